What follows belongs to an exercise in optimizing a design on an open flow for small area, a short achievable clock period and few clock cycles per item; a production flow would make more cautious choices.
RTL that was checked went through simulation tests only; none was proved equivalent to the original.
Runs are listed by start time; runs that overlapped did not see each other's results, and the first one shown may already differ from the original design.
Some runs may be left out. An edit can pass the tests and still lose a function that they never use.
The RTL of runs 4, 7 to 9, 11, 15, 17 to 22, 29, 36, 37, 60 and 63 was laid out without a check of its function.
In runs 26, 28 to 39, 41 to 47 and 49 to 63 the design's own scripts or RTL, not TritonCTS, make the clock network.
No driver is modelled on the clock port, so clock power and skew are understated where the tree is cut down; a real chip needs a root buffer or a tree.
Power is estimated from default activity; no workload was simulated.

===== design/flow/design.v =====
`timescale 1ns / 1ps
module SquareRoot(outdata,checkflag,clk,rst,start,indata);
 input wire clk;
 input wire rst;
 input wire start;
 input wire [31:0] indata;
 output reg [15:0] outdata;    
 output reg checkflag;
 reg [27:0] x;       
 reg [15:0] r;       
 reg        neg;     
 reg [3:0]  cnt;     
 wire go = start & (cnt == 4'd0);
 wire [17:0] sum = {r, x[27:26]} + {outdata ^ {16{~neg}}, 2'b11};
 reg [2:0] r0;       
 reg       n0;       
 reg [1:0] q0;
 always @(*) begin
    case (indata[31:28])
    4'd0:  begin r0 = 3'b111; n0 = 1'b1; q0 = 2'd0; end
    4'd1:  begin r0 = 3'd0;   n0 = 1'b0; q0 = 2'd1; end
    4'd2:  begin r0 = 3'd1;   n0 = 1'b0; q0 = 2'd1; end
    4'd3:  begin r0 = 3'd2;   n0 = 1'b0; q0 = 2'd1; end
    4'd4:  begin r0 = 3'b011; n0 = 1'b1; q0 = 2'd2; end
    4'd5:  begin r0 = 3'b100; n0 = 1'b1; q0 = 2'd2; end
    4'd6:  begin r0 = 3'b101; n0 = 1'b1; q0 = 2'd2; end
    4'd7:  begin r0 = 3'b110; n0 = 1'b1; q0 = 2'd2; end
    4'd8:  begin r0 = 3'b111; n0 = 1'b1; q0 = 2'd2; end
    4'd9:  begin r0 = 3'd0;   n0 = 1'b0; q0 = 2'd3; end
    4'd10: begin r0 = 3'd1;   n0 = 1'b0; q0 = 2'd3; end
    4'd11: begin r0 = 3'd2;   n0 = 1'b0; q0 = 2'd3; end
    4'd12: begin r0 = 3'd3;   n0 = 1'b0; q0 = 2'd3; end
    4'd13: begin r0 = 3'd4;   n0 = 1'b0; q0 = 2'd3; end
    4'd14: begin r0 = 3'd5;   n0 = 1'b0; q0 = 2'd3; end
    default: begin r0 = 3'd6; n0 = 1'b0; q0 = 2'd3; end
    endcase
 end
 always @(posedge clk) begin
    if (go) begin
        x       <= indata[27:0];
        r       <= {{13{n0}}, r0};
        neg     <= n0;
        outdata <= {14'd0, q0};
    end else begin
        x       <= {x[25:0], 2'b00};
        r       <= sum[15:0];
        neg     <= sum[17];
        if (cnt != 4'd0)
            outdata <= {outdata[14:0], ~sum[17]};
    end
 end
 always @(posedge clk) begin
    if (rst) begin
        cnt       <= 4'd0;
        checkflag <= 1'b0;
    end else if (go) begin
        cnt       <= 4'd14;
        checkflag <= 1'b0;
    end else if (cnt != 4'd0) begin
        cnt       <= cnt - 4'd1;
        checkflag <= (cnt == 4'd1);
    end
 end
endmodule

===== design/flow/run.sh =====
#!/bin/bash
# synth_recipe.tcl (not shown) runs the flow's synth.tcl, then flattens the netlist and writes it again
# the make line also repeats each setting of config.mk as NAME=value (left out here)
make -C /OpenROAD-flow-scripts/flow DESIGN_CONFIG=/design/flow/config.mk WORK_HOME=/design/flow/orfs CLKGATE_MAP_FILE= SYNTH_SCRIPT=/design/flow/synth_recipe.tcl finish

===== design/flow/config.mk =====
export PLATFORM = sky130hd
export DESIGN_NAME = SquareRoot
export DESIGN_NICKNAME = SquareRoot
export VERILOG_FILES = /design/flow/design.v
export SDC_FILE = /design/flow/constraint.sdc
export NUM_CORES = 4
export LEC_CHECK = 0
export CAP_MARGIN = 20
export CORE_MARGIN = 2
export CORE_UTILIZATION = 40
export SLEW_MARGIN = 20

===== design/flow/constraint.sdc =====
create_clock -name core_clock -period 8.5 [get_ports {clk}]
set_input_delay 1.7000 -clock core_clock [delete_from_list [all_inputs] [get_ports {clk}]]
set_output_delay 1.7000 -clock core_clock [all_outputs]
set_load 0.01 [all_outputs]

==> results of run 1 <==
[layer usage]
metal / share of wire [%] / GRT usage (%)
met1: 49 / 22.8
met2: 46 / 26.0
met3: 3.6 / 2.85
met4: 0.92 / 7.09
met5: 0 / 0
[cells in the final DEF, fill, tap and decap left out, types with 2 or more instances in the layout]
master / instances
clkdlybuf4s50_1: 51
o21ai_0: 31
nor2b_1: 2
and2_1: 3
a21boi_0: 2
inv_1: 14
nand4_1: 7
mux2i_1: 2
a21o_1: 3
buf_4: 2
a21oi_1: 18
o211ai_1: 7
a31oi_1: 3
a31o_2: 2
clkbuf_8: 11
dfxtp_1: 64
a211oi_1: 4
o31ai_1: 3
nand2b_1: 4
xnor2_1: 22
edfxtp_1: 2
xor2_1: 8
nor2_1: 7
nand2_1: 115
ha_1: 19
nor3_1: 4
nand3_1: 3
[area by class of cell]
class / instances / area share [%]
well taps: 102 / 3.23
clock buffers: 12 / 4.46
inverters: 15 / 1.42
repair buffers: 53 / 13.3
multi-input cells: 284 / 42.2
flip-flops and latches: 66 / 33.9
clock inverters: 4 / 1.39
[logic make-up after synthesis]
family | share of synthesized area (%)
multiplexers | 0.640
flip-flops | 42.9
AO/OA/AOI/OAI | 16.2
buffers and inverters | 3.88
adder cells (fa/ha/maj) | 7.60
AND/OR/NAND/NOR | 20.4
XOR/XNOR | 8.40
[sequential cells by signal, summed over array words and instances (netlist names)]
signal and flops:
checkflag 1, outdata 16, cnt 4, neg 1
x 28, r 16
[worst min-delay path: stages, from the launching register on]
cell and delay (ns):
dfxtp_1 0.31, nand2_1 0.04, nand2_1 0.05
[stage by stage]
step / setup slack (ns) / area [sq um]
floorplan: 5.71 / 3130
global placement: 4.69 / 3720
detailed placement: 4.65 / 3720
CTS: 5.01 / 3950
global route: 4.84 / 3950
finish: 5.00 / 3950
[final timing paths]
path              cells past startpoint          start                    to  slack [ns]
setup / recovery                      5          start  outdata[0]$_DFFE_PP_        5.00
hold / removal                        2  x[25]$_DFF_P_         x[27]$_DFF_P_        0.42
setup reg to reg                      8    neg$_DFF_P_         r[15]$_DFF_P_        5.51
hold reg to reg                       2  x[25]$_DFF_P_         x[27]$_DFF_P_        0.42
==> flow_metrics.env, run 1 <==
export IMPL_grt_antenna_before_repair=0
export IMPL_synth_most_common_cell="nand2_1"
export IMPL_grt_pass1_vias=2431
export IMPL_fillers=725
export IMPL_clockBufferDepth=2
export IMPL_drive_gt1_share_pct=5.99
export IMPL_crit_family="buffers and inverters"
export IMPL_die_h_um=92.5
export IMPL_hold_viol=0
export IMPL_cts_root_buffer="clkbuf_8"
export IMPL_dr_total_vias=2625
export IMPL_cp_slowest_cell="clkdlybuf4s50_1"
export IMPL_num_antenna_cells=0
export IMPL_drt_initial_drc_count=121
export IMPL_max_cap_violations=0
export IMPL_relSlewSlack_pct=32.7
export IMPL_ctsHoldBuffers=0
export IMPL_netlist_instances=382
export IMPL_place_inst=520
export IMPL_rows=32
export IMPL_fin_tns_setup_ns=0
export IMPL_cts_resized_gates=0
export IMPL_pin_count=52
export IMPL_clk_pin_slew_ns=0.08
export IMPL_insertion_delay_ns=0.34
export IMPL_synth_top_area_share_pct=40.9
export IMPL_crit_type="input pin to flop"
export IMPL_cts_tree="yes"
export IMPL_rsz0062_at_grt="false"
export IMPL_initial_core_util_pct=40.9
export IMPL_hold_class="flop to flop"
export IMPL_dieArea_sq_um=8550
export IMPL_synthTopCellsByArea="dfxtp_1 41%, nand2_1 14%, ha_1 7.6%, xnor2_1 6.2%, o21ai_0 5.0%"
export IMPL_ys_async_sr_fraction_pct=0
export IMPL_crit_chain="clkdlybuf4s50_1 > clkinv_1 > nor2_2 > o211ai_1 > o21a_1"
export IMPL_port_buffers=51
export IMPL_multiInputGateArea_sq_um=1670
export IMPL_post_synth_num_cell_types=42
export IMPL_synth_area_per_cell_sq_um=8.19
export IMPL_fin_nets=483
export IMPL_grt_total_usage_pct=16.7
export IMPL_worstSetupEndpointType="flop"
export IMPL_cts_setup_buffers=0
export IMPL_drv_slew=0
export IMPL_gp_congestion=0.827
export IMPL_cp_arrival_ns=3.59
export IMPL_dp_hpwl_um=4930
export IMPL_wl_um=6760
export IMPL_synth_largest_area_cell="dfxtp_1"
export IMPL_fmax_ghz=0.286
export IMPL_area_growth_pct=26.3
export IMPL_min_period_ns=3.50
export IMPL_synth_edf_count=2
export IMPL_viasPerCell=4.90
export IMPL_grt_pass1_wl_um=11300
export IMPL_cts_max_level=3
export IMPL_critPathLaunchType="input pin"
export IMPL_outcome="complete, no violations"
export IMPL_cts_sinks=66
export IMPL_ys_ff_latch=66
export IMPL_synth_common_cells="115 x nand2_1, 64 x dfxtp_1, 31 x o21ai_0, 22 x xnor2_1, 19 x ha_1"
export IMPL_fin_util_pct=51.7
export IMPL_skew_ns=0.00709
export IMPL_synth_area_sq_um=3130
export IMPL_wire_per_inst_um=12.6
export IMPL_core_area_sq_um=7650
export IMPL_crit_fanout=17
export IMPL_setup_viol=0
export IMPL_cp_num_buf_inv=2
export IMPL_cts_buffers=9
export IMPL_grt_max_degree=45
export IMPL_final_cells=536
export IMPL_layout_worst_path_cycle_share_pct=41.1
export IMPL_antenna_left=0
export IMPL_tightestPinTransition_ns=1.01
export IMPL_drc=0
export IMPL_seq_area_sq_um=1340
export IMPL_crit_required_ns=8.59
export IMPL_synth_yosys_seq_area_share_pct=42.9
export IMPL_synthFlopType="dfxtp_1"
export IMPL_max_stage_delay_ns=0.54
export IMPL_die_w_um=92.5
export IMPL_overflow=0
export IMPL_drtPass1Iterations=4
export IMPL_ys_warnings_count=1
export IMPL_hold_ws_ns=0.420
Testbench counts, summed over its fixed seeds: cycles 30,720, ops 2,048.
Power of run 1 is not shown: the default activity estimate is doubtful for this run.
==> run 2: changes to the inputs <==
--- a/design/flow/config.mk
+++ b/design/flow/config.mk
@@ -5,6 +5,7 @@
 export SDC_FILE = /design/flow/constraint.sdc
 export NUM_CORES = 4
 export LEC_CHECK = 0
+export ABC_CLOCK_PERIOD_IN_PS = 2500
 export CAP_MARGIN = 20
 export CORE_MARGIN = 2
 export CORE_UTILIZATION = 40
==> flow_metrics.env, run 2 <==
export IMPL_outcome="complete, no violations"
export IMPL_cp_slowest_cell="clkdlybuf4s50_1"
export IMPL_multiInputGateArea_sq_um=1670
export IMPL_dieArea_sq_um=8550
export IMPL_die_w_um=92.5
export IMPL_mostFrequentLayoutCells="115 x nand2_1, 64 x dfxtp_1, 51 x clkdlybuf4s50_1"
export IMPL_drv_slew=0
export IMPL_dp_hpwl_um=4930
export IMPL_ys_ff_latch=66
export IMPL_hold_path_depth=2
export IMPL_layout_worst_path_cycle_share_pct=41.1
export IMPL_post_synth_num_cell_types=42
export IMPL_seq_area_sq_um=1340
export IMPL_fillers=725
export IMPL_cts_buffers=9
export IMPL_netlist_instances=382
export IMPL_hold_viol=0
export IMPL_drc=0
export IMPL_max_stage_delay_ns=0.54
export IMPL_largest_register_ffs=28
export IMPL_grt_max_degree=45
export IMPL_r2r_start="neg$_DFF_P_"
export IMPL_cts_setup_buffers=0
export IMPL_critPathLaunchType="input pin"
export IMPL_fin_tns_setup_ns=0
export IMPL_dp_slack_ns=4.65
export IMPL_crit_chain="clkdlybuf4s50_1 > clkinv_1 > nor2_2 > o211ai_1 > o21a_1"
export IMPL_fmax_ghz=0.286
export IMPL_setup_viol=0
export IMPL_reg2reg_depth=8
export IMPL_hold_class="flop to flop"
export IMPL_cp_arrival_ns=3.59
export IMPL_insertion_delay_ns=0.34
export IMPL_die_h_um=92.5
export IMPL_tightestPinTransition_ns=1.01
export IMPL_rows=32
export IMPL_synth_most_common_cell="nand2_1"
export IMPL_drive_gt1_share_pct=5.99
export IMPL_skew_ns=0.00709
export IMPL_synth_top_area_share_pct=40.9
export IMPL_cts_sinks=66
export IMPL_grt_util_met3_pct=2.85
export IMPL_worstSetupEndpointType="flop"
export IMPL_synth_common_cells="115 x nand2_1, 64 x dfxtp_1, 31 x o21ai_0, 22 x xnor2_1, 19 x ha_1"
export IMPL_grt_antenna_before_repair=0
export IMPL_overflow=0
export IMPL_area_growth_pct=26.3
export IMPL_port_buffers=51
export IMPL_grt_pass1_vias=2431
export IMPL_wire_per_inst_um=12.6
export IMPL_dr_total_vias=2625
export IMPL_crit_required_ns=8.59
export IMPL_core_area_sq_um=7650
export IMPL_hold_ws_ns=0.420
export IMPL_setup_ws_ns=5.00
export IMPL_grt_total_usage_pct=16.7
export IMPL_crit_fanout=17
export IMPL_relSlewSlack_pct=32.7
export IMPL_drtPass1Iterations=4
export IMPL_wl_um=6760
export IMPL_synth_area_per_cell_sq_um=8.19
export IMPL_cts_resized_gates=0
export IMPL_initial_core_util_pct=40.9
export IMPL_min_period_ns=3.50
export IMPL_layout_commonest_cell="nand2_1"
export IMPL_met1_usage_pct=22.8
export IMPL_r2r_slack_ns=5.51
export IMPL_hold_start="x[25]$_DFF_P_"
export IMPL_synth_area_sq_um=3130
export IMPL_synth_yosys_seq_area_share_pct=42.9
export IMPL_drt_initial_drc_count=121
export IMPL_clockBufferDepth=2
export IMPL_synth_edf_count=2
export IMPL_ctsHoldBuffers=0
export IMPL_reg_top3="x: 28 flops, outdata: 16 flops, r: 16 flops"
export IMPL_synthTopCellsByArea="dfxtp_1 41%, nand2_1 14%, ha_1 7.6%, xnor2_1 6.2%, o21ai_0 5.0%"
export IMPL_r2r_end="r[15]$_DFF_P_"
export IMPL_top_register="x"
export IMPL_max_cap_violations=0
export IMPL_pin_count=52
export IMPL_busiest_layer="met2"
export IMPL_synth_largest_area_cell="dfxtp_1"
export IMPL_globalRouteMet2Util_pct=26.0
export IMPL_antenna_left=0
export IMPL_grt_pass1_wl_um=11300
export IMPL_num_antenna_cells=0
export IMPL_ys_warnings_count=1
export IMPL_gp_congestion=0.827
export IMPL_cts_max_level=3
export IMPL_hold_path_end="x[27]$_DFF_P_"
export IMPL_fin_nets=483
export IMPL_synthFlopType="dfxtp_1"
export IMPL_viasPerCell=4.90
export IMPL_crit_type="input pin to flop"
export IMPL_rsz0062_at_grt="false"
export IMPL_clk_pin_slew_ns=0.08
export IMPL_ys_async_sr_fraction_pct=0
export IMPL_cts_tree="yes"
export IMPL_cts_root_buffer="clkbuf_8"
==> run 2: how the worst max path moves through the flow <==
stage | startpoint | to | slack [ns] | cells after the start
after CTS | start | outdata[0]$_DFFE_PP_ | 5.01 | 5
after detailed placement | start | outdata[0]$_DFFE_PP_ | 4.65 | 5
after global placement | start | outdata[0]$_DFFE_PP_ | 4.69 | 5
after global routing | start | outdata[0]$_DFFE_PP_ | 4.84 | 5
after floorplan | start | outdata[0]$_DFFE_PP_ | 5.71 | 4
final | start | outdata[0]$_DFFE_PP_ | 5.00 | 5
==> run 2: per-layer routing <==
layer	routed length [um]	vias up
met1	3340	1192
met2	3110	43
li1	-	1383
met5	0	-
met4	62	0
met3	245	7
==> run 2: cell families after synthesis <==
family,Yosys count,share of synthesized area [%]
and+or+nand+nor,152,20.4
AOI/OAI and AO/OA,81,16.2
DFF,66,42.9
buffers and inverters,32,3.88
xor gates and xnor gates,30,8.40
adders and majority gates,19,7.60
muxes,2,0.640
==> run 2: critical path: cells and delay by family <==
kind	cells	cell delay (ns)
AO/OA/AOI/OAI	2	0.69
buffers and inverters	2	0.94
AND/OR/NAND/NOR	1	0.25
==> run 2: stage by stage <==
step / util, % / instance area (sq um) / cells
2_1_floorplan: - / 3130 / 382
3_3_place_gp: 48.6 / 3720 / 520
3_5_place_dp: 48.6 / 3720 / 520
4_1_cts: 51.7 / 3950 / 536
5_1_grt: 51.7 / 3950 / 536
6_report: 51.7 / 3950 / 536
==> run 2: layout make-up <==
class | count | share of cell area, %
inverter | 15 | 1.42
timing repair buffer | 53 | 13.3
clock inverter | 4 | 1.39
clock buffer | 12 | 4.46
sequential | 66 | 33.9
tap | 102 | 3.23
multi-input combinational | 284 | 42.2
Power of run 2 is not shown: the default activity estimate is doubtful for this run.
==> run 3: changes to the inputs <==
--- a/design/flow/config.mk
+++ b/design/flow/config.mk
@@ -5,7 +5,7 @@
 export SDC_FILE = /design/flow/constraint.sdc
 export NUM_CORES = 4
 export LEC_CHECK = 0
-export ABC_CLOCK_PERIOD_IN_PS = 2500
+export ABC_AREA = 1
 export CAP_MARGIN = 20
 export CORE_MARGIN = 2
 export CORE_UTILIZATION = 40
==> flow_metrics.env, run 3 <==
export IMPL_hold_class="flop to flop"
export IMPL_layout_commonest_cell="nand2_1"
export IMPL_setup_viol=0
export IMPL_largest_register_ffs=28
export IMPL_dieArea_sq_um=8710
export IMPL_synth_top_area_share_pct=40.1
export IMPL_synthFlopType="dfxtp_1"
export IMPL_relSlewSlack_pct=41.8
export IMPL_cts_buffers=9
export IMPL_wl_um=6900
export IMPL_reg_top3="x: 28 flops, outdata: 16 flops, r: 16 flops"
export IMPL_overflow=0
export IMPL_tightestPinTransition_ns=0.870
export IMPL_synth_xor_area_share_pct=4.94
export IMPL_worstSetupEndpointType="flop"
export IMPL_outcome="complete, no violations"
export IMPL_seq_area_sq_um=1340
export IMPL_mostFrequentLayoutCells="160 x nand2_1, 64 x dfxtp_1, 51 x clkdlybuf4s50_1"
export IMPL_wire_per_inst_um=11.7
export IMPL_die_w_um=93.3
export IMPL_cp_slowest_cell="nor2_4"
export IMPL_num_antenna_cells=0
export IMPL_synth_yosys_seq_area_share_pct=42.0
export IMPL_cts_sinks=66
export IMPL_ys_async_sr_fraction_pct=0
export IMPL_grt_pass1_wl_um=11800
export IMPL_layout_worst_path_cycle_share_pct=43.3
export IMPL_netlist_instances=435
export IMPL_synth_compound_area_share_pct=9.76
export IMPL_skew_ns=0.00832
export IMPL_synth_simple_area_share_pct=27.7
export IMPL_insertion_delay_ns=0.34
export IMPL_synth_largest_area_cell="dfxtp_1"
export IMPL_dp_hpwl_um=5150
export IMPL_clockBufferDepth=2
export IMPL_cts_root_buffer="clkbuf_8"
export IMPL_synth_area_sq_um=3190
export IMPL_die_h_um=93.3
export IMPL_drtPass1Iterations=4
export IMPL_fin_nets=538
export IMPL_grt_max_degree=42
export IMPL_gp_congestion=0.806
export IMPL_synth_area_mux_share_pct=0.313
export IMPL_crit_required_ns=8.71
export IMPL_synth_top_family_by_area="simple AND/OR/NAND/NOR gates"
export IMPL_viasPerCell=4.64
export IMPL_drive_gt1_share_pct=4.50
export IMPL_synth_most_common_cell="nand2_1"
export IMPL_antenna_left=0
export IMPL_rows=32
export IMPL_synth_area_per_cell_sq_um=7.34
export IMPL_top_register="x"
export IMPL_cp_num_buf_inv=3
export IMPL_pin_count=52
export IMPL_cp_arrival_ns=3.89
export IMPL_synth_adder_area_share_pct=7.45
export IMPL_area_growth_pct=24.1
export IMPL_port_buffers=51
export IMPL_synth_common_cells="160 x nand2_1, 64 x dfxtp_1, 46 x inv_1"
export IMPL_ys_ff_latch=66
export IMPL_max_cap_violations=0
export IMPL_max_stage_delay_ns=0.68
export IMPL_ys_warnings_count=1
export IMPL_synth_edf_count=2
export IMPL_critPathLaunchType="input pin"
export IMPL_cts_tree="yes"
export IMPL_post_synth_num_cell_types=33
export IMPL_grt_pass1_vias=2612
export IMPL_fmax_ghz=0.272
export IMPL_drv_slew=0
export IMPL_crit_fanout=41
export IMPL_multiInputGateArea_sq_um=1600
export IMPL_fin_tns_setup_ns=0
export IMPL_min_period_ns=3.68
export IMPL_grt_antenna_before_repair=0
export IMPL_crit_chain="clkdlybuf4s50_1 > inv_1 > nor2_4 > inv_2 > or2_0 > nand2_1"
export IMPL_dr_total_vias=2742
export IMPL_cts_setup_buffers=0
export IMPL_fillers=770
export IMPL_clk_pin_slew_ns=0.08
export IMPL_drt_initial_drc_count=77
export IMPL_crit_type="input pin to flop"
export IMPL_cts_resized_gates=0
export IMPL_hold_viol=0
export IMPL_initial_core_util_pct=41.3
export IMPL_rsz0062_at_grt="false"
export IMPL_crit_family="buffers and inverters"
export IMPL_grt_total_usage_pct=17.2
export IMPL_synthTopCellsByArea="dfxtp_1 40%, nand2_1 19%, ha_1 7.4%, inv_1 5.4%, xnor2_1 4.1%"
export IMPL_cts_max_level=3
export IMPL_core_area_sq_um=7730
export IMPL_ctsHoldBuffers=0
export IMPL_drc=0
run 3: cell types whose count changed after synthesis, moves of 12 or more:
cell and change:
clkbuf_1 -12, inv_1 +32, nand2_1 +45, nand3_1 +17, nor2_1 +12, o21ai_0 -15
o22ai_1 +12
run 3: routing by layer:
layer / routed length [um] / vias to the layer above / GRT usage, %
li1: - / 1481 / -
met1: 3380 / 1202 / 22.8
met2: 3110 / 49 / 26.6
met3: 307 / 10 / 4.51
met4: 115 / 0 / 6.99
met5: 0 / - / 0
run 3: layout make-up:
type                            instances  area share [%]
Multi-Input combinational cell        309            40.4
Sequential cell                        66            33.8
Timing Repair Buffer                   51            12.9
Inverter                               47            4.45
Tap cell                              102            3.22
Clock buffer                            9            3.13
Clock inverter                          7            2.08
run 3: stage by stage:
step                      setup WS [ns]  util [%]  hold slack (ns)  cell area (sq um)  instances
final                              4.82      51.3            0.418               3960        591
after detailed placement           4.43      48.6            0.402               3760        575
after global placement             4.44      48.6            0.401               3760        575
after global routing               4.59      51.3            0.425               3960        591
after CTS                          4.78      51.3            0.420               3960        591
after floorplan                    5.92         -            0.396               3190        435
run 3: final timing paths:
path,end,slack (ns),start,cells past startpoint
max,outdata[0]$_DFFE_PP_,4.82,start,6
min,x[14]$_DFF_P_,0.42,x[12]$_DFF_P_,2
max reg2reg,outdata[0]$_DFFE_PP_,5.78,neg$_DFF_P_,11
min reg2reg,x[14]$_DFF_P_,0.42,x[12]$_DFF_P_,2
run 3: kinds of logic (layout without fill, tap and decap cells):
| logic type | after synthesis | in the layout |
|---|---|---|
| AOI/OAI and AO/OA | 55 | 55 |
| xor gates and xnor gates | 18 | 18 |
| adders and majority gates | 19 | 19 |
| buffers and inverters | 60 | 114 |
| DFF | 66 | 66 |
| muxes | 1 | 1 |
| and+or+nand+nor | 216 | 216 |
run 3: worst min-delay path: stages, from the launching register on:
cell and delay [ns]:
dfxtp_1 0.31, nand2_1 0.05, nand2_1 0.04
Power of run 3 is not shown: the default activity estimate is doubtful for this run.
==> run 4: changes to the inputs <==
--- a/design/flow/design.v
+++ b/design/flow/design.v
@@ -9,9 +9,11 @@
  reg [27:0] x;       
  reg [15:0] r;       
  reg        neg;     
- reg [3:0]  cnt;     
- wire go = start & (cnt == 4'd0);
- wire [17:0] sum = {r, x[27:26]} + {outdata ^ {16{~neg}}, 2'b11};
+ reg [2:0]  cnt;     
+ wire go = start & (cnt == 3'd0);
+ wire [17:0] sa = {r, x[27:26]} + {outdata ^ {16{~neg}}, 2'b11};
+ wire [15:0] qa = {outdata[14:0], ~sa[17]};
+ wire [17:0] sum = {sa[15:0], x[25:24]} + {qa ^ {16{~sa[17]}}, 2'b11};
  reg [2:0] r0;       
  reg       n0;       
  reg [1:0] q0;
@@ -42,23 +44,23 @@
         neg     <= n0;
         outdata <= {14'd0, q0};
     end else begin
-        x       <= {x[25:0], 2'b00};
+        x       <= {x[23:0], 4'b0000};
         r       <= sum[15:0];
         neg     <= sum[17];
-        if (cnt != 4'd0)
-            outdata <= {outdata[14:0], ~sum[17]};
+        if (cnt != 3'd0)
+            outdata <= {qa[14:0], ~sum[17]};
     end
  end
  always @(posedge clk) begin
     if (rst) begin
-        cnt       <= 4'd0;
+        cnt       <= 3'd0;
         checkflag <= 1'b0;
     end else if (go) begin
-        cnt       <= 4'd14;
+        cnt       <= 3'd7;
         checkflag <= 1'b0;
-    end else if (cnt != 4'd0) begin
-        cnt       <= cnt - 4'd1;
-        checkflag <= (cnt == 4'd1);
+    end else if (cnt != 3'd0) begin
+        cnt       <= cnt - 3'd1;
+        checkflag <= (cnt == 3'd1);
     end
  end
 endmodule
--- a/design/flow/config.mk
+++ b/design/flow/config.mk
@@ -5,7 +5,6 @@
 export SDC_FILE = /design/flow/constraint.sdc
 export NUM_CORES = 4
 export LEC_CHECK = 0
-export ABC_AREA = 1
 export CAP_MARGIN = 20
 export CORE_MARGIN = 2
 export CORE_UTILIZATION = 40
==> flow_metrics.env, run 4 <==
export IMPL_outcome="complete, no violations"
export IMPL_drtPass1Iterations=4
export IMPL_dr_total_vias=3275
export IMPL_place_inst=635
export IMPL_initial_core_util_pct=41.6
export IMPL_min_period_ns=5.63
export IMPL_insertion_delay_ns=0.36
export IMPL_largest_register_ffs=28
export IMPL_drt_initial_drc_count=113
export IMPL_grt_total_usage_pct=18.8
export IMPL_max_stage_delay_ns=0.97
export IMPL_worstSetupEndpointType="flop"
export IMPL_critPathLaunchType="flop"
export IMPL_cts_root_buffer="clkbuf_8"
export IMPL_placed_area_sq_um=4500
export IMPL_rsz0062_at_grt="false"
export IMPL_ys_ff_latch=65
export IMPL_layout_worst_path_cycle_share_pct=66.2
export IMPL_crit_chain="xnor2_1 > ha_1 > o211ai_1 > o21ai_1 > o2111ai_1 > a21oi_1 > nor4_1 > nor3_4 > xnor2_1 > ha_1 > nand2b_1 > o21ai_0 > a21oi_1 > o22ai_1 > o221ai_1 > o21ai_0 > xor3_1 > o21a_1"
export IMPL_cts_tree="yes"
export IMPL_synth_most_common_cell="nand2_1"
export IMPL_dp_slack_ns=2.79
export IMPL_setup_viol=0
export IMPL_cp_num_buf_inv=0
export IMPL_hold_path_depth=2
export IMPL_relSlewSlack_pct=35.0
export IMPL_ys_async_sr_fraction_pct=0
export IMPL_r2r_slack_ns=2.87
export IMPL_port_buffers=51
export IMPL_hold_class="flop to flop"
export IMPL_die_w_um=102
export IMPL_fin_tns_setup_ns=0
export IMPL_synth_yosys_seq_area_share_pct=34.2
export IMPL_setup_ws_ns=2.87
export IMPL_wire_per_inst_um=13.7
export IMPL_fmax_ghz=0.178
export IMPL_synthTopCellsByArea="dfxtp_1 33%, ha_1 12%, nand2_1 11%, xnor2_1 10%, o21ai_0 4.8%"
export IMPL_netlist_instances=469
export IMPL_hold_viol=0
export IMPL_gp_congestion=0.838
export IMPL_crit_fanout=16
export IMPL_clk_pin_slew_ns=0.08
export IMPL_top_register="x"
export IMPL_rows=35
export IMPL_crit_type="flop to flop"
export IMPL_synth_common_cells="115 x nand2_1, 63 x dfxtp_1, 46 x xnor2_1, 37 x o21ai_0, 36 x ha_1"
export IMPL_grt_pass1_vias=3179
export IMPL_synth_largest_area_cell="dfxtp_1"
export IMPL_grt_max_degree=51
export IMPL_cp_arrival_ns=5.75
export IMPL_synth_area_per_cell_sq_um=8.24
export IMPL_dieArea_sq_um=10500
export IMPL_synth_edf_count=2
export IMPL_clockBufferDepth=2
export IMPL_die_h_um=102
export IMPL_core_area_sq_um=9280
export IMPL_worst_path_stages=18
export IMPL_synthFlopType="dfxtp_1"
export IMPL_synth_top_area_share_pct=32.7
export IMPL_drv_slew=0
export IMPL_grt_antenna_before_repair=0
export IMPL_cts_setup_buffers=0
export IMPL_overflow=0
export IMPL_final_cells=651
export IMPL_crit_family="compound AO/OA/AOI/OAI gates"
export IMPL_ys_warnings_count=1
export IMPL_layout_commonest_cell="nand2_1"
export IMPL_cts_resized_gates=0
export IMPL_viasPerCell=5.03
export IMPL_fin_nets=588
export IMPL_area_growth_pct=21.6
==> run 4: area by class of cell <==
cell class / count / area (sq um)
clock buffers: 9 / 124
clock inverters: 7 / 76.3
fillers: 939 / 4590
inverters: 12 / 45.0
multi-input cells: 375 / 2440
flip-flops and latches: 65 / 1320
well taps: 129 / 161
repair buffers: 54 / 533
==> run 4: worst paths after layout <==
kind	start	to
worst max-delay path	neg$_DFF_P_	outdata[0]$_DFFE_PP_
worst min-delay path	x[15]$_DFF_P_	x[19]$_DFF_P_
worst max register to register	neg$_DFF_P_	outdata[0]$_DFFE_PP_
worst min register to register	x[15]$_DFF_P_	x[19]$_DFF_P_
==> run 4: layer usage <==
layer | GRT usage (%) | vias to the layer above | routed length, um
met2 | 30.3 | 58 | 4210
met4 | 5.54 | 0 | 135
li1 | - | 1701 | -
met1 | 23.4 | 1508 | 4200
met5 | 0 | - | 0
met3 | 6.98 | 8 | 352
==> run 4: cells by family after synthesis <==
kind of cell               Yosys count  share of synthesized area (%)
and+or+nand+nor                    179                           21.0
DFF                                 65                           34.2
adders and majority gates           36                           11.7
buffers and inverters               29                           2.92
AOI/OAI and AO/OA                  101                           16.3
muxes                                5                           1.30
xor gates and xnor gates            54                           12.6
==> run 4: stage by stage <==
| stage | hold slack (ns) | util, % |
|---|---|---|
| after detailed placement | 0.409 | 48.4 |
| after floorplan | 0.399 | - |
| after global placement | 0.402 | 48.4 |
| after CTS | 0.426 | 50.6 |
| after global routing | 0.456 | 50.6 |
| final | 0.424 | 50.6 |
==> run 4: worst register-to-register path: stages, from the launching register on <==
cell       delay [ns]
dfxtp_1          0.97
xnor2_1          0.17
ha_1             0.38
o211ai_1         0.11
o21ai_1          0.35
o2111ai_1        0.18
a21oi_1          0.31
nor4_1           0.13
nor3_4           0.76
xnor2_1          0.16
ha_1             0.36
nand2b_1         0.08
o21ai_0          0.24
a21oi_1          0.14
o22ai_1          0.20
o221ai_1         0.19
o21ai_0          0.23
xor3_1           0.27
o21a_1           0.17
Power of run 4 is left out: the tool's default activity adds up to more than one toggle a clock period on the data nets, which glitch-free logic cannot reach.
==> run 5: changes to the inputs <==
--- a/design/flow/design.v
+++ b/design/flow/design.v
@@ -9,11 +9,9 @@
  reg [27:0] x;       
  reg [15:0] r;       
  reg        neg;     
- reg [2:0]  cnt;     
- wire go = start & (cnt == 3'd0);
- wire [17:0] sa = {r, x[27:26]} + {outdata ^ {16{~neg}}, 2'b11};
- wire [15:0] qa = {outdata[14:0], ~sa[17]};
- wire [17:0] sum = {sa[15:0], x[25:24]} + {qa ^ {16{~sa[17]}}, 2'b11};
+ reg [3:0]  cnt;     
+ wire go = start & (cnt == 4'd0);
+ wire [17:0] sum = {r, x[27:26]} + {outdata ^ {16{~neg}}, 2'b11};
  reg [2:0] r0;       
  reg       n0;       
  reg [1:0] q0;
@@ -44,23 +42,23 @@
         neg     <= n0;
         outdata <= {14'd0, q0};
     end else begin
-        x       <= {x[23:0], 4'b0000};
+        x       <= {x[25:0], 2'b00};
         r       <= sum[15:0];
         neg     <= sum[17];
-        if (cnt != 3'd0)
-            outdata <= {qa[14:0], ~sum[17]};
+        if (cnt != 4'd0)
+            outdata <= {outdata[14:0], ~sum[17]};
     end
  end
  always @(posedge clk) begin
     if (rst) begin
-        cnt       <= 3'd0;
+        cnt       <= 4'd0;
         checkflag <= 1'b0;
     end else if (go) begin
-        cnt       <= 3'd7;
+        cnt       <= 4'd14;
         checkflag <= 1'b0;
-    end else if (cnt != 3'd0) begin
-        cnt       <= cnt - 3'd1;
-        checkflag <= (cnt == 3'd1);
+    end else if (cnt != 4'd0) begin
+        cnt       <= cnt - 4'd1;
+        checkflag <= (cnt == 4'd1);
     end
  end
 endmodule
--- a/design/flow/config.mk
+++ b/design/flow/config.mk
@@ -7,5 +7,6 @@
 export LEC_CHECK = 0
 export CAP_MARGIN = 20
 export CORE_MARGIN = 2
-export CORE_UTILIZATION = 40
+export CORE_UTILIZATION = 60
+export SETUP_SLACK_MARGIN = 5
 export SLEW_MARGIN = 20
==> flow_metrics.env, run 5 <==
export IMPL_synth_top_area_share_pct=40.9
export IMPL_synth_yosys_seq_area_share_pct=42.9
export IMPL_seq_area_sq_um=1340
export IMPL_ys_ff_latch=66
export IMPL_ctsHoldBuffers=0
export IMPL_post_synth_num_cell_types=42
export IMPL_signal_buffers=54
export IMPL_placed_area_sq_um=3680
export IMPL_port_buffers=51
export IMPL_max_cap_violations=0
export IMPL_multi_input_gates=284
export IMPL_crit_type="input pin to flop"
export IMPL_nClkBuffers=12
export IMPL_die_w_um=76.2
export IMPL_inverters_excl_clock=15
export IMPL_synth_common_cells="115 x nand2_1, 64 x dfxtp_1, 31 x o21ai_0, 22 x xnor2_1, 19 x ha_1"
export IMPL_die_h_um=76.2
export IMPL_initial_core_util_pct=61.7
export IMPL_area_dominant_class="multi-input gates"
export IMPL_core_area_sq_um=5070
export IMPL_fin_tns_setup_ns=0
export IMPL_cts_max_level=3
export IMPL_synthTopCellsByArea="dfxtp_1 41%, nand2_1 14%, ha_1 7.6%, xnor2_1 6.2%, o21ai_0 5.0%"
export IMPL_dieArea_sq_um=5810
export IMPL_cts_tree="yes"
export IMPL_antenna_left=0
export IMPL_crit_required_ns=8.71
export IMPL_clk_pin_slew_ns=0.08
export IMPL_grt_pass1_wl_um=11700
export IMPL_hold_viol=0
export IMPL_busiest_layer="met2"
export IMPL_drv_slew=0
export IMPL_outcome="complete, no violations"
export IMPL_clk_share_pct=6.44
export IMPL_top_register="x"
export IMPL_taps=70
export IMPL_setup_viol=0
export IMPL_drtPass1Iterations=4
export IMPL_fmax_ghz=0.302
export IMPL_globalRouteMet2Util_pct=41.3
export IMPL_drc=0
export IMPL_seq_cells=66
export IMPL_synth_largest_area_cell="dfxtp_1"
export IMPL_synth_area_sq_um=3130
export IMPL_synth_xor_area_share_pct=8.40
export IMPL_wire_per_inst_um=13.3
export IMPL_overflow=0
export IMPL_synth_adder_area_share_pct=7.60
export IMPL_synth_simple_area_share_pct=20.4
export IMPL_clockBufferDepth=2
export IMPL_reg_top3="x: 28 flops, outdata: 16 flops, r: 16 flops"
export IMPL_grt_max_degree=45
export IMPL_netlist_instances=382
export IMPL_multi_input_area_share_pct=42.3
export IMPL_synth_top_family_by_area="simple AND/OR/NAND/NOR gates"
export IMPL_grt_antenna_before_repair=0
export IMPL_cts_buffers=9
export IMPL_synth_compound_area_share_pct=16.2
export IMPL_gp_congestion=0.848
export IMPL_cp_arrival_ns=3.52
export IMPL_pin_count=52
export IMPL_synth_area_mux_share_pct=0.640
export IMPL_dp_slack_ns=4.66
export IMPL_layout_commonest_cell="nand2_1"
export IMPL_tightestPinTransition_ns=0.835
export IMPL_fin_nets=484
export IMPL_drive_gt1_share_pct=6.21
export IMPL_buf_share_pct=13.5
export IMPL_synth_edf_count=2
export IMPL_dp_hpwl_um=4700
export IMPL_crit_fanout=44
-- run 5: cell count changes in the layout (fill, tap and decap cells not counted), moves of 5 or more --
| cell | change |
|---|---|
| nand4_1 | +5 |
| a21oi_1 | +5 |
| ha_1 | -17 |
| nor2b_1 | -5 |
| o21a_1 | -11 |
| a21o_1 | -5 |
| xnor2_1 | -24 |
| nor2_1 | -13 |
| o21ai_0 | -6 |
-- run 5: cells by family (layout without fill, tap and decap cells) --
group,after synthesis,in the layout
AO/OA/AOI/OAI,81,81
XOR/XNOR,30,30
buffers and inverters,32,85
adder cells (fa/ha/maj),19,19
AND/OR/NAND/NOR,152,152
flip-flops,66,66
multiplexers,2,2
-- run 5: layer usage --
layer | up-vias | routed length, um
li1 | 1380 | -
met5 | - | 0
met1 | 1210 | 3100
met3 | 5 | 321
met2 | 68 | 3230
met4 | 0 | 59
-- run 5: metrics by stage --
| step | hold slack, ns | util (%) | instances |
|---|---|---|---|
| global route | 0.437 | 77.7 | 505 |
| global placement | 0.401 | 72.5 | 488 |
| CTS | 0.423 | 77.5 | 504 |
| detailed placement | 0.406 | 72.5 | 488 |
| finish | 0.421 | 77.7 | 505 |
| floorplan | 0.399 | - | 382 |
-- run 5: timing repair --
item | 4_1_cts | 5_1_grt
buffers inserted | 0 | 1
setup endpoints to repair | 0 | 15
gates resized for setup | 0 | 1
-- run 5: final timing paths --
path | start | endpoint | slack [ns] | cells after the start
max | start | r[15]$_DFF_P_ | 5.19 | 6
min | x[8]$_DFF_P_ | x[10]$_DFF_P_ | 0.42 | 2
max reg2reg | neg$_DFF_P_ | outdata[0]$_DFFE_PP_ | 5.44 | 8
min reg2reg | x[8]$_DFF_P_ | x[10]$_DFF_P_ | 0.42 | 2
-- run 5: critical path: stages --
cell             delay (ns)
clkdlybuf4s50_1        0.59
clkinvlp_4             0.32
nor2_2                 0.22
buf_4                  0.41
or4_1                  0.19
nand4_1                0.09
Testbench counts for the RTL of run 5, summed over its fixed seeds: cycles 30,720, ops 2,048.
Power of run 5 is not shown: the default activity estimate is doubtful for this run.
==> run 6: changes to the inputs <==
--- a/design/flow/design.v
+++ b/design/flow/design.v
@@ -36,18 +36,21 @@
     endcase
  end
  always @(posedge clk) begin
-    if (go) begin
-        x       <= indata[27:0];
-        r       <= {{13{n0}}, r0};
-        neg     <= n0;
+    if (cnt == 4'd0) begin
+        x   <= indata[27:0];
+        r   <= {{13{n0}}, r0};
+        neg <= n0;
+    end else begin
+        x   <= {x[25:0], 2'b00};
+        r   <= sum[15:0];
+        neg <= sum[17];
+    end
+ end
+ always @(posedge clk) begin
+    if (cnt != 4'd0)
+        outdata <= {outdata[14:0], ~sum[17]};
+    else if (start)
         outdata <= {14'd0, q0};
-    end else begin
-        x       <= {x[25:0], 2'b00};
-        r       <= sum[15:0];
-        neg     <= sum[17];
-        if (cnt != 4'd0)
-            outdata <= {outdata[14:0], ~sum[17]};
-    end
  end
  always @(posedge clk) begin
     if (rst) begin
==> flow_metrics.env, run 6 <==
export IMPL_outcome="complete, no violations"
export IMPL_synth_edf_count=16
export IMPL_hold_start="x[0]$_SDFF_PN0_"
export IMPL_tightestPinTransition_ns=0.917
export IMPL_synthFlopType="dfxtp_1"
export IMPL_fin_area_sq_um=3940
export IMPL_ys_warnings_count=1
export IMPL_hold_path_depth=2
export IMPL_multiInputGateArea_sq_um=1610
export IMPL_busiest_layer="met2"
export IMPL_relSlewSlack_pct=38.8
export IMPL_die_w_um=77.2
export IMPL_core_area_sq_um=5140
export IMPL_synth_most_common_cell="nand2_1"
export IMPL_largest_register_ffs=28
export IMPL_drc=0
export IMPL_globalRouteMet2Util_pct=40.0
export IMPL_critPathLaunchType="input pin"
export IMPL_synth_largest_area_cell="dfxtp_1"
export IMPL_placed_area_sq_um=3740
export IMPL_top_register="x"
export IMPL_r2r_end="outdata[0]$_DFFE_PP_"
export IMPL_worstSetupEndpointType="flop"
export IMPL_grt_pass1_vias=2594
export IMPL_dieArea_sq_um=5950
export IMPL_ys_async_sr_fraction_pct=0
export IMPL_antenna_left=0
export IMPL_fin_util_pct=76.6
export IMPL_wire_per_inst_um=12.9
export IMPL_post_synth_num_cell_types=41
export IMPL_grt_total_usage_pct=23.3
export IMPL_cts_tree="yes"
export IMPL_port_buffers=51
export IMPL_r2r_slack_ns=5.56
export IMPL_clockBufferDepth=2
export IMPL_synth_common_cells="92 x nand2_1, 50 x dfxtp_1, 22 x xnor2_1, 20 x ha_1"
export IMPL_cp_arrival_ns=3.52
export IMPL_crit_fanout=3
export IMPL_synth_yosys_seq_area_share_pct=46.1
export IMPL_reg2reg_depth=7
export IMPL_layout_commonest_cell="nand2_1"
export IMPL_fillers=426
export IMPL_grt_util_met3_pct=5.29
export IMPL_r2r_start="neg$_DFF_P_"
export IMPL_dr_total_vias=2564
export IMPL_ys_ff_latch=66
export IMPL_mostFrequentLayoutCells="92 x nand2_1, 51 x clkdlybuf4s50_1, 50 x dfxtp_1"
export IMPL_fin_nets=460
export IMPL_insertion_delay_ns=0.35
export IMPL_rsz0062_at_grt="false"
export IMPL_synth_area_per_cell_sq_um=9.05
export IMPL_met1_usage_pct=26.8
export IMPL_fmax_ghz=0.300
export IMPL_wl_um=6210
export IMPL_synth_area_sq_um=3210
export IMPL_grt_pass1_wl_um=11000
export IMPL_grt_max_degree=51
export IMPL_setup_viol=0
export IMPL_initial_core_util_pct=62.5
export IMPL_crit_required_ns=8.69
export IMPL_gp_congestion=0.867
export IMPL_hold_viol=0
export IMPL_pin_count=52
export IMPL_max_cap_violations=0
export IMPL_drv_slew=0
export IMPL_synthTopCellsByArea="dfxtp_1 31%, edfxtp_1 15%, nand2_1 11%, ha_1 7.8%, xnor2_1 6.0%"
export IMPL_drive_gt1_share_pct=5.85
export IMPL_hold_class="flop to flop"
export IMPL_grt_antenna_before_repair=0
export IMPL_synth_top_area_share_pct=31.2
export IMPL_viasPerCell=5.34
export IMPL_dp_hpwl_um=4290
export IMPL_skew_ns=0.00833
export IMPL_cts_root_buffer="clkbuf_8"
export IMPL_clk_pin_slew_ns=0.08
export IMPL_drtPass1Iterations=4
export IMPL_drt_initial_drc_count=159
export IMPL_cts_max_level=3
export IMPL_netlist_instances=355
export IMPL_layout_worst_path_cycle_share_pct=39.2
export IMPL_overflow=0
export IMPL_hold_ws_ns=0.423
export IMPL_crit_type="input pin to flop"
export IMPL_seq_area_sq_um=1480
export IMPL_area_growth_pct=22.6
export IMPL_min_period_ns=3.33
export IMPL_cts_sinks=66
export IMPL_hold_path_end="x[2]$_DFF_P_"
export IMPL_die_h_um=77.2
export IMPL_reg_top3="x: 28 flops, outdata: 16 flops, r: 16 flops"
export IMPL_cts_buffers=9
export IMPL_num_antenna_cells=0
export IMPL_fin_tns_setup_ns=0
export IMPL_ctsHoldBuffers=0
export IMPL_rows=26
## run 6: cell types whose count changed after synthesis, moves of 8 or more
cell	change
and2_1	+13
edfxtp_1	+14
o21ai_0	-15
nand2_1	-23
dfxtp_1	-14
clkbuf_1	-8
## run 6: final cells by class
class                           count  area share [%]
Sequential cell                    66            37.6
Timing Repair Buffer               54            13.5
Inverter                           11            1.05
Clock inverter                      6            1.24
Tap cell                           70            2.22
Multi-Input combinational cell    263            40.9
Clock buffer                       10            3.49
## run 6: cells by family after synthesis
family / synth area share, %
buffers and inverters: 4.17
multiplexers: 0.935
AO/OA/AOI/OAI: 12.2
flip-flops: 46.1
AND/OR/NAND/NOR: 21.5
adder cells (fa/ha/maj): 7.79
XOR/XNOR: 7.36
## run 6: repair_timing
action,CTS,global route
setup buffers,1,0
setup endpoints to repair,2,0
resized for setup,1,0
endpoints found under the hold margin,0,0
## run 6: how the worst max path moves through the flow
stage / startpoint / to / slack (ns)
after global placement: indata[28] / outdata[0]$_DFFE_PP_ / 4.52
after detailed placement: indata[28] / outdata[0]$_DFFE_PP_ / 4.40
after floorplan: indata[28] / outdata[0]$_DFFE_PP_ / 5.39
after global routing: indata[28] / outdata[0]$_DFFE_PP_ / 5.08
after CTS: indata[28] / outdata[0]$_DFFE_PP_ / 5.16
final: indata[28] / outdata[0]$_DFFE_PP_ / 5.17
## run 6: stage by stage
step,std cells,setup WS [ns]
2_1_floorplan,355,5.39
3_3_place_gp,463,4.52
3_5_place_dp,463,4.40
4_1_cts,480,5.16
5_1_grt,480,5.08
6_report,480,5.17
## run 6: worst max-delay path, stage by stage
cell and delay (ns):
clkdlybuf4s50_1 0.48, inv_1 0.05, ha_1 0.20, nor2b_1 0.16, o21ai_4 0.17, inv_1 0.09
or4_1 0.56, o211ai_1 0.12
## run 6: metal layers
layer  share of wire (%)  up-vias
li1                    -     1309
met1                  44     1184
met2                  49       56
met3                 4.1       15
met4                 2.5        0
met5                   0        -
Testbench counts for the RTL of run 6, summed over its fixed seeds: cycles 30,720, ops 2,048.
Power of run 6 is not shown: the default activity estimate is doubtful for this run.
==> run 7: changes to the inputs <==
--- a/design/flow/design.v
+++ b/design/flow/design.v
@@ -6,12 +6,18 @@
  input wire [31:0] indata;
  output reg [15:0] outdata;    
  output reg checkflag;
- reg [27:0] x;       
+ reg [13:0] h;       
  reg [15:0] r;       
  reg        neg;     
  reg [3:0]  cnt;     
- wire go = start & (cnt == 4'd0);
- wire [17:0] sum = {r, x[27:26]} + {outdata ^ {16{~neg}}, 2'b11};
+ wire idle = (cnt == 4'd0);
+ reg [15:0] q;
+ integer k;
+ always @(*) begin
+    for (k = 0; k < 16; k = k + 1)
+        q[k] = outdata[k] & (cnt <= 15 - k);
+ end
+ wire [17:0] sum = {r, h[13], outdata[15]} + {q ^ {16{~neg}}, 2'b11};
  reg [2:0] r0;       
  reg       n0;       
  reg [1:0] q0;
@@ -35,31 +41,38 @@
     default: begin r0 = 3'd6; n0 = 1'b0; q0 = 2'd3; end
     endcase
  end
+ reg [13:0] hi_in, lo_in;
+ always @(*) begin
+    for (k = 0; k < 14; k = k + 1) begin
+        hi_in[k] = indata[2*k+1];
+        lo_in[k] = indata[2*k];
+    end
+ end
  always @(posedge clk) begin
-    if (cnt == 4'd0) begin
-        x   <= indata[27:0];
+    if (idle) begin
+        h   <= hi_in;
         r   <= {{13{n0}}, r0};
         neg <= n0;
     end else begin
-        x   <= {x[25:0], 2'b00};
+        h   <= {h[12:0], 1'b0};
         r   <= sum[15:0];
         neg <= sum[17];
     end
  end
  always @(posedge clk) begin
-    if (cnt != 4'd0)
+    if (!idle)
         outdata <= {outdata[14:0], ~sum[17]};
     else if (start)
-        outdata <= {14'd0, q0};
+        outdata <= {lo_in, q0};
  end
  always @(posedge clk) begin
     if (rst) begin
         cnt       <= 4'd0;
         checkflag <= 1'b0;
-    end else if (go) begin
+    end else if (start & idle) begin
         cnt       <= 4'd14;
         checkflag <= 1'b0;
-    end else if (cnt != 4'd0) begin
+    end else if (!idle) begin
         cnt       <= cnt - 4'd1;
         checkflag <= (cnt == 4'd1);
     end
==> design/flow/flow/run.sh (new file) <==
#!/bin/bash
set -euo pipefail
MARGIN=$(cat flow/margin.txt)
bash standard.sh "BUFFER_PORTS_ARGS=-buffer_cell sky130_fd_sc_hd__buf_2" \
  "SETUP_SLACK_MARGIN=$MARGIN" finish > standard.log 2>&1
==> design/flow/flow/margin.txt (new file) <==
5.8
==> design/flow/standard.sh (new file) <==
#!/bin/bash
# synth_recipe.tcl (not shown) runs the flow's synth.tcl, then flattens the netlist and writes it again
# the make line also repeats each setting of config.mk as NAME=value (left out here)
make -C /OpenROAD-flow-scripts/flow DESIGN_CONFIG=/design/flow/config.mk WORK_HOME=/design/flow/orfs CLKGATE_MAP_FILE= SYNTH_SCRIPT=/design/flow/synth_recipe.tcl "${@:-finish}"
removed: design/flow/run.sh
==> flow_metrics.env, run 7 <==
export IMPL_outcome="complete, no violations"
export IMPL_synthTopCellsByArea="dfxtp_1 24%, edfxtp_1 16%, nand2_1 13%, ha_1 9.9%, xor2_1 3.8%"
export IMPL_tightestPinTransition_ns=0.836
export IMPL_pin_count=52
export IMPL_antenna_left=0
export IMPL_post_synth_num_cell_types=48
export IMPL_hold_class="flop to flop"
export IMPL_drt_initial_drc_count=158
export IMPL_clk_pin_slew_ns=0.10
export IMPL_grt_total_usage_pct=26.4
export IMPL_worstSetupEndpointType="primary output"
export IMPL_wl_um=7410
export IMPL_dp_slack_ns=4.97
export IMPL_crit_fanout=5
export IMPL_crit_type="flop to primary output"
export IMPL_die_h_um=75.1
export IMPL_fin_nets=483
export IMPL_cts_root_buffer="clkbuf_8"
export IMPL_drive_gt1_share_pct=29.9
export IMPL_rsz0062_at_grt="true"
export IMPL_ctsHoldBuffers=0
export IMPL_r2r_slack_ns=5.85
export IMPL_grt_pass1_vias=2654
export IMPL_area_growth_pct=28.0
export IMPL_synth_yosys_seq_area_share_pct=39.7
export IMPL_rows=25
export IMPL_insertion_delay_ns=0.30
export IMPL_initial_core_util_pct=63.3
export IMPL_core_area_sq_um=4790
export IMPL_reg_top3="outdata: 16 flops, r: 16 flops, h: 14 flops"
export IMPL_setup_viol=0
export IMPL_cp_arrival_ns=0.97
export IMPL_synth_largest_area_cell="dfxtp_1"
export IMPL_drtPass1Iterations=4
export IMPL_max_cap_violations=0
export IMPL_ys_ff_latch=52
export IMPL_relSlewSlack_pct=44.3
export IMPL_mostFrequentLayoutCells="100 x nand2_1, 51 x buf_2, 31 x dfxtp_1"
export IMPL_wire_per_inst_um=15.1
export IMPL_grt_antenna_before_repair=0
export IMPL_die_w_um=75.1
export IMPL_fin_tns_setup_ns=0
export IMPL_overflow=0
export IMPL_num_antenna_cells=0
export IMPL_synthFlopType="dfxtp_1"
export IMPL_viasPerCell=5.57
export IMPL_synth_most_common_cell="nand2_1"
export IMPL_fillers=324
export IMPL_cts_max_level=2
export IMPL_cts_sinks=52
export IMPL_netlist_instances=354
export IMPL_max_stage_delay_ns=0.48
export IMPL_multiInputGateArea_sq_um=1920
export IMPL_grt_pass1_wl_um=11400
export IMPL_skew_ns=0.00522
export IMPL_synth_area_sq_um=3030
export IMPL_dr_total_vias=2740
export IMPL_crit_required_ns=6.80
export IMPL_seq_area_sq_um=1220
export IMPL_crit_family="flip-flops"
export IMPL_synth_area_per_cell_sq_um=8.56
export IMPL_clockBufferDepth=2
export IMPL_critPathLaunchType="flop"
export IMPL_min_period_ns=2.67
export IMPL_synth_edf_count=16
export IMPL_drc=0
export IMPL_cts_buffers=5
export IMPL_setup_ws_ns=5.83
export IMPL_synth_common_cells="103 x nand2_1, 36 x dfxtp_1, 24 x ha_1, 19 x a21oi_1, 18 x o21ai_0"
export IMPL_cp_slowest_cell="edfxtp_1"
export IMPL_dp_hpwl_um=4870
export IMPL_synth_top_area_share_pct=23.8
export IMPL_layout_worst_path_cycle_share_pct=31.5
export IMPL_dieArea_sq_um=5630
export IMPL_gp_congestion=0.857
export IMPL_layout_commonest_cell="nand2_1"
export IMPL_crit_chain="buf_2"
export IMPL_ys_async_sr_fraction_pct=0
export IMPL_cp_num_buf_inv=1
export IMPL_hold_viol=0
export IMPL_cts_tree="yes"
export IMPL_ys_warnings_count=1
export IMPL_fmax_ghz=0.374
export IMPL_grt_max_degree=41
export IMPL_drv_slew=0
export IMPL_port_buffers=51
-- run 7: changes by cell type in the layout (fill, tap and decap cells not counted), sizes merged, moves of 4 or more --
cell,delta
o21ai,+4
xor2,+8
o21a,+4
clkbuf,-5
and2,-15
xnor2,-12
a21oi,+4
dfxtp,-14
ha,+4
buf,+74
nand2,+11
clkdlybuf4s50,-51
-- run 7: path summary, 6_finish.rpt --
| check | startpoint | endpoint | cells after the start |
|---|---|---|---|
| min | h[6]$_DFF_P_ | h[7]$_DFF_P_ | 2 |
| min reg2reg | h[6]$_DFF_P_ | h[7]$_DFF_P_ | 2 |
| max reg2reg | cnt[1]$_SDFFE_PP0P_ | neg$_DFF_P_ | 12 |
| max | outdata[15]$_DFFE_PP_ | outdata[15] | 1 |
-- run 7: area by class of cell --
cell class	instances	area share (%)
multi-input combinational	278	49.6
sequential	52	31.4
timing repair buffer	77	12.0
tap	67	2.16
clock buffer	5	1.77
clock inverter	3	1.77
inverter	10	1.29
-- run 7: cells by family (layout without fill, tap and decap cells) --
group                      count (synthesis)  after routing  synth area share (%)
adders and majority gates                 24             24                  9.91
DFF                                       52             52                  39.7
and+or+nand+nor                          149            149                  21.2
muxes                                      3              3                  1.16
xor gates and xnor gates                  23             23                  6.65
buffers and inverters                     24             95                  3.18
AOI/OAI and AO/OA                         79             79                  18.3
-- run 7: repair_timing --
action                     CTS  global route
hold endpoints to repair     0             0
pin swaps                    9            21
setup endpoints to repair   16            11
resized for setup           20            33
buffers inserted             5            19
-- run 7: routing by layer --
metal,wire [um],global-route usage [%]
met5,0,0
met1,3350,33.8
met2,3580,44.0
met3,305,4.82
met4,172,10.9
-- run 7: metrics by stage --
stage          std cells  util [%]  hold WS (ns)  instance area, sq um
3_3_place_gp         460      69.8         0.401                  3340
2_1_floorplan        354         -         0.399                  3040
4_1_cts              473      74.8         0.431                  3580
6_report             492      81.0         0.429                  3880
3_5_place_dp         460      69.8         0.410                  3340
5_1_grt              492      81.0         0.448                  3880
Power of run 7 is left out: the tool's default activity adds up to more than one toggle a clock period on the data nets, which glitch-free logic cannot reach.
==> run 8: changes to the inputs <==
==> design/flow/design.v (replaced) <==
`timescale 1ns / 1ps
module SquareRoot(outdata,checkflag,clk,rst,start,indata);
 input wire clk;
 input wire rst;
 input wire start;
 input wire [31:0] indata;
 output reg [15:0] outdata;    
 output reg checkflag;
 reg [13:0] h;       
 reg [15:0] r;       
 reg        neg;     
 reg [2:0]  cnt;     
 wire idle = (cnt == 3'd0);
 wire [15:0] qa, qb;
 wire [15:0] za = {outdata[14:0], ~sa[17]};
 genvar k;
 generate
    for (k = 0; k < 16; k = k + 1) begin : mask
        assign qa[k] = outdata[k] & (2 * cnt <= 15 - k);
        assign qb[k] = za[k] & (2 * cnt <= 16 - k);
    end
 endgenerate
 wire [17:0] sa = {r, h[13], outdata[15]} + {qa ^ {16{~neg}}, 2'b11};
 wire [17:0] sum = {sa[15:0], h[12], outdata[14]} + {qb ^ {16{~sa[17]}}, 2'b11};
 function [5:0] first2;
    input [3:0] n;
    reg [2:0] r0;
    reg       n0;
    reg [1:0] q0;
    begin
    case (n)
    4'd0:  begin r0 = 3'b111; n0 = 1'b1; q0 = 2'd0; end
    4'd1:  begin r0 = 3'd0;   n0 = 1'b0; q0 = 2'd1; end
    4'd2:  begin r0 = 3'd1;   n0 = 1'b0; q0 = 2'd1; end
    4'd3:  begin r0 = 3'd2;   n0 = 1'b0; q0 = 2'd1; end
    4'd4:  begin r0 = 3'b011; n0 = 1'b1; q0 = 2'd2; end
    4'd5:  begin r0 = 3'b100; n0 = 1'b1; q0 = 2'd2; end
    4'd6:  begin r0 = 3'b101; n0 = 1'b1; q0 = 2'd2; end
    4'd7:  begin r0 = 3'b110; n0 = 1'b1; q0 = 2'd2; end
    4'd8:  begin r0 = 3'b111; n0 = 1'b1; q0 = 2'd2; end
    4'd9:  begin r0 = 3'd0;   n0 = 1'b0; q0 = 2'd3; end
    4'd10: begin r0 = 3'd1;   n0 = 1'b0; q0 = 2'd3; end
    4'd11: begin r0 = 3'd2;   n0 = 1'b0; q0 = 2'd3; end
    4'd12: begin r0 = 3'd3;   n0 = 1'b0; q0 = 2'd3; end
    4'd13: begin r0 = 3'd4;   n0 = 1'b0; q0 = 2'd3; end
    4'd14: begin r0 = 3'd5;   n0 = 1'b0; q0 = 2'd3; end
    default: begin r0 = 3'd6; n0 = 1'b0; q0 = 2'd3; end
    endcase
    first2 = {n0, r0, q0};
    end
 endfunction
 wire [2:0] r0;
 wire       n0;
 wire [1:0] q0;
 assign {n0, r0, q0} = first2(indata[31:28]);
 wire [13:0] hi_in, lo_in;
 generate
    for (k = 0; k < 14; k = k + 1) begin : split
        assign hi_in[k] = indata[2*k+1];
        assign lo_in[k] = indata[2*k];
    end
 endgenerate
 always @(posedge clk) begin
    if (idle) begin
        h   <= hi_in;
        r   <= {{13{n0}}, r0};
        neg <= n0;
    end else begin
        h   <= {h[11:0], 2'b00};
        r   <= sum[15:0];
        neg <= sum[17];
    end
 end
 always @(posedge clk) begin
    if (!idle)
        outdata <= {za[14:0], ~sum[17]};
    else if (start)
        outdata <= {lo_in, q0};
 end
 always @(posedge clk) begin
    if (rst) begin
        cnt       <= 3'd0;
        checkflag <= 1'b0;
    end else if (start & idle) begin
        cnt       <= 3'd7;
        checkflag <= 1'b0;
    end else if (!idle) begin
        cnt       <= cnt - 3'd1;
        checkflag <= (cnt == 3'd1);
    end
 end
endmodule
==> design/flow/run.sh (new file) <==
#!/bin/bash
# synth_recipe.tcl (not shown) runs the flow's synth.tcl, then flattens the netlist and writes it again
# the make line also repeats each setting of config.mk as NAME=value (left out here)
make -C /OpenROAD-flow-scripts/flow DESIGN_CONFIG=/design/flow/config.mk WORK_HOME=/design/flow/orfs CLKGATE_MAP_FILE= SYNTH_SCRIPT=/design/flow/synth_recipe.tcl finish
removed: design/flow/flow/run.sh
removed: design/flow/flow/margin.txt
removed: design/flow/standard.sh
==> flow_metrics.env, run 8 <==
export IMPL_clockBufferDepth=2
export IMPL_cts_setup_buffers=36
export IMPL_die_h_um=81.8
export IMPL_drv_slew=0
export IMPL_cts_root_buffer="clkbuf_8"
export IMPL_ys_async_sr_fraction_pct=0
export IMPL_synth_common_cells="40 x ha_1, 35 x dfxtp_1, 31 x xnor2_1, 26 x mux2_2, 26 x o21ai_0"
export IMPL_relSlewSlack_pct=50.3
export IMPL_drt_initial_drc_count=336
export IMPL_layout_worst_path_cycle_share_pct=51.8
export IMPL_synthFlopType="dfxtp_1"
export IMPL_seq_area_sq_um=1200
export IMPL_wl_um=10400
export IMPL_fin_tns_setup_ns=0
export IMPL_cts_sinks=51
export IMPL_crit_chain="ha_4 > o311ai_4 > xor2_1 > ha_1 > nand2_1 > o31ai_4 > o221ai_4 > xnor2_4 > buf_12 > xor2_1 > ha_1 > a21oi_2 > o21ai_2 > o21ai_2 > a31oi_2 > a31oi_1 > xnor3_1 > o21a_1"
export IMPL_hold_start="h[8]$_DFF_P_"
export IMPL_reg_top3="outdata: 16 flops, r: 16 flops, h: 14 flops"
export IMPL_fillers=273
export IMPL_clk_pin_slew_ns=0.10
export IMPL_initial_core_util_pct=61.8
export IMPL_layout_commonest_cell="clkdlybuf4s50_1"
export IMPL_gp_congestion=0.907
export IMPL_hold_path_end="h[10]$_DFF_P_"
export IMPL_crit_required_ns=8.57
export IMPL_worstSetupEndpointType="flop"
export IMPL_cts_resized_gates=31
export IMPL_port_buffers=51
export IMPL_cts_buffers=5
export IMPL_setup_viol=0
export IMPL_fmax_ghz=0.227
export IMPL_synth_edf_count=16
export IMPL_max_cap_violations=0
export IMPL_hold_path_depth=1
export IMPL_grt_max_degree=53
export IMPL_r2r_end="outdata[0]$_DFFE_PP_"
export IMPL_antenna_left=0
export IMPL_reg2reg_depth=18
export IMPL_hold_class="flop to flop"
export IMPL_drive_gt1_share_pct=31.8
export IMPL_post_synth_num_cell_types=43
export IMPL_multiInputGateArea_sq_um=2750
export IMPL_crit_fanout=9
export IMPL_cp_slowest_cell="dfxtp_4"
export IMPL_r2r_slack_ns=4.10
export IMPL_cts_tree="yes"
export IMPL_drtPass1Iterations=5
export IMPL_cts_max_level=2
export IMPL_fin_nets=546
export IMPL_critPathLaunchType="flop"
export IMPL_mostFrequentLayoutCells="51 x clkdlybuf4s50_1, 44 x buf_4, 31 x dfxtp_1"
export IMPL_dp_hpwl_um=6590
export IMPL_area_growth_pct=40.6
export IMPL_ctsHoldBuffers=0
export IMPL_core_area_sq_um=5890
export IMPL_die_w_um=81.8
export IMPL_outcome="complete, no violations"
export IMPL_synth_most_common_cell="ha_1"
export IMPL_crit_type="flop to flop"
export IMPL_dp_slack_ns=3.54
export IMPL_max_stage_delay_ns=0.41
export IMPL_crit_family="compound AO/OA/AOI/OAI gates"
export IMPL_grt_pass1_vias=3152
export IMPL_synthTopCellsByArea="dfxtp_1 19%, ha_1 14%, edfxtp_1 13%, mux2_2 8.1%, xnor2_1 7.5%"
export IMPL_ys_warnings_count=1
export IMPL_rows=28
export IMPL_drc=0
export IMPL_grt_antenna_before_repair=0
export IMPL_wire_per_inst_um=18.9
export IMPL_r2r_start="cnt[1]$_SDFFE_PP0P_"
export IMPL_tightestPinTransition_ns=0.745
[run 8: how the worst max path moves through the flow]
stage / startpoint / end / slack (ns) / cells past startpoint
2_1_floorplan: cnt[2]$_SDFFE_PP0P_ / outdata[0]$_DFFE_PP_ / 4.36 / 21
3_5_place_dp: neg$_DFF_P_ / outdata[0]$_DFFE_PP_ / 3.54 / 17
3_3_place_gp: neg$_DFF_P_ / outdata[0]$_DFFE_PP_ / 3.66 / 17
4_1_cts: cnt[1]$_SDFFE_PP0P_ / outdata[0]$_DFFE_PP_ / 4.26 / 23
6_report: cnt[1]$_SDFFE_PP0P_ / outdata[0]$_DFFE_PP_ / 4.10 / 18
5_1_grt: cnt[1]$_SDFFE_PP0P_ / outdata[0]$_DFFE_PP_ / 3.95 / 23
[run 8: cells by family after synthesis]
logic type | count (synthesis) | share of synthesized area, %
adders and majority gates | 40 | 13.8
and+or+nand+nor | 75 | 9.47
buffers and inverters | 31 | 3.24
DFF | 51 | 32.5
muxes | 29 | 8.88
xor gates and xnor gates | 57 | 14.6
AOI/OAI and AO/OA | 96 | 17.5
[run 8: metrics by stage]
step | instances | instance area (sq um) | utilization (%) | hold WS, ns
final | 547 | 5110 | 86.8 | 0.463
after global routing | 547 | 5110 | 86.8 | 0.480
after CTS | 537 | 4940 | 84.0 | 0.467
after detailed placement | 493 | 4410 | 74.9 | 0.440
after global placement | 493 | 4410 | 74.9 | 0.436
after floorplan | 379 | 3880 | - | 0.434
[run 8: layer usage]
layer / vias to the layer above / GRT usage, % / wire [um]
met3: 33 / 6.26 / 747
met5: - / 0 / 0
met4: 0 / 6.83 / 315
li1: 1531 / - / -
met2: 143 / 52.4 / 4980
met1: 1596 / 38.1 / 4310
[run 8: cell type report]
type | count | area share (%)
repair buffers | 98 | 17.3
clock inverters | 3 | 0.857
multi-input cells | 297 | 53.8
flip-flops and latches | 51 | 23.4
inverters | 18 | 1.47
well taps | 75 | 1.84
clock buffers | 5 | 1.35
Power of run 8 is left out for the same reason.
==> run 9: changes to the inputs <==
==> design/flow/flow/run.sh (new file) <==
#!/bin/bash
set -euo pipefail
MARGIN=$(cat flow/margin.txt)
bash standard.sh "BUFFER_PORTS_ARGS=-buffer_cell sky130_fd_sc_hd__buf_2" \
  "SETUP_SLACK_MARGIN=$MARGIN" finish > standard.log 2>&1
==> design/flow/flow/margin.txt (new file) <==
5.0
==> design/flow/standard.sh (new file) <==
#!/bin/bash
# synth_recipe.tcl (not shown) runs the flow's synth.tcl, then flattens the netlist and writes it again
# the make line also repeats each setting of config.mk as NAME=value (left out here)
make -C /OpenROAD-flow-scripts/flow DESIGN_CONFIG=/design/flow/config.mk WORK_HOME=/design/flow/orfs CLKGATE_MAP_FILE= SYNTH_SCRIPT=/design/flow/synth_recipe.tcl "${@:-finish}"
removed: design/flow/run.sh
==> flow_metrics.env, run 9 <==
export IMPL_antenna_left=0
export IMPL_synth_common_cells="40 x ha_1, 35 x dfxtp_1, 31 x xnor2_1, 26 x mux2_2, 26 x o21ai_0"
export IMPL_layout_worst_path_cycle_share_pct=51.5
export IMPL_min_period_ns=4.38
export IMPL_globalRouteMet2Util_pct=46.9
export IMPL_overflow=0
export IMPL_cts_max_level=2
export IMPL_multiInputGateArea_sq_um=2830
export IMPL_hold_class="flop to flop"
export IMPL_grt_util_met3_pct=5.05
export IMPL_busiest_layer="met2"
export IMPL_ys_ff_latch=51
export IMPL_cts_root_buffer="clkbuf_8"
export IMPL_cp_arrival_ns=4.47
export IMPL_gp_congestion=1.03
export IMPL_clk_pin_slew_ns=0.11
export IMPL_critPathLaunchType="flop"
export IMPL_cts_tree="yes"
export IMPL_fmax_ghz=0.228
export IMPL_dp_hpwl_um=6420
export IMPL_setup_viol=0
export IMPL_synthTopCellsByArea="dfxtp_1 19%, ha_1 14%, edfxtp_1 13%, mux2_2 8.1%, xnor2_1 7.5%"
export IMPL_die_h_um=81.8
export IMPL_fin_nets=556
export IMPL_core_area_sq_um=5890
export IMPL_crit_required_ns=8.59
export IMPL_wl_met3_um=705
export IMPL_taps=75
export IMPL_buf_share_pct=14.6
export IMPL_reg_top3="outdata: 16 flops, r: 16 flops, h: 14 flops"
export IMPL_grt_antenna_before_repair=0
export IMPL_drtPass1Iterations=4
export IMPL_cts_buffers=5
export IMPL_fillers=309
export IMPL_multi_input_gates=297
export IMPL_mostFrequentLayoutCells="51 x buf_2, 50 x buf_4, 31 x dfxtp_1"
export IMPL_dr_total_vias=3249
export IMPL_grt_total_usage_pct=28.3
export IMPL_synth_top_area_share_pct=19.3
export IMPL_crit_type="flop to flop"
export IMPL_drive_gt1_share_pct=46.5
export IMPL_port_buffers=51
export IMPL_drt_initial_drc_count=246
export IMPL_crit_fanout=6
export IMPL_drv_slew=0
export IMPL_rows=28
export IMPL_synth_edf_count=16
export IMPL_area_growth_pct=38.3
export IMPL_inverters_excl_clock=18
export IMPL_wl_um=10300
export IMPL_nClkBuffers=5
export IMPL_layout_commonest_cell="buf_2"
export IMPL_die_w_um=81.8
export IMPL_rsz0062_at_grt="true"
export IMPL_synth_area_sq_um=3630
export IMPL_synth_largest_area_cell="dfxtp_1"
export IMPL_synth_area_per_cell_sq_um=9.59
export IMPL_signal_buffers=108
export IMPL_wl_met1_um=4280
export IMPL_synthFlopType="dfxtp_1"
export IMPL_dieArea_sq_um=6700
export IMPL_pin_count=52
export IMPL_relSlewSlack_pct=48.9
export IMPL_tightestPinTransition_ns=0.767
export IMPL_top_layer="met4"
export IMPL_netlist_instances=379
export IMPL_met2_length_um=4940
export IMPL_met1_usage_pct=37.4
export IMPL_worstSetupEndpointType="flop"
export IMPL_drc=0
export IMPL_synth_yosys_seq_area_share_pct=32.5
export IMPL_grt_pass1_vias=2943
export IMPL_post_synth_num_cell_types=43
export IMPL_initial_core_util_pct=61.8
export IMPL_fin_tns_setup_ns=0
export IMPL_ys_async_sr_fraction_pct=0
export IMPL_grt_pass1_wl_um=14100
export IMPL_num_antenna_cells=0
export IMPL_outcome="complete, no violations"
export IMPL_grt_max_degree=53
export IMPL_wire_per_inst_um=18.4
export IMPL_clk_share_pct=1.89
export IMPL_insertion_delay_ns=0.32
export IMPL_viasPerCell=5.83
export IMPL_cts_sinks=51
export IMPL_seq_cell_share_pct=23.8
export IMPL_multi_input_area_share_pct=56.3
export IMPL_synth_most_common_cell="ha_1"
export IMPL_hold_viol=0
export IMPL_seq_area_sq_um=1200
export IMPL_ys_warnings_count=1
export IMPL_max_cap_violations=0
export IMPL_clockBufferDepth=2
export IMPL_skew_ns=0.0172
export IMPL_area_dominant_class="multi-input gates"
export IMPL_seq_cells=51
==> run 9: cell counts after synthesis <==
Identical to the previous run, type by type.
==> run 9: worst paths after layout <==
path	start	cells past startpoint	to	slack [ns]
max	cnt[1]$_SDFFE_PP0P_	24	outdata[0]$_DFFE_PP_	4.12
min	h[4]$_DFF_P_	1	h[6]$_DFF_P_	0.46
max reg2reg	cnt[1]$_SDFFE_PP0P_	24	outdata[0]$_DFFE_PP_	4.12
min reg2reg	h[4]$_DFF_P_	1	h[6]$_DFF_P_	0.46
==> run 9: timing repair <==
item,CTS,global route
setup endpoints to repair,15,14
resized for setup,35,45
pin swaps,31,37
hold buffers,0,0
setup buffers,35,19
gates cloned,1,0
==> run 9: cells by family after synthesis <==
kind of cell	synth area share, %
flops	32.5
compound gates	17.5
mux	8.88
xor+xnor	14.6
simple gates	9.47
buf+inv	3.24
fa+ha+maj	13.8
==> run 9: through the flow <==
stage	hold WS, ns	std cells	utilization (%)	worst slack, ns	area (sq um)
finish	0.461	557	85.4	4.12	5030
global placement	0.436	494	70.7	3.64	4160
global route	0.480	557	85.4	4.00	5030
floorplan	0.434	379	-	4.36	3880
CTS	0.468	538	79.7	4.19	4690
detailed placement	0.442	494	70.7	3.49	4160
==> run 9: critical path, cell delays in order (launching register included) <==
cell and delay [ns]:
dfxtp_4 0.41, inv_4 0.09, ha_4 0.13, inv_2 0.04
ha_4 0.15, nor2b_4 0.14, xnor2_1 0.08, ha_1 0.32
nand2_2 0.07, o21ai_2 0.18, nand3_2 0.12, o31ai_4 0.08
o221ai_4 0.16, xnor2_4 0.16, buf_6 0.15, buf_16 0.14
xor2_1 0.16, ha_2 0.37, o21ai_4 0.08, nor3_4 0.21
o21ai_2 0.11, a31oi_1 0.24, a31oi_1 0.15, xnor3_1 0.21
o21a_1 0.17
Power of run 9 is left out for the same reason.
==> run 10: changes to the inputs <==
==> design/flow/design.v (replaced) <==
`timescale 1ns / 1ps
module SquareRoot(outdata,checkflag,clk,rst,start,indata);
 input wire clk;
 input wire rst;
 input wire start;
 input wire [31:0] indata;
 output reg [15:0] outdata;    
 output reg checkflag;
 reg [27:0] x;       
 reg [15:0] r;       
 reg        neg;     
 reg [3:0]  cnt;     
 wire go = start & (cnt == 4'd0);
 wire [17:0] sum = {r, x[27:26]} + {outdata ^ {16{~neg}}, 2'b11};
 reg [2:0] r0;       
 reg       n0;       
 reg [1:0] q0;
 always @(*) begin
    case (indata[31:28])
    4'd0:  begin r0 = 3'b111; n0 = 1'b1; q0 = 2'd0; end
    4'd1:  begin r0 = 3'd0;   n0 = 1'b0; q0 = 2'd1; end
    4'd2:  begin r0 = 3'd1;   n0 = 1'b0; q0 = 2'd1; end
    4'd3:  begin r0 = 3'd2;   n0 = 1'b0; q0 = 2'd1; end
    4'd4:  begin r0 = 3'b011; n0 = 1'b1; q0 = 2'd2; end
    4'd5:  begin r0 = 3'b100; n0 = 1'b1; q0 = 2'd2; end
    4'd6:  begin r0 = 3'b101; n0 = 1'b1; q0 = 2'd2; end
    4'd7:  begin r0 = 3'b110; n0 = 1'b1; q0 = 2'd2; end
    4'd8:  begin r0 = 3'b111; n0 = 1'b1; q0 = 2'd2; end
    4'd9:  begin r0 = 3'd0;   n0 = 1'b0; q0 = 2'd3; end
    4'd10: begin r0 = 3'd1;   n0 = 1'b0; q0 = 2'd3; end
    4'd11: begin r0 = 3'd2;   n0 = 1'b0; q0 = 2'd3; end
    4'd12: begin r0 = 3'd3;   n0 = 1'b0; q0 = 2'd3; end
    4'd13: begin r0 = 3'd4;   n0 = 1'b0; q0 = 2'd3; end
    4'd14: begin r0 = 3'd5;   n0 = 1'b0; q0 = 2'd3; end
    default: begin r0 = 3'd6; n0 = 1'b0; q0 = 2'd3; end
    endcase
 end
 always @(posedge clk) begin
    if (cnt == 4'd0) begin
        x   <= indata[27:0];
        r   <= {{13{n0}}, r0};
        neg <= n0;
    end else begin
        x   <= {x[25:0], 2'b00};
        r   <= sum[15:0];
        neg <= sum[17];
    end
 end
 always @(posedge clk) begin
    if (cnt != 4'd0)
        outdata <= {outdata[14:0], ~sum[17]};
    else if (start)
        outdata <= {14'd0, q0};
 end
 always @(posedge clk) begin
    if (rst) begin
        cnt       <= 4'd0;
        checkflag <= 1'b0;
    end else if (go) begin
        cnt       <= 4'd14;
        checkflag <= 1'b0;
    end else if (cnt != 4'd0) begin
        cnt       <= cnt - 4'd1;
        checkflag <= (cnt == 4'd1);
    end
 end
endmodule
==> design/flow/flow/margin.txt (replaced) <==
5.8
==> flow_metrics.env, run 10 <==
export IMPL_outcome="complete, no violations"
export IMPL_met2_length_um=3120
export IMPL_tightestPinTransition_ns=0.487
export IMPL_setup_ws_ns=5.81
export IMPL_fin_tns_setup_ns=0
export IMPL_gp_congestion=0.850
export IMPL_seq_cell_share_pct=39.6
export IMPL_clk_pin_slew_ns=0.07
export IMPL_layout_worst_path_cycle_share_pct=31.7
export IMPL_dieArea_sq_um=5950
export IMPL_nClkBuffers=11
export IMPL_cts_buffers=9
export IMPL_top_register="x"
export IMPL_clk_share_pct=4.51
export IMPL_dp_slack_ns=5.18
export IMPL_crit_fanout=3
export IMPL_initial_core_util_pct=62.5
export IMPL_cp_arrival_ns=2.87
export IMPL_multi_input_gates=263
export IMPL_die_w_um=77.2
export IMPL_dr_total_vias=2553
export IMPL_crit_type="input pin to flop"
export IMPL_cts_max_level=3
export IMPL_insertion_delay_ns=0.34
export IMPL_drtPass1Iterations=4
export IMPL_inverters_excl_clock=11
export IMPL_signal_buffers=56
export IMPL_mostFrequentLayoutCells="92 x nand2_1, 49 x dfxtp_1, 49 x buf_2"
export IMPL_area_growth_pct=16.7
export IMPL_relSlewSlack_pct=67.6
export IMPL_synth_edf_count=16
export IMPL_taps=70
export IMPL_top_layer="met4"
export IMPL_core_area_sq_um=5140
export IMPL_wl_met3_um=364
export IMPL_cts_sinks=66
export IMPL_multi_input_area_share_pct=43.6
export IMPL_hold_class="flop to flop"
export IMPL_wl_um=6440
export IMPL_synthFlopType="dfxtp_1"
export IMPL_synth_area_sq_um=3210
export IMPL_reg_top3="x: 28 flops, outdata: 16 flops, r: 16 flops"
export IMPL_grt_pass1_wl_um=11000
export IMPL_num_antenna_cells=0
export IMPL_buf_share_pct=8.28
export IMPL_synth_largest_area_cell="dfxtp_1"
export IMPL_max_cap_violations=0
export IMPL_synth_common_cells="92 x nand2_1, 50 x dfxtp_1, 22 x xnor2_1, 20 x ha_1"
export IMPL_antenna_left=0
export IMPL_fillers=417
export IMPL_fin_nets=462
export IMPL_min_period_ns=2.69
export IMPL_setup_viol=0
export IMPL_pin_count=52
export IMPL_drc=0
export IMPL_cts_root_buffer="clkbuf_8"
export IMPL_grt_total_usage_pct=23.2
export IMPL_worstSetupEndpointType="flop"
export IMPL_synth_most_common_cell="nand2_1"
export IMPL_drive_gt1_share_pct=20.4
export IMPL_synth_area_per_cell_sq_um=9.05
export IMPL_multiInputGateArea_sq_um=1630
export IMPL_synth_yosys_seq_area_share_pct=46.1
export IMPL_grt_antenna_before_repair=0
export IMPL_largest_register_ffs=28
export IMPL_seq_area_sq_um=1490
export IMPL_wl_met1_um=2820
export IMPL_ys_async_sr_fraction_pct=0
export IMPL_clockBufferDepth=2
export IMPL_grt_max_degree=51
export IMPL_dp_hpwl_um=4240
export IMPL_netlist_instances=355
export IMPL_overflow=0
export IMPL_ys_warnings_count=1
export IMPL_grt_pass1_vias=2555
export IMPL_crit_required_ns=8.68
export IMPL_layout_commonest_cell="nand2_1"
export IMPL_viasPerCell=5.30
export IMPL_synth_top_area_share_pct=31.2
export IMPL_cts_tree="yes"
export IMPL_wire_per_inst_um=13.4
export IMPL_drv_slew=0
export IMPL_ys_ff_latch=66
export IMPL_synthTopCellsByArea="dfxtp_1 31%, edfxtp_1 15%, nand2_1 11%, ha_1 7.8%, xnor2_1 6.0%"
export IMPL_fmax_ghz=0.372
export IMPL_area_dominant_class="multi-input gates"
export IMPL_die_h_um=77.2
export IMPL_port_buffers=51
export IMPL_rsz0062_at_grt="true"
export IMPL_drt_initial_drc_count=116
export IMPL_post_synth_num_cell_types=41
export IMPL_rows=26
export IMPL_critPathLaunchType="input pin"
export IMPL_hold_viol=0
export IMPL_skew_ns=0.00761
export IMPL_seq_cells=66
==> run 10: through the flow <==
step / util [%] / instance area, sq um / instances / hold WS [ns]
final: 72.9 / 3750 / 482 / 0.423
after floorplan: - / 3260 / 355 / 0.399
after CTS: 72.1 / 3710 / 480 / 0.425
after global routing: 72.9 / 3750 / 482 / 0.443
after global placement: 68.6 / 3530 / 463 / 0.401
after detailed placement: 68.6 / 3530 / 463 / 0.409
==> run 10: worst paths after layout <==
check	endpoint	depth (start not counted)	slack, ns	from
worst max-delay path	outdata[0]$_DFFE_PP_	8	5.81	indata[29]
worst min-delay path	x[2]$_DFF_P_	2	0.42	x[0]$_SDFF_PN0_
worst max register to register	r[15]$_DFF_P_	8	6.05	neg$_DFF_P_
worst min register to register	x[2]$_DFF_P_	2	0.42	x[0]$_SDFF_PN0_
==> run 10: worst max-delay path, cell delays in order <==
cell and delay (ns):
buf_4 0.13, inv_12 0.03, ha_4 0.14, nor2b_4 0.13, o21ai_4 0.13, inv_2 0.06, or4_4 0.43, o211ai_1 0.11
==> run 10: cells by family after synthesis <==
logic type / count (synthesis) / share of synthesized area [%]
xor gates and xnor gates: 27 / 7.36
adders and majority gates: 20 / 7.79
and+or+nand+nor: 153 / 21.5
muxes: 3 / 0.935
buffers and inverters: 26 / 4.17
DFF: 66 / 46.1
AOI/OAI and AO/OA: 60 / 12.2
==> run 10: per-layer routing <==
| layer | vias to the layer above | global-route usage [%] |
|---|---|---|
| li1 | 1306 | - |
| met1 | 1160 | 26.8 |
| met2 | 75 | 41.7 |
| met3 | 12 | 4.47 |
| met4 | 0 | 9.64 |
| met5 | - | 0 |
==> run 10: timing repair <==
action | 4_1_cts | 5_1_grt
pin swaps | 1 | 0
endpoints found under the setup margin | 8 | 21
buffers inserted | 1 | 2
resized for setup | 2 | 4
hold buffers | 0 | 0
Testbench counts for the RTL of run 10, summed over its fixed seeds: cycles 30,720, ops 2,048.
Power of run 10 is left out for the same reason.
==> run 11: changes to the inputs <==
--- a/design/flow/design.v
+++ b/design/flow/design.v
@@ -6,17 +6,44 @@
  input wire [31:0] indata;
  output reg [15:0] outdata;    
  output reg checkflag;
- reg [27:0] x;       
+ reg [13:0] h;       
  reg [15:0] r;       
  reg        neg;     
  reg [3:0]  cnt;     
- wire go = start & (cnt == 4'd0);
- wire [17:0] sum = {r, x[27:26]} + {outdata ^ {16{~neg}}, 2'b11};
- reg [2:0] r0;       
- reg       n0;       
- reg [1:0] q0;
- always @(*) begin
-    case (indata[31:28])
+ wire idle = (cnt == 4'd0);
+ function [15:0] qmask;
+    input [3:0] c;
+    begin
+    case (c)
+    4'd0: qmask = 16'b1111111111111111;
+    4'd1: qmask = 16'b0111111111111111;
+    4'd2: qmask = 16'b0011111111111111;
+    4'd3: qmask = 16'b0001111111111111;
+    4'd4: qmask = 16'b0000111111111111;
+    4'd5: qmask = 16'b0000011111111111;
+    4'd6: qmask = 16'b0000001111111111;
+    4'd7: qmask = 16'b0000000111111111;
+    4'd8: qmask = 16'b0000000011111111;
+    4'd9: qmask = 16'b0000000001111111;
+    4'd10: qmask = 16'b0000000000111111;
+    4'd11: qmask = 16'b0000000000011111;
+    4'd12: qmask = 16'b0000000000001111;
+    4'd13: qmask = 16'b0000000000000111;
+    4'd14: qmask = 16'b0000000000000011;
+    default: qmask = 16'b0;
+    endcase
+    end
+ endfunction
+ wire [15:0] q = outdata & qmask(cnt);
+ genvar k;
+ wire [17:0] sum = {r, h[13], outdata[15]} + {q ^ {16{~neg}}, 2'b11};
+ function [5:0] first2;
+    input [3:0] n;
+    reg [2:0] r0;
+    reg       n0;
+    reg [1:0] q0;
+    begin
+    case (n)
     4'd0:  begin r0 = 3'b111; n0 = 1'b1; q0 = 2'd0; end
     4'd1:  begin r0 = 3'd0;   n0 = 1'b0; q0 = 2'd1; end
     4'd2:  begin r0 = 3'd1;   n0 = 1'b0; q0 = 2'd1; end
@@ -34,32 +61,45 @@
     4'd14: begin r0 = 3'd5;   n0 = 1'b0; q0 = 2'd3; end
     default: begin r0 = 3'd6; n0 = 1'b0; q0 = 2'd3; end
     endcase
- end
+    first2 = {n0, r0, q0};
+    end
+ endfunction
+ wire [2:0] r0;
+ wire       n0;
+ wire [1:0] q0;
+ assign {n0, r0, q0} = first2(indata[31:28]);
+ wire [13:0] hi_in, lo_in;
+ generate
+    for (k = 0; k < 14; k = k + 1) begin : split
+        assign hi_in[k] = indata[2*k+1];
+        assign lo_in[k] = indata[2*k];
+    end
+ endgenerate
  always @(posedge clk) begin
-    if (cnt == 4'd0) begin
-        x   <= indata[27:0];
+    if (idle) begin
+        h   <= hi_in;
         r   <= {{13{n0}}, r0};
         neg <= n0;
     end else begin
-        x   <= {x[25:0], 2'b00};
+        h   <= {h[12:0], 1'b0};
         r   <= sum[15:0];
         neg <= sum[17];
     end
  end
  always @(posedge clk) begin
-    if (cnt != 4'd0)
+    if (!idle)
         outdata <= {outdata[14:0], ~sum[17]};
     else if (start)
-        outdata <= {14'd0, q0};
+        outdata <= {lo_in, q0};
  end
  always @(posedge clk) begin
     if (rst) begin
         cnt       <= 4'd0;
         checkflag <= 1'b0;
-    end else if (go) begin
+    end else if (start & idle) begin
         cnt       <= 4'd14;
         checkflag <= 1'b0;
-    end else if (cnt != 4'd0) begin
+    end else if (!idle) begin
         cnt       <= cnt - 4'd1;
         checkflag <= (cnt == 4'd1);
     end
==> flow_metrics.env, run 11 <==
export IMPL_relSlewSlack_pct=57.0
export IMPL_grt_antenna_before_repair=0
export IMPL_fin_nets=482
export IMPL_layout_commonest_cell="nand2_1"
export IMPL_hold_ws_ns=0.431
export IMPL_place_inst=462
export IMPL_crit_family="compound AO/OA/AOI/OAI gates"
export IMPL_setup_viol=0
export IMPL_final_cells=493
export IMPL_fin_tns_setup_ns=0
export IMPL_worst_path_stages=10
export IMPL_netlist_instances=357
export IMPL_tightestPinTransition_ns=0.644
export IMPL_grt_util_met3_pct=4.42
export IMPL_outcome="complete, no violations"
export IMPL_cts_sinks=52
export IMPL_drtPass1Iterations=4
export IMPL_synthTopCellsByArea="dfxtp_1 24%, edfxtp_1 16%, nand2_1 13%, ha_1 9.1%, xor2_1 5.2%"
export IMPL_synth_yosys_seq_area_share_pct=39.7
export IMPL_met2_length_um=3480
export IMPL_skew_ns=0.0124
export IMPL_cp_slowest_cell="a2111o_1"
export IMPL_dp_hpwl_um=4820
export IMPL_crit_chain="ha_1 > nand2_1 > and3_1 > xnor2_1 > ha_2 > nand2_1 > o21ai_1 > a221o_1 > a2111o_1 > and3_1"
export IMPL_synth_largest_area_cell="dfxtp_1"
export IMPL_viasPerCell=5.59
export IMPL_drv_slew=0
export IMPL_cts_root_buffer="clkbuf_8"
export IMPL_pin_count=52
export IMPL_synth_area_sq_um=3020
export IMPL_r2r_start="cnt[1]$_SDFFE_PP0P_"
export IMPL_r2r_slack_ns=5.66
export IMPL_overflow=0
export IMPL_synth_common_cells="105 x nand2_1, 36 x dfxtp_1, 22 x ha_1, 18 x xor2_1, 16 x edfxtp_1"
export IMPL_crit_type="flop to flop"
export IMPL_drive_gt1_share_pct=29.6
export IMPL_synth_edf_count=16
export IMPL_cts_buffers=5
export IMPL_rows=25
export IMPL_globalRouteMet2Util_pct=42.0
export IMPL_crit_fanout=8
export IMPL_clk_pin_slew_ns=0.10
export IMPL_wire_per_inst_um=15.0
export IMPL_dr_total_vias=2755
export IMPL_fin_area_sq_um=3760
export IMPL_fmax_ghz=0.352
export IMPL_antenna_left=0
export IMPL_ys_ff_latch=52
export IMPL_crit_start="cnt[1]$_SDFFE_PP0P_"
export IMPL_synth_most_common_cell="nand2_1"
export IMPL_worstSetupEndpointType="flop"
export IMPL_busiest_layer="met2"
export IMPL_critPathLaunchType="flop"
export IMPL_rsz0062_at_grt="true"
export IMPL_max_stage_delay_ns=0.42
export IMPL_core_area_sq_um=4790
export IMPL_cts_max_level=2
export IMPL_port_buffers=51
export IMPL_placed_area_sq_um=3330
export IMPL_area_growth_pct=24.5
export IMPL_initial_core_util_pct=63.2
export IMPL_wl_um=7400
export IMPL_setup_worst_path_end="outdata[0]$_DFFE_PP_"
export IMPL_gp_congestion=0.866
export IMPL_wl_met3_um=498
export IMPL_setup_ws_ns=5.66
export IMPL_ys_warnings_count=1
export IMPL_r2r_end="outdata[0]$_DFFE_PP_"
export IMPL_grt_max_degree=43
export IMPL_ys_async_sr_fraction_pct=0
export IMPL_clockBufferDepth=2
[run 11: changes by cell type after synthesis, moves of 4 or more]
| cell | delta |
|---|---|
| and3_1 | +5 |
| o21a_1 | +5 |
| nand2_1 | +13 |
| dfxtp_1 | -14 |
| a21o_1 | +4 |
| xnor2_1 | -17 |
| nor3_1 | +4 |
| and2_1 | -16 |
| nand3_1 | +5 |
| nand4_1 | -5 |
| xor2_1 | +13 |
| a21oi_1 | -4 |
[run 11: logic make-up (layout without fill, tap and decap cells)]
logic type	Yosys count	after routing	share of synthesized area, %
AOI/OAI and AO/OA	72	72	16.8
xor gates and xnor gates	23	23	6.66
adders and majority gates	22	22	9.11
buffers and inverters	29	98	4.39
DFF	52	52	39.7
muxes	2	2	0.662
and+or+nand+nor	157	157	22.6
[run 11: worst min-delay path by stage]
stage	from	end	slack [ns]	cells past startpoint
finish	h[7]$_DFF_P_	h[8]$_DFF_P_	0.43	2
global route	h[6]$_DFF_P_	h[7]$_DFF_P_	0.44	2
CTS	h[7]$_DFF_P_	h[8]$_DFF_P_	0.43	2
detailed placement	h[6]$_DFF_P_	h[7]$_DFF_P_	0.41	2
global placement	h[6]$_DFF_P_	h[7]$_DFF_P_	0.40	2
floorplan	h[9]$_DFF_P_	h[10]$_DFF_P_	0.40	2
[run 11: final cells by class]
class / instances / area (sq um) / share of cell area (%)
multi-input cells: 276 / 1860 / 49.5
flip-flops and latches: 52 / 1220 / 32.4
repair buffers: 77 / 450 / 12.0
well taps: 67 / 83.8 / 2.23
clock buffers: 5 / 68.8 / 1.83
inverters: 13 / 56.3 / 1.50
clock inverters: 3 / 22.5 / 0.599
[run 11: timing repair]
action | 4_1_cts | 5_1_grt
resized for setup | 19 | 24
setup buffers | 12 | 11
endpoints found under the setup margin | 9 | 9
pin swaps | 8 | 13
Power of run 11 is left out for the same reason.
==> run 12: changes to the inputs <==
==> design/flow/design.v (replaced) <==
`timescale 1ns / 1ps
module SquareRoot(outdata,checkflag,clk,rst,start,indata);
 input wire clk;
 input wire rst;
 input wire start;
 input wire [31:0] indata;
 output reg [15:0] outdata;    
 output reg checkflag;
 reg [27:0] x;       
 reg [15:0] r;       
 reg        neg;     
 reg [3:0]  cnt;     
 wire go = start & (cnt == 4'd0);
 wire [17:0] sum = {r, x[27:26]} + {outdata ^ {16{~neg}}, 2'b11};
 reg [2:0] r0;       
 reg       n0;       
 reg [1:0] q0;
 always @(*) begin
    case (indata[31:28])
    4'd0:  begin r0 = 3'b111; n0 = 1'b1; q0 = 2'd0; end
    4'd1:  begin r0 = 3'd0;   n0 = 1'b0; q0 = 2'd1; end
    4'd2:  begin r0 = 3'd1;   n0 = 1'b0; q0 = 2'd1; end
    4'd3:  begin r0 = 3'd2;   n0 = 1'b0; q0 = 2'd1; end
    4'd4:  begin r0 = 3'b011; n0 = 1'b1; q0 = 2'd2; end
    4'd5:  begin r0 = 3'b100; n0 = 1'b1; q0 = 2'd2; end
    4'd6:  begin r0 = 3'b101; n0 = 1'b1; q0 = 2'd2; end
    4'd7:  begin r0 = 3'b110; n0 = 1'b1; q0 = 2'd2; end
    4'd8:  begin r0 = 3'b111; n0 = 1'b1; q0 = 2'd2; end
    4'd9:  begin r0 = 3'd0;   n0 = 1'b0; q0 = 2'd3; end
    4'd10: begin r0 = 3'd1;   n0 = 1'b0; q0 = 2'd3; end
    4'd11: begin r0 = 3'd2;   n0 = 1'b0; q0 = 2'd3; end
    4'd12: begin r0 = 3'd3;   n0 = 1'b0; q0 = 2'd3; end
    4'd13: begin r0 = 3'd4;   n0 = 1'b0; q0 = 2'd3; end
    4'd14: begin r0 = 3'd5;   n0 = 1'b0; q0 = 2'd3; end
    default: begin r0 = 3'd6; n0 = 1'b0; q0 = 2'd3; end
    endcase
 end
 always @(posedge clk) begin
    if (cnt == 4'd0) begin
        x   <= indata[27:0];
        r   <= {{13{n0}}, r0};
        neg <= n0;
    end else begin
        x   <= {x[25:0], 2'b00};
        r   <= sum[15:0];
        neg <= sum[17];
    end
 end
 always @(posedge clk) begin
    if (cnt != 4'd0)
        outdata <= {outdata[14:0], ~sum[17]};
    else if (start)
        outdata <= {14'd0, q0};
 end
 always @(posedge clk) begin
    if (rst) begin
        cnt       <= 4'd0;
        checkflag <= 1'b0;
    end else if (go) begin
        cnt       <= 4'd14;
        checkflag <= 1'b0;
    end else if (cnt != 4'd0) begin
        cnt       <= cnt - 4'd1;
        checkflag <= (cnt == 4'd1);
    end
 end
endmodule
==> design/flow/flow/run.sh (replaced) <==
#!/bin/bash
set -euo pipefail
MARGIN=$(cat flow/margin.txt)
bash standard.sh "BUFFER_PORTS_ARGS=-buffer_cell sky130_fd_sc_hd__buf_1" \
  "SETUP_SLACK_MARGIN=$MARGIN" finish > standard.log 2>&1
--- a/design/flow/config.mk
+++ b/design/flow/config.mk
@@ -7,6 +7,6 @@
 export LEC_CHECK = 0
 export CAP_MARGIN = 20
 export CORE_MARGIN = 2
-export CORE_UTILIZATION = 60
+export CORE_UTILIZATION = 75
 export SETUP_SLACK_MARGIN = 5
 export SLEW_MARGIN = 20
==> flow_metrics.env, run 12 <==
export IMPL_outcome="complete, no violations"
export IMPL_synth_edf_count=16
export IMPL_synth_simple_area_share_pct=21.5
export IMPL_top_layer="met4"
export IMPL_dieArea_sq_um=4820
export IMPL_netlist_instances=355
export IMPL_skew_ns=0.00563
export IMPL_synth_largest_area_cell="dfxtp_1"
export IMPL_synth_adder_area_share_pct=7.79
export IMPL_synth_top_family_by_area="simple AND/OR/NAND/NOR gates"
export IMPL_rows=23
export IMPL_wire_per_inst_um=15.7
export IMPL_overflow=0
export IMPL_grt_total_usage_pct=31.5
export IMPL_crit_fanout=2
export IMPL_cts_root_buffer="clkbuf_8"
export IMPL_ctsHoldBuffers=0
export IMPL_worstSetupEndpointType="flop"
export IMPL_insertion_delay_ns=0.35
export IMPL_hold_class="flop to flop"
export IMPL_synth_most_common_cell="nand2_1"
export IMPL_grt_pass1_wl_um=11900
export IMPL_drtPass1Iterations=5
export IMPL_ys_async_sr_fraction_pct=0
export IMPL_drt_initial_drc_count=176
export IMPL_synth_xor_area_share_pct=7.36
export IMPL_max_cap_violations=0
export IMPL_cts_tree="yes"
export IMPL_fin_tns_setup_ns=0
export IMPL_area_growth_pct=14.8
export IMPL_dp_hpwl_um=4490
export IMPL_min_period_ns=2.66
export IMPL_relSlewSlack_pct=53.8
export IMPL_clockBufferDepth=2
export IMPL_mostFrequentLayoutCells="92 x nand2_1, 49 x dfxtp_1, 49 x buf_1"
export IMPL_synth_common_cells="92 x nand2_1, 50 x dfxtp_1, 22 x xnor2_1, 20 x ha_1"
export IMPL_grt_max_degree=51
export IMPL_top_register="x"
export IMPL_critPathLaunchType="input pin"
export IMPL_num_antenna_cells=0
export IMPL_antenna_left=0
export IMPL_die_w_um=69.4
export IMPL_synthFlopType="dfxtp_1"
export IMPL_synth_compound_area_share_pct=12.2
export IMPL_met1_usage_pct=36.3
export IMPL_dr_total_vias=2674
export IMPL_wl_met1_um=2940
export IMPL_ys_warnings_count=1
export IMPL_wl_met3_um=345
export IMPL_busiest_layer="met2"
export IMPL_core_area_sq_um=4060
export IMPL_post_synth_num_cell_types=41
export IMPL_fmax_ghz=0.375
export IMPL_crit_type="input pin to flop"
export IMPL_cts_buffers=9
export IMPL_met2_length_um=3720
export IMPL_crit_required_ns=8.69
export IMPL_grt_pass1_vias=2603
export IMPL_synth_yosys_seq_area_share_pct=46.1
export IMPL_synth_area_mux_share_pct=0.935
export IMPL_synth_area_per_cell_sq_um=9.05
export IMPL_port_buffers=51
export IMPL_reg_top3="x: 28 flops, outdata: 16 flops, r: 16 flops"
export IMPL_setup_viol=0
export IMPL_synthTopCellsByArea="dfxtp_1 31%, edfxtp_1 15%, nand2_1 11%, ha_1 7.8%, xnor2_1 6.0%"
export IMPL_tightestPinTransition_ns=0.692
export IMPL_cts_sinks=66
export IMPL_synth_top_area_share_pct=31.2
export IMPL_globalRouteMet2Util_pct=55.2
export IMPL_grt_antenna_before_repair=0
export IMPL_ys_ff_latch=66
export IMPL_gp_congestion=0.878
export IMPL_cp_arrival_ns=2.86
export IMPL_drive_gt1_share_pct=8.03
export IMPL_drc=0
export IMPL_cts_max_level=3
export IMPL_largest_register_ffs=28
export IMPL_layout_worst_path_cycle_share_pct=31.3
export IMPL_rsz0062_at_grt="false"
export IMPL_drv_slew=0
export IMPL_clk_pin_slew_ns=0.08
export IMPL_viasPerCell=5.80
export IMPL_initial_core_util_pct=79.2
export IMPL_pin_count=52
export IMPL_synth_area_sq_um=3210
export IMPL_wl_um=7250
export IMPL_fin_nets=461
export IMPL_hold_viol=0
export IMPL_fillers=175
export IMPL_die_h_um=69.4
export IMPL_grt_util_met3_pct=5.96
export IMPL_layout_commonest_cell="nand2_1"
==> run 12: cell count changes in the layout (fill, tap and decap cells not counted), moves of 11 or more <==
cell	before	now
xnor2_1	5	22
dfxtp_1	31	49
buf_2	51	0
nand2_1	103	92
buf_4	26	5
and2_1	0	16
xor2_1	17	5
buf_1	0	49
==> run 12: timing repair <==
item | CTS | global route
gates resized for setup | 4 | 4
endpoints found under the setup margin | 8 | 4
pin swaps | 1 | 1
setup buffers | 1 | 1
==> run 12: critical path, stage by stage <==
cell	delay [ns]
buf_4	0.11
inv_6	0.03
ha_4	0.14
nor2b_4	0.13
o21ai_4	0.17
inv_2	0.06
or4_4	0.42
o211ai_1	0.10
==> run 12: worst paths after layout <==
check	start	slack [ns]	endpoint	depth (start not counted)
max	indata[28]	5.84	outdata[0]$_DFFE_PP_	8
min	x[18]$_DFF_P_	0.43	x[20]$_DFF_P_	2
max reg2reg	neg$_DFF_P_	6.01	outdata[0]$_DFFE_PP_	7
min reg2reg	x[18]$_DFF_P_	0.43	x[20]$_DFF_P_	2
==> run 12: cells by family after synthesis <==
logic type,count (synthesis)
AND/OR/NAND/NOR,153
flip-flops,66
AO/OA/AOI/OAI,60
XOR/XNOR,27
buffers and inverters,26
adder cells (fa/ha/maj),20
multiplexers,3
==> run 12: cell type report <==
class                   count  area (sq um)  area share (%)
clock buffers              10           128            3.46
clock inverters             6          88.8            2.41
inverters                  11          58.8            1.59
multi-input cells         263          1630            44.3
flip-flops and latches     66          1490            40.3
well taps                  50          62.6            1.70
repair buffers             55           233            6.31
==> run 12: per-stage QoR <==
step                instance area [sq um]  std cells  util (%)  setup slack [ns]  hold slack [ns]
floorplan                            3260        355         -              5.62            0.399
global route                         3690        461      90.9              5.80            0.450
finish                               3690        461      90.9              5.84            0.429
global placement                     3440        443      84.7              5.11            0.401
detailed placement                   3440        443      84.7              5.05            0.410
CTS                                  3670        460      90.4              5.82            0.430
Testbench counts for the RTL of run 12, summed over its fixed seeds: cycles 30,720, ops 2,048.
Power of run 12 is left out for the same reason.
==> run 13: changes to the inputs <==
==> design/flow/flow/run.sh (replaced) <==
#!/bin/bash
set -euo pipefail
MARGIN=$(cat flow/margin.txt)
bash standard.sh "BUFFER_PORTS_ARGS=-buffer_cell sky130_fd_sc_hd__buf_2" \
  "SETUP_SLACK_MARGIN=$MARGIN" finish > standard.log 2>&1
==> design/flow/flow/margin.txt (replaced) <==
6.0
--- a/design/flow/config.mk
+++ b/design/flow/config.mk
@@ -7,6 +7,6 @@
 export LEC_CHECK = 0
 export CAP_MARGIN = 20
 export CORE_MARGIN = 2
-export CORE_UTILIZATION = 75
+export CORE_UTILIZATION = 60
 export SETUP_SLACK_MARGIN = 5
 export SLEW_MARGIN = 20
==> flow_metrics.env, run 13 <==
export IMPL_synth_compound_area_share_pct=12.2
export IMPL_num_antenna_cells=0
export IMPL_worstSetupEndpointType="primary output"
export IMPL_crit_chain="buf_2"
export IMPL_fmax_ghz=0.378
export IMPL_hold_viol=0
export IMPL_clockBufferDepth=2
export IMPL_post_synth_num_cell_types=41
export IMPL_dr_total_vias=2617
export IMPL_r2r_slack_ns=6.05
export IMPL_synthTopCellsByArea="dfxtp_1 31%, edfxtp_1 15%, nand2_1 11%, ha_1 7.8%, xnor2_1 6.0%"
export IMPL_ys_async_sr_fraction_pct=0
export IMPL_ys_warnings_count=1
export IMPL_antenna_left=0
export IMPL_cts_max_level=3
export IMPL_ctsHoldBuffers=0
export IMPL_insertion_delay_ns=0.35
export IMPL_overflow=0
export IMPL_hold_start="x[7]$_DFF_P_"
export IMPL_wire_per_inst_um=12.8
export IMPL_gp_congestion=0.851
export IMPL_synth_largest_area_cell="dfxtp_1"
export IMPL_top_register="x"
export IMPL_cts_tree="yes"
export IMPL_r2r_start="neg$_DFF_P_"
export IMPL_cp_num_buf_inv=1
export IMPL_hold_class="flop to flop"
export IMPL_skew_ns=0.00608
export IMPL_tightestPinTransition_ns=0.504
export IMPL_drv_slew=0
export IMPL_cts_buffers=9
export IMPL_layout_commonest_cell="nand2_1"
export IMPL_cts_root_buffer="clkbuf_8"
export IMPL_drtPass1Iterations=4
export IMPL_synth_common_cells="92 x nand2_1, 50 x dfxtp_1, 22 x xnor2_1, 20 x ha_1"
export IMPL_synth_simple_area_share_pct=21.5
export IMPL_crit_start="outdata[6]$_SDFFCE_PP0P_"
export IMPL_die_h_um=77.2
export IMPL_fin_area_sq_um=3950
export IMPL_grt_total_usage_pct=23.1
export IMPL_mostFrequentLayoutCells="92 x nand2_1, 48 x dfxtp_1, 48 x buf_2"
export IMPL_drt_initial_drc_count=139
export IMPL_viasPerCell=5.19
export IMPL_relSlewSlack_pct=66.4
export IMPL_core_area_sq_um=5140
export IMPL_max_cap_violations=0
export IMPL_synth_yosys_seq_area_share_pct=46.1
export IMPL_netlist_instances=355
export IMPL_rsz0062_at_grt="true"
export IMPL_synth_top_family_by_area="simple AND/OR/NAND/NOR gates"
export IMPL_synth_area_mux_share_pct=0.935
export IMPL_outcome="complete, no violations"
export IMPL_crit_type="flop to primary output"
export IMPL_synth_most_common_cell="nand2_1"
export IMPL_cts_sinks=66
export IMPL_largest_register_ffs=28
export IMPL_synth_adder_area_share_pct=7.79
export IMPL_setup_viol=0
export IMPL_drc=0
export IMPL_fillers=412
export IMPL_die_w_um=77.2
export IMPL_hold_path_depth=2
export IMPL_fin_tns_setup_ns=0
export IMPL_max_stage_delay_ns=0.43
export IMPL_grt_antenna_before_repair=0
export IMPL_grt_pass1_wl_um=10900
export IMPL_cp_slowest_cell="edfxtp_1"
export IMPL_wl_um=6470
export IMPL_synth_edf_count=16
export IMPL_drive_gt1_share_pct=25.6
export IMPL_grt_pass1_vias=2559
## run 13: cell counts after synthesis
No cell type changed its count.
## run 13: kinds of logic after synthesis
group | after synthesis
muxes | 3
DFF | 66
adders and majority gates | 20
xor gates and xnor gates | 27
buffers and inverters | 26
AOI/OAI and AO/OA | 60
and+or+nand+nor | 153
## run 13: per-layer routing
layer / up-vias / track usage (%) / wire, um
met3: 7 / 4.59 / 238
met4: 0 / 11.1 / 85
met2: 54 / 39.3 / 3160
met1: 1200 / 27.9 / 2990
met5: - / 0 / 0
li1: 1356 / - / -
## run 13: worst register-to-register path, stage by stage (launching register included)
cell and delay, ns:
dfxtp_4 0.53, xnor2_1 0.14, ha_1 0.46, nand4_1 0.19, o221ai_1 0.19, a31oi_1 0.12, or4_4 0.55, o211ai_1 0.10
## run 13: per-stage QoR
| stage | worst slack [ns] | hold WS, ns | util [%] | instances |
|---|---|---|---|---|
| 6_report | 5.86 | 0.418 | 76.9 | 504 |
| 5_1_grt | 5.82 | 0.438 | 76.9 | 504 |
| 2_1_floorplan | 5.62 | 0.399 | - | 355 |
| 3_5_place_dp | 5.19 | 0.403 | 68.6 | 463 |
| 3_3_place_gp | 5.22 | 0.402 | 68.6 | 463 |
| 4_1_cts | 5.84 | 0.418 | 75.2 | 494 |
## run 13: how the worst max path moves through the flow
stage | endpoint
finish | outdata[6]
global route | outdata[6]
CTS | outdata[6]
detailed placement | outdata[0]$_DFFE_PP_
global placement | outdata[0]$_DFFE_PP_
floorplan | outdata[0]$_DFFE_PP_
## run 13: timing repair
item	in CTS	in global routing
resized for setup	10	6
setup buffers	15	10
pin swaps	1	3
setup endpoints to repair	28	38
## run 13: cell type report
type                       instances  area, sq um  area share (%)
multi-input combinational        263         1640            41.6
sequential                        66         1490            37.6
timing repair buffer              78          480            12.2
clock buffer                       9          124            3.13
tap                               70         87.6            2.22
clock inverter                     7         68.8            1.74
inverter                          11         62.6            1.58
Power of run 13 is left out for the same reason.
==> run 14: changes to the inputs <==
==> design/flow/design.v (replaced) <==
`timescale 1ns / 1ps
module SquareRoot(outdata,checkflag,clk,rst,start,indata);
 input wire clk;
 input wire rst;
 input wire start;
 input wire [31:0] indata;
 output reg [15:0] outdata;    
 output reg checkflag;
 reg [27:0] x;       
 reg [15:0] r;       
 reg        neg;     
 reg [3:0]  cnt;     
 wire idle = (cnt == 4'd0);
 wire [17:0] sum = {r, x[27:26]} + {outdata ^ {16{~neg}}, 2'b11};
 function [4:0] first2;
    input [3:0] n;
    begin
    case (n)
    4'd0:  first2 = {2'd0, 3'd0};
    4'd1:  first2 = {2'd1, 3'd0};
    4'd2:  first2 = {2'd1, 3'd1};
    4'd3:  first2 = {2'd1, 3'd2};
    4'd4:  first2 = {2'd2, 3'd0};
    4'd5:  first2 = {2'd2, 3'd1};
    4'd6:  first2 = {2'd2, 3'd2};
    4'd7:  first2 = {2'd2, 3'd3};
    4'd8:  first2 = {2'd2, 3'd4};
    4'd9:  first2 = {2'd3, 3'd0};
    4'd10: first2 = {2'd3, 3'd1};
    4'd11: first2 = {2'd3, 3'd2};
    4'd12: first2 = {2'd3, 3'd3};
    4'd13: first2 = {2'd3, 3'd4};
    4'd14: first2 = {2'd3, 3'd5};
    default: first2 = {2'd3, 3'd6};
    endcase
    end
 endfunction
 wire [1:0] q0;
 wire [2:0] r0;
 assign {q0, r0} = first2(indata[31:28]);
 always @(posedge clk) begin
    if (idle) begin
        x   <= indata[27:0];
        r   <= {13'd0, r0};
        neg <= 1'b0;
    end else begin
        x   <= {x[25:0], 2'b00};
        r   <= sum[15:0];
        neg <= sum[17];
    end
 end
 always @(posedge clk) begin
    if (!idle)
        outdata <= {outdata[14:0], ~sum[17]};
    else if (start)
        outdata <= {14'd0, q0};
 end
 always @(posedge clk) begin
    if (rst) begin
        cnt       <= 4'd0;
        checkflag <= 1'b0;
    end else if (start & idle) begin
        cnt       <= 4'd14;
        checkflag <= 1'b0;
    end else if (!idle) begin
        cnt       <= cnt - 4'd1;
        checkflag <= (cnt == 4'd1);
    end
 end
endmodule
==> design/flow/flow/run.sh (replaced) <==
#!/bin/bash
set -euo pipefail
MARGIN=$(cat flow/margin.txt)
bash standard.sh "BUFFER_PORTS_ARGS=-buffer_cell sky130_fd_sc_hd__buf_1" \
  "SETUP_SLACK_MARGIN=$MARGIN" finish > standard.log 2>&1
==> design/flow/flow/margin.txt (replaced) <==
5.7
--- a/design/flow/config.mk
+++ b/design/flow/config.mk
@@ -7,6 +7,6 @@
 export LEC_CHECK = 0
 export CAP_MARGIN = 20
 export CORE_MARGIN = 2
-export CORE_UTILIZATION = 60
+export CORE_UTILIZATION = 75
 export SETUP_SLACK_MARGIN = 5
 export SLEW_MARGIN = 20
==> flow_metrics.env, run 14 <==
export IMPL_crit_required_ns=8.47
export IMPL_area_growth_pct=14.2
export IMPL_synthFlopType="dfxtp_1"
export IMPL_ys_async_sr_fraction_pct=0
export IMPL_placed_area_sq_um=3390
export IMPL_grt_max_degree=52
export IMPL_drt_initial_drc_count=238
export IMPL_min_period_ns=2.67
export IMPL_synth_yosys_seq_area_share_pct=46.7
export IMPL_cp_num_buf_inv=1
export IMPL_setup_ws_ns=5.83
export IMPL_drc=0
export IMPL_wire_per_inst_um=16.4
export IMPL_layout_commonest_cell="nand2_1"
export IMPL_drtPass1Iterations=4
export IMPL_synth_area_per_cell_sq_um=9.16
export IMPL_wl_um=7410
export IMPL_dieArea_sq_um=4760
export IMPL_skew_ns=0.00526
export IMPL_mostFrequentLayoutCells="92 x nand2_1, 51 x buf_1, 49 x dfxtp_1"
export IMPL_fmax_ghz=0.374
export IMPL_antenna_left=0
export IMPL_ys_ff_latch=66
export IMPL_rows=23
export IMPL_synth_largest_area_cell="dfxtp_1"
export IMPL_port_buffers=51
export IMPL_tightestPinTransition_ns=0.898
export IMPL_cts_tree="yes"
export IMPL_synthTopCellsByArea="dfxtp_1 32%, edfxtp_1 15%, nand2_1 11%, ha_1 8.7%, xnor2_1 6.4%"
export IMPL_insertion_delay_ns=0.34
export IMPL_dp_hpwl_um=4570
export IMPL_reg_top3="x: 28 flops, outdata: 16 flops, r: 16 flops"
export IMPL_dp_slack_ns=5.46
export IMPL_core_area_sq_um=4030
export IMPL_relSlewSlack_pct=40.1
export IMPL_crit_fanout=17
export IMPL_cp_slowest_cell="nand2b_1"
export IMPL_initial_core_util_pct=78.7
export IMPL_viasPerCell=5.81
export IMPL_die_h_um=69.0
export IMPL_top_register="x"
export IMPL_grt_pass1_vias=2706
export IMPL_drv_slew=0
export IMPL_cts_max_level=3
export IMPL_grt_pass1_wl_um=12100
export IMPL_cts_setup_buffers=0
export IMPL_synth_common_cells="92 x nand2_1, 50 x dfxtp_1, 23 x xnor2_1, 22 x ha_1, 17 x nor2_1"
export IMPL_crit_family="simple AND/OR/NAND/NOR gates"
export IMPL_gp_congestion=0.893
export IMPL_setup_viol=0
export IMPL_largest_register_ffs=28
export IMPL_critPathLaunchType="input pin"
export IMPL_drive_gt1_share_pct=6.97
export IMPL_multiInputGateArea_sq_um=1610
export IMPL_dr_total_vias=2624
export IMPL_synth_top_area_share_pct=31.6
export IMPL_overflow=0
export IMPL_cts_buffers=9
export IMPL_fin_area_sq_um=3620
export IMPL_fillers=195
export IMPL_grt_total_usage_pct=32.1
export IMPL_fin_tns_setup_ns=0
export IMPL_synth_most_common_cell="nand2_1"
export IMPL_die_w_um=69.0
export IMPL_clockBufferDepth=2
export IMPL_max_stage_delay_ns=0.74
export IMPL_cp_arrival_ns=2.64
export IMPL_fin_util_pct=89.8
export IMPL_fin_nets=454
export IMPL_ys_warnings_count=1
export IMPL_crit_type="input pin to flop"
export IMPL_num_antenna_cells=0
export IMPL_clk_pin_slew_ns=0.07
export IMPL_max_cap_violations=0
export IMPL_crit_chain="buf_1 > nand2b_1"
export IMPL_layout_worst_path_cycle_share_pct=31.4
export IMPL_post_synth_num_cell_types=39
export IMPL_synth_area_sq_um=3170
export IMPL_outcome="complete, no violations"
export IMPL_pin_count=52
export IMPL_hold_class="flop to flop"
export IMPL_cts_sinks=66
export IMPL_cts_root_buffer="clkbuf_8"
export IMPL_synth_edf_count=16
export IMPL_hold_viol=0
export IMPL_grt_antenna_before_repair=0
export IMPL_netlist_instances=346
export IMPL_seq_area_sq_um=1490
export IMPL_rsz0062_at_grt="false"
export IMPL_worstSetupEndpointType="flop"
## run 14: cell count changes in the layout (fill, tap and decap cells not counted), moves of 4 or more
cell / delta
buf_1: +51
buf_2: -48
buf_4: -25
nand4_1: -5
nor2_1: +4
o21a_1: +5
o21ai_1: -5
## run 14: timing repair
action | in CTS | in global routing
resized for setup | 1 | 1
hold endpoints to repair | 0 | 0
endpoints found under the setup margin | 4 | 1
hold buffers | 0 | 0
## run 14: final timing paths
check	to	depth (start not counted)	slack, ns	from
worst max-delay path	outdata[2]$_SDFFCE_PP0P_	2	5.83	start
worst min-delay path	x[3]$_DFF_P_	2	0.42	x[1]$_SDFF_PN0_
worst max register to register	outdata[0]$_DFFE_PP_	8	5.91	neg$_SDFF_PP0_
worst min register to register	x[3]$_DFF_P_	2	0.42	x[1]$_SDFF_PN0_
## run 14: stage by stage
step / hold WS [ns] / std cells
5_1_grt: 0.449 / 452
2_1_floorplan: 0.399 / 346
3_3_place_gp: 0.403 / 436
3_5_place_dp: 0.408 / 436
4_1_cts: 0.429 / 452
6_report: 0.425 / 452
## run 14: kinds of logic (layout without fill, tap and decap cells)
logic type / after synthesis / count (layout) / share of synthesized area [%]
buf+inv: 21 / 77 / 2.49
xor+xnor: 30 / 30 / 8.29
simple gates: 148 / 148 / 20.5
fa+ha+maj: 22 / 22 / 8.69
flops: 66 / 66 / 46.7
compound gates: 59 / 59 / 13.3
## run 14: cell type report
type	instances	area share, %
flip-flops and latches	66	41.0
clock inverters	5	1.62
repair buffers	53	5.70
inverters	8	0.830
clock buffers	11	4.49
multi-input cells	259	44.6
well taps	50	1.73
## run 14: routing by layer
metal  global-route usage [%]  wire, um  up-vias
met5                        0         0        -
met4                     15.9       213        0
met3                     6.14       400       27
met2                     56.6      3820       94
met1                     36.9      2980     1222
li1                         -         -     1281
Testbench counts for the RTL of run 14, summed over its fixed seeds: cycles 30,720, ops 2,048.
Power of run 14 is left out for the same reason.
==> run 15: changes to the inputs <==
--- a/design/flow/design.v
+++ b/design/flow/design.v
@@ -11,7 +11,9 @@
  reg        neg;     
  reg [3:0]  cnt;     
  wire idle = (cnt == 4'd0);
- wire [17:0] sum = {r, x[27:26]} + {outdata ^ {16{~neg}}, 2'b11};
+ wire [15:0] s;
+ add16 adder (.a(r), .b(outdata ^ {16{~neg}}), .cin(x[27] | x[26]), .s(s));
+ wire [17:0] sum = {s, ~(x[27] ^ x[26]), ~x[26]};
  function [4:0] first2;
     input [3:0] n;
     begin
@@ -68,3 +70,91 @@
     end
  end
 endmodule
+module pg_black(input g1, input p1, input g0, input p0, output g, output p);
+ assign g = g1 | (p1 & g0);
+ assign p = p1 & p0;
+endmodule
+module pg_grey(input g1, input p1, input g0, output g);
+ assign g = g1 | (p1 & g0);
+endmodule
+module pg_gen(input a, input b, output g, output p);
+ assign g = a & b;
+ assign p = a ^ b;
+endmodule
+module add16(input [15:0] a, input [15:0] b, input cin, output [15:0] s);
+ wire [15:0] g0, p0;
+ genvar i;
+ generate for (i = 0; i < 16; i = i + 1) begin : gen
+  pg_gen u (.a(a[i]), .b(b[i]), .g(g0[i]), .p(p0[i]));
+ end endgenerate
+ wire c0g;
+ pg_grey uc (.g1(g0[0]), .p1(p0[0]), .g0(cin), .g(c0g));
+ wire n1;
+ pg_grey un1 (.g1(g0[1]), .p1(p0[1]), .g0(c0g), .g(n1));
+ wire n2, n3;
+ pg_black un2 (.g1(g0[3]), .p1(p0[3]), .g0(g0[2]), .p0(p0[2]), .g(n2), .p(n3));
+ wire n4, n5;
+ pg_black un4 (.g1(g0[5]), .p1(p0[5]), .g0(g0[4]), .p0(p0[4]), .g(n4), .p(n5));
+ wire n6, n7;
+ pg_black un6 (.g1(g0[7]), .p1(p0[7]), .g0(g0[6]), .p0(p0[6]), .g(n6), .p(n7));
+ wire n8, n9;
+ pg_black un8 (.g1(g0[9]), .p1(p0[9]), .g0(g0[8]), .p0(p0[8]), .g(n8), .p(n9));
+ wire n10, n11;
+ pg_black un10 (.g1(g0[11]), .p1(p0[11]), .g0(g0[10]), .p0(p0[10]), .g(n10), .p(n11));
+ wire n12, n13;
+ pg_black un12 (.g1(g0[13]), .p1(p0[13]), .g0(g0[12]), .p0(p0[12]), .g(n12), .p(n13));
+ wire n14, n15;
+ pg_black un14 (.g1(g0[15]), .p1(p0[15]), .g0(g0[14]), .p0(p0[14]), .g(n14), .p(n15));
+ wire n16;
+ pg_grey un16 (.g1(n2), .p1(n3), .g0(n1), .g(n16));
+ wire n17, n18;
+ pg_black un17 (.g1(n6), .p1(n7), .g0(n4), .p0(n5), .g(n17), .p(n18));
+ wire n19, n20;
+ pg_black un19 (.g1(n10), .p1(n11), .g0(n8), .p0(n9), .g(n19), .p(n20));
+ wire n21, n22;
+ pg_black un21 (.g1(n14), .p1(n15), .g0(n12), .p0(n13), .g(n21), .p(n22));
+ wire n23;
+ pg_grey un23 (.g1(n17), .p1(n18), .g0(n16), .g(n23));
+ wire n24, n25;
+ pg_black un24 (.g1(n21), .p1(n22), .g0(n19), .p0(n20), .g(n24), .p(n25));
+ wire n26;
+ pg_grey un26 (.g1(n24), .p1(n25), .g0(n23), .g(n26));
+ wire n27;
+ pg_grey un27 (.g1(n19), .p1(n20), .g0(n23), .g(n27));
+ wire n28;
+ pg_grey un28 (.g1(n4), .p1(n5), .g0(n16), .g(n28));
+ wire n29;
+ pg_grey un29 (.g1(n8), .p1(n9), .g0(n23), .g(n29));
+ wire n30;
+ pg_grey un30 (.g1(n12), .p1(n13), .g0(n27), .g(n30));
+ wire n31;
+ pg_grey un31 (.g1(g0[2]), .p1(p0[2]), .g0(n1), .g(n31));
+ wire n32;
+ pg_grey un32 (.g1(g0[4]), .p1(p0[4]), .g0(n16), .g(n32));
+ wire n33;
+ pg_grey un33 (.g1(g0[6]), .p1(p0[6]), .g0(n28), .g(n33));
+ wire n34;
+ pg_grey un34 (.g1(g0[8]), .p1(p0[8]), .g0(n23), .g(n34));
+ wire n35;
+ pg_grey un35 (.g1(g0[10]), .p1(p0[10]), .g0(n29), .g(n35));
+ wire n36;
+ pg_grey un36 (.g1(g0[12]), .p1(p0[12]), .g0(n27), .g(n36));
+ wire n37;
+ pg_grey un37 (.g1(g0[14]), .p1(p0[14]), .g0(n30), .g(n37));
+ assign s[0] = p0[0] ^ cin;
+ assign s[1] = p0[1] ^ c0g;
+ assign s[2] = p0[2] ^ n1;
+ assign s[3] = p0[3] ^ n31;
+ assign s[4] = p0[4] ^ n16;
+ assign s[5] = p0[5] ^ n32;
+ assign s[6] = p0[6] ^ n28;
+ assign s[7] = p0[7] ^ n33;
+ assign s[8] = p0[8] ^ n23;
+ assign s[9] = p0[9] ^ n34;
+ assign s[10] = p0[10] ^ n29;
+ assign s[11] = p0[11] ^ n35;
+ assign s[12] = p0[12] ^ n27;
+ assign s[13] = p0[13] ^ n36;
+ assign s[14] = p0[14] ^ n30;
+ assign s[15] = p0[15] ^ n37;
+endmodule
==> design/flow/flow/margin.txt (replaced) <==
5.8
--- a/design/flow/config.mk
+++ b/design/flow/config.mk
@@ -10,3 +10,4 @@
 export CORE_UTILIZATION = 75
 export SETUP_SLACK_MARGIN = 5
 export SLEW_MARGIN = 20
+export SYNTH_HIERARCHICAL = 1
==> flow_metrics.env, run 15 <==
export IMPL_synth_area_per_cell_sq_um=11.7
export IMPL_pin_count=52
export IMPL_crit_fanout=3
export IMPL_viasPerCell=5.86
export IMPL_crit_type="flop to flop"
export IMPL_hold_start="x[5]$_DFF_P_"
export IMPL_die_h_um=68.0
export IMPL_drtPass1Iterations=4
export IMPL_rsz0062_at_grt="true"
export IMPL_dr_total_vias=2245
export IMPL_setup_viol=0
export IMPL_fmax_ghz=0.328
export IMPL_grt_antenna_before_repair=0
export IMPL_wire_per_inst_um=18.6
export IMPL_r2r_slack_ns=5.45
export IMPL_clockBufferDepth=2
export IMPL_top_register="x"
export IMPL_crit_required_ns=8.58
export IMPL_initial_core_util_pct=77.4
export IMPL_drv_slew=0
export IMPL_outcome="complete, no violations"
export IMPL_fillers=160
export IMPL_reg_top3="x: 28 flops, outdata: 16 flops, r: 16 flops"
export IMPL_grt_total_usage_pct=32.0
export IMPL_top_layer="met4"
export IMPL_grt_pass1_vias=2191
export IMPL_relSlewSlack_pct=51.5
export IMPL_drc=0
export IMPL_cts_buffers=9
export IMPL_max_cap_violations=0
export IMPL_antenna_left=0
export IMPL_ctsHoldBuffers=0
export IMPL_cts_root_buffer="clkbuf_8"
export IMPL_cp_arrival_ns=3.12
export IMPL_drt_initial_drc_count=251
export IMPL_overflow=0
export IMPL_fin_nets=386
export IMPL_hold_class="flop to flop"
export IMPL_grt_pass1_wl_um=10400
export IMPL_largest_register_ffs=28
export IMPL_r2r_start="outdata[0]$_DFFE_PP_"
export IMPL_gp_congestion=0.819
export IMPL_cts_tree="yes"
export IMPL_skew_ns=0.00845
export IMPL_wl_met1_um=2780
export IMPL_layout_commonest_cell="buf_1"
export IMPL_hold_viol=0
export IMPL_dieArea_sq_um=4630
export IMPL_synth_area_sq_um=3080
export IMPL_grt_max_degree=69
export IMPL_num_antenna_cells=0
export IMPL_cts_max_level=3
export IMPL_wl_um=7110
export IMPL_port_buffers=51
export IMPL_min_period_ns=3.05
export IMPL_worstSetupEndpointType="flop"
export IMPL_layout_worst_path_cycle_share_pct=35.9
export IMPL_fin_tns_setup_ns=0
export IMPL_dp_slack_ns=5.00
export IMPL_area_growth_pct=17.6
export IMPL_tightestPinTransition_ns=0.727
export IMPL_dp_hpwl_um=3840
export IMPL_met2_length_um=3530
export IMPL_rows=23
export IMPL_core_area_sq_um=3970
export IMPL_setup_ws_ns=5.45
export IMPL_insertion_delay_ns=0.35
export IMPL_die_w_um=68.0
export IMPL_critPathLaunchType="flop"
export IMPL_crit_start="outdata[0]$_DFFE_PP_"
export IMPL_drive_gt1_share_pct=18.6
export IMPL_wl_met3_um=500
export IMPL_netlist_instances=262
export IMPL_mostFrequentLayoutCells="51 x buf_1, 49 x dfxtp_1, 27 x nor2b_1"
export IMPL_clk_pin_slew_ns=0.07
export IMPL_cts_sinks=66
export IMPL_ys_warnings_count=7
run 15: cell count changes in the layout (fill, tap and decap cells not counted), sizes merged, moves of 7 or more:
cell / previous run / this run
buf: 53 / 65
o21ai: 11 / 4
nor2: 17 / 2
nand2: 92 / 3
nor2b: 1 / 28
o21a: 8 / 0
a21o: 2 / 23
xor2: 7 / 15
a21oi: 14 / 4
mux2: 0 / 26
run 15: stage by stage:
step                      utilization (%)  cell area, sq um  hold WS, ns  std cells
after floorplan                         -              3080        0.410        262
after global placement               82.3              3270        0.419        354
after detailed placement             82.3              3270        0.433        354
after CTS                            89.9              3570        0.440        379
after global routing                 91.1              3620        0.455        383
final                                91.1              3620        0.439        383
run 15: routing by layer:
metal	global-route usage, %	up-vias
li1	-	1025
met1	36.6	1070
met2	52.3	119
met3	9.38	31
met4	20.0	0
met5	0	-
run 15: timing repair:
item                                    in CTS  in global routing
hold endpoints to repair                     0                  0
pin swaps                                    7                  9
setup buffers                                9                  4
resized for setup                            4                  4
endpoints found under the setup margin      11                 21
run 15: final timing paths:
check                                            end  depth (start not counted)
worst min register to register          x[7]$_DFF_P_                          1
worst min-delay path                    x[7]$_DFF_P_                          1
worst max register to register  outdata[0]$_DFFE_PP_                         12
worst max-delay path            outdata[0]$_DFFE_PP_                         12
run 15: cell type report:
cell class | count | area [sq um] | area share, %
clock buffers | 11 | 163 | 4.50
multi-input cells | 175 | 1510 | 41.6
repair buffers | 65 | 300 | 8.30
inverters | 11 | 41.3 | 1.14
well taps | 50 | 62.6 | 1.73
clock inverters | 5 | 58.8 | 1.63
flip-flops and latches | 66 | 1490 | 41.1
run 15: critical path, cell delays in order (launching register included):
cell,delay [ns]
edfxtp_1,0.47
xnor2_2,0.18
ha_1,0.32
a21o_1,0.22
a21o_1,0.18
a21o_1,0.18
a21o_1,0.17
a21o_1,0.19
a21o_1,0.20
a21o_1,0.17
xor2_1,0.23
nor2b_4,0.22
a21oi_2,0.04
Power of run 15 is not shown: the default activity estimate is doubtful for this run.
==> run 16: changes to the inputs <==
==> design/flow/design.v (replaced) <==
`timescale 1ns / 1ps
module SquareRoot(outdata,checkflag,clk,rst,start,indata);
 input wire clk;
 input wire rst;
 input wire start;
 input wire [31:0] indata;
 output reg [15:0] outdata;    
 output reg checkflag;
 reg [27:0] x;       
 reg [15:0] r;       
 reg        neg;     
 reg [3:0]  cnt;     
 wire idle = (cnt == 4'd0);
 wire [17:0] sum = {r, x[27:26]} + {outdata ^ {16{~neg}}, 2'b11};
 function [4:0] first2;
    input [3:0] n;
    begin
    case (n)
    4'd0:  first2 = {2'd0, 3'd0};
    4'd1:  first2 = {2'd1, 3'd0};
    4'd2:  first2 = {2'd1, 3'd1};
    4'd3:  first2 = {2'd1, 3'd2};
    4'd4:  first2 = {2'd2, 3'd0};
    4'd5:  first2 = {2'd2, 3'd1};
    4'd6:  first2 = {2'd2, 3'd2};
    4'd7:  first2 = {2'd2, 3'd3};
    4'd8:  first2 = {2'd2, 3'd4};
    4'd9:  first2 = {2'd3, 3'd0};
    4'd10: first2 = {2'd3, 3'd1};
    4'd11: first2 = {2'd3, 3'd2};
    4'd12: first2 = {2'd3, 3'd3};
    4'd13: first2 = {2'd3, 3'd4};
    4'd14: first2 = {2'd3, 3'd5};
    default: first2 = {2'd3, 3'd6};
    endcase
    end
 endfunction
 wire [1:0] q0;
 wire [2:0] r0;
 assign {q0, r0} = first2(indata[31:28]);
 always @(posedge clk) begin
    if (idle) begin
        x   <= indata[27:0];
        r   <= {13'd0, r0};
        neg <= 1'b0;
    end else begin
        x   <= {x[25:0], 2'b00};
        r   <= sum[15:0];
        neg <= sum[17];
    end
 end
 always @(posedge clk) begin
    if (!idle)
        outdata <= {outdata[14:0], ~sum[17]};
    else if (start)
        outdata <= {14'd0, q0};
 end
 always @(posedge clk) begin
    if (rst) begin
        cnt       <= 4'd0;
        checkflag <= 1'b0;
    end else if (start & idle) begin
        cnt       <= 4'd14;
        checkflag <= 1'b0;
    end else if (!idle) begin
        cnt       <= cnt - 4'd1;
        checkflag <= (cnt == 4'd1);
    end
 end
endmodule
--- a/design/flow/config.mk
+++ b/design/flow/config.mk
@@ -10,4 +10,3 @@
 export CORE_UTILIZATION = 75
 export SETUP_SLACK_MARGIN = 5
 export SLEW_MARGIN = 20
-export SYNTH_HIERARCHICAL = 1
==> flow_metrics.env, run 16 <==
export IMPL_synth_most_common_cell="nand2_1"
export IMPL_wl_met1_um=2850
export IMPL_outcome="complete, no violations"
export IMPL_synth_largest_area_cell="dfxtp_1"
export IMPL_crit_fanout=3
export IMPL_die_w_um=69.0
export IMPL_drc=0
export IMPL_crit_type="flop to primary output"
export IMPL_clockBufferDepth=2
export IMPL_dieArea_sq_um=4760
export IMPL_synthFlopType="dfxtp_1"
export IMPL_synth_edf_count=16
export IMPL_drive_gt1_share_pct=7.62
export IMPL_grt_pass1_wl_um=11400
export IMPL_cts_sinks=66
export IMPL_synth_area_sq_um=3170
export IMPL_synth_area_per_cell_sq_um=9.16
export IMPL_max_cap_violations=0
export IMPL_netlist_instances=346
export IMPL_layout_worst_path_cycle_share_pct=31.4
export IMPL_fmax_ghz=0.375
export IMPL_skew_ns=0.00752
export IMPL_synthTopCellsByArea="dfxtp_1 32%, edfxtp_1 15%, nand2_1 11%, ha_1 8.7%, xnor2_1 6.4%"
export IMPL_grt_max_degree=52
export IMPL_die_h_um=69.0
export IMPL_port_buffers=51
export IMPL_met2_length_um=3610
export IMPL_multiInputGateArea_sq_um=1610
export IMPL_overflow=0
export IMPL_reg_top3="x: 28 flops, outdata: 16 flops, r: 16 flops"
export IMPL_ys_async_sr_fraction_pct=0
export IMPL_synth_common_cells="92 x nand2_1, 50 x dfxtp_1, 23 x xnor2_1, 22 x ha_1, 17 x nor2_1"
export IMPL_viasPerCell=5.88
export IMPL_ys_ff_latch=66
export IMPL_cts_buffers=9
export IMPL_ctsHoldBuffers=0
export IMPL_rsz0062_at_grt="false"
export IMPL_fillers=177
export IMPL_dr_total_vias=2685
export IMPL_wl_um=7190
export IMPL_fin_nets=459
export IMPL_grt_antenna_before_repair=0
export IMPL_clk_pin_slew_ns=0.07
export IMPL_ys_warnings_count=1
export IMPL_gp_congestion=0.914
export IMPL_initial_core_util_pct=78.7
export IMPL_crit_family="flip-flops"
export IMPL_tightestPinTransition_ns=0.867
export IMPL_insertion_delay_ns=0.35
export IMPL_antenna_left=0
export IMPL_largest_register_ffs=28
export IMPL_core_area_sq_um=4030
export IMPL_top_layer="met4"
export IMPL_final_cells=457
export IMPL_top_register="x"
export IMPL_cp_slowest_cell="edfxtp_1"
export IMPL_crit_chain="buf_1"
export IMPL_hold_viol=0
export IMPL_cts_max_level=3
export IMPL_num_antenna_cells=0
export IMPL_synth_top_area_share_pct=31.6
export IMPL_cts_root_buffer="clkbuf_8"
export IMPL_drtPass1Iterations=5
export IMPL_grt_total_usage_pct=30.4
export IMPL_fin_util_pct=90.7
export IMPL_drt_initial_drc_count=179
export IMPL_max_stage_delay_ns=0.45
export IMPL_rows=23
export IMPL_hold_class="flop to flop"
export IMPL_layout_commonest_cell="nand2_1"
export IMPL_drv_slew=0
export IMPL_critPathLaunchType="flop"
export IMPL_wire_per_inst_um=15.7
export IMPL_area_growth_pct=15.3
export IMPL_place_inst=436
export IMPL_fin_tns_setup_ns=0
export IMPL_dp_hpwl_um=4370
export IMPL_cp_num_buf_inv=1
export IMPL_wl_met3_um=485
export IMPL_mostFrequentLayoutCells="92 x nand2_1, 51 x buf_1, 49 x dfxtp_1"
export IMPL_crit_required_ns=6.80
export IMPL_cp_arrival_ns=0.97
export IMPL_dp_slack_ns=5.41
export IMPL_relSlewSlack_pct=42.2
export IMPL_min_period_ns=2.67
export IMPL_worstSetupEndpointType="primary output"
export IMPL_cts_tree="yes"
export IMPL_setup_viol=0
export IMPL_setup_ws_ns=5.83
export IMPL_synth_yosys_seq_area_share_pct=46.7
export IMPL_seq_area_sq_um=1490
export IMPL_pin_count=52
export IMPL_post_synth_num_cell_types=39
export IMPL_grt_pass1_vias=2521
[run 16: per-layer routing]
metal  GRT usage, %  vias to the layer above
met3           8.04                       27
li1               -                     1286
met4           15.3                        0
met5              0                        -
met1           36.1                     1246
met2           50.9                      126
[run 16: final timing paths]
check / start / end / slack, ns / cells past startpoint
worst max-delay path: outdata[14]$_SDFFCE_PP0P_ / outdata[14] / 5.83 / 1
worst min-delay path: x[13]$_DFF_P_ / x[15]$_DFF_P_ / 0.43 / 2
worst max register to register: outdata[0]$_DFFE_PP_ / outdata[0]$_DFFE_PP_ / 5.88 / 8
worst min register to register: x[13]$_DFF_P_ / x[15]$_DFF_P_ / 0.43 / 2
[run 16: cell type report]
class | count | share of cell area, %
clock buffer | 14 | 5.65
clock inverter | 2 | 0.308
inverter | 8 | 0.822
multi-input combinational | 259 | 44.2
sequential | 66 | 40.7
tap | 50 | 1.71
timing repair buffer | 58 | 6.68
[run 16: cell families (layout without fill, tap and decap cells)]
group | after synthesis | count (layout) | share of synthesized area (%)
adders and majority gates | 22 | 22 | 8.69
xor gates and xnor gates | 30 | 30 | 8.29
buffers and inverters | 21 | 82 | 2.49
DFF | 66 | 66 | 46.7
and+or+nand+nor | 148 | 148 | 20.5
AOI/OAI and AO/OA | 59 | 59 | 13.3
[run 16: per-stage QoR]
step,area [sq um],hold WS (ns)
6_report,3650,0.426
5_1_grt,3650,0.436
4_1_cts,3620,0.425
3_5_place_dp,3390,0.409
3_3_place_gp,3390,0.403
2_1_floorplan,3170,0.399
[run 16: what timing repair did]
item	CTS	global route
setup endpoints to repair	7	1
resized for setup	2	0
buffers inserted	0	5
[run 16: worst reg2reg max path: cells and delay by family, from the launching register on]
kind	cells	cell delay [ns]
adder cells (fa/ha/maj)	1	0.24
flip-flops	1	0.44
AO/OA/AOI/OAI	4	0.97
AND/OR/NAND/NOR	1	0.43
XOR/XNOR	2	0.30
Testbench counts for the RTL of run 16, summed over its fixed seeds: cycles 30,720, ops 2,048.
Power of run 16 is not shown: default switching activity piles up to over one toggle a cycle in this logic, so the estimate is an artifact.
==> run 17: changes to the inputs <==
==> design/flow/design.v (replaced) <==
`timescale 1ns / 1ps
module SquareRoot(outdata,checkflag,clk,rst,start,indata);
 input wire clk;
 input wire rst;
 input wire start;
 input wire [31:0] indata;
 output reg [15:0] outdata;    
 output reg checkflag;
 reg [25:0] x;       
 reg [15:0] r;       
 reg        neg;     
 reg [3:0]  cnt;     
 wire idle = (cnt == 4'd0);
 wire [17:0] sum = {r, x[25:24]} + {outdata ^ {16{~neg}}, 2'b11};
 function [6:0] first3;
    input [5:0] n;
    begin
    case (n)
    6'd0: first3 = {3'd0, 4'd0};
    6'd1: first3 = {3'd1, 4'd0};
    6'd2: first3 = {3'd1, 4'd1};
    6'd3: first3 = {3'd1, 4'd2};
    6'd4: first3 = {3'd2, 4'd0};
    6'd5: first3 = {3'd2, 4'd1};
    6'd6: first3 = {3'd2, 4'd2};
    6'd7: first3 = {3'd2, 4'd3};
    6'd8: first3 = {3'd2, 4'd4};
    6'd9: first3 = {3'd3, 4'd0};
    6'd10: first3 = {3'd3, 4'd1};
    6'd11: first3 = {3'd3, 4'd2};
    6'd12: first3 = {3'd3, 4'd3};
    6'd13: first3 = {3'd3, 4'd4};
    6'd14: first3 = {3'd3, 4'd5};
    6'd15: first3 = {3'd3, 4'd6};
    6'd16: first3 = {3'd4, 4'd0};
    6'd17: first3 = {3'd4, 4'd1};
    6'd18: first3 = {3'd4, 4'd2};
    6'd19: first3 = {3'd4, 4'd3};
    6'd20: first3 = {3'd4, 4'd4};
    6'd21: first3 = {3'd4, 4'd5};
    6'd22: first3 = {3'd4, 4'd6};
    6'd23: first3 = {3'd4, 4'd7};
    6'd24: first3 = {3'd4, 4'd8};
    6'd25: first3 = {3'd5, 4'd0};
    6'd26: first3 = {3'd5, 4'd1};
    6'd27: first3 = {3'd5, 4'd2};
    6'd28: first3 = {3'd5, 4'd3};
    6'd29: first3 = {3'd5, 4'd4};
    6'd30: first3 = {3'd5, 4'd5};
    6'd31: first3 = {3'd5, 4'd6};
    6'd32: first3 = {3'd5, 4'd7};
    6'd33: first3 = {3'd5, 4'd8};
    6'd34: first3 = {3'd5, 4'd9};
    6'd35: first3 = {3'd5, 4'd10};
    6'd36: first3 = {3'd6, 4'd0};
    6'd37: first3 = {3'd6, 4'd1};
    6'd38: first3 = {3'd6, 4'd2};
    6'd39: first3 = {3'd6, 4'd3};
    6'd40: first3 = {3'd6, 4'd4};
    6'd41: first3 = {3'd6, 4'd5};
    6'd42: first3 = {3'd6, 4'd6};
    6'd43: first3 = {3'd6, 4'd7};
    6'd44: first3 = {3'd6, 4'd8};
    6'd45: first3 = {3'd6, 4'd9};
    6'd46: first3 = {3'd6, 4'd10};
    6'd47: first3 = {3'd6, 4'd11};
    6'd48: first3 = {3'd6, 4'd12};
    6'd49: first3 = {3'd7, 4'd0};
    6'd50: first3 = {3'd7, 4'd1};
    6'd51: first3 = {3'd7, 4'd2};
    6'd52: first3 = {3'd7, 4'd3};
    6'd53: first3 = {3'd7, 4'd4};
    6'd54: first3 = {3'd7, 4'd5};
    6'd55: first3 = {3'd7, 4'd6};
    6'd56: first3 = {3'd7, 4'd7};
    6'd57: first3 = {3'd7, 4'd8};
    6'd58: first3 = {3'd7, 4'd9};
    6'd59: first3 = {3'd7, 4'd10};
    6'd60: first3 = {3'd7, 4'd11};
    6'd61: first3 = {3'd7, 4'd12};
    6'd62: first3 = {3'd7, 4'd13};
    6'd63: first3 = {3'd7, 4'd14};
    endcase
    end
 endfunction
 wire [2:0] q0;
 wire [3:0] r0;
 assign {q0, r0} = first3(indata[31:26]);
 always @(posedge clk) begin
    if (idle) begin
        x   <= indata[25:0];
        r   <= {12'd0, r0};
        neg <= 1'b0;
    end else begin
        x   <= {x[23:0], 2'b00};
        r   <= sum[15:0];
        neg <= sum[17];
    end
 end
 always @(posedge clk) begin
    if (!idle)
        outdata <= {outdata[14:0], ~sum[17]};
    else if (start)
        outdata <= {13'd0, q0};
 end
 always @(posedge clk) begin
    if (rst) begin
        cnt       <= 4'd0;
        checkflag <= 1'b0;
    end else if (start & idle) begin
        cnt       <= 4'd13;
        checkflag <= 1'b0;
    end else if (!idle) begin
        cnt       <= cnt - 4'd1;
        checkflag <= (cnt == 4'd1);
    end
 end
endmodule
==> flow_metrics.env, run 17 <==
export IMPL_outcome="complete, no violations"
export IMPL_wire_per_inst_um=15.0
export IMPL_skew_ns=0.00930
export IMPL_crit_required_ns=8.76
export IMPL_hold_ws_ns=0.421
export IMPL_critPathLaunchType="input pin"
export IMPL_area_growth_pct=12.8
export IMPL_setup_ws_ns=5.75
export IMPL_crit_type="input pin to flop"
export IMPL_drtPass1Iterations=5
export IMPL_port_buffers=51
export IMPL_wl_um=7370
export IMPL_worstSetupEndpointType="flop"
export IMPL_synth_most_common_cell="nand2_1"
export IMPL_drive_gt1_share_pct=9.09
export IMPL_crit_fanout=4
export IMPL_rows=24
export IMPL_grt_max_degree=51
export IMPL_cts_tree="yes"
export IMPL_cts_sinks=64
export IMPL_gp_congestion=0.890
export IMPL_ys_async_sr_fraction_pct=0
export IMPL_placed_area_sq_um=3540
export IMPL_layout_commonest_cell="nand2_1"
export IMPL_synthFlopType="dfxtp_1"
export IMPL_dieArea_sq_um=5020
export IMPL_relSlewSlack_pct=48.4
export IMPL_ys_ff_latch=64
export IMPL_hold_class="flop to flop"
export IMPL_final_cells=492
export IMPL_core_area_sq_um=4320
export IMPL_min_period_ns=2.75
export IMPL_synth_area_sq_um=3350
export IMPL_fin_area_sq_um=3780
export IMPL_grt_pass1_wl_um=12200
export IMPL_grt_pass1_vias=2729
export IMPL_place_inst=470
export IMPL_overflow=0
export IMPL_grt_antenna_before_repair=0
export IMPL_cts_root_buffer="clkbuf_8"
export IMPL_rsz0062_at_grt="true"
export IMPL_max_cap_violations=0
export IMPL_drc=0
export IMPL_synth_top_area_share_pct=28.7
export IMPL_fin_tns_setup_ns=0
export IMPL_tightestPinTransition_ns=0.773
export IMPL_fin_nets=492
export IMPL_drv_slew=0
export IMPL_dp_slack_ns=5.26
export IMPL_max_stage_delay_ns=0.25
export IMPL_grt_total_usage_pct=30.6
export IMPL_reg_top3="x: 26 flops, outdata: 16 flops, r: 16 flops"
export IMPL_num_antenna_cells=0
export IMPL_cp_slowest_cell="ha_1"
export IMPL_die_w_um=70.9
export IMPL_clockBufferDepth=2
export IMPL_cp_arrival_ns=3.00
export IMPL_clk_pin_slew_ns=0.07
export IMPL_largest_register_ffs=26
export IMPL_crit_chain="buf_1 > inv_2 > ha_1 > nor3_1 > a31oi_1 > o22ai_1 > nor2_1 > a21oi_1"
export IMPL_synth_common_cells="86 x nand2_1, 48 x dfxtp_1, 26 x a21oi_1, 26 x nor2_1, 22 x ha_1"
export IMPL_antenna_left=0
export IMPL_crit_family="compound AO/OA/AOI/OAI gates"
export IMPL_synthTopCellsByArea="dfxtp_1 29%, edfxtp_1 14%, nand2_1 9.6%, ha_1 8.2%, xnor2_1 5.0%"
export IMPL_cts_buffers=9
export IMPL_ys_warnings_count=1
export IMPL_hold_viol=0
export IMPL_synth_yosys_seq_area_share_pct=43.0
export IMPL_layout_worst_path_cycle_share_pct=32.3
export IMPL_initial_core_util_pct=77.5
export IMPL_pin_count=52
export IMPL_netlist_instances=386
export IMPL_cp_num_buf_inv=2
export IMPL_synth_edf_count=16
export IMPL_die_h_um=70.9
export IMPL_top_register="x"
export IMPL_drt_initial_drc_count=257
export IMPL_dr_total_vias=2950
export IMPL_synth_largest_area_cell="dfxtp_1"
export IMPL_fin_util_pct=87.5
export IMPL_dp_hpwl_um=4710
export IMPL_synth_area_per_cell_sq_um=8.69
export IMPL_setup_viol=0
export IMPL_viasPerCell=6.00
export IMPL_post_synth_num_cell_types=50
export IMPL_insertion_delay_ns=0.34
export IMPL_cts_max_level=3
export IMPL_fmax_ghz=0.364
export IMPL_mostFrequentLayoutCells="86 x nand2_1, 47 x dfxtp_1, 45 x buf_1"
[run 17: changes by cell type in the layout (fill, tap and decap cells not counted), moves of 6 or more]
cell,before,now
a21oi_1,14,25
buf_1,51,45
nand2_1,92,86
nor2_1,17,25
[run 17: timing repair]
item / CTS / global route
buffers inserted: 0 / 6
hold buffers: 0 / 0
endpoints found under the setup margin: 11 / 9
gates resized for setup: 5 / 7
[run 17: per-layer routing]
metal	GRT usage, %	up-vias	share of wire [%]
met5	0	-	0
met4	11.5	0	2.8
met3	6.70	31	7.6
met2	49.6	149	47
met1	40.5	1353	42
li1	-	1417	-
[run 17: cells by family after synthesis]
group                      after synthesis  share of synthesized area, %
AOI/OAI and AO/OA                       73                          13.8
xor gates and xnor gates                30                          7.84
adders and majority gates               22                          8.21
buffers and inverters                   32                          4.25
DFF                                     64                          43.0
muxes                                    3                          1.08
and+or+nand+nor                        162                          21.8
[run 17: final cells by class]
| class | instances | area, sq um |
|---|---|---|
| sequential | 64 | 1450 |
| inverter | 11 | 41.3 |
| tap | 52 | 65.1 |
| fill | 243 | 541 |
| clock buffer | 13 | 149 |
| multi-input combinational | 290 | 1800 |
| timing repair buffer | 59 | 262 |
| clock inverter | 3 | 17.5 |
[run 17: path summary, 6_finish.rpt]
check / from / end / slack (ns) / cells past startpoint
max: indata[26] / r[3]$_DFF_P_ / 5.75 / 8
min reg2reg: x[21]$_DFF_P_ / x[23]$_DFF_P_ / 0.42 / 2
min: x[21]$_DFF_P_ / x[23]$_DFF_P_ / 0.42 / 2
max reg2reg: neg$_SDFF_PP0_ / outdata[0]$_DFFE_PP_ / 5.91 / 8
[run 17: worst reg2reg max path, cell delays in order (launching register included)]
cell	delay [ns]
dfxtp_4	0.49
xnor2_1	0.12
ha_1	0.41
nand4_2	0.17
or2_0	0.27
or4_1	0.40
nand3_1	0.11
xnor2_1	0.11
mux2_4	0.27
Power of run 17 is not shown: the default activity estimate is doubtful for this run.
==> run 18: changes to the inputs <==
==> design/flow/design.v (replaced) <==
`timescale 1ns / 1ps
module SquareRoot(outdata,checkflag,clk,rst,start,indata);
 input wire clk;
 input wire rst;
 input wire start;
 input wire [31:0] indata;
 output reg [15:0] outdata;    
 output reg checkflag;
 reg [13:0] h;       
 reg [15:0] r;       
 reg        neg;     
 reg        busy;
 reg [6:0]  j;       
 wire late = j[6] & ~j[0];
 wire last = j[6] & ~j[5];       
 wire [15:0] m;
 assign m[1:0] = 2'b11;
 genvar k;
 generate
    for (k = 2; k <= 8; k = k + 1) begin : mlo
        assign m[k] = j[k-2] | late;
    end
    for (k = 9; k <= 14; k = k + 1) begin : mhi
        assign m[k] = late & ~j[k-9];
    end
 endgenerate
 assign m[15] = 1'b0;
 wire [17:0] sum = {r, h[13], outdata[15]} + {(outdata & m) ^ {16{~neg}}, 2'b11};
 function [4:0] first2;
    input [3:0] n;
    begin
    case (n)
    4'd0:  first2 = {2'd0, 3'd0};
    4'd1:  first2 = {2'd1, 3'd0};
    4'd2:  first2 = {2'd1, 3'd1};
    4'd3:  first2 = {2'd1, 3'd2};
    4'd4:  first2 = {2'd2, 3'd0};
    4'd5:  first2 = {2'd2, 3'd1};
    4'd6:  first2 = {2'd2, 3'd2};
    4'd7:  first2 = {2'd2, 3'd3};
    4'd8:  first2 = {2'd2, 3'd4};
    4'd9:  first2 = {2'd3, 3'd0};
    4'd10: first2 = {2'd3, 3'd1};
    4'd11: first2 = {2'd3, 3'd2};
    4'd12: first2 = {2'd3, 3'd3};
    4'd13: first2 = {2'd3, 3'd4};
    4'd14: first2 = {2'd3, 3'd5};
    default: first2 = {2'd3, 3'd6};
    endcase
    end
 endfunction
 wire [1:0] q0;
 wire [2:0] r0;
 assign {q0, r0} = first2(indata[31:28]);
 wire [13:0] hi_in, lo_in;
 generate
    for (k = 0; k < 14; k = k + 1) begin : split
        assign hi_in[k] = indata[2*k+1];
        assign lo_in[k] = indata[2*k];
    end
 endgenerate
 always @(posedge clk) begin
    if (!busy) begin
        h   <= hi_in;
        r   <= {13'd0, r0};
        neg <= 1'b0;
        j   <= 7'd0;
    end else begin
        h   <= {h[12:0], 1'b0};
        r   <= sum[15:0];
        neg <= sum[17];
        j   <= {j[5:0], ~j[6]};
    end
 end
 always @(posedge clk) begin
    if (busy)
        outdata <= {outdata[14:0], ~sum[17]};
    else if (start)
        outdata <= {lo_in, q0};
 end
 always @(posedge clk) begin
    if (rst) begin
        busy      <= 1'b0;
        checkflag <= 1'b0;
    end else if (start & !busy) begin
        busy      <= 1'b1;
        checkflag <= 1'b0;
    end else if (busy & last) begin
        busy      <= 1'b0;
        checkflag <= 1'b1;
    end
 end
endmodule
==> flow_metrics.env, run 18 <==
export IMPL_layout_worst_path_cycle_share_pct=31.9
export IMPL_clk_share_pct=2.60
export IMPL_synthTopCellsByArea="dfxtp_1 26%, edfxtp_1 16%, mux2_2 10%, ha_1 8.9%, xor2_1 4.3%"
export IMPL_cts_buffers=5
export IMPL_ys_async_sr_fraction_pct=0
export IMPL_max_cap_violations=0
export IMPL_fmax_ghz=0.369
export IMPL_seq_cell_share_pct=36.3
export IMPL_ys_ff_latch=56
export IMPL_met2_length_um=3780
export IMPL_die_h_um=68.1
export IMPL_initial_core_util_pct=77.7
export IMPL_drv_slew=0
export IMPL_worstSetupEndpointType="flop"
export IMPL_setup_viol=0
export IMPL_ys_warnings_count=1
export IMPL_antenna_left=0
export IMPL_core_area_sq_um=3970
export IMPL_multi_input_area_share_pct=50.9
export IMPL_synth_area_sq_um=3080
export IMPL_rsz0062_at_grt="true"
export IMPL_fin_tns_setup_ns=0
export IMPL_synth_top_area_share_pct=26.0
export IMPL_drive_gt1_share_pct=20.8
export IMPL_top_layer="met4"
export IMPL_clockBufferDepth=2
export IMPL_insertion_delay_ns=0.32
export IMPL_synthFlopType="dfxtp_1"
export IMPL_rows=23
export IMPL_multi_input_gates=221
export IMPL_grt_pass1_vias=2214
export IMPL_reg_top3="outdata: 16 flops, r: 16 flops, h: 14 flops"
export IMPL_seq_cells=56
export IMPL_cp_arrival_ns=2.94
export IMPL_inverters_excl_clock=10
export IMPL_crit_required_ns=8.73
export IMPL_final_cells=405
export IMPL_nClkBuffers=5
export IMPL_tightestPinTransition_ns=0.652
export IMPL_hold_viol=0
export IMPL_min_period_ns=2.71
export IMPL_pin_count=52
export IMPL_buf_share_pct=7.31
export IMPL_drc=0
export IMPL_die_w_um=68.1
export IMPL_grt_pass1_wl_um=10500
export IMPL_synth_common_cells="40 x dfxtp_1, 28 x mux2_2, 22 x ha_1, 21 x nand2_1, 19 x o21ai_0"
export IMPL_cts_root_buffer="clkbuf_8"
export IMPL_overflow=0
export IMPL_cts_max_level=2
export IMPL_synth_edf_count=16
export IMPL_grt_total_usage_pct=31.1
export IMPL_wire_per_inst_um=18.3
export IMPL_wl_met3_um=439
export IMPL_fin_nets=411
export IMPL_dr_total_vias=2534
export IMPL_port_buffers=51
export IMPL_fillers=179
export IMPL_crit_fanout=17
export IMPL_relSlewSlack_pct=56.5
export IMPL_num_antenna_cells=0
export IMPL_met1_usage_pct=37.3
export IMPL_clk_pin_slew_ns=0.11
export IMPL_cts_tree="yes"
export IMPL_grt_max_degree=44
export IMPL_signal_buffers=60
export IMPL_dieArea_sq_um=4640
export IMPL_synth_area_per_cell_sq_um=10.2
export IMPL_area_dominant_class="multi-input gates"
export IMPL_sequentialPowerShare_pct=30.5
export IMPL_hold_class="flop to flop"
export IMPL_cts_sinks=56
export IMPL_drt_initial_drc_count=194
export IMPL_place_inst=388
export IMPL_multiInputGateArea_sq_um=1810
export IMPL_gp_congestion=0.896
export IMPL_seq_area_sq_um=1290
export IMPL_mostFrequentLayoutCells="50 x buf_1, 36 x dfxtp_1, 28 x mux2_2"
export IMPL_hold_ws_ns=0.462
export IMPL_synth_largest_area_cell="dfxtp_1"
export IMPL_layout_commonest_cell="buf_1"
export IMPL_setup_ws_ns=5.79
export IMPL_outcome="complete, no violations"
export IMPL_synth_most_common_cell="dfxtp_1"
export IMPL_dp_hpwl_um=4840
export IMPL_synth_yosys_seq_area_share_pct=41.5
export IMPL_wl_um=7430
export IMPL_globalRouteMet2Util_pct=53.9
export IMPL_area_growth_pct=15.4
export IMPL_busiest_layer="met2"
export IMPL_taps=50
export IMPL_critPathLaunchType="flop"
export IMPL_post_synth_num_cell_types=45
export IMPL_drtPass1Iterations=5
export IMPL_crit_type="flop to flop"
export IMPL_dp_slack_ns=5.27
export IMPL_grt_util_met3_pct=7.57
export IMPL_skew_ns=0.00957
export IMPL_grt_antenna_before_repair=0
export IMPL_viasPerCell=6.26
export IMPL_wl_met1_um=2980
export IMPL_netlist_instances=301
[run 18: worst max-delay path: stages, from the launching register on]
cell	delay (ns)
dfxtp_4	0.56
xor2_1	0.24
ha_1	0.37
a21oi_1	0.34
o211a_1	0.27
o41ai_4	0.10
buf_4	0.17
or3_2	0.40
and3_1	0.17
[run 18: what timing repair did]
action                                  4_1_cts  5_1_grt
cloned                                        1        0
endpoints found under the setup margin       10        1
pin swaps                                     2        9
gates resized for setup                      11       16
hold buffers                                  0        0
buffers inserted                              2        6
[run 18: final timing paths]
| path | depth (start not counted) | endpoint | slack, ns | startpoint |
|---|---|---|---|---|
| setup / recovery | 8 | r[13]$_SDFF_PN0_ | 5.79 | neg$_SDFF_PN0_ |
| hold / removal | 1 | h[10]$_DFF_P_ | 0.46 | h[9]$_DFF_P_ |
| setup reg to reg | 8 | r[13]$_SDFF_PN0_ | 5.79 | neg$_SDFF_PN0_ |
| hold reg to reg | 1 | h[10]$_DFF_P_ | 0.46 | h[9]$_DFF_P_ |
[run 18: power by group through the flow]
stage | Clock [mW] | Combinational (mW) | Sequential (mW)
after floorplan | 0 | 0.488 | 0.350
after global placement | 0 | 0.563 | 0.368
after detailed placement | 0 | 0.583 | 0.370
after CTS | 0.155 | 0.603 | 0.366
after global routing | 0.164 | 0.741 | 0.373
final | 0.156 | 0.686 | 0.369
[run 18: kinds of logic after synthesis]
group	after synthesis	share of synthesized area, %
AND/OR/NAND/NOR	80	14.5
adder cells (fa/ha/maj)	22	8.92
flip-flops	56	41.5
multiplexers	36	12.8
AO/OA/AOI/OAI	57	12.0
buffers and inverters	25	3.16
XOR/XNOR	25	7.10
[run 18: through the flow]
stage	cell area, sq um	utilization (%)
2_1_floorplan	3110	-
3_3_place_gp	3310	83.4
3_5_place_dp	3310	83.4
4_1_cts	3460	87.1
5_1_grt	3560	89.6
6_report	3560	89.6
==> run 19: changes to the inputs <==
==> design/flow/design.v (replaced) <==
`timescale 1ns / 1ps
module SquareRoot(outdata,checkflag,clk,rst,start,indata);
 input wire clk;
 input wire rst;
 input wire start;
 input wire [31:0] indata;
 output reg [15:0] outdata;    
 output reg checkflag;
 reg [27:0] x;       
 reg [15:0] r;       
 reg        neg;     
 reg [2:0]  cnt;     
 wire idle = (cnt == 3'd0);
 wire [17:0] sa = {r, x[27:26]} + {outdata ^ {16{~neg}}, 2'b11};
 wire [15:0] qa = {outdata[14:0], ~sa[17]};
 wire [17:0] sum = {sa[15:0], x[25:24]} + {qa ^ {16{~sa[17]}}, 2'b11};
 function [4:0] first2;
    input [3:0] n;
    begin
    case (n)
    4'd0:  first2 = {2'd0, 3'd0};
    4'd1:  first2 = {2'd1, 3'd0};
    4'd2:  first2 = {2'd1, 3'd1};
    4'd3:  first2 = {2'd1, 3'd2};
    4'd4:  first2 = {2'd2, 3'd0};
    4'd5:  first2 = {2'd2, 3'd1};
    4'd6:  first2 = {2'd2, 3'd2};
    4'd7:  first2 = {2'd2, 3'd3};
    4'd8:  first2 = {2'd2, 3'd4};
    4'd9:  first2 = {2'd3, 3'd0};
    4'd10: first2 = {2'd3, 3'd1};
    4'd11: first2 = {2'd3, 3'd2};
    4'd12: first2 = {2'd3, 3'd3};
    4'd13: first2 = {2'd3, 3'd4};
    4'd14: first2 = {2'd3, 3'd5};
    default: first2 = {2'd3, 3'd6};
    endcase
    end
 endfunction
 wire [1:0] q0;
 wire [2:0] r0;
 assign {q0, r0} = first2(indata[31:28]);
 always @(posedge clk) begin
    if (idle) begin
        x   <= indata[27:0];
        r   <= {13'd0, r0};
        neg <= 1'b0;
    end else begin
        x   <= {x[23:0], 4'b0000};
        r   <= sum[15:0];
        neg <= sum[17];
    end
 end
 always @(posedge clk) begin
    if (!idle)
        outdata <= {qa[14:0], ~sum[17]};
    else if (start)
        outdata <= {14'd0, q0};
 end
 always @(posedge clk) begin
    if (rst) begin
        cnt       <= 3'd0;
        checkflag <= 1'b0;
    end else if (start & idle) begin
        cnt       <= 3'd7;
        checkflag <= 1'b0;
    end else if (!idle) begin
        cnt       <= cnt - 3'd1;
        checkflag <= (cnt == 3'd1);
    end
 end
endmodule
==> design/flow/flow/margin.txt (replaced) <==
4.6
==> flow_metrics.env, run 19 <==
export IMPL_die_h_um=77.3
export IMPL_synth_area_sq_um=4030
export IMPL_rows=26
export IMPL_synth_edf_count=16
export IMPL_netlist_instances=449
export IMPL_synth_largest_area_cell="dfxtp_1"
export IMPL_cts_max_level=3
export IMPL_ys_warnings_count=1
export IMPL_synth_common_cells="89 x nand2_1, 49 x dfxtp_1, 39 x ha_1, 33 x xnor2_1, 24 x nor2_1"
export IMPL_outcome="stopped before the end"
export IMPL_worstEpCategory="register input"
export IMPL_synth_top_area_share_pct=24.4
export IMPL_grt_max_degree=32
export IMPL_worst_endpoint="outdata[0]$_DFFE_PP_/D"
export IMPL_synthTopCellsByArea="dfxtp_1 24%, ha_1 12%, edfxtp_1 12%, nand2_1 8.3%, xnor2_1 7.2%"
export IMPL_synth_most_common_cell="nand2_1"
export IMPL_synth_yosys_seq_area_share_pct=36.3
export IMPL_clockBufferDepth=2
export IMPL_synth_area_per_cell_sq_um=8.97
export IMPL_lastStage="global routing"
export IMPL_gp_congestion=0.939
export IMPL_initial_core_util_pct=78.3
export IMPL_ys_ff_latch=65
export IMPL_cts_buffers=9
export IMPL_cts_sinks=65
export IMPL_dp_hpwl_um=6180
export IMPL_ys_async_sr_fraction_pct=0
export IMPL_port_buffers=51
export IMPL_ctsHoldBuffers=0
export IMPL_die_w_um=77.3
export IMPL_stop_error="[ERROR DPL-0038] Utilization greater than 100%, impossible to legalize"
export IMPL_pin_count=52
export IMPL_cts_root_buffer="clkbuf_8"
export IMPL_synthFlopType="dfxtp_1"
export IMPL_post_synth_num_cell_types=54
## run 19: cells by family after synthesis
logic type | after synthesis | synth area share (%)
buffers and inverters | 29 | 3.85
AOI/OAI and AO/OA | 89 | 16.3
adders and majority gates | 39 | 12.1
and+or+nand+nor | 172 | 19.4
muxes | 1 | 0.342
DFF | 65 | 36.3
xor gates and xnor gates | 54 | 11.7
## run 19: per-stage QoR
step / cells / utilization [%] / cell area (sq um) / setup slack (ns)
CTS: 610 / 94.3 / 4850 / 4.36
global placement: 557 / 82.2 / 4230 / 3.33
floorplan: 449 / - / 4050 / 4.26
detailed placement: 557 / 82.2 / 4230 / 3.13
## run 19: timing repair
action | in CTS
gates resized for setup | 24
pin swaps | 35
endpoints found under the setup margin | 15
setup buffers | 37
## run 19: how the worst max path moves through the flow
stage | from | slack [ns] | to
3_5_place_dp | neg$_SDFF_PP0_ | 3.13 | outdata[0]$_DFFE_PP_
3_3_place_gp | neg$_SDFF_PP0_ | 3.33 | outdata[0]$_DFFE_PP_
4_1_cts | neg$_SDFF_PP0_ | 4.36 | outdata[0]$_DFFE_PP_
2_1_floorplan | neg$_SDFF_PP0_ | 4.26 | outdata[0]$_DFFE_PP_
==> run 20: changes to the inputs <==
--- a/design/flow/design.v
+++ b/design/flow/design.v
@@ -11,9 +11,14 @@
  reg        neg;     
  reg [2:0]  cnt;     
  wire idle = (cnt == 3'd0);
- wire [17:0] sa = {r, x[27:26]} + {outdata ^ {16{~neg}}, 2'b11};
- wire [15:0] qa = {outdata[14:0], ~sa[17]};
- wire [17:0] sum = {sa[15:0], x[25:24]} + {qa ^ {16{~sa[17]}}, 2'b11};
+ wire [15:0] qx = outdata ^ {16{~neg}};
+ wire [17:0] r1 = {r, x[27:26]} + {qx, 2'b11};
+ wire        q1 = ~r1[17];
+ wire [17:0] four_a = {r[13:0], x[27:24]};           
+ wire [17:0] four_b = {qx[13:0], 4'b1100};           
+ wire [17:0] rp = four_a + four_b + {~outdata[14:0], 3'b011};    
+ wire [17:0] rn = four_a + four_b + { outdata[14:0], 3'b011};    
+ wire [17:0] sum = q1 ? rp : rn;
  function [4:0] first2;
     input [3:0] n;
     begin
@@ -53,7 +58,7 @@
  end
  always @(posedge clk) begin
     if (!idle)
-        outdata <= {qa[14:0], ~sum[17]};
+        outdata <= {outdata[13:0], q1, ~sum[17]};
     else if (start)
         outdata <= {14'd0, q0};
  end
==> design/flow/flow/margin.txt (replaced) <==
5.8
==> flow_metrics.env, run 20 <==
export IMPL_outcome="stopped before the end"
export IMPL_lastStage="global routing"
export IMPL_stop_error="[ERROR DPL-0038] Utilization greater than 100%, impossible to legalize"
export IMPL_synth_area_sq_um=3960
export IMPL_gp_congestion=0.918
export IMPL_synth_most_common_cell="nand2_1"
export IMPL_cts_sinks=65
export IMPL_dp_slack_ns=3.75
export IMPL_synth_compound_area_share_pct=13.8
export IMPL_clockBufferDepth=2
export IMPL_grt_max_degree=47
export IMPL_ys_async_sr_fraction_pct=0
export IMPL_synth_largest_area_cell="dfxtp_1"
export IMPL_synth_area_per_cell_sq_um=8.82
export IMPL_post_synth_num_cell_types=50
export IMPL_cts_root_buffer="clkbuf_8"
export IMPL_die_w_um=76.7
export IMPL_worst_endpoint="r[14]$_SDFF_PP0_/D"
export IMPL_placed_area_sq_um=4220
export IMPL_synth_adder_area_share_pct=12.3
export IMPL_synth_yosys_seq_area_share_pct=36.9
export IMPL_ctsHoldBuffers=0
export IMPL_synth_top_area_share_pct=24.8
export IMPL_pin_count=52
export IMPL_port_buffers=51
export IMPL_rows=26
export IMPL_synthTopCellsByArea="dfxtp_1 25%, ha_1 12%, edfxtp_1 12%, nand2_1 8.2%, xnor2_1 6.4%"
export IMPL_synth_area_mux_share_pct=0.537
export IMPL_synth_edf_count=16
export IMPL_synth_simple_area_share_pct=20.4
export IMPL_netlist_instances=449
export IMPL_synth_common_cells="87 x nand2_1, 49 x dfxtp_1, 39 x ha_1, 32 x nor2_1, 29 x xnor2_1"
export IMPL_synth_top_family_by_area="simple AND/OR/NAND/NOR gates"
export IMPL_dp_hpwl_um=6310
export IMPL_cts_buffers=9
export IMPL_cts_max_level=3
export IMPL_synthFlopType="dfxtp_1"
export IMPL_synth_xor_area_share_pct=12.7
export IMPL_die_h_um=76.7
export IMPL_initial_core_util_pct=77.6
export IMPL_ys_ff_latch=65
export IMPL_worstEpCategory="register input"
export IMPL_ys_warnings_count=1
[run 20: changes by cell type after synthesis, sizes merged, moves of 4 or more]
cell,change
o211ai,+4
nor3,-6
xor2,+5
nor2,+8
a21o,-8
xnor2,-4
a21oi,+6
o21a,-7
[run 20: how the worst min path moves through the flow]
stage,cells after the start,endpoint,slack [ns],startpoint
detailed placement,2,x[8]$_DFF_P_,0.41,x[4]$_DFF_P_
CTS,2,x[10]$_DFF_P_,0.43,x[6]$_DFF_P_
floorplan,2,x[10]$_DFF_P_,0.40,x[6]$_DFF_P_
global placement,2,x[9]$_DFF_P_,0.40,x[5]$_DFF_P_
[run 20: cell families after synthesis]
| logic type | after synthesis |
|---|---|
| AOI/OAI and AO/OA | 81 |
| xor gates and xnor gates | 56 |
| adders and majority gates | 39 |
| buffers and inverters | 30 |
| DFF | 65 |
| muxes | 2 |
| and+or+nand+nor | 176 |
[run 20: stage by stage]
stage / hold WS [ns] / std cells
floorplan: 0.399 / 449
global placement: 0.401 / 558
detailed placement: 0.406 / 558
CTS: 0.427 / 610
[run 20: timing repair]
item	4_1_cts
pin swaps	27
endpoints found under the setup margin	22
buffers inserted	35
gates resized for setup	28
cloned	1
==> run 21: changes to the inputs <==
==> design/flow/flow/margin.txt (replaced) <==
4.8
--- a/design/flow/config.mk
+++ b/design/flow/config.mk
@@ -7,6 +7,6 @@
 export LEC_CHECK = 0
 export CAP_MARGIN = 20
 export CORE_MARGIN = 2
-export CORE_UTILIZATION = 75
+export CORE_UTILIZATION = 50
 export SETUP_SLACK_MARGIN = 5
 export SLEW_MARGIN = 20
==> flow_metrics.env, run 21 <==
export IMPL_hold_path_depth=2
export IMPL_crit_required_ns=8.61
export IMPL_outcome="complete, no violations"
export IMPL_grt_util_met3_pct=5.40
export IMPL_max_stage_delay_ns=0.37
export IMPL_grt_pass1_vias=2953
export IMPL_met2_length_um=4460
export IMPL_core_area_sq_um=7690
export IMPL_synth_common_cells="87 x nand2_1, 49 x dfxtp_1, 39 x ha_1, 32 x nor2_1, 29 x xnor2_1"
export IMPL_post_synth_num_cell_types=50
export IMPL_skew_ns=0.0162
export IMPL_layout_commonest_cell="nand2_1"
export IMPL_mostFrequentLayoutCells="85 x nand2_1, 51 x buf_1, 48 x dfxtp_1"
export IMPL_initial_core_util_pct=51.5
export IMPL_drive_gt1_share_pct=19.1
export IMPL_top_layer="met4"
export IMPL_cts_max_level=3
export IMPL_ys_async_sr_fraction_pct=0
export IMPL_fmax_ghz=0.246
export IMPL_top_register="x"
export IMPL_hold_viol=0
export IMPL_cts_tree="yes"
export IMPL_drv_slew=0
export IMPL_wire_per_inst_um=14.3
export IMPL_cts_buffers=9
export IMPL_worstSetupEndpointType="flop"
export IMPL_dieArea_sq_um=8650
export IMPL_max_cap_violations=0
export IMPL_crit_family="compound AO/OA/AOI/OAI gates"
export IMPL_dp_hpwl_um=5910
export IMPL_synth_most_common_cell="nand2_1"
export IMPL_busiest_layer="met2"
export IMPL_drc=0
export IMPL_synth_area_per_cell_sq_um=8.82
export IMPL_globalRouteMet2Util_pct=34.2
export IMPL_grt_max_degree=47
export IMPL_ys_ff_latch=65
export IMPL_tightestPinTransition_ns=0.507
export IMPL_synth_largest_area_cell="dfxtp_1"
export IMPL_layout_worst_path_cycle_share_pct=47.8
export IMPL_r2r_end="outdata[0]$_DFFE_PP_"
export IMPL_final_cells=647
export IMPL_fin_nets=614
export IMPL_rows=32
export IMPL_synth_area_sq_um=3960
export IMPL_wl_met1_um=4280
export IMPL_pin_count=52
export IMPL_cp_arrival_ns=4.18
export IMPL_synth_edf_count=16
export IMPL_insertion_delay_ns=0.36
export IMPL_fillers=683
export IMPL_grt_pass1_wl_um=14000
export IMPL_hold_start="x[1]$_SDFF_PN0_"
export IMPL_crit_type="flop to flop"
export IMPL_clockBufferDepth=2
export IMPL_min_period_ns=4.06
export IMPL_ys_warnings_count=1
export IMPL_drtPass1Iterations=4
export IMPL_hold_path_end="x[5]$_DFF_P_"
export IMPL_setup_viol=0
export IMPL_area_growth_pct=25.3
export IMPL_netlist_instances=449
export IMPL_fin_tns_setup_ns=0
export IMPL_cts_sinks=65
export IMPL_synth_yosys_seq_area_share_pct=36.9
export IMPL_port_buffers=51
export IMPL_wl_met3_um=409
export IMPL_wl_um=9260
export IMPL_antenna_left=0
export IMPL_reg2reg_depth=20
export IMPL_synthFlopType="dfxtp_1"
run 21: kinds of logic (layout without fill, tap and decap cells):
| logic type | Yosys count | in the layout | share of synthesized area, % |
|---|---|---|---|
| fa+ha+maj | 39 | 39 | 12.3 |
| flops | 65 | 65 | 36.9 |
| buf+inv | 30 | 126 | 3.28 |
| compound gates | 81 | 81 | 13.8 |
| mux | 2 | 2 | 0.537 |
| simple gates | 176 | 176 | 20.4 |
| xor+xnor | 56 | 56 | 12.7 |
run 21: worst max-delay path by stage:
| stage | startpoint | to | slack, ns | cells past startpoint |
|---|---|---|---|---|
| final | neg$_SDFF_PP0_ | outdata[0]$_DFFE_PP_ | 4.44 | 20 |
| after global routing | neg$_SDFF_PP0_ | outdata[0]$_DFFE_PP_ | 4.13 | 20 |
| after CTS | neg$_SDFF_PP0_ | outdata[0]$_DFFE_PP_ | 4.52 | 19 |
| after detailed placement | neg$_SDFF_PP0_ | outdata[0]$_DFFE_PP_ | 3.78 | 18 |
| after global placement | neg$_SDFF_PP0_ | outdata[0]$_DFFE_PP_ | 3.93 | 18 |
| after floorplan | neg$_SDFF_PP0_ | outdata[0]$_DFFE_PP_ | 4.60 | 21 |
run 21: repair_timing:
action,4_1_cts,5_1_grt
pin swaps,17,22
resized for setup,21,21
hold buffers,0,0
endpoints found under the setup margin,15,12
buffers inserted,23,18
gates cloned,0,0
run 21: area by class of cell:
type | instances | area, sq um | share of cell area (%)
Clock buffer | 9 | 124 | 2.50
Clock inverter | 7 | 82.6 | 1.66
Inverter | 15 | 56.3 | 1.13
Multi-Input combinational cell | 354 | 2540 | 51.1
Sequential cell | 65 | 1470 | 29.5
Tap cell | 102 | 128 | 2.57
Timing Repair Buffer | 95 | 569 | 11.5
run 21: per-stage QoR:
step	instance area, sq um	hold slack, ns	util (%)
after floorplan	4020	0.399	-
after global placement	4260	0.403	55.4
after detailed placement	4260	0.405	55.4
after CTS	4730	0.427	61.5
after global routing	4960	0.440	64.6
final	4960	0.426	64.6
Power of run 21 is left out: the tool's default activity adds up to more than one toggle a clock period on the data nets, which glitch-free logic cannot reach.
==> run 22: changes to the inputs <==
--- a/design/flow/design.v
+++ b/design/flow/design.v
@@ -16,8 +16,9 @@
  wire        q1 = ~r1[17];
  wire [17:0] four_a = {r[13:0], x[27:24]};           
  wire [17:0] four_b = {qx[13:0], 4'b1100};           
- wire [17:0] rp = four_a + four_b + {~outdata[14:0], 3'b011};    
- wire [17:0] rn = four_a + four_b + { outdata[14:0], 3'b011};    
+ wire [17:0] rp, rn;
+ add3 addp (.a(four_a), .b(four_b), .c({~outdata[14:0], 3'b011}), .s(rp));   
+ add3 addn (.a(four_a), .b(four_b), .c({ outdata[14:0], 3'b011}), .s(rn));   
  wire [17:0] sum = q1 ? rp : rn;
  function [4:0] first2;
     input [3:0] n;
@@ -75,3 +76,8 @@
     end
  end
 endmodule
+module add3(a, b, c, s);
+ input wire [17:0] a, b, c;
+ output wire [17:0] s;
+ assign s = a + b + c;
+endmodule
==> design/flow/flow/margin.txt (replaced) <==
5.5
--- a/design/flow/config.mk
+++ b/design/flow/config.mk
@@ -10,3 +10,4 @@
 export CORE_UTILIZATION = 50
 export SETUP_SLACK_MARGIN = 5
 export SLEW_MARGIN = 20
+export SYNTH_HIERARCHICAL = 1
==> flow_metrics.env, run 22 <==
export IMPL_hold_ws_ns=0.422
export IMPL_max_cap_violations=0
export IMPL_netlist_instances=571
export IMPL_overflow=0
export IMPL_initial_core_util_pct=51.2
export IMPL_reg_top3="x: 28 flops, outdata: 16 flops, r: 16 flops"
export IMPL_antenna_left=0
export IMPL_wire_per_inst_um=17.0
export IMPL_crit_type="flop to flop"
export IMPL_fin_nets=785
export IMPL_crit_fanout=5
export IMPL_top_register="x"
export IMPL_grt_pass1_vias=4303
export IMPL_worstSetupEndpointType="flop"
export IMPL_die_h_um=106
export IMPL_hold_class="flop to flop"
export IMPL_outcome="complete, no violations"
export IMPL_grt_total_usage_pct=24.3
export IMPL_setup_ws_ns=5.43
export IMPL_tightestPinTransition_ns=0.644
export IMPL_cp_slowest_cell="fa_2"
export IMPL_drt_initial_drc_count=242
export IMPL_insertion_delay_ns=0.37
export IMPL_pin_count=52
export IMPL_mostFrequentLayoutCells="90 x nand2_1, 51 x buf_1, 47 x dfxtp_1"
export IMPL_dr_total_vias=4374
export IMPL_ctsHoldBuffers=0
export IMPL_port_buffers=51
export IMPL_cts_max_level=3
export IMPL_final_cells=801
export IMPL_drtPass1Iterations=5
export IMPL_clockBufferDepth=2
export IMPL_cts_buffers=9
export IMPL_grt_pass1_wl_um=21100
export IMPL_place_inst=756
export IMPL_dieArea_sq_um=11300
export IMPL_rsz0062_at_grt="true"
export IMPL_skew_ns=0.0155
export IMPL_cts_root_buffer="clkbuf_8"
export IMPL_wl_um=13600
export IMPL_cts_sinks=65
export IMPL_setup_viol=0
export IMPL_num_antenna_cells=0
export IMPL_max_stage_delay_ns=0.58
export IMPL_gp_congestion=0.880
export IMPL_die_w_um=106
export IMPL_min_period_ns=3.07
export IMPL_dp_slack_ns=5.17
export IMPL_drive_gt1_share_pct=19.7
export IMPL_rows=37
export IMPL_ys_warnings_count=7
export IMPL_area_growth_pct=27.0
export IMPL_crit_required_ns=8.61
export IMPL_critPathLaunchType="flop"
export IMPL_grt_antenna_before_repair=0
export IMPL_synth_area_per_cell_sq_um=9.17
export IMPL_synth_area_sq_um=5240
export IMPL_core_area_sq_um=10200
export IMPL_fin_tns_setup_ns=0
export IMPL_largest_register_ffs=28
export IMPL_crit_chain="xnor2_4 > buf_4 > fa_2 > ha_4 > a21oi_2 > o211ai_1 > a211oi_1 > nor2_1 > xnor2_1 > nand2_1 > nor3_2 > nor3_1"
export IMPL_cp_arrival_ns=3.18
export IMPL_dp_hpwl_um=9540
export IMPL_viasPerCell=5.46
export IMPL_grt_max_degree=58
export IMPL_layout_commonest_cell="nand2_1"
export IMPL_fmax_ghz=0.326
export IMPL_relSlewSlack_pct=57.1
export IMPL_cts_tree="yes"
export IMPL_drv_slew=0
export IMPL_clk_pin_slew_ns=0.08
export IMPL_hold_viol=0
export IMPL_layout_worst_path_cycle_share_pct=36.1
export IMPL_drc=0
-- run 22: metal layers --
layer  wire, um  share of wire [%]  track usage (%)
met5          0                  0                0
met4        285                2.1             7.99
met3        801                5.9             4.23
met2       6760                 50             41.3
met1       5780                 42             31.5
-- run 22: cell type report --
class | instances | area (sq um)
clock inverters | 7 | 76.3
well taps | 136 | 170
repair buffers | 83 | 494
flip-flops and latches | 65 | 1470
multi-input cells | 461 | 4170
inverters | 40 | 150
fillers | 877 | 3580
clock buffers | 9 | 124
-- run 22: path summary, 6_finish.rpt --
check	depth (start not counted)	from	slack, ns	end
hold reg to reg	2	x[21]$_DFF_P_	0.42	x[25]$_DFF_P_
setup / recovery	12	outdata[4]$_SDFFCE_PP0P_	5.43	outdata[0]$_DFFE_PP_
hold / removal	2	x[21]$_DFF_P_	0.42	x[25]$_DFF_P_
setup reg to reg	12	outdata[4]$_SDFFCE_PP0P_	5.43	outdata[0]$_DFFE_PP_
-- run 22: timing repair --
| item | CTS | global route |
|---|---|---|
| buffers inserted | 11 | 17 |
| hold endpoints to repair | 0 | 0 |
| pin swaps | 7 | 31 |
| cloned | 1 | 0 |
| endpoints found under the setup margin | 19 | 18 |
| gates resized for setup | 25 | 58 |
-- run 22: worst max-delay path, delay by kind of cell (launching register included) --
| kind | cells | cell delay (ns) |
|---|---|---|
| simple gates | 4 | 0.36 |
| xor+xnor | 2 | 0.37 |
| fa+ha+maj | 2 | 0.81 |
| flops | 1 | 0.52 |
| compound gates | 3 | 0.61 |
| buf+inv | 1 | 0.15 |
-- run 22: stage by stage --
step	instance area, sq um	utilization, %
after floorplan	5360	-
after global placement	5650	55.2
after detailed placement	5650	55.2
after CTS	6160	60.2
after global routing	6650	65.0
final	6650	65.0
Power of run 22 is left out for the same reason.
==> run 23: changes to the inputs <==
==> design/flow/design.v (replaced) <==
`timescale 1ns / 1ps
module SquareRoot(outdata,checkflag,clk,rst,start,indata);
 input wire clk;
 input wire rst;
 input wire start;
 input wire [31:0] indata;
 output reg [15:0] outdata;    
 output reg checkflag;
 reg [13:0] h;       
 reg [15:0] r;       
 reg        neg;     
 reg        busy;
 reg [6:0]  j;       
 reg        late;    
 wire last = j[6] & ~j[5];       
 wire [15:0] m;
 assign m[1:0] = 2'b11;
 genvar k;
 generate
    for (k = 2; k <= 8; k = k + 1) begin : mlo
        assign m[k] = j[k-2] | late;
    end
    for (k = 9; k <= 14; k = k + 1) begin : mhi
        assign m[k] = late & ~j[k-9];
    end
 endgenerate
 assign m[15] = 1'b0;
 wire [17:0] sum = {r, h[13], outdata[15]} + {(outdata & m) ^ {16{~neg}}, 2'b11};
 function [4:0] first2;
    input [3:0] n;
    begin
    case (n)
    4'd0:  first2 = {2'd0, 3'd0};
    4'd1:  first2 = {2'd1, 3'd0};
    4'd2:  first2 = {2'd1, 3'd1};
    4'd3:  first2 = {2'd1, 3'd2};
    4'd4:  first2 = {2'd2, 3'd0};
    4'd5:  first2 = {2'd2, 3'd1};
    4'd6:  first2 = {2'd2, 3'd2};
    4'd7:  first2 = {2'd2, 3'd3};
    4'd8:  first2 = {2'd2, 3'd4};
    4'd9:  first2 = {2'd3, 3'd0};
    4'd10: first2 = {2'd3, 3'd1};
    4'd11: first2 = {2'd3, 3'd2};
    4'd12: first2 = {2'd3, 3'd3};
    4'd13: first2 = {2'd3, 3'd4};
    4'd14: first2 = {2'd3, 3'd5};
    default: first2 = {2'd3, 3'd6};
    endcase
    end
 endfunction
 wire [1:0] q0;
 wire [2:0] r0;
 assign {q0, r0} = first2(indata[31:28]);
 wire [13:0] hi_in, lo_in;
 generate
    for (k = 0; k < 14; k = k + 1) begin : split
        assign hi_in[k] = indata[2*k+1];
        assign lo_in[k] = indata[2*k];
    end
 endgenerate
 always @(posedge clk) begin
    if (!busy) begin
        h   <= hi_in;
        r   <= {13'd0, r0};
        neg <= 1'b0;
        j   <= 7'd0;
        late <= 1'b0;
    end else begin
        h   <= {h[12:0], 1'b0};
        r   <= sum[15:0];
        neg <= sum[17];
        j   <= {j[5:0], ~j[6]};
        late <= j[6] & (j[0] | j[5]);    
    end
 end
 always @(posedge clk) begin
    if (busy)
        outdata <= {outdata[14:0], ~sum[17]};
    else if (start)
        outdata <= {lo_in, q0};
 end
 always @(posedge clk) begin
    if (rst) begin
        busy      <= 1'b0;
        checkflag <= 1'b0;
    end else if (start & !busy) begin
        busy      <= 1'b1;
        checkflag <= 1'b0;
    end else if (busy & last) begin
        busy      <= 1'b0;
        checkflag <= 1'b1;
    end
 end
endmodule
==> design/flow/flow/run.sh (replaced) <==
#!/bin/bash
set -euo pipefail
MARGIN=$(cat flow/margin.txt)
CTS=$(cat flow/cts_args.txt)
bash standard.sh "BUFFER_PORTS_ARGS=-buffer_cell sky130_fd_sc_hd__buf_1" \
  "SETUP_SLACK_MARGIN=$MARGIN" "CTS_ARGS=$CTS" finish > standard.log 2>&1
==> design/flow/flow/cts_args.txt (new file) <==
-sink_clustering_enable -repair_clock_nets -dont_use_dummy_load
==> design/flow/flow/margin.txt (replaced) <==
5.8
--- a/design/flow/config.mk
+++ b/design/flow/config.mk
@@ -7,7 +7,6 @@
 export LEC_CHECK = 0
 export CAP_MARGIN = 20
 export CORE_MARGIN = 2
-export CORE_UTILIZATION = 50
+export CORE_UTILIZATION = 75
 export SETUP_SLACK_MARGIN = 5
 export SLEW_MARGIN = 20
-export SYNTH_HIERARCHICAL = 1
==> flow_metrics.env, run 23 <==
export IMPL_port_buffers=51
export IMPL_crit_chain="buf_1"
export IMPL_dieArea_sq_um=4530
export IMPL_met1_usage_pct=39.0
export IMPL_busiest_layer="met2"
export IMPL_rows=22
export IMPL_total_power_mw=1.11
export IMPL_cts_setup_buffers=0
export IMPL_hold_class="flop to flop"
export IMPL_cts_tree="yes"
export IMPL_drt_initial_drc_count=214
export IMPL_skew_ns=0.0179
export IMPL_die_w_um=67.3
export IMPL_hold_viol=0
export IMPL_grt_max_degree=51
export IMPL_viasPerCell=6.15
export IMPL_drv_slew=0
export IMPL_cts_root_buffer="clkbuf_8"
export IMPL_worstSetupEndpointType="primary output"
export IMPL_tightestPinTransition_ns=0.644
export IMPL_hold_path_depth=1
export IMPL_relSlewSlack_pct=57.0
export IMPL_drive_gt1_share_pct=14.8
export IMPL_cts_max_level=3
export IMPL_cp_num_buf_inv=1
export IMPL_synth_common_cells="41 x dfxtp_1, 27 x mux2_2, 22 x ha_1"
export IMPL_mostFrequentLayoutCells="51 x buf_1, 37 x dfxtp_1, 27 x mux2_2"
export IMPL_dr_total_vias=2331
export IMPL_max_stage_delay_ns=0.47
export IMPL_rsz0062_at_grt="false"
export IMPL_cp_slowest_cell="edfxtp_1"
export IMPL_fin_tns_setup_ns=0
export IMPL_synth_area_sq_um=3000
export IMPL_synth_most_common_cell="dfxtp_1"
export IMPL_grt_total_usage_pct=35.6
export IMPL_fin_nets=390
export IMPL_synthTopCellsByArea="dfxtp_1 27%, edfxtp_1 16%, mux2_2 10%, ha_1 9.2%, xor2_1 5.2%"
export IMPL_gp_congestion=0.878
export IMPL_dp_hpwl_um=4920
export IMPL_core_area_sq_um=3740
export IMPL_globalRouteMet2Util_pct=60.8
export IMPL_synthFlopType="dfxtp_1"
export IMPL_p_leak_nw=1.33
export IMPL_layout_worst_path_cycle_share_pct=31.5
export IMPL_crit_required_ns=6.80
export IMPL_post_synth_num_cell_types=41
export IMPL_wire_per_inst_um=18.7
export IMPL_ir_worst_vdd_mv=0.191
export IMPL_ys_ff_latch=57
export IMPL_cts_buffers=9
export IMPL_grt_util_met3_pct=9.50
export IMPL_crit_fanout=3
export IMPL_overflow=0
export IMPL_die_h_um=67.3
export IMPL_antenna_left=0
export IMPL_crit_family="flip-flops"
export IMPL_fmax_ghz=0.374
export IMPL_reg2reg_depth=9
export IMPL_synth_area_per_cell_sq_um=10.6
export IMPL_synth_edf_count=16
export IMPL_pin_count=52
export IMPL_ys_async_sr_fraction_pct=0
export IMPL_cts_resized_gates=2
export IMPL_synth_largest_area_cell="dfxtp_1"
export IMPL_cts_sinks=57
export IMPL_p_per_area_nw_per_um2=330
export IMPL_reg_top3="outdata: 16 flops, r: 16 flops, h: 14 flops"
export IMPL_synth_top_area_share_pct=27.3
export IMPL_setup_ws_ns=5.82
export IMPL_crit_type="flop to primary output"
export IMPL_insertion_delay_ns=0.34
export IMPL_wl_um=7080
export IMPL_outcome="complete, no violations"
export IMPL_cp_arrival_ns=0.98
export IMPL_grt_antenna_before_repair=0
export IMPL_area_growth_pct=11.7
export IMPL_initial_core_util_pct=80.2
export IMPL_dp_slack_ns=5.63
export IMPL_min_period_ns=2.68
export IMPL_worst_path_stages=1
export IMPL_ys_warnings_count=1
export IMPL_grt_pass1_vias=2433
export IMPL_fillers=171
export IMPL_layout_commonest_cell="buf_1"
export IMPL_synth_yosys_seq_area_share_pct=43.3
export IMPL_drc=0
export IMPL_setup_viol=0
export IMPL_grt_pass1_wl_um=11400
export IMPL_critPathLaunchType="flop"
export IMPL_num_antenna_cells=0
export IMPL_fin_util_pct=89.6
export IMPL_drtPass1Iterations=4
export IMPL_netlist_instances=282
export IMPL_clk_pin_slew_ns=0.05
export IMPL_clockBufferDepth=2
export IMPL_ctsHoldBuffers=0
export IMPL_max_cap_violations=0
-- run 23: kinds of logic (layout without fill, tap and decap cells) --
logic type | count (synthesis) | count (layout) | share of synthesized area (%)
and+or+nand+nor | 71 | 71 | 13.5
muxes | 34 | 34 | 12.5
xor gates and xnor gates | 27 | 27 | 7.88
AOI/OAI and AO/OA | 51 | 51 | 11.0
buffers and inverters | 20 | 69 | 2.71
adders and majority gates | 22 | 22 | 9.17
DFF | 57 | 57 | 43.3
-- run 23: cell type report --
class	instances	area, sq um	share of cell area (%)
Sequential cell	57	1310	39.1
Clock buffer	9	124	3.69
Timing Repair Buffer	52	199	5.93
Tap cell	48	60.1	1.79
Multi-Input combinational cell	205	1630	48.6
Inverter	8	30.0	0.895
-- run 23: path summary, 6_finish.rpt --
path,end,slack (ns),from
hold / removal,h[13]$_DFF_P_,0.45,h[12]$_DFF_P_
setup / recovery,outdata[0],5.82,outdata[0]$_DFFE_PP_
setup reg to reg,outdata[0]$_DFFE_PP_,5.88,late$_SDFF_PN0_
hold reg to reg,h[13]$_DFF_P_,0.45,h[12]$_DFF_P_
-- run 23: routing by layer --
| layer | wire [um] | share of wire, % | up-vias |
|---|---|---|---|
| met5 | 0 | 0 | - |
| met4 | 271 | 3.8 | 0 |
| met3 | 504 | 7.1 | 29 |
| met2 | 3580 | 50 | 110 |
| met1 | 2730 | 39 | 1101 |
| li1 | - | - | 1091 |
-- run 23: report_power, final --
group          total, mW  leakage, nW  internal (mW)  switching, mW
Clock              0.188       0.0647         0.0938         0.0947
Sequential         0.366        0.503          0.330         0.0361
Combinational      0.552        0.767          0.244          0.309
-- run 23: through the flow --
stage / instances / cell area, sq um / hold WS [ns]
after floorplan: 282 / 3000 / 0.423
after global routing: 379 / 3350 / 0.467
final: 379 / 3350 / 0.454
after detailed placement: 370 / 3210 / 0.444
after global placement: 370 / 3210 / 0.436
after CTS: 379 / 3340 / 0.456
Testbench counts for the RTL of run 23, summed over its fixed seeds: cycles 30,720, ops 2,048.
==> run 24: changes to the inputs <==
==> design/flow/flow/run.sh (replaced) <==
#!/bin/bash
set -euo pipefail
MARGIN=$(cat flow/margin.txt)
bash standard.sh "BUFFER_PORTS_ARGS=-buffer_cell sky130_fd_sc_hd__buf_1" \
  "SETUP_SLACK_MARGIN=$MARGIN" finish > standard.log 2>&1
removed: design/flow/flow/cts_args.txt
==> flow_metrics.env, run 24 <==
export IMPL_port_buffers=51
export IMPL_outcome="complete, no violations"
export IMPL_cp_slowest_cell="edfxtp_1"
export IMPL_grt_antenna_before_repair=0
export IMPL_p_leak_nw=1.39
export IMPL_cp_arrival_ns=0.98
export IMPL_cts_tree="yes"
export IMPL_grt_max_degree=51
export IMPL_setup_viol=0
export IMPL_layout_commonest_cell="buf_1"
export IMPL_drv_slew=0
export IMPL_synth_area_sq_um=3000
export IMPL_clk_pin_slew_ns=0.07
export IMPL_antenna_left=0
export IMPL_synth_area_per_cell_sq_um=10.6
export IMPL_fin_util_pct=92.7
export IMPL_wl_met1_um=3140
export IMPL_pin_count=52
export IMPL_post_synth_num_cell_types=41
export IMPL_netlist_instances=282
export IMPL_drc=0
export IMPL_synthFlopType="dfxtp_1"
export IMPL_cp_num_buf_inv=1
export IMPL_core_area_sq_um=3740
export IMPL_area_growth_pct=15.6
export IMPL_overflow=0
export IMPL_mostFrequentLayoutCells="51 x buf_1, 38 x dfxtp_1, 27 x mux2_2"
export IMPL_num_antenna_cells=0
export IMPL_hold_ws_ns=0.457
export IMPL_die_h_um=67.3
export IMPL_total_power_mw=1.23
export IMPL_wl_um=7920
export IMPL_crit_required_ns=6.80
export IMPL_synth_most_common_cell="dfxtp_1"
export IMPL_synth_common_cells="41 x dfxtp_1, 27 x mux2_2, 22 x ha_1"
export IMPL_synthTopCellsByArea="dfxtp_1 27%, edfxtp_1 16%, mux2_2 10%, ha_1 9.2%, xor2_1 5.2%"
export IMPL_max_cap_violations=0
export IMPL_layout_worst_path_cycle_share_pct=31.5
export IMPL_dr_total_vias=2450
export IMPL_cts_sinks=57
export IMPL_grt_total_usage_pct=35.6
export IMPL_gp_congestion=0.878
export IMPL_critPathLaunchType="flop"
export IMPL_synth_edf_count=16
export IMPL_die_w_um=67.3
export IMPL_dp_slack_ns=5.63
export IMPL_skew_ns=0.00682
export IMPL_min_period_ns=2.68
export IMPL_grt_pass1_wl_um=11400
export IMPL_grt_pass1_vias=2410
export IMPL_tightestPinTransition_ns=0.656
export IMPL_ys_async_sr_fraction_pct=0
export IMPL_insertion_delay_ns=0.35
export IMPL_crit_chain="buf_1"
export IMPL_wl_met3_um=534
export IMPL_dieArea_sq_um=4530
export IMPL_setup_ws_ns=5.82
export IMPL_hold_class="flop to flop"
export IMPL_synth_top_area_share_pct=27.3
export IMPL_drtPass1Iterations=5
export IMPL_worstSetupEndpointType="primary output"
export IMPL_p_per_area_nw_per_um2=355
export IMPL_viasPerCell=6.31
export IMPL_ys_warnings_count=1
export IMPL_fin_nets=392
export IMPL_cts_max_level=3
export IMPL_max_stage_delay_ns=0.46
export IMPL_reg_top3="outdata: 16 flops, r: 16 flops, h: 14 flops"
export IMPL_met2_length_um=4040
export IMPL_cts_buffers=9
export IMPL_fmax_ghz=0.374
export IMPL_relSlewSlack_pct=56.2
export IMPL_hold_viol=0
export IMPL_placed_area_sq_um=3210
export IMPL_dp_hpwl_um=4920
export IMPL_cts_root_buffer="clkbuf_8"
export IMPL_place_inst=370
export IMPL_crit_family="flip-flops"
export IMPL_rsz0062_at_grt="false"
export IMPL_synth_yosys_seq_area_share_pct=43.3
export IMPL_initial_core_util_pct=80.2
export IMPL_rows=22
export IMPL_fin_tns_setup_ns=0
export IMPL_wire_per_inst_um=20.4
export IMPL_crit_type="flop to primary output"
export IMPL_drt_initial_drc_count=308
export IMPL_clockBufferDepth=2
export IMPL_crit_fanout=4
export IMPL_top_layer="met4"
export IMPL_drive_gt1_share_pct=16.2
export IMPL_final_cells=388
export IMPL_ys_ff_latch=57
export IMPL_fin_area_sq_um=3470
export IMPL_synth_largest_area_cell="dfxtp_1"
export IMPL_ir_worst_vdd_mv=0.216
## run 24: final timing paths
| kind | from | to | slack, ns | depth (start not counted) |
|---|---|---|---|---|
| min | h[12]$_DFF_P_ | h[13]$_DFF_P_ | 0.46 | 1 |
| max | outdata[15]$_DFFE_PP_ | outdata[15] | 5.82 | 1 |
| max reg2reg | late$_SDFF_PN0_ | outdata[0]$_DFFE_PP_ | 5.85 | 9 |
| min reg2reg | h[12]$_DFF_P_ | h[13]$_DFF_P_ | 0.46 | 1 |
## run 24: timing repair
action | CTS | global route
setup buffers | 0 | 2
gates resized for setup | 3 | 11
gates cloned | 0 | 0
endpoints found under the hold margin | 0 | 0
endpoints found under the setup margin | 6 | 7
hold buffers | 0 | 0
## run 24: kinds of logic after synthesis
| family | share of synthesized area [%] |
|---|---|
| buffers and inverters | 2.71 |
| AO/OA/AOI/OAI | 11.0 |
| adder cells (fa/ha/maj) | 9.17 |
| AND/OR/NAND/NOR | 13.5 |
| XOR/XNOR | 7.88 |
| multiplexers | 12.5 |
| flip-flops | 43.3 |
## run 24: per-layer routing
layer  GRT usage [%]  vias to the layer above
met1            39.7                     1169
met5               0                        -
li1                -                     1092
met4            23.2                        0
met3            9.00                       23
met2            60.3                      166
## run 24: report_power, final
| part | internal [mW] | switching, mW |
|---|---|---|
| Combinational | 0.248 | 0.332 |
| Sequential | 0.330 | 0.0378 |
| Clock | 0.168 | 0.115 |
## run 24: layout make-up
cell class | instances | area [sq um]
clock buffers | 12 | 176
clock inverters | 4 | 47.5
fillers | 130 | 273
inverters | 8 | 30.0
multi-input cells | 205 | 1630
flip-flops and latches | 57 | 1310
well taps | 48 | 60.1
repair buffers | 54 | 214
==> run 25: changes to the inputs <==
==> design/flow/flow/run.sh (replaced) <==
#!/bin/bash
set -euo pipefail
MARGIN=$(cat flow/margin.txt)
CTS=$(cat flow/cts_args.txt)
bash standard.sh "BUFFER_PORTS_ARGS=-buffer_cell sky130_fd_sc_hd__buf_1" \
  "SETUP_SLACK_MARGIN=$MARGIN" "CTS_ARGS=$CTS" finish > standard.log 2>&1
==> design/flow/flow/cts_args.txt (new file) <==
-sink_clustering_enable -repair_clock_nets -dont_use_dummy_load -root_buf sky130_fd_sc_hd__clkbuf_16 -buf_list sky130_fd_sc_hd__clkbuf_16 -sink_clustering_size 80 -sink_clustering_max_diameter 400
==> flow_metrics.env, run 25 <==
export IMPL_critPathLaunchType="flop"
export IMPL_globalRouteMet2Util_pct=71.7
export IMPL_drive_gt1_share_pct=15.4
export IMPL_p_per_area_nw_per_um2=373
export IMPL_worstSetupEndpointType="flop"
export IMPL_synth_top_area_share_pct=27.3
export IMPL_relSlewSlack_pct=54.9
export IMPL_busiest_layer="met2"
export IMPL_dp_slack_ns=5.63
export IMPL_die_w_um=67.3
export IMPL_drc=0
export IMPL_max_cap_violations=0
export IMPL_dp_hpwl_um=4920
export IMPL_core_area_sq_um=3740
export IMPL_p_leak_nw=1.39
export IMPL_synthFlopType="dfxtp_1"
export IMPL_skew_ns=0.0133
export IMPL_crit_type="flop to flop"
export IMPL_setup_worst_path_end="outdata[0]$_DFFE_PP_"
export IMPL_netlist_instances=282
export IMPL_synthTopCellsByArea="dfxtp_1 27%, edfxtp_1 16%, mux2_2 10%, ha_1 9.2%, xor2_1 5.2%"
export IMPL_gp_congestion=0.878
export IMPL_hold_class="flop to flop"
export IMPL_drv_slew=0
export IMPL_cts_sinks=57
export IMPL_ys_async_sr_fraction_pct=0
export IMPL_r2r_end="outdata[0]$_DFFE_PP_"
export IMPL_synth_edf_count=16
export IMPL_pin_count=52
export IMPL_hold_viol=0
export IMPL_synth_area_per_cell_sq_um=10.6
export IMPL_clk_pin_slew_ns=0.05
export IMPL_layout_worst_path_cycle_share_pct=33.4
export IMPL_post_synth_num_cell_types=41
export IMPL_synth_largest_area_cell="dfxtp_1"
export IMPL_setup_viol=0
export IMPL_num_antenna_cells=0
export IMPL_wl_met1_um=3330
export IMPL_crit_start="late$_SDFF_PN0_"
export IMPL_wl_um=9870
export IMPL_synth_common_cells="41 x dfxtp_1, 27 x mux2_2, 22 x ha_1"
export IMPL_insertion_delay_ns=0.33
export IMPL_grt_pass1_wl_um=13200
export IMPL_min_period_ns=2.84
export IMPL_cts_max_level=3
export IMPL_rsz0062_at_grt="false"
export IMPL_area_growth_pct=15.8
export IMPL_drtPass1Iterations=5
export IMPL_die_h_um=67.3
export IMPL_ir_worst_vdd_mv=0.259
export IMPL_outcome="complete, no violations"
export IMPL_cts_buffers=9
export IMPL_cts_tree="yes"
export IMPL_grt_antenna_before_repair=0
export IMPL_ys_ff_latch=57
export IMPL_tightestPinTransition_ns=0.675
export IMPL_synth_area_sq_um=3000
export IMPL_ctsHoldBuffers=0
export IMPL_synth_simple_area_share_pct=13.5
export IMPL_setup_ws_ns=5.66
export IMPL_r2r_slack_ns=5.66
export IMPL_dieArea_sq_um=4530
export IMPL_antenna_left=0
export IMPL_met2_length_um=4750
export IMPL_ys_warnings_count=1
export IMPL_synth_compound_area_share_pct=11.0
export IMPL_top_layer="met4"
export IMPL_synth_xor_area_share_pct=7.87
export IMPL_synth_area_mux_share_pct=12.5
export IMPL_viasPerCell=7.08
export IMPL_met1_usage_pct=44.7
==> run 25: cell counts after synthesis <==
No cell type changed its count.
==> run 25: critical path, cell delays in order (launching register included) <==
cell	delay, ns
dfxtp_4	0.40
o21ai_0	0.30
xor2_1	0.36
ha_1	0.34
a21oi_1	0.31
o22ai_1	0.14
nor2_2	0.22
o311ai_2	0.17
xnor2_2	0.21
a21oi_1	0.09
==> run 25: layout make-up <==
| class | instances | area (sq um) | area share (%) |
|---|---|---|---|
| clock buffers | 9 | 225 | 6.48 |
| well taps | 48 | 60.1 | 1.73 |
| repair buffers | 53 | 206 | 5.94 |
| inverters | 8 | 30.0 | 0.864 |
| flip-flops and latches | 57 | 1310 | 37.7 |
| multi-input cells | 205 | 1650 | 47.3 |
==> run 25: worst min-delay path by stage <==
stage                    start              end  slack [ns]  cells after the start
2_1_floorplan  j[6]$_SDFF_PN0_  j[0]$_SDFF_PN0_        0.42                      1
3_3_place_gp      h[2]$_DFF_P_     h[3]$_DFF_P_        0.44                      1
3_5_place_dp     h[12]$_DFF_P_    h[13]$_DFF_P_        0.44                      1
4_1_cts          h[12]$_DFF_P_    h[13]$_DFF_P_        0.46                      1
5_1_grt           h[1]$_DFF_P_     h[2]$_DFF_P_        0.47                      1
6_report       h[0]$_SDFF_PP0_     h[1]$_DFF_P_        0.46                      1
==> run 25: per-stage QoR <==
step | hold slack, ns | area [sq um] | power (mW) | std cells
after floorplan | 0.423 | 3000 | 0.782 | 282
after global placement | 0.436 | 3210 | 0.867 | 370
after detailed placement | 0.444 | 3210 | 0.889 | 370
after CTS | 0.456 | 3440 | 1.20 | 379
after global routing | 0.473 | 3480 | 1.33 | 380
final | 0.459 | 3480 | 1.30 | 380
==> run 25: where the power goes <==
group / internal [mW] / switching (mW) / total (mW)
Sequential: 0.331 / 0.0401 / 0.371
Combinational: 0.254 / 0.368 / 0.622
Clock: 0.185 / 0.120 / 0.305
Total: 0.769 / 0.528 / 1.30
==> run 26: changes to the inputs <==
==> design/flow/flow/run.sh (replaced) <==
#!/bin/bash
set -euo pipefail
MARGIN=$(cat flow/margin.txt)
export PRE_CTS_TCL="$PWD/flow/pre_cts.tcl"
bash standard.sh "BUFFER_PORTS_ARGS=-buffer_cell sky130_fd_sc_hd__buf_1" \
  "SETUP_SLACK_MARGIN=$MARGIN" "PRE_CTS_TCL=$PRE_CTS_TCL" finish > standard.log 2>&1
==> design/flow/flow/pre_cts.tcl (new file) <==
# Sourced by ORFS's cts.tcl (PRE_CTS_TCL) just before clock_tree_synthesis.
# The design is small, so instead of TritonCTS's tree (a root buffer, eight
# leaf buffers and dummy loads) the clock port drives NBUF buffers directly,
# each driving the registers of one vertical stripe of the core: sinks are
# sorted by x and split evenly, and each buffer sits at its sinks' centroid.
# Every register sees one buffer between the port and its clock pin.
set ::manual_cts_nbuf 2
set ::manual_cts_cell sky130_fd_sc_hd__clkbuf_16

proc manual_cts {nbuf cb} {
  set block [ord::get_db_block]
  set clknet [$block findNet clk]
  set master [[ord::get_db] findMaster $cb]
  set sinks {}
  foreach iterm [$clknet getITerms] {
    set bb [[$iterm getInst] getBBox]
    lappend sinks [list [expr {([$bb xMin] + [$bb xMax]) / 2}] \
      [expr {([$bb yMin] + [$bb yMax]) / 2}] $iterm]
  }
  set sinks [lsort -integer -index 0 $sinks]
  set n [llength $sinks]
  puts "manual_cts: $n sinks, $nbuf x $cb"
  for {set k 0} {$k < $nbuf} {incr k} {
    set lo [expr {$k * $n / $nbuf}]
    set hi [expr {($k + 1) * $n / $nbuf - 1}]
    set buf [odb::dbInst_create $block $master clkbuf_${k}_clk]
    set net [odb::dbNet_create $block clknet_${k}_clk]
    $net setSigType CLOCK
    set sx 0
    set sy 0
    set m 0
    foreach s [lrange $sinks $lo $hi] {
      lassign $s x y iterm
      incr sx $x
      incr sy $y
      incr m
      $iterm disconnect
      $iterm connect $net
    }
    [$buf findITerm A] connect $clknet
    [$buf findITerm X] connect $net
    $buf setLocation [expr {$sx / $m}] [expr {$sy / $m}]
    $buf setPlacementStatus PLACED
  }
  set_propagated_clock [all_clocks]
}

rename clock_tree_synthesis tritoncts_clock_tree_synthesis
proc clock_tree_synthesis {args} {
  manual_cts $::manual_cts_nbuf $::manual_cts_cell
}
removed: design/flow/flow/cts_args.txt
==> flow_metrics.env, run 26 <==
export IMPL_outcome="complete, no violations"
export IMPL_pin_count=52
export IMPL_r2r_start="late$_SDFF_PN0_"
export IMPL_grt_pass1_wl_um=10100
export IMPL_wire_per_inst_um=17.1
export IMPL_hold_path_end="h[13]$_DFF_P_"
export IMPL_dieArea_sq_um=4530
export IMPL_hold_viol=0
export IMPL_drc=0
export IMPL_die_h_um=67.3
export IMPL_max_cap_violations=0
export IMPL_cts_setup_buffers=0
export IMPL_tightestPinTransition_ns=0.642
export IMPL_grt_pass1_vias=2239
export IMPL_fmax_ghz=0.388
export IMPL_synth_area_mux_share_pct=12.5
export IMPL_overflow=0
export IMPL_setup_viol=0
export IMPL_synth_adder_area_share_pct=9.17
export IMPL_antenna_left=0
export IMPL_layout_commonest_cell="buf_1"
export IMPL_crit_type="input pin to flop"
export IMPL_fillers=186
export IMPL_worstSetupEndpointType="flop"
export IMPL_insertion_delay_ns=0.17
export IMPL_synth_area_per_cell_sq_um=10.6
export IMPL_grt_max_degree=51
export IMPL_dr_total_vias=2240
export IMPL_initial_core_util_pct=80.2
export IMPL_synth_top_family_by_area="simple AND/OR/NAND/NOR gates"
export IMPL_dp_hpwl_um=4920
export IMPL_min_period_ns=2.58
export IMPL_crit_start="start"
export IMPL_ys_async_sr_fraction_pct=0
export IMPL_critPathLaunchType="input pin"
export IMPL_hold_ws_ns=0.467
export IMPL_synthTopCellsByArea="dfxtp_1 27%, edfxtp_1 16%, mux2_2 10%, ha_1 9.2%, xor2_1 5.2%"
export IMPL_relSlewSlack_pct=57.2
export IMPL_p_leak_nw=1.29
export IMPL_clk_pin_slew_ns=0.10
export IMPL_drv_slew=0
export IMPL_drtPass1Iterations=4
export IMPL_wl_um=6380
export IMPL_ys_warnings_count=1
export IMPL_r2r_end="outdata[0]$_DFFE_PP_"
export IMPL_synth_most_common_cell="dfxtp_1"
export IMPL_num_antenna_cells=0
export IMPL_grt_total_usage_pct=29.4
export IMPL_gp_congestion=0.878
export IMPL_port_buffers=51
export IMPL_total_power_mw=1.02
export IMPL_rsz0062_at_grt="false"
export IMPL_fin_nets=383
export IMPL_core_area_sq_um=3740
export IMPL_die_w_um=67.3
export IMPL_dp_slack_ns=5.63
export IMPL_layout_worst_path_cycle_share_pct=30.3
export IMPL_drive_gt1_share_pct=13.0
export IMPL_crit_required_ns=8.30
export IMPL_cts_resized_gates=2
export IMPL_synth_common_cells="41 x dfxtp_1, 27 x mux2_2, 22 x ha_1"
export IMPL_cp_arrival_ns=2.38
export IMPL_synth_area_sq_um=3000
export IMPL_ctsHoldBuffers=0
export IMPL_synth_top_area_share_pct=27.3
export IMPL_synth_largest_area_cell="dfxtp_1"
export IMPL_drt_initial_drc_count=217
export IMPL_hold_path_depth=1
export IMPL_fin_util_pct=87.6
export IMPL_skew_ns=0.0155
export IMPL_synth_simple_area_share_pct=13.5
export IMPL_synth_compound_area_share_pct=11.0
export IMPL_synth_edf_count=16
export IMPL_mostFrequentLayoutCells="51 x buf_1, 37 x dfxtp_1, 27 x mux2_2"
export IMPL_final_cells=372
export IMPL_synth_xor_area_share_pct=7.87
export IMPL_crit_fanout=16
export IMPL_netlist_instances=282
export IMPL_grt_antenna_before_repair=0
export IMPL_hold_class="flop to flop"
export IMPL_fin_tns_setup_ns=0
export IMPL_reg2reg_depth=9
export IMPL_synthFlopType="dfxtp_1"
export IMPL_place_inst=370
export IMPL_ys_ff_latch=57
export IMPL_r2r_slack_ns=5.94
export IMPL_placed_area_sq_um=3210
export IMPL_p_per_area_nw_per_um2=311
export IMPL_ir_worst_vdd_mv=0.260
export IMPL_rows=22
export IMPL_post_synth_num_cell_types=41
export IMPL_hold_start="h[12]$_DFF_P_"
export IMPL_viasPerCell=6.02
export IMPL_reg_top3="outdata: 16 flops, r: 16 flops, h: 14 flops"
export IMPL_setup_ws_ns=5.92
export IMPL_area_growth_pct=9.25
export IMPL_synth_yosys_seq_area_share_pct=43.3
export IMPL_fin_area_sq_um=3280
-- run 26: cell counts after synthesis --
No cell type changed its count.
-- run 26: worst max-delay path by stage --
| stage | endpoint | cells past startpoint |
|---|---|---|
| floorplan | outdata[0]$_DFFE_PP_ | 10 |
| global placement | outdata[0]$_DFFE_PP_ | 8 |
| detailed placement | outdata[0]$_DFFE_PP_ | 8 |
| CTS | outdata[0]$_DFFE_PP_ | 8 |
| global route | outdata[0]$_DFFE_PP_ | 9 |
| finish | outdata[8]$_DFFE_PP_ | 3 |
-- run 26: where the power goes --
| group | total [mW] | switching [mW] | internal [mW] | leakage (nW) |
|---|---|---|---|---|
| registers | 0.365 | 0.0353 | 0.329 | 0.503 |
| logic | 0.545 | 0.303 | 0.242 | 0.767 |
| clock network | 0.111 | 0.0670 | 0.0437 | 0.0246 |
| total | 1.02 | 0.405 | 0.615 | 1.29 |
-- run 26: area by class of cell --
cell class	instances	area (sq um)	share of cell area, %
Multi-Input combinational cell	205	1630	49.7
Sequential cell	57	1310	40.0
Timing Repair Buffer	52	199	6.06
Tap cell	48	60.1	1.83
Buffer	2	50.0	1.53
Inverter	8	30.0	0.915
-- run 26: per-layer routing --
metal | vias up | global-route usage, % | part of all wire, %
met4 | 0 | 8.67 | 2.2
li1 | 1077 | - | -
met5 | - | 0 | 0
met2 | 71 | 54.7 | 52
met3 | 18 | 4.33 | 4.5
met1 | 1074 | 35.0 | 42
-- run 26: critical path: stages --
cell and delay [ns]:
buf_1 0.10, nor2_1 0.07, inv_1 0.51
-- run 26: cell families (layout without fill, tap and decap cells) --
logic type               Yosys count  count (layout)
buffers and inverters             20              62
AND/OR/NAND/NOR                   71              71
AO/OA/AOI/OAI                     51              51
multiplexers                      34              34
adder cells (fa/ha/maj)           22              22
flip-flops                        57              57
XOR/XNOR                          27              27
==> run 27: changes to the inputs <==
--- a/design/flow/config.mk
+++ b/design/flow/config.mk
@@ -7,6 +7,6 @@
 export LEC_CHECK = 0
 export CAP_MARGIN = 20
 export CORE_MARGIN = 2
-export CORE_UTILIZATION = 75
+export CORE_UTILIZATION = 85
 export SETUP_SLACK_MARGIN = 5
 export SLEW_MARGIN = 20
==> flow_metrics.env, run 27 <==
export IMPL_netlist_instances=282
export IMPL_synth_largest_area_cell="dfxtp_1"
export IMPL_synthFlopType="dfxtp_1"
export IMPL_port_buffers=51
export IMPL_synth_common_cells="41 x dfxtp_1, 27 x mux2_2, 22 x ha_1"
export IMPL_ys_async_sr_fraction_pct=0
export IMPL_die_h_um=63.4
export IMPL_synth_yosys_seq_area_share_pct=43.3
export IMPL_synth_most_common_cell="dfxtp_1"
export IMPL_outcome="stopped before the end"
export IMPL_lastStage="global placement"
export IMPL_synth_edf_count=16
export IMPL_synthTopCellsByArea="dfxtp_1 27%, edfxtp_1 16%, mux2_2 10%, ha_1 9.2%, xor2_1 5.2%"
export IMPL_ys_ff_latch=57
export IMPL_rows=21
export IMPL_ys_warnings_count=1
export IMPL_stop_error="[ERROR GPL-0301] Utilization 100.646 % exceeds 100%."
export IMPL_synth_area_sq_um=3000
export IMPL_die_w_um=63.4
export IMPL_synth_area_per_cell_sq_um=10.6
export IMPL_post_synth_num_cell_types=41
export IMPL_initial_core_util_pct=89.3
export IMPL_pin_count=52
export IMPL_synth_top_area_share_pct=27.3
[run 27: kinds of logic after synthesis]
| family | after synthesis | share of synthesized area, % |
|---|---|---|
| adders and majority gates | 22 | 9.17 |
| and+or+nand+nor | 71 | 13.5 |
| AOI/OAI and AO/OA | 51 | 11.0 |
| buffers and inverters | 20 | 2.71 |
| xor gates and xnor gates | 27 | 7.88 |
| DFF | 57 | 43.3 |
| muxes | 34 | 12.5 |
==> run 28: changes to the inputs <==
==> design/flow/flow/margin.txt (replaced) <==
5.95
--- a/design/flow/config.mk
+++ b/design/flow/config.mk
@@ -7,6 +7,6 @@
 export LEC_CHECK = 0
 export CAP_MARGIN = 20
 export CORE_MARGIN = 2
-export CORE_UTILIZATION = 85
+export CORE_UTILIZATION = 75
 export SETUP_SLACK_MARGIN = 5
 export SLEW_MARGIN = 20
==> flow_metrics.env, run 28 <==
export IMPL_hold_path_end="h[9]$_DFF_P_"
export IMPL_port_buffers=51
export IMPL_synth_yosys_seq_area_share_pct=43.3
export IMPL_multiInputGateArea_sq_um=1650
export IMPL_crit_start="indata[29]"
export IMPL_p_clk_share_pct=10.7
export IMPL_r2r_start="late$_SDFF_PN0_"
export IMPL_crit_fanout=3
export IMPL_crit_type="input pin to flop"
export IMPL_drtPass1Iterations=4
export IMPL_r2r_slack_ns=6.00
export IMPL_ctsHoldBuffers=0
export IMPL_reg_top3="outdata: 16 flops, r: 16 flops, h: 14 flops"
export IMPL_die_w_um=67.3
export IMPL_power_frac_comb_pct=53.5
export IMPL_area_growth_pct=11.4
export IMPL_fin_nets=388
export IMPL_seq_cells=57
export IMPL_die_h_um=67.3
export IMPL_relSlewSlack_pct=56.6
export IMPL_pin_count=52
export IMPL_p_int_mw=0.627
export IMPL_gp_congestion=0.847
export IMPL_insertion_delay_ns=0.17
export IMPL_drive_gt1_share_pct=16.1
export IMPL_fillers=161
export IMPL_multi_input_gates=205
export IMPL_num_antenna_cells=0
export IMPL_synth_top_area_share_pct=27.3
export IMPL_ys_async_sr_fraction_pct=0
export IMPL_p_leak_nw=1.32
export IMPL_clk_pin_slew_ns=0.10
export IMPL_dr_total_vias=2290
export IMPL_hold_viol=0
export IMPL_inverters_excl_clock=8
export IMPL_ys_warnings_count=1
export IMPL_core_area_sq_um=3740
export IMPL_final_cells=377
export IMPL_critPathLaunchType="input pin"
export IMPL_layout_worst_path_cycle_share_pct=29.8
export IMPL_dieArea_sq_um=4530
export IMPL_synthFlopType="dfxtp_1"
export IMPL_ir_worst_vdd_mv=0.221
export IMPL_hold_class="flop to flop"
export IMPL_r2r_end="outdata[0]$_DFFE_PP_"
export IMPL_hold_path_depth=1
export IMPL_rsz0062_at_grt="true"
export IMPL_dp_hpwl_um=4690
export IMPL_netlist_instances=282
export IMPL_initial_core_util_pct=80.2
export IMPL_rows=22
export IMPL_synth_edf_count=16
export IMPL_setup_viol=0
export IMPL_synth_most_common_cell="dfxtp_1"
export IMPL_fin_tns_setup_ns=0
export IMPL_grt_antenna_before_repair=0
export IMPL_worstSetupEndpointType="flop"
export IMPL_viasPerCell=6.07
export IMPL_outcome="complete, no violations"
export IMPL_drv_slew=0
export IMPL_area_dominant_class="multi-input gates"
export IMPL_drc=0
export IMPL_reg2reg_depth=9
export IMPL_seq_area_sq_um=1310
export IMPL_layout_commonest_cell="buf_1"
export IMPL_max_cap_violations=0
export IMPL_p_switching_mw=0.408
export IMPL_synth_area_per_cell_sq_um=10.6
export IMPL_fin_util_pct=89.3
export IMPL_hold_start="h[8]$_DFF_P_"
export IMPL_taps=48
export IMPL_overflow=0
export IMPL_antenna_left=0
export IMPL_fmax_ghz=0.395
export IMPL_multi_input_area_share_pct=49.3
export IMPL_skew_ns=0.0135
export IMPL_synth_common_cells="41 x dfxtp_1, 27 x mux2_2, 22 x ha_1"
export IMPL_p_sw_share_pct=39.4
export IMPL_ys_ff_latch=57
export IMPL_cp_arrival_ns=2.56
export IMPL_sequentialPowerShare_pct=35.8
export IMPL_tightestPinTransition_ns=0.651
export IMPL_synthTopCellsByArea="dfxtp_1 27%, edfxtp_1 16%, mux2_2 10%, ha_1 9.2%, xor2_1 5.2%"
export IMPL_grt_total_usage_pct=27.8
export IMPL_min_period_ns=2.53
export IMPL_total_power_mw=1.04
export IMPL_post_synth_num_cell_types=41
export IMPL_place_inst=369
export IMPL_grt_max_degree=65
export IMPL_crit_required_ns=8.53
export IMPL_seq_cell_share_pct=39.3
export IMPL_mostFrequentLayoutCells="49 x buf_1, 37 x dfxtp_1, 27 x mux2_2"
export IMPL_p_per_area_nw_per_um2=310
export IMPL_setup_worst_path_end="r[1]$_DFF_P_"
export IMPL_synth_area_sq_um=3000
export IMPL_wire_per_inst_um=17.8
export IMPL_drt_initial_drc_count=153
export IMPL_synth_largest_area_cell="dfxtp_1"
export IMPL_grt_pass1_wl_um=9770
export IMPL_wl_um=6720
export IMPL_grt_pass1_vias=2167
-- run 28: power by group through the flow --
| stage | combinational [mW] | clock, mW | sequential [mW] |
|---|---|---|---|
| floorplan | 0.429 | 0 | 0.354 |
| global placement | 0.494 | 0 | 0.372 |
| detailed placement | 0.515 | 0 | 0.373 |
| CTS | 0.525 | 0.110 | 0.368 |
| global route | 0.605 | 0.120 | 0.376 |
| finish | 0.554 | 0.111 | 0.370 |
-- run 28: worst max-delay path, cell delays in order --
cell,delay [ns]
buf_2,0.12
inv_2,0.06
ha_1,0.29
mux2i_1,0.08
mux2i_1,0.21
mux2i_1,0.11
-- run 28: metal layers --
metal | wire length (um) | vias up | global-route usage [%]
met5 | 0 | - | 0
li1 | - | 1087 | -
met4 | 132 | 0 | 6.38
met1 | 2630 | 1094 | 34.2
met2 | 3630 | 94 | 52.2
met3 | 332 | 15 | 2.50
-- run 28: stage by stage --
| step | instance area (sq um) | hold slack (ns) | setup WS, ns |
|---|---|---|---|
| final | 3340 | 0.469 | 5.97 |
| after global routing | 3340 | 0.485 | 5.93 |
| after CTS | 3280 | 0.466 | 5.93 |
| after detailed placement | 3200 | 0.441 | 5.64 |
| after global placement | 3200 | 0.436 | 5.76 |
| after floorplan | 3010 | 0.423 | 5.99 |
-- run 28: timing repair --
| action | CTS | global route |
|---|---|---|
| buffers inserted | 2 | 4 |
| pin swaps | 0 | 3 |
| endpoints found under the setup margin | 26 | 7 |
| gates resized for setup | 6 | 17 |
-- run 28: logic make-up after synthesis --
kind of cell / count (synthesis) / share of synthesized area, %
buffers and inverters: 20 / 2.71
xor gates and xnor gates: 27 / 7.88
DFF: 57 / 43.3
and+or+nand+nor: 71 / 13.5
muxes: 34 / 12.5
adders and majority gates: 22 / 9.17
AOI/OAI and AO/OA: 51 / 11.0
==> run 29: changes to the inputs <==
==> design/flow/design.v (replaced) <==
`timescale 1ns / 1ps
module SquareRoot(outdata,checkflag,clk,rst,start,indata);
 input wire clk;
 input wire rst;
 input wire start;
 input wire [31:0] indata;
 output reg [15:0] outdata;    
 output reg checkflag;
 reg [12:0] h;       
 reg [15:0] r;       
 reg        neg;     
 reg        busy;
 reg [6:0]  j;       
 reg        late;    
 wire last = j[5] & ~j[4];       
 wire [15:0] m;
 assign m[2:0] = 3'b111;
 genvar k;
 generate
    for (k = 3; k <= 9; k = k + 1) begin : mlo
        assign m[k] = j[k-3] | late;
    end
    for (k = 10; k <= 14; k = k + 1) begin : mhi
        assign m[k] = late & ~j[k-10];
    end
 endgenerate
 assign m[15] = 1'b0;
 wire [17:0] sum = {r, h[12], outdata[15]} + {(outdata & m) ^ {16{~neg}}, 2'b11};
 function [6:0] first3;
    input [5:0] n;
    begin
    case (n)
    6'd0: first3 = {3'd0, 4'd0};
    6'd1: first3 = {3'd1, 4'd0};
    6'd2: first3 = {3'd1, 4'd1};
    6'd3: first3 = {3'd1, 4'd2};
    6'd4: first3 = {3'd2, 4'd0};
    6'd5: first3 = {3'd2, 4'd1};
    6'd6: first3 = {3'd2, 4'd2};
    6'd7: first3 = {3'd2, 4'd3};
    6'd8: first3 = {3'd2, 4'd4};
    6'd9: first3 = {3'd3, 4'd0};
    6'd10: first3 = {3'd3, 4'd1};
    6'd11: first3 = {3'd3, 4'd2};
    6'd12: first3 = {3'd3, 4'd3};
    6'd13: first3 = {3'd3, 4'd4};
    6'd14: first3 = {3'd3, 4'd5};
    6'd15: first3 = {3'd3, 4'd6};
    6'd16: first3 = {3'd4, 4'd0};
    6'd17: first3 = {3'd4, 4'd1};
    6'd18: first3 = {3'd4, 4'd2};
    6'd19: first3 = {3'd4, 4'd3};
    6'd20: first3 = {3'd4, 4'd4};
    6'd21: first3 = {3'd4, 4'd5};
    6'd22: first3 = {3'd4, 4'd6};
    6'd23: first3 = {3'd4, 4'd7};
    6'd24: first3 = {3'd4, 4'd8};
    6'd25: first3 = {3'd5, 4'd0};
    6'd26: first3 = {3'd5, 4'd1};
    6'd27: first3 = {3'd5, 4'd2};
    6'd28: first3 = {3'd5, 4'd3};
    6'd29: first3 = {3'd5, 4'd4};
    6'd30: first3 = {3'd5, 4'd5};
    6'd31: first3 = {3'd5, 4'd6};
    6'd32: first3 = {3'd5, 4'd7};
    6'd33: first3 = {3'd5, 4'd8};
    6'd34: first3 = {3'd5, 4'd9};
    6'd35: first3 = {3'd5, 4'd10};
    6'd36: first3 = {3'd6, 4'd0};
    6'd37: first3 = {3'd6, 4'd1};
    6'd38: first3 = {3'd6, 4'd2};
    6'd39: first3 = {3'd6, 4'd3};
    6'd40: first3 = {3'd6, 4'd4};
    6'd41: first3 = {3'd6, 4'd5};
    6'd42: first3 = {3'd6, 4'd6};
    6'd43: first3 = {3'd6, 4'd7};
    6'd44: first3 = {3'd6, 4'd8};
    6'd45: first3 = {3'd6, 4'd9};
    6'd46: first3 = {3'd6, 4'd10};
    6'd47: first3 = {3'd6, 4'd11};
    6'd48: first3 = {3'd6, 4'd12};
    6'd49: first3 = {3'd7, 4'd0};
    6'd50: first3 = {3'd7, 4'd1};
    6'd51: first3 = {3'd7, 4'd2};
    6'd52: first3 = {3'd7, 4'd3};
    6'd53: first3 = {3'd7, 4'd4};
    6'd54: first3 = {3'd7, 4'd5};
    6'd55: first3 = {3'd7, 4'd6};
    6'd56: first3 = {3'd7, 4'd7};
    6'd57: first3 = {3'd7, 4'd8};
    6'd58: first3 = {3'd7, 4'd9};
    6'd59: first3 = {3'd7, 4'd10};
    6'd60: first3 = {3'd7, 4'd11};
    6'd61: first3 = {3'd7, 4'd12};
    6'd62: first3 = {3'd7, 4'd13};
    6'd63: first3 = {3'd7, 4'd14};
    endcase
    end
 endfunction
 wire [2:0] q0;
 wire [3:0] r0;
 assign {q0, r0} = first3(indata[31:26]);
 wire [12:0] hi_in, lo_in;
 generate
    for (k = 0; k < 13; k = k + 1) begin : split
        assign hi_in[k] = indata[2*k+1];
        assign lo_in[k] = indata[2*k];
    end
 endgenerate
 always @(posedge clk) begin
    if (!busy) begin
        h   <= hi_in;
        r   <= {12'd0, r0};
        neg <= 1'b0;
        j   <= 7'd0;
        late <= 1'b0;
    end else begin
        h   <= {h[11:0], 1'b0};
        r   <= sum[15:0];
        neg <= sum[17];
        j   <= {j[5:0], ~j[6]};
        late <= j[6] & j[4];             
    end
 end
 always @(posedge clk) begin
    if (busy)
        outdata <= {outdata[14:0], ~sum[17]};
    else if (start)
        outdata <= {lo_in, q0};
 end
 always @(posedge clk) begin
    if (rst) begin
        busy      <= 1'b0;
        checkflag <= 1'b0;
    end else if (start & !busy) begin
        busy      <= 1'b1;
        checkflag <= 1'b0;
    end else if (busy & last) begin
        busy      <= 1'b0;
        checkflag <= 1'b1;
    end
 end
endmodule
==> design/flow/flow/margin.txt (replaced) <==
5.8
==> flow_metrics.env, run 29 <==
export IMPL_tightestPinTransition_ns=1.07
export IMPL_crit_type="input pin to flop"
export IMPL_layout_worst_path_cycle_share_pct=32.2
export IMPL_skew_ns=0.0158
export IMPL_grt_antenna_before_repair=0
export IMPL_synth_area_mux_share_pct=10.4
export IMPL_p_leak_nw=1.36
export IMPL_synth_xor_area_share_pct=6.87
export IMPL_ys_async_sr_fraction_pct=0
export IMPL_core_area_sq_um=4060
export IMPL_overflow=0
export IMPL_drc=0
export IMPL_total_power_mw=1.05
export IMPL_drtPass1Iterations=5
export IMPL_final_cells=412
export IMPL_area_dominant_class="multi-input gates"
export IMPL_grt_pass1_vias=2328
export IMPL_dieArea_sq_um=4790
export IMPL_ys_ff_latch=56
export IMPL_inverters_excl_clock=16
export IMPL_multi_input_area_share_pct=52.6
export IMPL_synth_adder_area_share_pct=8.64
export IMPL_die_w_um=69.2
export IMPL_multi_input_gates=237
export IMPL_drt_initial_drc_count=187
export IMPL_ir_worst_vdd_mv=0.195
export IMPL_antenna_left=0
export IMPL_drive_gt1_share_pct=14.9
export IMPL_wl_um=6840
export IMPL_num_antenna_cells=0
export IMPL_sequentialPowerShare_pct=34.6
export IMPL_synth_top_area_share_pct=25.1
export IMPL_synthFlopType="dfxtp_1"
export IMPL_fin_area_sq_um=3500
export IMPL_seq_area_sq_um=1280
export IMPL_clk_pin_slew_ns=0.11
export IMPL_synth_simple_area_share_pct=12.5
export IMPL_area_growth_pct=9.93
export IMPL_grt_pass1_wl_um=10700
export IMPL_p_clk_share_pct=10.6
export IMPL_netlist_instances=324
export IMPL_dp_hpwl_um=5070
export IMPL_wire_per_inst_um=16.6
export IMPL_placed_area_sq_um=3380
export IMPL_mostFrequentLayoutCells="45 x buf_1, 37 x dfxtp_1, 26 x mux2_2"
export IMPL_p_int_mw=0.628
export IMPL_cp_arrival_ns=2.84
export IMPL_place_inst=410
export IMPL_die_h_um=69.2
export IMPL_drv_slew=0
export IMPL_crit_required_ns=8.61
export IMPL_worstSetupEndpointType="flop"
export IMPL_reg_top3="outdata: 16 flops, r: 16 flops, h: 13 flops"
export IMPL_insertion_delay_ns=0.17
export IMPL_port_buffers=51
export IMPL_synth_top_family_by_area="compound AO/OA/AOI/OAI gates"
export IMPL_taps=50
export IMPL_fin_util_pct=86.3
export IMPL_ys_warnings_count=1
export IMPL_max_cap_violations=0
export IMPL_outcome="complete, no violations"
export IMPL_synth_edf_count=16
export IMPL_rsz0062_at_grt="true"
export IMPL_viasPerCell=6.24
export IMPL_rows=23
export IMPL_gp_congestion=0.933
export IMPL_hold_class="flop to flop"
export IMPL_power_frac_comb_pct=54.8
export IMPL_fin_tns_setup_ns=0
export IMPL_synthTopCellsByArea="dfxtp_1 25%, edfxtp_1 15%, mux2_2 9.2%, ha_1 8.6%, xor2_1 4.7%"
export IMPL_setup_viol=0
## run 29: cell types whose count changed after synthesis, moves of 3 or more
cell      delta
a21oi_1      +5
o21ai_0      +4
a21o_1       -3
nor3_1       +4
nor2_1      +14
clkbuf_1     +5
and2_1      -11
a31oi_1      +4
and3_1       +4
inv_1        +8
mux2i_1      -3
## run 29: power groups by stage
| stage | clock network, mW | logic (mW) | registers [mW] |
|---|---|---|---|
| after floorplan | 0 | 0.468 | 0.350 |
| after global placement | 0 | 0.546 | 0.367 |
| after detailed placement | 0 | 0.559 | 0.368 |
| after CTS | 0.111 | 0.565 | 0.363 |
| after global routing | 0.120 | 0.640 | 0.368 |
| final | 0.111 | 0.574 | 0.363 |
## run 29: final timing paths
path                                        endpoint  slack (ns)             from
worst max-delay path                    r[1]$_DFF_P_        5.77       indata[26]
worst min-delay path                 j[0]$_SDFF_PN0_        0.44  j[6]$_SDFF_PN0_
worst max register to register  outdata[0]$_DFFE_PP_        5.98   neg$_SDFF_PN0_
worst min register to register       j[0]$_SDFF_PN0_        0.44  j[6]$_SDFF_PN0_
## run 29: per-layer routing
metal  up-vias  global-route usage [%]  wire length [um]  share of wire (%)
met1      1223                    37.7              3050                 45
li1       1241                       -                 -                  -
met2        94                    46.2              3310                 48
met4         0                    3.70                87                1.3
met5         -                       0                 0                  0
met3        13                    2.18               380                5.6
## run 29: timing repair
action                     CTS  global route
hold buffers                 0             0
pin swaps                    2             2
setup buffers                0             0
hold endpoints to repair     0             0
setup endpoints to repair    9             6
resized for setup           12            12
## run 29: cells by family (layout without fill, tap and decap cells)
logic type / after synthesis / after routing
compound gates: 82 / 82
simple gates: 78 / 78
flops: 56 / 56
buf+inv: 31 / 69
mux: 30 / 30
xor+xnor: 25 / 25
fa+ha+maj: 22 / 22
## run 29: critical path: stages
cell and delay, ns:
buf_2 0.13, inv_2 0.11, ha_4 0.22, a32oi_1 0.24, o311a_1 0.23, a311oi_2 0.05
a21oi_1 0.16
==> run 30: changes to the inputs <==
==> design/flow/design.v (replaced) <==
`timescale 1ns / 1ps
module SquareRoot(outdata,checkflag,clk,rst,start,indata);
 input wire clk;
 input wire rst;
 input wire start;
 input wire [31:0] indata;
 output reg [15:0] outdata;    
 output reg checkflag;
 reg [13:0] h;       
 reg [15:0] r;       
 reg        neg;     
 reg        busy;
 reg [6:0]  j;       
 reg        late;    
 wire last = j[6] & ~j[5];       
 wire [15:0] m;
 assign m[1:0] = 2'b11;
 genvar k;
 generate
    for (k = 2; k <= 8; k = k + 1) begin : mlo
        assign m[k] = j[k-2] | late;
    end
    for (k = 9; k <= 14; k = k + 1) begin : mhi
        assign m[k] = late & ~j[k-9];
    end
 endgenerate
 assign m[15] = 1'b0;
 wire [17:0] sum = {r, h[13], outdata[15]} + {(outdata & m) ^ {16{~neg}}, 2'b11};
 function [4:0] first2;
    input [3:0] n;
    begin
    case (n)
    4'd0:  first2 = {2'd0, 3'd0};
    4'd1:  first2 = {2'd1, 3'd0};
    4'd2:  first2 = {2'd1, 3'd1};
    4'd3:  first2 = {2'd1, 3'd2};
    4'd4:  first2 = {2'd2, 3'd0};
    4'd5:  first2 = {2'd2, 3'd1};
    4'd6:  first2 = {2'd2, 3'd2};
    4'd7:  first2 = {2'd2, 3'd3};
    4'd8:  first2 = {2'd2, 3'd4};
    4'd9:  first2 = {2'd3, 3'd0};
    4'd10: first2 = {2'd3, 3'd1};
    4'd11: first2 = {2'd3, 3'd2};
    4'd12: first2 = {2'd3, 3'd3};
    4'd13: first2 = {2'd3, 3'd4};
    4'd14: first2 = {2'd3, 3'd5};
    default: first2 = {2'd3, 3'd6};
    endcase
    end
 endfunction
 wire [1:0] q0;
 wire [2:0] r0;
 assign {q0, r0} = first2(indata[31:28]);
 wire [13:0] hi_in, lo_in;
 generate
    for (k = 0; k < 14; k = k + 1) begin : split
        assign hi_in[k] = indata[2*k+1];
        assign lo_in[k] = indata[2*k];
    end
 endgenerate
 always @(posedge clk) begin
    if (!busy) begin
        h   <= hi_in;
        r   <= {13'd0, r0};
        neg <= 1'b0;
        j   <= 7'd0;
        late <= 1'b0;
    end else begin
        h   <= {h[12:0], 1'b0};
        r   <= sum[15:0];
        neg <= sum[17];
        j   <= {j[5:0], ~j[6]};
        late <= j[6] & (j[0] | j[5]);    
    end
 end
 always @(posedge clk) begin
    if (busy)
        outdata <= {outdata[14:0], ~sum[17]};
    else if (start)
        outdata <= {lo_in, q0};
 end
 always @(posedge clk) begin
    if (rst) begin
        busy      <= 1'b0;
        checkflag <= 1'b0;
    end else if (start & !busy) begin
        busy      <= 1'b1;
        checkflag <= 1'b0;
    end else if (busy & last) begin
        busy      <= 1'b0;
        checkflag <= 1'b1;
    end
 end
endmodule
--- a/design/flow/flow/pre_cts.tcl
+++ b/design/flow/flow/pre_cts.tcl
@@ -4,8 +4,8 @@
 # each driving the registers of one vertical stripe of the core: sinks are
 # sorted by x and split evenly, and each buffer sits at its sinks' centroid.
 # Every register sees one buffer between the port and its clock pin.
-set ::manual_cts_nbuf 2
-set ::manual_cts_cell sky130_fd_sc_hd__clkbuf_16
+set ::manual_cts_nbuf 3
+set ::manual_cts_cell sky130_fd_sc_hd__clkbuf_8
 
 proc manual_cts {nbuf cb} {
   set block [ord::get_db_block]
==> flow_metrics.env, run 30 <==
export IMPL_hold_path_end="h[13]$_DFF_P_"
export IMPL_max_cap_violations=0
export IMPL_area_growth_pct=8.96
export IMPL_ctsHoldBuffers=0
export IMPL_synth_most_common_cell="dfxtp_1"
export IMPL_p_sw_share_pct=40.1
export IMPL_pg_seq_mw=0.364
export IMPL_grt_total_usage_pct=29.5
export IMPL_fillers=188
export IMPL_r2r_start="late$_SDFF_PN0_"
export IMPL_r2r_slack_ns=5.95
export IMPL_die_h_um=67.3
export IMPL_grt_pass1_wl_um=10100
export IMPL_drive_gt1_share_pct=13.2
export IMPL_cp_num_buf_inv=2
export IMPL_outcome="complete, no violations"
export IMPL_hold_ws_ns=0.467
export IMPL_synth_edf_count=16
export IMPL_synth_top_area_share_pct=27.3
export IMPL_rows=22
export IMPL_setup_worst_path_end="outdata[9]$_DFFE_PP_"
export IMPL_synth_area_mux_share_pct=12.5
export IMPL_tightestPinTransition_ns=0.642
export IMPL_critPathLaunchType="input pin"
export IMPL_die_w_um=67.3
export IMPL_synth_area_per_cell_sq_um=10.6
export IMPL_sequentialPowerShare_pct=36.1
export IMPL_synth_xor_area_share_pct=7.87
export IMPL_fin_tns_setup_ns=0
export IMPL_synth_simple_area_share_pct=13.5
export IMPL_reg2reg_depth=9
export IMPL_crit_chain="buf_1 > nor2_1 > inv_1"
export IMPL_grt_max_degree=51
export IMPL_antenna_left=0
export IMPL_drc=0
export IMPL_p_per_area_nw_per_um2=308
export IMPL_wl_met3_um=319
export IMPL_skew_ns=0.0158
export IMPL_ys_ff_latch=57
export IMPL_worstSetupEndpointType="flop"
export IMPL_p_comb_mw=0.542
export IMPL_mostFrequentLayoutCells="51 x buf_1, 37 x dfxtp_1, 27 x mux2_2"
export IMPL_synth_top_family_by_area="simple AND/OR/NAND/NOR gates"
export IMPL_crit_type="input pin to flop"
export IMPL_p_int_mw=0.604
export IMPL_drt_initial_drc_count=204
export IMPL_p_clk_share_pct=10.0
export IMPL_synthTopCellsByArea="dfxtp_1 27%, edfxtp_1 16%, mux2_2 10%, ha_1 9.2%, xor2_1 5.2%"
export IMPL_r2r_end="outdata[0]$_DFFE_PP_"
export IMPL_fin_nets=384
export IMPL_crit_start="start"
export IMPL_post_synth_num_cell_types=41
export IMPL_synthFlopType="dfxtp_1"
export IMPL_fmax_ghz=0.389
export IMPL_port_buffers=51
export IMPL_met2_length_um=3280
export IMPL_powerClk_mw=0.101
export IMPL_dieArea_sq_um=4530
export IMPL_relSlewSlack_pct=57.2
export IMPL_multiInputGateArea_sq_um=1630
export IMPL_netlist_instances=282
export IMPL_worst_path_stages=3
export IMPL_layout_worst_path_cycle_share_pct=30.2
export IMPL_reg_top3="outdata: 16 flops, r: 16 flops, h: 14 flops"
export IMPL_crit_required_ns=8.31
export IMPL_max_stage_delay_ns=0.51
export IMPL_setup_viol=0
export IMPL_clk_pin_slew_ns=0.11
export IMPL_cp_arrival_ns=2.38
export IMPL_min_period_ns=2.57
export IMPL_ys_warnings_count=1
run 30: changes by cell type after synthesis, moves of 3 or more:
cell	delta
nor2_1	-14
and2_1	+11
inv_1	-8
a21oi_1	-5
clkbuf_1	-5
a31oi_1	-4
and3_1	-4
nor3_1	-4
o21ai_0	-4
a21o_1	+3
mux2i_1	+3
run 30: timing repair:
| action | in CTS | in global routing |
|---|---|---|
| pin swaps | 0 | 0 |
| endpoints found under the setup margin | 6 | 4 |
| gates resized for setup | 2 | 13 |
| buffers inserted | 0 | 0 |
run 30: cell type report:
type / count / area share [%]
tap: 48 / 1.84
multi-input combinational: 205 / 49.8
timing repair buffer: 52 / 6.08
buffer: 3 / 1.26
sequential: 57 / 40.1
inverter: 8 / 0.918
run 30: logic make-up after synthesis:
group	Yosys count
simple gates	71
flops	57
compound gates	51
mux	34
xor+xnor	27
fa+ha+maj	22
buf+inv	20
run 30: layer usage:
layer / track usage [%] / vias up
met2: 54.6 / 86
met1: 33.8 / 1067
met5: 0 / -
li1: - / 1078
met3: 4.67 / 25
met4: 11.5 / 0
run 30: through the flow:
| step | utilization (%) | worst slack, ns | std cells | instance area (sq um) | power [mW] |
|---|---|---|---|---|---|
| 4_1_cts | 87.0 | 5.90 | 373 | 3260 | 0.991 |
| 2_1_floorplan | - | 5.92 | 282 | 3000 | 0.782 |
| 3_5_place_dp | 85.8 | 5.63 | 370 | 3210 | 0.889 |
| 5_1_grt | 87.4 | 5.81 | 373 | 3270 | 1.08 |
| 3_3_place_gp | 85.8 | 5.77 | 370 | 3210 | 0.867 |
| 6_report | 87.4 | 5.93 | 373 | 3270 | 1.01 |
run 30: worst register-to-register path, cell delays in order (launching register included):
cell,delay [ns]
dfxtp_4,0.41
o21ai_0,0.28
xor2_1,0.16
ha_1,0.36
nand2_1,0.12
a2111oi_4,0.23
nor2_2,0.09
o311ai_2,0.32
xnor2_1,0.21
a21oi_1,0.11
Testbench counts for the RTL of run 30, summed over its fixed seeds: cycles 30,720, ops 2,048.
==> run 31: changes to the inputs <==
--- a/design/flow/flow/pre_cts.tcl
+++ b/design/flow/flow/pre_cts.tcl
@@ -4,8 +4,8 @@
 # each driving the registers of one vertical stripe of the core: sinks are
 # sorted by x and split evenly, and each buffer sits at its sinks' centroid.
 # Every register sees one buffer between the port and its clock pin.
-set ::manual_cts_nbuf 3
-set ::manual_cts_cell sky130_fd_sc_hd__clkbuf_8
+set ::manual_cts_nbuf 2
+set ::manual_cts_cell sky130_fd_sc_hd__clkbuf_16
 
 proc manual_cts {nbuf cb} {
   set block [ord::get_db_block]
--- a/design/flow/config.mk
+++ b/design/flow/config.mk
@@ -8,5 +8,6 @@
 export CAP_MARGIN = 20
 export CORE_MARGIN = 2
 export CORE_UTILIZATION = 75
+export PLACE_DENSITY = 0.8
 export SETUP_SLACK_MARGIN = 5
 export SLEW_MARGIN = 20
==> flow_metrics.env, run 31 <==
export IMPL_outcome="complete, no violations"
export IMPL_rows=22
export IMPL_rsz0062_at_grt="false"
export IMPL_layout_worst_path_cycle_share_pct=30.3
export IMPL_setup_ws_ns=5.92
export IMPL_crit_required_ns=8.30
export IMPL_dr_total_vias=2240
export IMPL_grt_antenna_before_repair=0
export IMPL_mostFrequentLayoutCells="51 x buf_1, 37 x dfxtp_1, 27 x mux2_2"
export IMPL_port_buffers=51
export IMPL_drive_gt1_share_pct=13.0
export IMPL_die_h_um=67.3
export IMPL_grt_pass1_wl_um=10100
export IMPL_hold_viol=0
export IMPL_r2r_slack_ns=5.94
export IMPL_worstSetupEndpointType="flop"
export IMPL_synth_top_area_share_pct=27.3
export IMPL_ys_warnings_count=1
export IMPL_gp_congestion=0.878
export IMPL_globalRouteMet2Util_pct=54.7
export IMPL_cp_arrival_ns=2.38
export IMPL_dp_hpwl_um=4920
export IMPL_synth_edf_count=16
export IMPL_ir_worst_vdd_mv=0.260
export IMPL_reg2reg_depth=9
export IMPL_synth_yosys_seq_area_share_pct=43.3
export IMPL_dp_slack_ns=5.63
export IMPL_crit_family="buffers and inverters"
export IMPL_cp_num_buf_inv=2
export IMPL_drv_slew=0
export IMPL_post_synth_num_cell_types=41
export IMPL_critPathLaunchType="input pin"
export IMPL_antenna_left=0
export IMPL_ys_ff_latch=57
export IMPL_hold_path_end="h[13]$_DFF_P_"
export IMPL_setup_viol=0
export IMPL_dieArea_sq_um=4530
export IMPL_grt_max_degree=51
export IMPL_r2r_end="outdata[0]$_DFFE_PP_"
export IMPL_max_cap_violations=0
export IMPL_grt_util_met3_pct=4.33
export IMPL_total_power_mw=1.02
export IMPL_die_w_um=67.3
export IMPL_cts_setup_buffers=0
export IMPL_busiest_layer="met2"
export IMPL_layout_commonest_cell="buf_1"
export IMPL_crit_type="input pin to flop"
export IMPL_p_int_mw=0.615
export IMPL_synthFlopType="dfxtp_1"
export IMPL_p_switching_mw=0.405
export IMPL_grt_total_usage_pct=29.4
export IMPL_viasPerCell=6.02
export IMPL_core_area_sq_um=3740
export IMPL_drt_initial_drc_count=217
export IMPL_drtPass1Iterations=4
export IMPL_synth_common_cells="41 x dfxtp_1, 27 x mux2_2, 22 x ha_1"
export IMPL_grt_pass1_vias=2239
export IMPL_final_cells=372
export IMPL_skew_ns=0.0155
export IMPL_overflow=0
export IMPL_met1_usage_pct=35.0
export IMPL_num_antenna_cells=0
export IMPL_hold_ws_ns=0.467
export IMPL_r2r_start="late$_SDFF_PN0_"
export IMPL_hold_start="h[12]$_DFF_P_"
export IMPL_hold_class="flop to flop"
export IMPL_sequentialPowerShare_pct=35.8
export IMPL_p_per_area_nw_per_um2=311
export IMPL_ys_async_sr_fraction_pct=0
export IMPL_drc=0
export IMPL_crit_chain="buf_1 > nor2_1 > inv_1"
==> run 31: cell counts after synthesis <==
Identical to the previous run, type by type.
==> run 31: cell type report <==
type	count	area [sq um]	area share, %
repair buffers	52	199	6.06
inverters	8	30.0	0.915
plain buffers	2	50.0	1.53
well taps	48	60.1	1.83
flip-flops and latches	57	1310	40.0
multi-input cells	205	1630	49.7
==> run 31: power by group through the flow <==
stage	registers, mW	clock network, mW	logic [mW]
after floorplan	0.354	0	0.428
after CTS	0.364	0.109	0.528
after global placement	0.367	0	0.500
after detailed placement	0.370	0	0.519
after global routing	0.370	0.116	0.597
final	0.365	0.111	0.545
==> run 31: cells by family after synthesis <==
family                   count (synthesis)  share of synthesized area [%]
flip-flops                              57                           43.3
AND/OR/NAND/NOR                         71                           13.5
XOR/XNOR                                27                           7.88
multiplexers                            34                           12.5
buffers and inverters                   20                           2.71
adder cells (fa/ha/maj)                 22                           9.17
AO/OA/AOI/OAI                           51                           11.0
==> run 31: per-layer routing <==
layer	part of all wire [%]	wire length, um
met4	2.2	138
met5	0	0
met2	52	3300
met1	42	2660
met3	4.5	286
==> run 31: timing repair <==
action,in CTS,in global routing
setup endpoints to repair,5,5
gates resized for setup,2,12
hold buffers,0,0
==> run 31: worst max-delay path by stage <==
stage                    start                    to  slack, ns  depth (start not counted)
3_3_place_gp    neg$_SDFF_PN0_  outdata[0]$_DFFE_PP_       5.77                          8
3_5_place_dp    neg$_SDFF_PN0_  outdata[0]$_DFFE_PP_       5.63                          8
5_1_grt        late$_SDFF_PN0_  outdata[0]$_DFFE_PP_       5.81                          9
2_1_floorplan   neg$_SDFF_PN0_  outdata[0]$_DFFE_PP_       5.92                         10
4_1_cts         neg$_SDFF_PN0_  outdata[0]$_DFFE_PP_       5.91                          8
6_report                 start  outdata[8]$_DFFE_PP_       5.92                          3
==> run 32: changes to the inputs <==
--- a/design/flow/config.mk
+++ b/design/flow/config.mk
@@ -8,6 +8,6 @@
 export CAP_MARGIN = 20
 export CORE_MARGIN = 2
 export CORE_UTILIZATION = 75
-export PLACE_DENSITY = 0.8
+export GPL_TIMING_DRIVEN = 1
 export SETUP_SLACK_MARGIN = 5
 export SLEW_MARGIN = 20
==> flow_metrics.env, run 32 <==
export IMPL_hold_viol=0
export IMPL_synth_adder_area_share_pct=9.17
export IMPL_crit_type="input pin to flop"
export IMPL_layout_commonest_cell="buf_1"
export IMPL_reg_top3="outdata: 16 flops, r: 16 flops, h: 14 flops"
export IMPL_fin_tns_setup_ns=0
export IMPL_synth_xor_area_share_pct=7.87
export IMPL_netlist_instances=282
export IMPL_setup_viol=0
export IMPL_core_area_sq_um=3740
export IMPL_drive_gt1_share_pct=13.0
export IMPL_drtPass1Iterations=4
export IMPL_clk_pin_slew_ns=0.10
export IMPL_final_cells=372
export IMPL_dieArea_sq_um=4530
export IMPL_synth_edf_count=16
export IMPL_mostFrequentLayoutCells="51 x buf_1, 37 x dfxtp_1, 27 x mux2_2"
export IMPL_fin_nets=383
export IMPL_area_growth_pct=9.25
export IMPL_antenna_left=0
export IMPL_place_inst=370
export IMPL_crit_required_ns=8.30
export IMPL_insertion_delay_ns=0.17
export IMPL_die_h_um=67.3
export IMPL_ir_worst_vdd_mv=0.260
export IMPL_cts_setup_buffers=0
export IMPL_ys_warnings_count=1
export IMPL_post_synth_num_cell_types=41
export IMPL_critPathLaunchType="input pin"
export IMPL_overflow=0
export IMPL_drv_slew=0
export IMPL_layout_worst_path_cycle_share_pct=30.3
export IMPL_cp_arrival_ns=2.38
export IMPL_setup_ws_ns=5.92
export IMPL_gp_congestion=0.878
export IMPL_grt_pass1_wl_um=10100
export IMPL_initial_core_util_pct=80.2
export IMPL_synth_common_cells="41 x dfxtp_1, 27 x mux2_2, 22 x ha_1"
export IMPL_hold_class="flop to flop"
export IMPL_multiInputGateArea_sq_um=1630
export IMPL_synth_compound_area_share_pct=11.0
export IMPL_p_leak_nw=1.29
export IMPL_port_buffers=51
export IMPL_outcome="complete, no violations"
export IMPL_synth_area_sq_um=3000
export IMPL_relSlewSlack_pct=57.2
export IMPL_grt_pass1_vias=2239
export IMPL_seq_area_sq_um=1310
export IMPL_synth_top_family_by_area="simple AND/OR/NAND/NOR gates"
export IMPL_globalRouteMet2Util_pct=54.7
export IMPL_tightestPinTransition_ns=0.642
export IMPL_pin_count=52
export IMPL_worstSetupEndpointType="flop"
export IMPL_synthFlopType="dfxtp_1"
export IMPL_rsz0062_at_grt="false"
export IMPL_p_per_area_nw_per_um2=311
export IMPL_die_w_um=67.3
export IMPL_synth_top_area_share_pct=27.3
export IMPL_fmax_ghz=0.388
export IMPL_grt_antenna_before_repair=0
export IMPL_grt_util_met3_pct=4.33
export IMPL_ys_async_sr_fraction_pct=0
export IMPL_grt_total_usage_pct=29.4
export IMPL_dr_total_vias=2240
export IMPL_ys_ff_latch=57
export IMPL_wl_um=6380
export IMPL_viasPerCell=6.02
export IMPL_drc=0
export IMPL_synth_largest_area_cell="dfxtp_1"
export IMPL_drt_initial_drc_count=217
export IMPL_wire_per_inst_um=17.1
export IMPL_max_cap_violations=0
export IMPL_synth_most_common_cell="dfxtp_1"
export IMPL_crit_fanout=16
export IMPL_synth_simple_area_share_pct=13.5
export IMPL_synth_yosys_seq_area_share_pct=43.3
export IMPL_min_period_ns=2.58
export IMPL_dp_hpwl_um=4920
export IMPL_rows=22
export IMPL_num_antenna_cells=0
export IMPL_grt_max_degree=51
export IMPL_met1_usage_pct=35.0
export IMPL_synthTopCellsByArea="dfxtp_1 27%, edfxtp_1 16%, mux2_2 10%, ha_1 9.2%, xor2_1 5.2%"
export IMPL_synth_area_per_cell_sq_um=10.6
export IMPL_fillers=186
export IMPL_skew_ns=0.0155
export IMPL_dp_slack_ns=5.63
export IMPL_busiest_layer="met2"
export IMPL_synth_area_mux_share_pct=12.5
-- run 32: worst paths after layout --
kind,endpoint,startpoint,depth (start not counted),slack (ns)
max,outdata[8]$_DFFE_PP_,start,3,5.92
min,h[13]$_DFF_P_,h[12]$_DFF_P_,1,0.47
max reg2reg,outdata[0]$_DFFE_PP_,late$_SDFF_PN0_,9,5.94
min reg2reg,h[13]$_DFF_P_,h[12]$_DFF_P_,1,0.47
-- run 32: layout make-up --
type                       instances  area share, %
buffer                             2           1.53
inverter                           8          0.915
multi-input combinational        205           49.7
sequential                        57           40.0
tap                               48           1.83
timing repair buffer              52           6.06
-- run 32: per-stage QoR --
step           total power [mW]  utilization (%)  hold slack (ns)  area [sq um]
3_5_place_dp              0.889             85.8            0.444          3210
3_3_place_gp              0.867             85.8            0.436          3210
4_1_cts                    1.00             87.2            0.467          3260
2_1_floorplan             0.782                -            0.423          3000
6_report                   1.02             87.6            0.467          3280
5_1_grt                    1.08             87.6            0.479          3280
-- run 32: worst max-delay path, cell delays in order --
cell    delay (ns)
buf_1         0.10
nor2_1        0.07
inv_1         0.51
-- run 32: what timing repair did --
item | in CTS | in global routing
hold buffers | 0 | 0
endpoints found under the setup margin | 5 | 5
resized for setup | 2 | 12
pin swaps | 0 | 0
-- run 32: kinds of logic after synthesis --
| family | Yosys count |
|---|---|
| AO/OA/AOI/OAI | 51 |
| XOR/XNOR | 27 |
| adder cells (fa/ha/maj) | 22 |
| buffers and inverters | 20 |
| flip-flops | 57 |
| multiplexers | 34 |
| AND/OR/NAND/NOR | 71 |
-- run 32: per-layer routing --
layer	vias up	routed length, um
li1	1077	-
met1	1074	2660
met2	71	3300
met3	18	286
met4	0	138
met5	-	0
-- run 32: power by group --
| part | total, mW | switching [mW] | leakage, nW | internal (mW) |
|---|---|---|---|---|
| registers | 0.365 | 0.0353 | 0.503 | 0.329 |
| logic | 0.545 | 0.303 | 0.767 | 0.242 |
| clock network | 0.111 | 0.0670 | 0.0246 | 0.0437 |
==> run 33: changes to the inputs <==
--- a/design/flow/config.mk
+++ b/design/flow/config.mk
@@ -7,7 +7,6 @@
 export LEC_CHECK = 0
 export CAP_MARGIN = 20
 export CORE_MARGIN = 2
-export CORE_UTILIZATION = 75
-export GPL_TIMING_DRIVEN = 1
+export CORE_UTILIZATION = 80
 export SETUP_SLACK_MARGIN = 5
 export SLEW_MARGIN = 20
==> flow_metrics.env, run 33 <==
export IMPL_fillers=145
export IMPL_multiInputGateArea_sq_um=1630
export IMPL_drt_initial_drc_count=214
export IMPL_power_frac_comb_pct=54.1
export IMPL_synth_most_common_cell="dfxtp_1"
export IMPL_synth_edf_count=16
export IMPL_fin_nets=384
export IMPL_wl_met1_um=2780
export IMPL_grt_antenna_before_repair=0
export IMPL_p_switching_mw=0.420
export IMPL_gp_congestion=0.897
export IMPL_synth_common_cells="41 x dfxtp_1, 27 x mux2_2, 22 x ha_1"
export IMPL_pin_count=52
export IMPL_hold_viol=0
export IMPL_relSlewSlack_pct=58.4
export IMPL_rsz0062_at_grt="false"
export IMPL_dp_hpwl_um=5150
export IMPL_wl_um=7120
export IMPL_num_antenna_cells=0
export IMPL_worstSetupEndpointType="flop"
export IMPL_wl_met3_um=403
export IMPL_placed_area_sq_um=3210
export IMPL_synth_area_per_cell_sq_um=10.6
export IMPL_min_period_ns=2.57
export IMPL_drv_slew=0
export IMPL_crit_type="flop to flop"
export IMPL_met2_length_um=3810
export IMPL_wire_per_inst_um=19.1
export IMPL_fmax_ghz=0.390
export IMPL_ys_warnings_count=1
export IMPL_ys_ff_latch=57
export IMPL_crit_required_ns=8.41
export IMPL_outcome="complete, no violations"
export IMPL_mostFrequentLayoutCells="51 x buf_1, 38 x dfxtp_1, 27 x mux2_2"
export IMPL_fin_tns_setup_ns=0
export IMPL_grt_pass1_wl_um=11200
export IMPL_die_h_um=65.3
export IMPL_drive_gt1_share_pct=12.9
export IMPL_crit_start="late$_SDFF_PN0_"
export IMPL_synth_area_sq_um=3000
export IMPL_total_power_mw=1.04
export IMPL_clk_pin_slew_ns=0.11
export IMPL_core_area_sq_um=3630
export IMPL_post_synth_num_cell_types=41
export IMPL_final_cells=373
export IMPL_initial_core_util_pct=82.6
export IMPL_setup_ws_ns=5.94
export IMPL_hold_start="h[8]$_DFF_P_"
export IMPL_seq_area_sq_um=1310
export IMPL_synth_top_area_share_pct=27.3
export IMPL_top_layer="met4"
export IMPL_netlist_instances=282
export IMPL_antenna_left=0
export IMPL_p_clk_share_pct=10.8
export IMPL_skew_ns=0.0144
export IMPL_critPathLaunchType="flop"
export IMPL_dp_slack_ns=5.64
export IMPL_drc=0
export IMPL_place_inst=370
export IMPL_drtPass1Iterations=4
export IMPL_fin_util_pct=90.5
export IMPL_grt_total_usage_pct=33.8
export IMPL_dieArea_sq_um=4260
export IMPL_max_cap_violations=0
export IMPL_setup_viol=0
export IMPL_grt_max_degree=50
export IMPL_p_sw_share_pct=40.4
export IMPL_area_growth_pct=9.50
export IMPL_synth_yosys_seq_area_share_pct=43.3
export IMPL_r2r_start="late$_SDFF_PN0_"
export IMPL_tightestPinTransition_ns=0.624
export IMPL_hold_ws_ns=0.472
export IMPL_port_buffers=51
export IMPL_cp_arrival_ns=2.48
export IMPL_hold_class="flop to flop"
export IMPL_viasPerCell=6.15
export IMPL_die_w_um=65.3
export IMPL_dr_total_vias=2294
export IMPL_fin_area_sq_um=3290
export IMPL_p_int_mw=0.620
export IMPL_p_leak_nw=1.30
export IMPL_sequentialPowerShare_pct=35.1
export IMPL_reg_top3="outdata: 16 flops, r: 16 flops, h: 14 flops"
export IMPL_synth_largest_area_cell="dfxtp_1"
export IMPL_rows=22
export IMPL_synthFlopType="dfxtp_1"
export IMPL_overflow=0
export IMPL_ys_async_sr_fraction_pct=0
export IMPL_ir_worst_vdd_mv=0.217
export IMPL_synthTopCellsByArea="dfxtp_1 27%, edfxtp_1 16%, mux2_2 10%, ha_1 9.2%, xor2_1 5.2%"
export IMPL_insertion_delay_ns=0.17
export IMPL_layout_worst_path_cycle_share_pct=30.2
export IMPL_crit_fanout=13
export IMPL_layout_commonest_cell="buf_1"
export IMPL_p_per_area_nw_per_um2=316
export IMPL_grt_pass1_vias=2257
[run 33: cell counts after synthesis]
Identical to the previous run, type by type.
[run 33: power by group through the flow]
stage	clock (mW)	combinational, mW	sequential [mW]
4_1_cts	0.110	0.530	0.364
3_5_place_dp	0	0.521	0.370
6_report	0.112	0.563	0.365
5_1_grt	0.119	0.613	0.369
3_3_place_gp	0	0.499	0.367
2_1_floorplan	0	0.428	0.354
[run 33: path summary, 6_finish.rpt]
kind	end	slack, ns	cells after the start
setup / recovery	outdata[0]$_DFFE_PP_	5.94	9
hold / removal	h[9]$_DFF_P_	0.47	1
setup reg to reg	outdata[0]$_DFFE_PP_	5.94	9
hold reg to reg	h[9]$_DFF_P_	0.47	1
[run 33: final cells by class]
| cell class | count | share of cell area, % |
|---|---|---|
| flip-flops and latches | 57 | 39.8 |
| well taps | 48 | 1.83 |
| multi-input cells | 205 | 49.6 |
| inverters | 8 | 0.913 |
| repair buffers | 53 | 6.28 |
| plain buffers | 2 | 1.52 |
[run 33: kinds of logic after synthesis]
group	Yosys count	share of synthesized area [%]
AO/OA/AOI/OAI	51	11.0
multiplexers	34	12.5
buffers and inverters	20	2.71
adder cells (fa/ha/maj)	22	9.17
flip-flops	57	43.3
AND/OR/NAND/NOR	71	13.5
XOR/XNOR	27	7.88
[run 33: metal layers]
metal | track usage [%] | vias to the layer above
met2 | 64.9 | 102
met3 | 2.91 | 16
li1 | - | 1078
met1 | 41.9 | 1098
met5 | 0 | -
met4 | 4.69 | 0
[run 33: what timing repair did]
item,CTS,global route
gates resized for setup,2,11
setup buffers,0,1
hold buffers,0,0
endpoints found under the setup margin,5,6
hold endpoints to repair,0,0
cloned,0,0
pin swaps,0,1
[run 33: critical path, stage by stage (launching register included)]
cell,delay (ns)
dfxtp_4,0.41
o21ai_0,0.25
xor2_1,0.29
ha_1,0.23
nand2_1,0.11
a2111oi_4,0.32
nor2_2,0.09
o311ai_2,0.29
xnor2_1,0.20
a21oi_1,0.11
==> run 34: changes to the inputs <==
==> design/flow/flow/margin.txt (replaced) <==
5.7
--- a/design/flow/config.mk
+++ b/design/flow/config.mk
@@ -7,6 +7,6 @@
 export LEC_CHECK = 0
 export CAP_MARGIN = 20
 export CORE_MARGIN = 2
-export CORE_UTILIZATION = 80
+export CORE_UTILIZATION = 75
 export SETUP_SLACK_MARGIN = 5
 export SLEW_MARGIN = 20
==> flow_metrics.env, run 34 <==
export IMPL_sequentialPowerShare_pct=35.8
export IMPL_synth_top_area_share_pct=27.3
export IMPL_p_comb_mw=0.543
export IMPL_hold_class="flop to flop"
export IMPL_layout_commonest_cell="buf_1"
export IMPL_worstSetupEndpointType="flop"
export IMPL_powerClk_mw=0.110
export IMPL_core_area_sq_um=3740
export IMPL_post_synth_num_cell_types=41
export IMPL_cts_setup_buffers=0
export IMPL_p_switching_mw=0.404
export IMPL_top_power_group="combinational cells"
export IMPL_reg_top3="outdata: 16 flops, r: 16 flops, h: 14 flops"
export IMPL_synth_area_mux_share_pct=12.5
export IMPL_r2r_slack_ns=5.84
export IMPL_max_cap_violations=0
export IMPL_p_int_mw=0.613
export IMPL_viasPerCell=6.05
export IMPL_reg2reg_depth=9
export IMPL_wire_per_inst_um=17.1
export IMPL_drc=0
export IMPL_synth_common_cells="41 x dfxtp_1, 27 x mux2_2, 22 x ha_1"
export IMPL_dp_hpwl_um=4920
export IMPL_ys_ff_latch=57
export IMPL_cp_arrival_ns=2.58
export IMPL_rsz0062_at_grt="false"
export IMPL_cp_num_buf_inv=0
export IMPL_synth_xor_area_share_pct=7.87
export IMPL_clk_pin_slew_ns=0.11
export IMPL_outcome="complete, no violations"
export IMPL_pg_seq_mw=0.365
export IMPL_p_sw_share_pct=39.7
export IMPL_p_leak_nw=1.29
export IMPL_min_period_ns=2.66
export IMPL_ir_worst_vdd_mv=0.259
export IMPL_fin_nets=383
export IMPL_overflow=0
export IMPL_num_antenna_cells=0
export IMPL_setup_viol=0
export IMPL_dieArea_sq_um=4530
export IMPL_ctsHoldBuffers=0
export IMPL_ys_async_sr_fraction_pct=0
export IMPL_crit_chain="o21ai_0 > xor2_1 > ha_1 > nand2_1 > a2111oi_4 > nor2_2 > o311ai_2 > xnor2_1 > a21oi_1"
export IMPL_synth_edf_count=16
export IMPL_antenna_left=0
export IMPL_grt_max_degree=51
export IMPL_synth_yosys_seq_area_share_pct=43.3
export IMPL_port_buffers=51
export IMPL_ys_warnings_count=1
export IMPL_p_per_area_nw_per_um2=311
export IMPL_drv_slew=0
export IMPL_drive_gt1_share_pct=12.0
export IMPL_mostFrequentLayoutCells="51 x buf_1, 38 x dfxtp_1, 27 x mux2_2"
export IMPL_netlist_instances=282
export IMPL_grt_pass1_vias=2250
export IMPL_p_clk_share_pct=10.8
export IMPL_crit_type="flop to flop"
export IMPL_hold_path_end="h[13]$_DFF_P_"
export IMPL_crit_family="compound AO/OA/AOI/OAI gates"
export IMPL_pin_count=52
export IMPL_synth_top_family_by_area="simple AND/OR/NAND/NOR gates"
export IMPL_tightestPinTransition_ns=0.650
export IMPL_grt_pass1_wl_um=10100
export IMPL_area_growth_pct=8.96
export IMPL_fin_tns_setup_ns=0
export IMPL_total_power_mw=1.02
export IMPL_synthTopCellsByArea="dfxtp_1 27%, edfxtp_1 16%, mux2_2 10%, ha_1 9.2%, xor2_1 5.2%"
export IMPL_wl_um=6380
export IMPL_fillers=188
export IMPL_hold_start="h[12]$_DFF_P_"
export IMPL_synth_adder_area_share_pct=9.17
run 34: cell type report:
| cell class | count | share of cell area, % |
|---|---|---|
| Tap cell | 48 | 1.84 |
| Buffer | 2 | 1.53 |
| Inverter | 8 | 0.918 |
| Multi-Input combinational cell | 205 | 49.6 |
| Timing Repair Buffer | 52 | 6.08 |
| Sequential cell | 57 | 40.0 |
run 34: per-layer routing:
layer / GRT usage, % / share of wire [%] / vias to the layer above / wire length (um)
met2: 54.5 / 52 / 75 / 3300
li1: - / - / 1078 / -
met5: 0 / 0 / - / 0
met3: 4.67 / 5.0 / 22 / 320
met4: 9.18 / 2.5 / 0 / 161
met1: 34.4 / 41 / 1076 / 2600
run 34: worst max path at each step:
stage / from / endpoint / slack, ns / cells past startpoint
2_1_floorplan: neg$_SDFF_PN0_ / outdata[0]$_DFFE_PP_ / 5.92 / 10
3_3_place_gp: neg$_SDFF_PN0_ / outdata[0]$_DFFE_PP_ / 5.77 / 8
3_5_place_dp: neg$_SDFF_PN0_ / outdata[0]$_DFFE_PP_ / 5.63 / 8
4_1_cts: late$_SDFF_PN0_ / outdata[0]$_DFFE_PP_ / 5.77 / 9
5_1_grt: late$_SDFF_PN0_ / outdata[0]$_DFFE_PP_ / 5.73 / 9
6_report: late$_SDFF_PN0_ / outdata[0]$_DFFE_PP_ / 5.84 / 9
run 34: timing repair:
item                       CTS  global route
cloned                       0             0
pin swaps                    0             0
setup endpoints to repair    1             7
gates resized for setup      1             6
run 34: through the flow:
stage                     hold WS, ns  cell area, sq um  instances  util [%]  worst slack, ns
final                           0.467              3270        372      87.4             5.84
after global routing            0.479              3270        372      87.4             5.73
after CTS                       0.467              3260        372      87.2             5.77
after detailed placement        0.444              3210        370      85.8             5.63
after global placement          0.436              3210        370      85.8             5.77
after floorplan                 0.423              3000        282         -             5.92
==> run 35: changes to the inputs <==
==> design/flow/flow/margin.txt (replaced) <==
5.85
==> flow_metrics.env, run 35 <==
export IMPL_outcome="complete, no violations"
export IMPL_wire_per_inst_um=19.0
export IMPL_synth_most_common_cell="dfxtp_1"
export IMPL_worst_path_stages=10
export IMPL_die_h_um=67.3
export IMPL_crit_start="late$_SDFF_PN0_"
export IMPL_synth_largest_area_cell="dfxtp_1"
export IMPL_grt_total_usage_pct=29.4
export IMPL_die_w_um=67.3
export IMPL_layout_commonest_cell="buf_1"
export IMPL_worstSetupEndpointType="flop"
export IMPL_dp_hpwl_um=4920
export IMPL_critPathLaunchType="flop"
export IMPL_cp_num_buf_inv=1
export IMPL_rsz0062_at_grt="false"
export IMPL_core_area_sq_um=3740
export IMPL_drt_initial_drc_count=250
export IMPL_fin_area_sq_um=3390
export IMPL_wl_um=7240
export IMPL_grt_antenna_before_repair=0
export IMPL_crit_type="flop to flop"
export IMPL_mostFrequentLayoutCells="51 x buf_1, 37 x dfxtp_1, 27 x mux2_2"
export IMPL_total_power_mw=1.10
export IMPL_dp_slack_ns=5.63
export IMPL_fin_tns_setup_ns=0
export IMPL_max_stage_delay_ns=0.40
export IMPL_p_leak_nw=1.35
export IMPL_setup_worst_path_end="outdata[0]$_DFFE_PP_"
export IMPL_min_period_ns=2.64
export IMPL_fin_nets=393
export IMPL_setup_ws_ns=5.86
export IMPL_area_growth_pct=13.0
export IMPL_gp_congestion=0.878
export IMPL_grt_max_degree=51
export IMPL_hold_viol=0
export IMPL_r2r_end="outdata[0]$_DFFE_PP_"
export IMPL_reg2reg_depth=10
export IMPL_drtPass1Iterations=5
export IMPL_crit_chain="buf_4 > o21ai_4 > xor2_1 > ha_1 > and4_2 > nor2b_1 > o21ai_1 > o311ai_2 > xnor2_1 > a21oi_1"
export IMPL_overflow=0
export IMPL_dr_total_vias=2395
export IMPL_crit_required_ns=8.41
export IMPL_synth_common_cells="41 x dfxtp_1, 27 x mux2_2, 22 x ha_1"
export IMPL_pin_count=52
export IMPL_skew_ns=0.0162
export IMPL_r2r_start="late$_SDFF_PN0_"
export IMPL_crit_fanout=8
export IMPL_initial_core_util_pct=80.2
export IMPL_hold_path_end="h[13]$_DFF_P_"
export IMPL_layout_worst_path_cycle_share_pct=31.0
export IMPL_cp_arrival_ns=2.55
export IMPL_rows=22
export IMPL_fmax_ghz=0.379
export IMPL_antenna_left=0
export IMPL_drive_gt1_share_pct=17.4
export IMPL_clk_pin_slew_ns=0.11
export IMPL_ir_worst_vdd_mv=0.262
export IMPL_relSlewSlack_pct=57.2
export IMPL_hold_path_depth=1
export IMPL_synth_edf_count=16
export IMPL_placed_area_sq_um=3210
export IMPL_ys_async_sr_fraction_pct=0
export IMPL_insertion_delay_ns=0.17
export IMPL_synth_top_area_share_pct=27.3
export IMPL_p_per_area_nw_per_um2=324
export IMPL_synthFlopType="dfxtp_1"
export IMPL_max_cap_violations=0
export IMPL_setup_viol=0
export IMPL_num_antenna_cells=0
export IMPL_synthTopCellsByArea="dfxtp_1 27%, edfxtp_1 16%, mux2_2 10%, ha_1 9.2%, xor2_1 5.2%"
export IMPL_fillers=155
export IMPL_hold_start="h[12]$_DFF_P_"
export IMPL_synth_yosys_seq_area_share_pct=43.3
export IMPL_dieArea_sq_um=4530
export IMPL_grt_pass1_wl_um=10100
export IMPL_multiInputGateArea_sq_um=1670
export IMPL_hold_class="flop to flop"
export IMPL_ctsHoldBuffers=0
export IMPL_port_buffers=51
export IMPL_r2r_slack_ns=5.86
export IMPL_ys_ff_latch=57
export IMPL_grt_pass1_vias=2239
export IMPL_seq_area_sq_um=1310
export IMPL_reg_top3="outdata: 16 flops, r: 16 flops, h: 14 flops"
export IMPL_drv_slew=0
export IMPL_synth_area_sq_um=3000
export IMPL_synth_area_per_cell_sq_um=10.6
export IMPL_cp_slowest_cell="dfxtp_4"
export IMPL_fin_util_pct=90.6
export IMPL_ys_warnings_count=1
export IMPL_tightestPinTransition_ns=0.641
export IMPL_viasPerCell=6.27
export IMPL_post_synth_num_cell_types=41
export IMPL_crit_family="compound AO/OA/AOI/OAI gates"
export IMPL_netlist_instances=282
export IMPL_drc=0
-- run 35: power breakdown --
| part | switching [mW] | total (mW) | internal, mW |
|---|---|---|---|
| logic | 0.350 | 0.622 | 0.272 |
| clock network | 0.0669 | 0.111 | 0.0437 |
| registers | 0.0368 | 0.366 | 0.329 |
| total | 0.454 | 1.10 | 0.645 |
-- run 35: cell type report --
cell class,instances,share of cell area (%)
plain buffers,2,1.47
well taps,48,1.77
flip-flops and latches,57,38.6
multi-input cells,205,49.2
repair buffers,62,8.08
inverters,8,0.885
-- run 35: metrics by stage --
step | std cells | hold slack [ns]
after floorplan | 282 | 0.423
after global placement | 370 | 0.436
after detailed placement | 370 | 0.444
after CTS | 372 | 0.467
after global routing | 382 | 0.479
final | 382 | 0.466
-- run 35: logic make-up after synthesis --
family | count (synthesis) | synth area share (%)
DFF | 57 | 43.3
buffers and inverters | 20 | 2.71
muxes | 34 | 12.5
adders and majority gates | 22 | 9.17
and+or+nand+nor | 71 | 13.5
xor gates and xnor gates | 27 | 7.88
AOI/OAI and AO/OA | 51 | 11.0
-- run 35: timing repair --
action / CTS / global route
pin swaps: 0 / 9
setup buffers: 0 / 10
setup endpoints to repair: 7 / 7
gates resized for setup: 2 / 25
-- run 35: layer usage --
metal  vias to the layer above  wire [um]  GRT usage, %  part of all wire, %
met4                         0        221          8.67                  3.1
met3                        36        417          4.33                  5.8
met2                       114       3760          54.7                   52
met5                         -          0             0                    0
li1                       1102          -             -                    -
met1                      1143       2840          35.0                   39
==> run 36: changes to the inputs <==
--- a/design/flow/design.v
+++ b/design/flow/design.v
@@ -10,22 +10,33 @@
  reg [15:0] r;       
  reg        neg;     
  reg        busy;
- reg [6:0]  j;       
+ reg [3:0]  c;       
  reg        late;    
- wire last = j[6] & ~j[5];       
- wire [15:0] m;
- assign m[1:0] = 2'b11;
+ wire last = c[2] & ~c[1];       
+ wire [6:1] ge;
+ assign ge[1] = c[0] | late;
+ assign ge[2] = c[1] | late;
+ assign ge[3] = c[2] | late;
+ assign ge[4] = c[3] | late;
+ assign ge[5] = late;
+ assign ge[6] = late & ~c[1];
+ wire [15:0] m1, m2;
+ assign m1[1:0] = 2'b11;
+ assign m2[2:0] = 3'b111;
  genvar k;
  generate
-    for (k = 2; k <= 8; k = k + 1) begin : mlo
-        assign m[k] = j[k-2] | late;
+    for (k = 2; k <= 13; k = k + 1) begin : mask1
+        assign m1[k] = ge[k/2];
     end
-    for (k = 9; k <= 14; k = k + 1) begin : mhi
-        assign m[k] = late & ~j[k-9];
+    for (k = 3; k <= 14; k = k + 1) begin : mask2
+        assign m2[k] = ge[(k-1)/2];
     end
  endgenerate
- assign m[15] = 1'b0;
- wire [17:0] sum = {r, h[13], outdata[15]} + {(outdata & m) ^ {16{~neg}}, 2'b11};
+ assign m1[15:14] = 2'b00;
+ assign m2[15] = 1'b0;
+ wire [17:0] sa = {r, h[13], outdata[15]} + {(outdata & m1) ^ {16{~neg}}, 2'b11};
+ wire [15:0] za = {outdata[14:0], ~sa[17]};
+ wire [17:0] sum = {sa[15:0], h[12], outdata[14]} + {(za & m2) ^ {16{~sa[17]}}, 2'b11};
  function [4:0] first2;
     input [3:0] n;
     begin
@@ -61,22 +72,22 @@
  endgenerate
  always @(posedge clk) begin
     if (!busy) begin
-        h   <= hi_in;
-        r   <= {13'd0, r0};
-        neg <= 1'b0;
-        j   <= 7'd0;
+        h    <= hi_in;
+        r    <= {13'd0, r0};
+        neg  <= 1'b0;
+        c    <= 4'd0;
         late <= 1'b0;
     end else begin
-        h   <= {h[12:0], 1'b0};
-        r   <= sum[15:0];
-        neg <= sum[17];
-        j   <= {j[5:0], ~j[6]};
-        late <= j[6] & (j[0] | j[5]);    
+        h    <= {h[11:0], 2'b00};
+        r    <= sum[15:0];
+        neg  <= sum[17];
+        c    <= {c[2:0], ~c[3]};
+        late <= c[3] & (c[0] | c[2]);    
     end
  end
  always @(posedge clk) begin
     if (busy)
-        outdata <= {outdata[14:0], ~sum[17]};
+        outdata <= {za[14:0], ~sum[17]};
     else if (start)
         outdata <= {lo_in, q0};
  end
==> design/flow/flow/margin.txt (replaced) <==
4.6
--- a/design/flow/config.mk
+++ b/design/flow/config.mk
@@ -7,6 +7,6 @@
 export LEC_CHECK = 0
 export CAP_MARGIN = 20
 export CORE_MARGIN = 2
-export CORE_UTILIZATION = 75
+export CORE_UTILIZATION = 65
 export SETUP_SLACK_MARGIN = 5
 export SLEW_MARGIN = 20
==> flow_metrics.env, run 36 <==
export IMPL_ys_ff_latch=54
export IMPL_viasPerCell=5.78
export IMPL_critPathLaunchType="flop"
export IMPL_top_layer="met4"
export IMPL_die_h_um=78.6
export IMPL_grt_total_usage_pct=27.5
export IMPL_outcome="complete, no violations"
export IMPL_rsz0062_at_grt="true"
export IMPL_hold_start="c[3]$_SDFF_PN0_"
export IMPL_core_area_sq_um=5440
export IMPL_layout_commonest_cell="buf_1"
export IMPL_relSlewSlack_pct=47.7
export IMPL_netlist_instances=377
export IMPL_synth_largest_area_cell="dfxtp_1"
export IMPL_dp_hpwl_um=5940
export IMPL_cp_arrival_ns=5.04
export IMPL_drv_slew=0
export IMPL_layout_worst_path_cycle_share_pct=59.9
export IMPL_rows=27
export IMPL_hold_class="flop to flop"
export IMPL_r2r_start="c[0]$_SDFF_PN0_"
export IMPL_setup_viol=0
export IMPL_ys_warnings_count=1
export IMPL_cp_slowest_cell="dfxtp_1"
export IMPL_drive_gt1_share_pct=22.8
export IMPL_drtPass1Iterations=6
export IMPL_num_antenna_cells=0
export IMPL_fmax_ghz=0.197
export IMPL_area_growth_pct=20.7
export IMPL_crit_chain="o21ai_4 > xnor2_2 > ha_1 > a21oi_1 > o211ai_1 > a221oi_2 > a211oi_2 > o31a_1 > buf_4 > a311oi_4 > buf_6 > xor2_2 > ha_4 > a211o_1 > a21oi_2 > o21ai_2 > a41oi_2 > a211oi_2 > or3_4 > and3_4 > o31a_1"
export IMPL_fin_nets=527
export IMPL_synth_top_family_by_area="compound AO/OA/AOI/OAI gates"
export IMPL_synth_area_mux_share_pct=8.93
export IMPL_synth_area_per_cell_sq_um=9.59
export IMPL_synth_area_sq_um=3620
export IMPL_max_cap_violations=0
export IMPL_worstSetupEndpointType="flop"
export IMPL_synthTopCellsByArea="dfxtp_1 21%, edfxtp_1 13%, ha_1 13%, xnor2_1 8.7%, mux2_2 8.1%"
export IMPL_crit_fanout=6
export IMPL_fin_tns_setup_ns=0
export IMPL_overflow=0
export IMPL_dieArea_sq_um=6180
export IMPL_grt_antenna_before_repair=0
export IMPL_antenna_left=0
export IMPL_crit_required_ns=8.45
export IMPL_hold_viol=0
export IMPL_pin_count=52
export IMPL_tightestPinTransition_ns=0.783
export IMPL_mostFrequentLayoutCells="51 x buf_1, 35 x ha_1, 35 x dfxtp_1"
export IMPL_post_synth_num_cell_types=48
export IMPL_synth_xor_area_share_pct=11.4
export IMPL_synth_yosys_seq_area_share_pct=34.3
export IMPL_wl_met3_um=412
export IMPL_synth_adder_area_share_pct=13.1
export IMPL_crit_type="flop to flop"
export IMPL_skew_ns=0.0268
export IMPL_clk_pin_slew_ns=0.12
export IMPL_max_stage_delay_ns=0.45
export IMPL_met2_length_um=4300
export IMPL_ctsHoldBuffers=0
export IMPL_hold_ws_ns=0.446
export IMPL_synth_top_area_share_pct=21.0
export IMPL_ys_async_sr_fraction_pct=0
export IMPL_min_period_ns=5.09
export IMPL_drc=0
export IMPL_grt_pass1_wl_um=13600
export IMPL_crit_start="c[0]$_SDFF_PN0_"
export IMPL_synthFlopType="dfxtp_1"
export IMPL_synth_common_cells="38 x dfxtp_1, 38 x ha_1, 36 x xnor2_1, 31 x nor2_1, 26 x mux2_2"
export IMPL_dr_total_vias=3028
export IMPL_port_buffers=51
export IMPL_synth_simple_area_share_pct=13.5
export IMPL_grt_pass1_vias=2911
export IMPL_drt_initial_drc_count=126
export IMPL_wire_per_inst_um=17.0
export IMPL_gp_congestion=0.844
export IMPL_insertion_delay_ns=0.18
export IMPL_wl_um=8890
export IMPL_synth_compound_area_share_pct=15.7
export IMPL_initial_core_util_pct=66.5
export IMPL_die_w_um=78.6
export IMPL_fillers=340
export IMPL_synth_edf_count=16
export IMPL_grt_max_degree=41
export IMPL_wl_met1_um=3970
export IMPL_reg_top3="outdata: 16 flops, r: 16 flops, h: 14 flops"
==> run 36: cell types whose count changed in the layout (fill, tap and decap cells not counted), sizes merged, moves of 5 or more <==
cell	change
nor3	+9
o211ai	+5
o21a	+7
xnor2	+27
nand2	+11
ha	+16
xor2	-7
and2	-16
nor2	+21
inv	+8
buf	+21
==> run 36: path summary, 6_finish.rpt <==
check | to | slack (ns) | cells after the start
min reg2reg | c[0]$_SDFF_PN0_ | 0.45 | 1
max | outdata[0]$_DFFE_PP_ | 3.41 | 21
max reg2reg | outdata[0]$_DFFE_PP_ | 3.41 | 21
min | c[0]$_SDFF_PN0_ | 0.45 | 1
==> run 36: worst max-delay path: cells and delay by family (launching register included) <==
family | cells | cell delay [ns]
buf+inv | 2 | 0.34
xor+xnor | 2 | 0.32
compound gates | 13 | 2.63
fa+ha+maj | 2 | 0.53
simple gates | 2 | 0.55
flops | 1 | 0.45
==> run 36: through the flow <==
stage                     cell area [sq um]  setup WS, ns  instances  utilization [%]
after global routing                   4360          3.28        524             80.2
after global placement                 3950          2.74        491             72.6
after floorplan                        3710          3.57        377                -
after CTS                              4220          3.38        517             77.6
after detailed placement               3950          2.61        491             72.6
final                                  4360          3.41        524             80.2
==> run 36: repair_timing <==
| action | CTS | global route |
|---|---|---|
| endpoints found under the setup margin | 15 | 15 |
| pin swaps | 20 | 21 |
| resized for setup | 12 | 15 |
| setup buffers | 24 | 7 |
| gates cloned | 0 | 0 |
==> run 36: layer usage <==
| metal | GRT usage (%) | vias to the layer above |
|---|---|---|
| met5 | 0 | - |
| met4 | 5.09 | 0 |
| met3 | 2.18 | 17 |
| met2 | 49.3 | 86 |
| met1 | 36.4 | 1431 |
| li1 | - | 1494 |
==> run 36: area by class of cell <==
cell class                      count  area, sq um  share of cell area, %
Sequential cell                    54         1250                   28.6
Tap cell                           72         90.1                   2.06
Inverter                           17         68.8                   1.58
Multi-Input combinational cell    296         2470                   56.5
Buffer                              2         50.0                   1.15
Timing Repair Buffer               83          439                   10.1
Power of run 36 is not shown: default switching activity piles up to over one toggle a cycle in this logic, so the estimate is an artifact.
==> run 37: changes to the inputs <==
--- a/design/flow/design.v
+++ b/design/flow/design.v
@@ -10,33 +10,23 @@
  reg [15:0] r;       
  reg        neg;     
  reg        busy;
- reg [3:0]  c;       
+ reg [6:0]  j;       
  reg        late;    
- wire last = c[2] & ~c[1];       
- wire [6:1] ge;
- assign ge[1] = c[0] | late;
- assign ge[2] = c[1] | late;
- assign ge[3] = c[2] | late;
- assign ge[4] = c[3] | late;
- assign ge[5] = late;
- assign ge[6] = late & ~c[1];
- wire [15:0] m1, m2;
- assign m1[1:0] = 2'b11;
- assign m2[2:0] = 3'b111;
+ wire last = j[6] & ~j[5];       
+ wire [15:0] m;
+ assign m[1:0] = 2'b11;
  genvar k;
  generate
-    for (k = 2; k <= 13; k = k + 1) begin : mask1
-        assign m1[k] = ge[k/2];
+    for (k = 2; k <= 8; k = k + 1) begin : mlo
+        assign m[k] = j[k-2] | late;
     end
-    for (k = 3; k <= 14; k = k + 1) begin : mask2
-        assign m2[k] = ge[(k-1)/2];
+    for (k = 9; k <= 14; k = k + 1) begin : mhi
+        assign m[k] = late & ~j[k-9];
     end
  endgenerate
- assign m1[15:14] = 2'b00;
- assign m2[15] = 1'b0;
- wire [17:0] sa = {r, h[13], outdata[15]} + {(outdata & m1) ^ {16{~neg}}, 2'b11};
- wire [15:0] za = {outdata[14:0], ~sa[17]};
- wire [17:0] sum = {sa[15:0], h[12], outdata[14]} + {(za & m2) ^ {16{~sa[17]}}, 2'b11};
+ assign m[15] = 1'b0;
+ wire [17:0] sum;
+ add18 adder (.a({r, h[13], outdata[15]}), .b({(outdata & m) ^ {16{~neg}}, 2'b11}), .s(sum));
  function [4:0] first2;
     input [3:0] n;
     begin
@@ -72,22 +62,22 @@
  endgenerate
  always @(posedge clk) begin
     if (!busy) begin
-        h    <= hi_in;
-        r    <= {13'd0, r0};
-        neg  <= 1'b0;
-        c    <= 4'd0;
+        h   <= hi_in;
+        r   <= {13'd0, r0};
+        neg <= 1'b0;
+        j   <= 7'd0;
         late <= 1'b0;
     end else begin
-        h    <= {h[11:0], 2'b00};
-        r    <= sum[15:0];
-        neg  <= sum[17];
-        c    <= {c[2:0], ~c[3]};
-        late <= c[3] & (c[0] | c[2]);    
+        h   <= {h[12:0], 1'b0};
+        r   <= sum[15:0];
+        neg <= sum[17];
+        j   <= {j[5:0], ~j[6]};
+        late <= j[6] & (j[0] | j[5]);    
     end
  end
  always @(posedge clk) begin
     if (busy)
-        outdata <= {za[14:0], ~sum[17]};
+        outdata <= {outdata[14:0], ~sum[17]};
     else if (start)
         outdata <= {lo_in, q0};
  end
@@ -104,3 +94,8 @@
     end
  end
 endmodule
+module add18(a, b, s);
+ input wire [17:0] a, b;
+ output wire [17:0] s;
+ assign s = a + b;
+endmodule
==> design/flow/flow/margin.txt (replaced) <==
5.8
--- a/design/flow/config.mk
+++ b/design/flow/config.mk
@@ -7,6 +7,7 @@
 export LEC_CHECK = 0
 export CAP_MARGIN = 20
 export CORE_MARGIN = 2
-export CORE_UTILIZATION = 65
+export CORE_UTILIZATION = 75
 export SETUP_SLACK_MARGIN = 5
 export SLEW_MARGIN = 20
+export SYNTH_HIERARCHICAL = 1
==> flow_metrics.env, run 37 <==
export IMPL_outcome="complete, no violations"
export IMPL_dr_total_vias=2309
export IMPL_initial_core_util_pct=77.6
export IMPL_skew_ns=0.0116
export IMPL_crit_type="flop to flop"
export IMPL_cp_slowest_cell="edfxtp_1"
export IMPL_reg2reg_depth=8
export IMPL_layout_worst_path_cycle_share_pct=30.7
export IMPL_drt_initial_drc_count=88
export IMPL_die_h_um=68.3
export IMPL_setup_ws_ns=5.89
export IMPL_synth_area_sq_um=3100
export IMPL_critPathLaunchType="flop"
export IMPL_drc=0
export IMPL_total_power_mw=1.08
export IMPL_dp_slack_ns=5.58
export IMPL_cp_num_buf_inv=0
export IMPL_min_period_ns=2.61
export IMPL_hold_path_depth=1
export IMPL_wl_um=6120
export IMPL_core_area_sq_um=4000
export IMPL_crit_family="compound AO/OA/AOI/OAI gates"
export IMPL_crit_start="outdata[0]$_DFFE_PP_"
export IMPL_setup_viol=0
export IMPL_fin_util_pct=85.5
export IMPL_grt_max_degree=62
export IMPL_ys_warnings_count=7
export IMPL_p_per_area_nw_per_um2=315
export IMPL_grt_total_usage_pct=26.0
export IMPL_cp_arrival_ns=2.73
export IMPL_dp_hpwl_um=4430
export IMPL_antenna_left=0
export IMPL_drv_slew=0
export IMPL_max_cap_violations=0
export IMPL_reg_top3="outdata: 16 flops, r: 16 flops, h: 14 flops"
export IMPL_crit_fanout=5
export IMPL_hold_class="flop to flop"
export IMPL_port_buffers=51
export IMPL_fmax_ghz=0.383
export IMPL_drtPass1Iterations=4
export IMPL_ir_worst_vdd_mv=0.178
export IMPL_hold_start="h[5]$_DFF_P_"
export IMPL_viasPerCell=5.74
export IMPL_insertion_delay_ns=0.17
export IMPL_crit_chain="xnor2_1 > ha_1 > a211oi_1 > nor2_1 > o21ai_1 > o21ai_0 > o311ai_0 > and2_1"
export IMPL_worst_path_stages=8
export IMPL_place_inst=395
export IMPL_layout_commonest_cell="buf_1"
export IMPL_grt_pass1_vias=2152
export IMPL_r2r_start="outdata[0]$_DFFE_PP_"
export IMPL_ctsHoldBuffers=0
export IMPL_dieArea_sq_um=4670
export IMPL_overflow=0
export IMPL_num_antenna_cells=0
export IMPL_worstSetupEndpointType="flop"
export IMPL_die_w_um=68.3
export IMPL_max_stage_delay_ns=0.46
export IMPL_fin_tns_setup_ns=0
export IMPL_relSlewSlack_pct=52.8
export IMPL_netlist_instances=304
export IMPL_rows=23
export IMPL_rsz0062_at_grt="false"
export IMPL_area_growth_pct=10.2
export IMPL_fin_nets=411
export IMPL_drive_gt1_share_pct=12.5
export IMPL_tightestPinTransition_ns=0.707
export IMPL_grt_antenna_before_repair=0
export IMPL_grt_pass1_wl_um=9400
export IMPL_gp_congestion=0.872
export IMPL_wire_per_inst_um=15.2
export IMPL_final_cells=402
export IMPL_hold_viol=0
export IMPL_p_leak_nw=1.34
export IMPL_mostFrequentLayoutCells="51 x buf_1, 38 x dfxtp_1, 26 x nor2_1"
export IMPL_pin_count=52
export IMPL_clk_pin_slew_ns=0.11
export IMPL_synth_area_per_cell_sq_um=10.2
export IMPL_crit_required_ns=8.62
==> run 37: routing by layer <==
| metal | GRT usage (%) | wire (um) | up-vias |
|---|---|---|---|
| met5 | 0 | 0 | - |
| li1 | - | - | 1154 |
| met4 | 1.50 | 17 | 0 |
| met1 | 32.6 | 2590 | 1094 |
| met2 | 50.0 | 3260 | 59 |
| met3 | 2.63 | 252 | 2 |
==> run 37: final cells by class <==
cell class                      count  area, sq um
Timing Repair Buffer               56          229
Sequential cell                    57         1310
Inverter                           12         45.0
Buffer                              2         50.0
Tap cell                           50         62.6
Multi-Input combinational cell    225         1720
Fill cell                         222          581
==> run 37: worst paths after layout <==
kind,end,slack (ns)
max,r[11]$_SDFF_PN0_,5.89
min,h[6]$_DFF_P_,0.46
max reg2reg,r[11]$_SDFF_PN0_,5.89
min reg2reg,h[6]$_DFF_P_,0.46
==> run 37: what timing repair did <==
action,CTS,global route
endpoints found under the setup margin,5,4
gates resized for setup,3,13
pin swaps,0,2
setup buffers,0,5
==> run 37: per-stage QoR <==
step                cell area (sq um)  hold WS [ns]
floorplan                        3110         0.409
global placement                 3280         0.421
detailed placement               3280         0.441
CTS                              3330         0.458
global route                     3420         0.480
finish                           3420         0.460
==> run 37: power by group <==
group,internal (mW),switching (mW),total [mW],leakage (nW)
clock,0.0436,0.0659,0.110,0.0246
combinational,0.286,0.321,0.606,0.818
sequential,0.329,0.0311,0.360,0.503
==> run 38: changes to the inputs <==
--- a/design/flow/design.v
+++ b/design/flow/design.v
@@ -25,8 +25,7 @@
     end
  endgenerate
  assign m[15] = 1'b0;
- wire [17:0] sum;
- add18 adder (.a({r, h[13], outdata[15]}), .b({(outdata & m) ^ {16{~neg}}, 2'b11}), .s(sum));
+ wire [17:0] sum = {r, h[13], outdata[15]} + {(outdata & m) ^ {16{~neg}}, 2'b11};
  function [4:0] first2;
     input [3:0] n;
     begin
@@ -94,8 +93,3 @@
     end
  end
 endmodule
-module add18(a, b, s);
- input wire [17:0] a, b;
- output wire [17:0] s;
- assign s = a + b;
-endmodule
==> design/flow/config.mk (replaced) <==
export PLATFORM = sky130hd
export DESIGN_NAME = SquareRoot
export DESIGN_NICKNAME = SquareRoot
export VERILOG_FILES = /design/flow/design.v
export SDC_FILE = /design/flow/constraint.sdc
export NUM_CORES = 4
export LEC_CHECK = 0
export CAP_MARGIN = 0
export CORE_MARGIN = 2
export CORE_UTILIZATION = 75
export SETUP_SLACK_MARGIN = 5
export SLEW_MARGIN = 0
==> flow_metrics.env, run 38 <==
export IMPL_outcome="complete, no violations"
export IMPL_synthTopCellsByArea="dfxtp_1 27%, edfxtp_1 16%, mux2_2 10%, ha_1 9.2%, xor2_1 5.2%"
export IMPL_layout_worst_path_cycle_share_pct=30.3
export IMPL_rows=22
export IMPL_ys_async_sr_fraction_pct=0
export IMPL_crit_family="buffers and inverters"
export IMPL_mostFrequentLayoutCells="51 x buf_1, 37 x dfxtp_1, 27 x mux2_2"
export IMPL_synth_area_sq_um=3000
export IMPL_gp_congestion=0.878
export IMPL_rsz0062_at_grt="false"
export IMPL_min_period_ns=2.58
export IMPL_drtPass1Iterations=4
export IMPL_core_area_sq_um=3740
export IMPL_reg2reg_depth=9
export IMPL_initial_core_util_pct=80.2
export IMPL_seq_area_sq_um=1310
export IMPL_cp_slowest_cell="inv_1"
export IMPL_crit_chain="buf_1 > nor2_1 > inv_1"
export IMPL_hold_path_end="h[13]$_DFF_P_"
export IMPL_hold_class="flop to flop"
export IMPL_overflow=0
export IMPL_hold_ws_ns=0.467
export IMPL_clk_pin_slew_ns=0.10
export IMPL_place_inst=370
export IMPL_r2r_end="outdata[0]$_DFFE_PP_"
export IMPL_fin_tns_setup_ns=0
export IMPL_area_growth_pct=9.25
export IMPL_dp_slack_ns=5.63
export IMPL_ys_warnings_count=1
export IMPL_antenna_left=0
export IMPL_fillers=186
export IMPL_drv_slew=0
export IMPL_max_cap_violations=0
export IMPL_dieArea_sq_um=4530
export IMPL_synth_common_cells="41 x dfxtp_1, 27 x mux2_2, 22 x ha_1"
export IMPL_tightestPinTransition_ns=0.642
export IMPL_drive_gt1_share_pct=13.0
export IMPL_relSlewSlack_pct=57.2
export IMPL_wl_um=6380
export IMPL_crit_fanout=16
export IMPL_synth_largest_area_cell="dfxtp_1"
export IMPL_dr_total_vias=2240
export IMPL_p_per_area_nw_per_um2=311
export IMPL_placed_area_sq_um=3210
export IMPL_netlist_instances=282
export IMPL_skew_ns=0.0155
export IMPL_cts_setup_buffers=0
export IMPL_num_antenna_cells=0
export IMPL_multiInputGateArea_sq_um=1630
export IMPL_synth_top_area_share_pct=27.3
export IMPL_synth_edf_count=16
export IMPL_ir_worst_vdd_mv=0.260
export IMPL_crit_required_ns=8.30
export IMPL_p_leak_nw=1.29
export IMPL_hold_path_depth=1
export IMPL_final_cells=372
export IMPL_hold_start="h[12]$_DFF_P_"
export IMPL_total_power_mw=1.02
export IMPL_critPathLaunchType="input pin"
export IMPL_drc=0
export IMPL_worstSetupEndpointType="flop"
export IMPL_grt_antenna_before_repair=0
export IMPL_pin_count=52
export IMPL_layout_commonest_cell="buf_1"
export IMPL_cts_resized_gates=2
export IMPL_crit_type="input pin to flop"
export IMPL_post_synth_num_cell_types=41
export IMPL_fin_util_pct=87.6
export IMPL_crit_start="start"
export IMPL_worst_path_stages=3
export IMPL_cp_arrival_ns=2.38
export IMPL_ctsHoldBuffers=0
export IMPL_wire_per_inst_um=17.1
export IMPL_synthFlopType="dfxtp_1"
export IMPL_synth_yosys_seq_area_share_pct=43.3
export IMPL_synth_most_common_cell="dfxtp_1"
export IMPL_die_h_um=67.3
export IMPL_r2r_slack_ns=5.94
export IMPL_grt_max_degree=51
export IMPL_cp_num_buf_inv=2
export IMPL_port_buffers=51
export IMPL_die_w_um=67.3
export IMPL_drt_initial_drc_count=217
export IMPL_insertion_delay_ns=0.17
export IMPL_reg_top3="outdata: 16 flops, r: 16 flops, h: 14 flops"
export IMPL_viasPerCell=6.02
export IMPL_hold_viol=0
export IMPL_r2r_start="late$_SDFF_PN0_"
export IMPL_grt_pass1_wl_um=10100
export IMPL_fmax_ghz=0.388
export IMPL_dp_hpwl_um=4920
export IMPL_fin_area_sq_um=3280
export IMPL_grt_pass1_vias=2239
export IMPL_setup_viol=0
export IMPL_max_stage_delay_ns=0.51
export IMPL_grt_total_usage_pct=29.4
export IMPL_synth_area_per_cell_sq_um=10.6
export IMPL_ys_ff_latch=57
export IMPL_fin_nets=383
export IMPL_setup_ws_ns=5.92
-- run 38: how the worst max path moves through the flow --
stage / end / slack (ns)
floorplan: outdata[0]$_DFFE_PP_ / 5.92
global placement: outdata[0]$_DFFE_PP_ / 5.77
detailed placement: outdata[0]$_DFFE_PP_ / 5.63
CTS: outdata[0]$_DFFE_PP_ / 5.91
global route: outdata[0]$_DFFE_PP_ / 5.81
finish: outdata[8]$_DFFE_PP_ / 5.92
-- run 38: cells by family after synthesis --
kind of cell | share of synthesized area (%)
AO/OA/AOI/OAI | 11.0
XOR/XNOR | 7.88
adder cells (fa/ha/maj) | 9.17
buffers and inverters | 2.71
flip-flops | 43.3
multiplexers | 12.5
AND/OR/NAND/NOR | 13.5
-- run 38: final cells by class --
class	instances	share of cell area, %
repair buffers	52	6.06
inverters	8	0.915
well taps	48	1.83
plain buffers	2	1.53
flip-flops and latches	57	40.0
multi-input cells	205	49.7
-- run 38: power breakdown --
part | switching, mW | internal [mW]
Sequential | 0.0353 | 0.329
Combinational | 0.303 | 0.242
Clock | 0.0670 | 0.0437
-- run 38: metal layers --
metal,routed length (um),part of all wire [%],track usage (%)
met1,2660,42,35.0
met2,3300,52,54.7
met3,286,4.5,4.33
met4,138,2.2,8.67
met5,0,0,0
Testbench counts for the RTL of run 38, summed over its fixed seeds: cycles 30,720, ops 2,048.
==> run 39: changes to the inputs <==
--- a/design/flow/design.v
+++ b/design/flow/design.v
@@ -74,12 +74,13 @@
         late <= j[6] & (j[0] | j[5]);    
     end
  end
- always @(posedge clk) begin
-    if (busy)
-        outdata <= {outdata[14:0], ~sum[17]};
-    else if (start)
-        outdata <= {lo_in, q0};
- end
+ wire sel_shift = busy;
+ wire sel_load  = ~busy & start;
+ wire sel_hold  = ~busy & ~start;
+ always @(posedge clk)
+    outdata <= ({16{sel_shift}} & {outdata[14:0], ~sum[17]})
+             | ({16{sel_load}}  & {lo_in, q0})
+             | ({16{sel_hold}}  & outdata);
  always @(posedge clk) begin
     if (rst) begin
         busy      <= 1'b0;
--- a/design/flow/config.mk
+++ b/design/flow/config.mk
@@ -5,8 +5,8 @@
 export SDC_FILE = /design/flow/constraint.sdc
 export NUM_CORES = 4
 export LEC_CHECK = 0
-export CAP_MARGIN = 0
+export CAP_MARGIN = 20
 export CORE_MARGIN = 2
 export CORE_UTILIZATION = 75
 export SETUP_SLACK_MARGIN = 5
-export SLEW_MARGIN = 0
+export SLEW_MARGIN = 20
==> flow_metrics.env, run 39 <==
export IMPL_relSlewSlack_pct=59.2
export IMPL_wl_met1_um=2790
export IMPL_wl_met3_um=221
export IMPL_synthTopCellsByArea="dfxtp_1 38%, ha_1 8.3%, mux2i_1 5.7%, mux2_1 4.9%, xnor2_1 4.1%"
export IMPL_port_buffers=51
export IMPL_synth_edf_count=0
export IMPL_fillers=217
export IMPL_placed_area_sq_um=3190
export IMPL_overflow=0
export IMPL_crit_required_ns=8.54
export IMPL_outcome="complete, no violations"
export IMPL_wire_per_inst_um=15.6
export IMPL_dp_slack_ns=5.40
export IMPL_fin_util_pct=87.0
export IMPL_synth_yosys_seq_area_share_pct=38.0
export IMPL_sequentialPowerShare_pct=32.7
export IMPL_initial_core_util_pct=80.2
export IMPL_crit_type="input pin to flop"
export IMPL_powerClk_mw=0.111
export IMPL_tightestPinTransition_ns=0.613
export IMPL_hold_class="flop to flop"
export IMPL_grt_antenna_before_repair=0
export IMPL_rsz0062_at_grt="false"
export IMPL_die_h_um=67.3
export IMPL_worstSetupEndpointType="flop"
export IMPL_p_sw_share_pct=41.9
export IMPL_hold_ws_ns=0.452
export IMPL_p_leak_nw=1.33
export IMPL_drt_initial_drc_count=157
export IMPL_top_power_group="combinational cells"
export IMPL_p_clk_share_pct=9.9
export IMPL_dieArea_sq_um=4530
export IMPL_synth_area_sq_um=3000
export IMPL_crit_chain="buf_1 > inv_1 > ha_1 > a21oi_1 > a211oi_2 > a21oi_1"
export IMPL_dr_total_vias=2438
export IMPL_drive_gt1_share_pct=3.86
export IMPL_met1_usage_pct=35.7
export IMPL_top_layer="met4"
export IMPL_grt_max_degree=70
export IMPL_min_period_ns=2.57
export IMPL_met2_length_um=3330
export IMPL_synth_common_cells="57 x dfxtp_1, 30 x nand2_1, 22 x o21ai_0, 20 x ha_1, 17 x mux2i_1"
export IMPL_place_inst=409
export IMPL_pg_seq_mw=0.366
export IMPL_critPathLaunchType="input pin"
export IMPL_hold_viol=0
export IMPL_synth_most_common_cell="dfxtp_1"
export IMPL_drv_slew=0
export IMPL_total_power_mw=1.12
export IMPL_globalRouteMet2Util_pct=57.2
export IMPL_ys_warnings_count=1
export IMPL_fin_tns_setup_ns=0
export IMPL_clk_pin_slew_ns=0.11
export IMPL_post_synth_num_cell_types=46
export IMPL_core_area_sq_um=3740
export IMPL_grt_pass1_wl_um=10300
export IMPL_ctsHoldBuffers=0
export IMPL_area_growth_pct=8.50
export IMPL_max_stage_delay_ns=0.29
export IMPL_synth_top_area_share_pct=38.0
export IMPL_skew_ns=0.0151
export IMPL_ys_async_sr_fraction_pct=0
export IMPL_fmax_ghz=0.388
export IMPL_setup_ws_ns=5.93
export IMPL_power_frac_comb_pct=57.4
export IMPL_p_per_area_nw_per_um2=344
export IMPL_antenna_left=0
export IMPL_grt_total_usage_pct=29.2
export IMPL_synth_largest_area_cell="dfxtp_1"
export IMPL_num_antenna_cells=0
export IMPL_drc=0
## run 39: changes by cell type in the layout (fill, tap and decap cells not counted), sizes merged, moves of 6 or more
cell    before  now
dfxtp       41   57
edfxtp      16    0
nand2       14   30
o21ai       19   35
mux2        27   13
mux2i        7   17
xor2        18   12
## run 39: final timing paths
| kind | end | slack [ns] | start | cells past startpoint |
|---|---|---|---|---|
| min | h[6]$_DFF_P_ | 0.45 | h[5]$_DFF_P_ | 1 |
| max reg2reg | outdata[0]$_DFF_P_ | 5.98 | late$_SDFF_PN0_ | 9 |
| max | r[1]$_DFF_P_ | 5.93 | indata[28] | 6 |
| min reg2reg | h[6]$_DFF_P_ | 0.45 | h[5]$_DFF_P_ | 1 |
## run 39: layout make-up
class | count | area (sq um) | share of cell area, %
multi-input combinational | 246 | 1770 | 54.4
sequential | 57 | 1150 | 35.2
timing repair buffer | 52 | 206 | 6.34
tap | 48 | 60.1 | 1.84
buffer | 2 | 50.0 | 1.54
inverter | 6 | 22.5 | 0.691
## run 39: worst reg2reg max path: cells and delay by family (launching register included)
family | cells | cell delay, ns
xor+xnor | 1 | 0.22
simple gates | 4 | 0.76
compound gates | 3 | 0.65
fa+ha+maj | 1 | 0.32
flops | 1 | 0.47
## run 39: what timing repair did
item                       4_1_cts  5_1_grt
setup endpoints to repair       19        3
hold endpoints to repair         0        0
gates resized for setup          3        3
cloned                           0        0
setup buffers                    0        0
## run 39: cells by family (layout without fill, tap and decap cells)
group / Yosys count / count (layout) / synth area share [%]
AO/OA/AOI/OAI: 81 / 81 / 17.0
AND/OR/NAND/NOR: 89 / 89 / 15.4
adder cells (fa/ha/maj): 20 / 20 / 8.33
flip-flops: 57 / 57 / 38.0
buffers and inverters: 20 / 60 / 3.17
multiplexers: 30 / 30 / 10.5
XOR/XNOR: 26 / 26 / 7.58
Testbench counts for the RTL of run 39, summed over its fixed seeds: cycles 30,720, ops 2,048.
==> run 40: changes to the inputs <==
==> design/flow/flow/margin.txt (replaced) <==
6.1
==> flow_metrics.env, run 40 <==
export IMPL_place_inst=409
export IMPL_synth_common_cells="57 x dfxtp_1, 30 x nand2_1, 22 x o21ai_0, 20 x ha_1, 17 x mux2i_1"
export IMPL_synth_area_mux_share_pct=10.5
export IMPL_ys_async_sr_fraction_pct=0
export IMPL_synth_yosys_seq_area_share_pct=38.0
export IMPL_synth_xor_area_share_pct=7.58
export IMPL_lastStage="global routing"
export IMPL_synth_area_per_cell_sq_um=9.30
export IMPL_synth_compound_area_share_pct=17.0
export IMPL_dp_hpwl_um=4830
export IMPL_synth_simple_area_share_pct=15.4
export IMPL_outcome="stopped before the end"
export IMPL_initial_core_util_pct=80.2
export IMPL_synthTopCellsByArea="dfxtp_1 38%, ha_1 8.3%, mux2i_1 5.7%, mux2_1 4.9%, xnor2_1 4.1%"
export IMPL_pin_count=52
export IMPL_grt_max_degree=73
export IMPL_synthFlopType="dfxtp_1"
export IMPL_post_synth_num_cell_types=46
export IMPL_synth_most_common_cell="dfxtp_1"
export IMPL_die_h_um=67.3
export IMPL_synth_adder_area_share_pct=8.33
export IMPL_rows=22
export IMPL_placed_area_sq_um=3190
export IMPL_die_w_um=67.3
export IMPL_synth_area_sq_um=3000
export IMPL_stop_error="[ERROR DPL-0038] Utilization greater than 100%, impossible to legalize"
export IMPL_ctsHoldBuffers=0
export IMPL_synth_largest_area_cell="dfxtp_1"
export IMPL_gp_congestion=0.895
export IMPL_synth_edf_count=0
export IMPL_netlist_instances=323
export IMPL_worst_endpoint="outdata[0]$_DFF_P_/D"
export IMPL_port_buffers=51
export IMPL_ys_ff_latch=57
export IMPL_worstEpCategory="register input"
export IMPL_ys_warnings_count=1
export IMPL_synth_top_area_share_pct=38.0
export IMPL_synth_top_family_by_area="compound AO/OA/AOI/OAI gates"
## run 40: cells by family after synthesis
group                    Yosys count
AND/OR/NAND/NOR                   89
AO/OA/AOI/OAI                     81
flip-flops                        57
multiplexers                      30
XOR/XNOR                          26
buffers and inverters             20
adder cells (fa/ha/maj)           20
## run 40: stage by stage
step	setup WS, ns	hold slack, ns
after detailed placement	5.37	0.430
after floorplan	6.10	0.417
after CTS	6.10	0.457
after global placement	5.47	0.418
## run 40: timing repair
item                                    CTS
buffers inserted                          5
gates resized for setup                  47
gates cloned                              0
endpoints found under the setup margin   46
pin swaps                                 4
## run 40: how the worst max path moves through the flow
stage	from	end	cells past startpoint	slack, ns
2_1_floorplan	indata[28]	r[1]$_DFF_P_	5	6.10
3_3_place_gp	start	outdata[11]$_DFF_P_	3	5.47
3_5_place_dp	start	outdata[14]$_DFF_P_	3	5.37
4_1_cts	outdata[9]$_DFF_P_	outdata[9]	1	6.10
==> run 41: changes to the inputs <==
==> design/flow/flow/margin.txt (replaced) <==
6.0
==> flow_metrics.env, run 41 <==
export IMPL_critPathLaunchType="flop"
export IMPL_grt_pass1_wl_um=9800
export IMPL_worst_path_stages=1
export IMPL_drt_initial_drc_count=164
export IMPL_p_leak_nw=1.35
export IMPL_relSlewSlack_pct=59.5
export IMPL_ys_ff_latch=57
export IMPL_rows=22
export IMPL_cp_arrival_ns=0.80
export IMPL_outcome="complete, no violations"
export IMPL_synth_simple_area_share_pct=15.4
export IMPL_insertion_delay_ns=0.17
export IMPL_synth_area_sq_um=3000
export IMPL_synth_common_cells="57 x dfxtp_1, 30 x nand2_1, 22 x o21ai_0, 20 x ha_1, 17 x mux2i_1"
export IMPL_fillers=204
export IMPL_dp_slack_ns=5.40
export IMPL_synth_top_area_share_pct=38.0
export IMPL_grt_pass1_vias=2203
export IMPL_overflow=0
export IMPL_synth_area_mux_share_pct=10.5
export IMPL_antenna_left=0
export IMPL_hold_path_depth=1
export IMPL_grt_total_usage_pct=27.2
export IMPL_synth_compound_area_share_pct=17.0
export IMPL_fin_area_sq_um=3310
export IMPL_dr_total_vias=2482
export IMPL_mostFrequentLayoutCells="51 x dfxtp_1, 47 x buf_1, 30 x nand2_1"
export IMPL_max_cap_violations=0
export IMPL_layout_commonest_cell="dfxtp_1"
export IMPL_max_stage_delay_ns=0.45
export IMPL_pin_count=52
export IMPL_core_area_sq_um=3740
export IMPL_synth_most_common_cell="dfxtp_1"
export IMPL_wire_per_inst_um=14.8
export IMPL_num_antenna_cells=0
export IMPL_synth_edf_count=0
export IMPL_ctsHoldBuffers=0
export IMPL_port_buffers=51
export IMPL_drive_gt1_share_pct=7.38
export IMPL_r2r_slack_ns=6.03
export IMPL_min_period_ns=2.50
export IMPL_die_w_um=67.3
export IMPL_dieArea_sq_um=4530
export IMPL_hold_viol=0
export IMPL_skew_ns=0.0153
export IMPL_dp_hpwl_um=4550
export IMPL_setup_viol=0
export IMPL_setup_ws_ns=6.00
export IMPL_cp_num_buf_inv=1
export IMPL_drtPass1Iterations=4
export IMPL_wl_um=6150
export IMPL_ir_worst_vdd_mv=0.207
export IMPL_grt_max_degree=48
export IMPL_reg_top3="outdata: 16 flops, r: 16 flops, h: 14 flops"
export IMPL_rsz0062_at_grt="true"
export IMPL_reg2reg_depth=9
export IMPL_cp_slowest_cell="dfxtp_1"
export IMPL_hold_class="flop to flop"
export IMPL_netlist_instances=323
export IMPL_placed_area_sq_um=3190
export IMPL_ys_warnings_count=1
export IMPL_crit_family="flip-flops"
export IMPL_synth_yosys_seq_area_share_pct=38.0
export IMPL_p_per_area_nw_per_um2=341
export IMPL_crit_chain="buf_1"
export IMPL_fin_util_pct=88.3
export IMPL_fin_tns_setup_ns=0
export IMPL_viasPerCell=6.00
export IMPL_synth_largest_area_cell="dfxtp_1"
export IMPL_fin_nets=423
export IMPL_clk_pin_slew_ns=0.12
export IMPL_die_h_um=67.3
export IMPL_post_synth_num_cell_types=46
export IMPL_ys_async_sr_fraction_pct=0
export IMPL_area_growth_pct=10.1
export IMPL_synth_xor_area_share_pct=7.58
export IMPL_grt_antenna_before_repair=0
export IMPL_gp_congestion=0.851
export IMPL_synth_adder_area_share_pct=8.33
export IMPL_synthFlopType="dfxtp_1"
export IMPL_synth_area_per_cell_sq_um=9.30
export IMPL_fmax_ghz=0.400
export IMPL_worstSetupEndpointType="primary output"
export IMPL_crit_fanout=4
export IMPL_initial_core_util_pct=80.2
export IMPL_layout_worst_path_cycle_share_pct=29.4
export IMPL_synthTopCellsByArea="dfxtp_1 38%, ha_1 8.3%, mux2i_1 5.7%, mux2_1 4.9%, xnor2_1 4.1%"
export IMPL_crit_required_ns=6.80
export IMPL_drc=0
export IMPL_drv_slew=0
export IMPL_tightestPinTransition_ns=0.607
export IMPL_crit_type="flop to primary output"
export IMPL_synth_top_family_by_area="compound AO/OA/AOI/OAI gates"
## run 41: cell counts after synthesis
No cell type changed its count.
## run 41: path summary, 6_finish.rpt
check                     start                 end
max reg2reg     late$_SDFF_PN0_  outdata[0]$_DFF_P_
min reg2reg        h[4]$_DFF_P_        h[5]$_DFF_P_
max          outdata[0]$_DFF_P_          outdata[0]
min                h[4]$_DFF_P_        h[5]$_DFF_P_
## run 41: timing repair
item / 4_1_cts / 5_1_grt
setup endpoints to repair: 28 / 9
pin swaps: 3 / 4
resized for setup: 9 / 14
buffers inserted: 0 / 3
## run 41: cell families (layout without fill, tap and decap cells)
logic type                 Yosys count  after routing
AOI/OAI and AO/OA                   81             81
muxes                               30             30
xor gates and xnor gates            26             26
DFF                                 57             57
buffers and inverters               20             63
and+or+nand+nor                     89             89
adders and majority gates           20             20
## run 41: power by group
part / switching [mW] / internal, mW
clock: 0.0685 / 0.0437
combinational: 0.348 / 0.298
sequential: 0.0468 / 0.321
## run 41: metal layers
| metal | share of wire, % | vias up | GRT usage [%] |
|---|---|---|---|
| li1 | - | 1231 | - |
| met2 | 50 | 82 | 48.5 |
| met1 | 43 | 1157 | 35.5 |
| met5 | 0 | - | 0 |
| met3 | 5.5 | 12 | 3.67 |
| met4 | 1.4 | 0 | 4.59 |
## run 41: through the flow
step | power [mW] | hold slack, ns | instances
floorplan | 0.857 | 0.417 | 323
global placement | 0.953 | 0.418 | 409
detailed placement | 0.982 | 0.426 | 409
CTS | 1.10 | 0.452 | 411
global route | 1.20 | 0.472 | 414
finish | 1.13 | 0.448 | 414
## run 41: final cells by class
cell class / count / area (sq um) / share of cell area, %
buffer: 2 / 50.0 / 1.51
sequential: 57 / 1150 / 34.9
inverter: 6 / 25.0 / 0.757
timing repair buffer: 55 / 231 / 7.00
multi-input combinational: 246 / 1790 / 54.0
tap: 48 / 60.1 / 1.82
==> run 42: changes to the inputs <==
==> design/flow/flow/margin.txt (replaced) <==
6.1
--- a/design/flow/config.mk
+++ b/design/flow/config.mk
@@ -5,6 +5,7 @@
 export SDC_FILE = /design/flow/constraint.sdc
 export NUM_CORES = 4
 export LEC_CHECK = 0
+export ABC_AREA = 1
 export CAP_MARGIN = 20
 export CORE_MARGIN = 2
 export CORE_UTILIZATION = 75
==> flow_metrics.env, run 42 <==
export IMPL_outcome="complete, no violations"
export IMPL_drc=0
export IMPL_drtPass1Iterations=7
export IMPL_synth_top_area_share_pct=38.4
export IMPL_multiInputGateArea_sq_um=1640
export IMPL_ys_warnings_count=1
export IMPL_post_synth_num_cell_types=23
export IMPL_ys_ff_latch=57
export IMPL_layout_worst_path_cycle_share_pct=29.5
export IMPL_drive_gt1_share_pct=12.3
export IMPL_p_per_area_nw_per_um2=325
export IMPL_total_power_mw=1.10
export IMPL_clk_pin_slew_ns=0.12
export IMPL_antenna_left=0
export IMPL_synthFlopType="dfxtp_1"
export IMPL_r2r_slack_ns=6.22
export IMPL_pin_count=52
export IMPL_crit_type="input pin to flop"
export IMPL_hold_class="flop to flop"
export IMPL_relSlewSlack_pct=49.7
export IMPL_hold_viol=0
export IMPL_grt_antenna_before_repair=0
export IMPL_synthTopCellsByArea="dfxtp_1 38%, nand2_1 19%, ha_1 8.4%, a21oi_1 5.2%, nand3_1 5.2%"
export IMPL_reg_top3="outdata: 16 flops, r: 16 flops, h: 14 flops"
export IMPL_grt_pass1_wl_um=11500
export IMPL_area_growth_pct=13.6
export IMPL_synth_common_cells="150 x nand2_1, 57 x dfxtp_1, 38 x inv_1"
export IMPL_synth_yosys_seq_area_share_pct=38.4
export IMPL_hold_ws_ns=0.423
export IMPL_seq_area_sq_um=1180
export IMPL_dieArea_sq_um=4480
export IMPL_core_area_sq_um=3740
export IMPL_fin_area_sq_um=3370
export IMPL_crit_fanout=4
export IMPL_die_h_um=66.9
export IMPL_fin_nets=535
export IMPL_setup_ws_ns=5.99
export IMPL_viasPerCell=6.00
export IMPL_fin_util_pct=90.0
export IMPL_fillers=174
export IMPL_overflow=0
export IMPL_setup_viol=0
export IMPL_cp_arrival_ns=2.62
export IMPL_fin_tns_setup_ns=0
export IMPL_num_antenna_cells=0
export IMPL_netlist_instances=429
export IMPL_mostFrequentLayoutCells="149 x nand2_1, 39 x dfxtp_1, 35 x inv_1"
export IMPL_tightestPinTransition_ns=0.753
export IMPL_layout_commonest_cell="nand2_1"
export IMPL_fmax_ghz=0.399
export IMPL_grt_max_degree=53
export IMPL_rows=22
export IMPL_grt_total_usage_pct=32.9
export IMPL_ir_worst_vdd_mv=0.199
export IMPL_synth_area_per_cell_sq_um=6.92
export IMPL_drt_initial_drc_count=510
export IMPL_synth_edf_count=0
export IMPL_dr_total_vias=3155
export IMPL_dp_slack_ns=5.84
export IMPL_drv_slew=0
export IMPL_min_period_ns=2.51
export IMPL_placed_area_sq_um=3160
export IMPL_insertion_delay_ns=0.18
export IMPL_skew_ns=0.0220
export IMPL_max_cap_violations=0
export IMPL_crit_required_ns=8.61
export IMPL_wire_per_inst_um=15.5
export IMPL_final_cells=526
export IMPL_synth_largest_area_cell="dfxtp_1"
export IMPL_grt_pass1_vias=2615
export IMPL_p_leak_nw=1.68
export IMPL_port_buffers=51
export IMPL_ys_async_sr_fraction_pct=0
export IMPL_wl_um=8150
export IMPL_critPathLaunchType="input pin"
export IMPL_place_inst=516
export IMPL_synth_area_sq_um=2970
export IMPL_die_w_um=66.9
export IMPL_gp_congestion=0.831
export IMPL_worstSetupEndpointType="flop"
export IMPL_initial_core_util_pct=79.3
export IMPL_dp_hpwl_um=5050
export IMPL_rsz0062_at_grt="false"
export IMPL_synth_most_common_cell="nand2_1"
## run 42: changes by cell type after synthesis, moves of 15 or more
cell / previous run / this run
a21oi_1: 16 / 31
inv_1: 6 / 38
mux2i_1: 17 / 0
nand2_1: 30 / 150
nand3_1: 3 / 31
nor2_1: 13 / 31
## run 42: final cells by class
class / instances / share of cell area (%)
multi-input combinational: 321 / 48.7
timing repair buffer: 60 / 8.50
sequential: 57 / 35.1
buffer: 2 / 1.48
tap: 48 / 1.78
inverter: 38 / 4.42
## run 42: kinds of logic after synthesis
family          synth area share (%)
compound gates                  11.3
buf+inv                         6.91
fa+ha+maj                       8.43
simple gates                    30.2
xor+xnor                        4.72
flops                           38.4
## run 42: where the power goes
group | total [mW] | internal [mW] | switching (mW)
Clock | 0.114 | 0.0438 | 0.0701
Sequential | 0.360 | 0.321 | 0.0391
Combinational | 0.622 | 0.211 | 0.411
Total | 1.10 | 0.576 | 0.520
## run 42: routing by layer
layer	global-route usage [%]	vias to the layer above	part of all wire, %
li1	-	1460	-
met1	41.6	1383	37
met2	61.4	253	48
met3	2.20	59	10
met4	6.38	0	5.1
met5	0	-	0
## run 42: worst max-delay path, stage by stage
cell and delay, ns:
buf_4 0.13, inv_2 0.08, ha_4 0.19, a21oi_1 0.19, o21ai_1 0.15, a22oi_1 0.17
## run 42: worst paths after layout
| kind | start | end | cells past startpoint |
|---|---|---|---|
| worst max register to register | late$_SDFF_PN0_ | outdata[0]$_DFF_P_ | 11 |
| worst max-delay path | indata[29] | r[1]$_DFF_P_ | 6 |
| worst min register to register | j[6]$_SDFF_PN0_ | j[0]$_SDFF_PN0_ | 1 |
| worst min-delay path | j[6]$_SDFF_PN0_ | j[0]$_SDFF_PN0_ | 1 |
## run 42: what timing repair did
item                                    in CTS  in global routing
resized for setup                           30                 25
pin swaps                                    2                  0
hold buffers                                 0                  0
setup buffers                                0                  8
hold endpoints to repair                     0                  0
endpoints found under the setup margin      35                 38
==> run 43: changes to the inputs <==
==> design/flow/flow/margin.txt (replaced) <==
5.9
==> flow_metrics.env, run 43 <==
export IMPL_outcome="complete, no violations"
export IMPL_drt_initial_drc_count=275
export IMPL_fin_nets=528
export IMPL_fin_area_sq_um=3250
export IMPL_crit_required_ns=6.80
export IMPL_reg2reg_depth=10
export IMPL_netlist_instances=429
export IMPL_p_leak_nw=1.59
export IMPL_grt_max_degree=53
export IMPL_r2r_slack_ns=6.20
export IMPL_synth_common_cells="150 x nand2_1, 57 x dfxtp_1, 38 x inv_1"
export IMPL_dieArea_sq_um=4480
export IMPL_relSlewSlack_pct=53.6
export IMPL_die_w_um=66.9
export IMPL_rows=22
export IMPL_die_h_um=66.9
export IMPL_mostFrequentLayoutCells="150 x nand2_1, 55 x dfxtp_1, 51 x buf_1"
export IMPL_ys_async_sr_fraction_pct=0
export IMPL_tightestPinTransition_ns=0.695
export IMPL_ys_ff_latch=57
export IMPL_num_antenna_cells=0
export IMPL_synth_most_common_cell="nand2_1"
export IMPL_synth_yosys_seq_area_share_pct=38.4
export IMPL_crit_type="flop to primary output"
export IMPL_grt_total_usage_pct=31.9
export IMPL_synth_largest_area_cell="dfxtp_1"
export IMPL_synthTopCellsByArea="dfxtp_1 38%, nand2_1 19%, ha_1 8.4%, a21oi_1 5.2%, nand3_1 5.2%"
export IMPL_grt_antenna_before_repair=0
export IMPL_total_power_mw=1.03
export IMPL_clk_pin_slew_ns=0.12
export IMPL_drv_slew=0
export IMPL_max_cap_violations=0
export IMPL_synth_area_sq_um=2970
export IMPL_dp_slack_ns=5.81
export IMPL_layout_commonest_cell="nand2_1"
export IMPL_synth_area_per_cell_sq_um=6.92
export IMPL_crit_fanout=6
export IMPL_r2r_start="neg$_SDFF_PN0_"
export IMPL_setup_viol=0
export IMPL_synthFlopType="dfxtp_1"
export IMPL_r2r_end="r[11]$_SDFF_PN0_"
export IMPL_grt_pass1_vias=2685
export IMPL_synth_top_area_share_pct=38.4
export IMPL_rsz0062_at_grt="false"
export IMPL_drc=0
export IMPL_crit_chain="buf_1"
export IMPL_layout_worst_path_cycle_share_pct=30.0
export IMPL_placed_area_sq_um=3160
export IMPL_cp_num_buf_inv=1
export IMPL_ir_worst_vdd_mv=0.214
export IMPL_crit_family="flip-flops"
export IMPL_wire_per_inst_um=13.4
export IMPL_reg_top3="outdata: 16 flops, r: 16 flops, h: 14 flops"
export IMPL_skew_ns=0.0207
export IMPL_post_synth_num_cell_types=23
export IMPL_p_per_area_nw_per_um2=317
export IMPL_final_cells=519
export IMPL_viasPerCell=5.61
export IMPL_dp_hpwl_um=5040
export IMPL_place_inst=516
export IMPL_max_stage_delay_ns=0.47
export IMPL_core_area_sq_um=3740
export IMPL_ctsHoldBuffers=0
export IMPL_fmax_ghz=0.392
export IMPL_worst_path_stages=1
export IMPL_grt_pass1_wl_um=11400
export IMPL_insertion_delay_ns=0.18
export IMPL_worstSetupEndpointType="primary output"
export IMPL_antenna_left=0
export IMPL_area_growth_pct=9.36
export IMPL_gp_congestion=0.837
export IMPL_hold_path_depth=2
export IMPL_drive_gt1_share_pct=2.97
export IMPL_synth_edf_count=0
export IMPL_cp_arrival_ns=0.85
export IMPL_fin_tns_setup_ns=0
export IMPL_critPathLaunchType="flop"
export IMPL_drtPass1Iterations=5
export IMPL_min_period_ns=2.55
export IMPL_wl_um=6970
export IMPL_port_buffers=51
export IMPL_hold_class="flop to flop"
export IMPL_ys_warnings_count=1
export IMPL_pin_count=52
export IMPL_dr_total_vias=2912
export IMPL_overflow=0
export IMPL_crit_start="outdata[15]$_DFF_P_"
export IMPL_setup_worst_path_end="outdata[15]"
export IMPL_cp_slowest_cell="dfxtp_1"
export IMPL_hold_viol=0
export IMPL_initial_core_util_pct=79.3
export IMPL_setup_ws_ns=5.95
## run 43: report_power, final
part	internal (mW)	switching (mW)	leakage [nW]
clock	0.0437	0.0676	0.0246
combinational	0.196	0.367	1.09
sequential	0.316	0.0384	0.476
total	0.556	0.473	1.59
## run 43: cell type report
cell class                 count  area [sq um]
timing repair buffer          53           219
fill                         217           498
multi-input combinational    321          1630
buffer                         2          50.0
sequential                    57          1140
inverter                      38           146
tap                           48          60.1
## run 43: per-stage QoR
step	util (%)	hold slack [ns]
final	86.7	0.425
after global routing	86.7	0.447
after CTS	85.9	0.421
after detailed placement	84.5	0.411
after global placement	84.5	0.404
after floorplan	-	0.403
## run 43: kinds of logic (layout without fill, tap and decap cells)
group / Yosys count / count (layout) / share of synthesized area, %
AO/OA/AOI/OAI: 63 / 63 / 11.3
adder cells (fa/ha/maj): 20 / 20 / 8.43
buffers and inverters: 51 / 93 / 6.91
flip-flops: 57 / 57 / 38.4
AND/OR/NAND/NOR: 222 / 222 / 30.2
XOR/XNOR: 16 / 16 / 4.72
## run 43: routing by layer
layer / GRT usage, % / part of all wire, %
met5: 0 / 0
met4: 7.65 / 2.7
met3: 2.36 / 6.8
met2: 59.3 / 48
met1: 39.7 / 43
## run 43: worst min-delay path by stage
stage | slack (ns) | endpoint | from
floorplan | 0.40 | h[10]$_DFF_P_ | h[9]$_DFF_P_
global placement | 0.40 | h[2]$_DFF_P_ | h[1]$_DFF_P_
detailed placement | 0.41 | h[6]$_DFF_P_ | h[5]$_DFF_P_
CTS | 0.42 | h[11]$_DFF_P_ | h[10]$_DFF_P_
global route | 0.45 | h[11]$_DFF_P_ | h[10]$_DFF_P_
finish | 0.42 | h[11]$_DFF_P_ | h[10]$_DFF_P_
## run 43: repair_timing
item / in CTS / in global routing
resized for setup: 0 / 4
setup buffers: 0 / 1
setup endpoints to repair: 0 / 11
hold endpoints to repair: 0 / 0
==> run 44: changes to the inputs <==
==> design/flow/flow/margin.txt (replaced) <==
6.0
==> flow_metrics.env, run 44 <==
export IMPL_outcome="complete, no violations"
export IMPL_p_per_area_nw_per_um2=317
export IMPL_reg_top3="outdata: 16 flops, r: 16 flops, h: 14 flops"
export IMPL_drt_initial_drc_count=285
export IMPL_synth_most_common_cell="nand2_1"
export IMPL_drive_gt1_share_pct=4.25
export IMPL_dp_hpwl_um=5040
export IMPL_setup_viol=0
export IMPL_synth_common_cells="150 x nand2_1, 57 x dfxtp_1, 38 x inv_1"
export IMPL_core_area_sq_um=3740
export IMPL_worst_path_stages=1
export IMPL_skew_ns=0.0182
export IMPL_critPathLaunchType="flop"
export IMPL_crit_family="flip-flops"
export IMPL_synth_top_area_share_pct=38.4
export IMPL_drtPass1Iterations=5
export IMPL_grt_total_usage_pct=32.0
export IMPL_cp_num_buf_inv=1
export IMPL_drv_slew=0
export IMPL_grt_pass1_vias=2691
export IMPL_cp_slowest_cell="dfxtp_1"
export IMPL_r2r_end="outdata[0]$_DFF_P_"
export IMPL_ys_async_sr_fraction_pct=0
export IMPL_wl_um=7120
export IMPL_fin_util_pct=86.9
export IMPL_final_cells=519
export IMPL_p_sw_share_pct=46.0
export IMPL_placed_area_sq_um=3160
export IMPL_dieArea_sq_um=4480
export IMPL_setup_worst_path_end="outdata[0]"
export IMPL_dp_slack_ns=5.81
export IMPL_synth_area_sq_um=2970
export IMPL_place_inst=516
export IMPL_crit_start="outdata[0]$_DFF_P_"
export IMPL_die_w_um=66.9
export IMPL_p_comb_mw=0.562
export IMPL_hold_ws_ns=0.436
export IMPL_power_frac_comb_pct=54.6
export IMPL_fin_tns_setup_ns=0
export IMPL_min_period_ns=2.48
export IMPL_total_power_mw=1.03
export IMPL_initial_core_util_pct=79.3
export IMPL_r2r_slack_ns=6.19
export IMPL_wire_per_inst_um=13.7
export IMPL_antenna_left=0
export IMPL_overflow=0
export IMPL_rsz0062_at_grt="false"
export IMPL_viasPerCell=5.57
export IMPL_ys_ff_latch=57
export IMPL_powerClk_mw=0.112
export IMPL_crit_fanout=4
export IMPL_synthTopCellsByArea="dfxtp_1 38%, nand2_1 19%, ha_1 8.4%, a21oi_1 5.2%, nand3_1 5.2%"
export IMPL_cp_arrival_ns=0.78
export IMPL_insertion_delay_ns=0.17
export IMPL_reg2reg_depth=10
export IMPL_post_synth_num_cell_types=23
export IMPL_crit_required_ns=6.80
export IMPL_hold_viol=0
export IMPL_fin_area_sq_um=3250
export IMPL_fmax_ghz=0.404
export IMPL_layout_worst_path_cycle_share_pct=29.1
export IMPL_p_switching_mw=0.473
export IMPL_worstSetupEndpointType="primary output"
export IMPL_relSlewSlack_pct=50.9
export IMPL_synth_yosys_seq_area_share_pct=38.4
export IMPL_hold_class="flop to flop"
export IMPL_rows=22
export IMPL_p_int_mw=0.556
export IMPL_grt_max_degree=53
export IMPL_crit_type="flop to primary output"
export IMPL_clk_pin_slew_ns=0.12
export IMPL_gp_congestion=0.837
export IMPL_tightestPinTransition_ns=0.735
export IMPL_crit_chain="buf_1"
export IMPL_mostFrequentLayoutCells="150 x nand2_1, 52 x dfxtp_1, 49 x buf_1"
export IMPL_dr_total_vias=2892
export IMPL_area_growth_pct=9.57
export IMPL_max_cap_violations=0
export IMPL_grt_antenna_before_repair=0
export IMPL_max_stage_delay_ns=0.42
export IMPL_r2r_start="neg$_SDFF_PN0_"
export IMPL_port_buffers=51
export IMPL_num_antenna_cells=0
export IMPL_pg_seq_mw=0.356
export IMPL_die_h_um=66.9
export IMPL_top_power_group="combinational cells"
export IMPL_fin_nets=528
export IMPL_grt_pass1_wl_um=11400
export IMPL_synth_edf_count=0
export IMPL_ir_worst_vdd_mv=0.215
export IMPL_synth_largest_area_cell="dfxtp_1"
export IMPL_p_clk_share_pct=10.9
export IMPL_layout_commonest_cell="nand2_1"
export IMPL_drc=0
export IMPL_pin_count=52
export IMPL_netlist_instances=429
export IMPL_sequentialPowerShare_pct=34.6
export IMPL_synthFlopType="dfxtp_1"
export IMPL_p_leak_nw=1.59
export IMPL_synth_area_per_cell_sq_um=6.92
export IMPL_ys_warnings_count=1
export IMPL_setup_ws_ns=6.02
==> run 44: cell types whose count changed in the layout (fill, tap and decap cells not counted) <==
cell and change:
dfxtp_1 -3, inv_2 +1, o21ai_1 +1, buf_1 -2, dfxtp_2 +3, inv_1 -1
o21ai_0 -1, clkbuf_2 +2
==> run 44: what timing repair did <==
action,CTS,global route
endpoints found under the setup margin,5,19
gates resized for setup,5,6
hold buffers,0,0
setup buffers,0,1
==> run 44: cells by family after synthesis <==
logic type / Yosys count / share of synthesized area [%]
AO/OA/AOI/OAI: 63 / 11.3
flip-flops: 57 / 38.4
adder cells (fa/ha/maj): 20 / 8.43
XOR/XNOR: 16 / 4.72
buffers and inverters: 51 / 6.91
AND/OR/NAND/NOR: 222 / 30.2
==> run 44: cell type report <==
cell class                 count  area [sq um]
sequential                    57          1150
timing repair buffer          53           221
tap                           48          60.1
inverter                      38           146
multi-input combinational    321          1630
buffer                         2          50.0
fill                         216           492
==> run 44: routing by layer <==
| layer | vias up | wire length [um] | GRT usage (%) |
|---|---|---|---|
| met5 | - | 0 | 0 |
| met4 | 0 | 164 | 8.67 |
| met3 | 14 | 390 | 2.36 |
| met2 | 128 | 3480 | 58.9 |
| met1 | 1296 | 3080 | 40.0 |
| li1 | 1454 | - | - |
==> run 44: how the worst min path moves through the flow <==
stage	from	endpoint	slack, ns	cells past startpoint
floorplan	h[9]$_DFF_P_	h[10]$_DFF_P_	0.40	2
global placement	h[1]$_DFF_P_	h[2]$_DFF_P_	0.40	2
finish	h[7]$_DFF_P_	h[8]$_DFF_P_	0.44	2
detailed placement	h[5]$_DFF_P_	h[6]$_DFF_P_	0.41	2
global route	h[9]$_DFF_P_	h[10]$_DFF_P_	0.46	2
CTS	h[10]$_DFF_P_	h[11]$_DFF_P_	0.42	2
==> run 45: changes to the inputs <==
--- a/design/flow/config.mk
+++ b/design/flow/config.mk
@@ -6,6 +6,7 @@
 export NUM_CORES = 4
 export LEC_CHECK = 0
 export ABC_AREA = 1
+export ABC_CLOCK_PERIOD_IN_PS = 2500
 export CAP_MARGIN = 20
 export CORE_MARGIN = 2
 export CORE_UTILIZATION = 75
==> flow_metrics.env, run 45 <==
export IMPL_outcome="complete, no violations"
export IMPL_ys_async_sr_fraction_pct=0
export IMPL_layout_commonest_cell="nand2_1"
export IMPL_synthFlopType="dfxtp_1"
export IMPL_clk_pin_slew_ns=0.12
export IMPL_grt_pass1_wl_um=11400
export IMPL_ys_warnings_count=1
export IMPL_overflow=0
export IMPL_setup_viol=0
export IMPL_core_area_sq_um=3740
export IMPL_synth_common_cells="150 x nand2_1, 57 x dfxtp_1, 38 x inv_1"
export IMPL_synth_yosys_seq_area_share_pct=38.4
export IMPL_drt_initial_drc_count=285
export IMPL_synth_simple_area_share_pct=30.2
export IMPL_initial_core_util_pct=79.3
export IMPL_dp_hpwl_um=5040
export IMPL_grt_pass1_vias=2691
export IMPL_p_clk_share_pct=10.9
export IMPL_r2r_start="neg$_SDFF_PN0_"
export IMPL_sequentialPowerShare_pct=34.6
export IMPL_crit_chain="buf_1"
export IMPL_cp_slowest_cell="dfxtp_1"
export IMPL_setup_ws_ns=6.02
export IMPL_skew_ns=0.0182
export IMPL_p_int_mw=0.556
export IMPL_synth_area_sq_um=2970
export IMPL_num_antenna_cells=0
export IMPL_synth_top_family_by_area="simple AND/OR/NAND/NOR gates"
export IMPL_area_growth_pct=9.57
export IMPL_tightestPinTransition_ns=0.735
export IMPL_drtPass1Iterations=5
export IMPL_synth_largest_area_cell="dfxtp_1"
export IMPL_synth_edf_count=0
export IMPL_drive_gt1_share_pct=4.25
export IMPL_met1_usage_pct=40.0
export IMPL_hold_ws_ns=0.436
export IMPL_grt_antenna_before_repair=0
export IMPL_crit_type="flop to primary output"
export IMPL_hold_start="h[7]$_DFF_P_"
export IMPL_worst_path_stages=1
export IMPL_relSlewSlack_pct=50.9
export IMPL_fmax_ghz=0.404
export IMPL_die_w_um=66.9
export IMPL_viasPerCell=5.57
export IMPL_hold_viol=0
export IMPL_reg2reg_depth=10
export IMPL_p_leak_nw=1.59
export IMPL_mostFrequentLayoutCells="150 x nand2_1, 52 x dfxtp_1, 49 x buf_1"
export IMPL_hold_path_end="h[8]$_DFF_P_"
export IMPL_fin_tns_setup_ns=0
export IMPL_min_period_ns=2.48
export IMPL_crit_required_ns=6.80
export IMPL_synth_xor_area_share_pct=4.72
export IMPL_synth_area_mux_share_pct=0
export IMPL_p_per_area_nw_per_um2=317
export IMPL_hold_class="flop to flop"
export IMPL_synthTopCellsByArea="dfxtp_1 38%, nand2_1 19%, ha_1 8.4%, a21oi_1 5.2%, nand3_1 5.2%"
export IMPL_antenna_left=0
export IMPL_synth_adder_area_share_pct=8.43
export IMPL_max_cap_violations=0
export IMPL_wl_um=7120
export IMPL_drv_slew=0
export IMPL_final_cells=519
export IMPL_power_frac_comb_pct=54.6
export IMPL_die_h_um=66.9
export IMPL_pin_count=52
export IMPL_fin_nets=528
export IMPL_globalRouteMet2Util_pct=58.9
export IMPL_p_switching_mw=0.473
export IMPL_wire_per_inst_um=13.7
export IMPL_drc=0
-- run 45: area by class of cell --
class,instances,area (sq um)
Multi-Input combinational cell,321,1630
Tap cell,48,60.1
Sequential cell,57,1150
Timing Repair Buffer,53,221
Buffer,2,50.0
Inverter,38,146
Fill cell,216,492
-- run 45: power by group through the flow --
| stage | clock network [mW] | logic, mW | registers [mW] |
|---|---|---|---|
| floorplan | 0 | 0.426 | 0.349 |
| global placement | 0 | 0.511 | 0.357 |
| detailed placement | 0 | 0.537 | 0.359 |
| CTS | 0.110 | 0.546 | 0.354 |
| global route | 0.119 | 0.632 | 0.361 |
| finish | 0.112 | 0.562 | 0.356 |
-- run 45: per-layer routing --
metal  part of all wire [%]  up-vias
li1                       -     1454
met1                     43     1296
met2                     49      128
met3                    5.5       14
met4                    2.3        0
met5                      0        -
-- run 45: worst reg2reg max path: cells and delay by family, from the launching register on --
family / cells / cell delay (ns)
adders and majority gates: 1 / 0.32
xor gates and xnor gates: 1 / 0.25
and+or+nand+nor: 6 / 0.73
buffers and inverters: 1 / 0.05
AOI/OAI and AO/OA: 1 / 0.22
DFF: 1 / 0.64
-- run 45: cell families after synthesis --
family                   count (synthesis)
AND/OR/NAND/NOR                        222
AO/OA/AOI/OAI                           63
flip-flops                              57
buffers and inverters                   51
adder cells (fa/ha/maj)                 20
XOR/XNOR                                16
-- run 45: how the worst max path moves through the flow --
stage | to | slack [ns]
6_report | outdata[0] | 6.02
5_1_grt | outdata[0] | 6.01
3_3_place_gp | r[1]$_DFF_P_ | 5.88
4_1_cts | outdata[2]$_DFF_P_ | 6.00
3_5_place_dp | r[1]$_DFF_P_ | 5.81
2_1_floorplan | r[1]$_DFF_P_ | 6.08
-- run 45: timing repair --
item | in CTS | in global routing
endpoints found under the hold margin | 0 | 0
endpoints found under the setup margin | 5 | 19
resized for setup | 5 | 6
setup buffers | 0 | 1
==> run 46: changes to the inputs <==
==> design/flow/flow/run.sh (replaced) <==
#!/bin/bash
set -euo pipefail
MARGIN=$(cat flow/margin.txt)
export PRE_CTS_TCL="$PWD/flow/pre_cts.tcl"
bash standard.sh "SYNTH_SCRIPT=$PWD/flow/synth.tcl" \
  "BUFFER_PORTS_ARGS=-buffer_cell sky130_fd_sc_hd__buf_1" \
  "SETUP_SLACK_MARGIN=$MARGIN" "PRE_CTS_TCL=$PRE_CTS_TCL" finish > standard.log 2>&1
==> design/flow/flow/abc.script (new file) <==
strash
&get -n
&st
&dch -f
&nf -a
&put
topo
stime -c
buffer -c
upsize -c
dnsize -c
==> design/flow/flow/synth.tcl (new file) <==
# The standard synthesis (synth_recipe.tcl, which keeps the registers and
# their names), with ABC given flow/abc.script instead of ORFS's script.
set ::own_abc_script [file join [file dirname [file normalize [info script]]] abc.script]
proc abc {args} {
  set i [lsearch -exact $args -script]
  if {$i >= 0} { lset args [expr {$i + 1}] $::own_abc_script }
  yosys abc {*}$args
}
source [file join [file dirname [file dirname [file normalize [info script]]]] synth_recipe.tcl]
--- a/design/flow/config.mk
+++ b/design/flow/config.mk
@@ -6,7 +6,6 @@
 export NUM_CORES = 4
 export LEC_CHECK = 0
 export ABC_AREA = 1
-export ABC_CLOCK_PERIOD_IN_PS = 2500
 export CAP_MARGIN = 20
 export CORE_MARGIN = 2
 export CORE_UTILIZATION = 75
==> flow_metrics.env, run 46 <==
export IMPL_outcome="complete, no violations"
export IMPL_synth_yosys_seq_area_share_pct=41.5
export IMPL_reg_top3="outdata: 16 flops, r: 16 flops, h: 14 flops"
export IMPL_met1_usage_pct=44.1
export IMPL_mostFrequentLayoutCells="49 x dfxtp_1, 47 x buf_1, 30 x nor2_1"
export IMPL_crit_fanout=13
export IMPL_die_w_um=64.5
export IMPL_crit_start="late$_SDFF_PN0_"
export IMPL_fmax_ghz=0.387
export IMPL_globalRouteMet2Util_pct=65.1
export IMPL_p_clk_share_pct=10.2
export IMPL_met2_length_um=4160
export IMPL_insertion_delay_ns=0.17
export IMPL_p_int_mw=0.616
export IMPL_post_synth_num_cell_types=34
export IMPL_drtPass1Iterations=8
export IMPL_fin_nets=411
export IMPL_p_per_area_nw_per_um2=349
export IMPL_fin_util_pct=93.3
export IMPL_total_power_mw=1.11
export IMPL_synthTopCellsByArea="dfxtp_1 42%, ha_1 9.1%, mux2_2 5.3%, a222oi_1 5.1%, xnor2_1 4.8%"
export IMPL_synth_area_sq_um=2750
export IMPL_netlist_instances=305
export IMPL_layout_worst_path_cycle_share_pct=30.4
export IMPL_setup_worst_path_end="outdata[0]$_DFF_P_"
export IMPL_synth_top_area_share_pct=41.5
export IMPL_dp_hpwl_um=4700
export IMPL_r2r_slack_ns=5.91
export IMPL_crit_type="flop to flop"
export IMPL_fin_area_sq_um=3190
export IMPL_wl_met3_um=924
export IMPL_ir_worst_vdd_mv=0.241
export IMPL_clk_pin_slew_ns=0.11
export IMPL_power_frac_comb_pct=57.1
export IMPL_max_cap_violations=0
export IMPL_grt_max_degree=48
export IMPL_tightestPinTransition_ns=0.492
export IMPL_antenna_left=0
export IMPL_sequentialPowerShare_pct=32.7
export IMPL_num_antenna_cells=0
export IMPL_hold_ws_ns=0.474
export IMPL_p_sw_share_pct=44.7
export IMPL_synth_most_common_cell="dfxtp_1"
export IMPL_hold_path_end="h[7]$_DFF_P_"
export IMPL_synth_area_per_cell_sq_um=9.00
export IMPL_min_period_ns=2.59
export IMPL_ys_warnings_count=1
export IMPL_crit_required_ns=8.54
export IMPL_setup_viol=0
export IMPL_grt_util_met3_pct=3.13
export IMPL_hold_class="flop to flop"
export IMPL_reg2reg_depth=9
export IMPL_grt_pass1_vias=2408
export IMPL_r2r_start="late$_SDFF_PN0_"
export IMPL_placed_area_sq_um=2960
export IMPL_drt_initial_drc_count=512
export IMPL_core_area_sq_um=3420
export IMPL_grt_pass1_wl_um=11500
export IMPL_gp_congestion=0.893
export IMPL_p_switching_mw=0.497
export IMPL_synthFlopType="dfxtp_1"
export IMPL_rows=21
export IMPL_critPathLaunchType="flop"
export IMPL_busiest_layer="met2"
export IMPL_dieArea_sq_um=4160
export IMPL_top_layer="met4"
export IMPL_pin_count=52
export IMPL_drc=0
export IMPL_drive_gt1_share_pct=14.1
export IMPL_drv_slew=0
export IMPL_initial_core_util_pct=80.4
-- run 46: cell types whose count changed after synthesis, moves of 7 or more --
cell      previous run  this run
xnor2_1              8        15
mux2_2               0        13
buf_2                8         1
nand3_1             31         2
a21oi_1             31        24
inv_1               38        20
a222oi_1             0        14
nand2_1            150        24
-- run 46: metrics by stage --
stage                     setup slack, ns  std cells
after global placement               5.52        391
after global routing                 5.83        400
after detailed placement             5.31        391
after CTS                            6.00        393
after floorplan                      5.96        305
final                                5.91        400
-- run 46: repair_timing --
action / CTS / global route
setup endpoints to repair: 28 / 26
hold buffers: 0 / 0
pin swaps: 3 / 5
resized for setup: 16 / 25
gates cloned: 0 / 1
buffers inserted: 0 / 6
-- run 46: logic make-up (layout without fill, tap and decap cells) --
family / Yosys count / count (layout) / synth area share, %
AO/OA/AOI/OAI: 81 / 81 / 19.0
XOR/XNOR: 28 / 28 / 8.93
adder cells (fa/ha/maj): 20 / 20 / 9.11
buffers and inverters: 32 / 81 / 4.42
flip-flops: 57 / 57 / 41.5
multiplexers: 13 / 13 / 5.33
AND/OR/NAND/NOR: 74 / 74 / 11.7
-- run 46: worst max-delay path, cell delays in order, from the launching register on --
cell     delay [ns]
dfxtp_4        0.41
o21ai_1        0.19
xor2_1         0.27
ha_1           0.26
nand2_1        0.14
nor4_1         0.35
a221o_1        0.35
a31oi_4        0.15
xnor2_2        0.24
o21ai_1        0.09
-- run 46: power by group through the flow --
stage / sequential, mW / combinational, mW / clock, mW
floorplan: 0.349 / 0.415 / 0
global placement: 0.359 / 0.497 / 0
detailed placement: 0.361 / 0.519 / 0
CTS: 0.357 / 0.563 / 0.111
global route: 0.366 / 0.676 / 0.120
finish: 0.364 / 0.635 / 0.113
-- run 46: layout make-up --
cell class / instances / area (sq um)
sequential: 57 / 1160
buffer: 2 / 50.0
timing repair buffer: 59 / 297
fill: 102 / 228
tap: 46 / 57.6
multi-input combinational: 216 / 1550
inverter: 20 / 75.1
==> run 47: changes to the inputs <==
==> design/flow/flow/abc.script (replaced) <==
strash
dch -f
map -a
topo
stime -c
buffer -c
upsize -c
dnsize -c
==> flow_metrics.env, run 47 <==
export IMPL_max_cap_violations=0
export IMPL_gp_congestion=0.835
export IMPL_grt_total_usage_pct=29.5
export IMPL_hold_path_depth=2
export IMPL_wl_met3_um=359
export IMPL_synthFlopType="dfxtp_1"
export IMPL_synth_simple_area_share_pct=18.5
export IMPL_worst_path_stages=1
export IMPL_synth_compound_area_share_pct=19.0
export IMPL_initial_core_util_pct=77.0
export IMPL_busiest_layer="met2"
export IMPL_synth_yosys_seq_area_share_pct=41.1
export IMPL_ir_worst_vdd_mv=0.186
export IMPL_outcome="complete, no violations"
export IMPL_critPathLaunchType="flop"
export IMPL_viasPerCell=5.79
export IMPL_area_growth_pct=14.2
export IMPL_synth_top_family_by_area="compound AO/OA/AOI/OAI gates"
export IMPL_grt_antenna_before_repair=0
export IMPL_wl_met1_um=2920
export IMPL_crit_family="flip-flops"
export IMPL_pin_count=52
export IMPL_tightestPinTransition_ns=0.414
export IMPL_wire_per_inst_um=15.1
export IMPL_reg_top3="outdata: 16 flops, r: 16 flops, h: 14 flops"
export IMPL_synth_adder_area_share_pct=9.01
export IMPL_place_inst=443
export IMPL_synth_common_cells="83 x nand2_1, 57 x dfxtp_1, 30 x a21oi_1, 28 x inv_1, 27 x nor2_1"
export IMPL_die_w_um=64.9
export IMPL_synth_area_sq_um=2780
export IMPL_drc=0
export IMPL_p_leak_nw=1.42
export IMPL_max_stage_delay_ns=0.46
export IMPL_crit_required_ns=6.80
export IMPL_met2_length_um=3410
export IMPL_drtPass1Iterations=5
export IMPL_overflow=0
export IMPL_ys_async_sr_fraction_pct=0
export IMPL_mostFrequentLayoutCells="82 x nand2_1, 54 x dfxtp_1, 48 x buf_1"
export IMPL_skew_ns=0.0153
export IMPL_hold_class="flop to flop"
export IMPL_crit_chain="buf_1"
export IMPL_synth_area_per_cell_sq_um=7.85
export IMPL_die_h_um=64.9
export IMPL_reg2reg_depth=13
export IMPL_grt_pass1_wl_um=10100
export IMPL_cp_num_buf_inv=1
export IMPL_fmax_ghz=0.398
export IMPL_rsz0062_at_grt="true"
export IMPL_port_buffers=51
export IMPL_cp_slowest_cell="dfxtp_1"
export IMPL_clk_pin_slew_ns=0.11
export IMPL_multiInputGateArea_sq_um=1500
export IMPL_dieArea_sq_um=4210
export IMPL_rows=22
export IMPL_crit_type="flop to primary output"
export IMPL_min_period_ns=2.51
export IMPL_synth_top_area_share_pct=41.1
export IMPL_grt_pass1_vias=2433
export IMPL_met1_usage_pct=37.9
export IMPL_cp_arrival_ns=0.81
export IMPL_r2r_start="outdata[0]$_DFF_P_"
export IMPL_setup_viol=0
export IMPL_crit_start="outdata[0]$_DFF_P_"
export IMPL_grt_util_met3_pct=2.26
export IMPL_hold_ws_ns=0.426
export IMPL_synth_largest_area_cell="dfxtp_1"
export IMPL_grt_max_degree=41
export IMPL_fillers=204
export IMPL_fin_nets=464
export IMPL_layout_worst_path_cycle_share_pct=29.6
[run 47: cell types whose count changed after synthesis, sizes merged, moves of 7 or more]
cell    change
inv        +12
nand2      +59
xnor2      -13
a222oi     -14
nand3       +7
mux2       -13
a22oi      +12
a21oi       +7
and2        -7
[run 47: cell type report]
type                            count  area share, %
Timing Repair Buffer               62           8.75
Multi-Input combinational cell    253           47.4
Tap cell                           48           1.89
Timing Repair inverter              1          0.237
Buffer                              2           1.58
Sequential cell                    57           36.2
Inverter                           32           3.90
[run 47: per-stage QoR]
stage / instance area, sq um / setup slack (ns) / power [mW] / util [%]
floorplan: 2780 / 6.07 / 0.757 / -
CTS: 3050 / 5.99 / 0.979 / 84.7
detailed placement: 2990 / 5.58 / 0.865 / 83.0
global placement: 2990 / 5.66 / 0.838 / 83.0
finish: 3170 / 5.99 / 1.05 / 88.0
global route: 3170 / 5.93 / 1.12 / 88.0
[run 47: where the power goes]
group / leakage [nW] / internal [mW] / total (mW) / switching [mW]
registers: 0.477 / 0.319 / 0.352 / 0.0331
clock network: 0.0246 / 0.0437 / 0.112 / 0.0683
logic: 0.923 / 0.221 / 0.590 / 0.370
[run 47: timing repair]
| action | 4_1_cts | 5_1_grt |
|---|---|---|
| endpoints found under the setup margin | 27 | 25 |
| resized for setup | 8 | 15 |
| buffers inserted | 0 | 9 |
| pin swaps | 0 | 7 |
| gates cloned | 0 | 1 |
[run 47: final timing paths]
path	to	slack (ns)
min	h[11]$_DFF_P_	0.43
max reg2reg	outdata[0]$_DFF_P_	6.08
min reg2reg	h[11]$_DFF_P_	0.43
max	outdata[0]	5.99
[run 47: worst register-to-register path, stage by stage, from the launching register on]
cell       delay [ns]
dfxtp_1          0.46
xnor2_1          0.19
ha_1             0.30
a21oi_1          0.26
o21ai_2          0.11
a21oi_2          0.22
o211ai_2         0.09
nand2_1          0.10
inv_2            0.06
nand3_2          0.06
o2111ai_2        0.11
xor2_1           0.25
nand2_1          0.08
nand3_1          0.07
==> run 48: changes to the inputs <==
==> design/flow/flow/abc.script (replaced) <==
strash
dc2
dch -f
map -a
topo
stime -c
buffer -c
upsize -c
dnsize -c
==> flow_metrics.env, run 48 <==
export IMPL_outcome="stopped before the end"
export IMPL_lastStage="global routing"
export IMPL_stop_error="[ERROR GRT-0232] Routing congestion too high. Check the congestion heatmap in the GUI."
export IMPL_worst_endpoint="outdata[0]$_DFF_P_/D"
export IMPL_synthFlopType="dfxtp_1"
export IMPL_initial_core_util_pct=79.7
export IMPL_post_synth_num_cell_types=32
export IMPL_synth_common_cells="82 x nand2_1, 57 x dfxtp_1, 31 x inv_1, 26 x nor2_1, 25 x o21ai_0"
export IMPL_overflow=225
export IMPL_synth_most_common_cell="nand2_1"
export IMPL_port_buffers=51
export IMPL_synth_yosys_seq_area_share_pct=42.3
export IMPL_grt_max_degree=45
export IMPL_grt_total_usage_pct=87.4
export IMPL_synth_largest_area_cell="dfxtp_1"
export IMPL_dp_slack_ns=4.76
export IMPL_gp_congestion=0.869
export IMPL_synth_area_per_cell_sq_um=7.96
export IMPL_worstEpCategory="register input"
export IMPL_synthTopCellsByArea="dfxtp_1 42%, nand2_1 11%, ha_1 9.3%, xor2_1 4.9%, o21ai_0 4.6%"
export IMPL_rows=21
export IMPL_synth_top_area_share_pct=42.3
export IMPL_die_h_um=64
export IMPL_dp_hpwl_um=4510
export IMPL_ctsHoldBuffers=0
export IMPL_synth_area_sq_um=2700
export IMPL_ys_async_sr_fraction_pct=0
export IMPL_die_w_um=64
export IMPL_pin_count=52
export IMPL_ys_warnings_count=1
export IMPL_synth_edf_count=0
export IMPL_netlist_instances=339
export IMPL_ys_ff_latch=57
## run 48: cell count changes after synthesis, sizes merged, moves of 3 or more
cell and change:
xor2 -3, nor3 -5, o21a -4, a21oi -11
## run 48: cells by family after synthesis
group,count (synthesis),share of synthesized area [%]
fa+ha+maj,20,9.27
simple gates,124,18.6
compound gates,74,17.8
flops,57,42.3
xor+xnor,17,5.51
buf+inv,47,6.58
## run 48: how the worst min path moves through the flow
stage,startpoint,endpoint,slack (ns),cells after the start
detailed placement,h[0]$_SDFF_PP0_,h[1]$_DFF_P_,0.41,2
floorplan,h[9]$_DFF_P_,h[10]$_DFF_P_,0.40,2
CTS,h[12]$_DFF_P_,h[13]$_DFF_P_,0.43,2
global placement,h[0]$_SDFF_PP0_,h[1]$_DFF_P_,0.41,2
## run 48: stage by stage
stage          util, %  instance area (sq um)  std cells
2_1_floorplan        -                   2720        339
3_3_place_gp      85.8                   2910        424
3_5_place_dp      85.8                   2910        424
4_1_cts           94.2                   3190        452
## run 48: repair_timing
item / in CTS
buffers inserted: 26
endpoints found under the setup margin: 28
hold endpoints to repair: 0
resized for setup: 15
pin swaps: 14
## run 48: per-layer routing
metal  GRT usage (%)  GRT overflow
met1            84.9             1
met2             115           169
met3            59.3             0
met4            95.7            55
met5               0             0
==> run 49: changes to the inputs <==
==> design/flow/flow/abc.script (replaced) <==
strash
dch -f
map -a
topo
stime -c
==> flow_metrics.env, run 49 <==
export IMPL_r2r_end="r[14]$_SDFF_PN0_"
export IMPL_drt_initial_drc_count=561
export IMPL_dp_hpwl_um=4720
export IMPL_fmax_ghz=0.389
export IMPL_fin_util_pct=95.2
export IMPL_relSlewSlack_pct=65.9
export IMPL_met2_length_um=4290
export IMPL_drv_slew=0
export IMPL_layout_worst_path_cycle_share_pct=30.3
export IMPL_rsz0062_at_grt="true"
export IMPL_fin_area_sq_um=3230
export IMPL_crit_family="simple AND/OR/NAND/NOR gates"
export IMPL_synth_largest_area_cell="dfxtp_1"
export IMPL_r2r_slack_ns=5.93
export IMPL_crit_start="neg$_SDFF_PN0_"
export IMPL_worst_path_stages=14
export IMPL_ys_ff_latch=57
export IMPL_outcome="complete, no violations"
export IMPL_viasPerCell=6.62
export IMPL_fin_tns_setup_ns=0
export IMPL_crit_chain="xnor2_1 > ha_1 > clkinvlp_4 > o31ai_4 > nand3_1 > nand2_1 > inv_2 > nor3_2 > nor2_1 > a21oi_2 > nand2_1 > nand2_1 > o21ai_0 > a21oi_1"
export IMPL_ir_worst_vdd_mv=0.208
export IMPL_synth_common_cells="83 x nand2_1, 57 x dfxtp_1, 32 x a21oi_1, 32 x clkinv_1, 28 x o21ai_0"
export IMPL_hold_start="h[6]$_DFF_P_"
export IMPL_port_buffers=51
export IMPL_top_layer="met4"
export IMPL_hold_path_end="h[7]$_DFF_P_"
export IMPL_synth_most_common_cell="nand2_1"
export IMPL_antenna_left=0
export IMPL_pin_count=52
export IMPL_crit_type="flop to flop"
export IMPL_max_cap_violations=0
export IMPL_grt_max_degree=41
export IMPL_drtPass1Iterations=6
export IMPL_core_area_sq_um=3390
export IMPL_setup_worst_path_end="r[14]$_SDFF_PN0_"
export IMPL_grt_pass1_wl_um=11600
export IMPL_overflow=0
export IMPL_place_inst=440
export IMPL_cp_slowest_cell="dfxtp_4"
export IMPL_dr_total_vias=3026
export IMPL_p_leak_nw=1.38
export IMPL_initial_core_util_pct=79.2
export IMPL_wl_met3_um=929
export IMPL_drive_gt1_share_pct=13.4
export IMPL_cp_num_buf_inv=2
export IMPL_gp_congestion=0.886
export IMPL_synth_edf_count=0
export IMPL_worstSetupEndpointType="flop"
export IMPL_insertion_delay_ns=0.17
export IMPL_synth_area_sq_um=2680
export IMPL_ctsHoldBuffers=0
export IMPL_synth_area_per_cell_sq_um=7.85
export IMPL_ys_async_sr_fraction_pct=0
export IMPL_setup_viol=0
export IMPL_final_cells=457
export IMPL_mostFrequentLayoutCells="83 x nand2_1, 52 x dfxtp_1, 48 x buf_1"
export IMPL_die_w_um=63.8
export IMPL_crit_required_ns=8.61
export IMPL_netlist_instances=342
export IMPL_ys_warnings_count=1
export IMPL_p_per_area_nw_per_um2=369
export IMPL_grt_pass1_vias=2568
export IMPL_area_growth_pct=20.3
export IMPL_reg_top3="outdata: 16 flops, r: 16 flops, h: 14 flops"
export IMPL_r2r_start="neg$_SDFF_PN0_"
export IMPL_critPathLaunchType="flop"
export IMPL_skew_ns=0.0177
export IMPL_dieArea_sq_um=4070
export IMPL_tightestPinTransition_ns=0.511
export IMPL_synthTopCellsByArea="dfxtp_1 43%, nand2_1 12%, ha_1 9.3%, a21oi_1 6.0%, xor2_1 5.9%"
## run 49: changes by cell type after synthesis, moves of 4 or more
| cell | delta |
|---|---|
| clkbuf_1 | -10 |
| clkinv_1 | +32 |
| a21oi_2 | -4 |
| nor3_1 | +5 |
| a21oi_1 | +15 |
| inv_1 | -31 |
| o21a_1 | +4 |
## run 49: routing by layer
| layer | vias to the layer above | track usage (%) |
|---|---|---|
| met2 | 290 | 63.3 |
| met4 | 0 | 8.42 |
| li1 | 1287 | - |
| met3 | 73 | 2.29 |
| met5 | - | 0 |
| met1 | 1376 | 44.7 |
## run 49: where the power goes
part	leakage, nW	internal, mW	total [mW]	switching [mW]
combinational	0.883	0.272	0.717	0.445
sequential	0.477	0.320	0.360	0.0402
clock	0.0246	0.0438	0.114	0.0698
total	1.38	0.636	1.19	0.555
## run 49: final cells by class
type / instances / area [sq um] / share of cell area (%)
multi-input combinational: 253 / 1520 / 47.2
inverter: 32 / 130 / 4.03
buffer: 2 / 50.0 / 1.55
timing repair buffer: 67 / 315 / 9.77
sequential: 57 / 1150 / 35.7
tap: 46 / 57.6 / 1.78
## run 49: stage by stage
stage	setup WS [ns]	hold WS, ns	power [mW]
after detailed placement	5.61	0.413	0.843
after floorplan	6.02	0.403	0.719
after global routing	5.81	0.460	1.23
after global placement	5.75	0.406	0.806
after CTS	5.87	0.435	0.978
final	5.93	0.439	1.19
## run 49: cells by family (layout without fill, tap and decap cells)
kind of cell	after synthesis	after routing	share of synthesized area, %
buf+inv	32	101	4.48
flops	57	57	42.5
fa+ha+maj	20	20	9.32
compound gates	86	86	18.6
simple gates	127	127	18.6
xor+xnor	20	20	6.53
## run 49: repair_timing
| item | in CTS | in global routing |
|---|---|---|
| setup buffers | 4 | 11 |
| hold endpoints to repair | 0 | 0 |
| gates resized for setup | 16 | 29 |
| pin swaps | 2 | 16 |
| endpoints found under the setup margin | 28 | 24 |
==> run 50: changes to the inputs <==
==> design/flow/flow/abc.script (replaced) <==
strash
dc2
dch -f
map -a
topo
stime -c
buffer -c
upsize -c
dnsize -c
--- a/design/flow/config.mk
+++ b/design/flow/config.mk
@@ -8,6 +8,6 @@
 export ABC_AREA = 1
 export CAP_MARGIN = 20
 export CORE_MARGIN = 2
-export CORE_UTILIZATION = 75
+export CORE_UTILIZATION = 65
 export SETUP_SLACK_MARGIN = 5
 export SLEW_MARGIN = 20
==> flow_metrics.env, run 50 <==
export IMPL_viasPerCell=6.08
export IMPL_gp_congestion=0.825
export IMPL_synthTopCellsByArea="dfxtp_1 42%, nand2_1 11%, ha_1 9.3%, xor2_1 4.9%, o21ai_0 4.6%"
export IMPL_layout_worst_path_cycle_share_pct=44.9
export IMPL_overflow=0
export IMPL_synthFlopType="dfxtp_1"
export IMPL_placed_area_sq_um=2910
export IMPL_reg_top3="outdata: 16 flops, r: 16 flops, h: 14 flops"
export IMPL_inverters_excl_clock=34
export IMPL_multi_input_gates=235
export IMPL_multi_input_area_share_pct=40.9
export IMPL_hold_path_end="h[10]$_DFF_P_"
export IMPL_fin_util_pct=88.7
export IMPL_wl_um=9740
export IMPL_setup_viol=0
export IMPL_synth_area_sq_um=2700
export IMPL_grt_antenna_before_repair=0
export IMPL_critPathLaunchType="flop"
export IMPL_place_inst=428
export IMPL_tightestPinTransition_ns=1.12
export IMPL_ys_ff_latch=57
export IMPL_relSlewSlack_pct=24.8
export IMPL_synth_common_cells="82 x nand2_1, 57 x dfxtp_1, 31 x inv_1, 26 x nor2_1, 25 x o21ai_0"
export IMPL_seq_cells=57
export IMPL_die_w_um=68.5
export IMPL_rows=23
export IMPL_fin_area_sq_um=3550
export IMPL_cp_slowest_cell="dfxtp_4"
export IMPL_ys_async_sr_fraction_pct=0
export IMPL_crit_family="compound AO/OA/AOI/OAI gates"
export IMPL_grt_pass1_vias=2701
export IMPL_area_growth_pct=31.4
export IMPL_drc=0
export IMPL_grt_total_usage_pct=37.4
export IMPL_synth_yosys_seq_area_share_pct=42.3
export IMPL_drt_initial_drc_count=361
export IMPL_hold_viol=0
export IMPL_port_buffers=51
export IMPL_synth_area_per_cell_sq_um=7.96
export IMPL_crit_fanout=3
export IMPL_synth_most_common_cell="nand2_1"
export IMPL_skew_ns=0.0242
export IMPL_rsz0062_at_grt="true"
export IMPL_core_area_sq_um=4000
export IMPL_hold_class="flop to flop"
export IMPL_drive_gt1_share_pct=25.2
export IMPL_drv_slew=0
export IMPL_synth_largest_area_cell="dfxtp_1"
export IMPL_ys_warnings_count=1
export IMPL_dp_slack_ns=4.86
export IMPL_grt_pass1_wl_um=12900
export IMPL_grt_max_degree=45
export IMPL_hold_start="h[9]$_DFF_P_"
export IMPL_multiInputGateArea_sq_um=1450
export IMPL_post_synth_num_cell_types=32
export IMPL_wire_per_inst_um=19.7
export IMPL_dp_hpwl_um=3940
export IMPL_max_stage_delay_ns=0.39
export IMPL_fmax_ghz=0.262
export IMPL_fin_nets=501
export IMPL_hold_ws_ns=0.436
export IMPL_min_period_ns=3.82
export IMPL_seq_cell_share_pct=32.6
export IMPL_reg2reg_depth=26
export IMPL_insertion_delay_ns=0.18
export IMPL_initial_core_util_pct=67.5
export IMPL_fin_tns_setup_ns=0
export IMPL_seq_area_sq_um=1160
export IMPL_setup_ws_ns=4.68
export IMPL_worstSetupEndpointType="flop"
export IMPL_num_antenna_cells=0
export IMPL_crit_required_ns=8.57
export IMPL_layout_commonest_cell="nand2_1"
export IMPL_final_cells=494
export IMPL_clk_pin_slew_ns=0.12
export IMPL_outcome="complete, no violations"
export IMPL_cp_num_buf_inv=4
export IMPL_drtPass1Iterations=6
export IMPL_hold_path_depth=2
export IMPL_synth_top_area_share_pct=42.3
export IMPL_taps=50
export IMPL_max_cap_violations=0
export IMPL_area_dominant_class="multi-input gates"
export IMPL_die_h_um=68.5
export IMPL_antenna_left=0
export IMPL_fillers=184
export IMPL_netlist_instances=339
export IMPL_r2r_end="outdata[0]$_DFF_P_"
export IMPL_synth_edf_count=0
export IMPL_ctsHoldBuffers=0
export IMPL_pin_count=52
export IMPL_mostFrequentLayoutCells="80 x nand2_1, 61 x buf_4, 48 x dfxtp_1, 48 x buf_1, 28 x inv_1"
export IMPL_dieArea_sq_um=4690
export IMPL_r2r_slack_ns=4.68
export IMPL_cp_arrival_ns=3.89
export IMPL_crit_type="flop to flop"
export IMPL_dr_total_vias=3005
export IMPL_r2r_start="neg$_SDFF_PN0_"
run 50: changes by cell type in the layout (fill, tap and decap cells not counted), moves of 5 or more:
| cell | previous run | this run |
|---|---|---|
| clkinv_1 | 22 | 0 |
| o21ai_1 | 2 | 7 |
| o21ai_0 | 24 | 18 |
| inv_1 | 0 | 28 |
| buf_4 | 16 | 61 |
| a21oi_1 | 25 | 14 |
run 50: what timing repair did:
| item | 4_1_cts | 5_1_grt |
|---|---|---|
| endpoints found under the setup margin | 28 | 36 |
| buffers inserted | 57 | 7 |
| resized for setup | 16 | 25 |
| pin swaps | 8 | 14 |
run 50: routing by layer:
layer / share of wire, % / global-route usage (%)
met4: 8.7 / 23.3
met2: 46 / 62.1
met3: 11 / 9.54
met5: 0 / 0
met1: 34 / 42.5
run 50: kinds of logic (layout without fill, tap and decap cells):
group                    count (synthesis)  after routing  synth area share [%]
AO/OA/AOI/OAI                           74             74                  17.8
XOR/XNOR                                17             17                  5.51
flip-flops                              57             57                  42.3
AND/OR/NAND/NOR                        124            124                  18.6
buffers and inverters                   47            152                  6.58
adder cells (fa/ha/maj)                 20             20                  9.27
run 50: tightest hold or removal path: cells and delay by family, from the launching register on:
| family | cells | cell delay [ns] |
|---|---|---|
| flops | 1 | 0.32 |
| simple gates | 2 | 0.10 |
run 50: how the worst max path moves through the flow:
stage,startpoint,end,depth (start not counted)
floorplan,neg$_SDFF_PN0_,outdata[0]$_DFF_P_,27
finish,neg$_SDFF_PN0_,outdata[0]$_DFF_P_,26
global route,neg$_SDFF_PN0_,r[5]$_SDFF_PN0_,23
detailed placement,neg$_SDFF_PN0_,outdata[0]$_DFF_P_,25
global placement,neg$_SDFF_PN0_,outdata[0]$_DFF_P_,25
CTS,neg$_SDFF_PN0_,r[14]$_SDFF_PN0_,26
Power of run 50 is not shown: the default activity estimate is doubtful for this run.
==> run 51: changes to the inputs <==
==> design/flow/flow/abc.script (replaced) <==
strash
dch -f
map -a
topo
stime -c
buffer -c
upsize -c
dnsize -c
==> flow_metrics.env, run 51 <==
export IMPL_min_period_ns=2.46
export IMPL_power_frac_comb_pct=53.4
export IMPL_die_h_um=69.4
export IMPL_netlist_instances=354
export IMPL_setup_worst_path_end="outdata[7]$_DFF_P_"
export IMPL_ys_async_sr_fraction_pct=0
export IMPL_fmax_ghz=0.406
export IMPL_worstSetupEndpointType="flop"
export IMPL_synth_most_common_cell="nand2_1"
export IMPL_ys_warnings_count=1
export IMPL_outcome="complete, no violations"
export IMPL_initial_core_util_pct=68.5
export IMPL_synth_largest_area_cell="dfxtp_1"
export IMPL_drc=0
export IMPL_grt_total_usage_pct=24.3
export IMPL_p_sw_share_pct=42.6
export IMPL_cp_slowest_cell="buf_12"
export IMPL_worst_path_stages=6
export IMPL_skew_ns=0.00936
export IMPL_crit_fanout=12
export IMPL_synth_xor_area_share_pct=6.31
export IMPL_relSlewSlack_pct=71.2
export IMPL_crit_chain="buf_1 > nand2_2 > clkinvlp_4 > buf_12 > a22oi_1 > nand2_1"
export IMPL_r2r_slack_ns=6.16
export IMPL_grt_pass1_vias=2256
export IMPL_pin_count=52
export IMPL_sequentialPowerShare_pct=35.7
export IMPL_drtPass1Iterations=6
export IMPL_place_inst=445
export IMPL_die_w_um=69.4
export IMPL_reg2reg_depth=14
export IMPL_fillers=321
export IMPL_synth_area_per_cell_sq_um=7.85
export IMPL_p_per_area_nw_per_um2=313
export IMPL_r2r_start="late$_SDFF_PN0_"
export IMPL_drt_initial_drc_count=87
export IMPL_rsz0062_at_grt="true"
export IMPL_crit_family="buffers and inverters"
export IMPL_critPathLaunchType="input pin"
export IMPL_wl_met1_um=2810
export IMPL_top_layer="met4"
export IMPL_antenna_left=0
export IMPL_post_synth_num_cell_types=30
export IMPL_layout_commonest_cell="nand2_1"
export IMPL_top_power_group="combinational cells"
export IMPL_p_int_mw=0.570
export IMPL_viasPerCell=5.40
export IMPL_hold_ws_ns=0.436
export IMPL_r2r_end="outdata[0]$_DFF_P_"
export IMPL_wl_met3_um=329
export IMPL_overflow=0
export IMPL_total_power_mw=0.993
export IMPL_core_area_sq_um=4060
export IMPL_dieArea_sq_um=4810
export IMPL_gp_congestion=0.866
export IMPL_insertion_delay_ns=0.17
export IMPL_wl_um=6030
export IMPL_grt_pass1_wl_um=10100
export IMPL_fin_util_pct=78.3
export IMPL_tightestPinTransition_ns=0.432
export IMPL_ys_ff_latch=57
export IMPL_setup_viol=0
export IMPL_crit_start="start"
export IMPL_final_cells=453
export IMPL_synth_common_cells="83 x nand2_1, 57 x dfxtp_1, 30 x a21oi_1, 28 x inv_1, 27 x nor2_1"
export IMPL_synthFlopType="dfxtp_1"
export IMPL_p_comb_mw=0.530
export IMPL_crit_type="input pin to flop"
export IMPL_rows=23
export IMPL_reg_top3="outdata: 16 flops, r: 16 flops, h: 14 flops"
export IMPL_dp_slack_ns=5.55
-- run 51: cell count changes after synthesis, sizes merged, moves of 2 or more --
cell    delta
nand3      +2
a31oi      -2
or2        -2
clkbuf     -2
o21ai      -2
xor2       +3
o211ai     +2
nor3       +5
a21oi     +11
o21a       +4
inv        -2
-- run 51: how the worst min path moves through the flow --
stage,from,to,slack (ns),depth (start not counted)
after floorplan,h[9]$_DFF_P_,h[10]$_DFF_P_,0.40,2
after global placement,h[0]$_SDFF_PP0_,h[1]$_DFF_P_,0.41,2
final,h[10]$_DFF_P_,h[11]$_DFF_P_,0.44,2
after global routing,h[12]$_DFF_P_,h[13]$_DFF_P_,0.45,2
after detailed placement,h[2]$_DFF_P_,h[3]$_DFF_P_,0.41,2
after CTS,h[10]$_DFF_P_,h[11]$_DFF_P_,0.43,2
-- run 51: timing repair --
item | CTS | global route
pin swaps | 0 | 2
resized for setup | 5 | 15
setup buffers | 0 | 6
setup endpoints to repair | 26 | 26
hold endpoints to repair | 0 | 0
-- run 51: layout make-up --
type	instances	share of cell area, %
buffer	2	1.58
multi-input combinational	253	47.6
timing repair buffer	59	8.79
sequential	57	36.2
tap	50	1.97
inverter	32	3.90
-- run 51: tightest hold or removal path: cells and delay by family (launching register included) --
kind,cells,cell delay [ns]
AND/OR/NAND/NOR,2,0.10
flip-flops,1,0.32
-- run 51: routing by layer --
layer	vias up	global-route usage (%)
met2	74	41.8
met3	7	1.74
met4	0	1.96
li1	1276	-
met5	-	0
met1	1089	35.0
-- run 51: kinds of logic (layout without fill, tap and decap cells) --
kind of cell / count (synthesis) / in the layout
buffers and inverters: 44 / 93
AO/OA/AOI/OAI: 86 / 86
flip-flops: 57 / 57
XOR/XNOR: 20 / 20
adder cells (fa/ha/maj): 20 / 20
AND/OR/NAND/NOR: 127 / 127
==> run 52: changes to the inputs <==
--- a/design/flow/config.mk
+++ b/design/flow/config.mk
@@ -8,6 +8,6 @@
 export ABC_AREA = 1
 export CAP_MARGIN = 20
 export CORE_MARGIN = 2
-export CORE_UTILIZATION = 65
+export CORE_UTILIZATION = 60
 export SETUP_SLACK_MARGIN = 5
 export SLEW_MARGIN = 20
==> flow_metrics.env, run 52 <==
export IMPL_wire_per_inst_um=12.8
export IMPL_hold_path_end="h[11]$_DFF_P_"
export IMPL_synth_xor_area_share_pct=6.31
export IMPL_core_area_sq_um=4410
export IMPL_synth_simple_area_share_pct=18.5
export IMPL_clk_pin_slew_ns=0.11
export IMPL_viasPerCell=5.24
export IMPL_worstSetupEndpointType="primary output"
export IMPL_total_power_mw=1.00
export IMPL_cp_slowest_cell="dfxtp_1"
export IMPL_synth_yosys_seq_area_share_pct=41.1
export IMPL_synth_area_mux_share_pct=0
export IMPL_skew_ns=0.0122
export IMPL_final_cells=460
export IMPL_fin_tns_setup_ns=0
export IMPL_p_clk_share_pct=11.1
export IMPL_synth_top_family_by_area="compound AO/OA/AOI/OAI gates"
export IMPL_hold_start="h[10]$_DFF_P_"
export IMPL_p_sw_share_pct=42.5
export IMPL_post_synth_num_cell_types=30
export IMPL_crit_fanout=4
export IMPL_rsz0062_at_grt="true"
export IMPL_dp_slack_ns=5.59
export IMPL_power_frac_comb_pct=53.9
export IMPL_synthTopCellsByArea="dfxtp_1 41%, nand2_1 11%, ha_1 9.0%, xor2_1 5.7%, a21oi_1 5.4%"
export IMPL_placed_area_sq_um=3000
export IMPL_drtPass1Iterations=4
export IMPL_rows=24
export IMPL_grt_antenna_before_repair=0
export IMPL_mostFrequentLayoutCells="82 x nand2_1, 54 x dfxtp_1, 49 x buf_1"
export IMPL_die_h_um=72.0
export IMPL_outcome="complete, no violations"
export IMPL_place_inst=447
export IMPL_reg_top3="outdata: 16 flops, r: 16 flops, h: 14 flops"
export IMPL_fmax_ghz=0.407
export IMPL_drt_initial_drc_count=143
export IMPL_port_buffers=51
export IMPL_r2r_start="late$_SDFF_PN0_"
export IMPL_crit_required_ns=6.80
export IMPL_fin_area_sq_um=3190
export IMPL_max_cap_violations=0
export IMPL_r2r_end="r[15]$_SDFF_PN0_"
export IMPL_grt_pass1_wl_um=9850
export IMPL_cp_num_buf_inv=1
export IMPL_fin_util_pct=72.3
export IMPL_sequentialPowerShare_pct=35.0
export IMPL_drive_gt1_share_pct=9.80
export IMPL_dp_hpwl_um=4230
export IMPL_setup_viol=0
export IMPL_ys_async_sr_fraction_pct=0
export IMPL_p_switching_mw=0.426
export IMPL_min_period_ns=2.46
export IMPL_p_leak_nw=1.44
export IMPL_fin_nets=465
export IMPL_dieArea_sq_um=5190
export IMPL_cp_arrival_ns=0.76
export IMPL_critPathLaunchType="flop"
export IMPL_num_antenna_cells=0
export IMPL_relSlewSlack_pct=70.3
export IMPL_synth_area_sq_um=2780
export IMPL_ir_worst_vdd_mv=0.218
export IMPL_pin_count=52
export IMPL_setup_ws_ns=6.04
export IMPL_ctsHoldBuffers=0
export IMPL_dr_total_vias=2410
export IMPL_drc=0
export IMPL_gp_congestion=0.845
export IMPL_wl_um=5870
export IMPL_netlist_instances=354
export IMPL_synth_edf_count=0
export IMPL_insertion_delay_ns=0.17
## run 52: worst max-delay path by stage
| stage | start | end | slack, ns | cells past startpoint |
|---|---|---|---|---|
| after floorplan | indata[28] | r[1]$_DFF_P_ | 6.07 | 5 |
| after global placement | start | outdata[15]$_DFF_P_ | 5.64 | 4 |
| after detailed placement | start | outdata[15]$_DFF_P_ | 5.59 | 4 |
| after CTS | neg$_SDFF_PN0_ | outdata[0]$_DFF_P_ | 6.00 | 15 |
| after global routing | late$_SDFF_PN0_ | outdata[0]$_DFF_P_ | 5.93 | 16 |
| final | outdata[0]$_DFF_P_ | outdata[0] | 6.04 | 1 |
## run 52: power groups by stage
stage | combinational [mW] | sequential, mW | clock, mW
global placement | 0.484 | 0.362 | 0
floorplan | 0.405 | 0.352 | 0
finish | 0.541 | 0.351 | 0.112
detailed placement | 0.491 | 0.363 | 0
global route | 0.616 | 0.357 | 0.123
CTS | 0.498 | 0.356 | 0.113
## run 52: kinds of logic (layout without fill, tap and decap cells)
| kind of cell | count (synthesis) | in the layout |
|---|---|---|
| simple gates | 127 | 127 |
| compound gates | 86 | 86 |
| flops | 57 | 57 |
| buf+inv | 44 | 98 |
| fa+ha+maj | 20 | 20 |
| xor+xnor | 20 | 20 |
## run 52: layout make-up
type                            instances  area [sq um]
Multi-Input combinational cell        253          1490
Buffer                                  2          50.0
Inverter                               32           124
Sequential cell                        57          1150
Fill cell                             366          1220
Timing Repair Buffer                   64           317
Tap cell                               52          65.1
## run 52: repair_timing
item / CTS / global route
pin swaps: 0 / 5
endpoints found under the hold margin: 0 / 0
setup buffers: 0 / 11
endpoints found under the setup margin: 26 / 19
gates resized for setup: 3 / 13
cloned: 0 / 0
## run 52: layer usage
layer	track usage, %	share of wire [%]	vias up
li1	-	-	1289
met1	32.8	51	1076
met2	39.3	46	43
met3	1.11	3.3	2
met4	2.10	0.46	0
met5	0	0	-
==> run 53: changes to the inputs <==
--- a/design/flow/config.mk
+++ b/design/flow/config.mk
@@ -8,6 +8,6 @@
 export ABC_AREA = 1
 export CAP_MARGIN = 20
 export CORE_MARGIN = 2
-export CORE_UTILIZATION = 60
+export CORE_UTILIZATION = 55
 export SETUP_SLACK_MARGIN = 5
 export SLEW_MARGIN = 20
==> flow_metrics.env, run 53 <==
export IMPL_outcome="complete, no violations"
export IMPL_synth_yosys_seq_area_share_pct=41.1
export IMPL_drt_initial_drc_count=115
export IMPL_p_leak_nw=1.42
export IMPL_mostFrequentLayoutCells="82 x nand2_1, 53 x dfxtp_1, 49 x buf_1"
export IMPL_post_synth_num_cell_types=30
export IMPL_crit_fanout=4
export IMPL_seq_area_sq_um=1150
export IMPL_core_area_sq_um=4790
export IMPL_grt_max_degree=40
export IMPL_dr_total_vias=2378
export IMPL_crit_chain="buf_1"
export IMPL_layout_commonest_cell="nand2_1"
export IMPL_synth_simple_area_share_pct=18.5
export IMPL_wl_met1_um=3080
export IMPL_dp_slack_ns=5.60
export IMPL_cp_num_buf_inv=1
export IMPL_synth_top_family_by_area="compound AO/OA/AOI/OAI gates"
export IMPL_hold_ws_ns=0.428
export IMPL_multiInputGateArea_sq_um=1480
export IMPL_fin_util_pct=66.3
export IMPL_rsz0062_at_grt="true"
export IMPL_pin_count=52
export IMPL_clk_pin_slew_ns=0.11
export IMPL_synth_most_common_cell="nand2_1"
export IMPL_netlist_instances=354
export IMPL_skew_ns=0.0112
export IMPL_grt_total_usage_pct=20.6
export IMPL_overflow=0
export IMPL_grt_pass1_vias=2045
export IMPL_wl_met3_um=187
export IMPL_layout_worst_path_cycle_share_pct=29.1
export IMPL_rows=25
export IMPL_max_cap_violations=0
export IMPL_synthFlopType="dfxtp_1"
export IMPL_r2r_slack_ns=6.17
export IMPL_cp_arrival_ns=0.77
export IMPL_synth_area_per_cell_sq_um=7.85
export IMPL_critPathLaunchType="flop"
export IMPL_ys_ff_latch=57
export IMPL_synth_area_sq_um=2780
export IMPL_initial_core_util_pct=58.0
export IMPL_num_antenna_cells=0
export IMPL_ir_worst_vdd_mv=0.222
export IMPL_synth_xor_area_share_pct=6.31
export IMPL_fmax_ghz=0.405
export IMPL_viasPerCell=5.04
export IMPL_crit_required_ns=6.80
export IMPL_relSlewSlack_pct=72.7
export IMPL_fin_nets=462
export IMPL_setup_viol=0
export IMPL_gp_congestion=0.923
export IMPL_ys_async_sr_fraction_pct=0
export IMPL_crit_start="outdata[2]$_DFF_P_"
export IMPL_tightestPinTransition_ns=0.409
export IMPL_hold_class="flop to flop"
export IMPL_cp_slowest_cell="dfxtp_1"
export IMPL_synth_common_cells="83 x nand2_1, 57 x dfxtp_1, 30 x a21oi_1, 28 x inv_1, 27 x nor2_1"
export IMPL_synth_largest_area_cell="dfxtp_1"
export IMPL_die_h_um=75.1
export IMPL_fin_tns_setup_ns=0
export IMPL_p_per_area_nw_per_um2=311
export IMPL_met2_length_um=2480
export IMPL_grt_pass1_wl_um=9350
export IMPL_wl_um=5780
export IMPL_setup_ws_ns=6.03
export IMPL_drive_gt1_share_pct=9.14
export IMPL_drtPass1Iterations=5
export IMPL_top_layer="met4"
export IMPL_drv_slew=0
export IMPL_insertion_delay_ns=0.17
-- run 53: changes by cell type in the layout (fill, tap and decap cells not counted) --
cell	delta
buf_12	-1
a21oi_1	+1
dfxtp_1	-1
o21ai_1	+1
a21oi_2	-1
o21ai_0	-1
buf_4	-2
dfxtp_2	+1
-- run 53: metrics by stage --
step | cell area (sq um) | cells | power (mW)
after floorplan | 2780 | 354 | 0.757
after global placement | 3020 | 462 | 0.848
after detailed placement | 3020 | 462 | 0.854
after CTS | 3070 | 464 | 0.964
after global routing | 3170 | 472 | 1.07
final | 3170 | 472 | 0.986
-- run 53: repair_timing --
action / CTS / global route
buffers inserted: 0 / 8
pin swaps: 0 / 3
endpoints found under the setup margin: 25 / 23
hold buffers: 0 / 0
resized for setup: 3 / 14
-- run 53: logic make-up after synthesis --
family,count (synthesis)
simple gates,127
compound gates,86
fa+ha+maj,20
buf+inv,44
xor+xnor,20
flops,57
-- run 53: final timing paths --
kind | endpoint | depth (start not counted)
max | outdata[2] | 1
max reg2reg | r[15]$_SDFF_PN0_ | 12
min | h[11]$_DFF_P_ | 2
min reg2reg | h[11]$_DFF_P_ | 2
-- run 53: power breakdown --
group | internal, mW | switching (mW) | total [mW]
Sequential | 0.320 | 0.0308 | 0.351
Clock | 0.0437 | 0.0666 | 0.110
Combinational | 0.205 | 0.321 | 0.525
Total | 0.568 | 0.418 | 0.986
-- run 53: layout make-up --
| class | instances | area share, % |
|---|---|---|
| repair buffers | 61 | 8.87 |
| flip-flops and latches | 57 | 36.3 |
| multi-input cells | 253 | 46.7 |
| well taps | 67 | 2.64 |
| plain buffers | 2 | 1.58 |
| inverters | 32 | 3.90 |
-- run 53: metal layers --
| layer | up-vias | GRT usage [%] |
|---|---|---|
| met4 | 0 | 0.794 |
| li1 | 1276 | - |
| met1 | 1050 | 31.7 |
| met3 | 2 | 1.07 |
| met5 | - | 0 |
| met2 | 50 | 33.5 |
==> run 54: changes to the inputs <==
==> design/flow/flow/margin.txt (replaced) <==
5.9
==> flow_metrics.env, run 54 <==
export IMPL_outcome="complete, no violations"
export IMPL_fin_tns_setup_ns=0
export IMPL_hold_path_end="h[11]$_DFF_P_"
export IMPL_dp_hpwl_um=4240
export IMPL_worst_path_stages=6
export IMPL_max_stage_delay_ns=0.21
export IMPL_synth_largest_area_cell="dfxtp_1"
export IMPL_grt_max_degree=40
export IMPL_setup_ws_ns=5.95
export IMPL_core_area_sq_um=4790
export IMPL_drtPass1Iterations=4
export IMPL_antenna_left=0
export IMPL_rsz0062_at_grt="true"
export IMPL_crit_required_ns=8.54
export IMPL_hold_start="h[10]$_DFF_P_"
export IMPL_initial_core_util_pct=58.0
export IMPL_skew_ns=0.0152
export IMPL_synth_top_area_share_pct=41.1
export IMPL_p_int_mw=0.555
export IMPL_fin_util_pct=65.0
export IMPL_grt_pass1_wl_um=9350
export IMPL_ys_async_sr_fraction_pct=0
export IMPL_layout_commonest_cell="nand2_1"
export IMPL_synth_area_per_cell_sq_um=7.85
export IMPL_relSlewSlack_pct=62.2
export IMPL_post_synth_num_cell_types=30
export IMPL_synth_edf_count=0
export IMPL_ys_warnings_count=1
export IMPL_dr_total_vias=2371
export IMPL_ir_worst_vdd_mv=0.213
export IMPL_synth_common_cells="83 x nand2_1, 57 x dfxtp_1, 30 x a21oi_1, 28 x inv_1, 27 x nor2_1"
export IMPL_reg_top3="outdata: 16 flops, r: 16 flops, h: 14 flops"
export IMPL_fmax_ghz=0.392
export IMPL_placed_area_sq_um=3020
export IMPL_drv_slew=0
export IMPL_p_clk_share_pct=11.5
export IMPL_crit_type="input pin to flop"
export IMPL_hold_path_depth=2
export IMPL_hold_viol=0
export IMPL_rows=25
export IMPL_synth_yosys_seq_area_share_pct=41.1
export IMPL_ctsHoldBuffers=0
export IMPL_wl_um=5620
export IMPL_setup_viol=0
export IMPL_crit_chain="buf_1 > nand2_1 > clkinvlp_4 > buf_4 > a22oi_1 > o21ai_0"
export IMPL_r2r_start="late$_SDFF_PN0_"
export IMPL_insertion_delay_ns=0.17
export IMPL_crit_fanout=6
export IMPL_num_antenna_cells=0
export IMPL_overflow=0
export IMPL_grt_pass1_vias=2058
export IMPL_layout_worst_path_cycle_share_pct=30.0
export IMPL_r2r_end="outdata[0]$_DFF_P_"
export IMPL_wire_per_inst_um=12.0
export IMPL_grt_total_usage_pct=20.4
export IMPL_gp_congestion=0.904
export IMPL_mostFrequentLayoutCells="83 x nand2_1, 55 x dfxtp_1, 51 x buf_1"
export IMPL_ys_ff_latch=57
export IMPL_synthFlopType="dfxtp_1"
export IMPL_worstSetupEndpointType="flop"
export IMPL_tightestPinTransition_ns=0.567
export IMPL_port_buffers=51
export IMPL_min_period_ns=2.55
export IMPL_drive_gt1_share_pct=6.25
export IMPL_sequentialPowerShare_pct=37.1
export IMPL_critPathLaunchType="input pin"
export IMPL_power_frac_comb_pct=51.4
export IMPL_area_growth_pct=12.1
export IMPL_synthTopCellsByArea="dfxtp_1 41%, nand2_1 11%, ha_1 9.0%, xor2_1 5.7%, a21oi_1 5.4%"
export IMPL_p_switching_mw=0.410
export IMPL_cp_slowest_cell="clkinvlp_4"
==> run 54: cell counts after synthesis <==
No cell type changed its count.
==> run 54: layout make-up <==
cell class,count,area (sq um)
Fill cell,472,1670
Multi-Input combinational cell,253,1470
Sequential cell,57,1150
Timing Repair Buffer,56,241
Inverter,32,124
Tap cell,67,83.8
Buffer,2,50.0
==> run 54: stage by stage <==
step                      std cells  hold WS, ns
after floorplan                 354        0.403
after global placement          462        0.405
after detailed placement        462        0.413
after CTS                       464        0.432
after global routing            467        0.443
final                           467        0.427
==> run 54: cell families after synthesis <==
family | Yosys count | share of synthesized area, %
AOI/OAI and AO/OA | 86 | 19.0
buffers and inverters | 44 | 6.17
DFF | 57 | 41.1
adders and majority gates | 20 | 9.01
xor gates and xnor gates | 20 | 6.31
and+or+nand+nor | 127 | 18.5
==> run 54: routing by layer <==
metal	GRT usage, %	part of all wire, %	vias up
met4	0.794	0.52	0
met5	0	0	-
li1	-	-	1267
met3	1.20	3.0	2
met1	31.2	53	1061
met2	33.4	43	41
==> run 54: what timing repair did <==
| action | CTS | global route |
|---|---|---|
| buffers inserted | 0 | 3 |
| endpoints found under the setup margin | 13 | 10 |
| pin swaps | 0 | 0 |
| resized for setup | 2 | 5 |
==> run 54: worst reg2reg max path: cells and delay by family, from the launching register on <==
family,cells,cell delay (ns)
AO/OA/AOI/OAI,4,0.46
XOR/XNOR,2,0.39
adder cells (fa/ha/maj),1,0.37
buffers and inverters,3,0.18
flip-flops,1,0.45
AND/OR/NAND/NOR,6,0.51
==> run 54: power by group through the flow <==
stage	clock, mW	sequential [mW]	combinational (mW)
floorplan	0	0.352	0.404
detailed placement	0	0.363	0.490
finish	0.111	0.358	0.496
global route	0.121	0.365	0.564
global placement	0	0.363	0.486
CTS	0.114	0.358	0.495
==> run 55: changes to the inputs <==
==> design/flow/flow/margin.txt (replaced) <==
6.3
==> flow_metrics.env, run 55 <==
export IMPL_outcome="complete, no violations"
export IMPL_fin_area_sq_um=3800
export IMPL_viasPerCell=5.19
export IMPL_ir_worst_vdd_mv=0.179
export IMPL_layout_worst_path_cycle_share_pct=29.2
export IMPL_ys_async_sr_fraction_pct=0
export IMPL_hold_path_depth=2
export IMPL_p_per_area_nw_per_um2=307
export IMPL_dr_total_vias=2596
export IMPL_synth_top_area_share_pct=41.1
export IMPL_drv_slew=0
export IMPL_netlist_instances=354
export IMPL_synthFlopType="dfxtp_1"
export IMPL_synth_common_cells="83 x nand2_1, 57 x dfxtp_1, 30 x a21oi_1, 28 x inv_1, 27 x nor2_1"
export IMPL_reg2reg_depth=17
export IMPL_synthTopCellsByArea="dfxtp_1 41%, nand2_1 11%, ha_1 9.0%, xor2_1 5.7%, a21oi_1 5.4%"
export IMPL_synth_largest_area_cell="dfxtp_1"
export IMPL_fin_tns_setup_ns=0
export IMPL_ys_ff_latch=57
export IMPL_hold_viol=0
export IMPL_port_buffers=51
export IMPL_p_leak_nw=1.70
export IMPL_drtPass1Iterations=4
export IMPL_clk_pin_slew_ns=0.10
export IMPL_powerClk_mw=0.112
export IMPL_grt_max_degree=41
export IMPL_antenna_left=0
export IMPL_r2r_start="outdata[2]$_DFF_P_"
export IMPL_skew_ns=0.0164
export IMPL_crit_start="outdata[2]$_DFF_P_"
export IMPL_fmax_ghz=0.403
export IMPL_area_growth_pct=36.9
export IMPL_drc=0
export IMPL_pg_seq_mw=0.351
export IMPL_rows=25
export IMPL_num_antenna_cells=0
export IMPL_initial_core_util_pct=58.0
export IMPL_hold_start="h[4]$_DFF_P_"
export IMPL_power_frac_comb_pct=60.3
export IMPL_placed_area_sq_um=3120
export IMPL_dp_hpwl_um=4540
export IMPL_hold_path_end="h[5]$_DFF_P_"
export IMPL_grt_total_usage_pct=24.1
export IMPL_dieArea_sq_um=5630
export IMPL_ctsHoldBuffers=0
export IMPL_synth_area_sq_um=2780
export IMPL_p_switching_mw=0.487
export IMPL_p_comb_mw=0.702
export IMPL_worstSetupEndpointType="primary output"
export IMPL_reg_top3="outdata: 16 flops, r: 16 flops, h: 14 flops"
export IMPL_gp_congestion=0.880
export IMPL_p_int_mw=0.678
export IMPL_max_cap_violations=0
export IMPL_crit_type="flop to primary output"
export IMPL_rsz0062_at_grt="true"
export IMPL_overflow=0
export IMPL_grt_pass1_wl_um=10900
export IMPL_min_period_ns=2.48
export IMPL_cp_arrival_ns=0.78
export IMPL_die_h_um=75.1
export IMPL_synth_most_common_cell="nand2_1"
export IMPL_grt_antenna_before_repair=0
export IMPL_crit_fanout=3
export IMPL_grt_pass1_vias=2456
export IMPL_crit_required_ns=6.80
export IMPL_fin_nets=490
export IMPL_synth_edf_count=0
export IMPL_sequentialPowerShare_pct=30.1
export IMPL_critPathLaunchType="flop"
export IMPL_p_sw_share_pct=41.8
export IMPL_setup_viol=0
export IMPL_tightestPinTransition_ns=0.660
export IMPL_relSlewSlack_pct=56.0
export IMPL_p_clk_share_pct=9.6
export IMPL_wire_per_inst_um=14.0
export IMPL_wl_um=7020
export IMPL_synth_yosys_seq_area_share_pct=41.1
export IMPL_mostFrequentLayoutCells="79 x nand2_1, 38 x dfxtp_1, 32 x buf_4"
export IMPL_core_area_sq_um=4790
export IMPL_r2r_slack_ns=6.05
export IMPL_drt_initial_drc_count=127
export IMPL_top_power_group="combinational cells"
export IMPL_drive_gt1_share_pct=30.5
export IMPL_pin_count=52
export IMPL_die_w_um=75.1
export IMPL_hold_class="flop to flop"
export IMPL_synth_area_per_cell_sq_um=7.85
export IMPL_post_synth_num_cell_types=30
export IMPL_layout_commonest_cell="nand2_1"
export IMPL_insertion_delay_ns=0.17
export IMPL_r2r_end="outdata[0]$_DFF_P_"
export IMPL_ys_warnings_count=1
==> run 55: kinds of logic after synthesis <==
family | after synthesis | synth area share [%]
simple gates | 127 | 18.5
compound gates | 86 | 19.0
flops | 57 | 41.1
buf+inv | 44 | 6.17
xor+xnor | 20 | 6.31
fa+ha+maj | 20 | 9.01
==> run 55: metal layers <==
metal,GRT usage (%),vias to the layer above,routed length [um]
li1,-,1340,-
met1,29.8,1187,3010
met2,45.8,59,3640
met3,2.81,10,294
met4,3.17,0,78
met5,0,-,0
==> run 55: final cells by class <==
| class | count | area (sq um) |
|---|---|---|
| timing repair buffer | 89 | 687 |
| fill | 355 | 983 |
| sequential | 57 | 1180 |
| multi-input combinational | 253 | 1660 |
| inverter | 32 | 148 |
| buffer | 2 | 50.0 |
| tap | 67 | 83.8 |
==> run 55: worst max-delay path, stage by stage, from the launching register on <==
cell	delay (ns)
dfxtp_4	0.37
buf_4	0.14
buf_6	0.11
==> run 55: through the flow <==
| stage | instances | worst slack (ns) | power [mW] | hold slack [ns] | utilization [%] |
|---|---|---|---|---|---|
| floorplan | 354 | 6.21 | 0.767 | 0.403 | - |
| finish | 500 | 6.02 | 1.17 | 0.434 | 79.5 |
| global route | 500 | 5.89 | 1.25 | 0.469 | 79.5 |
| detailed placement | 462 | 5.76 | 0.867 | 0.415 | 65.2 |
| global placement | 462 | 5.81 | 0.858 | 0.405 | 65.2 |
| CTS | 491 | 6.15 | 1.08 | 0.440 | 75.9 |
==> run 55: worst max path at each step <==
stage          slack (ns)  cells after the start            endpoint
6_report             6.02                      2          outdata[2]
5_1_grt              5.89                     17  outdata[0]$_DFF_P_
4_1_cts              6.15                      1         outdata[10]
3_5_place_dp         5.76                     11    r[15]$_SDFF_PN0_
3_3_place_gp         5.81                      6        r[1]$_DFF_P_
2_1_floorplan        6.21                      5        r[1]$_DFF_P_
==> run 55: timing repair <==
item,4_1_cts,5_1_grt
pin swaps,7,18
setup endpoints to repair,50,37
gates resized for setup,81,33
buffers inserted,27,9
==> run 56: changes to the inputs <==
==> design/flow/flow/margin.txt (replaced) <==
6.2
==> flow_metrics.env, run 56 <==
export IMPL_relSlewSlack_pct=71.3
export IMPL_grt_max_degree=41
export IMPL_max_cap_violations=0
export IMPL_rows=25
export IMPL_ir_worst_vdd_mv=0.162
export IMPL_setup_ws_ns=6.05
export IMPL_fillers=366
export IMPL_worstSetupEndpointType="primary output"
export IMPL_place_inst=461
export IMPL_synth_largest_area_cell="dfxtp_1"
export IMPL_synthTopCellsByArea="dfxtp_1 41%, nand2_1 11%, ha_1 9.0%, xor2_1 5.7%, a21oi_1 5.4%"
export IMPL_die_h_um=75.1
export IMPL_initial_core_util_pct=58.0
export IMPL_mostFrequentLayoutCells="82 x nand2_1, 37 x dfxtp_1, 29 x buf_1"
export IMPL_grt_antenna_before_repair=0
export IMPL_hold_viol=0
export IMPL_p_per_area_nw_per_um2=309
export IMPL_crit_type="flop to primary output"
export IMPL_min_period_ns=2.45
export IMPL_port_buffers=51
export IMPL_synth_common_cells="83 x nand2_1, 57 x dfxtp_1, 30 x a21oi_1, 28 x inv_1, 27 x nor2_1"
export IMPL_grt_pass1_vias=2460
export IMPL_layout_worst_path_cycle_share_pct=28.8
export IMPL_crit_fanout=2
export IMPL_hold_class="flop to flop"
export IMPL_sequentialPowerShare_pct=31.5
export IMPL_post_synth_num_cell_types=30
export IMPL_p_leak_nw=1.65
export IMPL_p_clk_share_pct=10.0
export IMPL_drive_gt1_share_pct=24.5
export IMPL_critPathLaunchType="flop"
export IMPL_fin_util_pct=76.1
export IMPL_skew_ns=0.0176
export IMPL_drc=0
export IMPL_drt_initial_drc_count=160
export IMPL_synth_yosys_seq_area_share_pct=41.1
export IMPL_cp_arrival_ns=0.75
export IMPL_grt_pass1_wl_um=10900
export IMPL_num_antenna_cells=0
export IMPL_ys_warnings_count=1
export IMPL_fin_nets=482
export IMPL_hold_ws_ns=0.413
export IMPL_reg_top3="outdata: 16 flops, r: 16 flops, h: 14 flops"
export IMPL_power_frac_comb_pct=58.5
export IMPL_wl_um=6650
export IMPL_tightestPinTransition_ns=0.431
export IMPL_dr_total_vias=2552
export IMPL_synth_area_sq_um=2780
export IMPL_gp_congestion=0.880
export IMPL_placed_area_sq_um=3040
export IMPL_die_w_um=75.1
export IMPL_dieArea_sq_um=5630
export IMPL_netlist_instances=354
export IMPL_viasPerCell=5.19
export IMPL_total_power_mw=1.12
export IMPL_synth_edf_count=0
export IMPL_synth_area_per_cell_sq_um=7.85
export IMPL_overflow=0
export IMPL_area_growth_pct=31.0
export IMPL_synth_most_common_cell="nand2_1"
export IMPL_final_cells=492
export IMPL_drtPass1Iterations=4
export IMPL_pin_count=52
export IMPL_core_area_sq_um=4790
export IMPL_dp_hpwl_um=4470
export IMPL_drv_slew=0
export IMPL_insertion_delay_ns=0.18
export IMPL_antenna_left=0
export IMPL_outcome="complete, no violations"
export IMPL_rsz0062_at_grt="true"
export IMPL_clk_pin_slew_ns=0.12
export IMPL_synthFlopType="dfxtp_1"
export IMPL_fin_tns_setup_ns=0
export IMPL_p_switching_mw=0.470
export IMPL_p_sw_share_pct=41.8
export IMPL_dp_slack_ns=5.76
export IMPL_p_int_mw=0.653
export IMPL_synth_top_area_share_pct=41.1
export IMPL_wire_per_inst_um=13.5
export IMPL_fin_area_sq_um=3640
export IMPL_grt_total_usage_pct=24.0
export IMPL_crit_required_ns=6.80
export IMPL_ys_async_sr_fraction_pct=0
export IMPL_ys_ff_latch=57
export IMPL_fmax_ghz=0.409
export IMPL_layout_commonest_cell="nand2_1"
export IMPL_setup_viol=0
[run 56: cell counts after synthesis]
No cell type changed its count.
[run 56: power by group through the flow]
stage	registers [mW]	clock network [mW]	logic (mW)
2_1_floorplan	0.352	0	0.407
3_3_place_gp	0.363	0	0.487
3_5_place_dp	0.364	0	0.497
4_1_cts	0.351	0.113	0.580
5_1_grt	0.360	0.123	0.733
6_report	0.354	0.112	0.657
[run 56: cell type report]
type                    instances  area (sq um)  area share [%]
multi-input cells             253          1560            43.0
plain buffers                   2          50.0            1.38
well taps                      67          83.8            2.30
repair buffers                 81           631            17.3
inverters                      32           138            3.78
flip-flops and latches         57          1170            32.2
[run 56: metal layers]
metal / vias to the layer above / wire, um / global-route usage [%]
li1: 1319 / - / -
met2: 51 / 3170 / 41.3
met4: 0 / 55 / 2.58
met3: 5 / 257 / 1.74
met5: - / 0 / 0
met1: 1177 / 3170 / 34.1
[run 56: critical path, stage by stage, from the launching register on]
cell and delay, ns:
dfxtp_2 0.35, buf_6 0.11, buf_6 0.11
[run 56: path summary, 6_finish.rpt]
check,startpoint,endpoint,slack (ns),cells past startpoint
setup / recovery,outdata[0]$_DFF_P_,outdata[0],6.05,2
hold / removal,h[10]$_DFF_P_,h[11]$_DFF_P_,0.41,2
setup reg to reg,outdata[0]$_DFF_P_,r[12]$_SDFF_PN0_,6.18,15
hold reg to reg,h[10]$_DFF_P_,h[11]$_DFF_P_,0.41,2
[run 56: repair_timing]
item / CTS / global route
gates resized for setup: 67 / 28
hold endpoints to repair: 0 / 0
pin swaps: 4 / 16
buffers inserted: 22 / 6
endpoints found under the setup margin: 48 / 36
hold buffers: 0 / 0
[run 56: logic make-up after synthesis]
group                      Yosys count  share of synthesized area, %
adders and majority gates           20                          9.01
DFF                                 57                          41.1
buffers and inverters               44                          6.17
xor gates and xnor gates            20                          6.31
AOI/OAI and AO/OA                   86                          19.0
and+or+nand+nor                    127                          18.5
==> run 57: changes to the inputs <==
==> design/flow/flow/margin.txt (replaced) <==
6.1
==> flow_metrics.env, run 57 <==
export IMPL_outcome="complete, no violations"
export IMPL_max_stage_delay_ns=0.38
export IMPL_drt_initial_drc_count=112
export IMPL_overflow=0
export IMPL_crit_fanout=4
export IMPL_r2r_end="outdata[0]$_DFF_P_"
export IMPL_power_frac_comb_pct=54.3
export IMPL_globalRouteMet2Util_pct=34.4
export IMPL_grt_util_met3_pct=1.47
export IMPL_worstSetupEndpointType="primary output"
export IMPL_reg_top3="outdata: 16 flops, r: 16 flops, h: 14 flops"
export IMPL_wl_met1_um=2970
export IMPL_min_period_ns=2.37
export IMPL_clk_pin_slew_ns=0.11
export IMPL_r2r_start="neg$_SDFF_PN0_"
export IMPL_grt_max_degree=33
export IMPL_drc=0
export IMPL_top_layer="met4"
export IMPL_grt_pass1_wl_um=9730
export IMPL_hold_class="flop to flop"
export IMPL_total_power_mw=1.02
export IMPL_crit_chain="clkbuf_2"
export IMPL_netlist_instances=354
export IMPL_ir_worst_vdd_mv=0.182
export IMPL_fin_tns_setup_ns=0
export IMPL_viasPerCell=5.02
export IMPL_hold_viol=0
export IMPL_hold_ws_ns=0.421
export IMPL_synth_yosys_seq_area_share_pct=41.1
export IMPL_core_area_sq_um=4790
export IMPL_synth_largest_area_cell="dfxtp_1"
export IMPL_critPathLaunchType="flop"
export IMPL_antenna_left=0
export IMPL_setup_ws_ns=6.13
export IMPL_crit_required_ns=6.80
export IMPL_cp_slowest_cell="dfxtp_2"
export IMPL_p_leak_nw=1.51
export IMPL_ctsHoldBuffers=0
export IMPL_sequentialPowerShare_pct=34.8
export IMPL_ys_warnings_count=1
export IMPL_max_cap_violations=0
export IMPL_drive_gt1_share_pct=19.2
export IMPL_p_switching_mw=0.426
export IMPL_die_w_um=75.1
export IMPL_synth_edf_count=0
export IMPL_grt_pass1_vias=2181
export IMPL_p_sw_share_pct=41.9
export IMPL_dp_hpwl_um=4330
export IMPL_wire_per_inst_um=12.2
export IMPL_reg2reg_depth=11
export IMPL_layout_worst_path_cycle_share_pct=27.9
export IMPL_dieArea_sq_um=5630
export IMPL_hold_start="h[10]$_DFF_P_"
export IMPL_ys_async_sr_fraction_pct=0
export IMPL_area_growth_pct=18.1
export IMPL_cp_arrival_ns=0.67
export IMPL_post_synth_num_cell_types=30
export IMPL_gp_congestion=0.831
export IMPL_insertion_delay_ns=0.17
export IMPL_dr_total_vias=2401
export IMPL_initial_core_util_pct=58.0
export IMPL_p_int_mw=0.590
export IMPL_r2r_slack_ns=6.18
export IMPL_die_h_um=75.1
export IMPL_mostFrequentLayoutCells="82 x nand2_1, 39 x dfxtp_1, 31 x buf_1"
export IMPL_hold_path_end="h[11]$_DFF_P_"
export IMPL_layout_commonest_cell="nand2_1"
export IMPL_rows=25
export IMPL_synth_common_cells="83 x nand2_1, 57 x dfxtp_1, 30 x a21oi_1, 28 x inv_1, 27 x nor2_1"
export IMPL_fmax_ghz=0.421
export IMPL_met1_usage_pct=32.5
[run 57: cell counts after synthesis]
Identical to the previous run, type by type.
[run 57: power groups by stage]
stage	sequential (mW)	clock (mW)	combinational (mW)
after global routing	0.360	0.121	0.629
after global placement	0.365	0	0.484
after CTS	0.361	0.113	0.503
after floorplan	0.352	0	0.405
final	0.354	0.111	0.552
after detailed placement	0.365	0	0.492
[run 57: how the worst max path moves through the flow]
stage,to,cells after the start
after floorplan,r[1]$_DFF_P_,5
after global placement,outdata[15]$_DFF_P_,4
after detailed placement,outdata[15]$_DFF_P_,4
after CTS,r[14]$_SDFF_PN0_,14
after global routing,r[14]$_SDFF_PN0_,15
final,outdata[4],1
[run 57: final cells by class]
cell class | instances | area [sq um] | share of cell area (%)
plain buffers | 2 | 50.0 | 1.53
inverters | 32 | 124 | 3.78
multi-input cells | 253 | 1510 | 45.9
flip-flops and latches | 57 | 1180 | 35.9
well taps | 67 | 83.8 | 2.56
repair buffers | 67 | 340 | 10.4
[run 57: cells by family (layout without fill, tap and decap cells)]
kind of cell	count (synthesis)	in the layout	share of synthesized area [%]
flops	57	57	41.1
xor+xnor	20	20	6.31
fa+ha+maj	20	20	9.01
buf+inv	44	101	6.17
compound gates	86	86	19.0
simple gates	127	127	18.5
[run 57: tightest hold or removal path, cell delays in order, from the launching register on]
cell,delay [ns]
dfxtp_1,0.32
nand2_1,0.04
nand2_1,0.05
[run 57: repair_timing]
item / in CTS / in global routing
buffers inserted: 3 / 11
gates resized for setup: 32 / 27
pin swaps: 0 / 2
endpoints found under the setup margin: 43 / 37
[run 57: through the flow]
stage          cells  area [sq um]  util (%)
2_1_floorplan    354          2780         -
3_3_place_gp     462          3020      63.0
3_5_place_dp     462          3020      63.0
4_1_cts          467          3140      65.6
5_1_grt          478          3280      68.5
6_report         478          3280      68.5
==> run 58: changes to the inputs <==
--- a/design/flow/config.mk
+++ b/design/flow/config.mk
@@ -8,6 +8,6 @@
 export ABC_AREA = 1
 export CAP_MARGIN = 20
 export CORE_MARGIN = 2
-export CORE_UTILIZATION = 55
+export CORE_UTILIZATION = 45
 export SETUP_SLACK_MARGIN = 5
 export SLEW_MARGIN = 20
==> flow_metrics.env, run 58 <==
export IMPL_grt_pass1_wl_um=10000
export IMPL_rsz0062_at_grt="true"
export IMPL_crit_type="flop to primary output"
export IMPL_fillers=585
export IMPL_synth_simple_area_share_pct=18.5
export IMPL_fmax_ghz=0.417
export IMPL_place_inst=470
export IMPL_drv_slew=0
export IMPL_overflow=0
export IMPL_synth_adder_area_share_pct=9.01
export IMPL_wl_um=6180
export IMPL_die_w_um=82.6
export IMPL_synth_area_per_cell_sq_um=7.85
export IMPL_reg_top3="outdata: 16 flops, r: 16 flops, h: 14 flops"
export IMPL_critPathLaunchType="flop"
export IMPL_clk_pin_slew_ns=0.12
export IMPL_drt_initial_drc_count=76
export IMPL_synth_compound_area_share_pct=19.0
export IMPL_sequentialPowerShare_pct=34.6
export IMPL_grt_antenna_before_repair=0
export IMPL_insertion_delay_ns=0.18
export IMPL_fin_tns_setup_ns=0
export IMPL_fin_nets=472
export IMPL_p_per_area_nw_per_um2=302
export IMPL_synthTopCellsByArea="dfxtp_1 41%, nand2_1 11%, ha_1 9.0%, xor2_1 5.7%, a21oi_1 5.4%"
export IMPL_crit_required_ns=6.80
export IMPL_skew_ns=0.0184
export IMPL_hold_class="flop to flop"
export IMPL_outcome="complete, no violations"
export IMPL_synth_edf_count=0
export IMPL_grt_max_degree=42
export IMPL_layout_commonest_cell="nand2_1"
export IMPL_netlist_instances=354
export IMPL_multiInputGateArea_sq_um=1530
export IMPL_gp_congestion=0.805
export IMPL_crit_fanout=4
export IMPL_fin_area_sq_um=3390
export IMPL_cp_num_buf_inv=1
export IMPL_worst_path_stages=1
export IMPL_ys_async_sr_fraction_pct=0
export IMPL_reg2reg_depth=11
export IMPL_dp_slack_ns=5.52
export IMPL_ir_worst_vdd_mv=0.192
export IMPL_synth_yosys_seq_area_share_pct=41.1
export IMPL_worstSetupEndpointType="primary output"
export IMPL_drive_gt1_share_pct=20.7
export IMPL_ys_warnings_count=1
export IMPL_dp_hpwl_um=4400
export IMPL_grt_pass1_vias=2202
export IMPL_p_int_mw=0.592
export IMPL_synth_area_mux_share_pct=0
export IMPL_cp_slowest_cell="dfxtp_2"
export IMPL_core_area_sq_um=5960
export IMPL_synth_largest_area_cell="dfxtp_1"
export IMPL_num_antenna_cells=0
export IMPL_relSlewSlack_pct=70.9
export IMPL_hold_ws_ns=0.420
export IMPL_initial_core_util_pct=46.6
export IMPL_area_growth_pct=22.0
export IMPL_synth_area_sq_um=2780
export IMPL_grt_total_usage_pct=18.3
export IMPL_hold_path_depth=2
export IMPL_power_frac_comb_pct=54.2
export IMPL_pin_count=52
export IMPL_rows=28
export IMPL_synth_top_family_by_area="compound AO/OA/AOI/OAI gates"
export IMPL_total_power_mw=1.02
export IMPL_ys_ff_latch=57
export IMPL_min_period_ns=2.40
export IMPL_dieArea_sq_um=6820
export IMPL_tightestPinTransition_ns=0.437
export IMPL_drc=0
export IMPL_crit_family="flip-flops"
export IMPL_setup_ws_ns=6.10
export IMPL_r2r_slack_ns=6.19
export IMPL_drtPass1Iterations=4
export IMPL_port_buffers=51
export IMPL_post_synth_num_cell_types=30
export IMPL_mostFrequentLayoutCells="82 x nand2_1, 38 x dfxtp_1, 32 x buf_1"
export IMPL_viasPerCell=4.95
export IMPL_die_h_um=82.6
export IMPL_setup_viol=0
export IMPL_synth_top_area_share_pct=41.1
export IMPL_wire_per_inst_um=12.6
export IMPL_p_sw_share_pct=42.2
export IMPL_max_cap_violations=0
export IMPL_max_stage_delay_ns=0.39
export IMPL_placed_area_sq_um=3030
export IMPL_antenna_left=0
export IMPL_synthFlopType="dfxtp_1"
export IMPL_crit_chain="buf_2"
export IMPL_synth_xor_area_share_pct=6.31
export IMPL_cp_arrival_ns=0.70
export IMPL_dr_total_vias=2426
export IMPL_p_clk_share_pct=11.2
export IMPL_seq_area_sq_um=1180
export IMPL_p_leak_nw=1.53
export IMPL_final_cells=490
export IMPL_p_switching_mw=0.432
export IMPL_synth_common_cells="83 x nand2_1, 57 x dfxtp_1, 30 x a21oi_1, 28 x inv_1, 27 x nor2_1"
export IMPL_hold_viol=0
export IMPL_layout_worst_path_cycle_share_pct=28.2
==> run 58: per-layer routing <==
| metal | up-vias | GRT usage, % | wire length [um] |
|---|---|---|---|
| met5 | - | 0 | 0 |
| met4 | 0 | 0.656 | 32 |
| met2 | 39 | 32.5 | 2780 |
| li1 | 1303 | - | - |
| met1 | 1082 | 25.9 | 3170 |
| met3 | 2 | 0.978 | 197 |
==> run 58: worst paths after layout <==
kind,startpoint,to
worst max-delay path,outdata[0]$_DFF_P_,outdata[0]
worst min-delay path,h[10]$_DFF_P_,h[11]$_DFF_P_
worst max register to register,neg$_SDFF_PN0_,outdata[0]$_DFF_P_
worst min register to register,h[10]$_DFF_P_,h[11]$_DFF_P_
==> run 58: power by group through the flow <==
stage          logic [mW]  clock network, mW  registers [mW]
2_1_floorplan       0.405                  0           0.352
3_3_place_gp        0.489                  0           0.363
3_5_place_dp        0.494                  0           0.364
4_1_cts             0.514              0.116           0.361
5_1_grt             0.627              0.125           0.361
6_report            0.555              0.114           0.354
==> run 58: timing repair <==
item,in CTS,in global routing
endpoints found under the setup margin,43,33
setup buffers,1,16
cloned,1,0
pin swaps,2,10
hold buffers,0,0
gates resized for setup,44,33
==> run 58: logic make-up (layout without fill, tap and decap cells) <==
kind of cell | Yosys count | in the layout
adder cells (fa/ha/maj) | 20 | 20
flip-flops | 57 | 57
buffers and inverters | 44 | 105
AO/OA/AOI/OAI | 86 | 86
AND/OR/NAND/NOR | 127 | 127
XOR/XNOR | 20 | 20
==> run 58: layout make-up <==
class	count	area share, %
tap	75	2.77
multi-input combinational	253	45.0
sequential	57	34.9
inverter	32	3.73
buffer	2	1.48
timing repair inverter	1	0.222
timing repair buffer	70	11.9
==> run 59: changes to the inputs <==
--- a/design/flow/config.mk
+++ b/design/flow/config.mk
@@ -8,6 +8,6 @@
 export ABC_AREA = 1
 export CAP_MARGIN = 20
 export CORE_MARGIN = 2
-export CORE_UTILIZATION = 45
+export CORE_UTILIZATION = 50
 export SETUP_SLACK_MARGIN = 5
 export SLEW_MARGIN = 20
==> flow_metrics.env, run 59 <==
export IMPL_synthTopCellsByArea="dfxtp_1 41%, nand2_1 11%, ha_1 9.0%, xor2_1 5.7%, a21oi_1 5.4%"
export IMPL_layout_worst_path_cycle_share_pct=28.9
export IMPL_insertion_delay_ns=0.17
export IMPL_final_cells=483
export IMPL_setup_viol=0
export IMPL_ctsHoldBuffers=0
export IMPL_max_stage_delay_ns=0.39
export IMPL_synth_area_per_cell_sq_um=7.85
export IMPL_num_antenna_cells=0
export IMPL_ys_async_sr_fraction_pct=0
export IMPL_tightestPinTransition_ns=0.424
export IMPL_overflow=0
export IMPL_rsz0062_at_grt="true"
export IMPL_reg_top3="outdata: 16 flops, r: 16 flops, h: 14 flops"
export IMPL_layout_commonest_cell="nand2_1"
export IMPL_skew_ns=0.0119
export IMPL_drc=0
export IMPL_relSlewSlack_pct=71.7
export IMPL_multi_input_area_share_pct=46.1
export IMPL_synthFlopType="dfxtp_1"
export IMPL_grt_antenna_before_repair=0
export IMPL_reg2reg_depth=17
export IMPL_dp_hpwl_um=4460
export IMPL_drt_initial_drc_count=94
export IMPL_drv_slew=0
export IMPL_hold_start="h[10]$_DFF_P_"
export IMPL_r2r_start="outdata[2]$_DFF_P_"
export IMPL_synth_yosys_seq_area_share_pct=41.1
export IMPL_outcome="complete, no violations"
export IMPL_multiInputGateArea_sq_um=1540
export IMPL_setup_worst_path_end="outdata[0]$_DFF_P_"
export IMPL_setup_ws_ns=6.05
export IMPL_synth_edf_count=0
export IMPL_hold_ws_ns=0.433
export IMPL_p_per_area_nw_per_um2=312
export IMPL_min_period_ns=2.45
export IMPL_ys_ff_latch=57
export IMPL_dp_slack_ns=5.55
export IMPL_clk_pin_slew_ns=0.11
export IMPL_drive_gt1_share_pct=20.9
export IMPL_place_inst=467
export IMPL_fillers=526
export IMPL_wl_um=6250
export IMPL_mostFrequentLayoutCells="81 x nand2_1, 37 x dfxtp_1, 30 x buf_1"
export IMPL_fin_nets=468
export IMPL_synth_largest_area_cell="dfxtp_1"
export IMPL_viasPerCell=5.00
export IMPL_synth_area_sq_um=2780
export IMPL_antenna_left=0
export IMPL_seq_cells=57
export IMPL_critPathLaunchType="flop"
export IMPL_hold_viol=0
export IMPL_die_w_um=78.5
export IMPL_drtPass1Iterations=4
export IMPL_fin_tns_setup_ns=0
export IMPL_synth_common_cells="83 x nand2_1, 57 x dfxtp_1, 30 x a21oi_1, 28 x inv_1, 27 x nor2_1"
export IMPL_p_leak_nw=1.51
export IMPL_seq_cell_share_pct=35.5
export IMPL_taps=72
export IMPL_initial_core_util_pct=51.1
export IMPL_crit_type="flop to flop"
export IMPL_ir_worst_vdd_mv=0.186
export IMPL_grt_pass1_wl_um=10200
export IMPL_synth_top_area_share_pct=41.1
export IMPL_total_power_mw=1.04
export IMPL_seq_area_sq_um=1180
export IMPL_grt_total_usage_pct=19.7
export IMPL_wire_per_inst_um=12.9
export IMPL_netlist_instances=354
export IMPL_rows=27
export IMPL_dr_total_vias=2417
[run 59: cell types whose count changed in the layout (fill, tap and decap cells not counted), sizes merged]
cell / change
buf: -9
clkinvlp: -1
clkbuf: +6
[run 59: metal layers]
metal,GRT usage (%),vias to the layer above,part of all wire (%)
met2,33.2,41,45
met1,29.2,1078,51
met4,1.23,0,0.48
met3,1.03,2,3.6
met5,0,-,0
li1,-,1296,-
[run 59: how the worst min path moves through the flow]
stage	to	slack, ns	cells after the start
after detailed placement	h[13]$_DFF_P_	0.41	2
after floorplan	h[10]$_DFF_P_	0.40	2
after CTS	h[11]$_DFF_P_	0.44	2
after global placement	h[1]$_DFF_P_	0.41	2
final	h[11]$_DFF_P_	0.43	2
after global routing	h[9]$_DFF_P_	0.46	2
[run 59: power by group]
part	leakage, nW	switching [mW]	total (mW)	internal, mW
logic	1.01	0.349	0.578	0.229
registers	0.481	0.0292	0.352	0.323
clock network	0.0246	0.0672	0.111	0.0437
[run 59: metrics by stage]
| stage | area (sq um) | utilization (%) |
|---|---|---|
| floorplan | 2780 | - |
| global placement | 3020 | 55.6 |
| detailed placement | 3020 | 55.6 |
| CTS | 3160 | 58.0 |
| global route | 3340 | 61.3 |
| finish | 3340 | 61.3 |
[run 59: cell families (layout without fill, tap and decap cells)]
kind of cell / Yosys count / count (layout) / synth area share, %
compound gates: 86 / 86 / 19.0
xor+xnor: 20 / 20 / 6.31
fa+ha+maj: 20 / 20 / 9.01
buf+inv: 44 / 101 / 6.17
flops: 57 / 57 / 41.1
simple gates: 127 / 127 / 18.5
[run 59: critical path: cells and delay by family, from the launching register on]
kind	cells	cell delay, ns
AO/OA/AOI/OAI	4	0.36
buffers and inverters	4	0.34
XOR/XNOR	2	0.40
AND/OR/NAND/NOR	6	0.52
flip-flops	1	0.39
adder cells (fa/ha/maj)	1	0.38
[run 59: timing repair]
item | in CTS | in global routing
endpoints found under the setup margin | 43 | 36
buffers inserted | 4 | 10
pin swaps | 0 | 12
gates resized for setup | 34 | 39
==> run 60: changes to the inputs <==
==> design/flow/design.v (replaced) <==
`timescale 1ns / 1ps
module SquareRoot(outdata,checkflag,clk,rst,start,indata);
 input wire clk;
 input wire rst;
 input wire start;
 input wire [31:0] indata;
 output reg [15:0] outdata;    
 output reg checkflag;
 reg [12:0] h;       
 reg [15:0] r;       
 reg        neg;     
 reg        busy;
 reg [6:0]  j;       
 reg        late;    
 wire last = j[5] & ~j[4];       
 wire [15:0] m;
 assign m[2:0] = 3'b111;
 genvar k;
 generate
    for (k = 3; k <= 9; k = k + 1) begin : mlo
        assign m[k] = j[k-3] | late;
    end
    for (k = 10; k <= 14; k = k + 1) begin : mhi
        assign m[k] = late & ~j[k-10];
    end
 endgenerate
 assign m[15] = 1'b0;
 wire [17:0] sum = {r, h[12], outdata[15]} + {(outdata & m) ^ {16{~neg}}, 2'b11};
 function [6:0] first3;
    input [5:0] n;
    begin
    case (n)
    6'd0: first3 = {3'd0, 4'd0};
    6'd1: first3 = {3'd1, 4'd0};
    6'd2: first3 = {3'd1, 4'd1};
    6'd3: first3 = {3'd1, 4'd2};
    6'd4: first3 = {3'd2, 4'd0};
    6'd5: first3 = {3'd2, 4'd1};
    6'd6: first3 = {3'd2, 4'd2};
    6'd7: first3 = {3'd2, 4'd3};
    6'd8: first3 = {3'd2, 4'd4};
    6'd9: first3 = {3'd3, 4'd0};
    6'd10: first3 = {3'd3, 4'd1};
    6'd11: first3 = {3'd3, 4'd2};
    6'd12: first3 = {3'd3, 4'd3};
    6'd13: first3 = {3'd3, 4'd4};
    6'd14: first3 = {3'd3, 4'd5};
    6'd15: first3 = {3'd3, 4'd6};
    6'd16: first3 = {3'd4, 4'd0};
    6'd17: first3 = {3'd4, 4'd1};
    6'd18: first3 = {3'd4, 4'd2};
    6'd19: first3 = {3'd4, 4'd3};
    6'd20: first3 = {3'd4, 4'd4};
    6'd21: first3 = {3'd4, 4'd5};
    6'd22: first3 = {3'd4, 4'd6};
    6'd23: first3 = {3'd4, 4'd7};
    6'd24: first3 = {3'd4, 4'd8};
    6'd25: first3 = {3'd5, 4'd0};
    6'd26: first3 = {3'd5, 4'd1};
    6'd27: first3 = {3'd5, 4'd2};
    6'd28: first3 = {3'd5, 4'd3};
    6'd29: first3 = {3'd5, 4'd4};
    6'd30: first3 = {3'd5, 4'd5};
    6'd31: first3 = {3'd5, 4'd6};
    6'd32: first3 = {3'd5, 4'd7};
    6'd33: first3 = {3'd5, 4'd8};
    6'd34: first3 = {3'd5, 4'd9};
    6'd35: first3 = {3'd5, 4'd10};
    6'd36: first3 = {3'd6, 4'd0};
    6'd37: first3 = {3'd6, 4'd1};
    6'd38: first3 = {3'd6, 4'd2};
    6'd39: first3 = {3'd6, 4'd3};
    6'd40: first3 = {3'd6, 4'd4};
    6'd41: first3 = {3'd6, 4'd5};
    6'd42: first3 = {3'd6, 4'd6};
    6'd43: first3 = {3'd6, 4'd7};
    6'd44: first3 = {3'd6, 4'd8};
    6'd45: first3 = {3'd6, 4'd9};
    6'd46: first3 = {3'd6, 4'd10};
    6'd47: first3 = {3'd6, 4'd11};
    6'd48: first3 = {3'd6, 4'd12};
    6'd49: first3 = {3'd7, 4'd0};
    6'd50: first3 = {3'd7, 4'd1};
    6'd51: first3 = {3'd7, 4'd2};
    6'd52: first3 = {3'd7, 4'd3};
    6'd53: first3 = {3'd7, 4'd4};
    6'd54: first3 = {3'd7, 4'd5};
    6'd55: first3 = {3'd7, 4'd6};
    6'd56: first3 = {3'd7, 4'd7};
    6'd57: first3 = {3'd7, 4'd8};
    6'd58: first3 = {3'd7, 4'd9};
    6'd59: first3 = {3'd7, 4'd10};
    6'd60: first3 = {3'd7, 4'd11};
    6'd61: first3 = {3'd7, 4'd12};
    6'd62: first3 = {3'd7, 4'd13};
    6'd63: first3 = {3'd7, 4'd14};
    endcase
    end
 endfunction
 wire [2:0] q0;
 wire [3:0] r0;
 assign {q0, r0} = first3(indata[31:26]);
 wire [12:0] hi_in, lo_in;
 generate
    for (k = 0; k < 13; k = k + 1) begin : split
        assign hi_in[k] = indata[2*k+1];
        assign lo_in[k] = indata[2*k];
    end
 endgenerate
 always @(posedge clk) begin
    if (!busy) begin
        h   <= hi_in;
        r   <= {12'd0, r0};
        neg <= 1'b0;
        j   <= 7'd0;
        late <= 1'b0;
    end else begin
        h   <= {h[11:0], 1'b0};
        r   <= sum[15:0];
        neg <= sum[17];
        j   <= {j[5:0], ~j[6]};
        late <= j[6] & j[4];             
    end
 end
 wire sel_shift = busy;
 wire sel_load  = ~busy & start;
 wire sel_hold  = ~busy & ~start;
 always @(posedge clk)
    outdata <= ({16{sel_shift}} & {outdata[14:0], ~sum[17]})
             | ({16{sel_load}}  & {lo_in, q0})
             | ({16{sel_hold}}  & outdata);
 always @(posedge clk) begin
    if (rst) begin
        busy      <= 1'b0;
        checkflag <= 1'b0;
    end else if (start & !busy) begin
        busy      <= 1'b1;
        checkflag <= 1'b0;
    end else if (busy & last) begin
        busy      <= 1'b0;
        checkflag <= 1'b1;
    end
 end
endmodule
--- a/design/flow/config.mk
+++ b/design/flow/config.mk
@@ -8,6 +8,6 @@
 export ABC_AREA = 1
 export CAP_MARGIN = 20
 export CORE_MARGIN = 2
-export CORE_UTILIZATION = 50
+export CORE_UTILIZATION = 55
 export SETUP_SLACK_MARGIN = 5
 export SLEW_MARGIN = 20
==> flow_metrics.env, run 60 <==
export IMPL_setup_viol=0
export IMPL_ys_async_sr_fraction_pct=0
export IMPL_r2r_start="neg$_SDFF_PN0_"
export IMPL_r2r_slack_ns=6.17
export IMPL_p_per_area_nw_per_um2=280
export IMPL_fillers=474
export IMPL_min_period_ns=2.57
export IMPL_multiInputGateArea_sq_um=1770
export IMPL_synth_area_sq_um=2970
export IMPL_area_growth_pct=26.3
export IMPL_fin_util_pct=72.9
export IMPL_reg_top3="outdata: 16 flops, r: 16 flops, h: 13 flops"
export IMPL_wire_per_inst_um=13.8
export IMPL_critPathLaunchType="input pin"
export IMPL_rsz0062_at_grt="true"
export IMPL_dieArea_sq_um=5990
export IMPL_drt_initial_drc_count=154
export IMPL_ctsHoldBuffers=0
export IMPL_ys_warnings_count=1
export IMPL_reg2reg_depth=11
export IMPL_hold_start="h[11]$_DFF_P_"
export IMPL_synth_most_common_cell="nand2_1"
export IMPL_mostFrequentLayoutCells="85 x nand2_1, 38 x dfxtp_1, 30 x inv_1"
export IMPL_synthTopCellsByArea="dfxtp_1 38%, nand2_1 11%, ha_1 8.4%, o21ai_0 5.6%, a21oi_1 4.7%"
export IMPL_fmax_ghz=0.390
export IMPL_drive_gt1_share_pct=22.1
export IMPL_overflow=0
export IMPL_fin_nets=515
export IMPL_globalRouteMet2Util_pct=44.1
export IMPL_dp_hpwl_um=5060
export IMPL_setup_worst_path_end="r[1]$_DFF_P_"
export IMPL_grt_max_degree=38
export IMPL_synth_edf_count=0
export IMPL_die_h_um=77.4
export IMPL_ir_worst_vdd_mv=0.165
export IMPL_synthFlopType="dfxtp_1"
export IMPL_fin_tns_setup_ns=0
export IMPL_drtPass1Iterations=4
export IMPL_synth_common_cells="88 x nand2_1, 56 x dfxtp_1, 37 x inv_1, 34 x nor2_1, 33 x o21ai_0"
export IMPL_outcome="complete, no violations"
export IMPL_drc=0
export IMPL_r2r_end="outdata[0]$_DFF_P_"
export IMPL_grt_pass1_vias=2555
export IMPL_cp_slowest_cell="ha_4"
export IMPL_cp_num_buf_inv=2
export IMPL_rows=26
export IMPL_synth_top_area_share_pct=37.8
export IMPL_grt_antenna_before_repair=0
export IMPL_crit_path_frequent_cell="nand2_1"
export IMPL_hold_path_depth=2
export IMPL_max_stage_delay_ns=0.24
export IMPL_seq_area_sq_um=1150
export IMPL_die_w_um=77.4
export IMPL_post_synth_num_cell_types=39
export IMPL_pin_count=52
export IMPL_p_leak_nw=1.67
export IMPL_insertion_delay_ns=0.17
export IMPL_clk_pin_slew_ns=0.11
export IMPL_layout_commonest_cell="nand2_1"
export IMPL_ys_ff_latch=56
export IMPL_cp_arrival_ns=2.68
export IMPL_synth_yosys_seq_area_share_pct=37.8
export IMPL_netlist_instances=396
export IMPL_synth_largest_area_cell="dfxtp_1"
export IMPL_crit_chain="buf_12 > inv_12 > ha_4 > o21ai_4 > a21oi_2 > o221ai_1 > nand2_1 > nand2_1 > nand2_1 > o21ai_1"
export IMPL_crit_type="input pin to flop"
export IMPL_gp_congestion=0.876
export IMPL_port_buffers=51
export IMPL_skew_ns=0.0104
export IMPL_met1_usage_pct=28.3
export IMPL_crit_start="indata[27]"
==> run 60: changes by cell type after synthesis, sizes merged, moves of 3 or more <==
| cell | before | now |
|---|---|---|
| nor2 | 27 | 34 |
| a21oi | 32 | 29 |
| o21ai | 28 | 33 |
| inv | 32 | 38 |
| nand2 | 83 | 89 |
| xor2 | 18 | 14 |
| clkbuf | 8 | 12 |
| o221ai | 2 | 5 |
==> run 60: area by class of cell <==
| class | instances | area share (%) |
|---|---|---|
| inverters | 40 | 5.31 |
| flip-flops and latches | 56 | 30.8 |
| repair buffers | 74 | 12.8 |
| multi-input cells | 286 | 47.4 |
| well taps | 70 | 2.34 |
| plain buffers | 2 | 1.34 |
==> run 60: cell families after synthesis <==
kind of cell	share of synthesized area, %
fa+ha+maj	8.44
xor+xnor	5.32
flops	37.8
simple gates	21.1
buf+inv	6.88
compound gates	20.4
==> run 60: what timing repair did <==
| item | in CTS | in global routing |
|---|---|---|
| pin swaps | 10 | 16 |
| buffers inserted | 4 | 17 |
| resized for setup | 55 | 39 |
| gates cloned | 0 | 0 |
| setup endpoints to repair | 47 | 36 |
==> run 60: tightest hold or removal path: stages, from the launching register on <==
cell and delay [ns]:
dfxtp_1 0.32, nand2_1 0.04, nand2_1 0.05
==> run 60: report_power, final <==
part           internal, mW  leakage [nW]  switching [mW]
sequential            0.317         0.471          0.0304
combinational         0.239          1.17           0.346
clock                0.0438        0.0246          0.0707
==> run 60: through the flow <==
| stage | area, sq um | std cells | worst slack [ns] |
|---|---|---|---|
| after floorplan | 3080 | 396 | 5.90 |
| after global placement | 3290 | 505 | 5.42 |
| after detailed placement | 3290 | 505 | 5.40 |
| after CTS | 3490 | 511 | 5.92 |
| after global routing | 3740 | 528 | 5.86 |
| final | 3740 | 528 | 5.93 |
==> run 60: routing by layer <==
layer | wire [um] | part of all wire (%)
met5 | 0 | 0
met4 | 48 | 0.66
met3 | 266 | 3.7
met2 | 3930 | 54
met1 | 3030 | 42
==> run 61: changes to the inputs <==
==> design/flow/design.v: back to that of run 39 <==
==> design/flow/flow/abc.script (replaced) <==
strash
dch -f
map -a
strash
dch -f
map -a
topo
stime -c
buffer -c
upsize -c
dnsize -c
==> flow_metrics.env, run 61 <==
export IMPL_outcome="complete, no violations"
export IMPL_p_sw_share_pct=41.2
export IMPL_multiInputGateArea_sq_um=1500
export IMPL_synth_simple_area_share_pct=17.5
export IMPL_sequentialPowerShare_pct=35.0
export IMPL_p_leak_nw=1.52
export IMPL_p_per_area_nw_per_um2=311
export IMPL_worstSetupEndpointType="flop"
export IMPL_grt_max_degree=37
export IMPL_die_h_um=74.8
export IMPL_crit_fanout=4
export IMPL_post_synth_num_cell_types=32
export IMPL_skew_ns=0.0179
export IMPL_rows=25
export IMPL_fin_area_sq_um=3300
export IMPL_relSlewSlack_pct=59.7
export IMPL_num_antenna_cells=0
export IMPL_synth_compound_area_share_pct=20.0
export IMPL_grt_pass1_vias=2250
export IMPL_pin_count=52
export IMPL_synth_common_cells="76 x nand2_1, 57 x dfxtp_1, 31 x inv_1, 28 x a21oi_1, 27 x o21ai_0"
export IMPL_dieArea_sq_um=5590
export IMPL_fin_nets=455
export IMPL_synth_area_mux_share_pct=0
export IMPL_port_buffers=51
export IMPL_initial_core_util_pct=57.5
export IMPL_max_stage_delay_ns=0.37
export IMPL_drt_initial_drc_count=128
export IMPL_ys_async_sr_fraction_pct=0
export IMPL_grt_util_met3_pct=1.47
export IMPL_synth_adder_area_share_pct=9.09
export IMPL_min_period_ns=2.42
export IMPL_synth_largest_area_cell="dfxtp_1"
export IMPL_mostFrequentLayoutCells="76 x nand2_1, 39 x dfxtp_1, 31 x buf_1"
export IMPL_power_frac_comb_pct=54.1
export IMPL_dp_hpwl_um=4340
export IMPL_synth_area_per_cell_sq_um=8.08
export IMPL_synth_most_common_cell="nand2_1"
export IMPL_placed_area_sq_um=2980
export IMPL_grt_pass1_wl_um=9890
export IMPL_globalRouteMet2Util_pct=38.2
export IMPL_p_int_mw=0.606
export IMPL_synth_edf_count=0
export IMPL_seq_area_sq_um=1180
export IMPL_layout_worst_path_cycle_share_pct=28.5
export IMPL_rsz0062_at_grt="true"
export IMPL_critPathLaunchType="flop"
export IMPL_synth_top_family_by_area="compound AO/OA/AOI/OAI gates"
export IMPL_area_growth_pct=20.0
export IMPL_tightestPinTransition_ns=0.604
export IMPL_netlist_instances=341
export IMPL_place_inst=448
export IMPL_crit_family="compound AO/OA/AOI/OAI gates"
export IMPL_insertion_delay_ns=0.17
export IMPL_crit_path_frequent_cell="nand2_1"
export IMPL_hold_class="flop to flop"
export IMPL_top_layer="met4"
export IMPL_hold_ws_ns=0.427
export IMPL_ys_warnings_count=1
export IMPL_setup_ws_ns=6.08
export IMPL_busiest_layer="met2"
export IMPL_met1_usage_pct=31.1
export IMPL_crit_required_ns=8.58
export IMPL_synthTopCellsByArea="dfxtp_1 41%, nand2_1 10%, ha_1 9.1%, a21oi_1 5.1%, o21ai_0 4.9%"
export IMPL_fin_tns_setup_ns=0
export IMPL_grt_antenna_before_repair=0
export IMPL_drv_slew=0
export IMPL_total_power_mw=1.03
export IMPL_wl_met3_um=214
export IMPL_overflow=0
export IMPL_ir_worst_vdd_mv=0.194
-- run 61: changes by cell type in the layout (fill, tap and decap cells not counted), sizes merged, moves of 2 or more --
cell / before / now
a22oi: 14 / 16
buf: 67 / 59
inv: 38 / 33
nand2: 89 / 77
nor2: 34 / 26
nor3: 8 / 3
o21ai: 33 / 29
o221ai: 5 / 1
o22ai: 2 / 0
or2: 2 / 0
xnor2: 4 / 2
-- run 61: final timing paths --
kind | startpoint | endpoint | slack, ns
min reg2reg | h[0]$_SDFF_PP0_ | h[1]$_DFF_P_ | 0.43
max reg2reg | neg$_SDFF_PN0_ | outdata[0]$_DFF_P_ | 6.08
max | neg$_SDFF_PN0_ | outdata[0]$_DFF_P_ | 6.08
min | h[0]$_SDFF_PP0_ | h[1]$_DFF_P_ | 0.43
-- run 61: power groups by stage --
stage | Sequential, mW | Clock [mW] | Combinational [mW]
finish | 0.360 | 0.113 | 0.557
global route | 0.365 | 0.123 | 0.620
CTS | 0.359 | 0.114 | 0.492
detailed placement | 0.368 | 0 | 0.467
global placement | 0.367 | 0 | 0.454
floorplan | 0.354 | 0 | 0.393
-- run 61: timing repair --
item | 4_1_cts | 5_1_grt
setup endpoints to repair | 45 | 38
setup buffers | 4 | 11
cloned | 0 | 0
pin swaps | 2 | 7
resized for setup | 38 | 37
-- run 61: cell type report --
type                            count  area share (%)
Buffer                              2            1.51
Sequential cell                    57            35.8
Tap cell                           67            2.54
Multi-Input combinational cell    239            45.4
Timing Repair Buffer               67            10.9
Inverter                           33            3.75
-- run 61: kinds of logic (layout without fill, tap and decap cells) --
family                   count (synthesis)  count (layout)
flip-flops                              57              57
adder cells (fa/ha/maj)                 20              20
AND/OR/NAND/NOR                        118             118
XOR/XNOR                                17              17
AO/OA/AOI/OAI                           84              84
buffers and inverters                   45             102
-- run 61: tightest hold or removal path: stages, from the launching register on --
cell and delay [ns]:
dfxtp_1 0.32, nand2_1 0.05, nand2_1 0.05
Testbench counts for the RTL of run 61, summed over its fixed seeds: cycles 30,720, ops 2,048.
==> run 62: changes to the inputs <==
==> design/flow/flow/abc.script (replaced) <==
strash
dch -f
map -a
topo
stime -c
buffer -c
upsize -c
dnsize -c
--- a/design/flow/flow/synth.tcl
+++ b/design/flow/flow/synth.tcl
@@ -4,6 +4,9 @@
 proc abc {args} {
   set i [lsearch -exact $args -script]
   if {$i >= 0} { lset args [expr {$i + 1}] $::own_abc_script }
+  # ORFS passes the SDC period (in ns) as -D, which ABC reads as ps
+  set i [lsearch -exact $args -D]
+  if {$i >= 0} { lset args [expr {$i + 1}] 2400 }
   yosys abc {*}$args
 }
 source [file join [file dirname [file dirname [file normalize [info script]]]] synth_recipe.tcl]
==> flow_metrics.env, run 62 <==
export IMPL_outcome="complete, no violations"
export IMPL_hold_start="h[10]$_DFF_P_"
export IMPL_reg_top3="outdata: 16 flops, r: 16 flops, h: 14 flops"
export IMPL_skew_ns=0.0144
export IMPL_synth_common_cells="83 x nand2_1, 57 x dfxtp_1, 30 x a21oi_1, 28 x inv_1, 27 x nor2_1"
export IMPL_max_stage_delay_ns=0.38
export IMPL_total_power_mw=1.02
export IMPL_rows=25
export IMPL_ctsHoldBuffers=0
export IMPL_drive_gt1_share_pct=19.2
export IMPL_synthTopCellsByArea="dfxtp_1 41%, nand2_1 11%, ha_1 9.0%, xor2_1 5.7%, a21oi_1 5.4%"
export IMPL_hold_class="flop to flop"
export IMPL_final_cells=478
export IMPL_placed_area_sq_um=3020
export IMPL_crit_type="flop to primary output"
export IMPL_area_growth_pct=18.1
export IMPL_place_inst=462
export IMPL_dieArea_sq_um=5630
export IMPL_sequentialPowerShare_pct=34.8
export IMPL_pin_count=52
export IMPL_relSlewSlack_pct=42.9
export IMPL_setup_ws_ns=6.13
export IMPL_dp_hpwl_um=4330
export IMPL_p_int_mw=0.590
export IMPL_fin_nets=468
export IMPL_p_per_area_nw_per_um2=310
export IMPL_critPathLaunchType="flop"
export IMPL_overflow=0
export IMPL_dr_total_vias=2401
export IMPL_cp_arrival_ns=0.67
export IMPL_drtPass1Iterations=4
export IMPL_netlist_instances=354
export IMPL_grt_pass1_vias=2181
export IMPL_drt_initial_drc_count=112
export IMPL_crit_family="flip-flops"
export IMPL_hold_viol=0
export IMPL_fillers=450
export IMPL_layout_commonest_cell="nand2_1"
export IMPL_port_buffers=51
export IMPL_min_period_ns=2.37
export IMPL_synth_area_sq_um=2780
export IMPL_p_clk_share_pct=10.9
export IMPL_antenna_left=0
export IMPL_p_leak_nw=1.51
export IMPL_tightestPinTransition_ns=0.856
export IMPL_ys_async_sr_fraction_pct=0
export IMPL_p_switching_mw=0.426
export IMPL_crit_fanout=4
export IMPL_gp_congestion=0.831
export IMPL_setup_viol=0
export IMPL_fmax_ghz=0.421
export IMPL_grt_max_degree=33
export IMPL_synth_area_per_cell_sq_um=7.85
export IMPL_synthFlopType="dfxtp_1"
export IMPL_fin_area_sq_um=3280
export IMPL_power_frac_comb_pct=54.3
export IMPL_grt_pass1_wl_um=9730
export IMPL_ys_ff_latch=57
export IMPL_synth_yosys_seq_area_share_pct=41.1
export IMPL_max_cap_violations=0
export IMPL_r2r_start="neg$_SDFF_PN0_"
export IMPL_initial_core_util_pct=58.0
export IMPL_grt_antenna_before_repair=0
export IMPL_dp_slack_ns=5.58
export IMPL_viasPerCell=5.02
export IMPL_grt_total_usage_pct=21.3
export IMPL_wl_um=5840
export IMPL_rsz0062_at_grt="true"
export IMPL_ir_worst_vdd_mv=0.182
export IMPL_layout_worst_path_cycle_share_pct=27.9
export IMPL_hold_ws_ns=0.421
export IMPL_fin_util_pct=68.5
export IMPL_synth_top_area_share_pct=41.1
export IMPL_crit_start="outdata[4]$_DFF_P_"
export IMPL_drv_slew=0
export IMPL_cp_num_buf_inv=1
export IMPL_die_h_um=75.1
export IMPL_post_synth_num_cell_types=30
export IMPL_p_sw_share_pct=41.9
export IMPL_num_antenna_cells=0
export IMPL_drc=0
export IMPL_synth_most_common_cell="nand2_1"
export IMPL_wire_per_inst_um=12.2
export IMPL_fin_tns_setup_ns=0
export IMPL_synth_edf_count=0
export IMPL_die_w_um=75.1
export IMPL_mostFrequentLayoutCells="82 x nand2_1, 39 x dfxtp_1, 31 x buf_1"
export IMPL_crit_chain="clkbuf_2"
export IMPL_worstSetupEndpointType="primary output"
export IMPL_synth_largest_area_cell="dfxtp_1"
export IMPL_clk_pin_slew_ns=0.11
export IMPL_crit_required_ns=6.80
export IMPL_core_area_sq_um=4790
export IMPL_cp_slowest_cell="dfxtp_2"
export IMPL_insertion_delay_ns=0.17
export IMPL_ys_warnings_count=1
run 62: layout make-up:
cell class / count / area, sq um / area share [%]
Buffer: 2 / 50.0 / 1.53
Inverter: 32 / 124 / 3.78
Multi-Input combinational cell: 253 / 1510 / 45.9
Sequential cell: 57 / 1180 / 35.9
Tap cell: 67 / 83.8 / 2.56
Timing Repair Buffer: 67 / 340 / 10.4
run 62: cell families (layout without fill, tap and decap cells):
logic type / count (synthesis) / count (layout) / share of synthesized area (%)
buf+inv: 44 / 101 / 6.17
simple gates: 127 / 127 / 18.5
compound gates: 86 / 86 / 19.0
xor+xnor: 20 / 20 / 6.31
fa+ha+maj: 20 / 20 / 9.01
flops: 57 / 57 / 41.1
run 62: worst paths after layout:
kind                   endpoint  slack, ns  cells after the start
max                  outdata[4]       6.13                      1
min               h[11]$_DFF_P_       0.42                      2
max reg2reg  outdata[0]$_DFF_P_       6.18                     11
min reg2reg       h[11]$_DFF_P_       0.42                      2
run 62: power groups by stage:
stage          clock (mW)  sequential, mW  combinational (mW)
2_1_floorplan           0           0.352               0.405
3_3_place_gp            0           0.365               0.484
3_5_place_dp            0           0.365               0.492
4_1_cts             0.113           0.361               0.503
5_1_grt             0.121           0.360               0.629
6_report            0.111           0.354               0.552
run 62: routing by layer:
metal  GRT usage, %  up-vias  part of all wire (%)  wire (um)
li1               -     1296                     -          -
met1           32.5     1059                    51       2970
met2           34.4       44                    45       2650
met3           1.47        2                   3.3        192
met4           1.59        0                  0.50         29
met5              0        -                     0          0
run 62: repair_timing:
| action | in CTS | in global routing |
|---|---|---|
| gates resized for setup | 32 | 27 |
| pin swaps | 0 | 2 |
| endpoints found under the setup margin | 43 | 37 |
| buffers inserted | 3 | 11 |
| endpoints found under the hold margin | 0 | 0 |
==> run 63: changes to the inputs <==
--- a/design/flow/design.v
+++ b/design/flow/design.v
@@ -11,7 +11,7 @@
  reg        neg;     
  reg        busy;
  reg [6:0]  j;       
- reg        late;    
+ wire late = j[6] & ~j[0];
  wire last = j[6] & ~j[5];       
  wire [15:0] m;
  assign m[1:0] = 2'b11;
@@ -65,13 +65,11 @@
         r   <= {13'd0, r0};
         neg <= 1'b0;
         j   <= 7'd0;
-        late <= 1'b0;
     end else begin
         h   <= {h[12:0], 1'b0};
         r   <= sum[15:0];
         neg <= sum[17];
         j   <= {j[5:0], ~j[6]};
-        late <= j[6] & (j[0] | j[5]);    
     end
  end
  wire sel_shift = busy;
==> design/flow/flow/synth.tcl (replaced) <==
# The standard synthesis (synth_recipe.tcl, which keeps the registers and
# their names), with ABC given flow/abc.script instead of ORFS's script.
set ::own_abc_script [file join [file dirname [file normalize [info script]]] abc.script]
proc abc {args} {
  set i [lsearch -exact $args -script]
  if {$i >= 0} { lset args [expr {$i + 1}] $::own_abc_script }
  yosys abc {*}$args
}
source [file join [file dirname [file dirname [file normalize [info script]]]] synth_recipe.tcl]
==> flow_metrics.env, run 63 <==
export IMPL_outcome="complete, no violations"
export IMPL_drc=0
export IMPL_hold_path_end="h[12]$_DFF_P_"
export IMPL_cp_slowest_cell="dfxtp_2"
export IMPL_top_layer="met4"
export IMPL_grt_pass1_vias=2236
export IMPL_total_power_mw=1.13
export IMPL_p_int_mw=0.642
export IMPL_rsz0062_at_grt="true"
export IMPL_die_h_um=75.3
export IMPL_hold_path_depth=2
export IMPL_synth_edf_count=0
export IMPL_grt_antenna_before_repair=0
export IMPL_synth_area_sq_um=2800
export IMPL_reg2reg_depth=17
export IMPL_cp_arrival_ns=0.67
export IMPL_drt_initial_drc_count=134
export IMPL_drv_slew=0
export IMPL_dieArea_sq_um=5670
export IMPL_port_buffers=51
export IMPL_insertion_delay_ns=0.17
export IMPL_seq_area_sq_um=1160
export IMPL_hold_start="h[11]$_DFF_P_"
export IMPL_pin_count=52
export IMPL_cp_num_buf_inv=1
export IMPL_globalRouteMet2Util_pct=38.1
export IMPL_fillers=395
export IMPL_synthTopCellsByArea="dfxtp_1 40%, nand2_1 11%, ha_1 9.0%, xor2_1 5.6%, a21oi_1 4.7%"
export IMPL_dr_total_vias=2512
export IMPL_setup_ws_ns=6.13
export IMPL_tightestPinTransition_ns=1.02
export IMPL_fmax_ghz=0.421
export IMPL_overflow=0
export IMPL_synth_top_area_share_pct=40.1
export IMPL_hold_viol=0
export IMPL_grt_pass1_wl_um=10100
export IMPL_r2r_start="j[6]$_SDFF_PN0_"
export IMPL_synthFlopType="dfxtp_1"
export IMPL_skew_ns=0.0139
export IMPL_mostFrequentLayoutCells="79 x nand2_1, 37 x dfxtp_1, 31 x buf_1"
export IMPL_ys_async_sr_fraction_pct=0
export IMPL_synth_yosys_seq_area_share_pct=40.1
export IMPL_fin_nets=475
export IMPL_synth_largest_area_cell="dfxtp_1"
export IMPL_post_synth_num_cell_types=30
export IMPL_p_sw_share_pct=43.3
export IMPL_crit_family="flip-flops"
export IMPL_crit_fanout=3
export IMPL_crit_required_ns=6.80
export IMPL_grt_total_usage_pct=22.1
export IMPL_synth_common_cells="80 x nand2_1, 56 x dfxtp_1, 30 x inv_1, 26 x a21oi_1"
export IMPL_gp_congestion=0.867
export IMPL_met1_usage_pct=31.8
export IMPL_dp_hpwl_um=4470
export IMPL_core_area_sq_um=4820
export IMPL_hold_class="flop to flop"
export IMPL_layout_worst_path_cycle_share_pct=27.9
export IMPL_crit_chain="buf_2"
export IMPL_wl_met1_um=3050
export IMPL_setup_viol=0
export IMPL_drtPass1Iterations=4
export IMPL_ir_worst_vdd_mv=0.179
export IMPL_fin_util_pct=72.8
export IMPL_num_antenna_cells=0
export IMPL_worstSetupEndpointType="primary output"
export IMPL_max_stage_delay_ns=0.37
export IMPL_power_frac_comb_pct=58.6
export IMPL_r2r_end="outdata[0]$_DFF_P_"
export IMPL_relSlewSlack_pct=31.7
export IMPL_rows=25
export IMPL_p_clk_share_pct=9.8
==> run 63: how the worst max path moves through the flow <==
stage                                    from                  end  slack (ns)  depth (start not counted)
after floorplan                    indata[28]         r[1]$_DFF_P_        6.10                          5
after global placement                  start  outdata[15]$_DFF_P_        5.63                          4
after detailed placement                start  outdata[14]$_DFF_P_        5.56                          4
after CTS                     j[6]$_SDFF_PN0_   outdata[0]$_DFF_P_        6.08                         12
after global routing          j[6]$_SDFF_PN0_   outdata[0]$_DFF_P_        6.02                         13
final                     outdata[14]$_DFF_P_          outdata[14]        6.13                          1
==> run 63: logic make-up (layout without fill, tap and decap cells) <==
family                     Yosys count  in the layout  synth area share [%]
AOI/OAI and AO/OA                   83             83                  18.8
buffers and inverters               48            112                  6.54
xor gates and xnor gates            21             21                  6.85
and+or+nand+nor                    126            126                  18.7
adders and majority gates           20             20                  8.95
DFF                                 56             56                  40.1
==> run 63: layout make-up <==
type | instances | share of cell area, %
plain buffers | 2 | 1.43
repair buffers | 75 | 12.3
multi-input cells | 250 | 46.7
inverters | 35 | 3.92
well taps | 67 | 2.39
flip-flops and latches | 56 | 33.2
==> run 63: repair_timing <==
item,in CTS,in global routing
endpoints found under the setup margin,44,38
resized for setup,40,64
setup buffers,10,13
pin swaps,5,12
hold endpoints to repair,0,0
==> run 63: stage by stage <==
stage          hold WS, ns  instances  cell area (sq um)
6_report             0.427        485               3510
5_1_grt              0.450        485               3510
4_1_cts              0.436        472               3220
3_5_place_dp         0.410        460               3030
3_3_place_gp         0.406        460               3030
2_1_floorplan        0.403        354               2800
==> run 63: power groups by stage <==
stage          logic (mW)  clock network [mW]  registers [mW]
2_1_floorplan       0.445                   0           0.346
3_3_place_gp        0.535                   0           0.357
3_5_place_dp        0.543                   0           0.358
4_1_cts             0.575               0.112           0.355
5_1_grt             0.724               0.121           0.365
6_report            0.663               0.111           0.358

[re-timing with driven ports]
How much do the figures lean on ideal ports? The routed layouts below were timed once more, with nothing changed but the port constraints.
Step 1 sets driving cells, clkbuf_16 on the clock port and buf_2 on the other inputs (assumed; they add their load-dependent delay and slew).
Step 2 adds t to the input delays and takes it off the output delays; t is the mean of the earliest and latest rising clock arrival at the registers after step 1. Input paths then give back, and output paths get back, about the clock's delay inside the block.
a / b / c = ideal ports / drivers / drivers and shift; a / b = the first two.
run | t (ns) | setup WS [ns] | worst hold slack (ns) | worst slew at a driven data input, ns | cell pins on the clock port's net
run 1 | 0.363 | 5.004 / 5.010 / 4.647 | 0.420 / 0.420 / 0.420 | 0.04 | 1
run 2 | 0.363 | 5.004 / 5.010 / 4.647 | 0.420 / 0.420 / 0.420 | 0.04 | 1
run 3 | 0.373 | 4.822 / 4.835 / 4.461 | 0.418 / 0.418 / 0.418 | 0.04 | 1
run 4 | 0.385 | 2.870 / 2.870 / 2.870 | 0.424 / 0.424 / 0.424 | 0.04 | 1
run 5 | 0.363 | 5.189 / 5.196 / 4.833 | 0.421 / 0.421 / 0.421 | 0.04 | 1
run 6 | 0.370 | 5.169 / 5.174 / 4.803 | 0.423 / 0.423 / 0.423 | 0.03 | 1
run 7 | 0.332 | 5.827 / 5.796 / 5.587 | 0.429 / 0.429 / 0.429 | 0.03 | 1
run 8 | 0.337 | 4.096 / 4.096 / 4.096 | 0.463 / 0.463 / 0.463 | 0.05 | 1
run 9 | 0.337 | 4.120 / 4.120 / 4.120 | 0.461 / 0.461 / 0.461 | 0.04 | 1
run 10 | 0.364 | 5.809 / 5.809 / 5.445 | 0.423 / 0.423 / 0.423 | 0.03 | 1
run 11 | 0.339 | 5.663 / 5.663 / 5.628 | 0.431 / 0.431 / 0.431 | 0.03 | 1
run 12 | 0.374 | 5.837 / 5.809 / 5.438 | 0.429 / 0.429 / 0.429 | 0.05 | 1
run 13 | 0.374 | 5.858 / 5.829 / 5.496 | 0.418 / 0.418 / 0.418 | 0.05 | 1
run 14 | 0.367 | 5.829 / 5.808 / 5.465 | 0.425 / 0.425 / 0.425 | 0.04 | 1
run 15 | 0.378 | 5.452 / 5.452 / 5.452 | 0.439 / 0.439 / 0.439 | 0.04 | 1
run 16 | 0.377 | 5.832 / 5.805 / 5.530 | 0.426 / 0.426 / 0.426 | 0.03 | 1
run 17 | 0.360 | 5.755 / 5.760 / 5.399 | 0.421 / 0.421 / 0.421 | 0.05 | 1
run 18 | 0.344 | 5.789 / 5.789 / 5.517 | 0.462 / 0.462 / 0.462 | 0.04 | 1
run 21 | 0.383 | 4.435 / 4.435 / 4.435 | 0.426 / 0.426 / 0.426 | 0.04 | 1
run 22 | 0.394 | 5.429 / 5.429 / 5.429 | 0.422 / 0.422 / 0.422 | 0.04 | 1
run 23 | 0.364 | 5.824 / 5.796 / 5.688 | 0.454 / 0.454 / 0.454 | 0.04 | 1
run 24 | 0.369 | 5.825 / 5.797 / 5.701 | 0.457 / 0.457 / 0.457 | 0.05 | 1
run 25 | 0.365 | 5.658 / 5.658 / 5.492 | 0.459 / 0.459 / 0.459 | 0.06 | 1
run 26 | 0.210 | 5.921 / 5.925 / 5.716 | 0.467 / 0.467 / 0.467 | 0.04 | 2
run 28 | 0.209 | 5.969 / 5.946 / 5.785 | 0.469 / 0.469 / 0.469 | 0.05 | 2
run 29 | 0.207 | 5.766 / 5.791 / 5.584 | 0.444 / 0.444 / 0.444 | 0.04 | 2
run 30 | 0.214 | 5.930 / 5.924 / 5.725 | 0.467 / 0.467 / 0.467 | 0.04 | 3
run 31 | 0.210 | 5.921 / 5.925 / 5.716 | 0.467 / 0.467 / 0.467 | 0.04 | 2
run 32 | 0.210 | 5.921 / 5.925 / 5.716 | 0.467 / 0.467 / 0.467 | 0.04 | 2
run 33 | 0.212 | 5.935 / 5.935 / 5.741 | 0.472 / 0.472 / 0.472 | 0.04 | 2
run 34 | 0.210 | 5.838 / 5.838 / 5.709 | 0.467 / 0.467 / 0.467 | 0.04 | 2
run 35 | 0.211 | 5.865 / 5.834 / 5.718 | 0.466 / 0.466 / 0.466 | 0.04 | 2
run 36 | 0.217 | 3.412 / 3.412 / 3.412 | 0.446 / 0.446 / 0.446 | 0.04 | 2
run 37 | 0.208 | 5.892 / 5.892 / 5.720 | 0.460 / 0.460 / 0.460 | 0.05 | 2
run 38 | 0.210 | 5.921 / 5.925 / 5.716 | 0.467 / 0.467 / 0.467 | 0.04 | 2
run 39 | 0.211 | 5.926 / 5.952 / 5.740 | 0.452 / 0.452 / 0.452 | 0.04 | 2
run 41 | 0.212 | 6.002 / 5.957 / 5.866 | 0.448 / 0.448 / 0.448 | 0.04 | 2
run 42 | 0.218 | 5.995 / 6.023 / 5.805 | 0.423 / 0.423 / 0.423 | 0.05 | 2
run 43 | 0.214 | 5.949 / 5.902 / 5.824 | 0.425 / 0.425 / 0.425 | 0.04 | 2
run 44 | 0.213 | 6.025 / 5.977 / 5.896 | 0.436 / 0.436 / 0.436 | 0.04 | 2
run 45 | 0.213 | 6.025 / 5.977 / 5.896 | 0.436 / 0.436 / 0.436 | 0.04 | 2
run 46 | 0.211 | 5.914 / 5.915 / 5.712 | 0.474 / 0.474 / 0.474 | 0.07 | 2
run 47 | 0.211 | 5.987 / 5.941 / 5.841 | 0.426 / 0.426 / 0.426 | 0.04 | 2
run 49 | 0.213 | 5.929 / 5.929 / 5.784 | 0.439 / 0.439 / 0.439 | 0.05 | 2
run 50 | 0.216 | 4.684 / 4.684 / 4.684 | 0.436 / 0.436 / 0.436 | 0.05 | 2
run 51 | 0.210 | 6.035 / 5.990 / 5.853 | 0.436 / 0.436 / 0.436 | 0.04 | 2
run 52 | 0.210 | 6.043 / 5.997 / 5.858 | 0.424 / 0.424 / 0.424 | 0.04 | 2
run 53 | 0.209 | 6.029 / 5.982 / 5.887 | 0.428 / 0.428 / 0.428 | 0.04 | 2
run 54 | 0.209 | 5.949 / 5.975 / 5.767 | 0.427 / 0.427 / 0.427 | 0.04 | 2
run 55 | 0.210 | 6.018 / 5.972 / 5.988 | 0.434 / 0.434 / 0.434 | 0.06 | 2
run 56 | 0.215 | 6.052 / 6.004 / 6.013 | 0.413 / 0.413 / 0.413 | 0.06 | 2
run 57 | 0.210 | 6.126 / 6.079 / 5.954 | 0.421 / 0.421 / 0.421 | 0.04 | 2
run 58 | 0.214 | 6.101 / 6.054 / 5.950 | 0.420 / 0.420 / 0.420 | 0.05 | 2
run 59 | 0.210 | 6.046 / 6.046 / 5.916 | 0.433 / 0.433 / 0.433 | 0.04 | 2
run 60 | 0.210 | 5.935 / 5.916 / 5.706 | 0.439 / 0.439 / 0.439 | 0.06 | 2
run 61 | 0.213 | 6.079 / 6.072 / 5.932 | 0.427 / 0.427 / 0.427 | 0.04 | 2
run 62 | 0.210 | 6.126 / 6.079 / 5.954 | 0.421 / 0.421 / 0.421 | 0.04 | 2
run 63 | 0.210 | 6.125 / 6.080 / 5.948 | 0.427 / 0.427 / 0.427 | 0.04 | 2
After both steps every run listed still meets setup and hold. The setup slack of run 12, which loses most, moves by -0.028 ns with the drivers and by -0.399 ns with both steps.
